From an optimization exercise on the open Yosys and OpenROAD flow, aimed at small area and a short achievable clock period; shortcuts taken in it are not production practice.
Where RTL was checked, it was by simulation tests only, not by an equivalence proof against the original.
Runs are listed by start time; runs that overlapped did not see each other's results, and the first one shown may already differ from the original design.
Some runs may be left out. An edit can pass the tests and still lose a function that they never use.
The RTL of runs 2 to 16, 24 to 26, 28, 29, 32 to 35 and 38 to 40 was laid out without a check of its function.
Power is estimated from default activity; no workload was simulated.

--- design.v ---
module barrel_shifter #(
  parameter int InputDataWidth  = 10,
  parameter int OutputDataWidth = 10,
  parameter int MaxShift        = 10
) (
  input  [InputDataWidth-1:0]     data_i,
  input  [$clog2(MaxShift+1)-1:0] shift_amount_i,
  output [OutputDataWidth-1:0]    data_o
);
  localparam int NumStages = $clog2(MaxShift+1);
  logic [OutputDataWidth-1:0] stage_out[0:NumStages-1];
  logic [OutputDataWidth-1:0] stage_in[0:NumStages-1];
  always_comb begin
    for (int i = 0; i < NumStages; i = i + 1) begin
      if (shift_amount_i[i]) begin
        stage_out[i] = stage_in[i] << 2**i;
      end else begin
        stage_out[i] = stage_in[i];
      end
    end
  end
  always_comb begin
    for (int j = 0; j < NumStages; j = j + 1) begin
      if (j == 0) begin
        stage_in[j] = data_i;
      end else begin
        stage_in[j] = stage_out[j-1];
      end
    end
  end
  assign data_o = stage_out[NumStages-1];
endmodule : barrel_shifter
module normalizer #(
  parameter  EXPONENT_WIDTH = 5,
  parameter  MANTISSA_WIDTH = 11
) (
  input                       clk_i,
  input                       sign_i,
  input  [EXPONENT_WIDTH-1:0] exp_i,
  input                       mant_carry_bit_i,
  input  [MANTISSA_WIDTH-1:0] mant_i,
  input                       mant_guard_bit_i,
                              mant_round_bit_i,
                              mant_sticky_bit_i,
  output [(1+EXPONENT_WIDTH-1+MANTISSA_WIDTH)-1:0] result_o   
);
  localparam DATA_WIDTH = 1 + EXPONENT_WIDTH - 1 + MANTISSA_WIDTH;   
  localparam LeadingBitMaxIndex = $bits({mant_carry_bit_i,
                                         mant_i,
                                         mant_guard_bit_i});
  logic [$clog2(LeadingBitMaxIndex+1)-1:0] leading_bit_pos;
  always_comb begin : leading_bit_index_encoder
    leading_bit_pos = 0;   
    for (int i = 0; i < LeadingBitMaxIndex; i = i + 1) begin
      if ({mant_carry_bit_i, mant_i, mant_guard_bit_i} >= 2**i) begin
        leading_bit_pos = (LeadingBitMaxIndex - 1) - i;
      end
    end
  end : leading_bit_index_encoder
  logic [(MANTISSA_WIDTH+1+1+1)-1:0] shifter_data_in;   
  logic [(MANTISSA_WIDTH+1+1+1)-1:0] shifter_data_out;
  assign shifter_data_in = {mant_i,
                            mant_guard_bit_i,
                            mant_round_bit_i,
                            mant_sticky_bit_i};
  barrel_shifter #(
    .InputDataWidth (MANTISSA_WIDTH+1+1+1),
    .OutputDataWidth(MANTISSA_WIDTH+1+1+1),
    .MaxShift       (LeadingBitMaxIndex-1)
  ) barrel_shifter_inst (
    .data_i        (shifter_data_in),
    .shift_amount_i(leading_bit_pos),
    .data_o        (shifter_data_out)
  );
  logic [MANTISSA_WIDTH-1:0] mant_unrounded;
  logic                      mant_unrounded_ulp;
  logic                      mant_unrounded_round_bit;
  logic                      mant_unrounded_sticky_bit;
  assign mant_unrounded = {1'b1, shifter_data_out[(MANTISSA_WIDTH+1+1+1)-1:4]};
  assign mant_unrounded_ulp  = shifter_data_out[4];
  assign mant_unrounded_round_bit = shifter_data_out[3];
  assign mant_unrounded_sticky_bit = |shifter_data_out[2:0];
  logic [MANTISSA_WIDTH-1:0] mant_rounded;
  logic                      mant_rounded_carry_bit;
  assign {mant_rounded_carry_bit, mant_rounded} = mant_unrounded +
                                                  (mant_unrounded_round_bit &&
                                                    (mant_unrounded_sticky_bit ||
                                                      mant_unrounded_ulp));
  logic                          result_sign_field;
  logic [EXPONENT_WIDTH-1:0]     result_exp_field;
  logic                          result_hidden_bit_field;   
  logic [(MANTISSA_WIDTH-1)-1:0] result_mant_field;         
  assign result_sign_field = sign_i;
  assign result_exp_field = (((exp_i + 1'b1) - leading_bit_pos) + mant_rounded_carry_bit);
  always_comb begin
    if (mant_rounded_carry_bit) begin
      result_mant_field = 0;
    end else begin
      result_mant_field = mant_rounded[(MANTISSA_WIDTH-1)-1:0];   
    end
  end
  logic [DATA_WIDTH-1:0] result_d,
                         result_q;
  assign result_d = {result_sign_field,
                     result_exp_field,
                     result_mant_field};
  always @(posedge clk_i) begin
    result_q <= result_d;
  end
  assign result_o = result_q;
endmodule : normalizer
module fp_addsub #(
  parameter  EXPONENT_WIDTH = 5,
  parameter  MANTISSA_WIDTH = 11
) (
  input  clk_i,
  input  addsub_i,
  input  [(1+EXPONENT_WIDTH-1+MANTISSA_WIDTH)-1:0] data_a_i,
                                                   data_b_i,
  output [(1+EXPONENT_WIDTH-1+MANTISSA_WIDTH)-1:0] result_o
);
  localparam DATA_WIDTH = 1 + EXPONENT_WIDTH - 1 + MANTISSA_WIDTH;   
  logic addsub_q;
  logic [DATA_WIDTH-1:0] data_a_q,
                         data_b_q;
  always @(posedge clk_i) begin
    addsub_q <= addsub_i;
  end
  always @(posedge clk_i) begin
    data_a_q <= data_a_i;
    data_b_q <= data_b_i;
  end
  logic                      exp_a_minus_b_sign;
  logic [EXPONENT_WIDTH-1:0] exp_a_minus_b;
  logic [EXPONENT_WIDTH-1:0] exp_a_minus_b_mag_d;
  assign {exp_a_minus_b_sign,
          exp_a_minus_b} = $signed({1'b0, exponent(data_a_q)}) -
                           $signed({1'b0, exponent(data_b_q)});
  always_comb begin
    if (exp_a_minus_b_sign) begin
      exp_a_minus_b_mag_d = -exp_a_minus_b;
    end else begin
      exp_a_minus_b_mag_d = exp_a_minus_b;
    end
  end
  logic exp_a_less_than_b;
  logic mant_a_less_than_b;
  logic a_less_than_b;
  assign exp_a_less_than_b = exp_a_minus_b_sign;
  assign mant_a_less_than_b = mantissa(data_a_q) < mantissa(data_b_q);
  assign a_less_than_b = (exp_a_minus_b != 0) ?
                         exp_a_less_than_b :
                         mant_a_less_than_b;
  logic                      high_sign_d;
  logic [EXPONENT_WIDTH-1:0] high_exp_d;
  logic [MANTISSA_WIDTH-1:0] high_mant_d;
  logic                      low_sign_d;
  logic [MANTISSA_WIDTH-1:0] low_mant_d;
  always_comb begin
    if (a_less_than_b) begin
      high_sign_d = sign(data_b_q) ^ addsub_q;   
      high_exp_d = exponent(data_b_q);
      high_mant_d = mantissa(data_b_q);
    end else begin
      high_sign_d = sign(data_a_q);
      high_exp_d = exponent(data_a_q);
      high_mant_d = mantissa(data_a_q);
    end
  end
  always_comb begin
    if (a_less_than_b) begin
      low_sign_d = sign(data_a_q);
      low_mant_d = mantissa(data_a_q);
    end else begin
      low_sign_d = sign(data_b_q) ^ addsub_q;   
      low_mant_d = mantissa(data_b_q);
    end
  end
  logic [EXPONENT_WIDTH-1:0] exp_a_minus_b_mag_q;
  logic                      high_sign_q;
  logic [EXPONENT_WIDTH-1:0] high_exp_q;
  logic [MANTISSA_WIDTH-1:0] high_mant_q;
  logic                      low_sign_q;
  logic [MANTISSA_WIDTH-1:0] low_mant_q;
  always @(posedge clk_i) begin
    exp_a_minus_b_mag_q <= exp_a_minus_b_mag_d;
  end
  always @(posedge clk_i) begin
    high_sign_q <= high_sign_d;
    high_exp_q <= high_exp_d;
    high_mant_q <= high_mant_d;
  end
  always @(posedge clk_i) begin
    low_sign_q <= low_sign_d;
    low_mant_q <= low_mant_d;
  end
  localparam MaxShift = MANTISSA_WIDTH + 1;   
  logic [MANTISSA_WIDTH-1:0]     aligner_data_in;
  logic [$clog2(MaxShift+1)-1:0] aligner_shift_amount;
  logic [2*MANTISSA_WIDTH-1:0]   aligner_data_out;
  always_comb begin
    for (int i = 0; i < MANTISSA_WIDTH; i = i + 1) begin
      aligner_data_in[i] = low_mant_q[MANTISSA_WIDTH-1-i];
    end
  end
  assign aligner_shift_amount = (exp_a_minus_b_mag_q < MaxShift) ?
                                exp_a_minus_b_mag_q[$clog2(MaxShift+1)-1:0] :
                                MaxShift;
  barrel_shifter #(
    .InputDataWidth (MANTISSA_WIDTH),
    .OutputDataWidth(2 * MANTISSA_WIDTH),
    .MaxShift       (MaxShift)
  ) aligner (
    .data_i        (aligner_data_in),
    .shift_amount_i(aligner_shift_amount),
    .data_o        (aligner_data_out)
  );
  logic [MANTISSA_WIDTH-1:0] low_mant_aligned_part,
                             low_mant_dropped_part;
  logic [MANTISSA_WIDTH-1:0] low_mant_d2;
  logic                      low_mant_guard_bit_d2,
                             low_mant_round_bit_d2,
                             low_mant_sticky_bit_d2;
  always_comb begin
    for (int j = 0; j < MANTISSA_WIDTH; j = j + 1) begin
      low_mant_aligned_part[j] = aligner_data_out[MANTISSA_WIDTH-1-j];
      low_mant_dropped_part[j] = aligner_data_out[2*MANTISSA_WIDTH-1-j];
    end
  end
  assign low_mant_d2 = low_mant_aligned_part;  
  assign low_mant_guard_bit_d2 = low_mant_dropped_part[MANTISSA_WIDTH-1];
  assign low_mant_round_bit_d2 = low_mant_dropped_part[MANTISSA_WIDTH-2];
  assign low_mant_sticky_bit_d2 = |low_mant_dropped_part[MANTISSA_WIDTH-3:0];     
  logic                      high_sign_q2;
  logic [EXPONENT_WIDTH-1:0] high_exp_q2;
  logic [MANTISSA_WIDTH-1:0] high_mant_q2;
  logic                      low_sign_q2;
  logic [MANTISSA_WIDTH-1:0] low_mant_q2;
  logic                      low_mant_guard_bit_q2,
                             low_mant_round_bit_q2,
                             low_mant_sticky_bit_q2;
  always @(posedge clk_i) begin
    high_sign_q2 <= high_sign_q;
    high_exp_q2 <= high_exp_q;
    high_mant_q2 <= high_mant_q;
  end
  always @(posedge clk_i) begin
    low_sign_q2 <= low_sign_q;
    low_mant_q2 <= low_mant_d2;
    low_mant_guard_bit_q2 <= low_mant_guard_bit_d2;
    low_mant_round_bit_q2 <= low_mant_round_bit_d2;
    low_mant_sticky_bit_q2 <= low_mant_sticky_bit_d2;
  end
  logic                              mant_adder_addsub;
  logic [(MANTISSA_WIDTH+1+1+1)-1:0] mant_adder_op_a,
                                     mant_adder_op_b;
  logic [(MANTISSA_WIDTH+1+1+1)-1:0] mant_adder_sum;
  logic                              mant_adder_carry;
  assign mant_adder_addsub = (high_sign_q2 != low_sign_q2);
  assign mant_adder_op_a = {high_mant_q2,
                            1'b0,
                            1'b0,
                            1'b0};
  assign mant_adder_op_b = {low_mant_q2,
                            low_mant_guard_bit_q2,
                            low_mant_round_bit_q2,
                            low_mant_sticky_bit_q2};
  assign {mant_adder_carry, mant_adder_sum} = mant_adder_addsub ?
                                              {1'b0, mant_adder_op_a} - {1'b0, mant_adder_op_b} :
                                              {1'b0, mant_adder_op_a} + {1'b0, mant_adder_op_b};
  logic                      result_sign_d3;
  logic [EXPONENT_WIDTH-1:0] result_exp_d3;
  logic                      result_mant_carry_bit_d3;
  logic [MANTISSA_WIDTH-1:0] result_mant_d3;
  logic                      result_mant_guard_bit_d3,
                             result_mant_round_bit_d3,
                             result_mant_stikcy_bit_d3;
  assign result_sign_d3 = high_sign_q2;
  assign result_exp_d3 = high_exp_q2;
  assign result_mant_carry_bit_d3 = mant_adder_carry;
  assign result_mant_d3 = mant_adder_sum[(MANTISSA_WIDTH+1+1+1)-1:3];
  assign result_mant_guard_bit_d3 = mant_adder_sum[2];
  assign result_mant_round_bit_d3 = mant_adder_sum[1];
  assign result_mant_stikcy_bit_d3 = mant_adder_sum[0];
  logic                      result_sign_q3;
  logic [EXPONENT_WIDTH-1:0] result_exp_q3;
  logic                      result_mant_carry_bit_q3;
  logic [MANTISSA_WIDTH-1:0] result_mant_q3;
  logic                      result_mant_guard_bit_q3,
                             result_mant_round_bit_q3,
                             result_mant_sticky_bit_q3;
  always @(posedge clk_i) begin
    result_sign_q3 <= result_sign_d3;
    result_exp_q3 <= result_exp_d3;
    result_mant_carry_bit_q3 <= result_mant_carry_bit_d3;
    result_mant_q3 <= result_mant_d3;
    result_mant_guard_bit_q3 <= result_mant_guard_bit_d3;
    result_mant_round_bit_q3 <= result_mant_round_bit_d3;
    result_mant_sticky_bit_q3 <= result_mant_stikcy_bit_d3;
  end
  normalizer #(
    .EXPONENT_WIDTH(EXPONENT_WIDTH),
    .MANTISSA_WIDTH(MANTISSA_WIDTH)
  ) normalizer_inst (
    .clk_i            (clk_i),
    .sign_i           (result_sign_q3),
    .exp_i            (result_exp_q3),
    .mant_carry_bit_i (result_mant_carry_bit_q3),
    .mant_i           (result_mant_q3),
    .mant_guard_bit_i (result_mant_guard_bit_q3),
    .mant_round_bit_i (result_mant_round_bit_q3),
    .mant_sticky_bit_i(result_mant_sticky_bit_q3),
    .result_o         (result_o)
  );
  function automatic sign(input [DATA_WIDTH-1:0] fp_in);
    sign = fp_in[EXPONENT_WIDTH+MANTISSA_WIDTH-1];
  endfunction
  function automatic [EXPONENT_WIDTH-1:0] exponent(input [DATA_WIDTH-1:0] fp_in);
    exponent = fp_in[EXPONENT_WIDTH+MANTISSA_WIDTH-1-1:MANTISSA_WIDTH-1];
  endfunction
  function automatic [MANTISSA_WIDTH-1:0] mantissa(input [DATA_WIDTH-1:0] fp_in);
    mantissa = {1'b1, fp_in[MANTISSA_WIDTH-1-1:0]};
  endfunction
endmodule : fp_addsub
module top_level (
  input         clk_i,
  input         addsub_i,
  input  [31:0] data_a_i,
                data_b_i,
  output [31:0] result_o
);
  fp_addsub #(
    .EXPONENT_WIDTH(8),
    .MANTISSA_WIDTH(24)
  ) fp_addsub_inst (
    .clk_i   (clk_i),
    .addsub_i(addsub_i),
    .data_a_i(data_a_i),
    .data_b_i(data_b_i),
    .result_o(result_o)
  );
endmodule
--- config.mk ---
export PLATFORM = sky130hd
export DESIGN_NAME = top_level
export DESIGN_NICKNAME = top_level
export VERILOG_FILES = /design/flow/design.v
export SDC_FILE = /design/flow/constraint.sdc
export NUM_CORES = 4
export LEC_CHECK = 0
export CAP_MARGIN = 20
export CORE_MARGIN = 2
export CORE_UTILIZATION = 40
export SLEW_MARGIN = 20
--- constraint.sdc ---
create_clock -name core_clock -period 6.0 [get_ports {clk_i}]
set_input_delay 1.2000 -clock core_clock [delete_from_list [all_inputs] [get_ports {clk_i}]]
set_output_delay 1.2000 -clock core_clock [all_outputs]
set_load 0.01 [all_outputs]
--- run.sh ---
#!/bin/bash
# synth_recipe.tcl (not shown) runs the flow's synth.tcl, then flattens the netlist and writes it again
# the make line also repeats each setting of config.mk as NAME=value (left out here)
make -C /OpenROAD-flow-scripts/flow DESIGN_CONFIG=/design/flow/config.mk WORK_HOME=/design/flow/orfs CLKGATE_MAP_FILE= SYNTH_SCRIPT=/design/flow/synth_recipe.tcl finish
==> impl_metrics.csv, run 1 <==
group,metric,value,unit
timing,finalSetupViolCount,0,
cells_and_area,layout.nets,1780,
route,ant_nets,0,
pwr,p_sw,0.002913,W
cells_and_area,fin_util,0.4894,
clock_tree,clockBufferDepth,3,
synth,syn_area,13680,µm²
grt,grt_use_total,0.2006,
route,vias,11302,
route,wl_per_cell,17.55,µm
placement,gp_congestion,0.9075,
grt,grt_pass1_vias,10923,
floorplan,coreArea,33620,µm²
pwr,powerDensity,454.0,nW/µm²
critical_path,reg2reg_depth,27,
critical_path,crit_path_end_kind,"flop",
route,drc,0,
synth,synth_edf_count,0,
synth,synth_cells,1496,
min_path,min-delay-start,"fp_addsub_inst.high_exp_q2[6]",
cells_and_area,stdcell_count,2090,
synth,synthTopCellsByArea,"dfxtp_1 (38%), ha_1 (8.1%), mux2i_1 (5.0%)",
min_path,hold_depth,0,
floorplan,die_h,189.0,µm
clock_tree,cts-root-buf,"clkbuf_16",
critical_path,reg2reg_slack,0.36,ns
placement,dp_hpwl,28740,µm
timing,worst_hold_slack,0.3191,ns
cells_and_area,antenna_cells,0,
floorplan,initial_core_util,0.4071,
synth,yosysTopAreaCell,"dfxtp_1",
timing,fin_skew,0.01589,ns
synth,synth-seq-area-share,0.3774,
critical_path,worst_ep_arrival_time,6.06,ns
floorplan,io_pins,98,
timing,post-route-period-util,0.9408,
grt,grt_max_degree,45,
pwr,combPwrFrac,0.447,
clock_tree,path_clk_slew,0.06,ns
clock_tree,cts_buffers,28,
placement,dp_cells,2036,
grt,antenna_found_initial,0,
clock_tree,cts_tree,"built",
route,drtIter0Drc,627,
floorplan,dieWidth,189.0,µm
pwr,p_clk_frac,0.234,
clock_tree,cts.sinks,258,
pwr,swShare,0.3900,
floorplan,design.die.area,35710,µm²
pwr,vdd_drop_max,0.2483,mV
timing,maxSlewHeadroom,0.3463,
timing,tightestPinTransition,0.9806,ns
grt,gr-total-overflow,0,
pwr,p_seq_frac,0.319,
synth,yosys_warnings,8,
timing,fin_setup_tns,0,ns
pwr,power,0.007470,W
placement,io_buffers,97,
cells_and_area,nFillCells,3145,
job,maxCapViolCount,0,
critical_path,reg2reg_to,"fp_addsub_inst.normalizer_inst.result_q[30]",
min_path,worstHoldEndpoint,"fp_addsub_inst.result_exp_q3[6]",
timing,hold_viol_final,0,
critical_path,worstSetupPathType,"reg2reg",
synth,netlist.area_leader.share,0.3774,
outcome,status,"finished clean",
min_path,hold_class,"reg2reg",
route,vias_per_cell,5.408,
floorplan,rows,67,
synth,ys_ff_latch,258,
grt,grt_pass1_wl,58080,µm
critical_path,reg2reg_from,"fp_addsub_inst.result_mant_q3[20]",
synth,synthFlopType,"dfxtp_1",
clock_tree,clk_latency,0.54,ns
route,wl,36680,µm
critical_path,cp.required,6.42,ns
synth,synth_cell_types,99,
timing,drv_slew,0,
cells_and_area,area_growth,20.23,%
timing,min_period,5.645,ns
critical_path,cp_max_fo,12,
cells_and_area,drive_gt1_frac,0.1449,
synth,syn_avg_cell_area,9.147,µm²
timing,max_freq,177.2,MHz
critical_path,cp-start-kind,"flop",
clock_tree,htreeDepth,1,
pwr,internal_power,0.004557,W
pwr,p_leak,7.041,nW
synth,async_flop_share,0,
route,drt-pass1-iter-count,5,
==> cells in the mapped netlist (12+ instances only) <==
| cell type | number |
|---|---|
| a211oi_1 | 26 |
| a21o_1 | 18 |
| a21oi_1 | 88 |
| and2_1 | 18 |
| and3_1 | 12 |
| clkbuf_1 | 45 |
| dfxtp_1 | 258 |
| ha_1 | 89 |
| inv_1 | 109 |
| mux2_2 | 60 |
| mux2i_1 | 68 |
| nand2_1 | 71 |
| nand2b_1 | 15 |
| nand3_1 | 37 |
| nor2_1 | 123 |
| nor2b_1 | 16 |
| nor3_1 | 51 |
| nor4_1 | 19 |
| o211ai_1 | 12 |
| o21ai_0 | 67 |
| xnor2_1 | 43 |
| xor2_1 | 16 |
==> worst max-delay path, stage by stage (launching register included) <==
cell	delay, ns
dfxtp_1	0.39
nor4_1	0.50
nor4_1	0.12
a2111oi_0	0.46
a211oi_2	0.14
buf_4	0.24
nand3b_1	0.21
nor2_1	0.15
a21oi_1	0.07
nor3_1	0.23
ha_1	0.23
o21ai_1	0.10
nor3_1	0.26
nand3_1	0.16
nor3_1	0.22
and4bb_1	0.28
inv_2	0.05
fa_1	0.38
inv_1	0.06
ha_1	0.16
inv_1	0.06
fa_1	0.40
inv_1	0.07
a21oi_1	0.06
o21bai_1	0.19
a21o_1	0.15
a21oi_1	0.07
xnor2_1	0.12
==> cells by family (layout without fill, tap and decap cells) <==
group	after synthesis	after routing	share of synthesized area
compound gates	357	357	0.1778
xor+xnor	59	59	0.03776
fa+ha+maj	93	93	0.08723
buf+inv	175	321	0.05102
flops	258	258	0.3774
mux	136	136	0.1123
simple gates	418	418	0.1564
==> layer usage <==
| layer | vias up | GRT usage | routed length, µm |
|---|---|---|---|
| met5 | - | 0 | 0 |
| met4 | 0 | 0.05799 | 960 |
| met3 | 69 | 0.02132 | 1555 |
| met2 | 303 | 0.3566 | 17990 |
| met1 | 5300 | 0.2563 | 16170 |
| li1 | 5630 | - | - |
==> registers in the layout (all words and copies together) (netlist names), 23 cells and up <==
name and flops:
fp_addsub_inst.data_a_q 32, fp_addsub_inst.result_mant_q3 24, fp_addsub_inst.high_mant_q2 23, fp_addsub_inst.data_b_q 32
fp_addsub_inst.high_mant_q 23, fp_addsub_inst.low_mant_q 23, fp_addsub_inst.low_mant_q2 24, fp_addsub_inst.normalizer_inst.result_q 32
==> how the worst max path moves through the flow <==
stage	from	to	slack [ns]	depth (start not counted)
floorplan	fp_addsub_inst.result_mant_q3[23]	fp_addsub_inst.normalizer_inst.result_q[30]	0.57	28
global placement	fp_addsub_inst.result_mant_q3[21]	fp_addsub_inst.normalizer_inst.result_q[30]	0.38	24
detailed placement	fp_addsub_inst.result_mant_q3[21]	fp_addsub_inst.normalizer_inst.result_q[30]	0.27	24
CTS	fp_addsub_inst.result_mant_q3[21]	fp_addsub_inst.normalizer_inst.result_q[30]	0.26	24
global route	fp_addsub_inst.result_mant_q3[16]	fp_addsub_inst.normalizer_inst.result_q[30]	-0.0002	27
finish	fp_addsub_inst.result_mant_q3[20]	fp_addsub_inst.normalizer_inst.result_q[30]	0.36	27
==> timing repair <==
action | CTS | global route
endpoints found under the setup margin | 0 | 2
setup buffers | 0 | 3
hold buffers | 0 | 0
gates resized for setup | 0 | 12
==> area by class of cell <==
class	instances	area, µm²	share of cell area
sequential	258	5167	0.3141
timing repair buffer	157	1434	0.08715
inverter	113	425.4	0.02586
clock inverter	17	177.7	0.01080
tap	448	560.5	0.03407
multi-input combinational	1063	7894	0.4798
clock buffer	34	794.5	0.04829
==> power by group through the flow <==
stage	combinational, W	sequential (W)	clock (W)
after CTS	0.00330	0.00238	0.00180
after detailed placement	0.00328	0.00241	0
after floorplan	0.00213	0.00233	0
after global placement	0.00330	0.00241	0
final	0.00334	0.00238	0.00175
after global routing	0.00363	0.00243	0.00187
==> through the flow <==
stage / setup WS [ns] / cell area (µm²)
after floorplan: 0.5699 / 13680
after global placement: 0.3781 / 15400
after detailed placement: 0.2682 / 15400
after CTS: 0.2639 / 16380
after global routing: -0.0002491 / 16450
final: 0.3554 / 16450
==> cells in the final DEF (no fill, tap or decap), types with 6 or more instances in the layout <==
cell type / n
xor2_1: 15
mux2_2: 60
o21ai_0: 67
ha_1: 89
buf_4: 59
a21boi_0: 6
o31ai_1: 11
mux4_2: 8
nor2b_1: 16
nand4_1: 7
clkbuf_16: 29
o21bai_1: 6
a211oi_1: 26
and2_1: 18
nor4_1: 18
a21oi_1: 88
a32oi_1: 6
and3_1: 12
clkinvlp_4: 6
mux2i_1: 68
a21o_1: 18
o21ai_1: 7
nand2_1: 69
clkdlybuf4s50_1: 97
nand2b_1: 15
nor3_1: 51
inv_1: 109
a22oi_1: 10
o211ai_1: 12
a31oi_1: 11
nor2_1: 123
o2111ai_1: 8
xnor2_1: 42
nand3_1: 37
or3_1: 11
o21a_1: 6
dfxtp_1: 256
o22ai_1: 11
==> run 2: changes to the inputs <==
==> design.v (replaced) <==
module top_level (
  input         clk_i,
  input         addsub_i,
  input  [31:0] data_a_i,
                data_b_i,
  output [31:0] result_o
);
  logic [31:0] a_q, b_q;
  always_ff @(posedge clk_i) begin
    a_q <= data_a_i;
    b_q <= {data_b_i[31] ^ addsub_i, data_b_i[30:0]};
  end
  logic [7:0]  ea, eb;
  logic [22:0] fa, fb;
  logic [8:0]  d_ab;
  logic [7:0]  d_ba, d_mag;
  logic        e_lt, e_eq, f_lt, swap;
  logic [4:0]  sh_d;
  assign ea = a_q[30:23];
  assign eb = b_q[30:23];
  assign fa = a_q[22:0];
  assign fb = b_q[22:0];
  assign d_ab  = {1'b0, ea} - {1'b0, eb};
  assign d_ba  = eb - ea;
  assign e_lt  = d_ab[8];
  assign e_eq  = (ea == eb);
  assign f_lt  = (fa < fb);
  assign swap  = e_lt | (e_eq & f_lt);
  assign d_mag = e_lt ? d_ba : d_ab[7:0];
  assign sh_d  = (d_mag < 8'd25) ? d_mag[4:0] : 5'd25;
  logic        hs_q2, es_q2;
  logic [7:0]  he_q2;
  logic [22:0] hf_q2, lf_q2;
  logic [4:0]  sh_q2;
  always_ff @(posedge clk_i) begin
    hs_q2 <= swap ? b_q[31] : a_q[31];
    es_q2 <= a_q[31] ^ b_q[31];
    he_q2 <= e_lt ? eb : ea;
    hf_q2 <= swap ? fb : fa;
    lf_q2 <= swap ? fa : fb;
    sh_q2 <= sh_d;
  end
  logic [23:0] lm;
  logic [26:0] al;
  logic [22:0] smask;
  logic        sticky;
  assign lm = {1'b1, lf_q2};
  assign al = {lm, 3'b000} >> sh_q2;
  always_comb begin
    for (int j = 0; j < 23; j++)
      smask[j] = ({27'd0, sh_q2} >= j + 3) && !(j == 0 && sh_q2 == 5'd25);
  end
  assign sticky = |(lm[22:0] & smask);
  logic        hs_q3, es_q3;
  logic [7:0]  he_q3;
  logic [22:0] hf_q3;
  logic [26:0] lo_q3;
  always_ff @(posedge clk_i) begin
    hs_q3 <= hs_q2;
    es_q3 <= es_q2;
    he_q3 <= he_q2;
    hf_q3 <= hf_q2;
    lo_q3 <= {al[26:1], sticky};
  end
  logic [27:0] sum;
  assign sum = es_q3 ? {2'b01, hf_q3, 3'b000} - {1'b0, lo_q3}
                     : {2'b01, hf_q3, 3'b000} + {1'b0, lo_q3};
  logic        hs_q4;
  logic [7:0]  he_q4;
  logic [27:0] sum_q4;
  always_ff @(posedge clk_i) begin
    hs_q4  <= hs_q3;
    he_q4  <= he_q3;
    sum_q4 <= sum;
  end
  logic [25:0] v;
  logic [4:0]  pos;
  logic [26:0] nrm;
  logic        ulp, rnd, stk, inc;
  assign v = sum_q4[27:2];
  always_comb begin
    pos = 5'd0;
    for (int i = 0; i < 26; i++)
      if (v[i]) pos = 5'(25 - i);
  end
  assign nrm = sum_q4[26:0] << pos;
  assign ulp = nrm[4];
  assign rnd = nrm[3];
  assign stk = |nrm[2:0];
  assign inc = rnd & (stk | ulp);
  logic [30:0] mag;
  assign mag = {he_q4 + 8'd1 - {3'd0, pos}, nrm[26:4]} + {30'd0, inc};
  logic [31:0] res_q;
  always_ff @(posedge clk_i) res_q <= {hs_q4, mag};
  assign result_o = res_q;
endmodule
--- a/config.mk
+++ b/config.mk
@@ -9,3 +9,4 @@
 export CORE_MARGIN = 2
 export CORE_UTILIZATION = 40
+export SETUP_SLACK_MARGIN = 3.5
 export SLEW_MARGIN = 20
==> run 2 against run 1 <==
  * Still clean on timing, DRC and antenna
  * Hold slack improved by 0.0025 ns
  * Via count is 11% higher
  * Sequential power fell by 3%
  * First-iteration DRC count increased by 62%
  * Final cell count grew 7.8%
  * Global-route usage is 1.8 points higher
  * Critical path type unchanged
  * Largest cell class unchanged
  * Highest routed layer unchanged
==> impl_metrics.csv, run 2 <==
group,metric,value,unit
outcome,status,"finished clean",
synth,synth_edf_count,0,
cells_and_area,largestRegisters,"a_q (32), b_q (32), res_q (32)",
synth,async_flop_share,0,
timing,fin_setup_tns,0,ns
critical_path,cp-start-kind,"flop",
timing,fin_ws,2.083,ns
clock_tree,clockBufferDepth,3,
pwr,internal_power,0.004499,W
floorplan,coreArea,34460,µm²
timing,fin_skew,0.01807,ns
critical_path,worstSetupPathType,"reg2reg",
route,ant_nets,0,
cells_and_area,layout.nets,1946,
grt,grt_use_total,0.2182,
pwr,p_leak,8.224,nW
cells_and_area,antenna_cells,0,
timing,drv_slew,0,
grt,grt_pass1_vias,12097,
route,wl,41100,µm
synth,synthTopCellsByArea,"dfxtp_1 (36%), ha_1 (8.6%), mux2_2 (4.8%)",
critical_path,crit_path_end_kind,"flop",
route,wl_per_cell,18.25,µm
critical_path,cp_max_fo,6,
synth,synth-seq-area-share,0.3640,
timing,rsz0062_at_grt,"true",
clock_tree,cts-root-buf,"clkbuf_16",
pwr,combPwrFrac,0.429,
grt,grt_pass1_wl,63880,µm
synth,synth_cells,1562,
pwr,p_clk_frac,0.246,
timing,max_freq,255.3,MHz
synth,synthFlopType,"dfxtp_1",
placement,io_buffers,97,
placement,dp_hpwl,27680,µm
critical_path,worst_ep_arrival_time,4.35,ns
timing,post-route-period-util,0.6528,
synth,netlist.area_leader.share,0.3640,
clock_tree,htreeDepth,1,
clock_tree,ctsHoldBuffers,0,
pwr,powerDensity,368.5,nW/µm²
pwr,p_seq_frac,0.325,
clock_tree,path_clk_slew,0.06,ns
min_path,hold_class,"reg2reg",
clock_tree,cts_tree,"built",
grt,gr-total-overflow,0,
pwr,vdd_drop_max,0.2103,mV
clock_tree,cts.sinks,254,
job,maxCapViolCount,0,
clock_tree,clk_latency,0.56,ns
route,drt-pass1-iter-count,7,
synth,synth.most_common_cell,"dfxtp_1",
floorplan,initial_core_util,0.4054,
synth,ys_ff_latch,254,
pwr,swShare,0.3633,
route,drc,0,
clock_tree,cts_buffers,28,
route,vias_per_cell,5.554,
route,vias,12508,
floorplan,io_pins,98,
synth,synth_common_cells,"dfxtp_1 (254), nand2_1 (110), inv_1 (109)",
timing,min_period,3.917,ns
cells_and_area,layout_commonest_cell,"dfxtp_1",
timing,hold_viol_final,0,
floorplan,design.die.area,36440,µm²
timing,maxSlewHeadroom,0.3665,
synth,synth_cell_types,95,
floorplan,dieWidth,190.9,µm
cells_and_area,area_growth,37.25,%
cells_and_area,most-common-layout-cells,"dfxtp_1 (219), buf_4 (111), nand2_1 (107)",
floorplan,rows,68,
floorplan,die_h,190.9,µm
critical_path,cp.required,6.43,ns
cells_and_area,drive_gt1_frac,0.2821,
synth,syn_area,13970,µm²
placement,dp_slack,1.409,ns
timing,tightestPinTransition,0.9489,ns
route,drtIter0Drc,1017,
timing,finalSetupViolCount,0,
grt,grt_max_degree,51,
pwr,p_sw,0.002567,W
grt,antenna_found_initial,0,
synth,yosys_warnings,1,
placement,gp_congestion,0.8951,
synth,syn_avg_cell_area,8.943,µm²
synth,yosysTopAreaCell,"dfxtp_1",
## run 2: cell families after synthesis
logic type	count (synthesis)	share of synthesized area
XOR/XNOR	62	0.03887
adder cells (fa/ha/maj)	100	0.09172
flip-flops	254	0.3640
AND/OR/NAND/NOR	419	0.1494
buffers and inverters	188	0.05732
multiplexers	123	0.09619
AO/OA/AOI/OAI	416	0.2025
## run 2: metal layers
metal / routed length, µm / vias up / global-route usage
met5: 0 / - / 0
met4: 1530 / 0 / 0.08915
met3: 2290 / 113 / 0.03239
met2: 19940 / 438 / 0.3764
met1: 17330 / 5899 / 0.2715
li1: - / 6058 / -
## run 2: path summary, 6_finish.rpt
check / depth (start not counted) / startpoint / slack [ns] / endpoint
min: 0 / hf_q2[15] / 0.32 / hf_q3[15]
min reg2reg: 0 / hf_q2[15] / 0.32 / hf_q3[15]
max reg2reg: 13 / sum_q4[11] / 2.08 / res_q[19]
max: 13 / sum_q4[11] / 2.08 / res_q[19]
## run 2: cell type report
cell class                      count  area, µm²
Clock buffer                       36      762.0
Clock inverter                     11      170.2
Fill cell                        2991      15280
Inverter                          116      449.2
Multi-Input combinational cell   1124       9509
Sequential cell                   254       5166
Tap cell                          455      569.3
Timing Repair Buffer              254       2535
Timing Repair inverter              2      12.51
## run 2: power by group through the flow
stage / Clock, W / Sequential (W) / Combinational (W)
4_1_cts: 0.00178 / 0.00229 / 0.00279
2_1_floorplan: 0 / 0.00223 / 0.00167
6_report: 0.00174 / 0.00230 / 0.00303
5_1_grt: 0.00186 / 0.00233 / 0.00325
3_5_place_dp: 0 / 0.00231 / 0.00232
3_3_place_gp: 0 / 0.00230 / 0.00232
## run 2: critical path: stages (launching register included)
cell	delay, ns
dfxtp_4	0.35
or4_4	0.54
o2111a_2	0.29
nor2_4	0.23
buf_4	0.17
inv_4	0.06
buf_4	0.15
nor2_2	0.11
a22oi_2	0.11
a2111oi_4	0.45
o2111ai_2	0.18
or4_4	0.56
or4_4	0.43
xor2_1	0.15
## run 2: what timing repair did
item,4_1_cts,5_1_grt
endpoints found under the setup margin,129,99
hold endpoints to repair,0,0
resized for setup,244,73
cloned,14,2
setup buffers,91,40
pin swaps,76,58
## run 2: stage by stage
step | hold slack (ns) | total power, W | std cells | utilization | cell area (µm²)
3_5_place_dp | 0.3121 | 0.004622 | 2058 | 0.4559 | 15710
2_1_floorplan | 0.3095 | 0.003899 | 1562 | - | 14520
6_report | 0.3216 | 0.007066 | 2252 | 0.5564 | 19170
5_1_grt | 0.3269 | 0.007440 | 2252 | 0.5564 | 19170
4_1_cts | 0.3235 | 0.006862 | 2210 | 0.5367 | 18490
3_3_place_gp | 0.3105 | 0.004618 | 2058 | 0.4559 | 15710
==> run 3: changes to the inputs <==
--- a/config.mk
+++ b/config.mk
@@ -9,4 +9,3 @@
 export CORE_MARGIN = 2
 export CORE_UTILIZATION = 40
-export SETUP_SLACK_MARGIN = 3.5
 export SLEW_MARGIN = 20
==> run 3 against run 2 <==
  * Synthesized area is the same
  * Non-clock buffer count down 140
  * Critical path depth fell by 1
  * Clock power fell by 3%
  * Flip-flop and latch count is the same
  * Synthesized cell count is the same
  * Die area stayed put
  * Power down 12%
  * Sequential share of layout area rose by 4.4 points
  * Critical endpoint unchanged
==> impl_metrics.csv, run 3 <==
group,metric,value,unit
clock_tree,cts_tree,"built",
min_path,worstHoldEndpoint,"he_q4[7]",
route,drc,0,
synth,netlist.area_leader.share,0.3640,
pwr,p_leak,6.874,nW
clock_tree,cts_buffers,28,
critical_path,cp_max_fo,34,
cells_and_area,layout_commonest_cell,"dfxtp_1",
synth,syn_avg_cell_area,8.943,µm²
grt,grt_pass1_wl,56100,µm
cells_and_area,antenna_cells,0,
timing,hold_viol_final,0,
critical_path,cp-start-kind,"flop",
floorplan,die_h,190.9,µm
route,vias_per_cell,5.457,
clock_tree,cts_setup_buffers,0,
critical_path,worstSetupPathType,"reg2reg",
timing,rsz0062_at_grt,"false",
floorplan,design.die.area,36440,µm²
synth,syn_area,13970,µm²
timing,finalSetupViolCount,0,
timing,maxSlewHeadroom,0.3690,
critical_path,crit_path_end_kind,"flop",
synth,synth-seq-area-share,0.3640,
pwr,combPwrFrac,0.362,
synth,synthFlopType,"dfxtp_1",
synth,synth_common_cells,"dfxtp_1 (254), nand2_1 (110), inv_1 (109)",
critical_path,cp.required,6.44,ns
synth,synth.most_common_cell,"dfxtp_1",
grt,gr-total-overflow,0,
route,wl,35550,µm
clock_tree,clk_latency,0.57,ns
timing,drv_slew,0,
critical_path,reg2reg_from,"sum_q4[11]",
grt,grt_use_total,0.1897,
critical_path,reg2reg_to,"res_q[19]",
grt,grt_max_degree,51,
timing,tightestPinTransition,0.9347,ns
cells_and_area,largestRegisters,"a_q (32), b_q (32), res_q (32)",
cells_and_area,drive_gt1_frac,0.09728,
critical_path,worst_ep_arrival_time,5.34,ns
route,drtIter0Drc,750,
critical_path,reg2reg_depth,12,
placement,dp_hpwl,26990,µm
grt,antenna_found_initial,1,
clock_tree,ctsHoldBuffers,0,
clock_tree,cts-root-buf,"clkbuf_16",
clock_tree,cts.sinks,254,
cells_and_area,layout.nets,1800,
synth,yosysTopAreaCell,"dfxtp_1",
pwr,p_seq_frac,0.367,
clock_tree,cts_resized,0,
floorplan,rows,68,
min_path,min-delay-start,"he_q3[7]",
floorplan,coreArea,34460,µm²
synth,synth_edf_count,0,
pwr,p_sw,0.002230,W
timing,fin_setup_tns,0,ns
min_path,hold_depth,0,
clock_tree,path_clk_slew,0.07,ns
route,wl_per_cell,16.85,µm
job,maxCapViolCount,0,
route,vias,11514,
timing,worst_hold_slack,0.3250,ns
timing,min_period,4.901,ns
timing,post-route-period-util,0.8168,
floorplan,io_pins,98,
floorplan,initial_core_util,0.4054,
pwr,powerDensity,382.3,nW/µm²
placement,gp_congestion,0.9383,
route,drt-pass1-iter-count,5,
synth,synth_cell_types,95,
grt,grt_pass1_vias,10683,
placement,io_buffers,97,
critical_path,reg2reg_slack,1.10,ns
synth,synthTopCellsByArea,"dfxtp_1 (36%), ha_1 (8.6%), mux2_2 (4.8%)",
pwr,internal_power,0.003967,W
pwr,swShare,0.3599,
pwr,p_clk_frac,0.271,
synth,yosys_warnings,1,
outcome,status,"finished clean",
min_path,hold_class,"reg2reg",
pwr,vdd_drop_max,0.2429,mV
synth,ys_ff_latch,254,
timing,max_freq,204.1,MHz
cells_and_area,most-common-layout-cells,"dfxtp_1 (254), nand2_1 (110), inv_1 (109)",
floorplan,dieWidth,190.9,µm
synth,async_flop_share,0,
cells_and_area,area_growth,16.04,%
clock_tree,htreeDepth,1,
route,ant_nets,0,
timing,fin_skew,0.04354,ns
synth,synth_cells,1562,
clock_tree,clockBufferDepth,3,
## run 3: cell counts after synthesis
Identical to the previous run, type by type.
## run 3: final cells by class
cell class                 instances  area (µm²)
clock buffer                      37       765.7
inverter                         116       437.9
timing repair buffer             114        1099
clock inverter                    14       152.6
fill                            3343       18250
sequential                       254        5085
multi-input combinational       1120        8102
tap                              455       569.3
## run 3: worst max path at each step
| stage | start | to | slack [ns] | cells after the start |
|---|---|---|---|---|
| 6_report | sum_q4[11] | res_q[19] | 1.10 | 12 |
| 5_1_grt | sum_q4[11] | res_q[19] | 0.81 | 12 |
| 4_1_cts | sum_q4[11] | res_q[19] | 1.19 | 12 |
| 3_5_place_dp | sum_q4[11] | res_q[19] | 1.22 | 12 |
| 3_3_place_gp | sum_q4[11] | res_q[19] | 1.25 | 12 |
| 2_1_floorplan | sum_q4[4] | res_q[30] | 2.03 | 22 |
## run 3: routing by layer
metal  vias up  GRT usage  share of wire
met1      5353     0.2533           0.46
met4         0    0.06231          0.025
met5         -          0              0
met3        64    0.02392          0.051
li1       5750          -              -
met2       347     0.3163           0.47
## run 3: kinds of logic after synthesis
family | share of synthesized area
muxes | 0.09619
AOI/OAI and AO/OA | 0.2025
and+or+nand+nor | 0.1494
adders and majority gates | 0.09172
DFF | 0.3640
xor gates and xnor gates | 0.03887
buffers and inverters | 0.05732
## run 3: power by group through the flow
stage	clock network, W	registers [W]	logic [W]
final	0.00168	0.00227	0.00224
after global routing	0.00180	0.00231	0.00245
after CTS	0.00173	0.00227	0.00223
after detailed placement	0	0.00231	0.00222
after global placement	0	0.00230	0.00223
after floorplan	0	0.00222	0.00155
## run 3: metrics by stage
stage | total power, W | instance area (µm²) | setup WS [ns] | util | std cells
floorplan | 0.003775 | 13970 | 2.033 | - | 1562
global placement | 0.004534 | 15290 | 1.248 | 0.4438 | 2059
detailed placement | 0.004529 | 15290 | 1.217 | 0.4438 | 2059
CTS | 0.006233 | 16210 | 1.186 | 0.4704 | 2110
global route | 0.006559 | 16210 | 0.8143 | 0.4704 | 2110
finish | 0.006197 | 16210 | 1.099 | 0.4704 | 2110
## run 3: critical path: stages, from the launching register on
cell and delay, ns:
dfxtp_1 0.40, or4_4 0.58, o2111a_2 0.31, nor2_4 0.51, inv_4 0.32, mux2i_1 0.22, o21ai_1 0.19, nand3_2 0.18
a2111oi_4 0.55, o2111ai_2 0.28, or4_1 0.60, or4_1 0.46, xor2_1 0.15
==> run 4: changes to the inputs <==
==> design.v (replaced) <==
module top_level (
  input         clk_i,
  input         addsub_i,
  input  [31:0] data_a_i,
                data_b_i,
  output [31:0] result_o
);
  logic [31:0] a_q, b_q;
  always_ff @(posedge clk_i) begin
    a_q <= data_a_i;
    b_q <= {data_b_i[31] ^ addsub_i, data_b_i[30:0]};
  end
  logic [7:0]  ea, eb;
  logic [22:0] fa, fb;
  logic [7:0]  d_ab, d_ba, d_mag;
  logic        e_lt, e_eq, f_lt, swm;
  logic [4:0]  sh_d;
  assign ea = a_q[30:23];
  assign eb = b_q[30:23];
  assign fa = a_q[22:0];
  assign fb = b_q[22:0];
  assign e_lt  = ea < eb;
  assign e_eq  = ea == eb;
  assign f_lt  = fa < fb;
  assign swm   = e_eq & f_lt;
  assign d_ab  = ea - eb;
  assign d_ba  = eb - ea;
  assign d_mag = e_lt ? d_ba : d_ab;
  assign sh_d  = (d_mag > 8'd24) ? 5'd25 : d_mag[4:0];
  logic        hs_q2, es_q2, swm_q2;
  logic [7:0]  he_q2;
  logic [22:0] xf_q2, yf_q2;
  logic [4:0]  sh_q2;
  always_ff @(posedge clk_i) begin
    hs_q2  <= (e_lt | swm) ? b_q[31] : a_q[31];
    es_q2  <= a_q[31] ^ b_q[31];
    swm_q2 <= swm;
    he_q2  <= e_lt ? eb : ea;
    xf_q2  <= e_lt ? fb : fa;
    yf_q2  <= e_lt ? fa : fb;
    sh_q2  <= sh_d;
  end
  logic [23:0] ly;
  logic [26:0] lv0, al;
  logic [22:0] smask;
  logic        sticky;
  logic [22:0] hf_d3;
  assign ly = {1'b1, yf_q2};
  assign lv0 = sh_q2[0] ? {1'b0, ly, 2'b00}
                        : (swm_q2 ? {1'b1, xf_q2, 3'b000} : {ly, 3'b000});
  assign al  = lv0 >> {sh_q2[4:1], 1'b0};
  always_comb begin
    for (int j = 0; j < 23; j++)
      smask[j] = ({27'd0, sh_q2} >= j + 3) && !(j == 0 && sh_q2 == 5'd25);
  end
  assign sticky = |(ly[22:0] & smask);
  assign hf_d3 = swm_q2 ? yf_q2 : xf_q2;
  logic        hs_q3, es_q3;
  logic [7:0]  he_q3;
  logic [22:0] hf_q3;
  logic [26:0] lo_q3;
  always_ff @(posedge clk_i) begin
    hs_q3 <= hs_q2;
    es_q3 <= es_q2;
    he_q3 <= he_q2;
    hf_q3 <= hf_d3;
    lo_q3 <= {al[26:1], sticky};
  end
  logic [26:0] opa;
  logic [27:0] sum;
  logic [26:0] t, z, f;
  logic [4:0]  lz;
  logic        fz;
  logic [2:0]  inc;
  assign opa = {1'b1, hf_q3, 3'b000};
  assign sum = es_q3 ? {1'b0, opa} - {1'b0, lo_q3} : {1'b0, opa} + {1'b0, lo_q3};
  assign t = opa ^ lo_q3;
  assign z = ~opa & lo_q3;
  assign f = t & ~{z[25:0], 1'b0};
  always_comb begin
    lz = 5'd0;
    for (int i = 2; i < 26; i++)
      if (f[i]) lz = 5'(25 - i);
  end
  assign fz = ~|f[25:2];
  assign inc[0] = sum[3] & (|sum[2:0] | sum[4]);
  assign inc[1] = sum[2] & (|sum[1:0] | sum[3]);
  assign inc[2] = sum[1] & (sum[0] | sum[2]);
  logic        hs_q4, c_q4, fz_q4;
  logic [7:0]  he_q4;
  logic [26:2] s_q4;
  logic [4:0]  lz_q4;
  logic [2:0]  inc_q4;
  always_ff @(posedge clk_i) begin
    hs_q4  <= hs_q3;
    he_q4  <= he_q3;
    c_q4   <= sum[27];
    s_q4   <= sum[26:2];
    lz_q4  <= lz;
    fz_q4  <= fz;
    inc_q4 <= inc;
  end
  logic [22:0] ff;
  logic [7:0]  fe;
  logic        finc, far;
  logic [30:0] fres;
  always_comb begin
    if (c_q4) begin
      ff = s_q4[26:4]; fe = he_q4 + 8'd1; finc = inc_q4[0];
    end else if (s_q4[26]) begin
      ff = s_q4[25:3]; fe = he_q4;        finc = inc_q4[1];
    end else begin
      ff = s_q4[24:2]; fe = he_q4 - 8'd1; finc = inc_q4[2];
    end
  end
  assign far  = c_q4 | s_q4[26] | s_q4[25];
  assign fres = {fe, ff} + {30'd0, finc};
  logic [27:0] nt, ny;
  logic [22:0] nf;
  logic [7:0]  ne;
  assign nt = {1'b0, s_q4[24:2], 4'b0000};
  assign ny = nt << lz_q4;
  assign nf = ny[27] ? ny[26:4] : ny[25:3];
  assign ne = ny[27] ? he_q4 - 8'd1 - {3'd0, lz_q4}
                     : he_q4 - 8'd2 - {3'd0, lz_q4};
  logic [30:0] res;
  always_comb begin
    if (far)        res = fres;
    else if (fz_q4) res = {he_q4 + 8'd1, 23'd0};
    else            res = {ne, nf};
  end
  logic [31:0] res_q;
  always_ff @(posedge clk_i) res_q <= {hs_q4, res};
  assign result_o = res_q;
endmodule
--- a/config.mk
+++ b/config.mk
@@ -6,4 +6,5 @@
 export NUM_CORES = 4
 export LEC_CHECK = 0
+export ABC_AREA = 1
 export CAP_MARGIN = 20
 export CORE_MARGIN = 2
==> run 4 against run 3 <==
  * Non-clock buffer count fell by 7
  * Sequential share of layout area is 2.2 points lower
  * Still clean on timing, DRC and antenna
  * Critical endpoint is now res_q[24]
  * Clock-buffer cell count up 1
  * Via count is 25% higher
  * Largest cell class unchanged
  * Power rose by 14%
  * Worst setup slack improved by 1.3 ns
  * Cell area is 11% higher
  * Critical path type unchanged
  * Highest routed layer unchanged
  * Die area is 13% higher
  * Maximum frequency increased by 37%
  * First-iteration DRC count up 18%
  * Routed wire length grew 27%
==> impl_metrics.csv, run 4 <==
group,metric,value,unit
outcome,status,"finished clean",
synth,muxShareOfSynthArea,0.009032,
clock_tree,cts_resized,0,
cells_and_area,most-common-layout-cells,"nand2_1 (483), inv_1 (288), dfxtp_1 (262)",
clock_tree,path_clk_slew,0.06,ns
critical_path,worst_ep_arrival_time,4.07,ns
synth,synth_top_family_by_area,"simple AND/OR/NAND/NOR gates",
floorplan,design.die.area,41090,µm²
critical_path,worstSetupPathType,"reg2reg",
cells_and_area,design_area,18010,µm²
timing,maxSlewHeadroom,0.3015,
clock_tree,cts_buffers,29,
clock_tree,cts.sinks,262,
critical_path,cp_max_fo,27,
route,wl_per_cell,16.13,µm
cells_and_area,drive_gt1_frac,0.04649,
clock_tree,cts_tree,"built",
cells_and_area,largestRegisters,"a_q (32), b_q (32), res_q (32)",
timing,post-route-period-util,0.5974,
cells_and_area,antenna_cells,0,
clock_tree,clockBufferDepth,3,
timing,rsz0062_at_grt,"false",
floorplan,die_h,202.7,µm
synth,yosysTopAreaCell,"dfxtp_1",
floorplan,coreArea,38830,µm²
route,drt-pass1-iter-count,5,
cells_and_area,layout.nets,2455,
synth,synthFlopType,"dfxtp_1",
grt,grt_max_degree,119,
floorplan,dieWidth,202.7,µm
timing,fin_skew,0.01882,ns
pwr,vdd_drop_max,0.2541,mV
synth,synth_cells,2225,
critical_path,cp.required,6.49,ns
cells_and_area,nFillCells,3950,
synth,yosys_warnings,1,
clock_tree,clk_latency,0.57,ns
clock_tree,ctsHoldBuffers,0,
floorplan,rows,72,
route,vias,14383,
floorplan,io_pins,98,
job,maxCapViolCount,0,
critical_path,cp-start-kind,"flop",
pwr,power,0.007052,W
floorplan,initial_core_util,0.4067,
timing,worst_hold_slack,0.3208,ns
placement,gp_congestion,0.9503,
pwr,powerDensity,391.5,nW/µm²
route,wl_met1,20820,µm
route,wl_met3,2446,µm
route,wl_met2,20370,µm
grt,antenna_found_initial,0,
synth,ys_ff_latch,262,
timing,max_freq,279.0,MHz
placement,io_buffers,97,
route,vias_per_cell,5.140,
timing,finalSetupViolCount,0,
timing,tightestPinTransition,1.046,ns
grt,grt_use_total,0.2142,
synth,synth-compound-area-share,0.2056,
synth,syn_area,15790,µm²
route,drc,0,
synth,synth_edf_count,0,
critical_path,crit_path_end_kind,"flop",
cells_and_area,layout_commonest_cell,"nand2_1",
synth,synth_common_cells,"nand2_1 (483), inv_1 (288), dfxtp_1 (262)",
synth,netlist.area_leader.share,0.3321,
route,ant_nets,0,
clock_tree,cts_setup_buffers,0,
cells_and_area,area_growth,14.05,%
synth,synth_simple_gate_area_frac,0.2080,
timing,drv_slew,0,
synth,synthXorXnorAreaFrac,0.03985,
pwr,p_leak,8.417,nW
synth,synth-seq-area-share,0.3321,
synth,synth.most_common_cell,"nand2_1",
clock_tree,cts-root-buf,"clkbuf_16",
timing,fin_setup_tns,0,ns
clock_tree,htreeDepth,1,
placement,dp_hpwl,36200,µm
route,top_layer,"met4",
grt,grt_pass1_wl,70800,µm
synth,synth_fa_ha_area_frac,0.1062,
route,drtIter0Drc,885,
cells_and_area,fin_util,0.4639,
synth,async_flop_share,0,
timing,min_period,3.584,ns
synth,syn_avg_cell_area,7.098,µm²
placement,placed_area,17040,µm²
synth,synthTopCellsByArea,"dfxtp_1 (33%), nand2_1 (11%), ha_1 (10%)",
timing,hold_viol_final,0,
grt,gr-total-overflow,0,
synth,synth_cell_types,67,
min_path,hold_class,"reg2reg",
grt,grt_pass1_vias,13218,
route,wl,45140,µm
[run 4: path summary, 6_finish.rpt]
path	depth (start not counted)	endpoint	from	slack, ns
min reg2reg	0	res_q[31]	hs_q4	0.32
max	15	res_q[24]	c_q4	2.42
max reg2reg	15	res_q[24]	c_q4	2.42
min	0	res_q[31]	hs_q4	0.32
[run 4: cell families (layout without fill, tap and decap cells)]
logic type                 count (synthesis)  in the layout
AOI/OAI and AO/OA                        555            555
xor gates and xnor gates                  71             71
adders and majority gates                131            131
buffers and inverters                    402            457
DFF                                      262            262
muxes                                     14             14
and+or+nand+nor                          790            790
[run 4: final cells by class]
| cell class | count | area [µm²] | share of cell area |
|---|---|---|---|
| Inverter | 297 | 1115 | 0.06190 |
| Sequential cell | 262 | 5245 | 0.2912 |
| Clock inverter | 15 | 132.6 | 0.007364 |
| Clock buffer | 38 | 839.6 | 0.04661 |
| Multi-Input combinational cell | 1561 | 8985 | 0.4989 |
| Tap cell | 518 | 648.1 | 0.03598 |
| Timing Repair Buffer | 107 | 1046 | 0.05808 |
[run 4: metrics by stage]
stage          worst slack (ns)  instances
2_1_floorplan             3.503       2225
3_3_place_gp              2.584       2745
3_5_place_dp              2.496       2745
4_1_cts                   2.472       2798
5_1_grt                   2.003       2798
6_report                  2.416       2798
[run 4: metal layers]
layer,up-vias,GRT usage
met2,362,0.3450
met1,6572,0.2929
met5,-,0
li1,7358,-
met3,91,0.02777
met4,0,0.07925
[run 4: power breakdown]
part	switching (W)	leakage, nW	internal, W	total [W]
sequential	0.000254	2.20	0.00209	0.00235
combinational	0.00187	5.75	0.00106	0.00294
clock	0.000736	0.473	0.00103	0.00177
total	0.00286	8.42	0.00419	0.00705
[run 4: critical path, cell delays in order (launching register included)]
cell	delay, ns
dfxtp_1	1.01
inv_2	0.38
nand2_4	0.42
inv_1	0.23
nand2_1	0.10
o221ai_1	0.11
ha_1	0.24
ha_1	0.25
nand4_2	0.15
inv_2	0.07
nand3b_4	0.11
nor2_4	0.05
nand2_1	0.08
xnor2_1	0.11
nand2_1	0.06
o211ai_1	0.11
==> run 5: changes to the inputs <==
==> design.v (replaced) <==
module pfx_add #(
  parameter int W = 8
) (
  input  [W-1:0] a,
  input  [W-1:0] b,
  input          ci,
  output [W-1:0] sum,
  output         co
);
  logic [W-1:0] p, g, gg, pp;
  logic [W-1:0] c;    
  assign p = a ^ b;
  assign g = a & b;
  always_comb begin
    gg = g;
    pp = p;
    for (int l = 0; (1 << l) < W; l++) begin
      for (int i = W - 1; i >= 0; i--) begin
        if ((i >> l) & 1) begin
          gg[i] = gg[i] | (pp[i] & gg[((i >> l) << l) - 1]);
          pp[i] = pp[i] & pp[((i >> l) << l) - 1];
        end
      end
    end
  end
  assign c   = {gg[W-2:0] | (pp[W-2:0] & {(W-1){ci}}), ci};
  assign sum = p ^ c;
  assign co  = gg[W-1] | (pp[W-1] & ci);
endmodule
module pfx_cout #(
  parameter int W = 8
) (
  input  [W-1:0] a,
  input  [W-1:0] b,
  input          ci,
  output         co
);
  logic [W:0] g, p;
  always_comb begin
    g = {a & b, ci};
    p = {a ^ b, 1'b0};
    for (int s = 1; s <= W; s = s * 2) begin
      for (int i = 0; i + s <= W; i += 2 * s) begin
        if (i + s <= W) begin
          g[i] = g[i + s] | (p[i + s] & g[i]);
          p[i] = p[i + s] & p[i];
        end
      end
    end
  end
  assign co = g[0];
endmodule
module top_level (
  input         clk_i,
  input         addsub_i,
  input  [31:0] data_a_i,
                data_b_i,
  output [31:0] result_o
);
  logic [7:0]  ea, eb;
  logic [22:0] fa, fb;
  logic [7:0]  d_ab, d_ba, d_mag;
  logic        co_ab, co_ba, co_f;
  logic        e_lt, e_eq, f_lt, swm;
  logic [4:0]  sh_d;
  assign ea = data_a_i[30:23];
  assign eb = data_b_i[30:23];
  assign fa = data_a_i[22:0];
  assign fb = data_b_i[22:0];
  pfx_add  #(.W(8))  u_dab (.a(ea), .b(~eb), .ci(1'b1), .sum(d_ab), .co(co_ab));
  pfx_add  #(.W(8))  u_dba (.a(eb), .b(~ea), .ci(1'b1), .sum(d_ba), .co(co_ba));
  pfx_cout #(.W(23)) u_flt (.a(fa), .b(~fb), .ci(1'b1), .co(co_f));
  assign e_lt  = ~co_ab;           
  assign e_eq  = ea == eb;
  assign f_lt  = ~co_f;            
  assign swm   = e_eq & f_lt;      
  assign d_mag = e_lt ? d_ba : d_ab;
  assign sh_d  = (d_mag > 8'd24) ? 5'd25 : d_mag[4:0];
  logic        sa_q1, sb_q1, elt_q1, swm_q1;
  logic [7:0]  he_q1;
  logic [22:0] xf_q1, yf_q1;
  logic [4:0]  sh_q1;
  always_ff @(posedge clk_i) begin
    sa_q1  <= data_a_i[31];
    sb_q1  <= data_b_i[31] ^ addsub_i;
    elt_q1 <= e_lt;
    swm_q1 <= swm;
    he_q1  <= e_lt ? eb : ea;
    xf_q1  <= e_lt ? fb : fa;      
    yf_q1  <= e_lt ? fa : fb;      
    sh_q1  <= sh_d;
  end
  logic [23:0] ly;
  logic [26:0] lv0, al;
  logic [22:0] smask;
  logic [31:0] thermo;
  logic        sticky, es;
  assign ly = {1'b1, yf_q1};
  assign es = sa_q1 ^ sb_q1;
  assign lv0 = sh_q1[0] ? {1'b0, ly, 2'b00}
                        : (swm_q1 ? {1'b1, xf_q1, 3'b000} : {ly, 3'b000});
  assign al  = lv0 >> {sh_q1[4:1], 1'b0};
  assign thermo = 32'hFFFF_FFFF << sh_q1;    
  assign smask  = {~thermo[24:3], ~thermo[2] & (sh_q1 != 5'd25)};
  assign sticky = |(ly[22:0] & smask);
  logic        hs_q2, es_q2;
  logic [7:0]  he_q2;
  logic [22:0] hf_q2;
  logic [26:0] lo_q2;
  always_ff @(posedge clk_i) begin
    hs_q2 <= (elt_q1 | swm_q1) ? sb_q1 : sa_q1;
    es_q2 <= es;
    he_q2 <= he_q1;
    hf_q2 <= swm_q1 ? yf_q1 : xf_q1;
    lo_q2 <= {al[26:1], sticky} ^ {27{es}};    
  end
  logic [26:0] opa;
  logic [27:0] sum;
  logic        add_co;
  logic [26:0] t, z, f;
  logic [4:0]  lz;
  logic        fz;
  logic [2:0]  inc;
  assign opa = {1'b1, hf_q2, 3'b000};
  pfx_add #(.W(27)) u_add (.a(opa), .b(lo_q2), .ci(es_q2),
                           .sum(sum[26:0]), .co(add_co));
  assign sum[27] = add_co ^ es_q2;
  assign t = ~(opa ^ lo_q2);
  assign z = ~(opa | lo_q2);
  assign f = t & ~{z[25:0], 1'b0};
  always_comb begin
    lz = 5'd0;
    for (int i = 2; i < 26; i++)
      if (f[i]) lz = 5'(25 - i);
  end
  assign fz = ~|f[25:2];
  assign inc[0] = sum[3] & (|sum[2:0] | sum[4]);
  assign inc[1] = sum[2] & (|sum[1:0] | sum[3]);
  assign inc[2] = sum[1] & (sum[0] | sum[2]);
  logic        hs_q3, c_q3, fz_q3;
  logic [7:0]  he_q3;
  logic [26:2] s_q3;
  logic [4:0]  lz_q3;
  logic [2:0]  inc_q3;
  always_ff @(posedge clk_i) begin
    hs_q3  <= hs_q2;
    he_q3  <= he_q2;
    c_q3   <= sum[27];
    s_q3   <= sum[26:2];
    lz_q3  <= lz;
    fz_q3  <= fz;
    inc_q3 <= inc;
  end
  logic        far, finc;
  logic [22:0] ff;
  logic [7:0]  fe, he_p1;
  logic [27:0] nt, ny;
  logic [7:0]  ne;
  assign he_p1 = he_q3 + 8'd1;
  assign far   = c_q3 | s_q3[26] | s_q3[25];
  always_comb begin
    if (c_q3) begin
      ff = s_q3[26:4]; fe = he_p1;         finc = inc_q3[0];
    end else if (s_q3[26]) begin
      ff = s_q3[25:3]; fe = he_q3;         finc = inc_q3[1];
    end else begin
      ff = s_q3[24:2]; fe = he_q3 - 8'd1;  finc = inc_q3[2];
    end
  end
  assign nt = {1'b0, s_q3[24:2], 4'b0000};
  assign ny = nt << lz_q3;
  assign ne = he_q3 + {3'b111, ~lz_q3};    
  logic        hs_q4, i_q4;
  logic [7:0]  e_q4;
  logic [24:0] m_q4;
  always_ff @(posedge clk_i) begin
    hs_q4 <= hs_q3;
    i_q4  <= far & finc;
    if (far) begin
      e_q4 <= fe;    m_q4 <= {1'b1, ff, 1'b0};
    end else if (fz_q3) begin
      e_q4 <= he_p1; m_q4 <= {1'b1, 24'd0};
    end else begin
      e_q4 <= ne;    m_q4 <= ny[27:3];
    end
  end
  logic [22:0] fr, fpre;
  logic        fall1;
  logic [7:0]  e_p1, e_m1;
  logic [30:0] res;
  always_comb begin
    fpre = m_q4[23:1];
    for (int l = 0; (1 << l) < 23; l++)
      for (int i = 22; i >= 0; i--)
        if ((i >> l) & 1)
          fpre[i] = fpre[i] & fpre[((i >> l) << l) - 1];
  end
  assign fr    = m_q4[23:1] ^ ({fpre[21:0], 1'b1} & {23{i_q4}});
  assign fall1 = fpre[22] & i_q4;
  assign e_p1  = e_q4 + 8'd1;
  assign e_m1  = e_q4 - 8'd1;
  assign res = m_q4[24] ? {fall1 ? e_p1 : e_q4, fr}
                        : {e_m1, m_q4[22:0]};
  logic [31:0] res_q;
  always_ff @(posedge clk_i) res_q <= {hs_q4, res};
  assign result_o = res_q;
endmodule
==> run 5 against run 4 <==
  * Global-route usage is 1.9 points lower
  * Clock power is 13% lower
  * Clock skew is 0.0097 ns lower
  * Flip-flop and latch count is 29 lower
  * Synthesized area is 15% lower
  * Sequential power is 2% higher
  * Maximum frequency is 5.4% lower
  * Hold slack better by 0.0024 ns
  * Sequential share of layout area is 0.67 points higher
  * Largest power group unchanged
==> impl_metrics.csv, run 5 <==
group,metric,value,unit
floorplan,dieWidth,187.5,µm
clock_tree,cts_setup_buffers,0,
clock_tree,clk_latency,0.53,ns
route,ant_nets,0,
cells_and_area,register_area,4664,µm²
timing,post-route-period-util,0.6316,
clock_tree,ctsHoldBuffers,0,
clock_tree,clockBufferDepth,3,
min_path,hold_class,"reg2reg",
timing,fin_setup_tns,0,ns
cells_and_area,area_growth,16.30,%
placement,io_buffers,97,
floorplan,io_pins,98,
cells_and_area,most-common-layout-cells,"nand2_1 (422), o21ai_0 (275), inv_1 (265)",
route,wl,34580,µm
critical_path,worstSetupPathType,"in2reg",
grt,gr-total-overflow,0,
placement,dp_slack,1.687,ns
synth,ys_ff_latch,233,
cells_and_area,layout_commonest_cell,"nand2_1",
cells_and_area,multi_input_area,7487,µm²
synth,syn_area,13460,µm²
grt,grt_pass1_vias,11405,
pwr,vdd_drop_max,0.2265,mV
placement,gp_congestion,0.9508,
cells_and_area,drive_gt1_frac,0.04064,
critical_path,cp_max_fo,25,
clock_tree,cts_tree,"built",
synth,synth.most_common_cell,"nand2_1",
job,maxCapViolCount,0,
synth,synthFlopType,"dfxtp_1",
timing,tightestPinTransition,0.9455,ns
cells_and_area,largestRegisters,"res_q (32), lo_q2 (27), s_q3 (25)",
critical_path,cp-start-kind,"input port",
cells_and_area,largest-register,"res_q",
clock_tree,htreeDepth,1,
timing,rsz0062_at_grt,"false",
synth,netlist.area_leader.share,0.3464,
synth,synth_cells,1913,
critical_path,crit_path_end_kind,"flop",
clock_tree,cts_resized,0,
synth,yosys_warnings,4,
timing,hold_viol_final,0,
pwr,p_leak,7.318,nW
synth,synth_cell_types,49,
cells_and_area,nFillCells,3419,
route,wl_per_cell,14.17,µm
timing,max_freq,263.9,MHz
synth,synth_edf_count,0,
timing,fin_ws,2.210,ns
timing,fin_skew,0.009081,ns
clock_tree,cts_buffers,26,
clock_tree,cts.sinks,233,
grt,antenna_found_initial,0,
grt,grt_pass1_wl,56600,µm
synth,synth-seq-area-share,0.3464,
timing,min_period,3.790,ns
floorplan,initial_core_util,0.4035,
cells_and_area,largest_reg_flops,32,
floorplan,design.die.area,35140,µm²
route,vias,11925,
synth,async_flop_share,0,
grt,grt_max_degree,49,
synth,synthTopCellsByArea,"dfxtp_1 (35%), nand2_1 (12%), o21ai_0 (10%)",
floorplan,coreArea,33360,µm²
cells_and_area,antenna_cells,0,
synth,synth_common_cells,"nand2_1 (423), o21ai_0 (275), inv_1 (265)",
timing,drv_slew,0,
timing,finalSetupViolCount,0,
placement,dp_hpwl,27540,µm
clock_tree,path_clk_slew,0.06,ns
pwr,power,0.007081,W
route,drtIter0Drc,673,
synth,syn_avg_cell_area,7.038,µm²
clock_tree,cts-root-buf,"clkbuf_16",
route,vias_per_cell,4.885,
timing,maxSlewHeadroom,0.3688,
synth,yosysTopAreaCell,"dfxtp_1",
cells_and_area,layout.nets,2136,
critical_path,worst_ep_arrival_time,4.25,ns
route,drc,0,
route,drt-pass1-iter-count,6,
critical_path,cp.required,6.46,ns
floorplan,die_h,187.5,µm
grt,grt_use_total,0.1949,
pwr,powerDensity,452.2,nW/µm²
outcome,status,"finished clean",
floorplan,rows,67,
## run 5: cell count changes after synthesis, moves of 23 or more
cell,delta
o21ai_0,+27
ha_1,-34
dfxtp_1,-29
nand2_1,-60
inv_1,-23
nor2_1,-50
a21oi_1,-64
## run 5: critical path, cell delays in order
cell and delay, ns:
clkdlybuf4s50_1 0.45, inv_1 0.09, ha_1 0.14, inv_1 0.05
fa_1 0.39, o21ai_0 0.21, or2_1 0.17, nand2_1 0.07
nand2_2 0.34, inv_2 0.14, nor2_1 0.15, a21oi_2 0.06
nand2_1 0.08, nand4_1 0.08, a21oi_1 0.16, nand2_1 0.07
nor2_1 0.21, inv_1 0.09, nor2_1 0.09
## run 5: path summary, 6_finish.rpt
check                                  start        to  slack, ns  cells after the start
worst min-delay path                he_q2[1]  he_q3[1]       0.32                      0
worst max-delay path            data_b_i[23]  sh_q1[1]       2.21                     19
worst min register to register      he_q2[1]  he_q3[1]       0.32                      0
worst max register to register      s_q3[26]  m_q4[12]       2.75                     12
## run 5: cell families after synthesis
group	count (synthesis)	synth area share
AO/OA/AOI/OAI	487	0.2040
XOR/XNOR	81	0.05269
adder cells (fa/ha/maj)	95	0.08995
AND/OR/NAND/NOR	654	0.1995
flip-flops	233	0.3464
buffers and inverters	350	0.09767
multiplexers	13	0.009758
## run 5: power by group
part           switching, W  internal, W  total [W]
Sequential         0.000344      0.00205    0.00239
Clock              0.000620     0.000921    0.00154
Combinational       0.00195      0.00119    0.00315
## run 5: through the flow
step / cell area, µm² / cells / hold WS (ns) / utilization
after floorplan: 13460 / 1913 / 0.3096 / -
after global placement: 14810 / 2395 / 0.3102 / 0.4440
after detailed placement: 14810 / 2395 / 0.3121 / 0.4440
after CTS: 15660 / 2441 / 0.3178 / 0.4693
after global routing: 15660 / 2441 / 0.3322 / 0.4693
final: 15660 / 2441 / 0.3233 / 0.4693
## run 5: cell type report
| class | count | area share |
|---|---|---|
| clock buffer | 35 | 0.04826 |
| clock inverter | 11 | 0.005753 |
| inverter | 273 | 0.06544 |
| multi-input combinational | 1330 | 0.4781 |
| sequential | 233 | 0.2979 |
| tap | 448 | 0.03580 |
| timing repair buffer | 111 | 0.06872 |
## run 5: routing by layer
metal | GRT usage | share of wire | vias to the layer above
met3 | 0.02402 | 0.036 | 71
met5 | 0 | 0 | -
met2 | 0.3549 | 0.49 | 259
met1 | 0.2306 | 0.43 | 5221
li1 | - | - | 6374
met4 | 0.08207 | 0.041 | 0
==> run 6: changes to the inputs <==
--- a/design.v
+++ b/design.v
@@ -132,5 +132,5 @@
     lz = 5'd0;
     for (int i = 2; i < 26; i++)
-      if (f[i]) lz = 5'(25 - i);
+      if (f[i]) lz = 5'(27 - i);
   end
   assign fz = ~|f[25:2];
@@ -153,22 +153,25 @@
   end
   logic        far, finc;
-  logic [22:0] ff;
-  logic [7:0]  fe, he_p1;
-  logic [27:0] nt, ny;
-  logic [7:0]  ne;
-  assign he_p1 = he_q3 + 8'd1;
-  assign far   = c_q3 | s_q3[26] | s_q3[25];
-  always_comb begin
-    if (c_q3) begin
-      ff = s_q3[26:4]; fe = he_p1;         finc = inc_q3[0];
-    end else if (s_q3[26]) begin
-      ff = s_q3[25:3]; fe = he_q3;         finc = inc_q3[1];
-    end else begin
-      ff = s_q3[24:2]; fe = he_q3 - 8'd1;  finc = inc_q3[2];
-    end
-  end
-  assign nt = {1'b0, s_q3[24:2], 4'b0000};
-  assign ny = nt << lz_q3;
-  assign ne = he_q3 + {3'b111, ~lz_q3};    
+  logic [1:0]  kf;
+  logic [4:0]  k;
+  logic [25:0] v;
+  logic [50:0] vs;
+  logic [24:0] m;
+  logic [7:0]  e;
+  assign far = c_q3 | s_q3[26] | s_q3[25];
+  assign kf  = c_q3 ? 2'd0 : (s_q3[26] ? 2'd1 : 2'd2);
+  assign k   = far ? {3'd0, kf} : lz_q3;
+  assign v   = {c_q3, s_q3[26:2]};
+  assign vs  = {25'd0, v} << k;
+  assign m   = (~far & fz_q3) ? {1'b1, 24'd0} : vs[25:1];
+  logic [7:0] ef, en;
+  assign ef  = c_q3 ? he_q3 + 8'd1 : (s_q3[26] ? he_q3 : he_q3 - 8'd1);
+  assign en  = he_q3 + 8'd1 - {3'd0, lz_q3};
+  assign e   = far ? ef : en;    
+  always_comb begin
+    if (c_q3)          finc = inc_q3[0];
+    else if (s_q3[26]) finc = inc_q3[1];
+    else               finc = inc_q3[2];
+  end
   logic        hs_q4, i_q4;
   logic [7:0]  e_q4;
@@ -177,11 +180,6 @@
     hs_q4 <= hs_q3;
     i_q4  <= far & finc;
-    if (far) begin
-      e_q4 <= fe;    m_q4 <= {1'b1, ff, 1'b0};
-    end else if (fz_q3) begin
-      e_q4 <= he_p1; m_q4 <= {1'b1, 24'd0};
-    end else begin
-      e_q4 <= ne;    m_q4 <= ny[27:3];
-    end
+    e_q4  <= e;
+    m_q4  <= m;
   end
   logic [22:0] fr, fpre;
==> flow/run.sh (new file) <==
#!/bin/bash



export BUFFER_PORTS_ARGS="-buffer_cell sky130_fd_sc_hd__buf_2"
bash standard.sh > standard.log 2>&1
==> standard.sh (new file) <==
#!/bin/bash
# synth_recipe.tcl (not shown) runs the flow's synth.tcl, then flattens the netlist and writes it again
# the make line also repeats each setting of config.mk as NAME=value (left out here)
make -C /OpenROAD-flow-scripts/flow DESIGN_CONFIG=/design/flow/config.mk WORK_HOME=/design/flow/orfs CLKGATE_MAP_FILE= SYNTH_SCRIPT=/design/flow/synth_recipe.tcl "${@:-finish}"
--- a/config.mk
+++ b/config.mk
@@ -9,4 +9,5 @@
 export CAP_MARGIN = 20
 export CORE_MARGIN = 2
-export CORE_UTILIZATION = 40
+export CORE_UTILIZATION = 60
+export SETUP_SLACK_MARGIN = 3.2
 export SLEW_MARGIN = 20
removed: run.sh
==> run 6 against run 5 <==
  * Maximum frequency increased by 29%
  * Routed wire length decreased by 3.8%
  * Worst setup slack improved by 0.84 ns
  * Combinational power decreased by 6%
  * Cell area decreased by 3.6%
  * Sequential share of layout area increased by 1.3 points
  * Final cell count decreased by 8.8%
  * Flip-flop and latch count increased by 1
  * Sequential power about the same
  * Global-route usage increased by 8.7 points
  * Register-to-register slack improved by 0.43 ns
  * Critical path depth decreased by 1
  * Largest cell class unchanged
  * Largest power group unchanged
==> impl_metrics.csv, run 6 <==
group,metric,value,unit
outcome,status,"finished clean",
timing,hold_viol_final,0,
timing,maxSlewHeadroom,0.4640,
route,vias_per_cell,5.413,
floorplan,coreArea,21620,µm²
clock_tree,ctsHoldBuffers,0,
floorplan,rows,54,
grt,gr-total-overflow,0,
floorplan,die_h,151.8,µm
timing,min_period,2.946,ns
cells_and_area,layout_commonest_cell,"nand2_1",
route,drtIter0Drc,895,
route,vias,12049,
floorplan,dieWidth,151.8,µm
timing,tightestPinTransition,0.7982,ns
cells_and_area,largest_reg_flops,32,
cells_and_area,nFillCells,1811,
synth,yosysTopAreaCell,"dfxtp_1",
clock_tree,cts.sinks,234,
synth,syn_area,13110,µm²
pwr,vdd_drop_max,0.1789,mV
grt,grt_use_total,0.2815,
clock_tree,cts_tree,"built",
cells_and_area,antenna_cells,0,
critical_path,cp.required,6.46,ns
cells_and_area,largest-register,"res_q",
placement,io_buffers,97,
synth,synth-seq-area-share,0.3573,
synth,yosys_warnings,4,
timing,finalSetupViolCount,0,
synth,synth_cell_types,55,
grt,grt_pass1_wl,54630,µm
synth,synth.most_common_cell,"nand2_1",
synth,syn_avg_cell_area,7.157,µm²
clock_tree,clk_latency,0.53,ns
clock_tree,clockBufferDepth,3,
cells_and_area,layout.nets,2089,
grt,antenna_found_initial,1,
route,ant_nets,0,
clock_tree,cts-root-buf,"clkbuf_16",
synth,synth_cells,1832,
critical_path,worstSetupPathType,"in2reg",
grt,grt_pass1_vias,11315,
clock_tree,cts_buffers,24,
route,drc,0,
cells_and_area,largestRegisters,"res_q (32), lo_q2 (27)",
synth,synth_common_cells,"nand2_1 (401), inv_1 (262), o21ai_0 (244)",
timing,rsz0062_at_grt,"true",
placement,gp_congestion,0.9166,
floorplan,initial_core_util,0.6064,
placement,placed_area,13800,µm²
floorplan,io_pins,98,
pwr,powerDensity,459.0,nW/µm²
cells_and_area,design_area,15090,µm²
cells_and_area,area_growth,15.10,%
timing,post-route-period-util,0.4910,
synth,synthTopCellsByArea,"dfxtp_1 (36%), nand2_1 (11%), o21ai_0 (9.3%)",
timing,fin_setup_tns,0,ns
critical_path,cp_max_fo,4,
synth,ys_ff_latch,234,
clock_tree,htreeDepth,1,
critical_path,cp-start-kind,"input port",
critical_path,crit_path_end_kind,"flop",
synth,synth_edf_count,0,
clock_tree,path_clk_slew,0.06,ns
cells_and_area,most-common-layout-cells,"nand2_1 (396), inv_1 (256), o21ai_0 (234)",
pwr,power,0.006926,W
placement,dp_hpwl,24590,µm
synth,synthFlopType,"dfxtp_1",
job,maxCapViolCount,0,
synth,async_flop_share,0,
timing,max_freq,339.5,MHz
timing,drv_slew,0,
pwr,p_leak,7.459,nW
route,wl,33280,µm
critical_path,worst_ep_arrival_time,3.41,ns
synth,netlist.area_leader.share,0.3573,
route,wl_per_cell,14.95,µm
cells_and_area,drive_gt1_frac,0.1228,
floorplan,design.die.area,23050,µm²
route,drt-pass1-iter-count,5,
grt,grt_max_degree,51,
min_path,hold_class,"reg2reg",
timing,fin_skew,0.02491,ns
run 6: cell type report:
class,instances,area [µm²],share of cell area
Multi-Input combinational cell,1268,7392,0.4898
Sequential cell,234,4687,0.3106
Inverter,268,1050,0.06956
Timing Repair Buffer,125,732.0,0.04850
Clock buffer,31,636.9,0.04220
Tap cell,280,350.3,0.02322
Clock inverter,13,190.2,0.01260
Timing Repair inverter,7,52.55,0.003482
run 6: path summary, 6_finish.rpt:
path | slack [ns] | end | start | cells after the start
setup / recovery | 3.05 | sh_q1[1] | data_b_i[23] | 18
hold / removal | 0.33 | res_q[31] | hs_q4 | 0
setup reg to reg | 3.18 | lo_q2[1] | sh_q1[1] | 7
hold reg to reg | 0.33 | res_q[31] | hs_q4 | 0
run 6: where the power goes:
group	internal, W	total [W]	switching (W)	leakage [nW]
logic	0.00108	0.00297	0.00189	5.09
registers	0.00207	0.00241	0.000340	1.97
clock network	0.000930	0.00154	0.000612	0.402
run 6: through the flow:
step | setup WS (ns) | utilization | hold WS (ns) | std cells
2_1_floorplan | 2.941 | - | 0.3096 | 1832
3_3_place_gp | 1.876 | 0.6385 | 0.3101 | 2152
3_5_place_dp | 1.771 | 0.6385 | 0.3121 | 2152
4_1_cts | 3.136 | 0.6902 | 0.3269 | 2213
5_1_grt | 2.934 | 0.6980 | 0.3291 | 2226
6_report | 3.054 | 0.6980 | 0.3258 | 2226
run 6: worst max-delay path, stage by stage:
cell and delay, ns:
buf_12 0.12, inv_12 0.04, ha_4 0.11, inv_2 0.04
fa_2 0.36, o21ai_2 0.15, or2_4 0.18, buf_6 0.10
inv_1 0.06, o21ai_1 0.14, nor2_1 0.06, a21oi_2 0.14
xor2_1 0.09, a21oi_1 0.12, o21ai_1 0.09, a21oi_2 0.18
nand2_1 0.10, nor2_1 0.11
run 6: cells by family (layout without fill, tap and decap cells):
kind of cell / after synthesis / count (layout) / share of synthesized area
AND/OR/NAND/NOR: 639 / 641 / 0.2028
AO/OA/AOI/OAI: 435 / 435 / 0.1853
buffers and inverters: 332 / 444 / 0.09533
flip-flops: 234 / 234 / 0.3573
adder cells (fa/ha/maj): 95 / 95 / 0.09238
XOR/XNOR: 76 / 76 / 0.05077
multiplexers: 21 / 21 / 0.01613
run 6: layer usage:
layer  GRT usage  wire length, µm
met1      0.3726            15250
met3     0.02938             1517
met5           0                0
met4     0.08767              863
met2      0.4858            15650
run 6: repair_timing:
item | 4_1_cts | 5_1_grt
gates cloned | 6 | 3
resized for setup | 35 | 21
pin swaps | 13 | 8
buffers inserted | 11 | 10
endpoints found under the setup margin | 64 | 29
==> run 7: changes to the inputs <==
--- a/config.mk
+++ b/config.mk
@@ -9,5 +9,4 @@
 export CAP_MARGIN = 20
 export CORE_MARGIN = 2
-export CORE_UTILIZATION = 60
-export SETUP_SLACK_MARGIN = 3.2
+export CORE_UTILIZATION = 40
 export SLEW_MARGIN = 20
==> run 7 against run 6 <==
  * Worst setup slack got worse by 1.0 ns
  * Hold slack got worse by 0.0065 ns
  * Final cell count rose by 6.1%
  * Combinational power fell by 6%
  * Clock skew fell by 0.012 ns
  * Register-to-register slack got worse by 0.66 ns
  * Critical path depth rose by 1
  * Clock-buffer cell count rose by 7
  * Flip-flop and latch count did not move
  * Still clean on timing, DRC and antenna
  * Highest routed layer unchanged
==> impl_metrics.csv, run 7 <==
group,metric,value,unit
outcome,status,"finished clean",
synth,synth.most_common_cell,"nand2_1",
critical_path,slowest_stage,"buf_4",
timing,fin_skew,0.01284,ns
synth,synth_cell_types,55,
timing,fin_ws,2.037,ns
route,wl,31200,µm
pwr,p_leak,7.334,nW
synth,synth_common_cells,"nand2_1 (401), inv_1 (262), o21ai_0 (244)",
clock_tree,ctsHoldBuffers,0,
floorplan,io_pins,98,
floorplan,coreArea,32370,µm²
critical_path,crit_path_end_kind,"flop",
clock_tree,cts.sinks,234,
critical_path,cp_num_cells,19,
timing,max_freq,252.3,MHz
timing,min_period,3.963,ns
critical_path,cp.required,6.47,ns
synth,async_flop_share,0,
pwr,powerDensity,455.1,nW/µm²
cells_and_area,register_area,4684,µm²
critical_path,reg2reg_depth,10,
clock_tree,cts_resized,0,
synth,synth_edf_count,0,
clock_tree,clk_latency,0.54,ns
clock_tree,cts-root-buf,"clkbuf_16",
timing,hold_viol_final,0,
timing,post-route-period-util,0.6605,
synth,yosysTopAreaCell,"dfxtp_1",
cells_and_area,fin_util,0.4578,
floorplan,initial_core_util,0.4050,
placement,dp_hpwl,24780,µm
cells_and_area,largestRegisters,"res_q (32), lo_q2 (27)",
floorplan,die_h,185.0,µm
route,vias,11536,
floorplan,rows,66,
route,ant_nets,0,
grt,grt_pass1_vias,10983,
cells_and_area,stdcell_count,2361,
grt,gr-total-overflow,0,
synth,ys_ff_latch,234,
timing,drv_slew,0,
cells_and_area,layout_commonest_cell,"nand2_1",
critical_path,critPathMaxStageDelay,0.46,ns
min_path,min-delay-start,"he_q2[0]",
grt,antenna_found_initial,0,
synth,syn_area,13110,µm²
synth,synth_cells,1832,
cells_and_area,drive_gt1_frac,0.09484,
cells_and_area,largest_reg_flops,32,
critical_path,worst_ep_arrival_time,4.43,ns
cells_and_area,antenna_cells,0,
route,drt-pass1-iter-count,5,
critical_path,cp_max_fo,70,
pwr,vdd_drop_max,0.2478,mV
clock_tree,cts_tree,"built",
critical_path,path_cells,"buf_2 > inv_1 > ha_1 > inv_1 > fa_1 > o21ai_0 > or2_2 > nand2_1 > nand2_2 > buf_4 > inv_2 > nand2_1 > o21ai_0 > or2_0 > a21oi_1 > o21ai_0 > a21oi_2 > nand2_1 > nor2_1",
timing,finalSetupViolCount,0,
cells_and_area,layout.nets,2062,
clock_tree,htreeDepth,1,
placement,io_buffers,97,
synth,netlist.area_leader.share,0.3573,
cells_and_area,nFillCells,3370,
route,drc,0,
critical_path,crit_start,"data_b_i[23]",
min_path,hold_class,"reg2reg",
grt,grt_pass1_wl,52060,µm
timing,rsz0062_at_grt,"false",
synth,synthTopCellsByArea,"dfxtp_1 (36%), nand2_1 (11%), o21ai_0 (9.3%)",
synth,yosys_warnings,4,
cells_and_area,area_growth,13.02,%
min_path,hold_depth,0,
placement,dp_cells,2315,
timing,fin_setup_tns,0,ns
clock_tree,clockBufferDepth,3,
job,maxCapViolCount,0,
clock_tree,cts_setup_buffers,0,
route,vias_per_cell,4.886,
synth,syn_avg_cell_area,7.157,µm²
floorplan,dieWidth,185.0,µm
critical_path,reg2reg_from,"c_q3",
cells_and_area,largest-register,"res_q",
grt,grt_max_degree,71,
placement,gp_congestion,0.9187,
clock_tree,cts_buffers,26,
critical_path,critPathTopFamily,"buffers and inverters",
clock_tree,path_clk_slew,0.06,ns
floorplan,design.die.area,34240,µm²
cells_and_area,most-common-layout-cells,"nand2_1 (400), inv_1 (262), o21ai_0 (244)",
critical_path,cp.buffers_inverters,5,
critical_path,cp-start-kind,"input port",
synth,synthFlopType,"dfxtp_1",
critical_path,worstSetupPathType,"in2reg",
timing,tightestPinTransition,0.8469,ns
synth,synth-seq-area-share,0.3573,
timing,worst_hold_slack,0.3194,ns
placement,dp_slack,1.463,ns
cells_and_area,multi_input_area,7179,µm²
grt,grt_use_total,0.1850,
route,wl_per_cell,13.22,µm
route,drtIter0Drc,578,
timing,maxSlewHeadroom,0.4348,
run 7: cell counts after synthesis:
No cell type changed its count.
run 7: power breakdown:
group	switching (W)	total, W	internal, W	leakage (nW)
registers	0.000322	0.00239	0.00207	1.97
clock network	0.000608	0.00155	0.000944	0.416
logic	0.00178	0.00280	0.00102	4.95
run 7: worst paths after layout:
kind | endpoint | slack (ns)
setup reg to reg | m_q4[22] | 2.52
hold / removal | he_q3[0] | 0.32
hold reg to reg | he_q3[0] | 0.32
setup / recovery | sh_q1[2] | 2.04
run 7: cell type report:
type	instances	area share
multi-input combinational	1266	0.4845
sequential	234	0.3161
inverter	268	0.06789
clock buffer	38	0.05032
tap	442	0.03732
timing repair buffer	105	0.03681
clock inverter	8	0.007008
run 7: cell families (layout without fill, tap and decap cells):
group | count (synthesis) | after routing | share of synthesized area
compound gates | 435 | 435 | 0.1853
xor+xnor | 76 | 76 | 0.05077
fa+ha+maj | 95 | 95 | 0.09238
buf+inv | 332 | 419 | 0.09533
flops | 234 | 234 | 0.3573
mux | 21 | 21 | 0.01613
simple gates | 639 | 639 | 0.2028
run 7: per-stage QoR:
step	total power, W	instance area [µm²]
after floorplan	0.004429	13110
after global placement	0.005210	13970
after detailed placement	0.005232	13970
after CTS	0.006812	14820
after global routing	0.007355	14820
final	0.006743	14820
run 7: routing by layer:
| metal | GRT usage | up-vias | wire, µm |
|---|---|---|---|
| met5 | 0 | - | 0 |
| met4 | 0.04921 | 0 | 626 |
| met3 | 0.02320 | 44 | 1382 |
| met2 | 0.3252 | 247 | 14540 |
| met1 | 0.2386 | 5163 | 14660 |
| li1 | - | 6082 | - |
==> run 8: changes to the inputs <==
--- a/design.v
+++ b/design.v
@@ -51,4 +51,34 @@
   assign co = g[0];
 endmodule
+module pfx_add2 #(
+  parameter int W = 8
+) (
+  input  [W-1:0] a,
+  input  [W-1:0] b,
+  output [W-1:0] s0,
+  output [W-1:0] s1,
+  output         co0,
+  output         co1
+);
+  logic [W-1:0] p, g, gg, pp;
+  assign p = a ^ b;
+  assign g = a & b;
+  always_comb begin
+    gg = g;
+    pp = p;
+    for (int l = 0; (1 << l) < W; l++) begin
+      for (int i = W - 1; i >= 0; i--) begin
+        if ((i >> l) & 1) begin
+          gg[i] = gg[i] | (pp[i] & gg[((i >> l) << l) - 1]);
+          pp[i] = pp[i] & pp[((i >> l) << l) - 1];
+        end
+      end
+    end
+  end
+  assign s0  = p ^ {gg[W-2:0], 1'b0};
+  assign s1  = p ^ {gg[W-2:0] | pp[W-2:0], 1'b1};
+  assign co0 = gg[W-1];
+  assign co1 = gg[W-1] | pp[W-1];
+endmodule
 module top_level (
   input         clk_i,
@@ -60,5 +90,4 @@
   logic [7:0]  ea, eb;
   logic [22:0] fa, fb;
-  logic [7:0]  d_ab, d_ba, d_mag;
   logic        co_ab, co_ba, co_f;
   logic        e_lt, e_eq, f_lt, swm;
@@ -68,26 +97,26 @@
   assign fa = data_a_i[22:0];
   assign fb = data_b_i[22:0];
-  pfx_add  #(.W(8))  u_dab (.a(ea), .b(~eb), .ci(1'b1), .sum(d_ab), .co(co_ab));
-  pfx_add  #(.W(8))  u_dba (.a(eb), .b(~ea), .ci(1'b1), .sum(d_ba), .co(co_ba));
-  pfx_cout #(.W(23)) u_flt (.a(fa), .b(~fb), .ci(1'b1), .co(co_f));
-  assign e_lt  = ~co_ab;           
-  assign e_eq  = ea == eb;
-  assign f_lt  = ~co_f;            
-  assign swm   = e_eq & f_lt;      
-  assign d_mag = e_lt ? d_ba : d_ab;
-  assign sh_d  = (d_mag > 8'd24) ? 5'd25 : d_mag[4:0];
-  logic        sa_q1, sb_q1, elt_q1, swm_q1;
+  logic [7:0] dx, dy;    
+  logic       big;
+  pfx_add2 #(.W(8))  u_dexp (.a(ea), .b(~eb), .s0(dx), .s1(dy), .co0(co_ab), .co1(co_ba));
+  pfx_cout #(.W(23)) u_flt  (.a(fa), .b(~fb), .ci(1'b1), .co(co_f));
+  assign e_lt   = ~co_ba;          
+  assign e_eq   = ea == eb;
+  assign f_lt   = ~co_f;           
+  assign swm    = e_eq & f_lt;     
+  assign big    = co_ab ? |dy[7:5] : ~&dx[7:5];
+  assign sh_d   = big ? 5'd31 : (co_ab ? dy[4:0] : ~dx[4:0]);
+  logic        sa_q1, sb_q1, sw_q1;
   logic [7:0]  he_q1;
-  logic [22:0] xf_q1, yf_q1;
+  logic [22:0] fa_q1, fb_q1;
   logic [4:0]  sh_q1;
   always_ff @(posedge clk_i) begin
-    sa_q1  <= data_a_i[31];
-    sb_q1  <= data_b_i[31] ^ addsub_i;
-    elt_q1 <= e_lt;
-    swm_q1 <= swm;
-    he_q1  <= e_lt ? eb : ea;
-    xf_q1  <= e_lt ? fb : fa;      
-    yf_q1  <= e_lt ? fa : fb;      
-    sh_q1  <= sh_d;
+    sa_q1 <= data_a_i[31];
+    sb_q1 <= data_b_i[31] ^ addsub_i;
+    sw_q1 <= e_lt | swm;           
+    he_q1 <= e_lt ? eb : ea;
+    fa_q1 <= fa;
+    fb_q1 <= fb;
+    sh_q1 <= sh_d;
   end
   logic [23:0] ly;
@@ -96,11 +125,12 @@
   logic [31:0] thermo;
   logic        sticky, es;
-  assign ly = {1'b1, yf_q1};
+  assign ly = sw_q1 ? {1'b1, fa_q1} : {1'b1, fb_q1};
   assign es = sa_q1 ^ sb_q1;
-  assign lv0 = sh_q1[0] ? {1'b0, ly, 2'b00}
-                        : (swm_q1 ? {1'b1, xf_q1, 3'b000} : {ly, 3'b000});
+  assign lv0 = sh_q1[0] ? {1'b0, ly, 2'b00} : {ly, 3'b000};
   assign al  = lv0 >> {sh_q1[4:1], 1'b0};
+  logic sat;
+  assign sat    = sh_q1 >= 5'd25;
   assign thermo = 32'hFFFF_FFFF << sh_q1;    
-  assign smask  = {~thermo[24:3], ~thermo[2] & (sh_q1 != 5'd25)};
+  assign smask  = {~thermo[24:3], ~thermo[2] & ~sat};
   assign sticky = |(ly[22:0] & smask);
   logic        hs_q2, es_q2;
@@ -109,9 +139,9 @@
   logic [26:0] lo_q2;
   always_ff @(posedge clk_i) begin
-    hs_q2 <= (elt_q1 | swm_q1) ? sb_q1 : sa_q1;
+    hs_q2 <= sw_q1 ? sb_q1 : sa_q1;
     es_q2 <= es;
     he_q2 <= he_q1;
-    hf_q2 <= swm_q1 ? yf_q1 : xf_q1;
-    lo_q2 <= {al[26:1], sticky} ^ {27{es}};    
+    hf_q2 <= sw_q1 ? fb_q1 : fa_q1;
+    lo_q2 <= {al[26:2], al[1] | sat, sticky} ^ {27{es}};    
   end
   logic [26:0] opa;
--- a/config.mk
+++ b/config.mk
@@ -9,4 +9,5 @@
 export CAP_MARGIN = 20
 export CORE_MARGIN = 2
-export CORE_UTILIZATION = 40
+export CORE_UTILIZATION = 60
+export SETUP_SLACK_MARGIN = 3.2
 export SLEW_MARGIN = 20
==> run 8 against run 7 <==
  * Critical path type unchanged
  * Maximum frequency increased by 37%
  * Largest power group unchanged
  * Power decreased by 2.5%
  * Largest cell class unchanged
  * Still clean on timing, DRC and antenna
  * Sequential power decreased by 3%
==> impl_metrics.csv, run 8 <==
group,metric,value,unit
outcome,status,"finished clean",
synth,synth.most_common_cell,"nand2_1",
pwr,p_sw,0.002670,W
timing,finalSetupViolCount,0,
cells_and_area,largest_reg_flops,32,
route,vias,11326,
placement,gp_congestion,0.9767,
grt,grt_pass1_wl,50600,µm
min_path,min-delay-start,"hs_q2",
synth,yosys_warnings,4,
grt,gr-total-overflow,0,
clock_tree,clockBufferDepth,3,
route,drtIter0Drc,885,
synth,netlist.area_leader.share,0.3729,
critical_path,reg2reg_from,"sh_q1[1]",
clock_tree,cts.sinks,233,
cells_and_area,most-common-layout-cells,"nand2_1 (445), inv_1 (236), dfxtp_1 (230)",
critical_path,cp_max_fo,5,
synth,synthTopCellsByArea,"dfxtp_1 (37%), nand2_1 (13%), ha_1 (8.7%)",
cells_and_area,drive_gt1_frac,0.1222,
pwr,swShare,0.4063,
floorplan,die_h,148.4,µm
timing,max_freq,346.6,MHz
grt,grt_pass1_vias,10599,
grt,grt_use_total,0.2821,
floorplan,initial_core_util,0.6142,
cells_and_area,register_area,4668,µm²
pwr,vdd_drop_max,0.2576,mV
floorplan,dieWidth,148.4,µm
cells_and_area,layout.nets,1990,
timing,hold_viol_final,0,
synth,async_flop_share,0,
timing,rsz0062_at_grt,"true",
pwr,combPwrFrac,0.422,
clock_tree,path_clk_slew,0.06,ns
synth,ys_ff_latch,233,
critical_path,worstSetupPathType,"in2reg",
cells_and_area,largest-register,"res_q",
route,vias_per_cell,5.342,
route,wl,31090,µm
pwr,p_leak,7.201,nW
synth,synth-seq-area-share,0.3729,
timing,tightestPinTransition,0.8070,ns
synth,synth_cell_types,53,
clock_tree,ctsHoldBuffers,0,
floorplan,coreArea,20360,µm²
cells_and_area,nFillCells,1780,
critical_path,crit_path_end_kind,"flop",
cells_and_area,multi_input_area,6774,µm²
synth,yosysTopAreaCell,"dfxtp_1",
route,drt-pass1-iter-count,5,
timing,maxSlewHeadroom,0.4594,
clock_tree,cts-root-buf,"clkbuf_16",
synth,syn_area,12510,µm²
timing,fin_skew,0.01152,ns
synth,syn_avg_cell_area,7.197,µm²
floorplan,io_pins,98,
route,wl_per_cell,14.66,µm
critical_path,cp.required,6.39,ns
grt,antenna_found_initial,2,
min_path,hold_class,"reg2reg",
synth,synth_common_cells,"nand2_1 (446), inv_1 (247), dfxtp_1 (233)",
timing,post-route-period-util,0.4809,
synth,synth_edf_count,0,
route,drc,0,
critical_path,reg2reg_slack,3.37,ns
route,ant_nets,0,
cells_and_area,area_growth,14.24,%
clock_tree,htreeDepth,1,
critical_path,worst_ep_arrival_time,3.28,ns
grt,grt_max_degree,58,
pwr,powerDensity,459.9,nW/µm²
clock_tree,clk_latency,0.53,ns
cells_and_area,antenna_cells,0,
floorplan,rows,52,
cells_and_area,layout_commonest_cell,"nand2_1",
placement,io_buffers,97,
pwr,p_seq_frac,0.353,
timing,worst_hold_slack,0.3260,ns
synth,synth_cells,1738,
timing,drv_slew,0,
pwr,p_clk_frac,0.226,
critical_path,crit_start,"data_a_i[23]",
clock_tree,cts_tree,"built",
job,maxCapViolCount,0,
floorplan,design.die.area,22020,µm²
cells_and_area,largestRegisters,"res_q (32), lo_q2 (27)",
clock_tree,cts_buffers,25,
timing,fin_setup_tns,0,ns
pwr,internal_power,0.003902,W
placement,dp_hpwl,23870,µm
critical_path,cp-start-kind,"input port",
timing,min_period,2.885,ns
synth,synthFlopType,"dfxtp_1",
run 8: cell types whose count changed after synthesis, moves of 5 or more:
cell and delta:
nand4_1 -7, buf_2 +6, clkbuf_1 -15, ha_1 -5
a21oi_1 -23, mux2i_1 -7, o21ai_0 -61, nand3_1 +7
or2_2 -9, xnor2_1 +5, nand2_1 +45, inv_1 -15
nor2_1 -5
run 8: routing by layer:
layer | track usage | part of all wire
met1 | 0.3823 | 0.46
met5 | 0 | 0
met3 | 0.03282 | 0.061
met4 | 0.06905 | 0.020
met2 | 0.4829 | 0.46
run 8: worst paths after layout:
check	cells after the start	end
hold / removal	0	hs_q3
hold reg to reg	0	hs_q3
setup reg to reg	8	lo_q2[2]
setup / recovery	12	sh_q1[1]
run 8: kinds of logic after synthesis:
logic type	Yosys count	share of synthesized area
simple gates	671	0.2183
compound gates	341	0.1543
buf+inv	309	0.09363
flops	233	0.3729
fa+ha+maj	91	0.09343
xor+xnor	78	0.05522
mux	15	0.01220
run 8: repair_timing:
item                       in CTS  in global routing
gates resized for setup        15                 30
pin swaps                       8                 14
setup endpoints to repair      58                 56
buffers inserted                7                 12
cloned                          1                  3
run 8: cell type report:
cell class	count	area share
Timing Repair inverter	4	0.001751
Clock buffer	34	0.05035
Multi-Input combinational cell	1196	0.4740
Timing Repair Buffer	121	0.04903
Clock inverter	10	0.005516
Tap cell	270	0.02364
Inverter	252	0.06900
Sequential cell	233	0.3267
run 8: worst max-delay path, stage by stage:
cell      delay (ns)
buf_2           0.13
ha_4            0.15
inv_2           0.05
fa_2            0.20
inv_2           0.04
a21oi_2         0.13
o21bai_2        0.12
fa_1            0.41
xnor2_1         0.22
a31oi_1         0.16
o31ai_4         0.33
o211ai_1        0.14
run 8: power groups by stage:
stage	clock network, W	registers, W	logic [W]
finish	0.00148	0.00232	0.00277
CTS	0.00150	0.00232	0.00269
global route	0.00157	0.00237	0.00314
floorplan	0	0.00230	0.00193
global placement	0	0.00233	0.00259
detailed placement	0	0.00234	0.00264
run 8: metrics by stage:
stage / worst slack (ns) / utilization / total power [W] / instance area (µm²) / cells
detailed placement: 2.390 / 0.6484 / 0.004982 / 13210 / 2053
global placement: 2.517 / 0.6484 / 0.004923 / 13210 / 2053
finish: 3.115 / 0.7017 / 0.006572 / 14290 / 2120
floorplan: 2.820 / - / 0.004224 / 12580 / 1738
CTS: 3.200 / 0.6930 / 0.006513 / 14110 / 2105
global route: 2.985 / 0.7017 / 0.007082 / 14290 / 2120
==> run 9: changes to the inputs <==
--- a/config.mk
+++ b/config.mk
@@ -10,4 +10,4 @@
 export CORE_MARGIN = 2
 export CORE_UTILIZATION = 60
-export SETUP_SLACK_MARGIN = 3.2
+export SETUP_SLACK_MARGIN = 3.6
 export SLEW_MARGIN = 20
==> run 9 against run 8 <==
  * Worst setup slack better by 0.034 ns
  * Global-route usage up 0.56 points
  * Synthesized cell count is the same
  * Power up 4.5%
  * Utilization is 3.2 points higher
  * Sequential share of layout area fell by 1.2 points
  * Synthesized area unchanged
  * Cell area up 4.5%
  * Clock power is essentially flat
  * Highest routed layer unchanged
  * Flip-flop and latch count did not move
  * Final cell count grew 1.3%
==> impl_metrics.csv, run 9 <==
group,metric,value,unit
clock_tree,cts-root-buf,"clkbuf_16",
placement,io_buffers,97,
pwr,p_leak,7.394,nW
clock_tree,clockBufferDepth,3,
route,wl,33090,µm
timing,tightestPinTransition,0.8128,ns
critical_path,reg2reg_depth,7,
min_path,hold_depth,0,
synth,synth_edf_count,0,
grt,grt_pass1_wl,51540,µm
route,vias_per_cell,5.411,
route,drt-pass1-iter-count,6,
timing,max_freq,350.7,MHz
timing,fin_ws,3.148,ns
grt,grtUsageMet3,0.03129,
grt,grt_max_degree,58,
outcome,status,"finished clean",
timing,rsz0062_at_grt,"true",
placement,dp_cells,2053,
timing,drv_slew,0,
timing,post-route-period-util,0.4753,
pwr,powerDensity,459.8,nW/µm²
critical_path,cp-start-kind,"input port",
grt,grt.met1_usage,0.3905,
synth,synth-seq-area-share,0.3729,
synth,synthTopCellsByArea,"dfxtp_1 (37%), nand2_1 (13%), ha_1 (8.7%)",
clock_tree,path_clk_slew,0.06,ns
clock_tree,cts_tree,"built",
clock_tree,htreeDepth,1,
job,maxCapViolCount,0,
min_path,hold_class,"reg2reg",
critical_path,worst_ep_arrival_time,3.24,ns
clock_tree,cts.sinks,233,
placement,dp_slack,2.390,ns
floorplan,rows,52,
timing,min_period,2.852,ns
cells_and_area,antenna_cells,0,
synth,yosysTopAreaCell,"dfxtp_1",
synth,synth_cell_types,53,
synth,syn_avg_cell_area,7.197,µm²
timing,fin_setup_tns,0,ns
critical_path,cp.required,6.39,ns
cells_and_area,nFillCells,1658,
synth,synthFlopType,"dfxtp_1",
cells_and_area,largestRegisters,"res_q (32), lo_q2 (27)",
critical_path,worstSetupPathType,"in2reg",
grt,antenna_found_initial,2,
synth,syn_area,12510,µm²
route,wl_per_cell,15.41,µm
route,ant_nets,0,
route,vias,11617,
route,drc,0,
floorplan,design.die.area,22020,µm²
placement,gp_congestion,0.9767,
pwr,vdd_drop_max,0.2562,mV
timing,worst_hold_slack,0.3238,ns
clock_tree,cts_buffers,25,
timing,maxSlewHeadroom,0.4555,
cells_and_area,largest-register,"res_q",
synth,yosys_warnings,4,
synth,async_flop_share,0,
timing,finalSetupViolCount,0,
critical_path,crit_path_end_kind,"flop",
floorplan,io_pins,98,
floorplan,coreArea,20360,µm²
cells_and_area,stdcell_count,2147,
synth,synth.most_common_cell,"nand2_1",
grt,gr-total-overflow,0,
floorplan,die_h,148.4,µm
grt,grt_use_total,0.2877,
timing,fin_skew,0.01559,ns
route,drtIter0Drc,909,
synth,synth_common_cells,"nand2_1 (446), inv_1 (247), dfxtp_1 (233)",
grt,met2_usage,0.4954,
cells_and_area,largest_reg_flops,32,
synth,ys_ff_latch,233,
synth,netlist.area_leader.share,0.3729,
cells_and_area,drive_gt1_frac,0.1684,
placement,dp_hpwl,23870,µm
cells_and_area,layout.nets,2017,
clock_tree,clk_latency,0.53,ns
synth,synth_cells,1738,
floorplan,initial_core_util,0.6142,
floorplan,dieWidth,148.4,µm
grt,grt_pass1_vias,10766,
cells_and_area,most-common-layout-cells,"nand2_1 (442), inv_1 (233), dfxtp_1 (216)",
timing,hold_viol_final,0,
grt,top_usage_layer,"met2",
critical_path,cp_max_fo,5,
cells_and_area,layout_commonest_cell,"nand2_1",
cells_and_area,area_growth,19.40,%
[run 9: cells by family (layout without fill, tap and decap cells)]
kind of cell	Yosys count	in the layout	synth area share
AO/OA/AOI/OAI	341	341	0.1543
XOR/XNOR	78	78	0.05522
adder cells (fa/ha/maj)	91	91	0.09343
buffers and inverters	309	448	0.09363
flip-flops	233	233	0.3729
multiplexers	15	15	0.01220
AND/OR/NAND/NOR	671	671	0.2183
[run 9: metrics by stage]
step | power [W] | utilization | area (µm²)
after floorplan | 0.004224 | - | 12580
after global placement | 0.004923 | 0.6484 | 13210
after detailed placement | 0.004982 | 0.6484 | 13210
after CTS | 0.006593 | 0.7036 | 14330
after global routing | 0.007361 | 0.7334 | 14930
final | 0.006866 | 0.7334 | 14930
[run 9: area by class of cell]
| type | instances | area [µm²] | area share |
|---|---|---|---|
| timing repair buffer | 147 | 972.2 | 0.06510 |
| tap | 270 | 337.8 | 0.02262 |
| multi-input combinational | 1196 | 7104 | 0.4757 |
| clock inverter | 10 | 78.83 | 0.005278 |
| timing repair inverter | 5 | 35.03 | 0.002346 |
| sequential | 233 | 4698 | 0.3146 |
| clock buffer | 34 | 719.4 | 0.04817 |
| inverter | 252 | 988.4 | 0.06619 |
[run 9: what timing repair did]
action | in CTS | in global routing
gates cloned | 4 | 4
gates resized for setup | 53 | 112
setup endpoints to repair | 75 | 82
pin swaps | 14 | 29
hold buffers | 0 | 0
buffers inserted | 18 | 24
[run 9: critical path, cell delays in order]
cell,delay [ns]
buf_2,0.07
inv_1,0.07
ha_1,0.35
inv_1,0.07
nor3_1,0.33
nand4_1,0.27
inv_1,0.17
nor2_2,0.07
xor2_2,0.16
o31ai_4,0.34
o211ai_1,0.14
[run 9: layer usage]
| layer | part of all wire | up-vias |
|---|---|---|
| li1 | - | 5812 |
| met1 | 0.45 | 5372 |
| met2 | 0.47 | 389 |
| met3 | 0.055 | 44 |
| met4 | 0.017 | 0 |
| met5 | 0 | - |
[run 9: final timing paths]
path	from	endpoint	slack [ns]
worst max register to register	sh_q1[4]	lo_q2[0]	3.35
worst min register to register	he_q2[1]	he_q3[1]	0.32
worst min-delay path	he_q2[1]	he_q3[1]	0.32
worst max-delay path	data_b_i[25]	sh_q1[2]	3.15
[run 9: where the power goes]
| part | switching [W] | internal [W] |
|---|---|---|
| Combinational | 0.00191 | 0.00114 |
| Clock | 0.000609 | 0.000878 |
| Sequential | 0.000300 | 0.00204 |
==> run 10: changes to the inputs <==
--- a/design.v
+++ b/design.v
@@ -92,5 +92,4 @@
   logic        co_ab, co_ba, co_f;
   logic        e_lt, e_eq, f_lt, swm;
-  logic [4:0]  sh_d;
   assign ea = data_a_i[30:23];
   assign eb = data_b_i[30:23];
@@ -105,10 +104,11 @@
   assign f_lt   = ~co_f;           
   assign swm    = e_eq & f_lt;     
-  assign big    = co_ab ? |dy[7:5] : ~&dx[7:5];
-  assign sh_d   = big ? 5'd31 : (co_ab ? dy[4:0] : ~dx[4:0]);
-  logic        sa_q1, sb_q1, sw_q1;
+  logic [4:0] u;
+  assign u   = dx[4:0] ^ {5{~co_ab}};
+  assign big = co_ab ? |dx[7:5] : ~&dx[7:5];
+  logic        sa_q1, sb_q1, sw_q1, gt_q1, big_q1;
   logic [7:0]  he_q1;
   logic [22:0] fa_q1, fb_q1;
-  logic [4:0]  sh_q1;
+  logic [4:0]  u_q1;
   always_ff @(posedge clk_i) begin
     sa_q1 <= data_a_i[31];
@@ -118,5 +118,7 @@
     fa_q1 <= fa;
     fb_q1 <= fb;
-    sh_q1 <= sh_d;
+    u_q1  <= u;
+    gt_q1 <= co_ab;
+    big_q1 <= big;
   end
   logic [23:0] ly;
@@ -127,10 +129,13 @@
   assign ly = sw_q1 ? {1'b1, fa_q1} : {1'b1, fb_q1};
   assign es = sa_q1 ^ sb_q1;
-  assign lv0 = sh_q1[0] ? {1'b0, ly, 2'b00} : {ly, 3'b000};
-  assign al  = lv0 >> {sh_q1[4:1], 1'b0};
+  logic [26:0] alu;
+  assign lv0 = u_q1[0] ? {1'b0, ly, 2'b00} : {ly, 3'b000};
+  assign alu = lv0 >> {u_q1[4:1], 1'b0};
+  assign al  = big_q1 ? 27'd0 : (gt_q1 ? {1'b0, alu[26:1]} : alu);
   logic sat;
-  assign sat    = sh_q1 >= 5'd25;
-  assign thermo = 32'hFFFF_FFFF << sh_q1;    
-  assign smask  = {~thermo[24:3], ~thermo[2] & ~sat};
+  assign sat    = big_q1 | (gt_q1 ? u_q1 >= 5'd24 : u_q1 >= 5'd25);
+  assign thermo = 32'hFFFF_FFFF << u_q1;     
+  assign smask  = (gt_q1 ? {~thermo[23:2], ~thermo[1] & ~sat}
+                         : {~thermo[24:3], ~thermo[2] & ~sat}) | {{22{big_q1}}, 1'b0};
   assign sticky = |(ly[22:0] & smask);
   logic        hs_q2, es_q2;
--- a/config.mk
+++ b/config.mk
@@ -10,4 +10,4 @@
 export CORE_MARGIN = 2
 export CORE_UTILIZATION = 60
-export SETUP_SLACK_MARGIN = 3.6
+export SETUP_SLACK_MARGIN = 3.2
 export SLEW_MARGIN = 20
==> run 10 against run 9 <==
  * Hold slack gained 0.0015 ns
  * Sequential power is 5% higher
  * Combinational power rose by 23%
==> impl_metrics.csv, run 10 <==
group,metric,value,unit
clock_tree,cts-root-buf,"clkbuf_16",
synth,synth_edf_count,0,
cells_and_area,layout.nets,2109,
pwr,p_leak,7.440,nW
floorplan,dieWidth,152.6,µm
floorplan,die_h,152.6,µm
min_path,hold_class,"reg2reg",
synth,yosys_warnings,4,
critical_path,cp_max_fo,54,
pwr,p_sw,0.003459,W
cells_and_area,largestRegisters,"res_q (32), lo_q2 (27)",
critical_path,path_cells,"clkbuf_8 > inv_8 > nand2_1 > and2_1 > nand2_1 > o21ai_1 > or2_1 > o21ai_1 > mux2i_1 > nand2_1 > o21ai_2 > nor2_1 > o21ai_1 > nand3_1 > xor2_1",
critical_path,worst_ep_arrival_time,3.00,ns
timing,rsz0062_at_grt,"true",
timing,max_freq,385.5,MHz
pwr,swShare,0.4429,
placement,io_buffers,97,
floorplan,design.die.area,23300,µm²
synth,synthFlopType,"dfxtp_1",
critical_path,critPathTopFamily,"simple AND/OR/NAND/NOR gates",
critical_path,crit_path_end_kind,"flop",
clock_tree,cts_tree,"built",
clock_tree,ctsHoldBuffers,0,
clock_tree,clockBufferDepth,3,
timing,fin_setup_tns,0,ns
timing,min_period,2.594,ns
critical_path,cp-start-kind,"flop",
cells_and_area,largest-register,"res_q",
synth,syn_area,13260,µm²
critical_path,slowest_stage,"clkbuf_8",
route,drt-pass1-iter-count,5,
clock_tree,cts_buffers,25,
synth,synth-seq-area-share,0.3549,
timing,post-route-period-util,0.4324,
pwr,p_seq_frac,0.315,
synth,netlist.area_leader.share,0.3549,
outcome,status,"finished clean",
pwr,vdd_drop_max,0.2535,mV
synth,synth_cells,1880,
route,vias,12159,
route,ant_nets,0,
route,wl,34030,µm
grt,grt_pass1_wl,55810,µm
clock_tree,clk_latency,0.54,ns
synth,synth_cell_types,57,
job,maxCapViolCount,0,
floorplan,coreArea,21760,µm²
synth,yosysTopAreaCell,"dfxtp_1",
synth,ys_ff_latch,235,
clock_tree,path_clk_slew,0.06,ns
synth,synthTopCellsByArea,"dfxtp_1 (35%), nand2_1 (14%), ha_1 (8.1%)",
floorplan,rows,54,
timing,finalSetupViolCount,0,
pwr,combPwrFrac,0.479,
pwr,internal_power,0.004350,W
clock_tree,cts.sinks,235,
cells_and_area,nFillCells,1983,
clock_tree,htreeDepth,1,
critical_path,cp.buffers_inverters,2,
cells_and_area,largest_reg_flops,32,
floorplan,io_pins,98,
cells_and_area,most-common-layout-cells,"nand2_1 (508), inv_1 (239), dfxtp_1 (231)",
timing,hold_viol_final,0,
pwr,power,0.007809,W
route,drc,0,
route,wl_per_cell,15.13,µm
grt,gr-total-overflow,0,
grt,grt_pass1_vias,11519,
grt,antenna_found_initial,2,
synth,synth.most_common_cell,"nand2_1",
timing,fin_skew,0.009205,ns
synth,synth_common_cells,"nand2_1 (508), inv_1 (243), dfxtp_1 (235)",
timing,tightestPinTransition,0.8126,ns
synth,async_flop_share,0,
placement,dp_hpwl,26130,µm
clock_tree,cts_resized,2,
critical_path,worstSetupPathType,"reg2reg",
pwr,powerDensity,528.0,nW/µm²
clock_tree,cts_setup_buffers,0,
placement,gp_congestion,1.010,
cells_and_area,drive_gt1_frac,0.1056,
floorplan,initial_core_util,0.6093,
timing,maxSlewHeadroom,0.4544,
cells_and_area,area_growth,11.56,%
timing,drv_slew,0,
route,drtIter0Drc,939,
route,vias_per_cell,5.404,
synth,syn_avg_cell_area,7.051,µm²
critical_path,cp.required,6.40,ns
grt,grt_use_total,0.2900,
pwr,p_clk_frac,0.206,
grt,grt_max_degree,55,
critical_path,critPathMaxStageDelay,0.33,ns
cells_and_area,layout_commonest_cell,"nand2_1",
==> run 10: changes by cell type in the layout (fill, tap and decap cells not counted), moves of 15 or more <==
cell     delta
a21oi_1    +18
buf_4      -31
dfxtp_1    +15
nand2_1    +66
nor2_1     +16
o21ai_1    +25
==> run 10: logic make-up after synthesis <==
family / after synthesis / share of synthesized area
buffers and inverters: 323 / 0.09704
AND/OR/NAND/NOR: 768 / 0.2384
adder cells (fa/ha/maj): 90 / 0.08722
multiplexers: 11 / 0.008307
XOR/XNOR: 85 / 0.05616
flip-flops: 235 / 0.3549
AO/OA/AOI/OAI: 368 / 0.1579
==> run 10: per-stage QoR <==
stage	instances	util	setup WS (ns)	cell area (µm²)	hold WS (ns)
after CTS	2243	0.6750	3.216	14690	0.3258
final	2250	0.6797	3.406	14790	0.3253
after detailed placement	2199	0.6353	2.900	13820	0.3121
after floorplan	1880	-	3.208	13260	0.3096
after global routing	2249	0.6796	3.188	14790	0.3272
after global placement	2199	0.6353	2.981	13820	0.3095
==> run 10: final cells by class <==
class	instances	area [µm²]	area share
sequential	235	4710	0.3185
timing repair buffer	108	574.3	0.03884
inverter	260	998.5	0.06752
multi-input combinational	1322	7293	0.4932
antenna	1	2.502	0.0001692
clock inverter	9	162.7	0.01100
tap	280	350.3	0.02369
timing repair inverter	1	7.507	0.0005077
clock buffer	34	689.4	0.04662
==> run 10: power groups by stage <==
stage / Sequential, W / Clock [W] / Combinational, W
5_1_grt: 0.00252 / 0.00169 / 0.00423
4_1_cts: 0.00246 / 0.00163 / 0.00365
3_5_place_dp: 0.00249 / 0 / 0.00360
3_3_place_gp: 0.00247 / 0 / 0.00356
6_report: 0.00246 / 0.00161 / 0.00374
2_1_floorplan: 0.00240 / 0 / 0.00273
==> run 10: per-layer routing <==
layer | track usage | part of all wire | vias to the layer above
met4 | 0.08422 | 0.027 | 0
met1 | 0.3860 | 0.45 | 5493
met3 | 0.04551 | 0.070 | 69
met5 | 0 | 0 | -
met2 | 0.4888 | 0.45 | 407
li1 | - | - | 6190
==> run 10: worst reg2reg max path: cells and delay by family, from the launching register on <==
family,cells,cell delay [ns]
flops,1,0.32
compound gates,4,0.49
mux,1,0.23
buf+inv,2,0.52
xor+xnor,1,0.15
simple gates,7,0.75
==> run 10: path summary, 6_finish.rpt <==
check / start / end / slack, ns / cells after the start
setup / recovery: sw_q1 / lo_q2[1] / 3.41 / 15
hold / removal: he_q2[3] / he_q3[3] / 0.33 / 0
setup reg to reg: sw_q1 / lo_q2[1] / 3.41 / 15
hold reg to reg: he_q2[3] / he_q3[3] / 0.33 / 0
==> run 11: changes to the inputs <==
--- a/design.v
+++ b/design.v
@@ -91,5 +91,5 @@
   logic [22:0] fa, fb;
   logic        co_ab, co_ba, co_f;
-  logic        e_lt, e_eq, f_lt, swm;
+  logic [4:0]  sh_d;
   assign ea = data_a_i[30:23];
   assign eb = data_b_i[30:23];
@@ -99,25 +99,19 @@
   logic       big;
   pfx_add2 #(.W(8))  u_dexp (.a(ea), .b(~eb), .s0(dx), .s1(dy), .co0(co_ab), .co1(co_ba));
-  pfx_cout #(.W(23)) u_flt  (.a(fa), .b(~fb), .ci(1'b1), .co(co_f));
-  assign e_lt   = ~co_ba;          
-  assign e_eq   = ea == eb;
-  assign f_lt   = ~co_f;           
-  assign swm    = e_eq & f_lt;     
-  logic [4:0] u;
-  assign u   = dx[4:0] ^ {5{~co_ab}};
-  assign big = co_ab ? |dx[7:5] : ~&dx[7:5];
-  logic        sa_q1, sb_q1, sw_q1, gt_q1, big_q1;
+  pfx_cout #(.W(31)) u_flt  (.a(data_a_i[30:0]), .b(~data_b_i[30:0]), .ci(1'b1), .co(co_f));
+  assign big    = co_f ? |dy[7:5] : ~&dx[7:5];
+  assign sh_d   = co_f ? dy[4:0] : ~dx[4:0];
+  logic        sa_q1, sb_q1, sw_q1, big_q1;
   logic [7:0]  he_q1;
   logic [22:0] fa_q1, fb_q1;
-  logic [4:0]  u_q1;
+  logic [4:0]  sh_q1;
   always_ff @(posedge clk_i) begin
     sa_q1 <= data_a_i[31];
     sb_q1 <= data_b_i[31] ^ addsub_i;
-    sw_q1 <= e_lt | swm;           
-    he_q1 <= e_lt ? eb : ea;
+    sw_q1 <= ~co_f;                
+    he_q1 <= co_f ? ea : eb;       
     fa_q1 <= fa;
     fb_q1 <= fb;
-    u_q1  <= u;
-    gt_q1 <= co_ab;
+    sh_q1 <= sh_d;
     big_q1 <= big;
   end
@@ -129,13 +123,12 @@
   assign ly = sw_q1 ? {1'b1, fa_q1} : {1'b1, fb_q1};
   assign es = sa_q1 ^ sb_q1;
-  logic [26:0] alu;
-  assign lv0 = u_q1[0] ? {1'b0, ly, 2'b00} : {ly, 3'b000};
-  assign alu = lv0 >> {u_q1[4:1], 1'b0};
-  assign al  = big_q1 ? 27'd0 : (gt_q1 ? {1'b0, alu[26:1]} : alu);
+  logic [4:0] sh;
+  assign sh  = sh_q1 | {5{big_q1}};
+  assign lv0 = sh[0] ? {1'b0, ly, 2'b00} : {ly, 3'b000};
+  assign al  = lv0 >> {sh[4:1], 1'b0};
   logic sat;
-  assign sat    = big_q1 | (gt_q1 ? u_q1 >= 5'd24 : u_q1 >= 5'd25);
-  assign thermo = 32'hFFFF_FFFF << u_q1;     
-  assign smask  = (gt_q1 ? {~thermo[23:2], ~thermo[1] & ~sat}
-                         : {~thermo[24:3], ~thermo[2] & ~sat}) | {{22{big_q1}}, 1'b0};
+  assign sat    = sh >= 5'd25;
+  assign thermo = 32'hFFFF_FFFF << sh;       
+  assign smask  = {~thermo[24:3], ~thermo[2] & ~sat};
   assign sticky = |(ly[22:0] & smask);
   logic        hs_q2, es_q2;
@@ -155,5 +148,4 @@
   logic [26:0] t, z, f;
   logic [4:0]  lz;
-  logic        fz;
   logic [2:0]  inc;
   assign opa = {1'b1, hf_q2, 3'b000};
@@ -169,9 +161,8 @@
       if (f[i]) lz = 5'(27 - i);
   end
-  assign fz = ~|f[25:2];
   assign inc[0] = sum[3] & (|sum[2:0] | sum[4]);
   assign inc[1] = sum[2] & (|sum[1:0] | sum[3]);
   assign inc[2] = sum[1] & (sum[0] | sum[2]);
-  logic        hs_q3, c_q3, fz_q3;
+  logic        hs_q3, c_q3;
   logic [7:0]  he_q3;
   logic [26:2] s_q3;
@@ -184,5 +175,4 @@
     s_q3   <= sum[26:2];
     lz_q3  <= lz;
-    fz_q3  <= fz;
     inc_q3 <= inc;
   end
@@ -199,5 +189,5 @@
   assign v   = {c_q3, s_q3[26:2]};
   assign vs  = {25'd0, v} << k;
-  assign m   = (~far & fz_q3) ? {1'b1, 24'd0} : vs[25:1];
+  assign m   = (~far & (lz_q3 == 5'd0)) ? {1'b1, 24'd0} : vs[25:1];
   logic [7:0] ef, en;
   assign ef  = c_q3 ? he_q3 + 8'd1 : (s_q3[26] ? he_q3 : he_q3 - 8'd1);
--- a/config.mk
+++ b/config.mk
@@ -10,4 +10,5 @@
 export CORE_MARGIN = 2
 export CORE_UTILIZATION = 60
+export CTS_BUF_LIST = sky130_fd_sc_hd__clkbuf_8
 export SETUP_SLACK_MARGIN = 3.2
 export SLEW_MARGIN = 20
==> run 11 against run 10 <==
  * Register-to-register slack got worse by 0.096 ns
  * Global-route usage fell by 0.79 points
  * Clock-buffer cell count rose by 15
  * Sequential share of layout area rose by 0.52 points
  * Clock skew rose by 0.020 ns
  * Combinational power fell by 16%
  * Largest power group unchanged
==> impl_metrics.csv, run 11 <==
group,metric,value,unit
synth,synth_cells,1764,
synth,synthTopCellsByArea,"dfxtp_1 (37%), nand2_1 (13%), ha_1 (8.6%)",
synth,async_flop_share,0,
timing,finalSetupViolCount,0,
route,wl,31610,µm
synth,synthXorXnorAreaFrac,0.05664,
grt,grt_max_degree,52,
pwr,p_sw,0.002962,W
clock_tree,cts-root-buf,"clkbuf_8",
route,vias,11629,
floorplan,initial_core_util,0.6059,
synth,yosys_warnings,4,
timing,fin_setup_tns,0,ns
min_path,hold_class,"reg2reg",
cells_and_area,largest_reg_flops,32,
critical_path,worstSetupPathType,"in2reg",
timing,max_freq,364.3,MHz
synth,synthFlopType,"dfxtp_1",
synth,synth-seq-area-share,0.3685,
synth,synth_top_family_by_area,"simple AND/OR/NAND/NOR gates",
synth,yosysTopAreaCell,"dfxtp_1",
timing,min_period,2.745,ns
cells_and_area,largest-register,"res_q",
synth,ys_ff_latch,233,
synth,syn_avg_cell_area,7.175,µm²
pwr,combPwrFrac,0.456,
synth,syn_area,12660,µm²
placement,gp_congestion,0.9542,
grt,grt_pass1_vias,10645,
clock_tree,htreeDepth,2,
timing,fin_skew,0.02921,ns
floorplan,io_pins,98,
cells_and_area,design_area,14420,µm²
timing,hold_viol_final,0,
pwr,internal_power,0.003960,W
pwr,vdd_drop_max,0.1859,mV
route,wl_per_cell,14.53,µm
route,drc,0,
route,drtIter0Drc,756,
critical_path,crit_path_end_kind,"flop",
synth,synth_simple_gate_area_frac,0.2316,
grt,gr-total-overflow,0,
clock_tree,cts_buffers,38,
critical_path,cp_max_fo,5,
pwr,powerDensity,479.8,nW/µm²
grt,grt_pass1_wl,50650,µm
route,vias_per_cell,5.344,
synth,synth_common_cells,"nand2_1 (449), inv_1 (252), dfxtp_1 (233)",
cells_and_area,drive_gt1_frac,0.1284,
cells_and_area,antenna_cells,0,
timing,post-route-period-util,0.4574,
clock_tree,clockBufferDepth,3,
grt,grt_use_total,0.2821,
clock_tree,path_clk_slew,0.06,ns
synth,synth_cell_types,50,
pwr,p_clk_frac,0.200,
floorplan,dieWidth,149.2,µm
clock_tree,clk_latency,0.54,ns
synth,netlist.area_leader.share,0.3685,
clock_tree,ctsHoldBuffers,0,
floorplan,rows,53,
cells_and_area,most-common-layout-cells,"nand2_1 (445), inv_1 (249), dfxtp_1 (232)",
cells_and_area,fin_util,0.6905,
cells_and_area,layout_commonest_cell,"nand2_1",
pwr,swShare,0.4279,
critical_path,worst_ep_arrival_time,3.17,ns
synth,synth-compound-area-share,0.1459,
timing,drv_slew,0,
timing,rsz0062_at_grt,"true",
critical_path,cp.required,6.42,ns
placement,dp_hpwl,24240,µm
pwr,p_seq_frac,0.344,
placement,placed_area,13420,µm²
cells_and_area,area_growth,13.96,%
placement,io_buffers,97,
critical_path,cp-start-kind,"input port",
clock_tree,cts_tree,"built",
synth,muxShareOfSynthArea,0.01186,
synth,synth_edf_count,0,
timing,tightestPinTransition,0.7936,ns
clock_tree,cts.sinks,233,
pwr,power,0.006921,W
route,drt-pass1-iter-count,5,
cells_and_area,layout.nets,2034,
floorplan,coreArea,20890,µm²
job,maxCapViolCount,0,
synth,synth.most_common_cell,"nand2_1",
synth,synth_fa_ha_area_frac,0.09233,
floorplan,die_h,149.2,µm
route,ant_nets,0,
floorplan,design.die.area,22270,µm²
cells_and_area,largestRegisters,"res_q (32), lo_q2 (27)",
pwr,p_leak,7.339,nW
outcome,status,"finished clean",
grt,antenna_found_initial,1,
timing,maxSlewHeadroom,0.4683,
-- run 11: cell types whose count changed in the layout (fill, tap and decap cells not counted), sizes merged, moves of 10 or more --
cell and delta:
a21oi -14, nand3 +10, buf +14, clkbuf +15, nand2 -60, nor3 -10
-- run 11: what timing repair did --
item                                    in CTS  in global routing
endpoints found under the setup margin      22                 25
gates cloned                                 4                  1
resized for setup                           10                 19
pin swaps                                    2                  3
buffers inserted                             5                 10
-- run 11: through the flow --
step           hold WS (ns)  std cells  setup slack (ns)
2_1_floorplan        0.3096       1764             3.180
3_3_place_gp         0.3096       2092             2.596
3_5_place_dp         0.3121       2092             2.543
4_1_cts              0.3246       2165             3.235
5_1_grt              0.3268       2176             3.115
6_report             0.3247       2176             3.255
-- run 11: critical path: stages --
cell	delay, ns
buf_2	0.07
inv_1	0.06
ha_1	0.37
nand4_1	0.21
nor4_4	0.29
inv_1	0.13
nor4_2	0.22
o21ai_2	0.14
nand2_2	0.15
buf_4	0.14
inv_1	0.05
nand2_1	0.05
o21ai_0	0.07
-- run 11: logic make-up (layout without fill, tap and decap cells) --
kind of cell | after synthesis | after routing
AOI/OAI and AO/OA | 336 | 336
and+or+nand+nor | 699 | 701
adders and majority gates | 91 | 91
xor gates and xnor gates | 81 | 81
buffers and inverters | 309 | 444
DFF | 233 | 233
muxes | 15 | 15
-- run 11: layer usage --
metal | share of wire | wire [µm] | global-route usage | up-vias
met5 | 0 | 0 | 0 | -
met4 | 0.017 | 539 | 0.06667 | 0
met3 | 0.066 | 2075 | 0.05229 | 43
met2 | 0.46 | 14680 | 0.4744 | 354
met1 | 0.45 | 14320 | 0.3770 | 5353
li1 | - | - | - | 5879
-- run 11: final cells by class --
cell class / instances / area [µm²]
Clock buffer: 49 / 674.4
Clock inverter: 15 / 102.6
Fill cell: 1813 / 6465
Inverter: 255 / 991.0
Multi-Input combinational cell: 1224 / 6940
Sequential cell: 233 / 4668
Tap cell: 275 / 344.1
Timing Repair Buffer: 122 / 683.2
Timing Repair inverter: 3 / 20.02
-- run 11: power groups by stage --
stage,sequential (W),clock [W],combinational [W]
CTS,0.00238,0.00141,0.00306
detailed placement,0.00241,0,0.00301
global placement,0.00240,0,0.00297
finish,0.00238,0.00138,0.00316
floorplan,0.00236,0,0.00221
global route,0.00244,0.00148,0.00357
-- run 11: path summary, 6_finish.rpt --
path                      from       end  slack [ns]  cells past startpoint
setup / recovery  data_b_i[25]  sh_q1[1]        3.26                     13
hold / removal           hs_q3     hs_q4        0.32                      0
setup reg to reg        big_q1  lo_q2[0]        3.31                     10
hold reg to reg          hs_q3     hs_q4        0.32                      0
==> run 12: changes to the inputs <==
--- a/config.mk
+++ b/config.mk
@@ -10,5 +10,4 @@
 export CORE_MARGIN = 2
 export CORE_UTILIZATION = 60
-export CTS_BUF_LIST = sky130_fd_sc_hd__clkbuf_8
 export SETUP_SLACK_MARGIN = 3.2
 export SLEW_MARGIN = 20
==> run 12 against run 11 <==
  * Still clean on timing, DRC and antenna
  * Critical path depth rose by 4
  * Worst setup slack better by 0.0051 ns
  * Non-clock buffer count fell by 1
  * Final cell count decreased by 0.92%
  * Via count shrank 1.0%
  * Flip-flop and latch count did not move
  * Critical path type unchanged
  * Critical endpoint is now big_q1
  * Largest power group unchanged
  * Highest routed layer unchanged
==> impl_metrics.csv, run 12 <==
group,metric,value,unit
clock_tree,cts-root-buf,"clkbuf_16",
floorplan,rows,53,
placement,io_buffers,97,
synth,netlist.area_leader.share,0.3685,
cells_and_area,layout.nets,2020,
floorplan,initial_core_util,0.6059,
cells_and_area,layout_commonest_cell,"nand2_1",
synth,synthTopCellsByArea,"dfxtp_1 (37%), nand2_1 (13%), ha_1 (8.6%)",
synth,syn_avg_cell_area,7.175,µm²
pwr,p_clk_frac,0.235,
route,vias,11508,
floorplan,dieWidth,149.2,µm
clock_tree,path_clk_slew,0.06,ns
timing,max_freq,365.0,MHz
critical_path,reg2reg_from,"big_q1",
grt,antenna_found_initial,1,
cells_and_area,antenna_cells,0,
grt,grt_pass1_wl,50630,µm
critical_path,crit_start,"data_b_i[23]",
cells_and_area,most-common-layout-cells,"nand2_1 (445), inv_1 (244), dfxtp_1 (232)",
critical_path,cp_max_fo,5,
route,wl_per_cell,14.72,µm
route,drtIter0Drc,653,
clock_tree,clockBufferDepth,3,
critical_path,cp.required,6.40,ns
synth,synth_cells,1764,
synth,ys_ff_latch,233,
synth,synth_edf_count,0,
pwr,power,0.007257,W
floorplan,design.die.area,22270,µm²
outcome,status,"finished clean",
min_path,min-delay-start,"he_q2[4]",
timing,fin_skew,0.02227,ns
cells_and_area,largestRegisters,"res_q (32), lo_q2 (27)",
route,ant_nets,0,
pwr,p_leak,7.361,nW
timing,hold_viol_final,0,
route,drt-pass1-iter-count,5,
pwr,p_seq_frac,0.328,
synth,synth_top_family_by_area,"simple AND/OR/NAND/NOR gates",
clock_tree,cts.sinks,233,
placement,gp_congestion,0.9542,
cells_and_area,largest-register,"res_q",
cells_and_area,largest_reg_flops,32,
synth,async_flop_share,0,
clock_tree,cts_buffers,25,
pwr,swShare,0.4154,
clock_tree,clk_latency,0.54,ns
route,vias_per_cell,5.338,
timing,finalSetupViolCount,0,
synth,synth_common_cells,"nand2_1 (449), inv_1 (252), dfxtp_1 (233)",
critical_path,worst_ep_arrival_time,3.14,ns
clock_tree,cts_tree,"built",
synth,synth_fa_ha_area_frac,0.09233,
pwr,powerDensity,497.7,nW/µm²
synth,synthXorXnorAreaFrac,0.05664,
pwr,vdd_drop_max,0.2521,mV
synth,synth_cell_types,50,
timing,drv_slew,0,
placement,dp_hpwl,24240,µm
synth,yosysTopAreaCell,"dfxtp_1",
timing,fin_setup_tns,0,ns
pwr,combPwrFrac,0.436,
grt,gr-total-overflow,0,
synth,muxShareOfSynthArea,0.01186,
cells_and_area,area_growth,15.21,%
route,drc,0,
synth,syn_area,12660,µm²
job,maxCapViolCount,0,
grt,grt_pass1_vias,10513,
clock_tree,ctsHoldBuffers,0,
timing,rsz0062_at_grt,"true",
floorplan,die_h,149.2,µm
grt,grt_use_total,0.2810,
timing,tightestPinTransition,0.7933,ns
synth,synth.most_common_cell,"nand2_1",
clock_tree,htreeDepth,1,
synth,synth_simple_gate_area_frac,0.2316,
cells_and_area,drive_gt1_frac,0.1223,
min_path,hold_class,"reg2reg",
critical_path,cp-start-kind,"input port",
floorplan,coreArea,20890,µm²
pwr,p_sw,0.003015,W
route,wl,31740,µm
synth,synthFlopType,"dfxtp_1",
floorplan,io_pins,98,
timing,post-route-period-util,0.4566,
synth,synth-seq-area-share,0.3685,
timing,min_period,2.740,ns
critical_path,crit_path_end_kind,"flop",
grt,grt_max_degree,52,
synth,synth-compound-area-share,0.1459,
synth,yosys_warnings,4,
critical_path,worstSetupPathType,"in2reg",
timing,maxSlewHeadroom,0.4685,
pwr,internal_power,0.004242,W
[run 12: path summary, 6_finish.rpt]
kind / endpoint / slack [ns] / depth (start not counted)
max: big_q1 / 3.26 / 17
min: he_q3[4] / 0.32 / 0
max reg2reg: lo_q2[0] / 3.35 / 10
min reg2reg: he_q3[4] / 0.32 / 0
[run 12: per-stage QoR]
step	cells	utilization	instance area [µm²]	setup slack, ns	hold WS, ns
2_1_floorplan	1764	-	12750	3.180	0.3096
3_3_place_gp	2092	0.6423	13420	2.596	0.3096
3_5_place_dp	2092	0.6423	13420	2.543	0.3121
4_1_cts	2146	0.6904	14420	3.274	0.3251
5_1_grt	2156	0.6981	14580	3.131	0.3298
6_report	2156	0.6981	14580	3.260	0.3220
[run 12: cell type report]
| cell class | count | area (µm²) |
|---|---|---|
| timing repair inverter | 3 | 20.02 |
| inverter | 255 | 991.0 |
| multi-input combinational | 1224 | 6943 |
| fill | 1770 | 6306 |
| sequential | 233 | 4668 |
| tap | 275 | 344.1 |
| timing repair buffer | 121 | 695.7 |
| clock inverter | 18 | 267.8 |
| clock buffer | 27 | 653.1 |
[run 12: logic make-up after synthesis]
family / Yosys count
buffers and inverters: 309
muxes: 15
xor gates and xnor gates: 81
and+or+nand+nor: 699
adders and majority gates: 91
DFF: 233
AOI/OAI and AO/OA: 336
[run 12: layer usage]
layer / up-vias / GRT usage / part of all wire
met3: 53 / 0.04526 / 0.063
li1: 5845 / - / -
met1: 5280 / 0.3805 / 0.46
met5: - / 0 / 0
met4: 0 / 0.06667 / 0.020
met2: 330 / 0.4717 / 0.46
[run 12: what timing repair did]
item	4_1_cts	5_1_grt
gates resized for setup	10	22
cloned	4	1
setup endpoints to repair	22	25
pin swaps	2	4
setup buffers	5	9
[run 12: power groups by stage]
| stage | combinational, W | sequential, W | clock [W] |
|---|---|---|---|
| final | 0.00317 | 0.00238 | 0.00171 |
| after global placement | 0.00297 | 0.00240 | 0 |
| after detailed placement | 0.00301 | 0.00241 | 0 |
| after floorplan | 0.00221 | 0.00236 | 0 |
| after global routing | 0.00357 | 0.00244 | 0.00179 |
| after CTS | 0.00307 | 0.00238 | 0.00172 |
[run 12: worst max-delay path: stages]
cell and delay [ns]:
buf_4 0.13, inv_12 0.03, ha_4 0.14, inv_2 0.05, fa_2 0.21, inv_2 0.05, nand3_2 0.07, nand2_2 0.08
nand3_2 0.07, nand2_1 0.06, nand2_2 0.09, nand2_2 0.09, a221oi_4 0.36, nand2_2 0.17, buf_6 0.16, nand3_1 0.08
o21ai_0 0.09
==> run 13: changes to the inputs <==
--- a/design.v
+++ b/design.v
@@ -182,5 +182,4 @@
   logic [25:0] v;
   logic [50:0] vs;
-  logic [24:0] m;
   logic [7:0]  e;
   assign far = c_q3 | s_q3[26] | s_q3[25];
@@ -188,6 +187,7 @@
   assign k   = far ? {3'd0, kf} : lz_q3;
   assign v   = {c_q3, s_q3[26:2]};
-  assign vs  = {25'd0, v} << k;
-  assign m   = (~far & (lz_q3 == 5'd0)) ? {1'b1, 24'd0} : vs[25:1];
+  logic [25:0] w;
+  assign vs  = {25'd0, v} << {k[4:1], 1'b0};
+  assign w   = (~far & (lz_q3 == 5'd0)) ? {1'b1, 25'd0} : vs[25:0];
   logic [7:0] ef, en;
   assign ef  = c_q3 ? he_q3 + 8'd1 : (s_q3[26] ? he_q3 : he_q3 - 8'd1);
@@ -199,12 +199,13 @@
     else               finc = inc_q3[2];
   end
-  logic        hs_q4, i_q4;
+  logic        hs_q4, i_q4, k0_q4;
   logic [7:0]  e_q4;
-  logic [24:0] m_q4;
+  logic [25:0] w_q4;
   always_ff @(posedge clk_i) begin
     hs_q4 <= hs_q3;
     i_q4  <= far & finc;
+    k0_q4 <= k[0];
     e_q4  <= e;
-    m_q4  <= m;
+    w_q4  <= w;
   end
   logic [22:0] fr, fpre;
@@ -212,4 +213,6 @@
   logic [7:0]  e_p1, e_m1;
   logic [30:0] res;
+  logic [24:0] m_q4;
+  assign m_q4 = k0_q4 ? w_q4[24:0] : w_q4[25:1];
   always_comb begin
     fpre = m_q4[23:1];
--- a/config.mk
+++ b/config.mk
@@ -10,4 +10,5 @@
 export CORE_MARGIN = 2
 export CORE_UTILIZATION = 60
-export SETUP_SLACK_MARGIN = 3.2
+export CTS_BUF_LIST = sky130_fd_sc_hd__clkbuf_8
+export SETUP_SLACK_MARGIN = 3.5
 export SLEW_MARGIN = 20
==> run 13 against run 12 <==
  * Worst setup slack worse by 0.094 ns
  * Critical endpoint is now sh_q1[3]
  * Die area is 0.66% higher
  * Sequential power hardly changed
  * Synthesized area is 0.68% higher
  * Largest power group unchanged
  * Global-route usage is 0.31 points higher
==> impl_metrics.csv, run 13 <==
group,metric,value,unit
min_path,worstHoldEndpoint,"hs_q4",
route,wl_per_cell,15.61,µm
clock_tree,htreeDepth,2,
synth,netlist.area_leader.share,0.3692,
grt,met2_usage,0.4998,
placement,gp_congestion,1.025,
pwr,internal_power,0.004331,W
grt,grtUsageMet3,0.04939,
synth,yosysTopAreaCell,"dfxtp_1",
route,drt-pass1-iter-count,6,
route,drc,0,
grt,grt.met1_usage,0.3435,
cells_and_area,layout.nets,2093,
synth,async_flop_share,0,
critical_path,reg2reg_depth,11,
clock_tree,clk_latency,0.55,ns
grt,antenna_found_initial,0,
timing,maxSlewHeadroom,0.2968,
critical_path,crit_path_end_kind,"flop",
synth,yosys_warnings,4,
synth,synth_cells,1784,
route,wl,34950,µm
route,ant_nets,0,
timing,hold_viol_final,0,
critical_path,reg2reg_from,"k0_q4",
pwr,swShare,0.4311,
grt,grt_pass1_vias,10780,
critical_path,worst_ep_arrival_time,3.26,ns
timing,rsz0062_at_grt,"true",
pwr,p_leak,7.716,nW
synth,ys_ff_latch,235,
grt,grt_max_degree,54,
clock_tree,cts-root-buf,"clkbuf_8",
cells_and_area,largestRegisters,"res_q (32), lo_q2 (27), w_q4 (26)",
critical_path,reg2reg_to,"res_q[30]",
min_path,min-delay-start,"hs_q3",
clock_tree,cts.sinks,235,
synth,syn_area,12740,µm²
min_path,hold_class,"reg2reg",
clock_tree,ctsHoldBuffers,0,
grt,grt_use_total,0.2841,
cells_and_area,drive_gt1_frac,0.1777,
cells_and_area,nFillCells,1684,
synth,synthTopCellsByArea,"dfxtp_1 (37%), nand2_1 (12%), ha_1 (8.5%)",
grt,gr-total-overflow,0,
pwr,p_seq_frac,0.316,
grt,grt_pass1_wl,51320,µm
pwr,vdd_drop_max,0.1967,mV
critical_path,reg2reg_slack,3.50,ns
timing,drv_slew,0,
outcome,status,"finished clean",
synth,synth_edf_count,0,
placement,dp_slack,2.612,ns
placement,dp_hpwl,24510,µm
cells_and_area,layout_commonest_cell,"nand2_1",
clock_tree,clockBufferDepth,3,
timing,post-route-period-util,0.4723,
cells_and_area,antenna_cells,0,
synth,synthFlopType,"dfxtp_1",
cells_and_area,area_growth,21.17,%
critical_path,cp_max_fo,6,
floorplan,coreArea,20960,µm²
route,drtIter0Drc,704,
synth,synth.most_common_cell,"nand2_1",
synth,synth-seq-area-share,0.3692,
timing,min_period,2.834,ns
pwr,p_clk_frac,0.197,
critical_path,crit_start,"data_b_i[28]",
synth,synth_cell_types,51,
floorplan,design.die.area,22420,µm²
timing,fin_setup_tns,0,ns
cells_and_area,largest-register,"res_q",
critical_path,cp.required,6.42,ns
route,vias,11925,
pwr,p_sw,0.003282,W
floorplan,io_pins,98,
floorplan,die_h,149.7,µm
pwr,powerDensity,493.1,nW/µm²
synth,synth_common_cells,"nand2_1 (418), inv_1 (269), dfxtp_1 (235)",
route,vias_per_cell,5.326,
timing,tightestPinTransition,1.044,ns
placement,io_buffers,97,
clock_tree,cts_tree,"built",
synth,syn_avg_cell_area,7.143,µm²
timing,fin_skew,0.02050,ns
pwr,combPwrFrac,0.487,
grt,top_usage_layer,"met2",
critical_path,worstSetupPathType,"in2reg",
timing,fin_ws,3.166,ns
timing,max_freq,352.9,MHz
timing,finalSetupViolCount,0,
cells_and_area,largest_reg_flops,32,
floorplan,dieWidth,149.7,µm
clock_tree,path_clk_slew,0.06,ns
floorplan,rows,53,
job,maxCapViolCount,0,
critical_path,cp-start-kind,"input port",
floorplan,initial_core_util,0.6081,
clock_tree,cts_buffers,40,
cells_and_area,most-common-layout-cells,"nand2_1 (399), inv_1 (263), dfxtp_1 (230)",
min_path,hold_depth,0,
critical_path,critPathCapture,"sh_q1[3]",
==> run 13: cell types whose count changed after synthesis, sizes merged, moves of 10 or more <==
| cell | delta |
|---|---|
| buf | -10 |
| clkbuf | +12 |
| inv | +16 |
| nand2 | -28 |
| nand3 | -12 |
| nor2 | +15 |
| o21ai | +17 |
==> run 13: final cells by class <==
cell class              count  area, µm²  area share
clock buffers              47      646.9     0.04189
clock inverters            23      200.2     0.01296
inverters                 274       1072     0.06944
multi-input cells        1221       7305      0.4731
flip-flops and latches    235       4716      0.3054
well taps                 275      344.1     0.02228
repair buffers            162       1142     0.07398
repair inverters            2      15.01   0.0009724
==> run 13: layer usage <==
layer / up-vias / wire (µm) / part of all wire
li1: 6030 / - / -
met1: 5380 / 14610 / 0.42
met2: 385 / 16940 / 0.48
met3: 130 / 1728 / 0.049
met4: 0 / 1667 / 0.048
met5: - / 0 / 0
==> run 13: worst max-delay path: stages <==
cell      delay [ns]
buf_2           0.11
inv_1           0.11
ha_4            0.24
a21oi_1         0.42
nand2_4         0.12
nand2_4         0.11
nand2_4         0.07
a221oi_4        0.38
nand2_4         0.16
o21ai_2         0.10
o21ai_2         0.08
xor2_1          0.14
==> run 13: per-stage QoR <==
| stage | instance area [µm²] | total power (W) | hold WS (ns) | cells | util |
|---|---|---|---|---|---|
| after global routing | 15440 | 0.008167 | 0.3357 | 2239 | 0.7369 |
| after CTS | 14770 | 0.007266 | 0.3275 | 2206 | 0.7047 |
| after detailed placement | 13550 | 0.005634 | 0.3121 | 2112 | 0.6464 |
| final | 15440 | 0.007614 | 0.3257 | 2239 | 0.7369 |
| after global placement | 13550 | 0.005569 | 0.3099 | 2112 | 0.6464 |
| after floorplan | 12870 | 0.004754 | 0.3096 | 1784 | - |
==> run 13: power groups by stage <==
stage	Sequential [W]	Clock (W)	Combinational (W)
2_1_floorplan	0.00235	0	0.00240
3_3_place_gp	0.00240	0	0.00317
3_5_place_dp	0.00241	0	0.00323
4_1_cts	0.00239	0.00152	0.00336
5_1_grt	0.00245	0.00159	0.00413
6_report	0.00240	0.00150	0.00371
==> run 13: cells by family after synthesis <==
logic type / after synthesis / synth area share
multiplexers: 16 / 0.01257
AO/OA/AOI/OAI: 354 / 0.1522
flip-flops: 235 / 0.3692
adder cells (fa/ha/maj): 91 / 0.09170
AND/OR/NAND/NOR: 672 / 0.2163
buffers and inverters: 330 / 0.09897
XOR/XNOR: 86 / 0.05911
==> run 13: repair_timing <==
item | CTS | global route
setup buffers | 21 | 28
gates resized for setup | 51 | 110
endpoints found under the hold margin | 0 | 0
cloned | 3 | 5
endpoints found under the setup margin | 66 | 68
pin swaps | 18 | 37
==> run 14: changes to the inputs <==
--- a/config.mk
+++ b/config.mk
@@ -11,4 +11,4 @@
 export CORE_UTILIZATION = 60
 export CTS_BUF_LIST = sky130_fd_sc_hd__clkbuf_8
-export SETUP_SLACK_MARGIN = 3.5
+export SETUP_SLACK_MARGIN = 3.35
 export SLEW_MARGIN = 20
==> run 14 against run 13 <==
  * Still clean on timing, DRC and antenna
  * Sequential share of layout area increased by 0.56 points
  * Die area is the same
  * Maximum frequency rose by 2.1%
  * Clock power is essentially flat
  * Synthesized cell count unchanged
  * Hold slack is essentially flat
  * Clock skew increased by 0.0033 ns
  * Critical path depth shrank 1
  * Largest cell class unchanged
==> impl_metrics.csv, run 14 <==
group,metric,value,unit
synth,netlist.area_leader.share,0.3692,
critical_path,cp_max_fo,6,
route,vias,11714,
floorplan,dieWidth,149.7,µm
min_path,hold_depth,0,
timing,rsz0062_at_grt,"true",
timing,min_period,2.776,ns
synth,syn_area,12740,µm²
route,ant_nets,0,
synth,synthXorXnorAreaFrac,0.05911,
route,drt-pass1-iter-count,5,
synth,synth_fa_ha_area_frac,0.09170,
floorplan,coreArea,20960,µm²
clock_tree,path_clk_slew,0.07,ns
outcome,status,"finished clean",
synth,synth.most_common_cell,"nand2_1",
cells_and_area,antenna_cells,0,
pwr,swShare,0.4311,
synth,synth_cell_types,51,
critical_path,slowest_stage,"nor4_4",
timing,maxSlewHeadroom,0.3924,
clock_tree,clockBufferDepth,3,
route,drc,0,
placement,dp_hpwl,24510,µm
cells_and_area,drive_gt1_frac,0.1577,
job,maxCapViolCount,0,
clock_tree,cts.sinks,235,
route,wl,33440,µm
cells_and_area,largest_reg_flops,32,
synth,synth_top_family_by_area,"simple AND/OR/NAND/NOR gates",
cells_and_area,most-common-layout-cells,"nand2_1 (404), inv_1 (262), dfxtp_1 (232)",
timing,hold_viol_final,0,
critical_path,path_cells,"buf_4 > ha_4 > nand4_1 > nor4_4 > inv_2 > nor4_4 > o21ai_4 > nand2_4 > o21ai_1 > o21ai_1 > xor2_1",
timing,finalSetupViolCount,0,
pwr,p_leak,7.597,nW
critical_path,cp-start-kind,"input port",
timing,tightestPinTransition,0.9019,ns
placement,dp_cells,2112,
pwr,powerDensity,493.5,nW/µm²
timing,max_freq,360.2,MHz
clock_tree,cts-root-buf,"clkbuf_8",
clock_tree,cts_tree,"built",
synth,synth_cells,1784,
floorplan,die_h,149.7,µm
critical_path,reg2reg_from,"k0_q4",
timing,fin_setup_tns,0,ns
synth,synth_simple_gate_area_frac,0.2163,
cells_and_area,multi_input_area,7182,µm²
placement,io_buffers,97,
critical_path,crit_path_end_kind,"flop",
synth,synth-seq-area-share,0.3692,
synth,syn_avg_cell_area,7.143,µm²
critical_path,worst_ep_arrival_time,3.24,ns
synth,muxShareOfSynthArea,0.01257,
synth,synthFlopType,"dfxtp_1",
grt,grt_use_total,0.2776,
critical_path,worstSetupPathType,"in2reg",
cells_and_area,stdcell_count,2222,
cells_and_area,register_area,4711,µm²
clock_tree,cts_buffers,40,
cells_and_area,nFillCells,1714,
pwr,internal_power,0.004252,W
pwr,p_sw,0.003222,W
floorplan,io_pins,98,
pwr,vdd_drop_max,0.2037,mV
critical_path,reg2reg_depth,16,
route,vias_per_cell,5.272,
cells_and_area,layout.nets,2076,
min_path,worstHoldEndpoint,"hs_q4",
critical_path,reg2reg_to,"res_q[20]",
critical_path,reg2reg_slack,3.28,ns
pwr,p_clk_frac,0.200,
critical_path,critPathMaxStageDelay,0.38,ns
grt,grt_pass1_vias,10541,
grt,gr-total-overflow,0,
pwr,combPwrFrac,0.479,
critical_path,critPathTopFamily,"simple AND/OR/NAND/NOR gates",
timing,fin_skew,0.02376,ns
clock_tree,clk_latency,0.54,ns
synth,yosysTopAreaCell,"dfxtp_1",
critical_path,cp.required,6.46,ns
grt,antenna_found_initial,0,
synth,synth_common_cells,"nand2_1 (418), inv_1 (269), dfxtp_1 (235)",
cells_and_area,layout_commonest_cell,"nand2_1",
cells_and_area,area_growth,18.85,%
route,wl_per_cell,15.05,µm
timing,drv_slew,0,
grt,grt_max_degree,54,
synth,yosys_warnings,4,
clock_tree,htreeDepth,2,
synth,async_flop_share,0,
placement,gp_congestion,1.025,
floorplan,initial_core_util,0.6081,
synth,synth_edf_count,0,
synth,ys_ff_latch,235,
min_path,hold_class,"reg2reg",
cells_and_area,fin_util,0.7228,
min_path,min-delay-start,"hs_q3",
synth,synth-compound-area-share,0.1522,
synth,synthTopCellsByArea,"dfxtp_1 (37%), nand2_1 (12%), ha_1 (8.5%)",
timing,post-route-period-util,0.4627,
cells_and_area,largest-register,"res_q",
route,drtIter0Drc,676,
floorplan,design.die.area,22420,µm²
pwr,p_seq_frac,0.321,
critical_path,cp.buffers_inverters,2,
grt,grt_pass1_wl,50120,µm
floorplan,rows,53,
cells_and_area,largestRegisters,"res_q (32), lo_q2 (27), w_q4 (26)",
[run 14: final cells by class]
class                           instances  area share
Multi-Input combinational cell       1221      0.4742
Timing Repair Buffer                  144     0.06435
Clock inverter                         23     0.01322
Timing Repair inverter                  3    0.001487
Inverter                              274     0.07030
Clock buffer                           47     0.04271
Sequential cell                       235      0.3110
Tap cell                              275     0.02272
[run 14: cells by family after synthesis]
| family | after synthesis |
|---|---|
| AO/OA/AOI/OAI | 354 |
| XOR/XNOR | 86 |
| adder cells (fa/ha/maj) | 91 |
| buffers and inverters | 330 |
| flip-flops | 235 |
| multiplexers | 16 |
| AND/OR/NAND/NOR | 672 |
[run 14: timing repair]
item / in CTS / in global routing
gates resized for setup: 19 / 90
endpoints found under the hold margin: 0 / 0
hold buffers: 0 / 0
cloned: 2 / 6
endpoints found under the setup margin: 44 / 62
pin swaps: 2 / 35
buffers inserted: 3 / 29
[run 14: worst max path at each step]
| stage | from | end | slack [ns] | depth (start not counted) |
|---|---|---|---|---|
| after floorplan | data_b_i[23] | sh_q1[3] | 3.18 | 16 |
| after global placement | data_b_i[23] | sh_q1[3] | 2.66 | 17 |
| after detailed placement | data_b_i[23] | sh_q1[3] | 2.61 | 17 |
| after CTS | data_b_i[24] | sh_q1[1] | 3.36 | 13 |
| after global routing | k0_q4 | res_q[20] | 3.14 | 16 |
| final | data_a_i[25] | sh_q1[3] | 3.22 | 11 |
[run 14: per-layer routing]
layer  wire length, µm  GRT usage  part of all wire
met4              1213     0.1118             0.036
met5                 0          0                 0
met3              1699    0.04634             0.051
met1             14370     0.3394              0.43
met2             16150     0.4860              0.48
[run 14: metrics by stage]
stage                     hold slack, ns  power [W]  area [µm²]  setup WS (ns)
after floorplan                   0.3096   0.004754       12870          3.185
after global placement            0.3099   0.005569       13550          2.657
after detailed placement          0.3121   0.005634       13550          2.612
after CTS                         0.3275   0.007172       14500          3.355
after global routing              0.3357   0.008025       15150          3.136
final                             0.3257   0.007474       15150          3.224
[run 14: power by group through the flow]
stage / Clock [W] / Combinational, W / Sequential, W
2_1_floorplan: 0 / 0.00240 / 0.00235
3_3_place_gp: 0 / 0.00317 / 0.00240
3_5_place_dp: 0 / 0.00323 / 0.00241
4_1_cts: 0.00152 / 0.00327 / 0.00238
5_1_grt: 0.00158 / 0.00399 / 0.00245
6_report: 0.00149 / 0.00358 / 0.00240
==> run 15: changes to the inputs <==
--- a/design.v
+++ b/design.v
@@ -91,5 +91,4 @@
   logic [22:0] fa, fb;
   logic        co_ab, co_ba, co_f;
-  logic [4:0]  sh_d;
   assign ea = data_a_i[30:23];
   assign eb = data_b_i[30:23];
@@ -100,19 +99,21 @@
   pfx_add2 #(.W(8))  u_dexp (.a(ea), .b(~eb), .s0(dx), .s1(dy), .co0(co_ab), .co1(co_ba));
   pfx_cout #(.W(31)) u_flt  (.a(data_a_i[30:0]), .b(~data_b_i[30:0]), .ci(1'b1), .co(co_f));
-  assign big    = co_f ? |dy[7:5] : ~&dx[7:5];
-  assign sh_d   = co_f ? dy[4:0] : ~dx[4:0];
-  logic        sa_q1, sb_q1, sw_q1, big_q1;
-  logic [7:0]  he_q1;
+  logic        sa_q1, sb_q1, sw_q1, sh0_q1, bab_q1, bba_q1;
+  logic [7:0]  ea_q1, eb_q1;
   logic [22:0] fa_q1, fb_q1;
-  logic [4:0]  sh_q1;
+  logic [4:1]  dab_q1, dba_q1;
   always_ff @(posedge clk_i) begin
     sa_q1 <= data_a_i[31];
     sb_q1 <= data_b_i[31] ^ addsub_i;
     sw_q1 <= ~co_f;                
-    he_q1 <= co_f ? ea : eb;       
+    ea_q1 <= ea;
+    eb_q1 <= eb;
     fa_q1 <= fa;
     fb_q1 <= fb;
-    sh_q1 <= sh_d;
-    big_q1 <= big;
+    sh0_q1 <= dy[0];               
+    dab_q1 <= dy[4:1];             
+    dba_q1 <= ~dx[4:1];            
+    bab_q1 <= |dy[7:5];            
+    bba_q1 <= ~&dx[7:5];           
   end
   logic [23:0] ly;
@@ -124,5 +125,7 @@
   assign es = sa_q1 ^ sb_q1;
   logic [4:0] sh;
-  assign sh  = sh_q1 | {5{big_q1}};
+  logic       big;
+  assign big = sw_q1 ? bba_q1 : bab_q1;
+  assign sh  = {sw_q1 ? dba_q1 : dab_q1, sh0_q1} | {5{big}};
   assign lv0 = sh[0] ? {1'b0, ly, 2'b00} : {ly, 3'b000};
   assign al  = lv0 >> {sh[4:1], 1'b0};
@@ -139,5 +142,5 @@
     hs_q2 <= sw_q1 ? sb_q1 : sa_q1;
     es_q2 <= es;
-    he_q2 <= he_q1;
+    he_q2 <= sw_q1 ? eb_q1 : ea_q1;    
     hf_q2 <= sw_q1 ? fb_q1 : fa_q1;
     lo_q2 <= {al[26:2], al[1] | sat, sticky} ^ {27{es}};    
@@ -182,4 +185,5 @@
   logic [25:0] v;
   logic [50:0] vs;
+  logic [24:0] m;
   logic [7:0]  e;
   assign far = c_q3 | s_q3[26] | s_q3[25];
@@ -187,7 +191,6 @@
   assign k   = far ? {3'd0, kf} : lz_q3;
   assign v   = {c_q3, s_q3[26:2]};
-  logic [25:0] w;
-  assign vs  = {25'd0, v} << {k[4:1], 1'b0};
-  assign w   = (~far & (lz_q3 == 5'd0)) ? {1'b1, 25'd0} : vs[25:0];
+  assign vs  = {25'd0, v} << k;
+  assign m   = (~far & (lz_q3 == 5'd0)) ? {1'b1, 24'd0} : vs[25:1];
   logic [7:0] ef, en;
   assign ef  = c_q3 ? he_q3 + 8'd1 : (s_q3[26] ? he_q3 : he_q3 - 8'd1);
@@ -199,13 +202,12 @@
     else               finc = inc_q3[2];
   end
-  logic        hs_q4, i_q4, k0_q4;
+  logic        hs_q4, i_q4;
   logic [7:0]  e_q4;
-  logic [25:0] w_q4;
+  logic [24:0] m_q4;
   always_ff @(posedge clk_i) begin
     hs_q4 <= hs_q3;
     i_q4  <= far & finc;
-    k0_q4 <= k[0];
     e_q4  <= e;
-    w_q4  <= w;
+    m_q4  <= m;
   end
   logic [22:0] fr, fpre;
@@ -213,6 +215,4 @@
   logic [7:0]  e_p1, e_m1;
   logic [30:0] res;
-  logic [24:0] m_q4;
-  assign m_q4 = k0_q4 ? w_q4[24:0] : w_q4[25:1];
   always_comb begin
     fpre = m_q4[23:1];
--- a/config.mk
+++ b/config.mk
@@ -11,4 +11,4 @@
 export CORE_UTILIZATION = 60
 export CTS_BUF_LIST = sky130_fd_sc_hd__clkbuf_8
-export SETUP_SLACK_MARGIN = 3.35
+export SETUP_SLACK_MARGIN = 3.5
 export SLEW_MARGIN = 20
==> run 15 against run 14 <==
  * Non-clock buffer count shrank 6
  * Global-route usage grew 2.1 points
  * Largest cell class unchanged
  * Highest routed layer unchanged
  * Critical path type unchanged
  * Largest power group unchanged
  * Power shrank 0.92%
  * Routed wire length grew 4.1%
  * Cell area grew 1.1%
==> impl_metrics.csv, run 15 <==
group,metric,value,unit
synth,muxShareOfSynthArea,0.01480,
clock_tree,path_clk_slew,0.06,ns
critical_path,slowest_stage,"fa_2",
grt,gr-total-overflow,0,
cells_and_area,most-common-layout-cells,"nand2_1 (421), inv_1 (261), dfxtp_1 (236)",
outcome,status,"finished clean",
grt,grt_pass1_wl,53820,µm
critical_path,critPathMaxStageDelay,0.40,ns
clock_tree,htreeDepth,2,
synth,synthFlopType,"dfxtp_1",
clock_tree,clk_latency,0.55,ns
floorplan,initial_core_util,0.6153,
clock_tree,cts.sinks,246,
cells_and_area,drive_gt1_frac,0.1613,
cells_and_area,largest-register,"res_q",
timing,fin_setup_tns,0,ns
clock_tree,ctsHoldBuffers,0,
pwr,powerDensity,483.5,nW/µm²
cells_and_area,area_growth,17.68,%
grt,grt_pass1_vias,10868,
synth,synth_fa_ha_area_frac,0.08978,
synth,synth.most_common_cell,"nand2_1",
placement,dp_hpwl,25700,µm
floorplan,design.die.area,22890,µm²
synth,yosys_warnings,4,
route,vias_per_cell,5.363,
cells_and_area,largest_reg_flops,32,
synth,synth_cell_types,51,
critical_path,crit_path_end_kind,"flop",
timing,drv_slew,0,
timing,fin_ws,3.501,ns
placement,gp_congestion,1.056,
synth,synth_top_family_by_area,"simple AND/OR/NAND/NOR gates",
route,vias,11916,
cells_and_area,stdcell_count,2222,
cells_and_area,antenna_cells,0,
timing,rsz0062_at_grt,"true",
clock_tree,cts_tree,"built",
synth,synth_edf_count,0,
pwr,p_leak,7.701,nW
critical_path,worst_ep_arrival_time,2.93,ns
route,drc,0,
synth,synth_common_cells,"nand2_1 (428), inv_1 (258), dfxtp_1 (246)",
floorplan,coreArea,21150,µm²
grt,antenna_found_initial,0,
timing,max_freq,400.1,MHz
placement,dp_cells,2113,
critical_path,path_cells,"buf_6 > inv_12 > ha_4 > inv_2 > fa_2 > inv_2 > a21oi_2 > o21bai_2 > buf_4 > fa_2 > inv_1 > nor2_2 > a21oi_1 > nand3b_1",
clock_tree,cts_buffers,42,
floorplan,die_h,151.3,µm
placement,io_buffers,97,
critical_path,cp-start-kind,"input port",
cells_and_area,nFillCells,1704,
cells_and_area,layout.nets,2075,
cells_and_area,layout_commonest_cell,"nand2_1",
floorplan,rows,53,
pwr,vdd_drop_max,0.2119,mV
timing,min_period,2.499,ns
timing,post-route-period-util,0.4166,
critical_path,worstSetupPathType,"in2reg",
grt,grt_use_total,0.2984,
timing,tightestPinTransition,0.7418,ns
clock_tree,cts-root-buf,"clkbuf_8",
route,ant_nets,0,
min_path,hold_class,"reg2reg",
critical_path,cp_max_fo,3,
critical_path,cp.required,6.43,ns
synth,synth_cells,1789,
cells_and_area,largestRegisters,"res_q (32), lo_q2 (27)",
route,wl_per_cell,15.66,µm
synth,synth-seq-area-share,0.3784,
synth,async_flop_share,0,
timing,finalSetupViolCount,0,
synth,ys_ff_latch,246,
timing,fin_skew,0.01651,ns
job,maxCapViolCount,0,
synth,netlist.area_leader.share,0.3784,
route,drtIter0Drc,742,
floorplan,io_pins,98,
route,wl,34790,µm
synth,syn_area,13020,µm²
timing,hold_viol_final,0,
synth,syn_avg_cell_area,7.276,µm²
clock_tree,clockBufferDepth,3,
grt,grt_max_degree,75,
placement,dp_slack,2.733,ns
synth,synthXorXnorAreaFrac,0.05585,
synth,synth_simple_gate_area_frac,0.2137,
synth,yosysTopAreaCell,"dfxtp_1",
floorplan,dieWidth,151.3,µm
route,drt-pass1-iter-count,6,
timing,maxSlewHeadroom,0.5002,
synth,synthTopCellsByArea,"dfxtp_1 (38%), nand2_1 (12%), ha_1 (8.4%)",
synth,synth-compound-area-share,0.1510,
run 15: changes by cell type after synthesis, sizes merged, moves of 3 or more:
cell	previous run	this run
nand2	424	430
clkbuf	44	38
nand3	45	55
o22ai	21	11
dfxtp	235	246
inv	271	264
xnor2	19	13
xor2	67	70
nor2	156	133
nor3	17	21
buf	12	20
a31oi	6	9
a21oi	74	79
run 15: routing by layer:
layer / GRT usage / share of wire
met1: 0.3890 / 0.44
met2: 0.4880 / 0.46
met3: 0.05964 / 0.067
met4: 0.1136 / 0.032
met5: 0 / 0
run 15: final timing paths:
path / start / endpoint / slack, ns / cells after the start
setup reg to reg: sw_q1 / lo_q2[1] / 3.52 / 15
hold / removal: he_q2[0] / he_q3[0] / 0.33 / 0
hold reg to reg: he_q2[0] / he_q3[0] / 0.33 / 0
setup / recovery: data_b_i[23] / bab_q1 / 3.50 / 14
run 15: final cells by class:
class | count | area (µm²) | share of cell area
multi-input cells | 1217 | 7128 | 0.4654
flip-flops and latches | 246 | 4947 | 0.3230
inverters | 268 | 1057 | 0.06902
repair buffers | 138 | 929.6 | 0.06069
clock buffers | 50 | 688.2 | 0.04493
well taps | 275 | 344.1 | 0.02246
clock inverters | 23 | 183.9 | 0.01201
repair inverters | 5 | 38.79 | 0.002532
run 15: cell families (layout without fill, tap and decap cells):
group	after synthesis	in the layout
buf+inv	326	484
mux	19	19
simple gates	667	667
compound gates	357	357
xor+xnor	83	83
fa+ha+maj	91	91
flops	246	246
run 15: critical path: cells and delay by family:
family / cells / cell delay, ns
adders and majority gates: 3 / 0.75
buffers and inverters: 6 / 0.48
AOI/OAI and AO/OA: 3 / 0.36
and+or+nand+nor: 2 / 0.14
run 15: report_power, final:
group          total (W)  leakage (nW)  switching, W  internal (W)
Sequential       0.00249          2.08      0.000328       0.00216
Clock            0.00156         0.491      0.000671      0.000888
Combinational    0.00336          5.13       0.00214       0.00122
Total            0.00741          7.70       0.00314       0.00427
run 15: timing repair:
| item | 4_1_cts | 5_1_grt |
|---|---|---|
| buffers inserted | 9 | 19 |
| cloned | 5 | 3 |
| gates resized for setup | 65 | 92 |
| setup endpoints to repair | 55 | 61 |
| pin swaps | 4 | 19 |
run 15: stage by stage:
step,util,hold slack (ns),total power (W),instance area [µm²]
CTS,0.7031,0.3243,0.007206,14870
global route,0.7241,0.3366,0.007981,15320
floorplan,-,0.3096,0.004689,13060
detailed placement,0.6485,0.3121,0.005537,13720
global placement,0.6485,0.3098,0.005484,13720
finish,0.7241,0.3294,0.007405,15320
==> run 16: changes to the inputs <==
--- a/config.mk
+++ b/config.mk
@@ -11,4 +11,4 @@
 export CORE_UTILIZATION = 60
 export CTS_BUF_LIST = sky130_fd_sc_hd__clkbuf_8
-export SETUP_SLACK_MARGIN = 3.5
+export SETUP_SLACK_MARGIN = 3.35
 export SLEW_MARGIN = 20
==> run 16 against run 15 <==
  * Maximum frequency fell by 3.2%
  * Utilization fell by 1.5 points
  * Combinational power fell by 3%
  * Clock skew rose by 0.019 ns
  * Sequential power barely moved
==> impl_metrics.csv, run 16 <==
group,metric,value,unit
critical_path,reg2reg_slack,3.42,ns
clock_tree,htreeDepth,2,
grt,met2_usage,0.5005,
grt,grt.met1_usage,0.3761,
cells_and_area,drive_gt1_frac,0.1341,
min_path,hold_class,"reg2reg",
synth,ys_ff_latch,246,
outcome,status,"finished clean",
clock_tree,clk_latency,0.56,ns
min_path,hold_depth,0,
clock_tree,clockBufferDepth,3,
critical_path,critPathTopFamily,"simple AND/OR/NAND/NOR gates",
timing,fin_skew,0.03577,ns
critical_path,cp.buffers_inverters,3,
pwr,p_leak,7.586,nW
floorplan,design.die.area,22890,µm²
synth,synth-seq-area-share,0.3784,
timing,hold_viol_final,0,
route,ant_nets,0,
synth,synthFlopType,"dfxtp_1",
critical_path,reg2reg_depth,13,
clock_tree,cts_buffers,41,
critical_path,reg2reg_to,"lo_q2[0]",
route,wl,34170,µm
grt,grt_use_total,0.2994,
route,drt-pass1-iter-count,6,
placement,gp_congestion,0.9401,
placement,dp_hpwl,25710,µm
pwr,powerDensity,485.5,nW/µm²
cells_and_area,nFillCells,1698,
clock_tree,ctsHoldBuffers,0,
timing,drv_slew,0,
clock_tree,cts-root-buf,"clkbuf_8",
timing,maxSlewHeadroom,0.4868,
grt,grtUsageMet3,0.07319,
clock_tree,cts_tree,"built",
synth,yosysTopAreaCell,"dfxtp_1",
synth,netlist.area_leader.share,0.3784,
synth,synth_fa_ha_area_frac,0.08978,
cells_and_area,layout.nets,2056,
route,drtIter0Drc,776,
synth,syn_area,13020,µm²
route,wl_per_cell,15.54,µm
cells_and_area,largestRegisters,"res_q (32), lo_q2 (27)",
cells_and_area,largest_reg_flops,32,
timing,post-route-period-util,0.4302,
synth,syn_avg_cell_area,7.276,µm²
route,vias_per_cell,5.368,
timing,finalSetupViolCount,0,
critical_path,cp_max_fo,3,
grt,gr-total-overflow,0,
cells_and_area,largest-register,"res_q",
grt,grt_max_degree,45,
clock_tree,path_clk_slew,0.06,ns
synth,async_flop_share,0,
cells_and_area,antenna_cells,0,
grt,top_usage_layer,"met2",
synth,synth_simple_gate_area_frac,0.2137,
critical_path,crit_path_end_kind,"flop",
floorplan,die_h,151.3,µm
clock_tree,cts.sinks,246,
pwr,vdd_drop_max,0.2073,mV
synth,synth_top_family_by_area,"simple AND/OR/NAND/NOR gates",
synth,yosys_warnings,4,
min_path,worstHoldEndpoint,"he_q3[0]",
critical_path,path_cells,"buf_2 > inv_1 > ha_1 > inv_1 > nor3_1 > nand4_1 > nor2_1 > nand4_1 > o211a_1",
critical_path,reg2reg_from,"sw_q1",
timing,fin_ws,3.419,ns
floorplan,io_pins,98,
synth,synth_common_cells,"nand2_1 (428), inv_1 (258), dfxtp_1 (246)",
critical_path,critPathMaxStageDelay,0.36,ns
job,maxCapViolCount,0,
grt,antenna_found_initial,0,
critical_path,cp.required,6.42,ns
timing,fin_setup_tns,0,ns
cells_and_area,area_growth,15.18,%
floorplan,rows,53,
synth,synthXorXnorAreaFrac,0.05585,
cells_and_area,most-common-layout-cells,"nand2_1 (424), inv_1 (258), dfxtp_1 (241)",
critical_path,slowest_stage,"ha_1",
critical_path,cp-start-kind,"input port",
placement,io_buffers,97,
timing,rsz0062_at_grt,"true",
synth,synth_edf_count,0,
route,vias,11805,
grt,grt_pass1_wl,53830,µm
min_path,min-delay-start,"he_q2[0]",
cells_and_area,layout_commonest_cell,"nand2_1",
floorplan,coreArea,21150,µm²
synth,synth_cell_types,51,
timing,max_freq,387.4,MHz
synth,synth_cells,1789,
critical_path,worst_ep_arrival_time,3.00,ns
synth,synth.most_common_cell,"nand2_1",
timing,tightestPinTransition,0.7618,ns
floorplan,dieWidth,151.3,µm
synth,synth-compound-area-share,0.1510,
synth,muxShareOfSynthArea,0.01480,
floorplan,initial_core_util,0.6153,
route,drc,0,
grt,grt_pass1_vias,11147,
synth,synthTopCellsByArea,"dfxtp_1 (38%), nand2_1 (12%), ha_1 (8.4%)",
timing,min_period,2.581,ns
critical_path,worstSetupPathType,"in2reg",
placement,dp_slack,2.669,ns
## run 16: how the worst max path moves through the flow
| stage | start | end | slack [ns] | cells after the start |
|---|---|---|---|---|
| global placement | sw_q1 | lo_q2[0] | 2.73 | 13 |
| floorplan | data_b_i[23] | bab_q1 | 3.19 | 13 |
| detailed placement | c_q3 | m_q4[24] | 2.67 | 12 |
| CTS | s_q3[26] | m_q4[24] | 3.34 | 15 |
| finish | data_b_i[26] | sw_q1 | 3.42 | 9 |
| global route | sw_q1 | lo_q2[0] | 3.24 | 13 |
## run 16: report_power, final
part	internal [W]	switching [W]	total (W)
Sequential	0.00215	0.000323	0.00248
Clock	0.000875	0.000670	0.00154
Combinational	0.00117	0.00209	0.00326
## run 16: kinds of logic after synthesis
family,Yosys count
compound gates,357
xor+xnor,83
fa+ha+maj,91
buf+inv,326
flops,246
mux,19
simple gates,667
## run 16: per-layer routing
metal	part of all wire	vias to the layer above
met4	0.027	0
met3	0.084	69
li1	-	5947
met2	0.46	444
met1	0.43	5345
met5	0	-
## run 16: layout make-up
cell class / count / area [µm²] / share of cell area
repair inverters: 2 / 15.01 / 0.001002
multi-input cells: 1217 / 6980 / 0.4656
flip-flops and latches: 246 / 4936 / 0.3292
well taps: 275 / 344.1 / 0.02295
inverters: 268 / 1047 / 0.06985
clock inverters: 15 / 120.1 / 0.008012
clock buffers: 53 / 729.5 / 0.04866
repair buffers: 123 / 819.5 / 0.05467
## run 16: per-stage QoR
step / cell area (µm²) / hold WS [ns] / power, W / utilization / instances
floorplan: 13050 / 0.3096 / 0.004688 / - / 1789
global placement: 13710 / 0.3101 / 0.005478 / 0.6483 / 2113
detailed placement: 13710 / 0.3132 / 0.005541 / 0.6483 / 2113
CTS: 14790 / 0.3237 / 0.007159 / 0.6992 / 2191
global route: 14990 / 0.3331 / 0.007843 / 0.7087 / 2199
finish: 14990 / 0.3097 / 0.007279 / 0.7087 / 2199
## run 16: timing repair
action,in CTS,in global routing
gates resized for setup,31,45
buffers inserted,6,6
setup endpoints to repair,50,45
gates cloned,4,2
pin swaps,3,8
==> run 17: changes to the inputs <==
--- a/design.v
+++ b/design.v
@@ -96,5 +96,4 @@
   assign fb = data_b_i[22:0];
   logic [7:0] dx, dy;    
-  logic       big;
   pfx_add2 #(.W(8))  u_dexp (.a(ea), .b(~eb), .s0(dx), .s1(dy), .co0(co_ab), .co1(co_ba));
   pfx_cout #(.W(31)) u_flt  (.a(data_a_i[30:0]), .b(~data_b_i[30:0]), .ci(1'b1), .co(co_f));
==> flow/run.sh (replaced) <==
#!/bin/bash
# Standard ORFS layout (standard.sh), with the port buffers made
# from buf_2 cells instead of the default delay-buffer cells.
export BUFFER_PORTS_ARGS="-buffer_cell sky130_fd_sc_hd__buf_2"
bash standard.sh > standard.log 2>&1
--- a/config.mk
+++ b/config.mk
@@ -11,4 +11,4 @@
 export CORE_UTILIZATION = 60
 export CTS_BUF_LIST = sky130_fd_sc_hd__clkbuf_8
-export SETUP_SLACK_MARGIN = 3.35
+export SETUP_SLACK_MARGIN = 3.5
 export SLEW_MARGIN = 20
==> run 17 against run 16 <==
  * First-iteration DRC count decreased by 4.4%
  * Clock skew fell by 0.019 ns
  * Largest cell class unchanged
  * Power is 1.7% higher
  * Maximum frequency grew 3.3%
  * Cell area increased by 2.2%
  * Still clean
==> impl_metrics.csv, run 17 <==
group,metric,value,unit
outcome,status,"finished clean",
clock_tree,clockBufferDepth,3,
synth,synth_cell_types,51,
synth,netlist.area_leader.share,0.3784,
synth,synth_edf_count,0,
grt,antenna_found_initial,0,
floorplan,die_h,151.3,µm
synth,synthTopCellsByArea,"dfxtp_1 (38%), nand2_1 (12%), ha_1 (8.4%)",
clock_tree,htreeDepth,2,
cells_and_area,antenna_cells,0,
cells_and_area,area_growth,17.68,%
clock_tree,clk_latency,0.55,ns
critical_path,crit_path_end_kind,"flop",
synth,synth.most_common_cell,"nand2_1",
floorplan,initial_core_util,0.6153,
floorplan,dieWidth,151.3,µm
synth,yosys_warnings,4,
grt,grt_pass1_vias,10868,
timing,max_freq,400.1,MHz
floorplan,rows,53,
placement,gp_congestion,1.056,
pwr,powerDensity,483.5,nW/µm²
route,vias,11916,
route,drc,0,
job,maxCapViolCount,0,
timing,maxSlewHeadroom,0.5002,
cells_and_area,layout_commonest_cell,"nand2_1",
timing,rsz0062_at_grt,"true",
timing,hold_viol_final,0,
floorplan,io_pins,98,
synth,syn_area,13020,µm²
timing,worst_hold_slack,0.3294,ns
floorplan,design.die.area,22890,µm²
synth,synthFlopType,"dfxtp_1",
grt,grt_use_total,0.2984,
synth,ys_ff_latch,246,
synth,syn_avg_cell_area,7.276,µm²
cells_and_area,layout.nets,2075,
clock_tree,cts.sinks,246,
cells_and_area,largest-register,"res_q",
route,wl_per_cell,15.66,µm
timing,post-route-period-util,0.4166,
critical_path,cp.required,6.43,ns
pwr,power,0.007405,W
timing,fin_skew,0.01651,ns
clock_tree,cts-root-buf,"clkbuf_8",
timing,finalSetupViolCount,0,
critical_path,critPathMaxStageDelay,0.40,ns
placement,io_buffers,97,
grt,gr-total-overflow,0,
route,ant_nets,0,
synth,synth-seq-area-share,0.3784,
synth,synth_cells,1789,
grt,grt_max_degree,75,
synth,synth_common_cells,"nand2_1 (428), inv_1 (258), dfxtp_1 (246)",
route,drt-pass1-iter-count,6,
synth,async_flop_share,0,
synth,yosysTopAreaCell,"dfxtp_1",
min_path,hold_class,"reg2reg",
critical_path,slowest_stage,"fa_2",
cells_and_area,drive_gt1_frac,0.1613,
cells_and_area,most-common-layout-cells,"nand2_1 (421), inv_1 (261), dfxtp_1 (236)",
grt,grt_pass1_wl,53820,µm
route,vias_per_cell,5.363,
route,wl,34790,µm
clock_tree,ctsHoldBuffers,0,
cells_and_area,largest_reg_flops,32,
pwr,p_leak,7.701,nW
critical_path,cp_max_fo,3,
floorplan,coreArea,21150,µm²
timing,min_period,2.499,ns
critical_path,worst_ep_arrival_time,2.93,ns
route,drtIter0Drc,742,
critical_path,worstSetupPathType,"in2reg",
clock_tree,path_clk_slew,0.06,ns
timing,drv_slew,0,
placement,dp_hpwl,25700,µm
cells_and_area,largestRegisters,"res_q (32), lo_q2 (27)",
timing,fin_setup_tns,0,ns
critical_path,cp-start-kind,"input port",
clock_tree,cts_buffers,42,
critical_path,path_cells,"buf_6 > inv_12 > ha_4 > inv_2 > fa_2 > inv_2 > a21oi_2 > o21bai_2 > buf_4 > fa_2 > inv_1 > nor2_2 > a21oi_1 > nand3b_1",
clock_tree,cts_tree,"built",
pwr,vdd_drop_max,0.2119,mV
timing,tightestPinTransition,0.7418,ns
-- run 17: where the power goes --
group          internal [W]  switching, W
logic               0.00122       0.00214
registers           0.00216      0.000328
clock network      0.000888      0.000671
-- run 17: per-stage QoR --
| step | utilization | std cells | area, µm² | setup slack [ns] |
|---|---|---|---|---|
| after CTS | 0.7031 | 2200 | 14870 | 3.476 |
| after detailed placement | 0.6485 | 2113 | 13720 | 2.733 |
| after global placement | 0.6485 | 2113 | 13720 | 2.713 |
| after global routing | 0.7241 | 2222 | 15320 | 3.400 |
| final | 0.7241 | 2222 | 15320 | 3.501 |
| after floorplan | - | 1789 | 13060 | 3.227 |
-- run 17: path summary, 6_finish.rpt --
check	startpoint	end	slack [ns]	depth (start not counted)
worst max-delay path	data_b_i[23]	bab_q1	3.50	14
worst min-delay path	he_q2[0]	he_q3[0]	0.33	0
worst max register to register	sw_q1	lo_q2[1]	3.52	15
worst min register to register	he_q2[0]	he_q3[0]	0.33	0
-- run 17: cells by family (layout without fill, tap and decap cells) --
kind of cell / count (synthesis) / count (layout) / synth area share
muxes: 19 / 19 / 0.01480
and+or+nand+nor: 667 / 667 / 0.2137
AOI/OAI and AO/OA: 357 / 357 / 0.1510
adders and majority gates: 91 / 91 / 0.08978
xor gates and xnor gates: 83 / 83 / 0.05585
buffers and inverters: 326 / 484 / 0.09651
DFF: 246 / 246 / 0.3784
-- run 17: cell type report --
type,instances,area [µm²]
clock buffers,50,688.2
clock inverters,23,183.9
fillers,1704,5837
inverters,268,1057
multi-input cells,1217,7128
flip-flops and latches,246,4947
well taps,275,344.1
repair buffers,138,929.6
repair inverters,5,38.79
-- run 17: critical path, delay by kind of cell --
family / cells / cell delay [ns]
buffers and inverters: 6 / 0.48
adder cells (fa/ha/maj): 3 / 0.75
AND/OR/NAND/NOR: 2 / 0.14
AO/OA/AOI/OAI: 3 / 0.36
-- run 17: repair_timing --
item,CTS,global route
gates cloned,5,3
endpoints found under the hold margin,0,0
endpoints found under the setup margin,55,61
pin swaps,4,19
buffers inserted,9,19
resized for setup,65,92
-- run 17: layer usage --
metal,share of wire,wire (µm),GRT usage,up-vias
met5,0,0,0,-
met4,0.032,1113,0.1136,0
met3,0.067,2325,0.05964,77
met2,0.46,16070,0.4880,445
met1,0.44,15290,0.3890,5388
li1,-,-,-,6006
==> run 18: changes to the inputs <==
--- a/config.mk
+++ b/config.mk
@@ -10,5 +10,6 @@
 export CORE_MARGIN = 2
 export CORE_UTILIZATION = 60
-export CTS_BUF_LIST = sky130_fd_sc_hd__clkbuf_8
+export CTS_CLUSTER_DIAMETER = 60
+export CTS_CLUSTER_SIZE = 20
 export SETUP_SLACK_MARGIN = 3.5
 export SLEW_MARGIN = 20
==> run 18 against run 17 <==
  * First-iteration DRC count is 4.3% higher
  * Largest power group unchanged
  * Sequential power about the same
  * Utilization is 1.1 points higher
  * Non-clock buffer count up 22
==> impl_metrics.csv, run 18 <==
group,metric,value,unit
route,wl_per_cell,16.19,µm
clock_tree,htreeDepth,1,
route,drtIter0Drc,774,
synth,syn_avg_cell_area,7.276,µm²
critical_path,cp.required,6.41,ns
clock_tree,path_clk_slew,0.07,ns
floorplan,design.die.area,22890,µm²
placement,io_buffers,97,
critical_path,worst_ep_arrival_time,2.99,ns
synth,syn_area,13020,µm²
floorplan,coreArea,21150,µm²
critical_path,cp.buffers_inverters,4,
clock_tree,ctsHoldBuffers,0,
timing,post-route-period-util,0.4288,
min_path,hold_class,"reg2reg",
critical_path,reg2reg_slack,3.53,ns
floorplan,io_pins,98,
synth,synth_cell_types,51,
clock_tree,cts_buffers,22,
critical_path,worstSetupPathType,"in2reg",
clock_tree,cts.sinks,246,
timing,drv_slew,0,
timing,fin_setup_tns,0,ns
job,maxCapViolCount,0,
outcome,status,"finished clean",
critical_path,critPathMaxStageDelay,0.37,ns
grt,grt_max_degree,75,
critical_path,crit_path_end_kind,"flop",
grt,grt_pass1_vias,10879,
timing,rsz0062_at_grt,"true",
grt,grt_pass1_wl,54190,µm
floorplan,initial_core_util,0.6153,
pwr,vdd_drop_max,0.2686,mV
timing,max_freq,388.7,MHz
timing,maxSlewHeadroom,0.5322,
synth,synth_common_cells,"nand2_1 (428), inv_1 (258), dfxtp_1 (246)",
synth,synth_edf_count,0,
route,vias_per_cell,5.433,
timing,hold_viol_final,0,
cells_and_area,largest_reg_flops,32,
cells_and_area,layout.nets,2078,
synth,synthTopCellsByArea,"dfxtp_1 (38%), nand2_1 (12%), ha_1 (8.4%)",
synth,netlist.area_leader.share,0.3784,
grt,antenna_found_initial,0,
cells_and_area,area_growth,19.45,%
clock_tree,cts_tree,"built",
synth,synth-seq-area-share,0.3784,
route,vias,12006,
route,ant_nets,0,
floorplan,die_h,151.3,µm
clock_tree,clockBufferDepth,3,
grt,gr-total-overflow,0,
synth,synthFlopType,"dfxtp_1",
synth,ys_ff_latch,246,
route,drc,0,
route,wl,35780,µm
placement,dp_slack,2.733,ns
critical_path,path_cells,"buf_12 > inv_12 > ha_4 > inv_2 > fa_2 > inv_2 > a21oi_2 > o21bai_2 > a21oi_2 > o21bai_2 > xor2_1 > o21ai_0 > nand3b_1",
cells_and_area,antenna_cells,0,
cells_and_area,most-common-layout-cells,"nand2_1 (415), inv_1 (249), dfxtp_1 (236)",
timing,fin_skew,0.02225,ns
synth,async_flop_share,0,
placement,dp_hpwl,25700,µm
timing,tightestPinTransition,0.6991,ns
pwr,p_leak,7.745,nW
grt,grt_use_total,0.2981,
cells_and_area,largest-register,"res_q",
floorplan,rows,53,
critical_path,cp-start-kind,"input port",
synth,synth_cells,1789,
synth,yosys_warnings,4,
pwr,powerDensity,481.4,nW/µm²
critical_path,slowest_stage,"fa_2",
critical_path,cp_max_fo,3,
cells_and_area,drive_gt1_frac,0.1674,
floorplan,dieWidth,151.3,µm
timing,finalSetupViolCount,0,
clock_tree,clk_latency,0.53,ns
timing,fin_ws,3.427,ns
critical_path,critPathTopFamily,"compound AO/OA/AOI/OAI gates",
clock_tree,cts-root-buf,"clkbuf_16",
cells_and_area,layout_commonest_cell,"nand2_1",
synth,yosysTopAreaCell,"dfxtp_1",
timing,min_period,2.573,ns
cells_and_area,largestRegisters,"res_q (32), lo_q2 (27)",
placement,gp_congestion,1.056,
synth,synth.most_common_cell,"nand2_1",
route,drt-pass1-iter-count,5,
[run 18: cell counts after synthesis]
No cell type changed its count.
[run 18: final timing paths]
check | from | endpoint | cells past startpoint
worst min-delay path | he_q2[0] | he_q3[0] | 0
worst max register to register | sw_q1 | lo_q2[1] | 16
worst min register to register | he_q2[0] | he_q3[0] | 0
worst max-delay path | data_b_i[23] | bab_q1 | 13
[run 18: where the power goes]
part,switching [W],internal [W],total (W)
clock network,0.000688,0.000768,0.00146
logic,0.00221,0.00133,0.00354
registers,0.000331,0.00216,0.00249
total,0.00323,0.00425,0.00748
[run 18: metal layers]
| layer | vias to the layer above | track usage | wire length (µm) |
|---|---|---|---|
| li1 | 5998 | - | - |
| met1 | 5494 | 0.3967 | 15590 |
| met2 | 417 | 0.4912 | 16650 |
| met3 | 97 | 0.04819 | 2178 |
| met4 | 0 | 0.1037 | 1362 |
| met5 | - | 0 | 0 |
[run 18: stage by stage]
step                instances  hold slack [ns]  utilization  instance area [µm²]  total power, W
floorplan                1789           0.3096            -                13060        0.004689
global placement         2113           0.3098       0.6485                13720        0.005484
detailed placement       2113           0.3121       0.6485                13720        0.005537
CTS                      2166           0.3280       0.6968                14740        0.007141
global route             2210           0.3405       0.7350                15550        0.008043
finish                   2210           0.3303       0.7350                15550        0.007485
[run 18: kinds of logic after synthesis]
family,count (synthesis),share of synthesized area
compound gates,357,0.1510
xor+xnor,83,0.05585
fa+ha+maj,91,0.08978
buf+inv,326,0.09651
flops,246,0.3784
mux,19,0.01480
simple gates,667,0.2137
[run 18: what timing repair did]
action | 4_1_cts | 5_1_grt
endpoints found under the setup margin | 55 | 54
setup buffers | 10 | 35
cloned | 5 | 9
pin swaps | 6 | 30
gates resized for setup | 63 | 124
[run 18: worst register-to-register path, delay by kind of cell (launching register included)]
kind	cells	cell delay [ns]
compound gates	6	0.63
simple gates	6	0.56
buf+inv	3	0.48
flops	1	0.48
xor+xnor	1	0.16
[run 18: area by class of cell]
cell class,instances,area (µm²)
multi-input cells,1217,7206
well taps,275,344.1
repair buffers,160,1201
clock inverters,14,175.2
clock buffers,24,568.0
repair inverters,6,45.04
flip-flops and latches,246,4947
inverters,268,1061
fillers,1654,5607
==> run 19: changes to the inputs <==
--- a/config.mk
+++ b/config.mk
@@ -10,6 +10,5 @@
 export CORE_MARGIN = 2
 export CORE_UTILIZATION = 60
-export CTS_CLUSTER_DIAMETER = 60
-export CTS_CLUSTER_SIZE = 20
-export SETUP_SLACK_MARGIN = 3.5
+export CTS_BUF_LIST = sky130_fd_sc_hd__clkbuf_8
+export SETUP_SLACK_MARGIN = 3.65
 export SLEW_MARGIN = 20
==> run 19 against run 18 <==
  * Still clean
  * Via count up 3.6%
  * Synthesized area unchanged
  * Highest routed layer unchanged
  * Maximum frequency up 4.1%
  * Final cell count up 3.3%
==> impl_metrics.csv, run 19 <==
group,metric,value,unit
critical_path,worst_ep_arrival_time,2.88,ns
cells_and_area,register_area,4961,µm²
placement,io_buffers,97,
cells_and_area,area_growth,26.63,%
floorplan,die_h,151.3,µm
route,vias,12436,
job,maxCapViolCount,0,
clock_tree,cts.sinks,246,
route,drc,0,
cells_and_area,layout.nets,2134,
floorplan,coreArea,21150,µm²
cells_and_area,most-common-layout-cells,"nand2_1 (409), inv_1 (257), dfxtp_1 (231)",
floorplan,rows,53,
synth,synth_simple_gate_area_frac,0.2137,
cells_and_area,drive_gt1_frac,0.2352,
synth,synth_cell_types,51,
cells_and_area,largestRegisters,"res_q (32), lo_q2 (27)",
clock_tree,ctsHoldBuffers,0,
route,vias_per_cell,5.447,
synth,netlist.area_leader.share,0.3784,
timing,tightestPinTransition,0.7463,ns
timing,finalSetupViolCount,0,
timing,max_freq,404.7,MHz
synth,synthTopCellsByArea,"dfxtp_1 (38%), nand2_1 (12%), ha_1 (8.4%)",
cells_and_area,largest_reg_flops,32,
cells_and_area,layout_commonest_cell,"nand2_1",
synth,synthFlopType,"dfxtp_1",
grt,antenna_found_initial,2,
clock_tree,cts_buffers,42,
synth,synth-seq-area-share,0.3784,
synth,synthXorXnorAreaFrac,0.05585,
route,ant_nets,0,
synth,synth.most_common_cell,"nand2_1",
timing,drv_slew,0,
timing,post-route-period-util,0.4118,
cells_and_area,nFillCells,1529,
timing,fin_setup_tns,0,ns
synth,synth_fa_ha_area_frac,0.08978,
placement,gp_congestion,0.9418,
cells_and_area,design_area,16480,µm²
route,drt-pass1-iter-count,6,
grt,gr-total-overflow,0,
route,drtIter0Drc,851,
critical_path,worstSetupPathType,"reg2reg",
timing,maxSlewHeadroom,0.4972,
synth,synth_edf_count,0,
timing,fin_skew,0.02070,ns
grt,grt_pass1_vias,11241,
synth,ys_ff_latch,246,
synth,syn_avg_cell_area,7.276,µm²
critical_path,cp-start-kind,"flop",
floorplan,io_pins,98,
synth,muxShareOfSynthArea,0.01480,
synth,synth_cells,1789,
critical_path,cp.required,6.41,ns
synth,synth_top_family_by_area,"simple AND/OR/NAND/NOR gates",
cells_and_area,multi_input_area,7657,µm²
timing,min_period,2.471,ns
route,wl_per_cell,16.34,µm
pwr,powerDensity,487.6,nW/µm²
clock_tree,clk_latency,0.56,ns
clock_tree,cts-root-buf,"clkbuf_8",
grt,grt_max_degree,45,
floorplan,design.die.area,22890,µm²
placement,dp_hpwl,25420,µm
critical_path,cp_max_fo,6,
synth,synth-compound-area-share,0.1510,
min_path,hold_class,"reg2reg",
clock_tree,clockBufferDepth,3,
placement,placed_area,13720,µm²
route,wl,37290,µm
floorplan,dieWidth,151.3,µm
floorplan,initial_core_util,0.6153,
cells_and_area,largest-register,"res_q",
grt,grt_pass1_wl,55790,µm
pwr,p_leak,8.176,nW
synth,syn_area,13020,µm²
synth,yosys_warnings,4,
synth,yosysTopAreaCell,"dfxtp_1",
clock_tree,htreeDepth,2,
critical_path,crit_path_end_kind,"flop",
clock_tree,cts_tree,"built",
timing,hold_viol_final,0,
synth,synth_common_cells,"nand2_1 (428), inv_1 (258), dfxtp_1 (246)",
outcome,status,"finished clean",
clock_tree,path_clk_slew,0.06,ns
pwr,vdd_drop_max,0.2213,mV
timing,rsz0062_at_grt,"true",
grt,grt_use_total,0.3102,
synth,async_flop_share,0,
## run 19: cell counts after synthesis
No cell type changed its count.
## run 19: logic make-up after synthesis
logic type,after synthesis
AOI/OAI and AO/OA,357
xor gates and xnor gates,83
adders and majority gates,91
buffers and inverters,326
DFF,246
muxes,19
and+or+nand+nor,667
## run 19: final timing paths
kind,start,to,slack [ns],cells past startpoint
setup reg to reg,sw_q1,lo_q2[0],3.53,16
setup / recovery,sw_q1,lo_q2[0],3.53,16
hold / removal,he_q2[0],he_q3[0],0.32,0
hold reg to reg,he_q2[0],he_q3[0],0.32,0
## run 19: power by group
| group | leakage, nW | total (W) | switching, W | internal [W] |
|---|---|---|---|---|
| Clock | 0.472 | 0.00147 | 0.000690 | 0.000779 |
| Sequential | 2.08 | 0.00250 | 0.000337 | 0.00216 |
| Combinational | 5.63 | 0.00407 | 0.00245 | 0.00162 |
| Total | 8.18 | 0.00804 | 0.00347 | 0.00456 |
## run 19: repair_timing
item,CTS,global route
cloned,10,3
pin swaps,28,51
endpoints found under the setup margin,68,66
setup buffers,37,45
resized for setup,137,198
## run 19: critical path, cell delays in order (launching register included)
cell        delay [ns]
dfxtp_4           0.39
buf_12            0.15
nand2_8           0.08
nand3_4           0.10
buf_12            0.16
clkinvlp_4        0.13
buf_6             0.12
nor2_4            0.04
inv_2             0.06
nor2_2            0.04
inv_2             0.09
nand2_2           0.07
o21ai_2           0.15
nand3_2           0.12
nor4_4            0.30
nand3_1           0.12
xor2_1            0.17
## run 19: cell type report
cell class | instances | area share
Antenna cell | 1 | 0.0001518
Clock buffer | 51 | 0.04259
Clock inverter | 23 | 0.007364
Inverter | 268 | 0.06430
Multi-Input combinational cell | 1217 | 0.4646
Sequential cell | 246 | 0.3010
Tap cell | 275 | 0.02088
Timing Repair Buffer | 198 | 0.09740
Timing Repair inverter | 4 | 0.001746
## run 19: metal layers
metal  track usage  up-vias  share of wire
li1              -     6139              -
met2        0.5303      507           0.47
met5             0        -              0
met4       0.08458        0          0.033
met1        0.3996     5688           0.43
met3       0.06084      102          0.069
## run 19: per-stage QoR
stage / power (W) / cells / hold slack, ns / setup slack, ns / util
floorplan: 0.004689 / 1789 / 0.3096 / 3.227 / -
global placement: 0.005477 / 2113 / 0.3102 / 2.726 / 0.6485
detailed placement: 0.005538 / 2113 / 0.3143 / 2.653 / 0.6485
CTS: 0.007389 / 2234 / 0.3204 / 3.625 / 0.7282
global route: 0.008601 / 2282 / 0.3254 / 3.457 / 0.7790
finish: 0.008036 / 2283 / 0.3204 / 3.529 / 0.7791
==> run 20: changes to the inputs <==
--- a/config.mk
+++ b/config.mk
@@ -9,6 +9,6 @@
 export CAP_MARGIN = 20
 export CORE_MARGIN = 2
-export CORE_UTILIZATION = 60
+export CORE_UTILIZATION = 70
 export CTS_BUF_LIST = sky130_fd_sc_hd__clkbuf_8
-export SETUP_SLACK_MARGIN = 3.65
+export SETUP_SLACK_MARGIN = 3.5
 export SLEW_MARGIN = 20
==> run 20 against run 19 <==
  * Routed wire length rose by 26%
  * Power fell by 1.0%
  * Synthesized area did not move
  * Global-route usage is 9.4 points higher
  * Non-clock buffer count fell by 37
  * Worst setup slack got worse by 0.55 ns
  * Flip-flop and latch count unchanged
  * Register-to-register slack worse by 0.22 ns
  * Critical path type is now in2reg
  * Largest cell class unchanged
==> impl_metrics.csv, run 20 <==
group,metric,value,unit
pwr,p_sw,0.003668,W
route,ant_nets,0,
cells_and_area,layout.nets,2101,
floorplan,initial_core_util,0.7197,
job,maxCapViolCount,0,
critical_path,cp.required,6.33,ns
synth,async_flop_share,0,
pwr,p_clk_frac,0.195,
placement,placed_area,13650,µm²
timing,rsz0062_at_grt,"true",
cells_and_area,largest-register,"res_q",
route,drtIter0Drc,1977,
critical_path,crit_path_end_kind,"flop",
timing,fin_setup_tns,0,ns
synth,netlist.area_leader.share,0.3784,
critical_path,cp_max_fo,3,
synth,yosysTopAreaCell,"dfxtp_1",
critical_path,critPathMaxStageDelay,0.43,ns
critical_path,reg2reg_depth,10,
floorplan,io_pins,98,
critical_path,reg2reg_to,"lo_q2[3]",
route,wl,46880,µm
critical_path,slowest_stage,"fa_2",
timing,drv_slew,0,
route,vias,13946,
critical_path,worstSetupPathType,"in2reg",
cells_and_area,most-common-layout-cells,"nand2_1 (418), inv_1 (265), dfxtp_1 (236)",
pwr,internal_power,0.004284,W
floorplan,design.die.area,19700,µm²
min_path,hold_class,"reg2reg",
synth,synth_cells,1789,
floorplan,die_h,140.4,µm
route,wl_per_cell,21.29,µm
pwr,swShare,0.4613,
timing,fin_ws,2.977,ns
clock_tree,path_clk_slew,0.07,ns
timing,fin_skew,0.02333,ns
grt,grt_pass1_vias,12677,
clock_tree,cts_tree,"built",
critical_path,worst_ep_arrival_time,3.36,ns
critical_path,path_cells,"buf_12 > inv_12 > ha_4 > inv_4 > fa_2 > inv_4 > a21oi_4 > o21bai_4 > a21oi_2 > o21bai_2 > a21oi_2 > nand2_1 > a21oi_2 > nand3b_1",
critical_path,reg2reg_from,"sw_q1",
synth,synth-seq-area-share,0.3784,
timing,max_freq,330.7,MHz
cells_and_area,largest_reg_flops,32,
placement,gp_congestion,0.9638,
min_path,hold_depth,0,
floorplan,coreArea,18090,µm²
route,drt-pass1-iter-count,9,
placement,dp_slack,2.368,ns
synth,synth.most_common_cell,"nand2_1",
cells_and_area,antenna_cells,0,
timing,min_period,3.023,ns
timing,hold_viol_final,0,
grt,grt_use_total,0.4045,
clock_tree,cts.sinks,246,
pwr,p_leak,7.824,nW
route,vias_per_cell,6.333,
timing,tightestPinTransition,1.059,ns
clock_tree,htreeDepth,2,
timing,finalSetupViolCount,0,
pwr,power,0.007952,W
placement,io_buffers,97,
clock_tree,clk_latency,0.57,ns
floorplan,rows,49,
timing,post-route-period-util,0.5039,
synth,yosys_warnings,4,
placement,dp_hpwl,27010,µm
clock_tree,cts_buffers,40,
critical_path,cpMostUsedCell,"a21oi_2",
cells_and_area,design_area,15500,µm²
min_path,worstHoldEndpoint,"hs_q3",
grt,grt_max_degree,45,
critical_path,reg2reg_slack,3.31,ns
clock_tree,cts-root-buf,"clkbuf_8",
synth,synth_edf_count,0,
synth,synth_cell_types,51,
pwr,powerDensity,512.9,nW/µm²
clock_tree,clockBufferDepth,3,
min_path,min-delay-start,"hs_q2",
pwr,combPwrFrac,0.487,
cells_and_area,drive_gt1_frac,0.1718,
synth,ys_ff_latch,246,
pwr,p_seq_frac,0.318,
synth,synthTopCellsByArea,"dfxtp_1 (38%), nand2_1 (12%), ha_1 (8.4%)",
synth,syn_avg_cell_area,7.276,µm²
critical_path,cp-start-kind,"input port",
cells_and_area,layout_commonest_cell,"nand2_1",
grt,antenna_found_initial,2,
grt,gr-total-overflow,0,
synth,syn_area,13020,µm²
pwr,vdd_drop_max,0.2713,mV
cells_and_area,largestRegisters,"res_q (32), lo_q2 (27)",
route,drc,0,
clock_tree,ctsHoldBuffers,0,
grt,grt_pass1_wl,63390,µm
cells_and_area,area_growth,19.11,%
floorplan,dieWidth,140.4,µm
synth,synthFlopType,"dfxtp_1",
cells_and_area,nFillCells,896,
outcome,status,"finished clean",
timing,maxSlewHeadroom,0.2867,
synth,synth_common_cells,"nand2_1 (428), inv_1 (258), dfxtp_1 (246)",
[run 20: worst max-delay path: cells and delay by family]
family                     cells  cell delay [ns]
AOI/OAI and AO/OA              6             0.77
adders and majority gates      2             0.55
and+or+nand+nor                2             0.51
buffers and inverters          4             0.31
[run 20: how the worst max path moves through the flow]
| stage | to | slack [ns] | from |
|---|---|---|---|
| finish | bab_q1 | 2.98 | data_b_i[23] |
| global route | bab_q1 | 2.93 | data_b_i[23] |
| CTS | lo_q2[1] | 3.48 | sw_q1 |
| detailed placement | lo_q2[1] | 2.37 | sw_q1 |
| global placement | lo_q2[1] | 2.44 | sw_q1 |
| floorplan | bab_q1 | 3.23 | data_b_i[23] |
[run 20: layer usage]
metal  vias to the layer above  global-route usage  wire (µm)
met5                         -                   0         10
met4                         2              0.2323       4127
met3                       403             0.08376       5429
met2                      1224              0.7033      21030
met1                      6250              0.4619      16290
li1                       6067                   -          -
[run 20: layout make-up]
| type | instances | area, µm² | area share |
|---|---|---|---|
| well taps | 229 | 286.5 | 0.01848 |
| flip-flops and latches | 246 | 4952 | 0.3194 |
| repair inverters | 4 | 30.03 | 0.001937 |
| repair buffers | 161 | 1086 | 0.07005 |
| clock inverters | 22 | 146.4 | 0.009442 |
| inverters | 268 | 1057 | 0.06819 |
| multi-input cells | 1223 | 7271 | 0.4690 |
| clock buffers | 49 | 674.4 | 0.04350 |
[run 20: cell families (layout without fill, tap and decap cells)]
family,count (synthesis),count (layout),share of synthesized area
AOI/OAI and AO/OA,357,362,0.1510
xor gates and xnor gates,83,83,0.05585
adders and majority gates,91,91,0.08978
buffers and inverters,326,504,0.09651
DFF,246,246,0.3784
muxes,19,19,0.01480
and+or+nand+nor,667,668,0.2137
[run 20: timing repair]
item / CTS / global route
setup buffers: 21 / 34
cloned: 6 / 5
pin swaps: 14 / 32
endpoints found under the setup margin: 56 / 61
gates resized for setup: 63 / 99
[run 20: stage by stage]
step | hold slack [ns] | util | std cells
floorplan | 0.3096 | - | 1789
global placement | 0.3101 | 0.7545 | 2065
detailed placement | 0.3136 | 0.7545 | 2065
CTS | 0.3276 | 0.8249 | 2163
global route | 0.3335 | 0.8572 | 2202
finish | 0.3265 | 0.8572 | 2202
[run 20: power by group through the flow]
stage	Sequential [W]	Clock, W	Combinational [W]
2_1_floorplan	0.00243	0	0.00225
3_3_place_gp	0.00247	0	0.00296
3_5_place_dp	0.00249	0	0.00308
4_1_cts	0.00247	0.00149	0.00330
5_1_grt	0.00256	0.00159	0.00413
6_report	0.00253	0.00155	0.00387
==> run 21: changes to the inputs <==
--- a/config.mk
+++ b/config.mk
@@ -6,8 +6,7 @@
 export NUM_CORES = 4
 export LEC_CHECK = 0
-export ABC_AREA = 1
 export CAP_MARGIN = 20
 export CORE_MARGIN = 2
-export CORE_UTILIZATION = 70
+export CORE_UTILIZATION = 60
 export CTS_BUF_LIST = sky130_fd_sc_hd__clkbuf_8
 export SETUP_SLACK_MARGIN = 3.5
==> run 21 against run 20 <==
  * Sequential share of layout area rose by 0.23 points
  * First-iteration DRC count decreased by 68%
  * Utilization shrank 15 points
  * Combinational power down 28%
  * Highest routed layer is now met4
  * Register-to-register slack better by 0.22 ns
  * Still clean
  * Via count shrank 21%
  * Synthesized cell count decreased by 18%
  * Critical path type unchanged
  * Maximum frequency up 15%
  * Critical path depth decreased by 1
==> impl_metrics.csv, run 21 <==
group,metric,value,unit
route,drtIter0Drc,642,
synth,synth_cells,1474,
critical_path,cp-start-kind,"input port",
synth,synthFlopType,"dfxtp_1",
critical_path,cp_max_fo,3,
floorplan,die_h,152.4,µm
synth,synth_common_cells,"dfxtp_1 (246), mux2i_1 (130), nand2_1 (118)",
route,vias_per_cell,5.803,
min_path,hold_class,"reg2reg",
clock_tree,ctsHoldBuffers,0,
clock_tree,cts_buffers,41,
synth,synth-seq-area-share,0.3729,
placement,gp_congestion,0.9567,
timing,drv_slew,0,
critical_path,cp.required,6.44,ns
floorplan,io_pins,98,
route,wl_per_cell,17.73,µm
cells_and_area,most-common-layout-cells,"dfxtp_1 (232), mux2i_1 (123), inv_1 (122)",
synth,synthTopCellsByArea,"dfxtp_1 (37%), mux2i_1 (9.9%), ha_1 (8.2%)",
cells_and_area,largestRegisters,"res_q (32), lo_q2 (27)",
cells_and_area,layout.nets,1744,
grt,met2_usage,0.5184,
placement,dp_slack,2.605,ns
clock_tree,path_clk_slew,0.06,ns
outcome,status,"finished clean",
clock_tree,cts_tree,"built",
synth,synth.most_common_cell,"dfxtp_1",
floorplan,initial_core_util,0.6090,
critical_path,worstSetupPathType,"in2reg",
cells_and_area,design_area,15390,µm²
pwr,vdd_drop_max,0.2228,mV
clock_tree,clk_latency,0.54,ns
synth,syn_avg_cell_area,8.960,µm²
grt,grtUsageMet3,0.03925,
critical_path,reg2reg_slack,3.53,ns
grt,antenna_found_initial,1,
route,drt-pass1-iter-count,7,
synth,async_flop_share,0,
critical_path,reg2reg_depth,10,
timing,maxSlewHeadroom,0.4781,
floorplan,coreArea,21690,µm²
timing,finalSetupViolCount,0,
timing,max_freq,381.7,MHz
cells_and_area,largest_reg_flops,32,
synth,yosys_warnings,4,
floorplan,design.die.area,23220,µm²
synth,synth_edf_count,0,
job,maxCapViolCount,0,
timing,fin_setup_tns,0,ns
grt,grt_pass1_vias,10755,
pwr,power,0.006781,W
synth,synth_cell_types,69,
timing,hold_viol_final,0,
timing,min_period,2.620,ns
placement,dp_hpwl,24740,µm
route,drc,0,
synth,netlist.area_leader.share,0.3729,
timing,fin_skew,0.01506,ns
cells_and_area,area_growth,16.54,%
timing,post-route-period-util,0.4367,
cells_and_area,antenna_cells,0,
grt,top_usage_layer,"met2",
placement,placed_area,13920,µm²
pwr,powerDensity,440.6,nW/µm²
cells_and_area,layout_commonest_cell,"dfxtp_1",
placement,io_buffers,97,
critical_path,crit_path_end_kind,"flop",
floorplan,dieWidth,152.4,µm
timing,rsz0062_at_grt,"true",
timing,tightestPinTransition,0.7809,ns
grt,grt_pass1_wl,53010,µm
clock_tree,clockBufferDepth,3,
synth,yosysTopAreaCell,"dfxtp_1",
route,vias,10990,
cells_and_area,register_area,4952,µm²
timing,fin_ws,3.380,ns
pwr,p_leak,7.041,nW
cells_and_area,largest-register,"res_q",
clock_tree,cts.sinks,246,
floorplan,rows,54,
route,ant_nets,0,
synth,syn_area,13210,µm²
cells_and_area,multi_input_area,7866,µm²
clock_tree,cts-root-buf,"clkbuf_8",
synth,ys_ff_latch,246,
grt,gr-total-overflow,0,
grt,grt.met1_usage,0.3122,
grt,grt_use_total,0.2788,
cells_and_area,nFillCells,1671,
clock_tree,htreeDepth,2,
cells_and_area,drive_gt1_frac,0.2020,
route,wl,33580,µm
grt,grt_max_degree,54,
critical_path,worst_ep_arrival_time,3.06,ns
min_path,hold_depth,0,
==> run 21: kinds of logic (layout without fill, tap and decap cells) <==
family	Yosys count	count (layout)	share of synthesized area
AND/OR/NAND/NOR	393	393	0.1401
AO/OA/AOI/OAI	306	307	0.1507
flip-flops	246	246	0.3729
buffers and inverters	183	322	0.05580
multiplexers	177	177	0.1403
adder cells (fa/ha/maj)	91	91	0.08848
XOR/XNOR	78	78	0.05172
==> run 21: per-stage QoR <==
| stage | util | std cells | hold slack [ns] |
|---|---|---|---|
| final | 0.7097 | 1894 | 0.3209 |
| after floorplan | - | 1474 | 0.3096 |
| after global routing | 0.7097 | 1894 | 0.3302 |
| after detailed placement | 0.6417 | 1797 | 0.3128 |
| after CTS | 0.6985 | 1887 | 0.3230 |
| after global placement | 0.6417 | 1797 | 0.3100 |
==> run 21: worst max-delay path: stages <==
cell      delay [ns]
buf_4           0.13
ha_4            0.15
inv_2           0.05
fa_2            0.21
nor2b_1         0.05
o21ai_1         0.17
a21boi_1        0.11
o21ai_2         0.14
nand2b_1        0.10
buf_4           0.14
a21o_1          0.15
a221o_1         0.29
a31oi_1         0.17
==> run 21: path summary, 6_finish.rpt <==
kind,endpoint,start
setup / recovery,sw_q1,data_a_i[23]
hold / removal,he_q3[1],he_q2[1]
setup reg to reg,c_q3,hf_q2[6]
hold reg to reg,he_q3[1],he_q2[1]
==> run 21: per-layer routing <==
layer	share of wire	wire, µm	up-vias
li1	-	-	5430
met1	0.40	13430	5107
met2	0.51	17140	352
met3	0.044	1464	101
met4	0.046	1549	0
met5	0	0	-
==> run 21: timing repair <==
item                                   4_1_cts  5_1_grt
gates resized for setup                     53       37
buffers inserted                            18        5
endpoints found under the hold margin        0        0
gates cloned                                 2        2
pin swaps                                   18        9
setup endpoints to repair                   60       45
==> run 21: final cells by class <==
type | instances | share of cell area
sequential | 246 | 0.3217
tap | 280 | 0.02276
timing repair buffer | 136 | 0.06023
clock inverter | 18 | 0.008616
clock buffer | 52 | 0.04650
multi-input combinational | 1046 | 0.5111
inverter | 116 | 0.02910
==> run 21: where the power goes <==
group          switching (W)  internal, W
clock               0.000633     0.000862
sequential          0.000370      0.00212
combinational        0.00159      0.00121
==> run 22: changes to the inputs <==
--- a/design.v
+++ b/design.v
@@ -98,5 +98,5 @@
   pfx_add2 #(.W(8))  u_dexp (.a(ea), .b(~eb), .s0(dx), .s1(dy), .co0(co_ab), .co1(co_ba));
   pfx_cout #(.W(31)) u_flt  (.a(data_a_i[30:0]), .b(~data_b_i[30:0]), .ci(1'b1), .co(co_f));
-  logic        sa_q1, sb_q1, sw_q1, sh0_q1, bab_q1, bba_q1;
+  logic        sa_q1, sb_q1, sw_q1, nsw_q1, gt_q1, sh0_q1, bab_q1, bba_q1;
   logic [7:0]  ea_q1, eb_q1;
   logic [22:0] fa_q1, fb_q1;
@@ -105,5 +105,7 @@
     sa_q1 <= data_a_i[31];
     sb_q1 <= data_b_i[31] ^ addsub_i;
-    sw_q1 <= ~co_f;                
+    sw_q1  <= ~co_f;               
+    nsw_q1 <= co_f;                
+    gt_q1  <= co_ab;               
     ea_q1 <= ea;
     eb_q1 <= eb;
@@ -125,6 +127,6 @@
   logic [4:0] sh;
   logic       big;
-  assign big = sw_q1 ? bba_q1 : bab_q1;
-  assign sh  = {sw_q1 ? dba_q1 : dab_q1, sh0_q1} | {5{big}};
+  assign big = gt_q1 ? bab_q1 : bba_q1;
+  assign sh  = {gt_q1 ? dab_q1 : dba_q1, sh0_q1} | {5{big}};
   assign lv0 = sh[0] ? {1'b0, ly, 2'b00} : {ly, 3'b000};
   assign al  = lv0 >> {sh[4:1], 1'b0};
@@ -139,8 +141,8 @@
   logic [26:0] lo_q2;
   always_ff @(posedge clk_i) begin
-    hs_q2 <= sw_q1 ? sb_q1 : sa_q1;
+    hs_q2 <= nsw_q1 ? sa_q1 : sb_q1;
     es_q2 <= es;
-    he_q2 <= sw_q1 ? eb_q1 : ea_q1;    
-    hf_q2 <= sw_q1 ? fb_q1 : fa_q1;
+    he_q2 <= nsw_q1 ? ea_q1 : eb_q1;   
+    hf_q2 <= nsw_q1 ? fa_q1 : fb_q1;
     lo_q2 <= {al[26:2], al[1] | sat, sticky} ^ {27{es}};    
   end
--- a/config.mk
+++ b/config.mk
@@ -6,4 +6,5 @@
 export NUM_CORES = 4
 export LEC_CHECK = 0
+export ABC_AREA = 1
 export CAP_MARGIN = 20
 export CORE_MARGIN = 2
==> run 22 against run 21 <==
  * Still clean
  * Sequential power barely moved
  * Hold slack gained 0.0036 ns
  * Synthesized area down 0.44%
  * Combinational power rose by 22%
  * Clock skew grew 0.011 ns
  * First-iteration DRC count up 59%
  * Final cell count up 17%
  * Non-clock buffer count decreased by 5
  * Via count up 8.1%
  * Maximum frequency increased by 3.3%
  * Highest routed layer unchanged
==> impl_metrics.csv, run 22 <==
group,metric,value,unit
floorplan,initial_core_util,0.6063,
timing,tightestPinTransition,0.7273,ns
grt,grt_pass1_vias,10802,
timing,worst_hold_slack,0.3245,ns
min_path,min-delay-start,"he_q2[5]",
critical_path,worst_ep_arrival_time,2.96,ns
cells_and_area,most-common-layout-cells,"nand2_1 (399), inv_1 (268), dfxtp_1 (238)",
pwr,p_leak,7.580,nW
grt,grt_max_degree,48,
cells_and_area,largest-register,"res_q",
route,wl_met3,1936,µm
synth,netlist.area_leader.share,0.3775,
critical_path,crit_path_end_kind,"flop",
clock_tree,cts-root-buf,"clkbuf_8",
floorplan,rows,54,
synth,synth.most_common_cell,"nand2_1",
critical_path,slowest_stage,"fa_2",
cells_and_area,layout.nets,2074,
pwr,vdd_drop_max,0.2093,mV
placement,dp_hpwl,25140,µm
clock_tree,cts.sinks,248,
critical_path,path_cells,"buf_6 > inv_12 > ha_4 > inv_2 > fa_2 > o21ai_4 > a21oi_2 > o21bai_1 > a21o_1 > xnor2_2 > or3_1",
floorplan,die_h,152.0,µm
placement,io_buffers,97,
critical_path,worstSetupPathType,"in2reg",
synth,synth-seq-area-share,0.3775,
synth,synthTopCellsByArea,"dfxtp_1 (38%), nand2_1 (11%), ha_1 (8.3%)",
timing,max_freq,394.2,MHz
critical_path,cp.required,6.42,ns
grt,grt_pass1_wl,52870,µm
clock_tree,path_clk_slew,0.06,ns
clock_tree,cts_tree,"built",
synth,synthFlopType,"dfxtp_1",
floorplan,coreArea,21690,µm²
clock_tree,ctsHoldBuffers,0,
cells_and_area,area_growth,14.87,%
route,wl_per_cell,15.55,µm
route,wl_met1,13960,µm
synth,yosysTopAreaCell,"dfxtp_1",
critical_path,cp_max_fo,3,
route,wl_met2,16620,µm
critical_path,reg2reg_from,"c_q3",
grt,grt_use_total,0.2805,
clock_tree,cts_buffers,41,
synth,synth_cell_types,58,
timing,post-route-period-util,0.4228,
timing,finalSetupViolCount,0,
cells_and_area,stdcell_count,2219,
route,vias,11879,
cells_and_area,nFillCells,1878,
synth,syn_area,13150,µm²
cells_and_area,layout_commonest_cell,"nand2_1",
floorplan,dieWidth,152.0,µm
timing,hold_viol_final,0,
route,vias_per_cell,5.353,
critical_path,reg2reg_slack,3.57,ns
critical_path,reg2reg_to,"m_q4[23]",
min_path,hold_class,"reg2reg",
route,drc,0,
clock_tree,htreeDepth,2,
route,top_layer,"met4",
route,drtIter0Drc,1020,
pwr,powerDensity,479.6,nW/µm²
timing,drv_slew,0,
synth,syn_avg_cell_area,7.342,µm²
clock_tree,clockBufferDepth,3,
route,drt-pass1-iter-count,6,
critical_path,critPathMaxStageDelay,0.39,ns
critical_path,cp.buffers_inverters,3,
timing,maxSlewHeadroom,0.5152,
critical_path,critPathTopFamily,"compound AO/OA/AOI/OAI gates",
min_path,worstHoldEndpoint,"he_q3[5]",
synth,synth_cells,1791,
synth,synth_edf_count,0,
timing,rsz0062_at_grt,"true",
cells_and_area,largestRegisters,"res_q (32), lo_q2 (27)",
grt,gr-total-overflow,0,
timing,fin_setup_tns,0,ns
route,wl,34510,µm
clock_tree,clk_latency,0.56,ns
critical_path,cp-start-kind,"input port",
floorplan,io_pins,98,
synth,synth_common_cells,"nand2_1 (401), inv_1 (262), dfxtp_1 (248)",
grt,antenna_found_initial,1,
timing,min_period,2.537,ns
placement,gp_congestion,0.9730,
cells_and_area,antenna_cells,0,
synth,async_flop_share,0,
timing,fin_skew,0.02598,ns
route,ant_nets,0,
floorplan,design.die.area,23120,µm²
placement,dp_cells,2118,
synth,yosys_warnings,4,
min_path,hold_depth,0,
synth,ys_ff_latch,248,
critical_path,reg2reg_depth,13,
job,maxCapViolCount,0,
cells_and_area,largest_reg_flops,32,
outcome,status,"finished clean",
cells_and_area,drive_gt1_frac,0.1537,
-- run 22: cell count changes in the layout (fill, tap and decap cells not counted), moves of 22 or more --
cell,change
nand2_1,+283
inv_1,+146
mux2i_1,-115
o21ai_0,+96
xor2_1,+46
o21ai_1,+43
nor2_1,+41
xnor2_1,-37
mux2_2,-36
a21o_1,-22
nor3_1,-22
-- run 22: layer usage --
layer,up-vias,track usage
met5,-,0
met4,0,0.1469
met3,148,0.03765
met2,474,0.4976
met1,5272,0.3303
li1,5985,-
-- run 22: logic make-up after synthesis --
logic type / count (synthesis) / share of synthesized area
flip-flops: 248 / 0.3775
AO/OA/AOI/OAI: 356 / 0.1500
XOR/XNOR: 89 / 0.05928
buffers and inverters: 331 / 0.1023
adder cells (fa/ha/maj): 91 / 0.08887
multiplexers: 19 / 0.01532
AND/OR/NAND/NOR: 657 / 0.2067
-- run 22: stage by stage --
stage	cell area, µm²	utilization	total power (W)	setup WS (ns)
global route	15110	0.6965	0.007781	3.405
floorplan	13200	-	0.004742	3.217
finish	15110	0.6965	0.007245	3.463
global placement	13780	0.6353	0.005519	2.703
detailed placement	13780	0.6353	0.005568	2.691
CTS	14740	0.6795	0.007033	3.495
-- run 22: worst max path at each step --
stage,startpoint,end,cells past startpoint
3_3_place_gp,data_b_i[23],sw_q1,9
6_report,data_b_i[23],bba_q1,11
2_1_floorplan,data_b_i[23],bba_q1,10
3_5_place_dp,data_a_i[23],sw_q1,10
5_1_grt,c_q3,m_q4[23],13
4_1_cts,s_q3[26],m_q4[24],14
-- run 22: repair_timing --
action	in CTS	in global routing
pin swaps	6	14
cloned	6	2
buffers inserted	10	18
gates resized for setup	27	60
setup endpoints to repair	55	52
-- run 22: layout make-up --
| cell class | count | area, µm² | area share |
|---|---|---|---|
| multi-input cells | 1219 | 7188 | 0.4759 |
| flip-flops and latches | 248 | 4980 | 0.3297 |
| inverters | 275 | 1074 | 0.07107 |
| repair buffers | 131 | 773.2 | 0.05119 |
| clock buffers | 47 | 646.9 | 0.04282 |
| well taps | 280 | 350.3 | 0.02319 |
| clock inverters | 18 | 86.33 | 0.005715 |
| repair inverters | 1 | 7.507 | 0.0004970 |
-- run 22: report_power, final --
group / switching [W] / internal (W) / total [W]
sequential: 0.000327 / 0.00217 / 0.00249
clock: 0.000637 / 0.000709 / 0.00135
combinational: 0.00220 / 0.00121 / 0.00341
==> run 23: changes to the inputs <==
--- a/config.mk
+++ b/config.mk
@@ -11,4 +11,5 @@
 export CORE_UTILIZATION = 60
 export CTS_BUF_LIST = sky130_fd_sc_hd__clkbuf_8
+export PLACE_DENSITY = 0.75
 export SETUP_SLACK_MARGIN = 3.5
 export SLEW_MARGIN = 20
==> run 23 against run 22 <==
  * Combinational power shrank 4%
  * Global-route usage shrank 1.6 points
  * Hold slack lost 0.0041 ns
  * Routed wire length shrank 6.2%
  * Worst setup slack lost 0.0028 ns
  * Utilization grew 0.54 points
  * Maximum frequency shrank 0.11%
  * Via count shrank 2.0%
  * Sequential power is essentially flat
  * Final cell count grew 0.14%
  * Largest cell class unchanged
  * Highest routed layer unchanged
==> impl_metrics.csv, run 23 <==
group,metric,value,unit
timing,max_freq,393.7,MHz
cells_and_area,area_growth,15.77,%
cells_and_area,largestRegisters,"res_q (32), lo_q2 (27)",
critical_path,critPathMaxStageDelay,0.42,ns
route,drtIter0Drc,630,
floorplan,rows,54,
route,wl_per_cell,14.56,µm
grt,grt_use_total,0.2642,
synth,yosysTopAreaCell,"dfxtp_1",
critical_path,path_cells,"buf_12 > inv_12 > ha_4 > inv_2 > fa_2 > o21ai_4 > a21oi_2 > o21bai_2 > a21o_1 > xnor2_2 > or3_1",
clock_tree,cts_buffers,40,
pwr,swShare,0.4200,
cells_and_area,largest-register,"res_q",
clock_tree,cts_tree,"built",
placement,gp_congestion,0.9836,
critical_path,cp.required,6.43,ns
critical_path,slowest_stage,"fa_2",
timing,rsz0062_at_grt,"true",
timing,fin_setup_tns,0,ns
timing,finalSetupViolCount,0,
pwr,p_seq_frac,0.341,
pwr,combPwrFrac,0.452,
floorplan,io_pins,98,
grt,gr-total-overflow,0,
clock_tree,cts.sinks,248,
route,wl,32360,µm
synth,synth-seq-area-share,0.3775,
grt,grt_max_degree,56,
route,ant_nets,0,
clock_tree,clockBufferDepth,3,
clock_tree,cts-root-buf,"clkbuf_8",
cells_and_area,most-common-layout-cells,"nand2_1 (397), inv_1 (262), dfxtp_1 (238)",
timing,min_period,2.540,ns
synth,synth_cells,1791,
placement,dp_hpwl,23960,µm
timing,maxSlewHeadroom,0.3272,
critical_path,reg2reg_slack,3.60,ns
cells_and_area,largest_reg_flops,32,
cells_and_area,antenna_cells,0,
synth,synth_cell_types,58,
synth,ys_ff_latch,248,
critical_path,worst_ep_arrival_time,2.97,ns
timing,post-route-period-util,0.4233,
floorplan,coreArea,21690,µm²
clock_tree,ctsHoldBuffers,0,
route,drc,0,
timing,hold_viol_final,0,
outcome,status,"finished clean",
floorplan,die_h,152.0,µm
route,drt-pass1-iter-count,6,
synth,async_flop_share,0,
synth,synthFlopType,"dfxtp_1",
pwr,p_sw,0.003052,W
critical_path,cp_max_fo,3,
route,vias_per_cell,5.239,
floorplan,design.die.area,23120,µm²
grt,antenna_found_initial,0,
grt,grt_pass1_wl,50190,µm
grt,grt_pass1_vias,10793,
pwr,powerDensity,477.4,nW/µm²
pwr,p_clk_frac,0.208,
pwr,vdd_drop_max,0.1853,mV
critical_path,worstSetupPathType,"in2reg",
synth,synth.most_common_cell,"nand2_1",
cells_and_area,multi_input_area,7201,µm²
synth,yosys_warnings,4,
synth,synth_common_cells,"nand2_1 (401), inv_1 (262), dfxtp_1 (248)",
critical_path,cp-start-kind,"input port",
cells_and_area,layout_commonest_cell,"nand2_1",
timing,drv_slew,0,
placement,io_buffers,97,
timing,fin_skew,0.01950,ns
synth,netlist.area_leader.share,0.3775,
clock_tree,clk_latency,0.55,ns
job,maxCapViolCount,0,
min_path,hold_class,"reg2reg",
timing,worst_hold_slack,0.3204,ns
cells_and_area,drive_gt1_frac,0.1581,
clock_tree,path_clk_slew,0.06,ns
synth,syn_area,13150,µm²
cells_and_area,layout.nets,2072,
synth,synthTopCellsByArea,"dfxtp_1 (38%), nand2_1 (11%), ha_1 (8.3%)",
clock_tree,htreeDepth,2,
pwr,p_leak,7.636,nW
floorplan,dieWidth,152.0,µm
cells_and_area,nFillCells,1782,
critical_path,crit_path_end_kind,"flop",
floorplan,initial_core_util,0.6063,
cells_and_area,register_area,4982,µm²
synth,synth_edf_count,0,
pwr,internal_power,0.004215,W
route,vias,11640,
synth,syn_avg_cell_area,7.342,µm²
timing,tightestPinTransition,1.009,ns
==> run 23: area by class of cell <==
type                    instances  area share
clock inverters                17    0.008712
inverters                     275     0.07011
repair buffers                131     0.05038
clock buffers                  52     0.04701
repair inverters                1   0.0004931
flip-flops and latches        248      0.3273
multi-input cells            1218      0.4730
well taps                     280     0.02301
==> run 23: metrics by stage <==
stage / worst slack (ns) / cells / util / area [µm²] / power [W]
global route: 3.400 / 2222 / 0.7019 / 15220 / 0.007796
global placement: 2.574 / 2117 / 0.6350 / 13770 / 0.005440
CTS: 3.434 / 2199 / 0.6835 / 14820 / 0.007102
detailed placement: 2.549 / 2117 / 0.6350 / 13770 / 0.005492
finish: 3.460 / 2222 / 0.7019 / 15220 / 0.007267
floorplan: 3.217 / 1791 / - / 13200 / 0.004742
==> run 23: routing by layer <==
metal  track usage  part of all wire  vias up
li1              -                 -     5975
met1        0.2829              0.40     5148
met2        0.4798              0.49      381
met3       0.03765             0.044      136
met4        0.1807             0.072        0
met5             0                 0        -
==> run 23: kinds of logic after synthesis <==
| group | count (synthesis) | share of synthesized area |
|---|---|---|
| flops | 248 | 0.3775 |
| xor+xnor | 89 | 0.05928 |
| buf+inv | 331 | 0.1023 |
| fa+ha+maj | 91 | 0.08887 |
| simple gates | 657 | 0.2067 |
| compound gates | 356 | 0.1500 |
| mux | 19 | 0.01532 |
==> run 23: worst paths after layout <==
path	from	end	depth (start not counted)
max	data_b_i[23]	bba_q1	11
min	he_q2[5]	he_q3[5]	0
max reg2reg	s_q3[26]	m_q4[21]	11
min reg2reg	he_q2[5]	he_q3[5]	0
==> run 23: worst max-delay path, delay by kind of cell <==
family	cells	cell delay, ns
AO/OA/AOI/OAI	4	0.64
AND/OR/NAND/NOR	1	0.33
buffers and inverters	3	0.18
XOR/XNOR	1	0.07
adder cells (fa/ha/maj)	2	0.53
==> run 23: power groups by stage <==
stage	combinational [W]	clock, W	sequential [W]
after floorplan	0.00230	0	0.00244
after global placement	0.00295	0	0.00249
after detailed placement	0.00299	0	0.00250
after CTS	0.00309	0.00154	0.00247
after global routing	0.00365	0.00162	0.00253
final	0.00328	0.00151	0.00248
==> run 23: repair_timing <==
| action | in CTS | in global routing |
|---|---|---|
| gates cloned | 6 | 1 |
| resized for setup | 26 | 57 |
| setup buffers | 7 | 22 |
| pin swaps | 5 | 20 |
| endpoints found under the setup margin | 55 | 53 |
==> run 24: changes to the inputs <==
--- a/design.v
+++ b/design.v
@@ -160,9 +160,11 @@
   assign z = ~(opa | lo_q2);
   assign f = t & ~{z[25:0], 1'b0};
-  always_comb begin
-    lz = 5'd0;
-    for (int i = 2; i < 26; i++)
-      if (f[i]) lz = 5'(27 - i);
-  end
+  logic [4:0] lzr;
+  always_comb begin
+    lzr = 5'd0;
+    for (int i = 2; i < 27; i++)
+      if (f[i]) lzr = 5'(27 - i);
+  end
+  assign lz = es_q2 ? lzr : 5'd0;
   assign inc[0] = sum[3] & (|sum[2:0] | sum[4]);
   assign inc[1] = sum[2] & (|sum[1:0] | sum[3]);
@@ -190,7 +192,9 @@
   assign far = c_q3 | s_q3[26] | s_q3[25];
   assign kf  = c_q3 ? 2'd0 : (s_q3[26] ? 2'd1 : 2'd2);
-  assign k   = far ? {3'd0, kf} : lz_q3;
+  logic [50:0] vh;
+  assign k   = {lz_q3[4:2], far ? kf : lz_q3[1:0]};
   assign v   = {c_q3, s_q3[26:2]};
-  assign vs  = {25'd0, v} << k;
+  assign vh  = {25'd0, v} << {k[4:2], 2'b00};
+  assign vs  = vh << k[1:0];
   assign m   = (~far & (lz_q3 == 5'd0)) ? {1'b1, 24'd0} : vs[25:1];
   logic [7:0] ef, en;
--- a/config.mk
+++ b/config.mk
@@ -11,5 +11,4 @@
 export CORE_UTILIZATION = 60
 export CTS_BUF_LIST = sky130_fd_sc_hd__clkbuf_8
-export PLACE_DENSITY = 0.75
 export SETUP_SLACK_MARGIN = 3.5
 export SLEW_MARGIN = 20
==> run 24 against run 23 <==
  * Clock power increased by 4%
  * Maximum frequency is 4.0% lower
  * Highest routed layer unchanged
  * Largest cell class unchanged
  * Sequential share of layout area rose by 0.34 points
  * Utilization grew 1.8 points
  * Final cell count is 3.3% lower
  * Power shrank 0.33%
==> impl_metrics.csv, run 24 <==
group,metric,value,unit
outcome,status,"finished clean",
timing,finalSetupViolCount,0,
cells_and_area,area_growth,17.78,%
floorplan,io_pins,98,
critical_path,reg2reg_slack,3.51,ns
cells_and_area,nFillCells,1634,
synth,synthTopCellsByArea,"dfxtp_1 (39%), nand2_1 (10%), ha_1 (8.6%)",
synth,synthFlopType,"dfxtp_1",
clock_tree,ctsHoldBuffers,0,
synth,ys_ff_latch,248,
critical_path,crit_path_end_kind,"flop",
clock_tree,htreeDepth,2,
grt,grt_use_total,0.2918,
synth,synth_cell_types,54,
synth,syn_area,12800,µm²
timing,max_freq,378.1,MHz
synth,yosysTopAreaCell,"dfxtp_1",
placement,io_buffers,97,
synth,synth.most_common_cell,"nand2_1",
floorplan,die_h,150.1,µm
timing,maxSlewHeadroom,0.5713,
clock_tree,cts_tree,"built",
grt,grt_pass1_wl,52440,µm
synth,synth-seq-area-share,0.3877,
floorplan,dieWidth,150.1,µm
synth,yosys_warnings,4,
timing,drv_slew,0,
cells_and_area,drive_gt1_frac,0.1735,
cells_and_area,largestRegisters,"res_q (32), lo_q2 (27)",
critical_path,cp_max_fo,3,
timing,hold_viol_final,0,
pwr,vdd_drop_max,0.2420,mV
cells_and_area,stdcell_count,2148,
synth,netlist.area_leader.share,0.3877,
pwr,powerDensity,480.3,nW/µm²
grt,grt_pass1_vias,10916,
clock_tree,cts-root-buf,"clkbuf_8",
placement,dp_cells,2046,
route,drtIter0Drc,793,
route,vias_per_cell,5.323,
placement,gp_congestion,1.006,
route,wl,33740,µm
floorplan,design.die.area,22530,µm²
critical_path,cp.required,6.44,ns
route,wl_per_cell,15.71,µm
timing,fin_setup_tns,0,ns
critical_path,worstSetupPathType,"in2reg",
timing,rsz0062_at_grt,"true",
clock_tree,cts_buffers,41,
floorplan,coreArea,20960,µm²
placement,dp_hpwl,24740,µm
critical_path,worst_ep_arrival_time,3.08,ns
timing,min_period,2.645,ns
timing,tightestPinTransition,0.6363,ns
cells_and_area,antenna_cells,0,
pwr,p_leak,7.377,nW
synth,synth_edf_count,0,
grt,antenna_found_initial,0,
synth,syn_avg_cell_area,7.445,µm²
cells_and_area,layout.nets,2003,
route,drt-pass1-iter-count,7,
critical_path,cp-start-kind,"input port",
floorplan,initial_core_util,0.6111,
cells_and_area,largest-register,"res_q",
synth,synth_common_cells,"nand2_1 (351), inv_1 (257), dfxtp_1 (248)",
min_path,hold_class,"reg2reg",
clock_tree,cts.sinks,248,
cells_and_area,most-common-layout-cells,"nand2_1 (344), inv_1 (255), dfxtp_1 (236)",
route,vias,11434,
timing,post-route-period-util,0.4408,
synth,synth_cells,1720,
clock_tree,clk_latency,0.56,ns
grt,gr-total-overflow,0,
clock_tree,path_clk_slew,0.07,ns
timing,worst_hold_slack,0.3258,ns
timing,fin_skew,0.02614,ns
grt,grt_max_degree,52,
clock_tree,clockBufferDepth,3,
synth,async_flop_share,0,
route,ant_nets,0,
cells_and_area,largest_reg_flops,32,
floorplan,rows,53,
route,drc,0,
job,maxCapViolCount,0,
cells_and_area,layout_commonest_cell,"nand2_1",
==> run 24: critical path: stages <==
cell and delay, ns:
buf_12 0.11, inv_12 0.04, ha_4 0.11, inv_2 0.03
fa_2 0.37, inv_2 0.11, a21oi_4 0.07, o21bai_4 0.17
fa_2 0.26, xor2_2 0.14, inv_1 0.08, or3_1 0.37
==> run 24: final timing paths <==
path	start	end	cells past startpoint
worst min register to register	he_q2[4]	he_q3[4]	0
worst max register to register	m_q4[2]	res_q[26]	19
worst min-delay path	he_q2[4]	he_q3[4]	0
worst max-delay path	data_b_i[23]	bba_q1	12
==> run 24: cells by family (layout without fill, tap and decap cells) <==
logic type	Yosys count	in the layout	share of synthesized area
AND/OR/NAND/NOR	607	609	0.1973
AO/OA/AOI/OAI	349	349	0.1543
buffers and inverters	321	472	0.09547
flip-flops	248	248	0.3877
adder cells (fa/ha/maj)	92	92	0.09224
XOR/XNOR	86	86	0.05882
multiplexers	17	17	0.01417
==> run 24: through the flow <==
stage / total power, W / instance area (µm²) / util / setup slack (ns)
global placement: 0.005307 / 13510 / 0.6446 / 2.768
global route: 0.007770 / 15080 / 0.7197 / 3.314
CTS: 0.007011 / 14630 / 0.6982 / 3.411
finish: 0.007243 / 15080 / 0.7197 / 3.355
floorplan: 0.004560 / 12840 / - / 3.037
detailed placement: 0.005366 / 13510 / 0.6446 / 2.647
==> run 24: timing repair <==
action | 4_1_cts | 5_1_grt
cloned | 2 | 1
setup endpoints to repair | 64 | 74
pin swaps | 15 | 24
buffers inserted | 14 | 14
gates resized for setup | 33 | 80
==> run 24: per-layer routing <==
metal	routed length [µm]	global-route usage	part of all wire	vias to the layer above
li1	-	-	-	5791
met1	14630	0.3737	0.43	5157
met2	15780	0.4879	0.47	396
met3	2206	0.05488	0.065	90
met4	1129	0.1113	0.033	0
met5	0	0	0	-
==> run 24: where the power goes <==
group | switching, W | internal (W)
sequential | 0.000332 | 0.00217
clock | 0.000680 | 0.000890
combinational | 0.00201 | 0.00116
==> run 24: area by class of cell <==
cell class / count / area, µm² / area share
clock buffer: 57 / 784.5 / 0.05202
clock inverter: 14 / 106.4 / 0.007052
inverter: 270 / 1042 / 0.06911
multi-input combinational: 1153 / 7044 / 0.4671
sequential: 248 / 4987 / 0.3307
tap: 275 / 344.1 / 0.02281
timing repair buffer: 130 / 765.7 / 0.05077
timing repair inverter: 1 / 7.507 / 0.0004978
==> run 25: changes to the inputs <==
--- a/config.mk
+++ b/config.mk
@@ -11,4 +11,4 @@
 export CORE_UTILIZATION = 60
 export CTS_BUF_LIST = sky130_fd_sc_hd__clkbuf_8
-export SETUP_SLACK_MARGIN = 3.5
+export SETUP_SLACK_MARGIN = 3.6
 export SLEW_MARGIN = 20
==> run 25 against run 24 <==
  * Clock-buffer cell count unchanged
  * Non-clock buffer count increased by 21
  * Maximum frequency increased by 4.5%
  * Clock skew increased by 0.0076 ns
  * Worst setup slack improved by 0.11 ns
  * Synthesized area unchanged
  * Clock power about the same
  * Cell area increased by 2.6%
  * Sequential power about the same
  * Synthesized cell count unchanged
==> impl_metrics.csv, run 25 <==
group,metric,value,unit
synth,yosysTopAreaCell,"dfxtp_1",
timing,finalSetupViolCount,0,
floorplan,dieWidth,150.1,µm
grt,grt_use_total,0.2940,
critical_path,worstSetupPathType,"in2reg",
floorplan,io_pins,98,
cells_and_area,largest-register,"res_q",
critical_path,reg2reg_depth,16,
floorplan,die_h,150.1,µm
critical_path,cp_max_fo,3,
synth,syn_avg_cell_area,7.445,µm²
timing,max_freq,395.1,MHz
critical_path,cp-start-kind,"input port",
synth,netlist.area_leader.share,0.3877,
critical_path,worst_ep_arrival_time,2.98,ns
cells_and_area,largestRegisters,"res_q (32), lo_q2 (27)",
grt,grt_max_degree,52,
synth,synth_cells,1720,
synth,ys_ff_latch,248,
floorplan,rows,53,
min_path,hold_depth,0,
route,wl_met1,14860,µm
critical_path,cp.required,6.45,ns
cells_and_area,multi_input_area,7244,µm²
cells_and_area,layout.nets,2024,
synth,synth_common_cells,"nand2_1 (351), inv_1 (257), dfxtp_1 (248)",
route,wl_met3,2205,µm
synth,synth-seq-area-share,0.3877,
critical_path,critPathTopFamily,"adder cells",
critical_path,crit_path_end_kind,"flop",
min_path,worstHoldEndpoint,"he_q3[5]",
cells_and_area,register_area,4997,µm²
placement,io_buffers,97,
clock_tree,cts.sinks,248,
clock_tree,cts_tree,"built",
synth,synthTopCellsByArea,"dfxtp_1 (39%), nand2_1 (10%), ha_1 (8.6%)",
cells_and_area,drive_gt1_frac,0.2070,
cells_and_area,nFillCells,1550,
synth,synthFlopType,"dfxtp_1",
critical_path,reg2reg_slack,3.62,ns
route,wl_met2,16080,µm
route,vias_per_cell,5.390,
route,wl,34460,µm
timing,drv_slew,0,
cells_and_area,layout_commonest_cell,"nand2_1",
route,wl_per_cell,15.89,µm
route,drc,0,
critical_path,reg2reg_to,"c_q3",
timing,maxSlewHeadroom,0.5445,
timing,fin_setup_tns,0,ns
job,maxCapViolCount,0,
floorplan,design.die.area,22530,µm²
critical_path,slowest_stage,"fa_2",
grt,grt_pass1_wl,52870,µm
pwr,powerDensity,478.7,nW/µm²
synth,synth_edf_count,0,
clock_tree,cts-root-buf,"clkbuf_8",
synth,synth.most_common_cell,"nand2_1",
cells_and_area,area_growth,20.83,%
synth,yosys_warnings,4,
pwr,vdd_drop_max,0.2208,mV
outcome,status,"finished clean",
critical_path,path_cells,"buf_12 > inv_12 > ha_4 > inv_2 > fa_2 > inv_2 > a21oi_4 > o21bai_4 > fa_2 > xor2_1 > inv_1 > or3_1",
route,ant_nets,0,
min_path,min-delay-start,"he_q2[5]",
clock_tree,htreeDepth,2,
synth,synth_cell_types,54,
clock_tree,cts_buffers,41,
cells_and_area,antenna_cells,0,
synth,async_flop_share,0,
timing,min_period,2.531,ns
route,vias,11691,
clock_tree,clockBufferDepth,3,
cells_and_area,fin_util,0.7384,
timing,post-route-period-util,0.4218,
clock_tree,clk_latency,0.57,ns
critical_path,reg2reg_from,"lo_q2[7]",
timing,fin_skew,0.03378,ns
pwr,p_leak,7.505,nW
critical_path,cp.buffers_inverters,5,
critical_path,critPathMaxStageDelay,0.39,ns
floorplan,coreArea,20960,µm²
clock_tree,path_clk_slew,0.06,ns
floorplan,initial_core_util,0.6111,
grt,grt_pass1_vias,11020,
min_path,hold_class,"reg2reg",
timing,tightestPinTransition,0.6761,ns
route,top_layer,"met4",
grt,gr-total-overflow,0,
timing,hold_viol_final,0,
cells_and_area,largest_reg_flops,32,
grt,antenna_found_initial,0,
timing,rsz0062_at_grt,"true",
cells_and_area,most-common-layout-cells,"nand2_1 (339), inv_1 (252), dfxtp_1 (228)",
placement,dp_hpwl,24740,µm
route,drtIter0Drc,806,
timing,worst_hold_slack,0.3253,ns
route,drt-pass1-iter-count,6,
placement,gp_congestion,1.006,
synth,syn_area,12800,µm²
[run 25: cell counts after synthesis]
No cell type changed its count.
[run 25: worst max-delay path by stage]
| stage | start | endpoint | slack [ns] | depth (start not counted) |
|---|---|---|---|---|
| 5_1_grt | data_b_i[23] | bba_q1 | 3.40 | 12 |
| 3_3_place_gp | data_b_i[23] | bba_q1 | 2.77 | 13 |
| 6_report | data_b_i[23] | bba_q1 | 3.47 | 12 |
| 4_1_cts | data_b_i[23] | bba_q1 | 3.42 | 13 |
| 2_1_floorplan | data_b_i[23] | bba_q1 | 3.04 | 12 |
| 3_5_place_dp | data_b_i[23] | bba_q1 | 2.65 | 13 |
[run 25: timing repair]
action                                  CTS  global route
pin swaps                                19            36
cloned                                    2             1
endpoints found under the hold margin     0             0
hold buffers                              0             0
setup buffers                            28            21
resized for setup                        47           129
endpoints found under the setup margin   73            70
[run 25: final cells by class]
cell class	instances	share of cell area
multi-input combinational	1153	0.4682
tap	275	0.02224
timing repair buffer	151	0.06097
sequential	248	0.3230
clock buffer	57	0.05070
clock inverter	14	0.006874
inverter	270	0.06752
timing repair inverter	1	0.0004852
[run 25: power breakdown]
part | switching [W] | internal [W] | total, W
registers | 0.000331 | 0.00217 | 0.00250
logic | 0.00208 | 0.00125 | 0.00333
clock network | 0.000684 | 0.000890 | 0.00157
[run 25: kinds of logic (layout without fill, tap and decap cells)]
family / count (synthesis) / in the layout / synth area share
DFF: 248 / 248 / 0.3877
and+or+nand+nor: 607 / 609 / 0.1973
muxes: 17 / 17 / 0.01417
AOI/OAI and AO/OA: 349 / 349 / 0.1543
buffers and inverters: 321 / 493 / 0.09547
xor gates and xnor gates: 86 / 86 / 0.05882
adders and majority gates: 92 / 92 / 0.09224
[run 25: layer usage]
metal,global-route usage,vias up
li1,-,5834
met1,0.3756,5302
met2,0.4941,446
met3,0.05366,109
met4,0.1118,0
met5,0,-
[run 25: per-stage QoR]
step,cells,power [W],setup WS [ns],area (µm²)
after global placement,2046,0.005307,2.768,13510
after global routing,2169,0.007928,3.403,15470
after detailed placement,2046,0.005366,2.647,13510
after CTS,2147,0.007046,3.422,14770
after floorplan,1720,0.004560,3.037,12840
final,2169,0.007407,3.469,15470
==> run 26: changes to the inputs <==
--- a/design.v
+++ b/design.v
@@ -98,4 +98,12 @@
   pfx_add2 #(.W(8))  u_dexp (.a(ea), .b(~eb), .s0(dx), .s1(dy), .co0(co_ab), .co1(co_ba));
   pfx_cout #(.W(31)) u_flt  (.a(data_a_i[30:0]), .b(~data_b_i[30:0]), .ci(1'b1), .co(co_f));
+  logic       bl_ab, bl_ba, bab, bba;
+  logic [2:0] eah, ebh;
+  assign eah   = ea[7:5];
+  assign ebh   = eb[7:5];
+  assign bl_ab = ea[4:0] < eb[4:0];
+  assign bl_ba = eb[4:0] < ea[4:0];
+  assign bab   = bl_ab ? ({1'b0, eah} >= {1'b0, ebh} + 4'd2) : (eah > ebh);
+  assign bba   = bl_ba ? ({1'b0, ebh} >= {1'b0, eah} + 4'd2) : (ebh > eah);
   logic        sa_q1, sb_q1, sw_q1, nsw_q1, gt_q1, sh0_q1, bab_q1, bba_q1;
   logic [7:0]  ea_q1, eb_q1;
@@ -115,6 +123,6 @@
     dab_q1 <= dy[4:1];             
     dba_q1 <= ~dx[4:1];            
-    bab_q1 <= |dy[7:5];            
-    bba_q1 <= ~&dx[7:5];           
+    bab_q1 <= bab;                 
+    bba_q1 <= bba;                 
   end
   logic [23:0] ly;
==> run 26 against run 25 <==
  * Die area rose by 2.0%
  * Clock-buffer cell count fell by 2
  * Register-to-register slack got worse by 0.05 ns
  * Critical path type is now reg2reg
  * Largest cell class unchanged
  * Sequential share of layout area fell by 0.24 points
  * Cell area rose by 1.1%
  * Flip-flop and latch count did not move
  * Synthesized cell count rose by 1.6%
  * Hold slack got worse by 0.00054 ns
  * Combinational power rose by 18%
  * Clock skew rose by 0.0018 ns
==> impl_metrics.csv, run 26 <==
group,metric,value,unit
clock_tree,ctsHoldBuffers,0,
floorplan,dieWidth,151.6,µm
clock_tree,htreeDepth,2,
grt,grt_use_total,0.3032,
cells_and_area,layout_commonest_cell,"nand2_1",
placement,dp_hpwl,26330,µm
pwr,swShare,0.4386,
pwr,powerDensity,514.1,nW/µm²
timing,min_period,2.434,ns
grt,grt_max_degree,56,
synth,yosysTopAreaCell,"dfxtp_1",
placement,dp_slack,2.375,ns
cells_and_area,largest-register,"res_q",
synth,ys_ff_latch,248,
floorplan,coreArea,21220,µm²
outcome,status,"finished clean",
synth,synth_common_cells,"nand2_1 (359), inv_1 (264), dfxtp_1 (248)",
cells_and_area,register_area,5015,µm²
critical_path,cp-start-kind,"flop",
clock_tree,cts-root-buf,"clkbuf_8",
grt,top_usage_layer,"met2",
clock_tree,cts_buffers,41,
route,wl_per_cell,16.73,µm
cells_and_area,multi_input_area,7433,µm²
floorplan,rows,53,
synth,synthTopCellsByArea,"dfxtp_1 (38%), nand2_1 (10%), ha_1 (9.6%)",
synth,syn_area,13070,µm²
timing,fin_setup_tns,0,ns
synth,syn_avg_cell_area,7.475,µm²
clock_tree,path_clk_slew,0.06,ns
pwr,combPwrFrac,0.488,
placement,gp_congestion,0.9460,
timing,max_freq,410.8,MHz
floorplan,io_pins,98,
floorplan,die_h,151.6,µm
clock_tree,cts.sinks,248,
min_path,hold_class,"reg2reg",
cells_and_area,most-common-layout-cells,"nand2_1 (347), inv_1 (260), dfxtp_1 (224)",
critical_path,worstSetupPathType,"reg2reg",
grt,met2_usage,0.5158,
grt,antenna_found_initial,1,
critical_path,crit_path_end_kind,"flop",
synth,synth.most_common_cell,"nand2_1",
grt,grtUsageMet3,0.04311,
critical_path,cp_max_fo,6,
route,vias_per_cell,5.466,
cells_and_area,area_growth,19.72,%
cells_and_area,largestRegisters,"res_q (32), lo_q2 (27)",
cells_and_area,nFillCells,1662,
pwr,vdd_drop_max,0.2458,mV
synth,synth_cell_types,60,
grt,grt_pass1_vias,10956,
route,wl_met1,15780,µm
timing,rsz0062_at_grt,"true",
clock_tree,clockBufferDepth,3,
synth,yosys_warnings,4,
critical_path,worst_ep_arrival_time,2.86,ns
timing,post-route-period-util,0.4057,
cells_and_area,largest_reg_flops,32,
floorplan,initial_core_util,0.6157,
route,wl_met3,2237,µm
timing,maxSlewHeadroom,0.2801,
pwr,internal_power,0.004514,W
critical_path,reg2reg_slack,3.57,ns
route,drtIter0Drc,914,
pwr,p_leak,7.708,nW
critical_path,cp.required,6.42,ns
timing,hold_viol_final,0,
pwr,p_clk_frac,0.189,
timing,drv_slew,0,
synth,netlist.area_leader.share,0.3800,
pwr,p_sw,0.003528,W
synth,synth-seq-area-share,0.3800,
clock_tree,clk_latency,0.56,ns
grt,grt.met1_usage,0.3951,
synth,async_flop_share,0,
synth,synth_edf_count,0,
route,vias,12004,
floorplan,design.die.area,22970,µm²
route,wl,36740,µm
route,drc,0,
placement,io_buffers,97,
clock_tree,cts_tree,"built",
pwr,p_seq_frac,0.323,
synth,synthFlopType,"dfxtp_1",
cells_and_area,drive_gt1_frac,0.2022,
grt,gr-total-overflow,0,
cells_and_area,layout.nets,2059,
route,top_layer,"met4",
route,ant_nets,0,
job,maxCapViolCount,0,
route,drt-pass1-iter-count,6,
timing,finalSetupViolCount,0,
timing,fin_skew,0.03560,ns
timing,tightestPinTransition,1.075,ns
synth,synth_cells,1748,
route,wl_met2,17530,µm
timing,fin_ws,3.566,ns
grt,grt_pass1_wl,54560,µm
run 26: changes by cell type after synthesis, sizes merged, moves of 5 or more:
cell	delta
nor2	-11
nand2	+7
inv	+9
a21oi	-5
nor4	+5
ha	+12
o211ai	+8
o22ai	-6
xnor2	-10
xor2	+5
nor3	-6
o21ai	+6
nand3	+14
run 26: worst max-delay path: stages, from the launching register on:
cell       delay (ns)
dfxtp_4          0.36
nand2_1          0.17
nand2_8          0.13
nor2_4           0.25
buf_6            0.17
buf_4            0.16
o21ai_0          0.18
nand2_1          0.11
o2111ai_1        0.16
o31ai_2          0.29
nand3_1          0.14
xor2_1           0.16
run 26: area by class of cell:
type                            count  share of cell area
Multi-Input combinational cell   1170              0.4752
Sequential cell                   248              0.3206
Inverter                          278             0.06927
Timing Repair Buffer              149             0.05711
Clock buffer                       55             0.04839
Tap cell                          275             0.02200
Clock inverter                     17            0.006239
Timing Repair inverter              2           0.0008799
Antenna cell                        2           0.0003199
run 26: what timing repair did:
action,CTS,global route
buffers inserted,18,30
endpoints found under the setup margin,67,62
pin swaps,10,50
gates cloned,2,1
resized for setup,55,129
hold endpoints to repair,0,0
run 26: power by group through the flow:
stage | logic (W) | clock network [W] | registers (W)
3_3_place_gp | 0.00328 | 0 | 0.00259
6_report | 0.00392 | 0.00152 | 0.00260
3_5_place_dp | 0.00332 | 0 | 0.00260
5_1_grt | 0.00432 | 0.00161 | 0.00265
2_1_floorplan | 0.00244 | 0 | 0.00250
4_1_cts | 0.00350 | 0.00153 | 0.00257
run 26: kinds of logic after synthesis:
logic type / after synthesis / synth area share
AO/OA/AOI/OAI: 356 / 0.1577
XOR/XNOR: 81 / 0.05429
adder cells (fa/ha/maj): 103 / 0.1004
buffers and inverters: 331 / 0.09700
flip-flops: 248 / 0.3800
multiplexers: 15 / 0.01245
AND/OR/NAND/NOR: 614 / 0.1982
run 26: through the flow:
stage / utilization / total power, W / hold slack [ns] / instances / cell area, µm²
3_3_place_gp: 0.6490 / 0.005863 / 0.3107 / 2071 / 13770
2_1_floorplan: - / 0.004944 / 0.3096 / 1748 / 13140
6_report: 0.7371 / 0.008042 / 0.3247 / 2196 / 15640
5_1_grt: 0.7369 / 0.008583 / 0.3267 / 2194 / 15640
3_5_place_dp: 0.6490 / 0.005916 / 0.3121 / 2071 / 13770
4_1_cts: 0.7044 / 0.007601 / 0.3269 / 2163 / 14950
run 26: path summary, 6_finish.rpt:
path / startpoint / endpoint / depth (start not counted)
max: gt_q1 / lo_q2[0] / 11
min: he_q2[0] / he_q3[0] / 0
max reg2reg: gt_q1 / lo_q2[0] / 11
min reg2reg: he_q2[0] / he_q3[0] / 0
==> run 27: changes to the inputs <==
--- a/design.v
+++ b/design.v
@@ -98,12 +98,4 @@
   pfx_add2 #(.W(8))  u_dexp (.a(ea), .b(~eb), .s0(dx), .s1(dy), .co0(co_ab), .co1(co_ba));
   pfx_cout #(.W(31)) u_flt  (.a(data_a_i[30:0]), .b(~data_b_i[30:0]), .ci(1'b1), .co(co_f));
-  logic       bl_ab, bl_ba, bab, bba;
-  logic [2:0] eah, ebh;
-  assign eah   = ea[7:5];
-  assign ebh   = eb[7:5];
-  assign bl_ab = ea[4:0] < eb[4:0];
-  assign bl_ba = eb[4:0] < ea[4:0];
-  assign bab   = bl_ab ? ({1'b0, eah} >= {1'b0, ebh} + 4'd2) : (eah > ebh);
-  assign bba   = bl_ba ? ({1'b0, ebh} >= {1'b0, eah} + 4'd2) : (ebh > eah);
   logic        sa_q1, sb_q1, sw_q1, nsw_q1, gt_q1, sh0_q1, bab_q1, bba_q1;
   logic [7:0]  ea_q1, eb_q1;
@@ -123,6 +115,6 @@
     dab_q1 <= dy[4:1];             
     dba_q1 <= ~dx[4:1];            
-    bab_q1 <= bab;                 
-    bba_q1 <= bba;                 
+    bab_q1 <= |dy[7:5];            
+    bba_q1 <= ~&dx[7:5];           
   end
   logic [23:0] ly;
@@ -168,11 +160,9 @@
   assign z = ~(opa | lo_q2);
   assign f = t & ~{z[25:0], 1'b0};
-  logic [4:0] lzr;
-  always_comb begin
-    lzr = 5'd0;
-    for (int i = 2; i < 27; i++)
-      if (f[i]) lzr = 5'(27 - i);
-  end
-  assign lz = es_q2 ? lzr : 5'd0;
+  always_comb begin
+    lz = 5'd0;
+    for (int i = 2; i < 26; i++)
+      if (f[i]) lz = 5'(27 - i);
+  end
   assign inc[0] = sum[3] & (|sum[2:0] | sum[4]);
   assign inc[1] = sum[2] & (|sum[1:0] | sum[3]);
@@ -200,9 +190,7 @@
   assign far = c_q3 | s_q3[26] | s_q3[25];
   assign kf  = c_q3 ? 2'd0 : (s_q3[26] ? 2'd1 : 2'd2);
-  logic [50:0] vh;
-  assign k   = {lz_q3[4:2], far ? kf : lz_q3[1:0]};
+  assign k   = far ? {3'd0, kf} : lz_q3;
   assign v   = {c_q3, s_q3[26:2]};
-  assign vh  = {25'd0, v} << {k[4:2], 2'b00};
-  assign vs  = vh << k[1:0];
+  assign vs  = {25'd0, v} << k;
   assign m   = (~far & (lz_q3 == 5'd0)) ? {1'b1, 24'd0} : vs[25:1];
   logic [7:0] ef, en;
--- a/config.mk
+++ b/config.mk
@@ -11,4 +11,4 @@
 export CORE_UTILIZATION = 60
 export CTS_BUF_LIST = sky130_fd_sc_hd__clkbuf_8
-export SETUP_SLACK_MARGIN = 3.6
+export SETUP_SLACK_MARGIN = 3.55
 export SLEW_MARGIN = 20
==> run 27 against run 26 <==
  * Non-clock buffer count shrank 19
  * Power decreased by 7.3%
  * Via count down 1.4%
  * Sequential power fell by 4%
  * Critical path depth unchanged
  * Largest cell class unchanged
  * Critical endpoint is now bba_q1
  * Clock power is essentially flat
  * Global-route usage decreased by 2.3 points
  * Clock skew down 0.016 ns
  * Clock-buffer cell count shrank 3
  * Routed wire length shrank 7.6%
  * Die area rose by 0.63%
==> impl_metrics.csv, run 27 <==
group,metric,value,unit
placement,dp_hpwl,24810,µm
timing,hold_viol_final,0,
timing,worst_hold_slack,0.3260,ns
floorplan,coreArea,21690,µm²
floorplan,design.die.area,23120,µm²
placement,placed_area,13790,µm²
route,drc,0,
grt,gr-total-overflow,0,
synth,synth_cells,1791,
critical_path,path_cells,"buf_6 > inv_12 > ha_4 > inv_2 > fa_2 > o21ai_4 > a21oi_2 > o21bai_2 > a21o_1 > xnor2_1 > or3_1",
cells_and_area,layout_commonest_cell,"nand2_1",
synth,yosys_warnings,4,
cells_and_area,drive_gt1_frac,0.1752,
synth,ys_ff_latch,248,
cells_and_area,antenna_cells,0,
cells_and_area,largest_reg_flops,32,
timing,finalSetupViolCount,0,
clock_tree,clk_latency,0.55,ns
route,wl,33950,µm
timing,tightestPinTransition,0.7677,ns
synth,synth.most_common_cell,"nand2_1",
synth,yosysTopAreaCell,"dfxtp_1",
synth,netlist.area_leader.share,0.3775,
critical_path,worstSetupPathType,"in2reg",
cells_and_area,design_area,15460,µm²
route,drtIter0Drc,832,
min_path,hold_depth,0,
timing,fin_skew,0.01911,ns
placement,dp_cells,2119,
critical_path,reg2reg_slack,3.64,ns
critical_path,reg2reg_from,"gt_q1",
cells_and_area,nFillCells,1785,
floorplan,dieWidth,152.0,µm
min_path,min-delay-start,"he_q2[1]",
min_path,worstHoldEndpoint,"he_q3[1]",
min_path,hold_class,"reg2reg",
synth,async_flop_share,0,
clock_tree,path_clk_slew,0.06,ns
clock_tree,cts-root-buf,"clkbuf_8",
timing,max_freq,412.9,MHz
timing,drv_slew,0,
timing,rsz0062_at_grt,"true",
synth,synth_common_cells,"nand2_1 (401), inv_1 (262), dfxtp_1 (248)",
cells_and_area,most-common-layout-cells,"nand2_1 (396), inv_1 (263), dfxtp_1 (231)",
timing,min_period,2.422,ns
cells_and_area,stdcell_count,2232,
critical_path,slowest_stage,"fa_2",
pwr,p_leak,7.697,nW
cells_and_area,layout.nets,2076,
critical_path,reg2reg_to,"lo_q2[0]",
timing,fin_setup_tns,0,ns
critical_path,reg2reg_depth,12,
timing,maxSlewHeadroom,0.4828,
job,maxCapViolCount,0,
critical_path,cp-start-kind,"input port",
floorplan,io_pins,98,
grt,grt_max_degree,48,
critical_path,worst_ep_arrival_time,2.86,ns
route,vias_per_cell,5.301,
critical_path,cp_max_fo,3,
grt,antenna_found_initial,0,
grt,grt_pass1_wl,53240,µm
synth,syn_avg_cell_area,7.342,µm²
cells_and_area,area_growth,17.59,%
floorplan,rows,54,
grt,grt_pass1_vias,10949,
synth,syn_area,13150,µm²
pwr,powerDensity,482.2,nW/µm²
synth,synth_edf_count,0,
route,wl_per_cell,15.21,µm
critical_path,cp.required,6.43,ns
pwr,vdd_drop_max,0.2076,mV
placement,gp_congestion,0.9835,
clock_tree,cts_buffers,42,
clock_tree,htreeDepth,2,
route,drt-pass1-iter-count,7,
synth,synthFlopType,"dfxtp_1",
route,ant_nets,0,
placement,io_buffers,97,
timing,post-route-period-util,0.4037,
critical_path,critPathMaxStageDelay,0.36,ns
critical_path,crit_path_end_kind,"flop",
outcome,status,"finished clean",
cells_and_area,largestRegisters,"res_q (32), lo_q2 (27)",
clock_tree,clockBufferDepth,3,
synth,synth_cell_types,58,
synth,synth-seq-area-share,0.3775,
synth,synthTopCellsByArea,"dfxtp_1 (38%), nand2_1 (11%), ha_1 (8.3%)",
floorplan,die_h,152.0,µm
grt,grt_use_total,0.2805,
cells_and_area,multi_input_area,7336,µm²
cells_and_area,largest-register,"res_q",
floorplan,initial_core_util,0.6063,
cells_and_area,register_area,4991,µm²
route,vias,11831,
clock_tree,cts_tree,"built",
clock_tree,cts.sinks,248,
run 27: cell type report:
type	instances	share of cell area
multi-input cells	1220	0.4744
flip-flops and latches	248	0.3228
inverters	275	0.06942
repair buffers	130	0.05243
clock buffers	52	0.04628
well taps	280	0.02266
clock inverters	25	0.01125
repair inverters	2	0.0008091
run 27: worst max-delay path by stage:
stage | startpoint | endpoint | slack (ns) | cells past startpoint
finish | data_b_i[23] | bba_q1 | 3.58 | 11
global route | gt_q1 | lo_q2[0] | 3.39 | 12
CTS | data_b_i[23] | bba_q1 | 3.53 | 11
detailed placement | data_b_i[25] | sw_q1 | 2.58 | 10
global placement | data_b_i[23] | sw_q1 | 2.63 | 9
floorplan | data_b_i[23] | bba_q1 | 3.22 | 10
run 27: power by group:
part / total (W) / internal [W] / switching [W]
Sequential: 0.00249 / 0.00217 / 0.000325
Clock: 0.00155 / 0.000876 / 0.000671
Combinational: 0.00342 / 0.00124 / 0.00218
run 27: critical path: cells and delay by family:
kind	cells	cell delay [ns]
AO/OA/AOI/OAI	4	0.57
XOR/XNOR	1	0.09
adder cells (fa/ha/maj)	2	0.47
buffers and inverters	3	0.19
AND/OR/NAND/NOR	1	0.34
run 27: cell families after synthesis:
family	after synthesis	share of synthesized area
and+or+nand+nor	657	0.2067
AOI/OAI and AO/OA	356	0.1500
buffers and inverters	331	0.1023
DFF	248	0.3775
adders and majority gates	91	0.08887
xor gates and xnor gates	89	0.05928
muxes	19	0.01532
run 27: stage by stage:
step             util  setup WS (ns)  power (W)
3_3_place_gp   0.6358          2.625   0.005506
4_1_cts        0.6918          3.532   0.007249
2_1_floorplan       -          3.217   0.004742
3_5_place_dp   0.6358          2.578   0.005557
6_report       0.7130          3.578   0.007456
5_1_grt        0.7130          3.395   0.008026
run 27: routing by layer:
| metal | vias to the layer above | wire length, µm | global-route usage | part of all wire |
|---|---|---|---|---|
| li1 | 6007 | - | - | - |
| met1 | 5278 | 14110 | 0.3386 | 0.42 |
| met2 | 415 | 16370 | 0.4955 | 0.48 |
| met3 | 131 | 1827 | 0.04335 | 0.054 |
| met4 | 0 | 1631 | 0.1224 | 0.048 |
| met5 | - | 0 | 0 | 0 |
run 27: what timing repair did:
action,in CTS,in global routing
endpoints found under the setup margin,57,59
hold buffers,0,0
cloned,7,4
setup buffers,10,15
hold endpoints to repair,0,0
resized for setup,46,83
pin swaps,11,33
==> run 28: changes to the inputs <==
--- a/design.v
+++ b/design.v
@@ -98,4 +98,12 @@
   pfx_add2 #(.W(8))  u_dexp (.a(ea), .b(~eb), .s0(dx), .s1(dy), .co0(co_ab), .co1(co_ba));
   pfx_cout #(.W(31)) u_flt  (.a(data_a_i[30:0]), .b(~data_b_i[30:0]), .ci(1'b1), .co(co_f));
+  logic       bl_ab, bl_ba, bab, bba;
+  logic [2:0] eah, ebh;
+  assign eah   = ea[7:5];
+  assign ebh   = eb[7:5];
+  assign bl_ab = ea[4:0] < eb[4:0];
+  assign bl_ba = eb[4:0] < ea[4:0];
+  assign bab   = bl_ab ? ({1'b0, eah} >= {1'b0, ebh} + 4'd2) : (eah > ebh);
+  assign bba   = bl_ba ? ({1'b0, ebh} >= {1'b0, eah} + 4'd2) : (ebh > eah);
   logic        sa_q1, sb_q1, sw_q1, nsw_q1, gt_q1, sh0_q1, bab_q1, bba_q1;
   logic [7:0]  ea_q1, eb_q1;
@@ -115,6 +123,6 @@
     dab_q1 <= dy[4:1];             
     dba_q1 <= ~dx[4:1];            
-    bab_q1 <= |dy[7:5];            
-    bba_q1 <= ~&dx[7:5];           
+    bab_q1 <= bab;                 
+    bba_q1 <= bba;                 
   end
   logic [23:0] ly;
@@ -160,9 +168,11 @@
   assign z = ~(opa | lo_q2);
   assign f = t & ~{z[25:0], 1'b0};
-  always_comb begin
-    lz = 5'd0;
-    for (int i = 2; i < 26; i++)
-      if (f[i]) lz = 5'(27 - i);
-  end
+  logic [4:0] lzr;
+  always_comb begin
+    lzr = 5'd0;
+    for (int i = 2; i < 27; i++)
+      if (f[i]) lzr = 5'(27 - i);
+  end
+  assign lz = es_q2 ? lzr : 5'd0;
   assign inc[0] = sum[3] & (|sum[2:0] | sum[4]);
   assign inc[1] = sum[2] & (|sum[1:0] | sum[3]);
@@ -190,7 +200,9 @@
   assign far = c_q3 | s_q3[26] | s_q3[25];
   assign kf  = c_q3 ? 2'd0 : (s_q3[26] ? 2'd1 : 2'd2);
-  assign k   = far ? {3'd0, kf} : lz_q3;
+  logic [50:0] vh;
+  assign k   = {lz_q3[4:2], far ? kf : lz_q3[1:0]};
   assign v   = {c_q3, s_q3[26:2]};
-  assign vs  = {25'd0, v} << k;
+  assign vh  = {25'd0, v} << {k[4:2], 2'b00};
+  assign vs  = vh << k[1:0];
   assign m   = (~far & (lz_q3 == 5'd0)) ? {1'b1, 24'd0} : vs[25:1];
   logic [7:0] ef, en;
==> run 28 against run 27 <==
  * Combinational power grew 11%
  * Power up 6.9%
  * Flip-flop and latch count is the same
  * Global-route usage increased by 2.1 points
  * Synthesized cell count shrank 2.4%
  * Sequential power grew 4%
  * Sequential share of layout area decreased by 0.058 points
  * Critical path type is now reg2reg
  * Critical endpoint is now lo_q2[0]
  * Largest power group unchanged
==> impl_metrics.csv, run 28 <==
group,metric,value,unit
timing,drv_slew,0,
critical_path,slowest_stage,"o21ai_0",
placement,dp_hpwl,26390,µm
cells_and_area,most-common-layout-cells,"nand2_1 (348), inv_1 (262), dfxtp_1 (231)",
cells_and_area,design_area,15520,µm²
clock_tree,cts-root-buf,"clkbuf_8",
clock_tree,cts_buffers,41,
cells_and_area,layout.nets,2052,
timing,hold_viol_final,0,
timing,rsz0062_at_grt,"true",
floorplan,die_h,151.6,µm
route,wl_met3,2294,µm
route,drtIter0Drc,891,
min_path,worstHoldEndpoint,"he_q3[1]",
route,top_layer,"met4",
timing,min_period,2.427,ns
synth,synth-seq-area-share,0.3800,
critical_path,path_cells,"inv_2 > nand2_2 > nand2_4 > nor2_8 > buf_4 > nor2_1 > inv_1 > o21ai_0 > inv_1 > o211ai_1 > o31ai_2 > nand3_1 > xor2_1",
synth,synthTopCellsByArea,"dfxtp_1 (38%), nand2_1 (10%), ha_1 (9.6%)",
clock_tree,path_clk_slew,0.07,ns
timing,post-route-period-util,0.4046,
route,wl,35530,µm
timing,worst_hold_slack,0.3246,ns
clock_tree,ctsHoldBuffers,0,
critical_path,reg2reg_depth,13,
clock_tree,cts.sinks,248,
synth,synth_common_cells,"nand2_1 (359), inv_1 (264), dfxtp_1 (248)",
cells_and_area,largest_reg_flops,32,
critical_path,cp_max_fo,8,
cells_and_area,largest-register,"res_q",
outcome,status,"finished clean",
min_path,min-delay-start,"he_q2[1]",
synth,synth_cells,1748,
synth,async_flop_share,0,
clock_tree,clk_latency,0.55,ns
synth,netlist.area_leader.share,0.3800,
synth,syn_area,13070,µm²
critical_path,cp.required,6.48,ns
timing,finalSetupViolCount,0,
floorplan,initial_core_util,0.6157,
synth,yosysTopAreaCell,"dfxtp_1",
critical_path,crit_path_end_kind,"flop",
critical_path,cp.buffers_inverters,4,
floorplan,coreArea,21220,µm²
floorplan,design.die.area,22970,µm²
route,drc,0,
cells_and_area,fin_util,0.7315,
critical_path,crit_start,"gt_q1",
floorplan,dieWidth,151.6,µm
synth,synth.most_common_cell,"nand2_1",
synth,synthFlopType,"dfxtp_1",
grt,grt_pass1_vias,10837,
critical_path,reg2reg_to,"lo_q2[0]",
cells_and_area,layout_commonest_cell,"nand2_1",
clock_tree,cts_tree,"built",
route,ant_nets,0,
placement,placed_area,13770,µm²
floorplan,io_pins,98,
grt,grt_pass1_wl,53880,µm
timing,maxSlewHeadroom,0.2996,
pwr,vdd_drop_max,0.2501,mV
route,wl_per_cell,16.26,µm
placement,io_buffers,97,
timing,max_freq,412.0,MHz
synth,yosys_warnings,4,
synth,synth_edf_count,0,
cells_and_area,register_area,5001,µm²
floorplan,rows,53,
route,wl_met2,15970,µm
route,vias_per_cell,5.382,
timing,tightestPinTransition,1.045,ns
cells_and_area,nFillCells,1684,
critical_path,worstSetupPathType,"reg2reg",
critical_path,cpMostUsedCell,"inv_1",
synth,ys_ff_latch,248,
min_path,hold_class,"reg2reg",
pwr,powerDensity,513.5,nW/µm²
grt,antenna_found_initial,1,
critical_path,cp-start-kind,"flop",
critical_path,reg2reg_from,"gt_q1",
clock_tree,clockBufferDepth,3,
critical_path,worst_ep_arrival_time,2.91,ns
placement,gp_congestion,0.9528,
clock_tree,htreeDepth,2,
cells_and_area,antenna_cells,0,
synth,synth_cell_types,60,
route,drt-pass1-iter-count,6,
route,wl_met1,16160,µm
cells_and_area,largestRegisters,"res_q (32), lo_q2 (27)",
pwr,power,0.007971,W
timing,fin_setup_tns,0,ns
critical_path,reg2reg_slack,3.57,ns
cells_and_area,drive_gt1_frac,0.1901,
cells_and_area,multi_input_area,7375,µm²
pwr,p_leak,7.672,nW
job,maxCapViolCount,0,
critical_path,critPathMaxStageDelay,0.37,ns
timing,fin_skew,0.02344,ns
route,vias,11760,
critical_path,critPathTopFamily,"simple AND/OR/NAND/NOR gates",
grt,grt_max_degree,56,
grt,grt_use_total,0.3013,
synth,syn_avg_cell_area,7.475,µm²
cells_and_area,area_growth,18.80,%
min_path,hold_depth,0,
grt,gr-total-overflow,0,
[run 28: cell count changes after synthesis, moves of 7 or more]
| cell | change |
|---|---|
| o21ai_1 | -28 |
| a21oi_1 | -16 |
| clkbuf_1 | +10 |
| o211ai_1 | +7 |
| nor3_1 | -9 |
| xnor2_1 | -13 |
| o22ai_1 | +18 |
| nand2_1 | -42 |
| ha_1 | +13 |
| buf_6 | -8 |
[run 28: final cells by class]
class,instances,share of cell area
sequential,248,0.3222
clock inverter,19,0.01072
inverter,278,0.06908
multi-input combinational,1170,0.4751
timing repair inverter,1,0.0004836
tap,275,0.02217
clock buffer,51,0.04522
timing repair buffer,143,0.05505
[run 28: worst max path at each step]
stage	slack, ns	cells past startpoint	to
3_5_place_dp	2.55	14	lo_q2[0]
6_report	3.57	13	lo_q2[0]
2_1_floorplan	3.49	13	sw_q1
3_3_place_gp	2.56	13	lo_q2[0]
5_1_grt	3.46	12	lo_q2[0]
4_1_cts	3.49	16	lo_q2[0]
[run 28: report_power, final]
| group | leakage (nW) | internal [W] | switching [W] |
|---|---|---|---|
| clock network | 0.490 | 0.000896 | 0.000662 |
| registers | 2.09 | 0.00221 | 0.000396 |
| logic | 5.09 | 0.00140 | 0.00241 |
| total | 7.67 | 0.00450 | 0.00347 |
[run 28: per-layer routing]
| metal | vias to the layer above | track usage |
|---|---|---|
| met3 | 82 | 0.06018 |
| met4 | 0 | 0.1019 |
| met2 | 404 | 0.4803 |
| li1 | 5916 | - |
| met5 | - | 0 |
| met1 | 5358 | 0.4097 |
[run 28: metrics by stage]
stage | setup WS (ns) | std cells
finish | 3.573 | 2185
global route | 3.465 | 2185
CTS | 3.488 | 2158
detailed placement | 2.546 | 2072
global placement | 2.562 | 2072
floorplan | 3.488 | 1748
[run 28: logic make-up after synthesis]
kind of cell	after synthesis	share of synthesized area
buf+inv	331	0.09700
flops	248	0.3800
xor+xnor	81	0.05429
fa+ha+maj	103	0.1004
compound gates	356	0.1577
simple gates	614	0.1982
mux	15	0.01245
[run 28: timing repair]
item,CTS,global route
resized for setup,42,102
gates cloned,2,0
buffers inserted,14,27
pin swaps,5,35
setup endpoints to repair,63,59
[run 28: worst register-to-register path: cells and delay by family (launching register included)]
kind,cells,cell delay [ns]
xor gates and xnor gates,1,0.13
AOI/OAI and AO/OA,3,0.68
DFF,1,0.34
buffers and inverters,4,0.51
and+or+nand+nor,5,0.69
==> run 29: changes to the inputs <==
--- a/config.mk
+++ b/config.mk
@@ -6,9 +6,8 @@
 export NUM_CORES = 4
 export LEC_CHECK = 0
-export ABC_AREA = 1
 export CAP_MARGIN = 20
 export CORE_MARGIN = 2
 export CORE_UTILIZATION = 60
 export CTS_BUF_LIST = sky130_fd_sc_hd__clkbuf_8
-export SETUP_SLACK_MARGIN = 3.55
+export SETUP_SLACK_MARGIN = 3.6
 export SLEW_MARGIN = 20
==> run 29 against run 28 <==
  * Final cell count decreased by 11%
  * Clock-buffer cell count increased by 1
  * Global-route usage decreased by 2.2 points
  * Critical endpoint is now s_q3[25]
  * Utilization increased by 0.91 points
  * Sequential share of layout area decreased by 1.2 points
  * Power decreased by 4.0%
==> impl_metrics.csv, run 29 <==
group,metric,value,unit
synth,synth_cells,1478,
synth,syn_avg_cell_area,8.956,µm²
route,vias_per_cell,5.824,
grt,grt_use_total,0.2790,
critical_path,worstSetupPathType,"reg2reg",
critical_path,crit_start,"lo_q2[4]",
floorplan,io_pins,98,
floorplan,dieWidth,152.5,µm
critical_path,cp_max_fo,4,
floorplan,design.die.area,23270,µm²
grt,grt_pass1_vias,10350,
critical_path,critPathMaxStageDelay,0.34,ns
route,drc,0,
timing,fin_skew,0.01241,ns
critical_path,critPathTopFamily,"compound AO/OA/AOI/OAI gates",
synth,synthFlopType,"dfxtp_1",
clock_tree,htreeDepth,2,
cells_and_area,largest-register,"res_q",
timing,post-route-period-util,0.4240,
cells_and_area,multi_input_area,8323,µm²
floorplan,initial_core_util,0.6085,
job,maxCapViolCount,0,
synth,synth-seq-area-share,0.3750,
cells_and_area,largestRegisters,"res_q (32), lo_q2 (27)",
route,wl_met2,15670,µm
route,vias,11292,
pwr,p_leak,7.094,nW
placement,gp_congestion,0.9822,
synth,synth_common_cells,"dfxtp_1 (248), inv_1 (118), nand2_1 (114)",
placement,dp_cells,1803,
cells_and_area,fin_util,0.7406,
synth,yosys_warnings,4,
critical_path,slowest_stage,"o31a_1",
floorplan,rows,54,
cells_and_area,largest_reg_flops,32,
critical_path,cp-start-kind,"flop",
critical_path,path_cells,"inv_2 > ha_4 > and2_4 > a41o_1 > o211a_1 > o2111a_1 > o31a_1 > buf_4 > buf_6 > a31oi_1 > a21oi_1",
outcome,status,"finished clean",
floorplan,coreArea,21760,µm²
min_path,min-delay-start,"he_q2[2]",
clock_tree,cts-root-buf,"clkbuf_8",
cells_and_area,layout_commonest_cell,"dfxtp_1",
timing,hold_viol_final,0,
clock_tree,cts_buffers,42,
timing,max_freq,393.0,MHz
synth,synth_cell_types,83,
route,drtIter0Drc,824,
route,drt-pass1-iter-count,5,
clock_tree,clk_latency,0.55,ns
route,wl_met1,15370,µm
critical_path,cp.required,6.43,ns
synth,synthTopCellsByArea,"dfxtp_1 (38%), ha_1 (9.5%), mux2i_1 (5.1%)",
cells_and_area,layout.nets,1798,
critical_path,cp.buffers_inverters,3,
route,wl_per_cell,17.67,µm
synth,synth.most_common_cell,"dfxtp_1",
synth,synth_edf_count,0,
synth,ys_ff_latch,248,
cells_and_area,nFillCells,1625,
grt,gr-total-overflow,0,
critical_path,worst_ep_arrival_time,2.97,ns
clock_tree,cts.sinks,248,
placement,io_buffers,97,
pwr,powerDensity,474.8,nW/µm²
critical_path,crit_path_end_kind,"flop",
timing,finalSetupViolCount,0,
route,ant_nets,0,
clock_tree,ctsHoldBuffers,0,
timing,maxSlewHeadroom,0.3526,
synth,async_flop_share,0,
grt,grt_max_degree,48,
cells_and_area,area_growth,21.72,%
min_path,hold_class,"reg2reg",
route,wl,34250,µm
floorplan,die_h,152.5,µm
critical_path,reg2reg_from,"lo_q2[4]",
clock_tree,path_clk_slew,0.06,ns
grt,grt_pass1_wl,53240,µm
cells_and_area,antenna_cells,0,
cells_and_area,drive_gt1_frac,0.2743,
timing,min_period,2.544,ns
synth,netlist.area_leader.share,0.3750,
timing,drv_slew,0,
synth,syn_area,13240,µm²
timing,tightestPinTransition,0.9646,ns
synth,yosysTopAreaCell,"dfxtp_1",
route,top_layer,"met4",
clock_tree,clockBufferDepth,3,
cells_and_area,register_area,4995,µm²
timing,rsz0062_at_grt,"true",
cells_and_area,most-common-layout-cells,"dfxtp_1 (234), inv_1 (115), nand2_1 (112)",
pwr,power,0.007651,W
cells_and_area,stdcell_count,1939,
pwr,vdd_drop_max,0.1974,mV
timing,fin_setup_tns,0,ns
clock_tree,cts_tree,"built",
placement,dp_hpwl,24420,µm
grt,antenna_found_initial,1,
route,wl_met3,1995,µm
[run 29: changes by cell type after synthesis, sizes merged, moves of 15 or more]
cell   delta
nand2   -250
inv     -157
o21ai   -104
mux2i    +63
xor2     -55
nor2     -49
xnor2    +49
mux2     +45
a21oi    +39
nor3     +32
nand3    -15
[run 29: metrics by stage]
stage / area [µm²] / worst slack [ns] / hold slack (ns)
4_1_cts: 15270 / 3.354 / 0.3251
3_3_place_gp: 14020 / 2.818 / 0.3102
6_report: 16110 / 3.456 / 0.3252
2_1_floorplan: 13360 / 3.375 / 0.3096
5_1_grt: 16110 / 3.351 / 0.3331
3_5_place_dp: 14020 / 2.767 / 0.3128
[run 29: worst paths after layout]
| path | endpoint | slack [ns] | depth (start not counted) |
|---|---|---|---|
| max | s_q3[25] | 3.46 | 11 |
| max reg2reg | s_q3[25] | 3.46 | 11 |
| min reg2reg | he_q3[2] | 0.33 | 0 |
| min | he_q3[2] | 0.33 | 0 |
[run 29: logic make-up after synthesis]
family,share of synthesized area
xor gates and xnor gates,0.04962
and+or+nand+nor,0.1390
muxes,0.1118
buffers and inverters,0.05302
AOI/OAI and AO/OA,0.1724
adders and majority gates,0.09906
DFF,0.3750
[run 29: metal layers]
metal	track usage	vias up
met2	0.4524	400
met5	0	-
met1	0.3766	5244
li1	-	5547
met4	0.09480	0
met3	0.05319	101
[run 29: final cells by class]
type | count | share of cell area
repair buffers | 164 | 0.06694
clock inverters | 22 | 0.01079
well taps | 280 | 0.02174
inverters | 120 | 0.02959
clock buffers | 52 | 0.04442
multi-input cells | 1053 | 0.5165
flip-flops and latches | 248 | 0.3100
[run 29: worst register-to-register path: cells and delay by family (launching register included)]
kind | cells | cell delay (ns)
fa+ha+maj | 1 | 0.23
simple gates | 1 | 0.15
compound gates | 6 | 1.38
flops | 1 | 0.33
buf+inv | 3 | 0.33
[run 29: what timing repair did]
action | in CTS | in global routing
endpoints found under the setup margin | 59 | 48
cloned | 2 | 1
setup buffers | 15 | 44
pin swaps | 18 | 48
gates resized for setup | 62 | 118
[run 29: power by group]
group	switching, W	internal [W]	total [W]
Combinational	0.00195	0.00154	0.00349
Clock	0.000677	0.000878	0.00156
Sequential	0.000433	0.00217	0.00260
Total	0.00306	0.00459	0.00765
==> run 30: changes to the inputs <==
--- a/design.v
+++ b/design.v
@@ -98,12 +98,4 @@
   pfx_add2 #(.W(8))  u_dexp (.a(ea), .b(~eb), .s0(dx), .s1(dy), .co0(co_ab), .co1(co_ba));
   pfx_cout #(.W(31)) u_flt  (.a(data_a_i[30:0]), .b(~data_b_i[30:0]), .ci(1'b1), .co(co_f));
-  logic       bl_ab, bl_ba, bab, bba;
-  logic [2:0] eah, ebh;
-  assign eah   = ea[7:5];
-  assign ebh   = eb[7:5];
-  assign bl_ab = ea[4:0] < eb[4:0];
-  assign bl_ba = eb[4:0] < ea[4:0];
-  assign bab   = bl_ab ? ({1'b0, eah} >= {1'b0, ebh} + 4'd2) : (eah > ebh);
-  assign bba   = bl_ba ? ({1'b0, ebh} >= {1'b0, eah} + 4'd2) : (ebh > eah);
   logic        sa_q1, sb_q1, sw_q1, nsw_q1, gt_q1, sh0_q1, bab_q1, bba_q1;
   logic [7:0]  ea_q1, eb_q1;
@@ -123,6 +115,6 @@
     dab_q1 <= dy[4:1];             
     dba_q1 <= ~dx[4:1];            
-    bab_q1 <= bab;                 
-    bba_q1 <= bba;                 
+    bab_q1 <= |dy[7:5];            
+    bba_q1 <= ~&dx[7:5];           
   end
   logic [23:0] ly;
@@ -168,11 +160,9 @@
   assign z = ~(opa | lo_q2);
   assign f = t & ~{z[25:0], 1'b0};
-  logic [4:0] lzr;
-  always_comb begin
-    lzr = 5'd0;
-    for (int i = 2; i < 27; i++)
-      if (f[i]) lzr = 5'(27 - i);
-  end
-  assign lz = es_q2 ? lzr : 5'd0;
+  always_comb begin
+    lz = 5'd0;
+    for (int i = 2; i < 26; i++)
+      if (f[i]) lz = 5'(27 - i);
+  end
   assign inc[0] = sum[3] & (|sum[2:0] | sum[4]);
   assign inc[1] = sum[2] & (|sum[1:0] | sum[3]);
@@ -200,9 +190,7 @@
   assign far = c_q3 | s_q3[26] | s_q3[25];
   assign kf  = c_q3 ? 2'd0 : (s_q3[26] ? 2'd1 : 2'd2);
-  logic [50:0] vh;
-  assign k   = {lz_q3[4:2], far ? kf : lz_q3[1:0]};
+  assign k   = far ? {3'd0, kf} : lz_q3;
   assign v   = {c_q3, s_q3[26:2]};
-  assign vh  = {25'd0, v} << {k[4:2], 2'b00};
-  assign vs  = vh << k[1:0];
+  assign vs  = {25'd0, v} << k;
   assign m   = (~far & (lz_q3 == 5'd0)) ? {1'b1, 24'd0} : vs[25:1];
   logic [7:0] ef, en;
--- a/config.mk
+++ b/config.mk
@@ -6,8 +6,8 @@
 export NUM_CORES = 4
 export LEC_CHECK = 0
+export ABC_AREA = 1
 export CAP_MARGIN = 20
 export CORE_MARGIN = 2
 export CORE_UTILIZATION = 60
-export CTS_BUF_LIST = sky130_fd_sc_hd__clkbuf_8
-export SETUP_SLACK_MARGIN = 3.6
+export SETUP_SLACK_MARGIN = 3.55
 export SLEW_MARGIN = 20
==> run 30 against run 29 <==
  * Die area shrank 0.64%
  * Synthesized area fell by 0.66%
  * Global-route usage fell by 0.10 points
  * Non-clock buffer count shrank 37
  * Critical path type is now in2reg
==> impl_metrics.csv, run 30 <==
group,metric,value,unit
outcome,status,"finished clean",
clock_tree,cts-root-buf,"clkbuf_16",
critical_path,path_cells,"buf_6 > inv_12 > ha_4 > inv_2 > fa_2 > o21ai_4 > a21oi_2 > o21bai_2 > a21o_1 > xnor2_1 > or3_1",
placement,dp_hpwl,24810,µm
grt,grt_pass1_wl,52950,µm
floorplan,initial_core_util,0.6063,
floorplan,rows,54,
clock_tree,clockBufferDepth,3,
min_path,hold_class,"reg2reg",
timing,tightestPinTransition,0.6355,ns
synth,synth_cell_types,58,
route,drc,0,
synth,async_flop_share,0,
placement,gp_congestion,0.9835,
clock_tree,ctsHoldBuffers,0,
timing,drv_slew,0,
grt,antenna_found_initial,1,
placement,placed_area,13790,µm²
clock_tree,clk_latency,0.54,ns
synth,synthFlopType,"dfxtp_1",
cells_and_area,antenna_cells,0,
clock_tree,path_clk_slew,0.06,ns
timing,maxSlewHeadroom,0.5719,
cells_and_area,area_growth,18.17,%
pwr,vdd_drop_max,0.2716,mV
cells_and_area,largest-register,"res_q",
grt,grt_pass1_vias,10789,
synth,ys_ff_latch,248,
critical_path,cp.required,6.42,ns
grt,grt_use_total,0.2780,
floorplan,die_h,152.0,µm
synth,synth-seq-area-share,0.3775,
critical_path,cp_max_fo,3,
floorplan,dieWidth,152.0,µm
critical_path,worst_ep_arrival_time,2.87,ns
cells_and_area,largestRegisters,"res_q (32), lo_q2 (27)",
timing,finalSetupViolCount,0,
clock_tree,cts.sinks,248,
route,wl_per_cell,15.30,µm
synth,yosys_warnings,4,
floorplan,coreArea,21690,µm²
grt,grt_max_degree,48,
cells_and_area,stdcell_count,2201,
cells_and_area,layout_commonest_cell,"nand2_1",
cells_and_area,layout.nets,2058,
critical_path,slowest_stage,"fa_2",
cells_and_area,drive_gt1_frac,0.1661,
cells_and_area,largest_reg_flops,32,
route,drtIter0Drc,775,
route,ant_nets,0,
job,maxCapViolCount,0,
clock_tree,cts_tree,"built",
synth,syn_avg_cell_area,7.342,µm²
pwr,p_leak,7.672,nW
critical_path,critPathTopFamily,"compound AO/OA/AOI/OAI gates",
synth,yosysTopAreaCell,"dfxtp_1",
synth,synth_cells,1791,
timing,fin_skew,0.01997,ns
synth,synth_edf_count,0,
timing,max_freq,408.4,MHz
cells_and_area,design_area,15540,µm²
placement,io_buffers,97,
critical_path,cp.buffers_inverters,3,
placement,dp_cells,2119,
timing,fin_setup_tns,0,ns
timing,rsz0062_at_grt,"true",
synth,synth.most_common_cell,"nand2_1",
route,vias,11750,
route,drt-pass1-iter-count,6,
cells_and_area,nFillCells,1787,
critical_path,crit_path_end_kind,"flop",
route,vias_per_cell,5.338,
route,wl,33680,µm
floorplan,io_pins,98,
synth,syn_area,13150,µm²
synth,synth_common_cells,"nand2_1 (401), inv_1 (262), dfxtp_1 (248)",
critical_path,cp-start-kind,"input port",
synth,synthTopCellsByArea,"dfxtp_1 (38%), nand2_1 (11%), ha_1 (8.3%)",
clock_tree,htreeDepth,1,
pwr,powerDensity,499.5,nW/µm²
timing,hold_viol_final,0,
timing,min_period,2.449,ns
critical_path,critPathMaxStageDelay,0.37,ns
cells_and_area,most-common-layout-cells,"nand2_1 (396), inv_1 (253), dfxtp_1 (231)",
timing,post-route-period-util,0.4081,
clock_tree,cts_buffers,27,
grt,gr-total-overflow,0,
synth,netlist.area_leader.share,0.3775,
critical_path,worstSetupPathType,"in2reg",
floorplan,design.die.area,23120,µm²
==> run 30: changes by cell type after synthesis, moves of 15 or more <==
cell,previous run,this run
xnor2_1,56,20
nor3_1,45,22
nand3_1,32,47
nand2_1,114,401
inv_1,118,262
a21oi_1,110,88
mux2_2,55,9
o21ai_1,1,41
xor2_1,19,69
mux2i_1,68,10
o21ai_0,70,157
o22ai_1,38,11
nor2_1,106,145
==> run 30: routing by layer <==
layer,vias to the layer above,track usage,share of wire
met5,-,0,0
met4,0,0.1179,0.052
met3,114,0.03223,0.049
met2,371,0.4914,0.48
met1,5300,0.3433,0.42
li1,5965,-,-
==> run 30: final timing paths <==
| kind | cells past startpoint | end | slack (ns) | start |
|---|---|---|---|---|
| setup / recovery | 11 | bba_q1 | 3.55 | data_b_i[23] |
| hold / removal | 0 | he_q3[3] | 0.32 | he_q2[3] |
| setup reg to reg | 15 | lo_q2[0] | 3.62 | gt_q1 |
| hold reg to reg | 0 | he_q3[3] | 0.32 | he_q2[3] |
==> run 30: kinds of logic after synthesis <==
family          Yosys count  share of synthesized area
buf+inv                 331                     0.1023
simple gates            657                     0.2067
flops                   248                     0.3775
mux                      19                    0.01532
xor+xnor                 89                    0.05928
compound gates          356                     0.1500
fa+ha+maj                91                    0.08887
==> run 30: final cells by class <==
class	instances	area, µm²	share of cell area
flip-flops and latches	248	4991	0.3212
repair inverters	2	12.51	0.0008052
inverters	275	1072	0.06900
clock buffers	33	738.2	0.04750
clock inverters	16	277.8	0.01787
repair buffers	127	770.7	0.04960
multi-input cells	1220	7327	0.4715
well taps	280	350.3	0.02254
==> run 30: timing repair <==
| action | in CTS | in global routing |
|---|---|---|
| endpoints found under the setup margin | 56 | 56 |
| setup buffers | 9 | 14 |
| resized for setup | 43 | 80 |
| pin swaps | 11 | 31 |
| gates cloned | 7 | 3 |
==> run 30: report_power, final <==
part	switching [W]	leakage [nW]	total [W]	internal, W
Clock	0.000673	0.502	0.00185	0.00118
Sequential	0.000326	2.09	0.00249	0.00217
Combinational	0.00218	5.08	0.00342	0.00124
==> run 30: per-stage QoR <==
| step | total power [W] | worst slack (ns) | hold slack [ns] | utilization |
|---|---|---|---|---|
| floorplan | 0.004742 | 3.217 | 0.3096 | - |
| global placement | 0.005506 | 2.625 | 0.3107 | 0.6358 |
| detailed placement | 0.005557 | 2.578 | 0.3136 | 0.6358 |
| CTS | 0.007554 | 3.529 | 0.3275 | 0.6964 |
| global route | 0.008315 | 3.475 | 0.3279 | 0.7165 |
| finish | 0.007763 | 3.551 | 0.3244 | 0.7165 |
==> run 31: changes to the inputs <==
--- a/config.mk
+++ b/config.mk
@@ -9,5 +9,6 @@
 export CAP_MARGIN = 20
 export CORE_MARGIN = 2
-export CORE_UTILIZATION = 60
+export CORE_UTILIZATION = 50
+export CTS_BUF_LIST = sky130_fd_sc_hd__clkbuf_8
 export SETUP_SLACK_MARGIN = 3.55
 export SLEW_MARGIN = 20
==> run 31 against run 30 <==
  * Cell area decreased by 0.26%
  * Global-route usage shrank 3.4 points
  * Clock-buffer cell count is 20 higher
  * Largest cell class unchanged
==> impl_metrics.csv, run 31 <==
group,metric,value,unit
outcome,status,"finished clean",
critical_path,crit_path_end_kind,"flop",
cells_and_area,register_area,4982,µm²
critical_path,cp.required,6.43,ns
placement,gp_congestion,0.9391,
synth,ys_ff_latch,248,
timing,post-route-period-util,0.4073,
clock_tree,cts_buffers,44,
cells_and_area,largest-register,"res_q",
timing,fin_ws,3.556,ns
synth,syn_avg_cell_area,7.342,µm²
critical_path,reg2reg_depth,10,
route,wl,34400,µm
cells_and_area,multi_input_area,7223,µm²
critical_path,reg2reg_from,"sw_q1",
cells_and_area,drive_gt1_frac,0.1655,
grt,antenna_found_initial,3,
timing,finalSetupViolCount,0,
critical_path,critPathMaxStageDelay,0.36,ns
clock_tree,clockBufferDepth,3,
critical_path,cp-start-kind,"input port",
pwr,powerDensity,486.6,nW/µm²
placement,dp_slack,2.900,ns
floorplan,rows,59,
timing,max_freq,409.2,MHz
synth,syn_area,13150,µm²
synth,synthFlopType,"dfxtp_1",
route,drt-pass1-iter-count,5,
critical_path,reg2reg_to,"lo_q2[6]",
synth,synthTopCellsByArea,"dfxtp_1 (38%), nand2_1 (11%), ha_1 (8.3%)",
route,wl_per_cell,15.00,µm
cells_and_area,layout.nets,2084,
timing,fin_setup_tns,0,ns
timing,tightestPinTransition,1.047,ns
grt,grt_max_degree,56,
synth,synth.most_common_cell,"nand2_1",
cells_and_area,nFillCells,2491,
floorplan,design.die.area,27610,µm²
synth,synth_common_cells,"nand2_1 (401), inv_1 (262), dfxtp_1 (248)",
synth,synth_cells,1791,
cells_and_area,antenna_cells,0,
cells_and_area,most-common-layout-cells,"nand2_1 (392), inv_1 (262), dfxtp_1 (238)",
critical_path,slowest_stage,"fa_1",
synth,synth_edf_count,0,
grt,gr-total-overflow,0,
placement,dp_hpwl,25310,µm
clock_tree,path_clk_slew,0.06,ns
route,drtIter0Drc,694,
cells_and_area,largestRegisters,"res_q (32), lo_q2 (27)",
timing,rsz0062_at_grt,"true",
critical_path,worstSetupPathType,"in2reg",
job,maxCapViolCount,0,
grt,grt_pass1_vias,11105,
cells_and_area,area_growth,17.87,%
critical_path,cp_max_fo,4,
pwr,vdd_drop_max,0.3270,mV
critical_path,critPathTopFamily,"adder cells",
timing,maxSlewHeadroom,0.3018,
route,vias,11681,
floorplan,coreArea,25910,µm²
clock_tree,clk_latency,0.55,ns
synth,synth_cell_types,58,
cells_and_area,largest_reg_flops,32,
critical_path,crit_start,"data_b_i[26]",
route,drc,0,
clock_tree,cts_tree,"built",
floorplan,dieWidth,166.2,µm
floorplan,io_pins,98,
grt,grt_pass1_wl,55030,µm
synth,netlist.area_leader.share,0.3775,
min_path,hold_class,"reg2reg",
timing,fin_skew,0.01298,ns
timing,drv_slew,0,
critical_path,reg2reg_slack,3.64,ns
placement,io_buffers,97,
timing,min_period,2.444,ns
cells_and_area,layout_commonest_cell,"nand2_1",
critical_path,cp.buffers_inverters,4,
min_path,hold_depth,0,
synth,yosysTopAreaCell,"dfxtp_1",
pwr,p_leak,7.715,nW
critical_path,cpMostUsedCell,"inv_1",
synth,async_flop_share,0,
route,vias_per_cell,5.094,
synth,synth-seq-area-share,0.3775,
critical_path,worst_ep_arrival_time,2.87,ns
grt,grt_use_total,0.2440,
floorplan,initial_core_util,0.5075,
timing,hold_viol_final,0,
critical_path,path_cells,"buf_2 > inv_1 > ha_4 > a21oi_4 > o21ai_4 > buf_4 > fa_1 > xor2_1 > inv_1 > or3_1",
min_path,worstHoldEndpoint,"he_q3[2]",
clock_tree,cts.sinks,248,
floorplan,die_h,166.2,µm
clock_tree,htreeDepth,2,
min_path,min-delay-start,"he_q2[2]",
synth,yosys_warnings,4,
clock_tree,cts-root-buf,"clkbuf_8",
route,ant_nets,0,
-- run 31: where the power goes --
| part | total [W] | leakage [nW] | switching [W] | internal (W) |
|---|---|---|---|---|
| clock | 0.00171 | 0.538 | 0.000692 | 0.00102 |
| sequential | 0.00250 | 2.09 | 0.000331 | 0.00217 |
| combinational | 0.00333 | 5.08 | 0.00213 | 0.00121 |
-- run 31: cells by family (layout without fill, tap and decap cells) --
kind of cell / after synthesis / after routing / share of synthesized area
simple gates: 657 / 661 / 0.2067
compound gates: 356 / 361 / 0.1500
buf+inv: 331 / 489 / 0.1023
flops: 248 / 248 / 0.3775
fa+ha+maj: 91 / 91 / 0.08887
xor+xnor: 89 / 89 / 0.05928
mux: 19 / 19 / 0.01532
-- run 31: timing repair --
action | in CTS | in global routing
pin swaps | 12 | 24
hold buffers | 0 | 0
gates resized for setup | 28 | 68
cloned | 8 | 3
buffers inserted | 13 | 19
setup endpoints to repair | 50 | 59
-- run 31: metrics by stage --
step | area [µm²] | std cells | util | hold WS, ns | total power [W]
2_1_floorplan | 13200 | 1791 | - | 0.3096 | 0.004742
4_1_cts | 15090 | 2271 | 0.5824 | 0.3276 | 0.007415
3_3_place_gp | 13850 | 2173 | 0.5346 | 0.3109 | 0.005551
5_1_grt | 15500 | 2293 | 0.5982 | 0.3347 | 0.008155
6_report | 15500 | 2293 | 0.5982 | 0.3257 | 0.007543
3_5_place_dp | 13850 | 2173 | 0.5346 | 0.3136 | 0.005563
-- run 31: worst max path at each step --
stage	end	slack [ns]	depth (start not counted)
2_1_floorplan	bba_q1	3.22	10
3_3_place_gp	bba_q1	2.94	11
3_5_place_dp	bba_q1	2.90	11
4_1_cts	lo_q2[8]	3.53	11
5_1_grt	lo_q2[1]	3.50	14
6_report	bba_q1	3.56	10
-- run 31: final cells by class --
| cell class | count | area share |
|---|---|---|
| inverter | 275 | 0.06934 |
| clock inverter | 24 | 0.01590 |
| timing repair inverter | 2 | 0.0008072 |
| multi-input combinational | 1221 | 0.4660 |
| clock buffer | 53 | 0.04706 |
| timing repair buffer | 135 | 0.05239 |
| tap | 335 | 0.02704 |
| sequential | 248 | 0.3214 |
-- run 31: layer usage --
| layer | GRT usage | part of all wire | up-vias |
|---|---|---|---|
| met5 | 0 | 0 | - |
| met4 | 0.1127 | 0.043 | 0 |
| met3 | 0.03456 | 0.043 | 99 |
| met2 | 0.4072 | 0.46 | 330 |
| met1 | 0.3130 | 0.46 | 5236 |
| li1 | - | - | 6016 |
==> run 32: changes to the inputs <==
--- a/design.v
+++ b/design.v
@@ -98,4 +98,12 @@
   pfx_add2 #(.W(8))  u_dexp (.a(ea), .b(~eb), .s0(dx), .s1(dy), .co0(co_ab), .co1(co_ba));
   pfx_cout #(.W(31)) u_flt  (.a(data_a_i[30:0]), .b(~data_b_i[30:0]), .ci(1'b1), .co(co_f));
+  logic       bl_ab, bl_ba, bab, bba;
+  logic [2:0] eah, ebh;
+  assign eah   = ea[7:5];
+  assign ebh   = eb[7:5];
+  assign bl_ab = ea[4:0] < eb[4:0];
+  assign bl_ba = eb[4:0] < ea[4:0];
+  assign bab   = bl_ab ? ({1'b0, eah} >= {1'b0, ebh} + 4'd2) : (eah > ebh);
+  assign bba   = bl_ba ? ({1'b0, ebh} >= {1'b0, eah} + 4'd2) : (ebh > eah);
   logic        sa_q1, sb_q1, sw_q1, nsw_q1, gt_q1, sh0_q1, bab_q1, bba_q1;
   logic [7:0]  ea_q1, eb_q1;
@@ -115,6 +123,6 @@
     dab_q1 <= dy[4:1];             
     dba_q1 <= ~dx[4:1];            
-    bab_q1 <= |dy[7:5];            
-    bba_q1 <= ~&dx[7:5];           
+    bab_q1 <= bab;                 
+    bba_q1 <= bba;                 
   end
   logic [23:0] ly;
@@ -160,9 +168,11 @@
   assign z = ~(opa | lo_q2);
   assign f = t & ~{z[25:0], 1'b0};
-  always_comb begin
-    lz = 5'd0;
-    for (int i = 2; i < 26; i++)
-      if (f[i]) lz = 5'(27 - i);
-  end
+  logic [4:0] lzr;
+  always_comb begin
+    lzr = 5'd0;
+    for (int i = 2; i < 27; i++)
+      if (f[i]) lzr = 5'(27 - i);
+  end
+  assign lz = es_q2 ? lzr : 5'd0;
   assign inc[0] = sum[3] & (|sum[2:0] | sum[4]);
   assign inc[1] = sum[2] & (|sum[1:0] | sum[3]);
@@ -190,7 +200,9 @@
   assign far = c_q3 | s_q3[26] | s_q3[25];
   assign kf  = c_q3 ? 2'd0 : (s_q3[26] ? 2'd1 : 2'd2);
-  assign k   = far ? {3'd0, kf} : lz_q3;
+  logic [50:0] vh;
+  assign k   = {lz_q3[4:2], far ? kf : lz_q3[1:0]};
   assign v   = {c_q3, s_q3[26:2]};
-  assign vs  = {25'd0, v} << k;
+  assign vh  = {25'd0, v} << {k[4:2], 2'b00};
+  assign vs  = vh << k[1:0];
   assign m   = (~far & (lz_q3 == 5'd0)) ? {1'b1, 24'd0} : vs[25:1];
   logic [7:0] ef, en;
--- a/config.mk
+++ b/config.mk
@@ -9,6 +9,8 @@
 export CAP_MARGIN = 20
 export CORE_MARGIN = 2
-export CORE_UTILIZATION = 50
+export CORE_UTILIZATION = 60
 export CTS_BUF_LIST = sky130_fd_sc_hd__clkbuf_8
-export SETUP_SLACK_MARGIN = 3.55
+export SETUP_SLACK_MARGIN = 3.75
 export SLEW_MARGIN = 20
+export SYNTH_HIERARCHICAL = 1
+export SYNTH_MINIMUM_KEEP_SIZE = 0
==> run 32 against run 31 <==
  * Still clean on timing, DRC and antenna
  * Final cell count grew 5.4%
  * Critical path depth increased by 5
  * Cell area is 8.2% higher
  * Clock-buffer cell count increased by 1
  * Clock skew grew 0.0084 ns
  * Worst setup slack better by 0.065 ns
  * Via count grew 10%
  * Largest cell class unchanged
  * Largest power group unchanged
  * Highest routed layer unchanged
==> impl_metrics.csv, run 32 <==
group,metric,value,unit
outcome,status,"finished clean",
grt,grt_pass1_wl,59180,µm
critical_path,reg2reg_slack,3.62,ns
placement,io_buffers,97,
cells_and_area,antenna_cells,0,
timing,fin_skew,0.02138,ns
clock_tree,cts.sinks,248,
critical_path,slowest_stage,"dfxtp_4",
cells_and_area,layout_commonest_cell,"nand2_1",
floorplan,initial_core_util,0.6115,
pwr,powerDensity,506.2,nW/µm²
cells_and_area,most-common-layout-cells,"nand2_1 (424), inv_1 (308), dfxtp_1 (228)",
pwr,p_leak,8.506,nW
timing,fin_setup_tns,0,ns
grt,grt_max_degree,56,
route,drc,0,
cells_and_area,layout.nets,2283,
cells_and_area,drive_gt1_frac,0.2003,
timing,max_freq,420.3,MHz
route,drt-pass1-iter-count,6,
clock_tree,ctsHoldBuffers,0,
grt,antenna_found_initial,1,
cells_and_area,register_area,5007,µm²
critical_path,path_cells,"buf_4 > nand2_1 > o21ai_2 > nor2_1 > buf_6 > inv_6 > nor2_4 > inv_4 > nor2_4 > inv_1 > o211ai_1 > nand2_1 > nor3_2 > nand3_1 > xor2_1",
placement,dp_cells,2258,
route,ant_nets,0,
job,maxCapViolCount,0,
cells_and_area,area_growth,20.75,%
min_path,hold_depth,0,
synth,syn_avg_cell_area,7.225,µm²
timing,hold_viol_final,0,
synth,yosys_warnings,10,
placement,placed_area,14590,µm²
route,drtIter0Drc,1040,
critical_path,crit_path_end_kind,"flop",
cells_and_area,design_area,16770,µm²
critical_path,cp.required,6.43,ns
grt,grt_pass1_vias,11940,
clock_tree,cts-root-buf,"clkbuf_8",
critical_path,critPathMaxStageDelay,0.38,ns
cells_and_area,nFillCells,1838,
critical_path,reg2reg_from,"gt_q1",
clock_tree,clockBufferDepth,3,
cells_and_area,largest_reg_flops,32,
route,vias,12894,
synth,synth_cells,1922,
route,wl_per_cell,15.53,µm
grt,grt_use_total,0.3034,
critical_path,cp_max_fo,14,
clock_tree,path_clk_slew,0.06,ns
route,wl,37530,µm
clock_tree,cts_buffers,43,
placement,gp_congestion,0.9782,
timing,rsz0062_at_grt,"true",
placement,dp_hpwl,27440,µm
cells_and_area,largest-register,"res_q",
min_path,hold_class,"reg2reg",
cells_and_area,stdcell_count,2417,
timing,maxSlewHeadroom,0.3166,
floorplan,die_h,156.1,µm
clock_tree,clk_latency,0.57,ns
timing,post-route-period-util,0.3965,
cells_and_area,fin_util,0.7384,
timing,finalSetupViolCount,0,
critical_path,reg2reg_depth,15,
min_path,min-delay-start,"he_q2[0]",
timing,tightestPinTransition,1.025,ns
critical_path,cp-start-kind,"flop",
pwr,vdd_drop_max,0.2218,mV
critical_path,worstSetupPathType,"reg2reg",
floorplan,dieWidth,156.1,µm
clock_tree,htreeDepth,2,
timing,drv_slew,0,
route,vias_per_cell,5.335,
floorplan,rows,55,
floorplan,coreArea,22710,µm²
critical_path,worst_ep_arrival_time,2.81,ns
floorplan,io_pins,98,
min_path,worstHoldEndpoint,"he_q3[0]",
timing,min_period,2.379,ns
grt,gr-total-overflow,0,
cells_and_area,multi_input_area,7995,µm²
synth,syn_area,13890,µm²
clock_tree,cts_tree,"built",
critical_path,reg2reg_to,"lo_q2[0]",
floorplan,design.die.area,24380,µm²
cells_and_area,largestRegisters,"res_q (32), lo_q2 (27)",
run 32: repair_timing:
action | CTS | global route
pin swaps | 16 | 41
buffers inserted | 27 | 48
resized for setup | 103 | 110
gates cloned | 5 | 0
endpoints found under the setup margin | 72 | 68
run 32: stage by stage:
| step | hold WS [ns] | worst slack [ns] | total power, W |
|---|---|---|---|
| floorplan | 0.3096 | 3.366 | 0.005201 |
| global placement | 0.3095 | 2.834 | 0.006121 |
| detailed placement | 0.3121 | 2.772 | 0.006210 |
| CTS | 0.3240 | 3.669 | 0.008110 |
| global route | 0.3288 | 3.499 | 0.009118 |
| finish | 0.3238 | 3.621 | 0.008488 |
run 32: layout make-up:
class,count,share of cell area
clock inverter,25,0.01388
clock buffer,54,0.04432
sequential,248,0.2986
tap,285,0.02127
timing repair inverter,3,0.001343
inverter,316,0.07380
timing repair buffer,176,0.06999
multi-input combinational,1310,0.4768
run 32: worst max path at each step:
stage / start / endpoint / cells past startpoint / slack [ns]
6_report: gt_q1 / lo_q2[0] / 15 / 3.62
5_1_grt: gt_q1 / lo_q2[0] / 15 / 3.50
3_3_place_gp: gt_q1 / lo_q2[0] / 14 / 2.83
2_1_floorplan: data_b_i[23] / dba_q1[4] / 9 / 3.37
4_1_cts: gt_q1 / lo_q2[0] / 14 / 3.67
3_5_place_dp: gt_q1 / lo_q2[0] / 14 / 2.77
run 32: power by group:
part           internal, W  switching [W]  leakage [nW]
combinational      0.00159        0.00260          5.88
clock             0.000992       0.000702         0.536
sequential         0.00221       0.000391          2.09
run 32: layer usage:
layer  GRT usage  routed length [µm]  up-vias
met5           0                   0        -
met4      0.1035                1224        0
met3     0.04806                2337      102
met2      0.5072               17360      449
met1      0.4006               16600     5821
li1            -                   -     6522
run 32: critical path, delay by kind of cell (launching register included):
| kind | cells | cell delay, ns |
|---|---|---|
| compound gates | 2 | 0.29 |
| buf+inv | 5 | 0.56 |
| simple gates | 7 | 0.88 |
| flops | 1 | 0.38 |
| xor+xnor | 1 | 0.15 |
==> run 33: changes to the inputs <==
--- a/config.mk
+++ b/config.mk
@@ -11,5 +11,5 @@
 export CORE_UTILIZATION = 60
 export CTS_BUF_LIST = sky130_fd_sc_hd__clkbuf_8
-export SETUP_SLACK_MARGIN = 3.75
+export SETUP_SLACK_MARGIN = 3.6
 export SLEW_MARGIN = 20
 export SYNTH_HIERARCHICAL = 1
==> run 33 against run 32 <==
  * Power fell by 3.5%
  * Critical endpoint is now res_q[28]
  * Cell area fell by 3.3%
  * Maximum frequency fell by 0.59%
  * Critical path depth rose by 3
  * Clock power fell by 7%
  * Clock skew fell by 0.0028 ns
  * Flip-flop and latch count did not move
  * Global-route usage fell by 0.39 points
  * Die area did not move
  * Sequential power barely moved
  * Final cell count fell by 1.9%
==> impl_metrics.csv, run 33 <==
group,metric,value,unit
critical_path,worst_ep_arrival_time,2.82,ns
grt,grtUsageMet3,0.04583,
timing,post-route-period-util,0.3989,
timing,worst_hold_slack,0.3256,ns
cells_and_area,drive_gt1_frac,0.1745,
floorplan,rows,55,
synth,synth_cells,1922,
timing,finalSetupViolCount,0,
floorplan,coreArea,22710,µm²
critical_path,worstSetupPathType,"reg2reg",
grt,grt_pass1_wl,58420,µm
floorplan,dieWidth,156.1,µm
placement,gp_congestion,0.9906,
clock_tree,cts.sinks,248,
grt,met2_usage,0.5006,
grt,grt.met1_usage,0.3920,
route,ant_nets,0,
pwr,p_leak,8.199,nW
cells_and_area,nFillCells,1956,
timing,drv_slew,0,
critical_path,reg2reg_slack,3.61,ns
route,drc,0,
grt,grt_use_total,0.2996,
timing,fin_skew,0.01856,ns
critical_path,cp-start-kind,"flop",
job,maxCapViolCount,0,
cells_and_area,largestRegisters,"res_q (32), lo_q2 (27)",
route,wl_per_cell,15.55,µm
clock_tree,path_clk_slew,0.06,ns
clock_tree,ctsHoldBuffers,0,
timing,hold_viol_final,0,
floorplan,die_h,156.1,µm
min_path,hold_class,"reg2reg",
timing,rsz0062_at_grt,"true",
route,vias,12734,
placement,io_buffers,97,
pwr,internal_power,0.004591,W
synth,yosys_warnings,10,
cells_and_area,largest_reg_flops,32,
pwr,p_clk_frac,0.191,
synth,syn_avg_cell_area,7.225,µm²
outcome,status,"finished clean",
route,wl,36860,µm
critical_path,cp_max_fo,6,
floorplan,initial_core_util,0.6115,
timing,max_freq,417.9,MHz
cells_and_area,antenna_cells,0,
grt,antenna_found_initial,1,
floorplan,io_pins,98,
placement,placed_area,14580,µm²
clock_tree,cts_tree,"built",
timing,fin_setup_tns,0,ns
floorplan,design.die.area,24380,µm²
critical_path,cp.required,6.43,ns
pwr,powerDensity,505.4,nW/µm²
grt,grt_max_degree,48,
timing,maxSlewHeadroom,0.5252,
pwr,combPwrFrac,0.494,
route,vias_per_cell,5.371,
pwr,p_seq_frac,0.315,
grt,grt_pass1_vias,12106,
clock_tree,cts_buffers,41,
route,drtIter0Drc,963,
clock_tree,clk_latency,0.56,ns
pwr,vdd_drop_max,0.2533,mV
cells_and_area,area_growth,16.77,%
cells_and_area,layout.nets,2248,
clock_tree,htreeDepth,2,
cells_and_area,most-common-layout-cells,"nand2_1 (425), inv_1 (299), dfxtp_1 (231)",
cells_and_area,largest-register,"res_q",
clock_tree,clockBufferDepth,3,
cells_and_area,design_area,16220,µm²
timing,min_period,2.393,ns
grt,gr-total-overflow,0,
pwr,p_sw,0.003604,W
timing,tightestPinTransition,0.7048,ns
placement,dp_hpwl,27390,µm
pwr,swShare,0.4398,
grt,top_usage_layer,"met2",
route,drt-pass1-iter-count,6,
synth,syn_area,13890,µm²
clock_tree,cts-root-buf,"clkbuf_8",
critical_path,crit_path_end_kind,"flop",
cells_and_area,layout_commonest_cell,"nand2_1",
[run 33: worst paths after layout]
check / start / end / depth (start not counted)
max: i_q4 / res_q[28] / 18
max reg2reg: i_q4 / res_q[28] / 18
min reg2reg: he_q2[7] / he_q3[7] / 0
min: he_q2[7] / he_q3[7] / 0
[run 33: timing repair]
item	in CTS	in global routing
resized for setup	41	113
pin swaps	6	51
gates cloned	6	1
setup buffers	14	25
setup endpoints to repair	63	60
[run 33: final cells by class]
cell class                      count  area [µm²]  area share
Tap cell                          285       356.6     0.02199
Clock buffer                       51       701.9     0.04329
Multi-Input combinational cell   1310        7885      0.4863
Clock inverter                     15       158.9    0.009799
Sequential cell                   248        5001      0.3084
Timing Repair Buffer              141       850.8     0.05247
Timing Repair inverter              5       37.54    0.002315
Inverter                          316        1224     0.07546
[run 33: critical path, stage by stage (launching register included)]
cell     delay, ns
dfxtp_4       0.38
nand4_4       0.12
nor2_4        0.16
nand2_2       0.08
nor2_4        0.09
nand2_2       0.06
inv_2         0.09
nand4_4       0.08
nor2_4        0.17
nand3_4       0.11
nor2_4        0.14
nand2_2       0.08
nor2_4        0.13
nand2_2       0.09
nor2_4        0.11
nand2_4       0.08
nand2_8       0.09
nand2_2       0.07
xnor2_2       0.13
[run 33: per-stage QoR]
stage,util,power [W],setup slack [ns],instances
floorplan,-,0.005200,3.366,1926
finish,0.7141,0.008195,3.607,2371
global route,0.7141,0.008853,3.450,2371
CTS,0.6908,0.007889,3.602,2345
global placement,0.6422,0.006112,2.714,2259
detailed placement,0.6422,0.006202,2.660,2259
[run 33: layer usage]
metal | share of wire | vias to the layer above
met4 | 0.034 | 0
li1 | - | 6455
met5 | 0 | -
met2 | 0.46 | 422
met1 | 0.45 | 5753
met3 | 0.058 | 104
[run 33: power by group through the flow]
stage                     clock network [W]  registers (W)  logic [W]
after floorplan                           0        0.00249    0.00271
after global placement                    0        0.00258    0.00353
after detailed placement                  0        0.00259    0.00361
after CTS                           0.00159        0.00256    0.00374
after global routing                0.00166        0.00264    0.00455
final                               0.00157        0.00258    0.00405
==> run 34: changes to the inputs <==
--- a/design.v
+++ b/design.v
@@ -139,8 +139,16 @@
   assign lv0 = sh[0] ? {1'b0, ly, 2'b00} : {ly, 3'b000};
   assign al  = lv0 >> {sh[4:1], 1'b0};
-  logic sat;
+  logic sat, sat_ab, sat_ba;
+  logic [4:0]  sh_ab, sh_ba;
+  logic [31:0] th_ab, th_ba;
+  assign sh_ab  = {dab_q1, sh0_q1} | {5{bab_q1}};
+  assign sh_ba  = {dba_q1, sh0_q1} | {5{bba_q1}};
   assign sat    = sh >= 5'd25;
-  assign thermo = 32'hFFFF_FFFF << sh;       
-  assign smask  = {~thermo[24:3], ~thermo[2] & ~sat};
+  assign sat_ab = sh_ab >= 5'd25;
+  assign sat_ba = sh_ba >= 5'd25;
+  assign th_ab  = 32'hFFFF_FFFF << sh_ab;    
+  assign th_ba  = 32'hFFFF_FFFF << sh_ba;
+  assign thermo = gt_q1 ? th_ab : th_ba;
+  assign smask  = {~thermo[24:3], ~thermo[2] & ~(gt_q1 ? sat_ab : sat_ba)};
   assign sticky = |(ly[22:0] & smask);
   logic        hs_q2, es_q2;
--- a/config.mk
+++ b/config.mk
@@ -13,4 +13,2 @@
 export SETUP_SLACK_MARGIN = 3.6
 export SLEW_MARGIN = 20
-export SYNTH_HIERARCHICAL = 1
-export SYNTH_MINIMUM_KEEP_SIZE = 0
==> run 34 against run 33 <==
  * Still clean on timing, DRC and antenna
  * Register-to-register slack gained 0.05 ns
  * Die area shrank 5.3%
  * Synthesized area shrank 5.5%
  * Clock-buffer cell count shrank 4
  * Routed wire length shrank 9.0%
  * Cell area shrank 2.9%
  * Clock power shrank 8%
  * Non-clock buffer count grew 15
  * Largest power group unchanged
==> impl_metrics.csv, run 34 <==
group,metric,value,unit
outcome,status,"finished clean",
synth,synthFlopType,"dfxtp_1",
timing,max_freq,424.7,MHz
cells_and_area,most-common-layout-cells,"nand2_1 (340), inv_1 (272), dfxtp_1 (228)",
timing,fin_ws,3.646,ns
min_path,hold_depth,0,
min_path,hold_class,"reg2reg",
critical_path,reg2reg_slack,3.66,ns
route,ant_nets,0,
clock_tree,clockBufferDepth,3,
floorplan,coreArea,21620,µm²
synth,synth-seq-area-share,0.3781,
route,drt-pass1-iter-count,6,
grt,grt_max_degree,56,
clock_tree,ctsHoldBuffers,0,
clock_tree,htreeDepth,2,
placement,io_buffers,97,
synth,yosys_warnings,4,
timing,fin_setup_tns,0,ns
synth,synth_edf_count,0,
timing,hold_viol_final,0,
route,vias_per_cell,5.349,
cells_and_area,area_growth,19.92,%
timing,fin_skew,0.02178,ns
synth,synthTopCellsByArea,"dfxtp_1 (38%), nand2_1 (10%), ha_1 (9.5%)",
timing,min_period,2.354,ns
synth,syn_avg_cell_area,7.389,µm²
grt,grt_pass1_vias,10851,
floorplan,rows,54,
critical_path,cp.required,6.45,ns
clock_tree,cts_tree,"built",
cells_and_area,largest-register,"res_q",
cells_and_area,drive_gt1_frac,0.1983,
pwr,p_leak,7.659,nW
grt,antenna_found_initial,1,
grt,grt_use_total,0.2752,
critical_path,worst_ep_arrival_time,2.81,ns
synth,synth_cells,1777,
cells_and_area,layout.nets,2093,
clock_tree,cts-root-buf,"clkbuf_8",
route,wl,33560,µm
timing,post-route-period-util,0.3924,
grt,grt_pass1_wl,52770,µm
floorplan,io_pins,98,
route,wl_per_cell,15.02,µm
route,drc,0,
placement,gp_congestion,0.9912,
critical_path,cp_max_fo,3,
floorplan,design.die.area,23080,µm²
timing,maxSlewHeadroom,0.3309,
synth,synth.most_common_cell,"nand2_1",
critical_path,cp-start-kind,"input port",
route,vias,11949,
critical_path,crit_path_end_kind,"flop",
route,drtIter0Drc,810,
timing,drv_slew,0,
pwr,vdd_drop_max,0.2993,mV
clock_tree,clk_latency,0.56,ns
synth,async_flop_share,0,
cells_and_area,layout_commonest_cell,"nand2_1",
clock_tree,cts_buffers,41,
synth,syn_area,13130,µm²
floorplan,initial_core_util,0.6073,
grt,gr-total-overflow,0,
synth,yosysTopAreaCell,"dfxtp_1",
placement,dp_slack,2.752,ns
timing,rsz0062_at_grt,"true",
critical_path,reg2reg_depth,13,
cells_and_area,largest_reg_flops,32,
synth,netlist.area_leader.share,0.3781,
timing,tightestPinTransition,1.004,ns
clock_tree,cts.sinks,248,
floorplan,die_h,151.9,µm
timing,finalSetupViolCount,0,
clock_tree,path_clk_slew,0.06,ns
cells_and_area,largestRegisters,"res_q (32), lo_q2 (27)",
job,maxCapViolCount,0,
pwr,powerDensity,485.1,nW/µm²
synth,ys_ff_latch,248,
critical_path,worstSetupPathType,"in2reg",
floorplan,dieWidth,151.9,µm
synth,synth_cell_types,54,
synth,synth_common_cells,"nand2_1 (354), inv_1 (273), dfxtp_1 (248)",
placement,dp_hpwl,23840,µm
## run 34: routing by layer
| layer | global-route usage | vias to the layer above | part of all wire |
|---|---|---|---|
| met4 | 0.1010 | 0 | 0.033 |
| li1 | - | 6026 | - |
| met5 | 0 | - | 0 |
| met1 | 0.3696 | 5386 | 0.45 |
| met3 | 0.04934 | 103 | 0.065 |
| met2 | 0.4455 | 434 | 0.45 |
## run 34: kinds of logic (layout without fill, tap and decap cells)
family	count (synthesis)	count (layout)	share of synthesized area
AOI/OAI and AO/OA	369	369	0.1586
muxes	16	16	0.01306
other	0	2	0
adders and majority gates	103	103	0.09987
DFF	248	248	0.3781
and+or+nand+nor	615	619	0.1943
buffers and inverters	341	512	0.09939
xor gates and xnor gates	85	85	0.05670
## run 34: critical path, cell delays in order
cell      delay (ns)
buf_4           0.15
inv_12          0.05
ha_4            0.12
inv_2           0.04
fa_2            0.34
inv_2           0.07
a31oi_1         0.08
nand2_1         0.16
a21oi_2         0.08
o211ai_1        0.28
a21oi_1         0.09
nand2_2         0.10
inv_1           0.05
## run 34: report_power, final
| part | total [W] | leakage, nW | internal (W) | switching, W |
|---|---|---|---|---|
| sequential | 0.00255 | 2.09 | 0.00219 | 0.000354 |
| combinational | 0.00364 | 5.10 | 0.00138 | 0.00226 |
| clock | 0.00145 | 0.461 | 0.000767 | 0.000683 |
## run 34: final timing paths
check / startpoint / endpoint
worst max-delay path: data_b_i[23] / sw_q1
worst min-delay path: hs_q4 / res_q[31]
worst max register to register: gt_q1 / lo_q2[3]
worst min register to register: hs_q4 / res_q[31]
## run 34: through the flow
| step | utilization | hold slack, ns | cell area, µm² | total power, W | instances |
|---|---|---|---|---|---|
| CTS | 0.6933 | 0.3247 | 14990 | 0.007232 | 2192 |
| global placement | 0.6409 | 0.3097 | 13860 | 0.005571 | 2100 |
| finish | 0.7282 | 0.3260 | 15750 | 0.007638 | 2234 |
| detailed placement | 0.6409 | 0.3121 | 13860 | 0.005619 | 2100 |
| floorplan | - | 0.3096 | 13230 | 0.004790 | 1777 |
| global route | 0.7280 | 0.3261 | 15740 | 0.008224 | 2232 |
## run 34: repair_timing
item | 4_1_cts | 5_1_grt
cloned | 5 | 5
pin swaps | 6 | 45
buffers inserted | 16 | 35
setup endpoints to repair | 65 | 71
gates resized for setup | 48 | 123
## run 34: layout make-up
class | instances | area [µm²]
clock inverter | 24 | 150.1
clock buffer | 47 | 646.9
antenna | 2 | 5.005
fill | 1730 | 5876
timing repair inverter | 4 | 22.52
timing repair buffer | 156 | 953.4
inverter | 281 | 1116
multi-input combinational | 1192 | 7496
tap | 280 | 350.3
sequential | 248 | 5005
==> run 35: changes to the inputs <==
--- a/config.mk
+++ b/config.mk
@@ -11,4 +11,4 @@
 export CORE_UTILIZATION = 60
 export CTS_BUF_LIST = sky130_fd_sc_hd__clkbuf_8
-export SETUP_SLACK_MARGIN = 3.6
+export SETUP_SLACK_MARGIN = 3.55
 export SLEW_MARGIN = 20
==> run 35 against run 34 <==
  * Still clean on timing, DRC and antenna
  * Cell area down 1.7%
  * Register-to-register slack worse by 0.03 ns
  * Hold slack worse by 0.0015 ns
  * Utilization down 1.2 points
  * Combinational power down 5.5%
  * Maximum frequency down 0.63%
  * Critical endpoint is now lo_q2[0]
  * Largest power group unchanged
==> impl_metrics.csv, run 35 <==
group,metric,value,unit
pwr,vdd_drop_max,0.2566,mV
pwr,swShare,0.4207,
critical_path,worst_ep_arrival_time,2.79,ns
grt,gr-total-overflow,0,
grt,grt_pass1_wl,52070,µm
floorplan,design.die.area,23080,µm²
route,wl,32290,µm
synth,yosysTopAreaCell,"dfxtp_1",
route,drtIter0Drc,797,
timing,maxSlewHeadroom,0.4952,
placement,dp_hpwl,23930,µm
grt,grt_use_total,0.2707,
route,vias,11640,
clock_tree,htreeDepth,2,
critical_path,cp.required,6.42,ns
cells_and_area,largest_reg_flops,32,
timing,min_period,2.369,ns
synth,synth_common_cells,"nand2_1 (354), inv_1 (273), dfxtp_1 (248)",
timing,worst_hold_slack,0.3245,ns
timing,finalSetupViolCount,0,
cells_and_area,largest-register,"res_q",
timing,fin_ws,3.631,ns
pwr,p_leak,7.545,nW
grt,grt_max_degree,56,
critical_path,cp_max_fo,25,
critical_path,reg2reg_slack,3.63,ns
synth,synth-seq-area-share,0.3781,
critical_path,crit_path_end_kind,"flop",
grt,antenna_found_initial,3,
placement,gp_congestion,0.9898,
synth,synthFlopType,"dfxtp_1",
synth,synth_cells,1777,
pwr,p_seq_frac,0.332,
critical_path,critPathMaxStageDelay,0.38,ns
clock_tree,clk_latency,0.55,ns
critical_path,cp-start-kind,"flop",
floorplan,initial_core_util,0.6073,
route,ant_nets,0,
floorplan,coreArea,21620,µm²
synth,syn_area,13130,µm²
synth,synthTopCellsByArea,"dfxtp_1 (38%), nand2_1 (10%), ha_1 (9.5%)",
route,drc,0,
cells_and_area,drive_gt1_frac,0.1732,
placement,dp_slack,2.783,ns
timing,post-route-period-util,0.3949,
synth,synth_cell_types,54,
pwr,power,0.007635,W
cells_and_area,layout.nets,2062,
critical_path,worstSetupPathType,"reg2reg",
cells_and_area,stdcell_count,2209,
critical_path,path_cells,"nor2_1 > nor2_4 > nor2_1 > buf_6 > clkinvlp_4 > buf_4 > a211oi_1 > nor3_1 > nor3_1 > o211ai_1 > xor2_1",
route,drt-pass1-iter-count,6,
timing,drv_slew,0,
outcome,status,"finished clean",
cells_and_area,most-common-layout-cells,"nand2_1 (346), inv_1 (272), dfxtp_1 (230)",
pwr,p_sw,0.003212,W
floorplan,io_pins,98,
floorplan,dieWidth,151.9,µm
clock_tree,ctsHoldBuffers,0,
pwr,powerDensity,493.2,nW/µm²
placement,io_buffers,97,
timing,hold_viol_final,0,
floorplan,die_h,151.9,µm
cells_and_area,layout_commonest_cell,"nand2_1",
route,wl_per_cell,14.62,µm
pwr,p_clk_frac,0.217,
job,maxCapViolCount,0,
cells_and_area,area_growth,17.90,%
timing,fin_setup_tns,0,ns
clock_tree,cts_buffers,43,
pwr,internal_power,0.004423,W
clock_tree,cts-root-buf,"clkbuf_8",
synth,synth.most_common_cell,"nand2_1",
clock_tree,path_clk_slew,0.07,ns
pwr,combPwrFrac,0.450,
grt,grt_pass1_vias,10838,
timing,fin_skew,0.01839,ns
min_path,hold_class,"reg2reg",
floorplan,rows,54,
synth,async_flop_share,0,
synth,netlist.area_leader.share,0.3781,
synth,ys_ff_latch,248,
clock_tree,cts_tree,"built",
timing,max_freq,422.1,MHz
placement,dp_cells,2101,
synth,syn_avg_cell_area,7.389,µm²
timing,tightestPinTransition,0.7493,ns
cells_and_area,largestRegisters,"res_q (32), lo_q2 (27)",
cells_and_area,nFillCells,1821,
clock_tree,cts.sinks,248,
timing,rsz0062_at_grt,"true",
critical_path,slowest_stage,"dfxtp_4",
route,vias_per_cell,5.269,
synth,yosys_warnings,4,
clock_tree,clockBufferDepth,3,
synth,synth_edf_count,0,
[run 35: cell families (layout without fill, tap and decap cells)]
group / Yosys count / in the layout / share of synthesized area
and+or+nand+nor: 615 / 616 / 0.1943
DFF: 248 / 248 / 0.3781
buffers and inverters: 341 / 491 / 0.09939
AOI/OAI and AO/OA: 369 / 369 / 0.1586
xor gates and xnor gates: 85 / 85 / 0.05670
adders and majority gates: 103 / 103 / 0.09987
other: 0 / 1 / 0
muxes: 16 / 16 / 0.01306
[run 35: final cells by class]
| cell class | count | area, µm² | area share |
|---|---|---|---|
| repair buffers | 126 | 737.0 | 0.04761 |
| diodes | 1 | 2.502 | 0.0001617 |
| inverters | 281 | 1114 | 0.07194 |
| clock inverters | 28 | 246.5 | 0.01592 |
| flip-flops and latches | 248 | 4995 | 0.3227 |
| repair inverters | 4 | 22.52 | 0.001455 |
| clock buffers | 52 | 715.7 | 0.04623 |
| multi-input cells | 1189 | 7297 | 0.4714 |
| well taps | 280 | 350.3 | 0.02263 |
[run 35: worst paths after layout]
kind              start  cells past startpoint        end
setup reg to reg  gt_q1                     11   lo_q2[0]
setup / recovery  gt_q1                     11   lo_q2[0]
hold reg to reg   hs_q4                      0  res_q[31]
hold / removal    hs_q4                      0  res_q[31]
[run 35: power by group through the flow]
stage               Clock (W)  Sequential [W]  Combinational (W)
floorplan                   0         0.00246            0.00233
global placement            0         0.00253            0.00304
detailed placement          0         0.00254            0.00309
CTS                   0.00169         0.00251            0.00317
global route          0.00177         0.00260            0.00386
finish                0.00166         0.00254            0.00344
[run 35: per-stage QoR]
step / util / instance area, µm²
final: 0.7160 / 15480
after global routing: 0.7159 / 15480
after CTS: 0.6932 / 14990
after detailed placement: 0.6412 / 13860
after global placement: 0.6412 / 13860
after floorplan: - / 13230
[run 35: per-layer routing]
layer,wire length [µm],GRT usage,vias to the layer above
li1,-,-,5967
met2,14640,0.4528,360
met1,14970,0.3668,5249
met4,804,0.07610,0
met5,0,0,-
met3,1869,0.03908,64
[run 35: worst max-delay path, delay by kind of cell (launching register included)]
family | cells | cell delay [ns]
AOI/OAI and AO/OA | 2 | 0.34
and+or+nand+nor | 5 | 0.74
DFF | 1 | 0.38
buffers and inverters | 3 | 0.63
xor gates and xnor gates | 1 | 0.16
[run 35: timing repair]
item / 4_1_cts / 5_1_grt
setup endpoints to repair: 60 / 63
pin swaps: 1 / 21
setup buffers: 4 / 16
gates resized for setup: 32 / 95
cloned: 2 / 5
==> run 36: changes to the inputs <==
--- a/design.v
+++ b/design.v
@@ -170,6 +170,12 @@
   logic [2:0]  inc;
   assign opa = {1'b1, hf_q2, 3'b000};
-  pfx_add #(.W(27)) u_add (.a(opa), .b(lo_q2), .ci(es_q2),
-                           .sum(sum[26:0]), .co(add_co));
+  logic        c13, co_h0, co_h1;
+  logic [13:0] sh0, sh1;
+  pfx_add  #(.W(13)) u_addl (.a(opa[12:0]), .b(lo_q2[12:0]), .ci(es_q2),
+                             .sum(sum[12:0]), .co(c13));
+  pfx_add2 #(.W(14)) u_addh (.a(opa[26:13]), .b(lo_q2[26:13]),
+                             .s0(sh0), .s1(sh1), .co0(co_h0), .co1(co_h1));
+  assign sum[26:13] = c13 ? sh1 : sh0;
+  assign add_co     = c13 ? co_h1 : co_h0;
   assign sum[27] = add_co ^ es_q2;
   assign t = ~(opa ^ lo_q2);
@@ -223,5 +229,13 @@
     else               finc = inc_q3[2];
   end
-  logic        hs_q4, i_q4;
+  logic lo1;
+  always_comb begin
+    case (kf)
+      2'd0:    lo1 = &s_q3[14:4];
+      2'd1:    lo1 = &s_q3[13:3];
+      default: lo1 = &s_q3[12:2];
+    endcase
+  end
+  logic        hs_q4, i_q4, l1_q4;
   logic [7:0]  e_q4;
   logic [24:0] m_q4;
@@ -229,20 +243,31 @@
     hs_q4 <= hs_q3;
     i_q4  <= far & finc;
+    l1_q4 <= lo1;
     e_q4  <= e;
     m_q4  <= m;
   end
-  logic [22:0] fr, fpre;
+  logic [22:0] fr;
   logic        fall1;
   logic [7:0]  e_p1, e_m1;
   logic [30:0] res;
-  always_comb begin
-    fpre = m_q4[23:1];
-    for (int l = 0; (1 << l) < 23; l++)
-      for (int i = 22; i >= 0; i--)
-        if ((i >> l) & 1)
-          fpre[i] = fpre[i] & fpre[((i >> l) << l) - 1];
-  end
-  assign fr    = m_q4[23:1] ^ ({fpre[21:0], 1'b1} & {23{i_q4}});
-  assign fall1 = fpre[22] & i_q4;
+  logic [10:0] plo;
+  logic [11:0] phi;
+  logic        chi;
+  always_comb begin
+    plo = m_q4[11:1];
+    for (int l = 0; (1 << l) < 11; l++)
+      for (int j = 10; j >= 0; j--)
+        if ((j >> l) & 1)
+          plo[j] = plo[j] & plo[((j >> l) << l) - 1];
+    phi = m_q4[23:12];
+    for (int l = 0; (1 << l) < 12; l++)
+      for (int j = 11; j >= 0; j--)
+        if ((j >> l) & 1)
+          phi[j] = phi[j] & phi[((j >> l) << l) - 1];
+  end
+  assign chi   = i_q4 & l1_q4;
+  assign fr    = m_q4[23:1] ^ {{phi[10:0], 1'b1} & {12{chi}},
+                               {plo[9:0], 1'b1} & {11{i_q4}}};
+  assign fall1 = phi[11] & chi;
   assign e_p1  = e_q4 + 8'd1;
   assign e_m1  = e_q4 - 8'd1;
--- a/config.mk
+++ b/config.mk
@@ -11,4 +11,4 @@
 export CORE_UTILIZATION = 60
 export CTS_BUF_LIST = sky130_fd_sc_hd__clkbuf_8
-export SETUP_SLACK_MARGIN = 3.55
+export SETUP_SLACK_MARGIN = 3.6
 export SLEW_MARGIN = 20
==> run 36 against run 35 <==
  * Cell area is 1.3% lower
  * Power is 3.2% lower
  * Worst setup slack better by 0.018 ns
  * Synthesized cell count is 0.68% lower
  * Clock skew is 0.0018 ns higher
==> impl_metrics.csv, run 36 <==
group,metric,value,unit
outcome,status,"finished clean",
cells_and_area,most-common-layout-cells,"nand2_1 (350), inv_1 (281), dfxtp_1 (234)",
cells_and_area,antenna_cells,0,
min_path,hold_class,"reg2reg",
synth,synth_cell_types,61,
route,drtIter0Drc,581,
timing,fin_ws,3.649,ns
clock_tree,htreeDepth,2,
placement,dp_hpwl,22740,µm
route,wl_per_cell,13.82,µm
floorplan,rows,54,
critical_path,cp.buffers_inverters,1,
synth,synthFlopType,"dfxtp_1",
pwr,internal_power,0.004328,W
job,maxCapViolCount,0,
route,wl,30230,µm
route,drt-pass1-iter-count,5,
clock_tree,clk_latency,0.54,ns
pwr,p_leak,7.563,nW
timing,rsz0062_at_grt,"true",
pwr,vdd_drop_max,0.2397,mV
grt,gr-total-overflow,0,
cells_and_area,largestRegisters,"res_q (32), lo_q2 (27)",
route,drc,0,
pwr,swShare,0.4142,
critical_path,slowest_stage,"dfxtp_2",
timing,fin_setup_tns,0,ns
synth,yosysTopAreaCell,"dfxtp_1",
critical_path,critPathTopFamily,"compound AO/OA/AOI/OAI gates",
pwr,powerDensity,483.4,nW/µm²
placement,io_buffers,97,
clock_tree,cts.sinks,249,
route,ant_nets,0,
grt,grt_use_total,0.2502,
synth,ys_ff_latch,249,
cells_and_area,layout_commonest_cell,"nand2_1",
floorplan,dieWidth,152.4,µm
clock_tree,cts_buffers,42,
critical_path,path_cells,"inv_2 > ha_4 > a21o_1 > a21oi_2 > o21bai_2 > a21oi_2 > o21bai_1 > a21oi_2 > o21bai_4 > a31oi_1 > o21ai_1 > xor2_1",
grt,grt_pass1_vias,10517,
floorplan,design.die.area,23210,µm²
placement,dp_slack,3.104,ns
clock_tree,cts_tree,"built",
route,vias_per_cell,5.171,
floorplan,coreArea,21690,µm²
timing,tightestPinTransition,1.025,ns
critical_path,cpMostUsedCell,"a21oi_2",
clock_tree,ctsHoldBuffers,0,
cells_and_area,nFillCells,1813,
cells_and_area,layout.nets,2052,
critical_path,critPathMaxStageDelay,0.34,ns
grt,grt_pass1_wl,48150,µm
placement,dp_cells,2090,
synth,synth.most_common_cell,"nand2_1",
timing,fin_skew,0.02020,ns
grt,antenna_found_initial,0,
clock_tree,path_clk_slew,0.07,ns
clock_tree,cts-root-buf,"clkbuf_8",
cells_and_area,multi_input_area,7206,µm²
cells_and_area,stdcell_count,2188,
clock_tree,clockBufferDepth,3,
synth,yosys_warnings,5,
synth,netlist.area_leader.share,0.3775,
pwr,combPwrFrac,0.461,
grt,grt_max_degree,56,
route,vias,11315,
floorplan,die_h,152.4,µm
synth,synthTopCellsByArea,"dfxtp_1 (38%), nand2_1 (10%), ha_1 (9.6%)",
critical_path,crit_path_end_kind,"flop",
critical_path,worstSetupPathType,"reg2reg",
timing,hold_viol_final,0,
cells_and_area,area_growth,15.72,%
synth,synth_common_cells,"nand2_1 (359), inv_1 (281), dfxtp_1 (249)",
synth,syn_avg_cell_area,7.482,µm²
critical_path,cp_max_fo,5,
floorplan,initial_core_util,0.6089,
pwr,p_clk_frac,0.203,
timing,drv_slew,0,
cells_and_area,register_area,5006,µm²
timing,min_period,2.351,ns
timing,max_freq,425.3,MHz
pwr,p_seq_frac,0.336,
synth,async_flop_share,0,
cells_and_area,largest-register,"res_q",
critical_path,cp.required,6.40,ns
placement,gp_congestion,0.9586,
cells_and_area,largest_reg_flops,32,
critical_path,worst_ep_arrival_time,2.75,ns
timing,post-route-period-util,0.3919,
pwr,p_sw,0.003060,W
synth,synth_edf_count,0,
timing,maxSlewHeadroom,0.3169,
cells_and_area,drive_gt1_frac,0.1735,
timing,finalSetupViolCount,0,
synth,synth_cells,1765,
floorplan,io_pins,98,
critical_path,cp-start-kind,"flop",
synth,synth-seq-area-share,0.3775,
synth,syn_area,13210,µm²
## run 36: timing repair
item | in CTS | in global routing
setup buffers | 7 | 14
endpoints found under the setup margin | 59 | 67
pin swaps | 4 | 18
resized for setup | 21 | 84
cloned | 4 | 3
## run 36: power groups by stage
stage / sequential, W / clock, W / combinational, W
final: 0.00248 / 0.00150 / 0.00341
after global routing: 0.00254 / 0.00160 / 0.00383
after global placement: 0.00249 / 0 / 0.00303
after CTS: 0.00247 / 0.00154 / 0.00316
after floorplan: 0.00247 / 0 / 0.00236
after detailed placement: 0.00250 / 0 / 0.00308
## run 36: cells by family (layout without fill, tap and decap cells)
family,Yosys count,count (layout),share of synthesized area
flops,249,249,0.3775
simple gates,594,598,0.1884
xor+xnor,79,79,0.05239
compound gates,375,375,0.1641
fa+ha+maj,104,104,0.1002
buf+inv,347,486,0.1036
mux,17,17,0.01374
## run 36: per-layer routing
metal / GRT usage / share of wire / up-vias / wire length, µm
met5: 0 / 0 / - / 0
met2: 0.4550 / 0.49 / 293 / 14800
met3: 0.03242 / 0.037 / 93 / 1111
li1: - / - / 5924 / -
met4: 0.1242 / 0.046 / 0 / 1402
met1: 0.2890 / 0.43 / 5005 / 12920
## run 36: cell type report
type,count,area share
multi-input cells,1173,0.4715
flip-flops and latches,249,0.3276
inverters,289,0.07516
repair buffers,124,0.04626
clock buffers,51,0.04593
well taps,280,0.02292
clock inverters,19,0.009170
repair inverters,3,0.001474
## run 36: per-stage QoR
stage               hold slack, ns  utilization  area (µm²)  total power [W]
CTS                         0.3258       0.6852       14860         0.007164
detailed placement          0.3121       0.6398       13880         0.005584
global route                0.3338       0.7046       15280         0.007974
global placement            0.3096       0.6398       13880         0.005526
finish                      0.3257       0.7046       15280         0.007388
floorplan                   0.3096            -       13270         0.004830
## run 36: final timing paths
check | from | cells past startpoint | slack (ns) | endpoint
setup / recovery | lo_q2[14] | 12 | 3.65 | s_q3[23]
hold / removal | hs_q3 | 0 | 0.33 | hs_q4
setup reg to reg | lo_q2[14] | 12 | 3.65 | s_q3[23]
hold reg to reg | hs_q3 | 0 | 0.33 | hs_q4
==> run 37: changes to the inputs <==
--- a/config.mk
+++ b/config.mk
@@ -11,4 +11,4 @@
 export CORE_UTILIZATION = 60
 export CTS_BUF_LIST = sky130_fd_sc_hd__clkbuf_8
-export SETUP_SLACK_MARGIN = 3.6
+export SETUP_SLACK_MARGIN = 3.65
 export SLEW_MARGIN = 20
==> run 37 against run 36 <==
  * Still clean on timing, DRC and antenna
  * Critical path depth unchanged
  * Die area unchanged
  * Routed wire length up 3.5%
  * Worst setup slack worse by 0.017 ns
  * Hold slack about the same
  * Global-route usage up 0.13 points
==> impl_metrics.csv, run 37 <==
group,metric,value,unit
cells_and_area,largest_reg_flops,32,
timing,hold_viol_final,0,
placement,dp_hpwl,22740,µm
cells_and_area,largest-register,"res_q",
synth,synth_common_cells,"nand2_1 (359), inv_1 (281), dfxtp_1 (249)",
min_path,hold_class,"reg2reg",
route,wl,31290,µm
cells_and_area,antenna_cells,0,
timing,min_period,2.368,ns
floorplan,design.die.area,23210,µm²
timing,fin_ws,3.632,ns
critical_path,cpMostUsedCell,"a21oi_2",
synth,syn_area,13210,µm²
pwr,vdd_drop_max,0.2405,mV
timing,rsz0062_at_grt,"true",
grt,grt_use_total,0.2515,
route,drtIter0Drc,602,
synth,netlist.area_leader.share,0.3775,
placement,dp_cells,2090,
timing,max_freq,422.2,MHz
placement,io_buffers,97,
clock_tree,ctsHoldBuffers,0,
timing,finalSetupViolCount,0,
timing,post-route-period-util,0.3947,
cells_and_area,layout_commonest_cell,"nand2_1",
synth,synth-seq-area-share,0.3775,
critical_path,cp_max_fo,5,
min_path,hold_depth,0,
timing,fin_setup_tns,0,ns
critical_path,crit_start,"lo_q2[14]",
route,drc,0,
timing,tightestPinTransition,1.032,ns
floorplan,rows,54,
synth,synth_cells,1765,
timing,drv_slew,0,
clock_tree,clk_latency,0.54,ns
synth,yosysTopAreaCell,"dfxtp_1",
floorplan,io_pins,98,
grt,gr-total-overflow,0,
critical_path,reg2reg_depth,12,
clock_tree,clockBufferDepth,3,
clock_tree,htreeDepth,2,
synth,synth_edf_count,0,
critical_path,cp-start-kind,"flop",
route,drt-pass1-iter-count,6,
critical_path,reg2reg_to,"s_q3[23]",
route,vias_per_cell,5.223,
synth,synth.most_common_cell,"nand2_1",
timing,maxSlewHeadroom,0.3120,
clock_tree,path_clk_slew,0.07,ns
cells_and_area,most-common-layout-cells,"nand2_1 (346), inv_1 (275), dfxtp_1 (231)",
route,vias,11533,
synth,syn_avg_cell_area,7.482,µm²
grt,grt_pass1_vias,10570,
synth,ys_ff_latch,249,
floorplan,die_h,152.4,µm
route,wl_per_cell,14.17,µm
outcome,status,"finished clean",
critical_path,worstSetupPathType,"reg2reg",
min_path,worstHoldEndpoint,"hs_q4",
grt,grt_pass1_wl,48360,µm
synth,synth_cell_types,61,
critical_path,slowest_stage,"dfxtp_2",
timing,fin_skew,0.02280,ns
synth,async_flop_share,0,
critical_path,worst_ep_arrival_time,2.76,ns
floorplan,coreArea,21690,µm²
clock_tree,cts_tree,"built",
cells_and_area,fin_util,0.7209,
min_path,min-delay-start,"hs_q3",
placement,gp_congestion,0.9586,
cells_and_area,stdcell_count,2208,
cells_and_area,largestRegisters,"res_q (32), lo_q2 (27)",
job,maxCapViolCount,0,
placement,dp_slack,3.104,ns
cells_and_area,nFillCells,1761,
clock_tree,cts-root-buf,"clkbuf_8",
cells_and_area,layout.nets,2072,
synth,synthFlopType,"dfxtp_1",
critical_path,path_cells,"inv_2 > ha_4 > a21o_1 > a21oi_2 > o21bai_1 > a21oi_2 > o21bai_1 > a21oi_2 > o21bai_4 > a31oi_1 > o21ai_1 > xor2_1",
clock_tree,cts.sinks,249,
grt,antenna_found_initial,0,
pwr,power,0.007551,W
critical_path,reg2reg_slack,3.63,ns
clock_tree,cts_buffers,42,
synth,synthTopCellsByArea,"dfxtp_1 (38%), nand2_1 (10%), ha_1 (9.6%)",
critical_path,cp.required,6.40,ns
route,ant_nets,0,
critical_path,critPathMaxStageDelay,0.34,ns
pwr,powerDensity,483.0,nW/µm²
cells_and_area,drive_gt1_frac,0.1961,
critical_path,reg2reg_from,"lo_q2[14]",
floorplan,dieWidth,152.4,µm
grt,grt_max_degree,56,
cells_and_area,area_growth,18.39,%
synth,yosys_warnings,5,
pwr,p_leak,7.675,nW
floorplan,initial_core_util,0.6089,
critical_path,crit_path_end_kind,"flop",
[run 37: cell type report]
class | count | area [µm²] | area share
Multi-Input combinational cell | 1174 | 7345 | 0.4697
Sequential cell | 249 | 5012 | 0.3206
Clock inverter | 19 | 140.1 | 0.008963
Clock buffer | 51 | 701.9 | 0.04489
Tap cell | 280 | 350.3 | 0.02241
Timing Repair Buffer | 140 | 874.6 | 0.05594
Inverter | 289 | 1169 | 0.07474
Timing Repair inverter | 6 | 42.54 | 0.002721
[run 37: worst max-delay path by stage]
stage	end
after detailed placement	lo_q2[0]
after CTS	lo_q2[0]
after global routing	s_q3[23]
final	s_q3[23]
after floorplan	dab_q1[3]
after global placement	nsw_q1
[run 37: per-stage QoR]
step	hold slack, ns	cell area (µm²)
6_report	0.3256	15640
5_1_grt	0.3338	15640
4_1_cts	0.3258	14930
3_5_place_dp	0.3121	13880
3_3_place_gp	0.3096	13880
2_1_floorplan	0.3096	13270
[run 37: where the power goes]
| group | switching (W) | total, W | internal (W) |
|---|---|---|---|
| registers | 0.000294 | 0.00249 | 0.00219 |
| logic | 0.00220 | 0.00357 | 0.00137 |
| clock network | 0.000648 | 0.00150 | 0.000851 |
| total | 0.00314 | 0.00755 | 0.00441 |
[run 37: what timing repair did]
item | 4_1_cts | 5_1_grt
setup buffers | 8 | 28
gates cloned | 5 | 7
pin swaps | 6 | 39
endpoints found under the setup margin | 64 | 71
resized for setup | 33 | 129
[run 37: per-layer routing]
metal	GRT usage	wire (µm)	vias up
li1	-	-	5973
met1	0.2894	13050	5091
met2	0.4571	15280	347
met3	0.03242	1221	122
met4	0.1286	1741	0
met5	0	0	-
[run 37: cells by family after synthesis]
family	after synthesis	synth area share
AO/OA/AOI/OAI	375	0.1641
XOR/XNOR	79	0.05239
adder cells (fa/ha/maj)	104	0.1002
buffers and inverters	347	0.1036
flip-flops	249	0.3775
multiplexers	17	0.01374
AND/OR/NAND/NOR	594	0.1884
[run 37: critical path, delay by kind of cell, from the launching register on]
kind,cells,cell delay (ns)
AOI/OAI and AO/OA,9,1.45
DFF,1,0.34
adders and majority gates,1,0.24
xor gates and xnor gates,1,0.15
buffers and inverters,1,0.05
==> run 38: changes to the inputs <==
--- a/design.v
+++ b/design.v
@@ -80,4 +80,17 @@
   assign co0 = gg[W-1];
   assign co1 = gg[W-1] | pp[W-1];
+endmodule
+module align_sticky (
+  input  [22:0] f,
+  input  [4:0]  sh,
+  output        sticky
+);
+  logic [31:0] thermo;
+  logic [22:0] mask;
+  logic        sat;
+  assign sat    = sh >= 5'd25;
+  assign thermo = 32'hFFFF_FFFF << sh;       
+  assign mask   = {~thermo[24:3], ~thermo[2] & ~sat};
+  assign sticky = |(f & mask);
 endmodule
 module top_level (
@@ -128,6 +141,4 @@
   logic [23:0] ly;
   logic [26:0] lv0, al;
-  logic [22:0] smask;
-  logic [31:0] thermo;
   logic        sticky, es;
   assign ly = sw_q1 ? {1'b1, fa_q1} : {1'b1, fb_q1};
@@ -139,17 +150,9 @@
   assign lv0 = sh[0] ? {1'b0, ly, 2'b00} : {ly, 3'b000};
   assign al  = lv0 >> {sh[4:1], 1'b0};
-  logic sat, sat_ab, sat_ba;
-  logic [4:0]  sh_ab, sh_ba;
-  logic [31:0] th_ab, th_ba;
-  assign sh_ab  = {dab_q1, sh0_q1} | {5{bab_q1}};
-  assign sh_ba  = {dba_q1, sh0_q1} | {5{bba_q1}};
-  assign sat    = sh >= 5'd25;
-  assign sat_ab = sh_ab >= 5'd25;
-  assign sat_ba = sh_ba >= 5'd25;
-  assign th_ab  = 32'hFFFF_FFFF << sh_ab;    
-  assign th_ba  = 32'hFFFF_FFFF << sh_ba;
-  assign thermo = gt_q1 ? th_ab : th_ba;
-  assign smask  = {~thermo[24:3], ~thermo[2] & ~(gt_q1 ? sat_ab : sat_ba)};
-  assign sticky = |(ly[22:0] & smask);
+  logic sat, st_b, st_a;
+  assign sat = sh >= 5'd25;
+  align_sticky u_stb (.f(fb_q1), .sh({dab_q1, sh0_q1} | {5{bab_q1}}), .sticky(st_b));
+  align_sticky u_sta (.f(fa_q1), .sh({dba_q1, sh0_q1} | {5{bba_q1}}), .sticky(st_a));
+  assign sticky = gt_q1 ? st_b : st_a;
   logic        hs_q2, es_q2;
   logic [7:0]  he_q2;
==> run 38 against run 37 <==
  * Sequential share of layout area is 0.25 points lower
  * Final cell count up 3.2%
  * Critical endpoint is now c_q3
  * Clock skew up 0.011 ns
  * Worst setup slack improved by 0.046 ns
  * Via count rose by 7.5%
  * Non-clock buffer count fell by 4
  * Still clean
  * Clock power about the same
  * Global-route usage increased by 4.0 points
  * Critical path type unchanged
  * Utilization decreased by 0.28 points
==> impl_metrics.csv, run 38 <==
group,metric,value,unit
outcome,status,"finished clean",
floorplan,dieWidth,153.9,µm
min_path,min-delay-start,"hs_q3",
floorplan,rows,54,
grt,grt_max_degree,56,
placement,dp_hpwl,26750,µm
cells_and_area,stdcell_count,2279,
route,ant_nets,0,
timing,min_period,2.323,ns
synth,synthTopCellsByArea,"dfxtp_1 (37%), nand2_1 (11%), ha_1 (9.4%)",
synth,synth_cell_types,60,
clock_tree,cts_tree,"built",
clock_tree,cts_buffers,42,
cells_and_area,antenna_cells,0,
critical_path,reg2reg_from,"hf_q2[11]",
cells_and_area,most-common-layout-cells,"nand2_1 (376), inv_1 (298), dfxtp_1 (231)",
synth,netlist.area_leader.share,0.3700,
cells_and_area,nFillCells,1816,
grt,grt_pass1_wl,55950,µm
cells_and_area,multi_input_area,7515,µm²
synth,synth_edf_count,0,
timing,fin_skew,0.03341,ns
critical_path,cp.buffers_inverters,1,
floorplan,design.die.area,23670,µm²
critical_path,critPathTopFamily,"compound AO/OA/AOI/OAI gates",
critical_path,crit_start,"hf_q2[11]",
critical_path,slowest_stage,"dfxtp_2",
cells_and_area,largestRegisters,"res_q (32), lo_q2 (27)",
timing,post-route-period-util,0.3871,
min_path,hold_class,"reg2reg",
route,vias_per_cell,5.438,
floorplan,die_h,153.9,µm
placement,gp_congestion,0.9747,
cells_and_area,largest-register,"res_q",
floorplan,coreArea,21960,µm²
critical_path,path_cells,"inv_2 > ha_4 > a21o_1 > a21oi_2 > o21bai_1 > a21oi_1 > o21bai_1 > a21oi_2 > o21bai_4 > nand2_1 > nand3_2 > nor2_4 > xor2_2",
clock_tree,clk_latency,0.56,ns
pwr,vdd_drop_max,0.2060,mV
route,wl,36290,µm
timing,max_freq,430.5,MHz
cells_and_area,largest_reg_flops,32,
synth,ys_ff_latch,249,
placement,dp_cells,2166,
synth,synth.most_common_cell,"nand2_1",
grt,grt_pass1_vias,11436,
timing,worst_hold_slack,0.3203,ns
cells_and_area,area_growth,17.03,%
cells_and_area,layout_commonest_cell,"nand2_1",
grt,antenna_found_initial,3,
synth,synth-seq-area-share,0.3700,
critical_path,crit_path_end_kind,"flop",
clock_tree,cts.sinks,249,
synth,synth_cells,1841,
clock_tree,cts-root-buf,"clkbuf_8",
clock_tree,path_clk_slew,0.06,ns
timing,hold_viol_final,0,
route,wl_per_cell,15.92,µm
route,drc,0,
synth,yosys_warnings,5,
route,drt-pass1-iter-count,8,
synth,yosysTopAreaCell,"dfxtp_1",
timing,finalSetupViolCount,0,
cells_and_area,layout.nets,2138,
synth,synth_common_cells,"nand2_1 (385), inv_1 (295), dfxtp_1 (249)",
critical_path,worstSetupPathType,"reg2reg",
timing,drv_slew,0,
cells_and_area,drive_gt1_frac,0.1681,
clock_tree,htreeDepth,2,
critical_path,worst_ep_arrival_time,2.78,ns
floorplan,initial_core_util,0.6136,
synth,syn_area,13470,µm²
critical_path,critPathMaxStageDelay,0.34,ns
pwr,powerDensity,497.3,nW/µm²
timing,fin_setup_tns,0,ns
route,vias,12394,
cells_and_area,register_area,5015,µm²
synth,synthFlopType,"dfxtp_1",
timing,maxSlewHeadroom,0.3479,
clock_tree,clockBufferDepth,3,
critical_path,cp-start-kind,"flop",
grt,grt_use_total,0.2917,
route,drtIter0Drc,1088,
grt,gr-total-overflow,0,
synth,syn_avg_cell_area,7.318,µm²
synth,async_flop_share,0,
timing,rsz0062_at_grt,"true",
timing,tightestPinTransition,0.9781,ns
floorplan,io_pins,98,
critical_path,cp_max_fo,4,
critical_path,cp.required,6.45,ns
job,maxCapViolCount,0,
pwr,p_leak,7.832,nW
placement,io_buffers,97,
run 38: final timing paths:
path / slack, ns / end / cells past startpoint
setup / recovery: 3.68 / c_q3 / 13
hold reg to reg: 0.32 / hs_q4 / 0
hold / removal: 0.32 / hs_q4 / 0
setup reg to reg: 3.68 / c_q3 / 13
run 38: kinds of logic (layout without fill, tap and decap cells):
logic type	count (synthesis)	in the layout	synth area share
AOI/OAI and AO/OA	399	399	0.1706
buffers and inverters	360	517	0.1043
adders and majority gates	104	104	0.09825
DFF	249	249	0.3700
xor gates and xnor gates	78	78	0.05071
and+or+nand+nor	635	636	0.1934
muxes	16	16	0.01272
run 38: layer usage:
layer	vias up	share of wire	global-route usage
met5	-	0	0
met2	428	0.47	0.4946
li1	6215	-	-
met1	5660	0.43	0.3821
met3	91	0.063	0.04030
met4	0	0.036	0.1050
run 38: final cells by class:
class / instances / share of cell area
inverters: 304 / 0.07435
repair inverters: 2 / 0.001032
well taps: 280 / 0.02222
multi-input cells: 1233 / 0.4766
clock inverters: 21 / 0.007380
clock buffers: 54 / 0.04714
flip-flops and latches: 249 / 0.3180
repair buffers: 136 / 0.05325
run 38: power by group:
group	internal (W)	switching, W
clock network	0.000849	0.000686
logic	0.00139	0.00232
registers	0.00220	0.000405
run 38: repair_timing:
action | CTS | global route
setup buffers | 12 | 23
cloned | 1 | 2
hold buffers | 0 | 0
endpoints found under the setup margin | 82 | 70
gates resized for setup | 44 | 79
pin swaps | 14 | 26
run 38: per-stage QoR:
step	total power [W]	area [µm²]	worst slack, ns	util
after detailed placement	0.005815	14140	3.049	0.6441
after global placement	0.005766	14140	3.208	0.6441
after CTS	0.007533	15280	3.588	0.6961
after global routing	0.008408	15770	3.536	0.7181
final	0.007842	15770	3.677	0.7181
after floorplan	0.004941	13530	3.493	-
==> run 39: changes to the inputs <==
--- a/design.v
+++ b/design.v
@@ -173,12 +173,16 @@
   logic [2:0]  inc;
   assign opa = {1'b1, hf_q2, 3'b000};
-  logic        c13, co_h0, co_h1;
-  logic [13:0] sh0, sh1;
-  pfx_add  #(.W(13)) u_addl (.a(opa[12:0]), .b(lo_q2[12:0]), .ci(es_q2),
-                             .sum(sum[12:0]), .co(c13));
-  pfx_add2 #(.W(14)) u_addh (.a(opa[26:13]), .b(lo_q2[26:13]),
-                             .s0(sh0), .s1(sh1), .co0(co_h0), .co1(co_h1));
-  assign sum[26:13] = c13 ? sh1 : sh0;
-  assign add_co     = c13 ? co_h1 : co_h0;
+  logic       c9, c18, co_m0, co_m1, co_h0, co_h1;
+  logic [8:0] sm0, sm1, sh0, sh1;
+  pfx_add  #(.W(9)) u_addl (.a(opa[8:0]), .b(lo_q2[8:0]), .ci(es_q2),
+                            .sum(sum[8:0]), .co(c9));
+  pfx_add2 #(.W(9)) u_addm (.a(opa[17:9]), .b(lo_q2[17:9]),
+                            .s0(sm0), .s1(sm1), .co0(co_m0), .co1(co_m1));
+  pfx_add2 #(.W(9)) u_addh (.a(opa[26:18]), .b(lo_q2[26:18]),
+                            .s0(sh0), .s1(sh1), .co0(co_h0), .co1(co_h1));
+  assign sum[17:9]  = c9 ? sm1 : sm0;
+  assign c18        = c9 ? co_m1 : co_m0;
+  assign sum[26:18] = c18 ? sh1 : sh0;
+  assign add_co     = c18 ? co_h1 : co_h0;
   assign sum[27] = add_co ^ es_q2;
   assign t = ~(opa ^ lo_q2);
--- a/config.mk
+++ b/config.mk
@@ -11,4 +11,4 @@
 export CORE_UTILIZATION = 60
 export CTS_BUF_LIST = sky130_fd_sc_hd__clkbuf_8
-export SETUP_SLACK_MARGIN = 3.65
+export SETUP_SLACK_MARGIN = 3.55
 export SLEW_MARGIN = 20
==> run 39 against run 38 <==
  * Largest power group unchanged
  * Synthesized cell count fell by 0.98%
  * Final cell count decreased by 2.0%
  * Power decreased by 1.6%
  * Critical path type unchanged
  * Sequential share of layout area up 0.52 points
  * Sequential power barely moved
  * Non-clock buffer count shrank 28
  * Hold slack better by 0.0022 ns
  * Still clean on timing, DRC and antenna
  * Combinational power down 5%
  * Utilization down 1.2 points
  * Die area increased by 0.42%
  * Critical path depth is 1 lower
  * Routed wire length fell by 6.9%
==> impl_metrics.csv, run 39 <==
group,metric,value,unit
synth,synth-seq-area-share,0.3684,
floorplan,design.die.area,23770,µm²
pwr,powerDensity,497.8,nW/µm²
cells_and_area,multi_input_area,7453,µm²
grt,grt_max_degree,56,
clock_tree,path_clk_slew,0.06,ns
pwr,p_leak,7.594,nW
grt,antenna_found_initial,3,
cells_and_area,fin_util,0.7059,
cells_and_area,register_area,5011,µm²
timing,max_freq,410.6,MHz
placement,io_buffers,97,
pwr,vdd_drop_max,0.2246,mV
critical_path,cp.required,6.46,ns
critical_path,worst_ep_arrival_time,2.90,ns
job,maxCapViolCount,0,
floorplan,io_pins,98,
cells_and_area,drive_gt1_frac,0.1598,
cells_and_area,most-common-layout-cells,"nand2_1 (381), inv_1 (286), dfxtp_1 (236)",
floorplan,initial_core_util,0.6162,
grt,grt_pass1_wl,53800,µm
route,ant_nets,0,
grt,grt_pass1_vias,10897,
timing,hold_viol_final,0,
critical_path,slowest_stage,"dfxtp_1",
cells_and_area,antenna_cells,0,
placement,gp_congestion,1.008,
floorplan,dieWidth,154.2,µm
synth,syn_area,13530,µm²
cells_and_area,largestRegisters,"res_q (32), lo_q2 (27)",
synth,yosysTopAreaCell,"dfxtp_1",
cells_and_area,nFillCells,1860,
synth,synth_edf_count,0,
synth,ys_ff_latch,249,
clock_tree,clk_latency,0.54,ns
synth,synth_cell_types,65,
timing,fin_skew,0.02589,ns
critical_path,crit_path_end_kind,"flop",
synth,synthFlopType,"dfxtp_1",
floorplan,die_h,154.2,µm
route,drc,0,
synth,synth_simple_gate_area_frac,0.1926,
synth,muxShareOfSynthArea,0.01119,
synth,netlist.area_leader.share,0.3684,
synth,synthXorXnorAreaFrac,0.05243,
critical_path,cp-start-kind,"flop",
synth,async_flop_share,0,
synth,synth.most_common_cell,"nand2_1",
cells_and_area,layout.nets,2092,
synth,yosys_warnings,5,
critical_path,critPathTopFamily,"compound AO/OA/AOI/OAI gates",
critical_path,cp_max_fo,4,
timing,min_period,2.435,ns
timing,tightestPinTransition,0.9844,ns
floorplan,rows,54,
synth,synthTopCellsByArea,"dfxtp_1 (37%), nand2_1 (11%), ha_1 (9.3%)",
cells_and_area,layout_commonest_cell,"nand2_1",
clock_tree,clockBufferDepth,3,
route,drtIter0Drc,910,
outcome,status,"finished clean",
clock_tree,cts.sinks,249,
timing,drv_slew,0,
critical_path,worstSetupPathType,"reg2reg",
synth,synth-compound-area-share,0.1731,
timing,fin_setup_tns,0,ns
cells_and_area,area_growth,14.55,%
placement,dp_hpwl,26160,µm
clock_tree,cts-root-buf,"clkbuf_8",
clock_tree,cts_tree,"built",
grt,grt_use_total,0.2786,
synth,synth_cells,1823,
min_path,hold_class,"reg2reg",
floorplan,coreArea,21960,µm²
critical_path,critPathMaxStageDelay,0.37,ns
clock_tree,cts_buffers,42,
synth,synth_common_cells,"nand2_1 (385), inv_1 (289), dfxtp_1 (249)",
synth,synth_fa_ha_area_frac,0.09783,
route,vias_per_cell,5.300,
route,drt-pass1-iter-count,6,
clock_tree,ctsHoldBuffers,0,
timing,worst_hold_slack,0.3225,ns
critical_path,path_cells,"inv_1 > ha_1 > a21oi_1 > o21bai_1 > a21oi_1 > nor2_1 > a211oi_2 > o21bai_1 > a21oi_2 > o31ai_4 > nor2_1 > xor2_1",
timing,post-route-period-util,0.4059,
route,wl_per_cell,15.12,µm
grt,gr-total-overflow,0,
timing,finalSetupViolCount,0,
route,vias,11834,
cells_and_area,largest_reg_flops,32,
critical_path,cp.buffers_inverters,1,
timing,rsz0062_at_grt,"true",
synth,syn_avg_cell_area,7.423,µm²
synth,synth_top_family_by_area,"simple AND/OR/NAND/NOR gates",
cells_and_area,largest-register,"res_q",
route,wl,33770,µm
timing,maxSlewHeadroom,0.3437,
clock_tree,htreeDepth,2,
==> run 39: cell count changes in the layout (fill, tap and decap cells not counted), moves of 4 or more <==
cell	delta
buf_2	+4
buf_4	-25
buf_6	-5
clkinv_2	+7
dfxtp_1	+5
dfxtp_2	-6
inv_1	-12
inv_2	-4
nand2_1	+5
nor2_1	-13
nor4_1	-4
o21ai_1	-5
o21ai_2	+6
==> run 39: routing by layer <==
metal  track usage  up-vias  part of all wire
met2        0.4593      368              0.46
li1              -     6095                 -
met4       0.06676        4             0.019
met3       0.04175       56             0.063
met5             0        -           0.00065
met1        0.3868     5311              0.46
==> run 39: area by class of cell <==
| type | instances | area share |
|---|---|---|
| multi-input combinational | 1220 | 0.4808 |
| sequential | 249 | 0.3233 |
| inverter | 298 | 0.07563 |
| clock buffer | 53 | 0.04706 |
| timing repair buffer | 108 | 0.03745 |
| tap | 280 | 0.02260 |
| clock inverter | 22 | 0.01187 |
| timing repair inverter | 3 | 0.001291 |
==> run 39: logic make-up (layout without fill, tap and decap cells) <==
group,count (synthesis),after routing
AO/OA/AOI/OAI,396,396
XOR/XNOR,81,81
multiplexers,14,14
buffers and inverters,355,484
AND/OR/NAND/NOR,624,625
flip-flops,249,249
adder cells (fa/ha/maj),104,104
==> run 39: repair_timing <==
item | 4_1_cts | 5_1_grt
resized for setup | 24 | 59
pin swaps | 2 | 14
cloned | 2 | 2
setup buffers | 1 | 8
setup endpoints to repair | 76 | 64
==> run 39: power breakdown <==
group | internal (W) | switching [W] | total, W | leakage, nW
Sequential | 0.00220 | 0.000410 | 0.00261 | 2.10
Combinational | 0.00130 | 0.00221 | 0.00351 | 4.99
Clock | 0.000929 | 0.000667 | 0.00160 | 0.502
Total | 0.00443 | 0.00329 | 0.00772 | 7.59
==> run 39: worst paths after layout <==
check | start | end | slack [ns] | depth (start not counted)
setup / recovery | hf_q2[16] | c_q3 | 3.56 | 12
hold / removal | he_q2[7] | he_q3[7] | 0.32 | 0
setup reg to reg | hf_q2[16] | c_q3 | 3.56 | 12
hold reg to reg | he_q2[7] | he_q3[7] | 0.32 | 0
==> run 39: through the flow <==
step | area (µm²) | cells | total power, W | worst slack, ns
after floorplan | 13620 | 1823 | 0.004987 | 3.510
after global routing | 15500 | 2233 | 0.008322 | 3.398
after global placement | 14180 | 2145 | 0.005793 | 3.028
after CTS | 15190 | 2223 | 0.007530 | 3.556
final | 15500 | 2233 | 0.007717 | 3.565
after detailed placement | 14180 | 2145 | 0.005848 | 2.914
==> run 40: changes to the inputs <==
--- a/design.v
+++ b/design.v
@@ -173,16 +173,12 @@
   logic [2:0]  inc;
   assign opa = {1'b1, hf_q2, 3'b000};
-  logic       c9, c18, co_m0, co_m1, co_h0, co_h1;
-  logic [8:0] sm0, sm1, sh0, sh1;
-  pfx_add  #(.W(9)) u_addl (.a(opa[8:0]), .b(lo_q2[8:0]), .ci(es_q2),
-                            .sum(sum[8:0]), .co(c9));
-  pfx_add2 #(.W(9)) u_addm (.a(opa[17:9]), .b(lo_q2[17:9]),
-                            .s0(sm0), .s1(sm1), .co0(co_m0), .co1(co_m1));
-  pfx_add2 #(.W(9)) u_addh (.a(opa[26:18]), .b(lo_q2[26:18]),
-                            .s0(sh0), .s1(sh1), .co0(co_h0), .co1(co_h1));
-  assign sum[17:9]  = c9 ? sm1 : sm0;
-  assign c18        = c9 ? co_m1 : co_m0;
-  assign sum[26:18] = c18 ? sh1 : sh0;
-  assign add_co     = c18 ? co_h1 : co_h0;
+  logic        c13, co_h0, co_h1;
+  logic [13:0] sh0, sh1;
+  pfx_add  #(.W(13)) u_addl (.a(opa[12:0]), .b(lo_q2[12:0]), .ci(es_q2),
+                             .sum(sum[12:0]), .co(c13));
+  pfx_add2 #(.W(14)) u_addh (.a(opa[26:13]), .b(lo_q2[26:13]),
+                             .s0(sh0), .s1(sh1), .co0(co_h0), .co1(co_h1));
+  assign sum[26:13] = c13 ? sh1 : sh0;
+  assign add_co     = c13 ? co_h1 : co_h0;
   assign sum[27] = add_co ^ es_q2;
   assign t = ~(opa ^ lo_q2);
==> run 40 against run 39 <==
  * Highest routed layer is now met4
  * Sequential power decreased by 2%
  * Hold slack hardly changed
  * Power is 4.0% lower
  * Utilization shrank 1.1 points
  * Still clean
  * Final cell count rose by 0.67%
  * Synthesized area shrank 0.43%
  * Maximum frequency rose by 3.1%
  * Clock-buffer cell count shrank 7
  * Routed wire length is 1.4% higher
  * First-iteration DRC count grew 4.4%
==> impl_metrics.csv, run 40 <==
group,metric,value,unit
synth,ys_ff_latch,249,
critical_path,worst_ep_arrival_time,2.80,ns
synth,synth_common_cells,"nand2_1 (385), inv_1 (295), dfxtp_1 (249)",
clock_tree,cts_buffers,40,
cells_and_area,most-common-layout-cells,"nand2_1 (380), inv_1 (301), dfxtp_1 (235)",
critical_path,reg2reg_to,"c_q3",
floorplan,design.die.area,23670,µm²
pwr,powerDensity,485.5,nW/µm²
pwr,vdd_drop_max,0.2175,mV
timing,min_period,2.361,ns
floorplan,io_pins,98,
route,wl_per_cell,15.23,µm
grt,grt_pass1_wl,54560,µm
outcome,status,"finished clean",
placement,gp_congestion,0.9962,
clock_tree,htreeDepth,2,
route,drc,0,
grt,gr-total-overflow,0,
timing,fin_setup_tns,0,ns
critical_path,reg2reg_slack,3.64,ns
pwr,p_leak,7.630,nW
floorplan,die_h,153.9,µm
cells_and_area,largestRegisters,"res_q (32), lo_q2 (27)",
route,vias_per_cell,5.376,
pwr,p_clk_frac,0.178,
floorplan,initial_core_util,0.6136,
critical_path,reg2reg_from,"hf_q2[14]",
floorplan,coreArea,21960,µm²
grt,grt_max_degree,55,
critical_path,reg2reg_depth,10,
timing,maxSlewHeadroom,0.5290,
critical_path,crit_start,"hf_q2[14]",
floorplan,dieWidth,153.9,µm
grt,grt_use_total,0.2847,
pwr,p_seq_frac,0.345,
clock_tree,cts-root-buf,"clkbuf_8",
placement,io_buffers,97,
clock_tree,path_clk_slew,0.06,ns
synth,syn_avg_cell_area,7.318,µm²
synth,netlist.area_leader.share,0.3700,
critical_path,cp_max_fo,6,
cells_and_area,nFillCells,1881,
route,ant_nets,0,
timing,max_freq,423.5,MHz
synth,async_flop_share,0,
clock_tree,clk_latency,0.55,ns
clock_tree,cts.sinks,249,
grt,antenna_found_initial,2,
timing,rsz0062_at_grt,"true",
cells_and_area,area_growth,13.23,%
critical_path,critPathCapture,"c_q3",
timing,drv_slew,0,
synth,synth.most_common_cell,"nand2_1",
cells_and_area,register_area,5007,µm²
timing,tightestPinTransition,0.7021,ns
placement,dp_hpwl,26680,µm
pwr,swShare,0.4366,
timing,hold_viol_final,0,
route,wl,34240,µm
pwr,combPwrFrac,0.477,
clock_tree,cts_tree,"built",
timing,finalSetupViolCount,0,
critical_path,cp-start-kind,"flop",
grt,grt_pass1_vias,11168,
synth,yosysTopAreaCell,"dfxtp_1",
cells_and_area,multi_input_area,7370,µm²
timing,post-route-period-util,0.3936,
critical_path,crit_path_end_kind,"flop",
cells_and_area,largest_reg_flops,32,
cells_and_area,drive_gt1_frac,0.1403,
pwr,internal_power,0.004173,W
route,drtIter0Drc,950,
critical_path,worstSetupPathType,"reg2reg",
synth,synthTopCellsByArea,"dfxtp_1 (37%), nand2_1 (11%), ha_1 (9.4%)",
job,maxCapViolCount,0,
clock_tree,ctsHoldBuffers,0,
min_path,hold_class,"reg2reg",
pwr,p_sw,0.003233,W
synth,synthFlopType,"dfxtp_1",
synth,synth_cell_types,60,
synth,yosys_warnings,5,
synth,syn_area,13470,µm²
cells_and_area,layout_commonest_cell,"nand2_1",
critical_path,cp.required,6.44,ns
cells_and_area,layout.nets,2116,
clock_tree,clockBufferDepth,3,
pwr,power,0.007406,W
synth,synth_cells,1841,
route,vias,12085,
timing,fin_skew,0.02112,ns
cells_and_area,fin_util,0.6948,
route,drt-pass1-iter-count,6,
synth,synth_edf_count,0,
synth,synth-seq-area-share,0.3700,
floorplan,rows,54,
cells_and_area,largest-register,"res_q",
run 40: cell types whose count changed after synthesis, sizes merged, moves of 3 or more:
cell and delta:
a21o -3, buf -7, clkbuf +6, inv +7, nor2 +8, nor4 +5, o21bai +5, xnor2 -3
run 40: cell families after synthesis:
group	synth area share
xor+xnor	0.05071
simple gates	0.1934
fa+ha+maj	0.09825
mux	0.01272
buf+inv	0.1043
compound gates	0.1706
flops	0.3700
run 40: worst max-delay path, cell delays in order, from the launching register on:
cell     delay (ns)
dfxtp_1        0.35
inv_1          0.06
ha_1           0.33
inv_1          0.08
nor4_1         0.39
nand2_1        0.18
nor3_4         0.26
nand3_1        0.18
nand3_4        0.15
nor2_4         0.05
xor2_2         0.24
run 40: power by group through the flow:
stage	logic [W]	clock network (W)	registers [W]
detailed placement	0.00326	0	0.00257
finish	0.00353	0.00132	0.00255
global placement	0.00321	0	0.00256
global route	0.00397	0.00142	0.00260
CTS	0.00335	0.00135	0.00254
floorplan	0.00246	0	0.00248
run 40: worst min path at each step:
stage          slack (ns)  depth (start not counted)     start       end
2_1_floorplan        0.31                          0  he_q2[0]  he_q3[0]
4_1_cts              0.33                          0  he_q2[4]  he_q3[4]
5_1_grt              0.33                          0  he_q2[3]  he_q3[3]
6_report             0.32                          0  he_q2[6]  he_q3[6]
3_3_place_gp         0.31                          0  he_q2[3]  he_q3[3]
3_5_place_dp         0.31                          0  he_q2[0]  he_q3[0]
run 40: per-layer routing:
layer / GRT usage / vias to the layer above / share of wire
met5: 0 / - / 0
met4: 0.1046 / 0 / 0.036
met3: 0.03890 / 96 / 0.063
met2: 0.4730 / 402 / 0.46
met1: 0.3804 / 5425 / 0.44
li1: - / 6162 / -
run 40: repair_timing:
| item | 4_1_cts | 5_1_grt |
|---|---|---|
| buffers inserted | 1 | 14 |
| endpoints found under the setup margin | 57 | 57 |
| resized for setup | 22 | 52 |
| pin swaps | 3 | 9 |
| cloned | 1 | 0 |
run 40: final cells by class:
| class | instances | area share |
|---|---|---|
| Tap cell | 280 | 0.02296 |
| Sequential cell | 249 | 0.3282 |
| Inverter | 304 | 0.07603 |
| Clock buffer | 46 | 0.04150 |
| Timing Repair inverter | 1 | 0.0004921 |
| Timing Repair Buffer | 118 | 0.04265 |
| Antenna cell | 1 | 0.0001640 |
| Multi-Input combinational cell | 1232 | 0.4831 |
| Clock inverter | 17 | 0.004921 |
run 40: metrics by stage:
stage	hold WS, ns	std cells	cell area, µm²	setup WS, ns
final	0.3228	2248	15260	3.639
after detailed placement	0.3121	2168	14160	3.053
after global routing	0.3295	2247	15250	3.502
after global placement	0.3110	2168	14160	3.232
after floorplan	0.3096	1841	13530	3.460
after CTS	0.3255	2233	14990	3.571
==> run 41: changes to the inputs <==
--- a/design.v
+++ b/design.v
@@ -80,17 +80,4 @@
   assign co0 = gg[W-1];
   assign co1 = gg[W-1] | pp[W-1];
-endmodule
-module align_sticky (
-  input  [22:0] f,
-  input  [4:0]  sh,
-  output        sticky
-);
-  logic [31:0] thermo;
-  logic [22:0] mask;
-  logic        sat;
-  assign sat    = sh >= 5'd25;
-  assign thermo = 32'hFFFF_FFFF << sh;       
-  assign mask   = {~thermo[24:3], ~thermo[2] & ~sat};
-  assign sticky = |(f & mask);
 endmodule
 module top_level (
@@ -141,4 +128,6 @@
   logic [23:0] ly;
   logic [26:0] lv0, al;
+  logic [22:0] smask;
+  logic [31:0] thermo;
   logic        sticky, es;
   assign ly = sw_q1 ? {1'b1, fa_q1} : {1'b1, fb_q1};
@@ -150,9 +139,17 @@
   assign lv0 = sh[0] ? {1'b0, ly, 2'b00} : {ly, 3'b000};
   assign al  = lv0 >> {sh[4:1], 1'b0};
-  logic sat, st_b, st_a;
-  assign sat = sh >= 5'd25;
-  align_sticky u_stb (.f(fb_q1), .sh({dab_q1, sh0_q1} | {5{bab_q1}}), .sticky(st_b));
-  align_sticky u_sta (.f(fa_q1), .sh({dba_q1, sh0_q1} | {5{bba_q1}}), .sticky(st_a));
-  assign sticky = gt_q1 ? st_b : st_a;
+  logic sat, sat_ab, sat_ba;
+  logic [4:0]  sh_ab, sh_ba;
+  logic [31:0] th_ab, th_ba;
+  assign sh_ab  = {dab_q1, sh0_q1} | {5{bab_q1}};
+  assign sh_ba  = {dba_q1, sh0_q1} | {5{bba_q1}};
+  assign sat    = sh >= 5'd25;
+  assign sat_ab = sh_ab >= 5'd25;
+  assign sat_ba = sh_ba >= 5'd25;
+  assign th_ab  = 32'hFFFF_FFFF << sh_ab;    
+  assign th_ba  = 32'hFFFF_FFFF << sh_ba;
+  assign thermo = gt_q1 ? th_ab : th_ba;
+  assign smask  = {~thermo[24:3], ~thermo[2] & ~(gt_q1 ? sat_ab : sat_ba)};
+  assign sticky = |(ly[22:0] & smask);
   logic        hs_q2, es_q2;
   logic [7:0]  he_q2;
==> run 41 against run 40 <==
  * Still clean
  * Worst setup slack improved by 0.015 ns
  * Register-to-register slack about the same
  * Global-route usage decreased by 2.9 points
  * Final cell count decreased by 2.5%
  * Routed wire length decreased by 10%
  * Clock power increased by 11%
  * Critical path depth increased by 6
  * Largest power group unchanged
==> impl_metrics.csv, run 41 <==
group,metric,value,unit
outcome,status,"finished clean",
cells_and_area,largestRegisters,"res_q (32), lo_q2 (27)",
timing,hold_viol_final,0,
cells_and_area,drive_gt1_frac,0.1695,
clock_tree,htreeDepth,2,
pwr,powerDensity,487.1,nW/µm²
timing,tightestPinTransition,1.001,ns
grt,grt_use_total,0.2555,
clock_tree,cts_tree,"built",
synth,netlist.area_leader.share,0.3775,
cells_and_area,largest_reg_flops,32,
placement,io_buffers,97,
synth,synth_common_cells,"nand2_1 (359), inv_1 (281), dfxtp_1 (249)",
grt,top_usage_layer,"met2",
grt,met2_usage,0.4685,
pwr,internal_power,0.004303,W
synth,ys_ff_latch,249,
timing,drv_slew,0,
floorplan,io_pins,98,
synth,synth_cell_types,61,
placement,placed_area,13840,µm²
route,drtIter0Drc,624,
synth,synth_fa_ha_area_frac,0.1002,
clock_tree,cts_buffers,40,
pwr,swShare,0.4177,
grt,gr-total-overflow,0,
cells_and_area,fin_util,0.6994,
cells_and_area,layout.nets,2053,
critical_path,worst_ep_arrival_time,2.76,ns
min_path,hold_class,"reg2reg",
synth,synthTopCellsByArea,"dfxtp_1 (38%), nand2_1 (10%), ha_1 (9.6%)",
clock_tree,cts-root-buf,"clkbuf_8",
grt,grt_pass1_vias,10703,
pwr,combPwrFrac,0.465,
min_path,min-delay-start,"he_q2[1]",
synth,synth_cells,1765,
critical_path,cp_max_fo,3,
grt,grt.met1_usage,0.2919,
critical_path,cp-start-kind,"flop",
critical_path,critPathMaxStageDelay,0.33,ns
route,wl,30800,µm
synth,synth_edf_count,0,
route,wl_per_cell,14.06,µm
timing,max_freq,426.1,MHz
clock_tree,clk_latency,0.55,ns
job,maxCapViolCount,0,
grt,grt_max_degree,56,
cells_and_area,stdcell_count,2191,
critical_path,reg2reg_from,"hf_q2[0]",
synth,synthFlopType,"dfxtp_1",
synth,yosysTopAreaCell,"dfxtp_1",
synth,syn_area,13210,µm²
grt,grtUsageMet3,0.03669,
synth,async_flop_share,0,
cells_and_area,layout_commonest_cell,"nand2_1",
critical_path,crit_start,"hf_q2[0]",
floorplan,coreArea,21690,µm²
cells_and_area,largest-register,"res_q",
synth,muxShareOfSynthArea,0.01374,
route,drc,0,
clock_tree,clockBufferDepth,3,
timing,rsz0062_at_grt,"true",
cells_and_area,most-common-layout-cells,"nand2_1 (348), inv_1 (277), dfxtp_1 (237)",
critical_path,slowest_stage,"dfxtp_1",
critical_path,critPathTopFamily,"simple AND/OR/NAND/NOR gates",
synth,synth_top_family_by_area,"simple AND/OR/NAND/NOR gates",
timing,finalSetupViolCount,0,
synth,synth-compound-area-share,0.1641,
route,vias_per_cell,5.185,
floorplan,dieWidth,152.4,µm
synth,yosys_warnings,5,
cells_and_area,area_growth,14.86,%
grt,antenna_found_initial,0,
cells_and_area,antenna_cells,0,
floorplan,initial_core_util,0.6089,
synth,synth_simple_gate_area_frac,0.1884,
critical_path,path_cells,"inv_1 > ha_1 > nand4_1 > inv_1 > nand2_1 > nand2_1 > nand2_1 > nand2_1 > a21o_1 > a21oi_2 > o21bai_2 > nand3_1 > nand2_1 > nand3_1 > nand2_1 > xor2_1",
pwr,p_seq_frac,0.337,
floorplan,rows,54,
timing,post-route-period-util,0.3911,
route,drt-pass1-iter-count,7,
synth,syn_avg_cell_area,7.482,µm²
floorplan,die_h,152.4,µm
placement,dp_cells,2089,
synth,synth-seq-area-share,0.3775,
synth,synthXorXnorAreaFrac,0.05239,
pwr,vdd_drop_max,0.2170,mV
critical_path,cpMostUsedCell,"nand2_1",
critical_path,worstSetupPathType,"reg2reg",
pwr,p_clk_frac,0.198,
grt,grt_pass1_wl,49160,µm
critical_path,crit_path_end_kind,"flop",
pwr,p_leak,7.539,nW
timing,fin_setup_tns,0,ns
clock_tree,cts.sinks,249,
clock_tree,path_clk_slew,0.06,ns
critical_path,cp.buffers_inverters,2,
cells_and_area,design_area,15170,µm²
timing,fin_skew,0.03255,ns
placement,gp_congestion,0.9854,
critical_path,cp.required,6.41,ns
timing,min_period,2.347,ns
route,vias,11360,
pwr,p_sw,0.003086,W
route,ant_nets,0,
synth,synth.most_common_cell,"nand2_1",
timing,maxSlewHeadroom,0.3324,
timing,worst_hold_slack,0.3276,ns
floorplan,design.die.area,23210,µm²
placement,dp_hpwl,23230,µm
## run 41: cell types whose count changed after synthesis, sizes merged, moves of 6 or more
cell,change
a21oi,+8
buf,+7
a211oi,-6
nand2,-25
inv,-11
o21ai,-17
nand3,-7
## run 41: final cells by class
| cell class | count | area, µm² |
|---|---|---|
| multi-input combinational | 1174 | 7132 |
| fill | 1830 | 6519 |
| sequential | 249 | 5000 |
| inverter | 289 | 1129 |
| timing repair buffer | 126 | 714.4 |
| clock buffer | 49 | 674.4 |
| tap | 280 | 350.3 |
| clock inverter | 21 | 150.1 |
| timing repair inverter | 3 | 20.02 |
## run 41: per-stage QoR
stage / worst slack, ns / total power (W)
detailed placement: 2.819 / 0.005621
global placement: 2.879 / 0.005564
global route: 3.436 / 0.007988
CTS: 3.551 / 0.007195
floorplan: 3.532 / 0.004829
finish: 3.653 / 0.007389
## run 41: per-layer routing
layer / vias up / share of wire
li1: 5926 / -
met1: 5031 / 0.41
met2: 302 / 0.50
met3: 101 / 0.043
met4: 0 / 0.044
met5: - / 0
## run 41: cells by family after synthesis
| group | after synthesis |
|---|---|
| AO/OA/AOI/OAI | 375 |
| XOR/XNOR | 79 |
| adder cells (fa/ha/maj) | 104 |
| buffers and inverters | 347 |
| flip-flops | 249 |
| multiplexers | 17 |
| AND/OR/NAND/NOR | 594 |
## run 41: repair_timing
| item | CTS | global route |
|---|---|---|
| gates cloned | 4 | 4 |
| buffers inserted | 13 | 11 |
| gates resized for setup | 23 | 69 |
| endpoints found under the setup margin | 61 | 65 |
| hold buffers | 0 | 0 |
| pin swaps | 13 | 28 |
## run 41: final timing paths
check,to,slack [ns],cells past startpoint
worst max-delay path,s_q3[12],3.65,16
worst min-delay path,he_q3[1],0.33,0
worst max register to register,s_q3[12],3.65,16
worst min register to register,he_q3[1],0.33,0
## run 41: worst register-to-register path, delay by kind of cell (launching register included)
family,cells,cell delay (ns)
and+or+nand+nor,9,0.80
AOI/OAI and AO/OA,3,0.49
DFF,1,0.33
adders and majority gates,1,0.32
xor gates and xnor gates,1,0.14
buffers and inverters,2,0.12
## run 41: power groups by stage
stage               sequential, W  clock, W  combinational [W]
global placement          0.00250         0            0.00306
CTS                       0.00248   0.00150            0.00321
detailed placement        0.00252         0            0.00311
floorplan                 0.00247         0            0.00236
global route              0.00254   0.00158            0.00387
finish                    0.00249   0.00147            0.00343
==> run 42: changes to the inputs <==
--- a/config.mk
+++ b/config.mk
@@ -9,5 +9,5 @@
 export CAP_MARGIN = 20
 export CORE_MARGIN = 2
-export CORE_UTILIZATION = 60
+export CORE_UTILIZATION = 55
 export CTS_BUF_LIST = sky130_fd_sc_hd__clkbuf_8
 export SETUP_SLACK_MARGIN = 3.55
==> run 42 against run 41 <==
  * Critical path depth down 4
  * Clock skew decreased by 0.010 ns
  * Cell area rose by 1.1%
  * Utilization down 4.8 points
  * Critical path type unchanged
  * Critical endpoint is now lo_q2[0]
==> impl_metrics.csv, run 42 <==
group,metric,value,unit
outcome,status,"finished clean",
synth,synth-seq-area-share,0.3775,
pwr,p_leak,7.600,nW
floorplan,coreArea,23540,µm²
cells_and_area,largest-register,"res_q",
cells_and_area,design_area,15340,µm²
grt,gr-total-overflow,0,
synth,syn_avg_cell_area,7.482,µm²
job,maxCapViolCount,0,
synth,synth_common_cells,"nand2_1 (359), inv_1 (281), dfxtp_1 (249)",
route,wl,31050,µm
timing,fin_ws,3.638,ns
timing,min_period,2.362,ns
route,drc,0,
grt,grt_use_total,0.2350,
placement,gp_congestion,0.9259,
clock_tree,htreeDepth,2,
cells_and_area,most-common-layout-cells,"nand2_1 (355), inv_1 (282), dfxtp_1 (237)",
grt,grt_max_degree,56,
synth,ys_ff_latch,249,
timing,post-route-period-util,0.3937,
synth,synthFlopType,"dfxtp_1",
floorplan,die_h,159.0,µm
clock_tree,path_clk_slew,0.06,ns
timing,tightestPinTransition,0.9777,ns
clock_tree,clockBufferDepth,3,
grt,grt_pass1_wl,49180,µm
critical_path,reg2reg_from,"gt_q1",
route,wl_per_cell,13.87,µm
min_path,min-delay-start,"he_q2[7]",
cells_and_area,layout.nets,2060,
route,vias,11366,
floorplan,io_pins,98,
pwr,powerDensity,484.3,nW/µm²
floorplan,rows,56,
synth,yosysTopAreaCell,"dfxtp_1",
placement,io_buffers,97,
cells_and_area,antenna_cells,0,
cells_and_area,stdcell_count,2238,
placement,placed_area,13890,µm²
synth,synth.most_common_cell,"nand2_1",
route,drt-pass1-iter-count,5,
synth,synth_cell_types,61,
clock_tree,cts_buffers,42,
timing,fin_skew,0.02249,ns
clock_tree,cts.sinks,249,
critical_path,crit_start,"gt_q1",
critical_path,worstSetupPathType,"reg2reg",
timing,max_freq,423.4,MHz
route,ant_nets,0,
grt,antenna_found_initial,0,
placement,dp_hpwl,23360,µm
grt,grt_pass1_vias,10660,
synth,yosys_warnings,5,
min_path,hold_class,"reg2reg",
route,drtIter0Drc,632,
timing,fin_setup_tns,0,ns
synth,async_flop_share,0,
clock_tree,ctsHoldBuffers,0,
critical_path,cp_max_fo,21,
timing,rsz0062_at_grt,"true",
pwr,vdd_drop_max,0.2371,mV
synth,synth_edf_count,0,
placement,dp_cells,2128,
placement,dp_slack,2.825,ns
timing,hold_viol_final,0,
floorplan,initial_core_util,0.5610,
cells_and_area,largestRegisters,"res_q (32), lo_q2 (27)",
cells_and_area,area_growth,16.13,%
timing,worst_hold_slack,0.3228,ns
timing,drv_slew,0,
critical_path,cp.required,6.40,ns
clock_tree,cts_tree,"built",
cells_and_area,drive_gt1_frac,0.1688,
critical_path,worst_ep_arrival_time,2.76,ns
cells_and_area,layout_commonest_cell,"nand2_1",
cells_and_area,largest_reg_flops,32,
synth,synth_cells,1765,
timing,maxSlewHeadroom,0.3482,
timing,finalSetupViolCount,0,
clock_tree,clk_latency,0.54,ns
synth,syn_area,13210,µm²
floorplan,dieWidth,159.0,µm
clock_tree,cts-root-buf,"clkbuf_8",
critical_path,crit_path_end_kind,"flop",
critical_path,cp-start-kind,"flop",
route,vias_per_cell,5.079,
synth,netlist.area_leader.share,0.3775,
floorplan,design.die.area,25270,µm²
synth,synthTopCellsByArea,"dfxtp_1 (38%), nand2_1 (10%), ha_1 (9.6%)",
run 42: cell types whose count changed in the layout (fill, tap and decap cells not counted), sizes merged:
cell / before / now
buf: 126 / 129
bufinv: 2 / 1
clkbuf: 49 / 54
clkinv: 6 / 5
clkinvlp: 9 / 10
inv: 296 / 298
nand2: 363 / 362
run 42: critical path: stages, from the launching register on:
cell,delay (ns)
dfxtp_4,0.38
inv_4,0.06
nand2_1,0.07
nand2_2,0.15
nor2_4,0.31
inv_4,0.16
nor2_1,0.13
inv_1,0.08
o21ai_1,0.15
nand4_1,0.14
a311oi_2,0.30
o211ai_2,0.12
xor2_1,0.15
run 42: cells by family (layout without fill, tap and decap cells):
group,count (synthesis),after routing,share of synthesized area
simple gates,594,598,0.1884
compound gates,375,375,0.1641
buf+inv,347,497,0.1036
flops,249,249,0.3775
fa+ha+maj,104,104,0.1002
xor+xnor,79,79,0.05239
mux,17,17,0.01374
run 42: power by group:
part	internal, W	switching, W	total [W]
combinational	0.00130	0.00215	0.00344
clock	0.000835	0.000653	0.00149
sequential	0.00219	0.000304	0.00249
total	0.00432	0.00310	0.00743
run 42: timing repair:
action                     CTS  global route
gates resized for setup     18            87
cloned                       4             5
setup endpoints to repair   59            66
buffers inserted             8            20
pin swaps                    8            33
run 42: final cells by class:
class | instances | area, µm²
Clock buffer | 53 | 729.5
Clock inverter | 20 | 115.1
Fill cell | 2136 | 8207
Inverter | 289 | 1142
Multi-Input combinational cell | 1173 | 7153
Sequential cell | 249 | 5007
Tap cell | 319 | 399.1
Timing Repair Buffer | 130 | 755.7
Timing Repair inverter | 5 | 33.78
run 42: stage by stage:
stage          utilization  total power (W)
5_1_grt             0.6514         0.008016
4_1_cts             0.6318         0.007200
3_5_place_dp        0.5899         0.005622
6_report            0.6514         0.007428
2_1_floorplan            -         0.004829
3_3_place_gp        0.5899         0.005586
run 42: worst paths after layout:
path	to	slack (ns)	cells past startpoint
hold reg to reg	he_q3[7]	0.32	0
hold / removal	he_q3[7]	0.32	0
setup reg to reg	lo_q2[0]	3.64	12
setup / recovery	lo_q2[0]	3.64	12
run 42: metal layers:
| layer | GRT usage | vias up | part of all wire |
|---|---|---|---|
| li1 | - | 5946 | - |
| met1 | 0.2636 | 5040 | 0.41 |
| met2 | 0.4460 | 306 | 0.51 |
| met3 | 0.03751 | 74 | 0.046 |
| met4 | 0.08843 | 0 | 0.032 |
| met5 | 0 | - | 0 |
==> run 43: changes to the inputs <==
==> flow/run.sh (replaced) <==
#!/bin/bash
# Standard ORFS layout (standard.sh), with the port buffers made
# from buf_1 cells instead of the default delay-buffer cells.
export BUFFER_PORTS_ARGS="-buffer_cell sky130_fd_sc_hd__buf_1"
bash standard.sh > standard.log 2>&1
--- a/config.mk
+++ b/config.mk
@@ -9,5 +9,5 @@
 export CAP_MARGIN = 20
 export CORE_MARGIN = 2
-export CORE_UTILIZATION = 55
+export CORE_UTILIZATION = 60
 export CTS_BUF_LIST = sky130_fd_sc_hd__clkbuf_8
 export SETUP_SLACK_MARGIN = 3.55
==> run 43 against run 42 <==
  * Die area is 8.1% lower
  * Hold slack better by 0.0027 ns
  * Sequential power hardly changed
  * Non-clock buffer count is 9 lower
  * Via count is 0.55% higher
  * Combinational power is 1% lower
  * Synthesized cell count stayed put
  * Flip-flop and latch count stayed put
  * First-iteration DRC count is 22% lower
  * Clock-buffer cell count is 5 higher
  * Register-to-register slack better by 0.06 ns
  * Synthesized area stayed put
  * Largest cell class unchanged
  * Highest routed layer unchanged
==> impl_metrics.csv, run 43 <==
group,metric,value,unit
floorplan,io_pins,98,
timing,post-route-period-util,0.3909,
placement,io_buffers,97,
outcome,status,"finished clean",
timing,min_period,2.345,ns
grt,grt_max_degree,56,
synth,synth_edf_count,0,
route,ant_nets,0,
critical_path,worstSetupPathType,"in2reg",
timing,hold_viol_final,0,
clock_tree,cts.sinks,249,
floorplan,rows,54,
route,wl_per_cell,14.20,µm
timing,rsz0062_at_grt,"true",
synth,synth.most_common_cell,"nand2_1",
critical_path,cp-start-kind,"input port",
floorplan,die_h,152.4,µm
cells_and_area,area_growth,14.78,%
pwr,vdd_drop_max,0.2850,mV
floorplan,coreArea,21690,µm²
timing,fin_ws,3.655,ns
grt,antenna_found_initial,0,
cells_and_area,antenna_cells,0,
synth,synthFlopType,"dfxtp_1",
critical_path,reg2reg_slack,3.70,ns
cells_and_area,most-common-layout-cells,"nand2_1 (350), inv_1 (276), dfxtp_1 (235)",
clock_tree,cts-root-buf,"clkbuf_8",
grt,grt_pass1_vias,10887,
timing,maxSlewHeadroom,0.2902,
critical_path,worst_ep_arrival_time,2.78,ns
clock_tree,path_clk_slew,0.06,ns
timing,fin_skew,0.02597,ns
critical_path,cp.required,6.43,ns
timing,finalSetupViolCount,0,
pwr,p_leak,7.277,nW
critical_path,reg2reg_to,"lo_q2[3]",
synth,syn_avg_cell_area,7.482,µm²
synth,synth_cells,1765,
timing,drv_slew,0,
job,maxCapViolCount,0,
clock_tree,htreeDepth,2,
critical_path,critPathCapture,"dab_q1[3]",
critical_path,crit_start,"data_b_i[23]",
timing,tightestPinTransition,1.065,ns
synth,synth-seq-area-share,0.3775,
clock_tree,clockBufferDepth,3,
cells_and_area,layout.nets,2050,
clock_tree,cts_buffers,41,
cells_and_area,drive_gt1_frac,0.1226,
synth,ys_ff_latch,249,
placement,gp_congestion,0.9387,
synth,synthTopCellsByArea,"dfxtp_1 (38%), nand2_1 (10%), ha_1 (9.6%)",
route,vias,11429,
synth,syn_area,13210,µm²
grt,gr-total-overflow,0,
cells_and_area,layout_commonest_cell,"nand2_1",
route,vias_per_cell,5.223,
grt,grt_use_total,0.2610,
route,drtIter0Drc,491,
cells_and_area,largest-register,"res_q",
route,wl,31080,µm
synth,yosys_warnings,5,
cells_and_area,largestRegisters,"res_q (32), lo_q2 (27)",
floorplan,initial_core_util,0.6089,
min_path,hold_class,"reg2reg",
synth,synth_common_cells,"nand2_1 (359), inv_1 (281), dfxtp_1 (249)",
placement,dp_hpwl,23420,µm
clock_tree,clk_latency,0.55,ns
cells_and_area,design_area,15160,µm²
cells_and_area,register_area,5005,µm²
critical_path,crit_path_end_kind,"flop",
cells_and_area,nFillCells,1837,
grt,grt_pass1_wl,50390,µm
cells_and_area,multi_input_area,7184,µm²
synth,synth_cell_types,61,
timing,fin_setup_tns,0,ns
synth,yosysTopAreaCell,"dfxtp_1",
route,drt-pass1-iter-count,5,
floorplan,dieWidth,152.4,µm
cells_and_area,largest_reg_flops,32,
synth,netlist.area_leader.share,0.3775,
floorplan,design.die.area,23210,µm²
clock_tree,cts_tree,"built",
critical_path,reg2reg_from,"gt_q1",
clock_tree,ctsHoldBuffers,0,
critical_path,cp_max_fo,3,
timing,max_freq,426.4,MHz
placement,placed_area,13720,µm²
synth,async_flop_share,0,
placement,dp_slack,2.861,ns
critical_path,reg2reg_depth,13,
pwr,powerDensity,493.0,nW/µm²
route,drc,0,
## run 43: cell count changes in the layout (fill, tap and decap cells not counted), moves of 4 or more
cell      before  now
buf_1          0   97
buf_2         97    0
buf_4         27   21
inv_1        282  276
clkbuf_8      53   58
nand2_1      355  350
nand2_2        6   11
dfxtp_2        9   13
inv_2          7   11
o21ai_2       16   20
## run 43: cells by family (layout without fill, tap and decap cells)
| group | Yosys count | in the layout | share of synthesized area |
|---|---|---|---|
| mux | 17 | 17 | 0.01374 |
| buf+inv | 347 | 485 | 0.1036 |
| compound gates | 375 | 375 | 0.1641 |
| simple gates | 594 | 599 | 0.1884 |
| flops | 249 | 249 | 0.3775 |
| xor+xnor | 79 | 79 | 0.05239 |
| fa+ha+maj | 104 | 104 | 0.1002 |
## run 43: how the worst min path moves through the flow
stage / startpoint / end / cells past startpoint
finish: he_q2[5] / he_q3[5] / 0
global placement: hs_q3 / hs_q4 / 0
global route: he_q2[7] / he_q3[7] / 0
CTS: he_q2[5] / he_q3[5] / 0
detailed placement: he_q2[5] / he_q3[5] / 0
floorplan: he_q2[0] / he_q3[0] / 0
## run 43: critical path: stages
cell and delay, ns:
buf_1 0.34, inv_12 0.03, ha_4 0.16, inv_2 0.05
fa_2 0.23, inv_2 0.05, fa_2 0.36, a31o_2 0.23
xor2_1 0.13
## run 43: report_power, final
group          switching (W)  internal, W
registers           0.000306      0.00219
logic                0.00215      0.00123
clock network       0.000650     0.000938
## run 43: timing repair
action	4_1_cts	5_1_grt
buffers inserted	8	11
pin swaps	9	29
endpoints found under the setup margin	57	66
hold endpoints to repair	0	0
cloned	4	5
resized for setup	22	82
## run 43: area by class of cell
| cell class | instances | share of cell area |
|---|---|---|
| sequential | 249 | 0.3302 |
| timing repair inverter | 4 | 0.001651 |
| clock buffer | 58 | 0.05266 |
| multi-input combinational | 1174 | 0.4740 |
| inverter | 289 | 0.07421 |
| clock inverter | 13 | 0.007346 |
| tap | 280 | 0.02311 |
| timing repair buffer | 121 | 0.03690 |
## run 43: layer usage
metal	vias to the layer above	global-route usage	part of all wire
met5	-	0	0
met3	92	0.03697	0.040
met4	0	0.1268	0.044
met1	5113	0.2969	0.41
li1	5932	-	-
met2	292	0.4790	0.51
## run 43: through the flow
stage,power [W],instances,utilization,hold slack [ns]
3_5_place_dp,0.005589,2089,0.6325,0.3121
2_1_floorplan,0.004829,1765,-,0.3096
5_1_grt,0.008076,2188,0.6989,0.3334
4_1_cts,0.007268,2172,0.6822,0.3265
6_report,0.007473,2188,0.6989,0.3255
3_3_place_gp,0.005533,2089,0.6325,0.3102
==> run 44: changes to the inputs <==
--- a/config.mk
+++ b/config.mk
@@ -11,4 +11,4 @@
 export CORE_UTILIZATION = 60
 export CTS_BUF_LIST = sky130_fd_sc_hd__clkbuf_8
-export SETUP_SLACK_MARGIN = 3.55
+export SETUP_SLACK_MARGIN = 3.6
 export SLEW_MARGIN = 20
==> run 44 against run 43 <==
  * Worst setup slack better by 0.0099 ns
  * Routed wire length down 4.4%
  * First-iteration DRC count increased by 49%
  * Non-clock buffer count is 1 lower
  * Utilization decreased by 0.48 points
  * Synthesized cell count stayed put
  * Combinational power is 3% lower
  * Via count fell by 0.73%
  * Flip-flop and latch count is the same
==> impl_metrics.csv, run 44 <==
group,metric,value,unit
outcome,status,"finished clean",
floorplan,coreArea,21690,µm²
synth,synth_cell_types,61,
floorplan,initial_core_util,0.6089,
pwr,vdd_drop_max,0.1865,mV
synth,yosys_warnings,5,
min_path,hold_class,"reg2reg",
route,ant_nets,0,
synth,synthFlopType,"dfxtp_1",
critical_path,reg2reg_depth,16,
cells_and_area,layout.nets,2049,
critical_path,cp-start-kind,"flop",
timing,max_freq,428.2,MHz
cells_and_area,layout_commonest_cell,"nand2_1",
clock_tree,cts.sinks,249,
job,maxCapViolCount,0,
critical_path,cp_max_fo,3,
cells_and_area,largestRegisters,"res_q (32), lo_q2 (27)",
cells_and_area,area_growth,13.98,%
synth,synth-seq-area-share,0.3775,
critical_path,worst_ep_arrival_time,2.79,ns
critical_path,crit_path_end_kind,"flop",
critical_path,cp.buffers_inverters,2,
timing,fin_skew,0.02423,ns
cells_and_area,nFillCells,1852,
grt,grt_pass1_vias,10608,
grt,antenna_found_initial,0,
grt,grt_max_degree,56,
synth,syn_area,13210,µm²
grt,gr-total-overflow,0,
timing,min_period,2.335,ns
timing,drv_slew,0,
route,vias_per_cell,5.200,
critical_path,cpMostUsedCell,"nand2_1",
floorplan,die_h,152.4,µm
timing,finalSetupViolCount,0,
floorplan,io_pins,98,
floorplan,design.die.area,23210,µm²
cells_and_area,antenna_cells,0,
clock_tree,clockBufferDepth,3,
placement,io_buffers,97,
pwr,powerDensity,480.8,nW/µm²
placement,gp_congestion,0.9616,
synth,synth_common_cells,"nand2_1 (359), inv_1 (281), dfxtp_1 (249)",
synth,synth.most_common_cell,"nand2_1",
cells_and_area,largest-register,"res_q",
route,drt-pass1-iter-count,5,
min_path,hold_depth,0,
timing,rsz0062_at_grt,"true",
cells_and_area,largest_reg_flops,32,
cells_and_area,drive_gt1_frac,0.1167,
timing,post-route-period-util,0.3892,
route,wl_per_cell,13.62,µm
critical_path,critPathTopFamily,"simple AND/OR/NAND/NOR gates",
synth,synth_edf_count,0,
route,vias,11346,
critical_path,worstSetupPathType,"reg2reg",
critical_path,path_cells,"inv_1 > ha_1 > nand4_1 > inv_1 > nand2_2 > nand2_1 > nand2_1 > nand2_1 > a21o_1 > a21oi_2 > o21bai_2 > nand3_1 > nand2_2 > nand3_1 > nand2_1 > xor2_1",
clock_tree,cts_buffers,41,
timing,maxSlewHeadroom,0.3203,
pwr,p_leak,7.245,nW
synth,synthTopCellsByArea,"dfxtp_1 (38%), nand2_1 (10%), ha_1 (9.6%)",
cells_and_area,most-common-layout-cells,"nand2_1 (355), inv_1 (278), dfxtp_1 (234)",
critical_path,cp.required,6.45,ns
route,drc,0,
grt,grt_pass1_wl,47840,µm
clock_tree,cts-root-buf,"clkbuf_8",
timing,tightestPinTransition,1.019,ns
clock_tree,cts_tree,"built",
synth,yosysTopAreaCell,"dfxtp_1",
critical_path,cp_num_cells,16,
placement,dp_hpwl,22460,µm
route,wl,29720,µm
critical_path,slowest_stage,"dfxtp_2",
critical_path,critPathMaxStageDelay,0.35,ns
grt,grt_use_total,0.2471,
timing,hold_viol_final,0,
clock_tree,htreeDepth,2,
floorplan,rows,54,
synth,async_flop_share,0,
clock_tree,clk_latency,0.55,ns
synth,netlist.area_leader.share,0.3775,
timing,fin_setup_tns,0,ns
synth,syn_avg_cell_area,7.482,µm²
floorplan,dieWidth,152.4,µm
timing,fin_ws,3.665,ns
synth,ys_ff_latch,249,
synth,synth_cells,1765,
route,drtIter0Drc,734,
placement,dp_slack,2.803,ns
clock_tree,path_clk_slew,0.06,ns
run 44: timing repair:
item / CTS / global route
endpoints found under the setup margin: 63 / 66
gates resized for setup: 22 / 81
hold buffers: 0 / 0
cloned: 6 / 3
buffers inserted: 7 / 12
pin swaps: 6 / 10
run 44: per-layer routing:
metal	routed length [µm]	part of all wire	vias to the layer above	track usage
li1	-	-	5917	-
met1	12520	0.42	5016	0.2809
met2	14740	0.50	317	0.4597
met3	1292	0.043	96	0.03527
met4	1174	0.040	0	0.1073
met5	0	0	-	0
run 44: power by group:
part	switching [W]	internal [W]	total [W]	leakage (nW)
sequential	0.000306	0.00219	0.00250	2.10
combinational	0.00208	0.00121	0.00330	4.70
clock	0.000636	0.000803	0.00144	0.442
run 44: layout make-up:
cell class / count / area, µm² / share of cell area
clock buffer: 51 / 701.9 / 0.04663
inverter: 289 / 1144 / 0.07597
tap: 280 / 350.3 / 0.02327
timing repair buffer: 120 / 561.8 / 0.03732
multi-input combinational: 1174 / 7158 / 0.4755
clock inverter: 15 / 97.59 / 0.006483
timing repair inverter: 4 / 26.28 / 0.001745
sequential: 249 / 5014 / 0.3331
run 44: final timing paths:
path,to,slack (ns),from
worst max-delay path,s_q3[12],3.66,hf_q2[0]
worst min-delay path,hs_q4,0.32,hs_q3
worst max register to register,s_q3[12],3.66,hf_q2[0]
worst min register to register,hs_q4,0.32,hs_q3
run 44: through the flow:
step / area (µm²) / hold slack (ns) / utilization / total power, W / cells
floorplan: 13270 / 0.3096 / - / 0.004830 / 1765
global placement: 13740 / 0.3100 / 0.6336 / 0.005497 / 2088
detailed placement: 13740 / 0.3121 / 0.6336 / 0.005545 / 2088
CTS: 14710 / 0.3225 / 0.6780 / 0.007077 / 2167
global route: 15050 / 0.3331 / 0.6941 / 0.007824 / 2182
finish: 15050 / 0.3250 / 0.6941 / 0.007237 / 2182
run 44: cells by family (layout without fill, tap and decap cells):
| group | count (synthesis) | in the layout | share of synthesized area |
|---|---|---|---|
| compound gates | 375 | 375 | 0.1641 |
| xor+xnor | 79 | 79 | 0.05239 |
| fa+ha+maj | 104 | 104 | 0.1002 |
| buf+inv | 347 | 479 | 0.1036 |
| flops | 249 | 249 | 0.3775 |
| mux | 17 | 17 | 0.01374 |
| simple gates | 594 | 599 | 0.1884 |
run 44: worst register-to-register path, stage by stage, from the launching register on:
cell,delay (ns)
dfxtp_2,0.35
inv_1,0.05
ha_1,0.33
nand4_1,0.11
inv_1,0.10
nand2_2,0.07
nand2_1,0.08
nand2_1,0.06
nand2_1,0.10
a21o_1,0.18
a21oi_2,0.09
o21bai_2,0.17
nand3_1,0.12
nand2_2,0.11
nand3_1,0.08
nand2_1,0.08
xor2_1,0.16
==> run 45: changes to the inputs <==
--- a/config.mk
+++ b/config.mk
@@ -11,4 +11,6 @@
 export CORE_UTILIZATION = 60
 export CTS_BUF_LIST = sky130_fd_sc_hd__clkbuf_8
-export SETUP_SLACK_MARGIN = 3.6
+export CTS_CLUSTER_DIAMETER = 40
+export CTS_CLUSTER_SIZE = 12
+export SETUP_SLACK_MARGIN = 3.55
 export SLEW_MARGIN = 20
==> run 45 against run 44 <==
  * Still clean
  * Die area unchanged
  * First-iteration DRC count down 19%
  * Clock skew shrank 0.0030 ns
  * Power rose by 0.61%
  * Critical path type is now in2reg
  * Hold slack gained 0.0034 ns
  * Sequential share of layout area barely moved
  * Critical path depth fell by 7
  * Synthesized cell count stayed put
  * Worst setup slack worse by 0.013 ns
  * Utilization shrank 0.069 points
  * Maximum frequency decreased by 0.54%
==> impl_metrics.csv, run 45 <==
group,metric,value,unit
outcome,status,"finished clean",
cells_and_area,most-common-layout-cells,"nand2_1 (350), inv_1 (273), dfxtp_1 (234)",
placement,gp_congestion,0.9387,
pwr,powerDensity,484.2,nW/µm²
floorplan,dieWidth,152.4,µm
timing,fin_ws,3.652,ns
clock_tree,htreeDepth,2,
clock_tree,cts-root-buf,"clkbuf_8",
floorplan,initial_core_util,0.6089,
critical_path,reg2reg_from,"gt_q1",
synth,synthXorXnorAreaFrac,0.05239,
critical_path,critPathMaxStageDelay,0.36,ns
synth,synthTopCellsByArea,"dfxtp_1 (38%), nand2_1 (10%), ha_1 (9.6%)",
critical_path,crit_path_end_kind,"flop",
synth,yosysTopAreaCell,"dfxtp_1",
job,maxCapViolCount,0,
synth,synth_cell_types,61,
floorplan,io_pins,98,
critical_path,critPathCapture,"dab_q1[3]",
synth,yosys_warnings,5,
route,vias,11406,
timing,tightestPinTransition,1.066,ns
timing,fin_setup_tns,0,ns
synth,synth_top_family_by_area,"simple AND/OR/NAND/NOR gates",
synth,ys_ff_latch,249,
timing,rsz0062_at_grt,"true",
timing,min_period,2.348,ns
critical_path,reg2reg_to,"lo_q2[0]",
critical_path,reg2reg_slack,3.66,ns
route,drt-pass1-iter-count,5,
pwr,p_leak,7.197,nW
synth,synth-compound-area-share,0.1641,
clock_tree,cts.sinks,249,
route,wl,30930,µm
timing,max_freq,425.9,MHz
pwr,power,0.007281,W
timing,drv_slew,0,
cells_and_area,fin_util,0.6934,
cells_and_area,largest_reg_flops,32,
critical_path,path_cells,"buf_1 > inv_12 > ha_4 > inv_2 > fa_2 > inv_2 > fa_2 > a31o_2 > xor2_1",
cells_and_area,stdcell_count,2180,
floorplan,die_h,152.4,µm
placement,dp_cells,2089,
route,wl_per_cell,14.19,µm
cells_and_area,largestRegisters,"res_q (32), lo_q2 (27)",
synth,synth_edf_count,0,
critical_path,cp_max_fo,3,
pwr,vdd_drop_max,0.2257,mV
placement,dp_hpwl,23420,µm
critical_path,cp.required,6.42,ns
critical_path,worstSetupPathType,"in2reg",
timing,hold_viol_final,0,
critical_path,cp-start-kind,"input port",
synth,synthFlopType,"dfxtp_1",
clock_tree,ctsHoldBuffers,0,
placement,dp_slack,2.861,ns
timing,maxSlewHeadroom,0.2895,
timing,finalSetupViolCount,0,
synth,synth-seq-area-share,0.3775,
critical_path,crit_start,"data_b_i[23]",
floorplan,design.die.area,23210,µm²
grt,grt_pass1_wl,50010,µm
cells_and_area,nFillCells,1848,
cells_and_area,layout_commonest_cell,"nand2_1",
synth,synth_fa_ha_area_frac,0.1002,
clock_tree,path_clk_slew,0.07,ns
route,vias_per_cell,5.232,
grt,antenna_found_initial,0,
route,drtIter0Drc,592,
cells_and_area,largest-register,"res_q",
clock_tree,clockBufferDepth,3,
cells_and_area,layout.nets,2047,
clock_tree,clk_latency,0.53,ns
floorplan,rows,54,
synth,synth.most_common_cell,"nand2_1",
synth,syn_avg_cell_area,7.482,µm²
clock_tree,cts_tree,"built",
floorplan,coreArea,21690,µm²
cells_and_area,area_growth,13.87,%
synth,muxShareOfSynthArea,0.01374,
timing,fin_skew,0.02128,ns
synth,async_flop_share,0,
critical_path,slowest_stage,"fa_2",
cells_and_area,drive_gt1_frac,0.1221,
critical_path,reg2reg_depth,13,
route,drc,0,
grt,gr-total-overflow,0,
critical_path,worst_ep_arrival_time,2.77,ns
timing,post-route-period-util,0.3913,
grt,grt_max_degree,56,
synth,synth_common_cells,"nand2_1 (359), inv_1 (281), dfxtp_1 (249)",
critical_path,cp.buffers_inverters,4,
placement,io_buffers,97,
clock_tree,cts_buffers,35,
critical_path,cp_num_cells,9,
critical_path,critPathTopFamily,"adder cells",
synth,netlist.area_leader.share,0.3775,
synth,synth_simple_gate_area_frac,0.1884,
synth,syn_area,13210,µm²
cells_and_area,antenna_cells,0,
route,ant_nets,0,
synth,synth_cells,1765,
grt,grt_pass1_vias,10804,
grt,grt_use_total,0.2592,
min_path,hold_class,"reg2reg",
[run 45: cell counts after synthesis]
No cell type changed its count.
[run 45: area by class of cell]
cell class / instances / area [µm²] / area share
multi-input cells: 1174 / 7211 / 0.4795
clock buffers: 39 / 536.8 / 0.03569
repair buffers: 124 / 586.8 / 0.03902
inverters: 289 / 1127 / 0.07496
well taps: 280 / 350.3 / 0.02330
repair inverters: 4 / 27.53 / 0.001830
flip-flops and latches: 249 / 5006 / 0.3329
clock inverters: 21 / 192.7 / 0.01281
[run 45: worst reg2reg max path: stages, from the launching register on]
cell and delay, ns:
dfxtp_2 0.39, inv_2 0.09, nor2_4 0.14, nor2_8 0.06
buf_4 0.16, nor2_4 0.12, inv_2 0.16, nor2_1 0.14
inv_1 0.09, o21ai_0 0.17, nand4_1 0.13, a311oi_1 0.26
o211ai_2 0.14, xor2_1 0.15
[run 45: how the worst min path moves through the flow]
stage / startpoint / to / slack (ns) / cells past startpoint
final: he_q2[5] / he_q3[5] / 0.33 / 0
after global routing: he_q2[1] / he_q3[1] / 0.34 / 0
after CTS: he_q2[5] / he_q3[5] / 0.33 / 0
after detailed placement: he_q2[5] / he_q3[5] / 0.31 / 0
after global placement: hs_q3 / hs_q4 / 0.31 / 0
after floorplan: he_q2[0] / he_q3[0] / 0.31 / 0
[run 45: timing repair]
action	in CTS	in global routing
cloned	4	5
hold endpoints to repair	0	0
pin swaps	10	33
resized for setup	26	86
setup endpoints to repair	58	61
buffers inserted	8	14
[run 45: logic make-up (layout without fill, tap and decap cells)]
logic type               count (synthesis)  in the layout
AND/OR/NAND/NOR                        594            599
AO/OA/AOI/OAI                          375            375
buffers and inverters                  347            477
flip-flops                             249            249
adder cells (fa/ha/maj)                104            104
XOR/XNOR                                79             79
multiplexers                            17             17
[run 45: per-layer routing]
layer  share of wire  GRT usage
met1            0.41     0.2958
met2            0.50     0.4713
met3           0.038    0.03470
met4           0.053     0.1357
met5               0          0
[run 45: metrics by stage]
step	cell area, µm²	hold slack (ns)
2_1_floorplan	13240	0.3096
6_report	15040	0.3284
4_1_cts	14630	0.3296
3_3_place_gp	13720	0.3102
5_1_grt	15040	0.3362
3_5_place_dp	13720	0.3121
[run 45: where the power goes]
group	internal (W)	switching [W]	total [W]
clock	0.000710	0.000653	0.00136
sequential	0.00219	0.000307	0.00250
combinational	0.00125	0.00217	0.00342
total	0.00416	0.00313	0.00728
==> run 46: changes to the inputs <==
--- a/config.mk
+++ b/config.mk
@@ -11,6 +11,6 @@
 export CORE_UTILIZATION = 60
 export CTS_BUF_LIST = sky130_fd_sc_hd__clkbuf_8
-export CTS_CLUSTER_DIAMETER = 40
-export CTS_CLUSTER_SIZE = 12
+export CTS_CLUSTER_DIAMETER = 50
+export CTS_CLUSTER_SIZE = 16
 export SETUP_SLACK_MARGIN = 3.55
 export SLEW_MARGIN = 20
==> run 46 against run 45 <==
  * Sequential power barely moved
  * Critical endpoint is now res_q[28]
  * Maximum frequency down 0.33%
  * Hold slack gained 0.0027 ns
  * Via count is 0.63% lower
  * Synthesized cell count unchanged
  * Largest cell class unchanged
  * Power shrank 2.5%
  * Global-route usage fell by 0.24 points
==> impl_metrics.csv, run 46 <==
group,metric,value,unit
clock_tree,ctsHoldBuffers,0,
cells_and_area,largest-register,"res_q",
route,drt-pass1-iter-count,6,
synth,synthTopCellsByArea,"dfxtp_1 (38%), nand2_1 (10%), ha_1 (9.6%)",
route,drtIter0Drc,500,
cells_and_area,layout.nets,2037,
grt,grt_max_degree,56,
critical_path,worst_ep_arrival_time,2.87,ns
placement,io_buffers,97,
placement,dp_hpwl,23420,µm
cells_and_area,fin_util,0.6850,
floorplan,dieWidth,152.4,µm
clock_tree,cts_buffers,27,
floorplan,io_pins,98,
critical_path,reg2reg_slack,3.64,ns
cells_and_area,largest_reg_flops,32,
synth,async_flop_share,0,
synth,yosys_warnings,5,
grt,grt_use_total,0.2567,
synth,netlist.area_leader.share,0.3775,
timing,min_period,2.356,ns
critical_path,crit_path_end_kind,"flop",
cells_and_area,drive_gt1_frac,0.1125,
grt,grt_pass1_vias,10688,
synth,syn_area,13210,µm²
route,vias,11334,
clock_tree,cts-root-buf,"clkbuf_8",
critical_path,path_cells,"nand2_1 > nor2_4 > nand2_2 > nor2_4 > nand4_4 > nor2_4 > nand2_2 > nor3_4 > nand2_2 > nor4_4 > nand3_2 > mux2i_1 > xor2_1",
clock_tree,cts.sinks,249,
job,maxCapViolCount,0,
cells_and_area,nFillCells,1862,
critical_path,slowest_stage,"dfxtp_2",
critical_path,critPathMaxStageDelay,0.35,ns
synth,synth_edf_count,0,
timing,hold_viol_final,0,
synth,synth-seq-area-share,0.3775,
critical_path,cp_max_fo,4,
placement,gp_congestion,0.9387,
critical_path,worstSetupPathType,"reg2reg",
cells_and_area,layout_commonest_cell,"nand2_1",
floorplan,rows,54,
synth,synth_cells,1765,
outcome,status,"finished clean",
synth,yosysTopAreaCell,"dfxtp_1",
floorplan,design.die.area,23210,µm²
cells_and_area,most-common-layout-cells,"nand2_1 (349), inv_1 (270), dfxtp_1 (235)",
timing,post-route-period-util,0.3926,
route,ant_nets,0,
clock_tree,cts_tree,"built",
floorplan,die_h,152.4,µm
synth,synthFlopType,"dfxtp_1",
timing,maxSlewHeadroom,0.3070,
cells_and_area,area_growth,12.50,%
pwr,internal_power,0.003977,W
min_path,hold_class,"reg2reg",
route,wl,30800,µm
timing,tightestPinTransition,1.040,ns
pwr,p_seq_frac,0.351,
synth,synth_common_cells,"nand2_1 (359), inv_1 (281), dfxtp_1 (249)",
critical_path,cp-start-kind,"flop",
timing,fin_skew,0.02455,ns
grt,grt_pass1_wl,49680,µm
synth,ys_ff_latch,249,
timing,rsz0062_at_grt,"true",
cells_and_area,antenna_cells,0,
clock_tree,clockBufferDepth,3,
route,drc,0,
clock_tree,path_clk_slew,0.09,ns
grt,gr-total-overflow,0,
timing,drv_slew,0,
critical_path,cp.required,6.51,ns
grt,antenna_found_initial,0,
timing,worst_hold_slack,0.3311,ns
timing,finalSetupViolCount,0,
synth,syn_avg_cell_area,7.482,µm²
timing,max_freq,424.5,MHz
pwr,powerDensity,477.7,nW/µm²
cells_and_area,largestRegisters,"res_q (32), lo_q2 (27)",
synth,synth_cell_types,61,
synth,synth.most_common_cell,"nand2_1",
clock_tree,htreeDepth,1,
pwr,p_clk_frac,0.171,
route,vias_per_cell,5.235,
pwr,combPwrFrac,0.478,
floorplan,initial_core_util,0.6089,
pwr,swShare,0.4396,
pwr,p_leak,7.106,nW
pwr,vdd_drop_max,0.2255,mV
pwr,p_sw,0.003120,W
clock_tree,clk_latency,0.59,ns
timing,fin_setup_tns,0,ns
route,wl_per_cell,14.23,µm
floorplan,coreArea,21690,µm²
-- run 46: cell counts after synthesis --
Identical to the previous run, type by type.
-- run 46: what timing repair did --
action	CTS	global route
cloned	4	5
resized for setup	25	75
endpoints found under the setup margin	56	60
pin swaps	11	27
hold endpoints to repair	0	0
buffers inserted	7	13
-- run 46: final timing paths --
path,start,cells after the start,end
max,m_q4[13],13,res_q[28]
min,he_q2[1],0,he_q3[1]
max reg2reg,m_q4[13],13,res_q[28]
min reg2reg,he_q2[1],0,he_q3[1]
-- run 46: cell families after synthesis --
family,after synthesis,share of synthesized area
fa+ha+maj,104,0.1002
mux,17,0.01374
flops,249,0.3775
xor+xnor,79,0.05239
simple gates,594,0.1884
buf+inv,347,0.1036
compound gates,375,0.1641
-- run 46: area by class of cell --
type,instances,area [µm²],share of cell area
Timing Repair inverter,4,25.02,0.001684
Timing Repair Buffer,122,575.6,0.03874
Sequential cell,249,5005,0.3369
Clock buffer,30,412.9,0.02779
Tap cell,280,350.3,0.02358
Inverter,289,1127,0.07588
Multi-Input combinational cell,1174,7158,0.4818
Clock inverter,17,202.7,0.01364
-- run 46: power by group through the flow --
stage          clock network, W  registers, W  logic (W)
2_1_floorplan                 0       0.00247    0.00236
3_3_place_gp                  0       0.00251    0.00303
3_5_place_dp                  0       0.00252    0.00307
4_1_cts                 0.00125       0.00248    0.00317
5_1_grt                 0.00132       0.00255    0.00383
6_report                0.00121       0.00249    0.00339
-- run 46: per-stage QoR --
| stage | setup WS, ns | area, µm² | instances | power [W] |
|---|---|---|---|---|
| floorplan | 3.532 | 13240 | 1765 | 0.004829 |
| global placement | 2.918 | 13720 | 2089 | 0.005533 |
| detailed placement | 2.861 | 13720 | 2089 | 0.005589 |
| CTS | 3.551 | 14510 | 2147 | 0.006907 |
| global route | 3.458 | 14860 | 2165 | 0.007697 |
| finish | 3.644 | 14860 | 2165 | 0.007097 |
-- run 46: routing by layer --
| layer | wire length, µm | vias up | global-route usage | part of all wire |
|---|---|---|---|---|
| met5 | 0 | - | 0 | 0 |
| met4 | 1318 | 0 | 0.1148 | 0.043 |
| met3 | 1375 | 93 | 0.02958 | 0.045 |
| met2 | 15620 | 308 | 0.4749 | 0.51 |
| met1 | 12490 | 5046 | 0.2972 | 0.41 |
| li1 | - | 5887 | - | - |
-- run 46: critical path, delay by kind of cell (launching register included) --
family,cells,cell delay (ns)
AND/OR/NAND/NOR,11,1.60
XOR/XNOR,1,0.15
multiplexers,1,0.18
flip-flops,1,0.35
==> run 47: changes to the inputs <==
--- a/config.mk
+++ b/config.mk
@@ -11,6 +11,6 @@
 export CORE_UTILIZATION = 60
 export CTS_BUF_LIST = sky130_fd_sc_hd__clkbuf_8
-export CTS_CLUSTER_DIAMETER = 50
-export CTS_CLUSTER_SIZE = 16
+export CTS_CLUSTER_DIAMETER = 60
+export CTS_CLUSTER_SIZE = 20
 export SETUP_SLACK_MARGIN = 3.55
 export SLEW_MARGIN = 20
==> run 47 against run 46 <==
  * Still clean
  * First-iteration DRC count shrank 4.0%
  * Combinational power is essentially flat
  * Routed wire length shrank 1.4%
  * Non-clock buffer count shrank 2
  * Sequential share of layout area grew 0.33 points
  * Synthesized cell count is the same
  * Sequential power is essentially flat
  * Critical path type unchanged
  * Largest cell class unchanged
==> impl_metrics.csv, run 47 <==
group,metric,value,unit
synth,synth_edf_count,0,
cells_and_area,layout_commonest_cell,"nand2_1",
synth,yosysTopAreaCell,"dfxtp_1",
critical_path,worst_ep_arrival_time,2.78,ns
timing,maxSlewHeadroom,0.2924,
cells_and_area,fin_util,0.6784,
timing,max_freq,431.1,MHz
critical_path,crit_path_end_kind,"flop",
pwr,power,0.006945,W
timing,fin_skew,0.03844,ns
route,drt-pass1-iter-count,7,
synth,netlist.area_leader.share,0.3775,
cells_and_area,antenna_cells,0,
clock_tree,cts-root-buf,"clkbuf_8",
clock_tree,cts_tree,"built",
clock_tree,cts.sinks,249,
timing,rsz0062_at_grt,"true",
min_path,min-delay-start,"he_q2[0]",
grt,grt_pass1_vias,10631,
timing,fin_ws,3.680,ns
floorplan,rows,54,
synth,async_flop_share,0,
grt,top_usage_layer,"met2",
grt,grt_pass1_wl,49300,µm
critical_path,crit_start,"gt_q1",
floorplan,die_h,152.4,µm
cells_and_area,design_area,14710,µm²
clock_tree,clockBufferDepth,3,
grt,gr-total-overflow,0,
critical_path,cp.required,6.46,ns
timing,hold_viol_final,0,
floorplan,coreArea,21690,µm²
grt,met2_usage,0.4685,
route,drtIter0Drc,480,
job,maxCapViolCount,0,
route,drc,0,
critical_path,cp-start-kind,"flop",
timing,min_period,2.320,ns
placement,dp_hpwl,23420,µm
cells_and_area,largest-register,"res_q",
cells_and_area,area_growth,11.42,%
synth,syn_area,13210,µm²
timing,tightestPinTransition,1.061,ns
pwr,powerDensity,472.0,nW/µm²
synth,yosys_warnings,5,
synth,synthTopCellsByArea,"dfxtp_1 (38%), nand2_1 (10%), ha_1 (9.6%)",
clock_tree,clk_latency,0.57,ns
cells_and_area,largestRegisters,"res_q (32), lo_q2 (27)",
grt,grt.met1_usage,0.2958,
grt,antenna_found_initial,0,
floorplan,initial_core_util,0.6089,
pwr,p_leak,7.023,nW
synth,synth_cells,1765,
timing,finalSetupViolCount,0,
synth,synth_cell_types,61,
pwr,vdd_drop_max,0.2570,mV
route,wl_per_cell,14.11,µm
grt,grt_max_degree,56,
critical_path,worstSetupPathType,"reg2reg",
clock_tree,cts_buffers,22,
route,wl,30380,µm
timing,fin_setup_tns,0,ns
critical_path,reg2reg_from,"gt_q1",
synth,synthFlopType,"dfxtp_1",
outcome,status,"finished clean",
placement,io_buffers,97,
route,vias,11282,
clock_tree,htreeDepth,1,
cells_and_area,largest_reg_flops,32,
grt,grt_use_total,0.2536,
timing,post-route-period-util,0.3866,
route,ant_nets,0,
synth,synth-seq-area-share,0.3775,
placement,placed_area,13720,µm²
synth,synth_common_cells,"nand2_1 (359), inv_1 (281), dfxtp_1 (249)",
min_path,hold_class,"reg2reg",
placement,gp_congestion,0.9387,
cells_and_area,layout.nets,2030,
floorplan,dieWidth,152.4,µm
placement,dp_slack,2.861,ns
floorplan,design.die.area,23210,µm²
cells_and_area,drive_gt1_frac,0.1068,
floorplan,io_pins,98,
route,vias_per_cell,5.240,
synth,syn_avg_cell_area,7.482,µm²
synth,synth.most_common_cell,"nand2_1",
cells_and_area,most-common-layout-cells,"nand2_1 (349), inv_1 (269), dfxtp_1 (237)",
timing,drv_slew,0,
grt,grtUsageMet3,0.02730,
clock_tree,path_clk_slew,0.11,ns
synth,ys_ff_latch,249,
critical_path,cp_max_fo,21,
-- run 47: path summary, 6_finish.rpt --
kind / depth (start not counted) / slack, ns / end
max: 16 / 3.68 / lo_q2[6]
min: 0 / 0.34 / he_q3[0]
max reg2reg: 16 / 3.68 / lo_q2[6]
min reg2reg: 0 / 0.34 / he_q3[0]
-- run 47: timing repair --
item                       CTS  global route
hold buffers                 0             0
setup endpoints to repair   56            61
pin swaps                   13            16
cloned                       4             5
gates resized for setup     25            70
buffers inserted             8            10
-- run 47: logic make-up (layout without fill, tap and decap cells) --
logic type      Yosys count  after routing  share of synthesized area
xor+xnor                 79             79                    0.05239
simple gates            594            599                     0.1884
fa+ha+maj               104            104                     0.1002
mux                      17             17                    0.01374
flops                   249            249                     0.3775
compound gates          375            375                     0.1641
buf+inv                 347            450                     0.1036
-- run 47: power breakdown --
part           leakage, nW  switching (W)  internal [W]  total (W)
registers             2.10       0.000306       0.00219    0.00249
clock network        0.243       0.000643      0.000425    0.00107
logic                 4.68        0.00214       0.00124    0.00338
-- run 47: layout make-up --
cell class / count / area, µm²
clock buffer: 24 / 330.3
clock inverter: 13 / 163.9
fill: 1895 / 6974
inverter: 289 / 1127
multi-input combinational: 1174 / 7152
sequential: 249 / 5005
tap: 280 / 350.3
timing repair buffer: 120 / 560.5
timing repair inverter: 4 / 25.02
-- run 47: layer usage --
metal  part of all wire  vias to the layer above
met5                  0                        -
met4              0.045                        0
met3              0.037                       88
li1                   -                     5884
met1               0.41                     5011
met2               0.51                      299
-- run 47: per-stage QoR --
stage | hold WS (ns) | cells
after CTS | 0.3383 | 2138
after global placement | 0.3102 | 2089
after global routing | 0.3468 | 2153
final | 0.3359 | 2153
after floorplan | 0.3096 | 1765
after detailed placement | 0.3121 | 2089
-- run 47: critical path: stages (launching register included) --
cell     delay, ns
dfxtp_4       0.38
inv_2         0.11
nor2_4        0.06
nor2_8        0.17
inv_4         0.08
nand2_8       0.12
inv_6         0.10
or2_0         0.20
o21ai_1       0.13
inv_1         0.09
o21ai_2       0.17
nand2_1       0.07
nand2_1       0.13
o21ai_0       0.09
nand2_1       0.10
o21ai_2       0.06
xor2_1        0.15
==> run 48: changes to the inputs <==
--- a/config.mk
+++ b/config.mk
@@ -13,4 +13,4 @@
 export CTS_CLUSTER_DIAMETER = 60
 export CTS_CLUSTER_SIZE = 20
-export SETUP_SLACK_MARGIN = 3.55
+export SETUP_SLACK_MARGIN = 3.6
 export SLEW_MARGIN = 20
==> run 48 against run 47 <==
  * Still clean on timing, DRC and antenna
  * Register-to-register slack lost 0.06 ns
  * Sequential power hardly changed
  * Utilization rose by 0.075 points
  * Clock-buffer cell count down 5
  * Hold slack got worse by 0.012 ns
  * Maximum frequency is 2.5% lower
  * Critical endpoint is now lo_q2[0]
==> impl_metrics.csv, run 48 <==
group,metric,value,unit
cells_and_area,fin_util,0.6792,
cells_and_area,largest_reg_flops,32,
synth,yosysTopAreaCell,"dfxtp_1",
synth,synth_common_cells,"nand2_1 (359), inv_1 (281), dfxtp_1 (249)",
timing,fin_ws,3.621,ns
grt,antenna_found_initial,0,
cells_and_area,drive_gt1_frac,0.1070,
floorplan,initial_core_util,0.6089,
pwr,p_clk_frac,0.153,
floorplan,io_pins,98,
route,drtIter0Drc,666,
placement,dp_hpwl,22460,µm
pwr,vdd_drop_max,0.2078,mV
cells_and_area,layout_commonest_cell,"nand2_1",
cells_and_area,largestRegisters,"res_q (32), lo_q2 (27)",
clock_tree,cts.sinks,249,
pwr,p_sw,0.002953,W
floorplan,coreArea,21690,µm²
timing,max_freq,420.4,MHz
pwr,powerDensity,465.2,nW/µm²
job,maxCapViolCount,0,
floorplan,die_h,152.4,µm
critical_path,cp.buffers_inverters,4,
timing,drv_slew,0,
route,wl,29250,µm
critical_path,cp-start-kind,"flop",
synth,synth_simple_gate_area_frac,0.1884,
pwr,combPwrFrac,0.483,
critical_path,worst_ep_arrival_time,2.79,ns
synth,synthFlopType,"dfxtp_1",
clock_tree,clockBufferDepth,3,
critical_path,worstSetupPathType,"reg2reg",
timing,hold_viol_final,0,
critical_path,slowest_stage,"dfxtp_4",
critical_path,reg2reg_depth,13,
grt,grt_pass1_vias,10376,
pwr,swShare,0.4310,
critical_path,crit_path_end_kind,"flop",
placement,io_buffers,97,
placement,gp_congestion,0.9616,
critical_path,cpMostUsedCell,"nor2_4",
grt,grt_use_total,0.2408,
synth,synth_top_family_by_area,"simple AND/OR/NAND/NOR gates",
timing,fin_skew,0.01897,ns
synth,async_flop_share,0,
synth,synth-seq-area-share,0.3775,
floorplan,rows,54,
critical_path,path_cells,"inv_4 > nor2_4 > nor2_8 > buf_4 > nor2_4 > inv_8 > nor2_4 > a21oi_1 > inv_2 > a21oi_1 > a311oi_2 > o211ai_2 > xor2_1",
synth,muxShareOfSynthArea,0.01374,
synth,synth.most_common_cell,"nand2_1",
timing,tightestPinTransition,1.024,ns
timing,rsz0062_at_grt,"true",
clock_tree,cts-root-buf,"clkbuf_8",
min_path,hold_class,"reg2reg",
critical_path,cp_max_fo,8,
outcome,status,"finished clean",
timing,min_period,2.379,ns
route,ant_nets,0,
critical_path,cp.required,6.41,ns
route,vias_per_cell,5.232,
route,vias,11243,
timing,finalSetupViolCount,0,
clock_tree,clk_latency,0.54,ns
synth,yosys_warnings,5,
pwr,power,0.006853,W
synth,synth_fa_ha_area_frac,0.1002,
cells_and_area,layout.nets,2028,
min_path,hold_depth,0,
synth,synth_cells,1765,
cells_and_area,antenna_cells,0,
cells_and_area,area_growth,11.54,%
grt,gr-total-overflow,0,
route,wl_per_cell,13.61,µm
critical_path,critPathTopFamily,"compound AO/OA/AOI/OAI gates",
floorplan,design.die.area,23210,µm²
pwr,p_leak,7.042,nW
pwr,internal_power,0.003900,W
synth,syn_avg_cell_area,7.482,µm²
synth,ys_ff_latch,249,
synth,synth-compound-area-share,0.1641,
synth,synth_edf_count,0,
floorplan,dieWidth,152.4,µm
cells_and_area,most-common-layout-cells,"nand2_1 (354), inv_1 (271), dfxtp_1 (234)",
route,drt-pass1-iter-count,5,
synth,netlist.area_leader.share,0.3775,
critical_path,cp_num_cells,13,
grt,grt_max_degree,56,
clock_tree,cts_tree,"built",
synth,synth_cell_types,61,
timing,post-route-period-util,0.3964,
pwr,p_seq_frac,0.363,
synth,synthXorXnorAreaFrac,0.05239,
placement,dp_slack,2.803,ns
timing,fin_setup_tns,0,ns
synth,syn_area,13210,µm²
grt,grt_pass1_wl,47080,µm
critical_path,critPathMaxStageDelay,0.40,ns
route,drc,0,
synth,synthTopCellsByArea,"dfxtp_1 (38%), nand2_1 (10%), ha_1 (9.6%)",
clock_tree,htreeDepth,1,
cells_and_area,largest-register,"res_q",
cells_and_area,nFillCells,1893,
timing,maxSlewHeadroom,0.3171,
clock_tree,path_clk_slew,0.11,ns
clock_tree,cts_buffers,19,
-- run 48: cell counts after synthesis --
Identical to the previous run, type by type.
-- run 48: worst paths after layout --
kind              slack, ns  endpoint     start
setup / recovery       3.62  lo_q2[0]     gt_q1
hold / removal         0.32  he_q3[3]  he_q2[3]
setup reg to reg       3.62  lo_q2[0]     gt_q1
hold reg to reg        0.32  he_q3[3]  he_q2[3]
-- run 48: per-stage QoR --
step	std cells	hold WS, ns	instance area, µm²
after floorplan	1765	0.3096	13270
after global placement	2088	0.3100	13740
after detailed placement	2088	0.3121	13740
after CTS	2133	0.3250	14350
after global routing	2149	0.3215	14730
final	2149	0.3236	14730
-- run 48: logic make-up (layout without fill, tap and decap cells) --
logic type                 Yosys count  count (layout)
and+or+nand+nor                    594             599
AOI/OAI and AO/OA                  375             375
buffers and inverters              347             446
DFF                                249             249
adders and majority gates          104             104
xor gates and xnor gates            79              79
muxes                               17              17
-- run 48: what timing repair did --
action	in CTS	in global routing
hold buffers	0	0
pin swaps	6	10
endpoints found under the hold margin	0	0
resized for setup	19	88
cloned	6	3
buffers inserted	7	13
setup endpoints to repair	62	68
-- run 48: final cells by class --
type	count	area (µm²)	area share
clock buffers	19	261.5	0.01775
multi-input cells	1174	7164	0.4864
repair buffers	121	564.3	0.03831
clock inverters	13	201.4	0.01368
inverters	289	1151	0.07814
well taps	280	350.3	0.02378
repair inverters	4	26.28	0.001784
flip-flops and latches	249	5011	0.3402
-- run 48: metal layers --
metal / GRT usage / up-vias / routed length (µm)
met1: 0.2824 / 4997 / 12430
li1: - / 5850 / -
met5: 0 / - / 0
met4: 0.08634 / 0 / 1171
met3: 0.02588 / 89 / 1208
met2: 0.4530 / 307 / 14440
-- run 48: power by group through the flow --
stage / registers (W) / clock network [W] / logic (W)
2_1_floorplan: 0.00247 / 0 / 0.00236
3_3_place_gp: 0.00251 / 0 / 0.00298
3_5_place_dp: 0.00253 / 0 / 0.00302
4_1_cts: 0.00249 / 0.00108 / 0.00310
5_1_grt: 0.00255 / 0.00115 / 0.00374
6_report: 0.00249 / 0.00105 / 0.00331

-- separate check: timing with driven ports --
The results above use ideal ports. As a check the final layouts listed here were re-extracted and re-timed, cells and wires unchanged. Step 1, drivers: a clkbuf_16 drives clk_i and a buf_2 each remaining input, both assumed. Step 2, shift: input delay + t, output delay - t, t = (earliest + latest rising clock arrival at the registers) / 2. This alone moves slack from input paths to output paths. Slacks: no drivers / after step 1 / after step 2; pairs: no drivers / after step 1.
| run | shift t [ns] | setup WS [ns] | hold WS [ns] |
|---|---|---|---|
| run 1 | 0.581 | 0.355 / 0.355 / 0.355 | 0.319 / 0.319 / 0.319 |
| run 2 | 0.601 | 2.083 / 2.083 / 2.083 | 0.322 / 0.322 / 0.322 |
| run 3 | 0.597 | 1.099 / 1.099 / 1.099 | 0.325 / 0.325 / 0.325 |
| run 4 | 0.619 | 2.416 / 2.416 / 2.416 | 0.321 / 0.321 / 0.321 |
| run 5 | 0.577 | 2.210 / 2.242 / 1.665 | 0.323 / 0.323 / 0.323 |
| run 6 | 0.566 | 3.054 / 3.052 / 2.486 | 0.326 / 0.326 / 0.326 |
| run 7 | 0.575 | 2.037 / 2.065 / 1.490 | 0.319 / 0.319 / 0.319 |
| run 8 | 0.568 | 3.115 / 3.124 / 2.557 | 0.326 / 0.326 / 0.326 |
| run 9 | 0.567 | 3.148 / 3.177 / 2.611 | 0.324 / 0.324 / 0.324 |
| run 10 | 0.589 | 3.406 / 3.406 / 2.912 | 0.325 / 0.325 / 0.325 |
| run 11 | 0.564 | 3.255 / 3.277 / 2.713 | 0.325 / 0.325 / 0.325 |
| run 12 | 0.572 | 3.260 / 3.284 / 2.713 | 0.322 / 0.322 / 0.322 |
| run 13 | 0.585 | 3.166 / 3.182 / 2.598 | 0.326 / 0.326 / 0.326 |
| run 14 | 0.575 | 3.224 / 3.234 / 2.659 | 0.326 / 0.326 / 0.326 |
| run 15 | 0.588 | 3.501 / 3.504 / 2.916 | 0.329 / 0.329 / 0.329 |
| run 16 | 0.589 | 3.419 / 3.420 / 2.857 | 0.310 / 0.310 / 0.310 |
| run 17 | 0.588 | 3.501 / 3.504 / 2.916 | 0.329 / 0.329 / 0.329 |
| run 18 | 0.567 | 3.427 / 3.424 / 2.858 | 0.330 / 0.330 / 0.330 |
| run 19 | 0.591 | 3.529 / 3.529 / 2.985 | 0.320 / 0.320 / 0.320 |
| run 20 | 0.600 | 2.977 / 2.976 / 2.376 | 0.326 / 0.326 / 0.326 |
| run 21 | 0.575 | 3.380 / 3.371 / 2.797 | 0.321 / 0.321 / 0.321 |
| run 22 | 0.585 | 3.463 / 3.467 / 2.882 | 0.324 / 0.324 / 0.324 |
| run 23 | 0.581 | 3.460 / 3.449 / 2.869 | 0.320 / 0.320 / 0.320 |
| run 24 | 0.589 | 3.355 / 3.351 / 2.762 | 0.326 / 0.326 / 0.326 |
| run 25 | 0.597 | 3.469 / 3.451 / 2.854 | 0.325 / 0.325 / 0.325 |
| run 26 | 0.587 | 3.566 / 3.566 / 3.085 | 0.325 / 0.325 / 0.325 |
| run 27 | 0.581 | 3.578 / 3.590 / 3.009 | 0.326 / 0.326 / 0.326 |
| run 28 | 0.585 | 3.573 / 3.573 / 3.087 | 0.325 / 0.325 / 0.325 |
| run 29 | 0.585 | 3.456 / 3.456 / 3.040 | 0.325 / 0.325 / 0.325 |
| run 30 | 0.582 | 3.551 / 3.570 / 2.988 | 0.324 / 0.324 / 0.324 |
| run 31 | 0.591 | 3.556 / 3.566 / 2.975 | 0.326 / 0.326 / 0.326 |
| run 32 | 0.599 | 3.621 / 3.621 / 3.199 | 0.324 / 0.324 / 0.324 |
| run 33 | 0.589 | 3.607 / 3.607 / 3.126 | 0.326 / 0.326 / 0.326 |
| run 34 | 0.592 | 3.646 / 3.656 / 3.076 | 0.326 / 0.326 / 0.326 |
| run 35 | 0.589 | 3.631 / 3.631 / 3.111 | 0.325 / 0.325 / 0.325 |
| run 36 | 0.569 | 3.649 / 3.649 / 3.120 | 0.326 / 0.326 / 0.326 |
| run 37 | 0.569 | 3.632 / 3.632 / 3.204 | 0.326 / 0.326 / 0.326 |
| run 38 | 0.587 | 3.677 / 3.677 / 3.181 | 0.320 / 0.320 / 0.320 |
| run 39 | 0.572 | 3.565 / 3.565 / 3.136 | 0.323 / 0.323 / 0.323 |
| run 40 | 0.579 | 3.639 / 3.639 / 3.133 | 0.323 / 0.323 / 0.323 |
| run 41 | 0.581 | 3.653 / 3.653 / 3.117 | 0.328 / 0.328 / 0.328 |
| run 42 | 0.574 | 3.638 / 3.638 / 3.137 | 0.323 / 0.323 / 0.323 |
| run 43 | 0.586 | 3.655 / 3.676 / 3.090 | 0.325 / 0.325 / 0.325 |
| run 44 | 0.578 | 3.665 / 3.665 / 3.124 | 0.325 / 0.325 / 0.325 |
| run 45 | 0.564 | 3.652 / 3.657 / 3.110 | 0.328 / 0.328 / 0.328 |
| run 46 | 0.621 | 3.644 / 3.644 / 3.099 | 0.331 / 0.331 / 0.331 |
| run 47 | 0.597 | 3.680 / 3.680 / 3.113 | 0.336 / 0.336 / 0.336 |
| run 48 | 0.570 | 3.621 / 3.621 / 3.140 | 0.324 / 0.324 / 0.324 |
After both steps every run listed still meets setup and hold. The setup slack of run 25, which loses most, moves by -0.018 ns with the drivers and by -0.615 ns with both steps.
